What follows belongs to an exercise in optimizing a design on an open flow for small area; a production flow would make more cautious choices.
Where RTL was checked, it was by simulation tests only, not by an equivalence proof against the original.
Order is by start time. A run may have started before the one above it ended, and the first run may already hold edits.
Not every run is shown, and edits may drop behaviour that the tests do not exercise.
Only the layout flow was run in runs 3, 5 and 7 to 12; the RTL was not checked for function there.
No driver is modelled on the clock port, so clocking that relies on it looks cheaper here than on a real chip.
Power figures rest on the tool's default switching activity, not on a simulated workload.

### flow/run.sh
#!/bin/bash
# synth_recipe.tcl (not shown) runs the flow's synth.tcl, then flattens the netlist and writes it again
# the make line also repeats each setting of config.mk as NAME=value (left out here)
make -C /OpenROAD-flow-scripts/flow DESIGN_CONFIG=/design/flow/config.mk WORK_HOME=/design/flow/orfs CLKGATE_MAP_FILE= SYNTH_SCRIPT=/design/flow/synth_recipe.tcl finish
### flow/config.mk
export PLATFORM = sky130hd
export DESIGN_NAME = INTC
export DESIGN_NICKNAME = INTC
export VERILOG_FILES = /design/flow/design.v
export SDC_FILE = /design/flow/constraint.sdc
export NUM_CORES = 4
export LEC_CHECK = 0
export CAP_MARGIN = 20
export CORE_AREA = 5 5 145 145
export DIE_AREA = 0 0 150 150
export SLEW_MARGIN = 20
### flow/constraint.sdc
create_clock -name core_clock -period 6.5 [get_ports {clk}]
set_input_delay 1.3000 -clock core_clock [delete_from_list [all_inputs] [get_ports {clk}]]
set_output_delay 1.3000 -clock core_clock [all_outputs]
set_load 0.01 [all_outputs]
### flow/design.v
module INTC
(
    input   wire            clk,
    input   wire            rst_n,
    output  wire[31:0]      data_out,
    input   wire[62:0]      set_in,      
    input   wire[62:0]      en_in,       
    input   wire            reset_in,
    output  wire[30:0]      intc_int_en
);
    wire[63:0]  res_with_set, res_with_set_t, res, res_t;
    wire[63:0]  sr_o;
    wire[63:0]  reset_en;
    wire[5:0]   data_in;
    wire[5:0]   dec_o[63:0];
    assign intc_int_en = ~(res_with_set[62:32] | sr_o[62:32]); 
    reg[5:0]    data;
    assign data_out = {26'd0, data};
    always @(posedge clk, negedge rst_n) begin
        if (!rst_n) data <= 6'b111111;
        else begin
            data <= data_in;
        end
    end
    assign sr_o[63] = 1'b1;
    assign res_with_set_t[0] = set_in[0] | sr_o[0];
    assign res_with_set_t[1] = set_in[1] | sr_o[1] | res_with_set_t[0];
    assign res_with_set_t[2] = set_in[2] | sr_o[2];
    assign res_with_set_t[3] = set_in[3] | sr_o[3] | res_with_set_t[1] | res_with_set_t[2];
    assign res_with_set_t[4] = set_in[4] | sr_o[4];
    assign res_with_set_t[5] = set_in[5] | sr_o[5] | res_with_set_t[4];
    assign res_with_set_t[6] = set_in[6] | sr_o[6];
    assign res_with_set_t[7] = set_in[7] | sr_o[7] | res_with_set_t[3] | res_with_set_t[5] | res_with_set_t[6];
    assign res_with_set_t[8] = set_in[8] | sr_o[8];
    assign res_with_set_t[9] = set_in[9] | sr_o[9] | res_with_set_t[8];
    assign res_with_set_t[10] = set_in[10] | sr_o[10];
    assign res_with_set_t[11] = set_in[11] | sr_o[11] | res_with_set_t[9] | res_with_set_t[10];
    assign res_with_set_t[12] = set_in[12] | sr_o[12];
    assign res_with_set_t[13] = set_in[13] | sr_o[13] | res_with_set_t[12];
    assign res_with_set_t[14] = set_in[14] | sr_o[14];
    assign res_with_set_t[15] = set_in[15] | sr_o[15] | res_with_set_t[7] | res_with_set_t[11] | res_with_set_t[13] | res_with_set_t[14];
    assign res_with_set_t[16] = set_in[16] | sr_o[16];
    assign res_with_set_t[17] = set_in[17] | sr_o[17] | res_with_set_t[16];
    assign res_with_set_t[18] = set_in[18] | sr_o[18];
    assign res_with_set_t[19] = set_in[19] | sr_o[19] | res_with_set_t[17] | res_with_set_t[18];
    assign res_with_set_t[20] = set_in[20] | sr_o[20];
    assign res_with_set_t[21] = set_in[21] | sr_o[21] | res_with_set_t[20];
    assign res_with_set_t[22] = set_in[22] | sr_o[22];
    assign res_with_set_t[23] = set_in[23] | sr_o[23] | res_with_set_t[19] | res_with_set_t[21] | res_with_set_t[22];
    assign res_with_set_t[24] = set_in[24] | sr_o[24];
    assign res_with_set_t[25] = set_in[25] | sr_o[25] | res_with_set_t[24];
    assign res_with_set_t[26] = set_in[26] | sr_o[26];
    assign res_with_set_t[27] = set_in[27] | sr_o[27] | res_with_set_t[25] | res_with_set_t[26];
    assign res_with_set_t[28] = set_in[28] | sr_o[28];
    assign res_with_set_t[29] = set_in[29] | sr_o[29] | res_with_set_t[28];
    assign res_with_set_t[30] = set_in[30] | sr_o[30];
    assign res_with_set_t[31] = set_in[31] | sr_o[31] | res_with_set_t[15] | res_with_set_t[23] | res_with_set_t[27] | res_with_set_t[29] | res_with_set_t[30];
    assign res_with_set_t[32] = set_in[32] | sr_o[32];
    assign res_with_set_t[33] = set_in[33] | sr_o[33] | res_with_set_t[32];
    assign res_with_set_t[34] = set_in[34] | sr_o[34];
    assign res_with_set_t[35] = set_in[35] | sr_o[35] | res_with_set_t[33] | res_with_set_t[34];
    assign res_with_set_t[36] = set_in[36] | sr_o[36];
    assign res_with_set_t[37] = set_in[37] | sr_o[37] | res_with_set_t[36];
    assign res_with_set_t[38] = set_in[38] | sr_o[38];
    assign res_with_set_t[39] = set_in[39] | sr_o[39] | res_with_set_t[35] | res_with_set_t[37] | res_with_set_t[38];
    assign res_with_set_t[40] = set_in[40] | sr_o[40];
    assign res_with_set_t[41] = set_in[41] | sr_o[41] | res_with_set_t[40];
    assign res_with_set_t[42] = set_in[42] | sr_o[42];
    assign res_with_set_t[43] = set_in[43] | sr_o[43] | res_with_set_t[41] | res_with_set_t[42];
    assign res_with_set_t[44] = set_in[44] | sr_o[44];
    assign res_with_set_t[45] = set_in[45] | sr_o[45] | res_with_set_t[44];
    assign res_with_set_t[46] = set_in[46] | sr_o[46];
    assign res_with_set_t[47] = set_in[47] | sr_o[47] | res_with_set_t[39] | res_with_set_t[43] | res_with_set_t[45] | res_with_set_t[46];
    assign res_with_set_t[48] = set_in[48] | sr_o[48];
    assign res_with_set_t[49] = set_in[49] | sr_o[49] | res_with_set_t[48];
    assign res_with_set_t[50] = set_in[50] | sr_o[50];
    assign res_with_set_t[51] = set_in[51] | sr_o[51] | res_with_set_t[49] | res_with_set_t[50];
    assign res_with_set_t[52] = set_in[52] | sr_o[52];
    assign res_with_set_t[53] = set_in[53] | sr_o[53] | res_with_set_t[52];
    assign res_with_set_t[54] = set_in[54] | sr_o[54];
    assign res_with_set_t[55] = set_in[55] | sr_o[55] | res_with_set_t[51] | res_with_set_t[53] | res_with_set_t[54];
    assign res_with_set_t[56] = set_in[56] | sr_o[56];
    assign res_with_set_t[57] = set_in[57] | sr_o[57] | res_with_set_t[56];
    assign res_with_set_t[58] = set_in[58] | sr_o[58];
    assign res_with_set_t[59] = set_in[59] | sr_o[59] | res_with_set_t[57] | res_with_set_t[58];
    assign res_with_set_t[60] = set_in[60] | sr_o[60];
    assign res_with_set_t[61] = set_in[61] | sr_o[61] | res_with_set_t[60];
    assign res_with_set_t[62] = set_in[62] | sr_o[62];
    assign res_with_set_t[63] = 1'b1;
    assign res_with_set[0] = 1'b0;
    assign res_with_set[1] = res_with_set_t[0];
    assign res_with_set[2] = res_with_set_t[1];
    assign res_with_set[3] = res_with_set_t[2] | res_with_set_t[1];
    assign res_with_set[4] = res_with_set_t[3];
    assign res_with_set[5] = res_with_set_t[4] | res_with_set_t[3];
    assign res_with_set[6] = res_with_set_t[5] | res_with_set_t[3];
    assign res_with_set[7] = res_with_set_t[6] | res_with_set_t[5] | res_with_set_t[3];
    assign res_with_set[8] = res_with_set_t[7];
    assign res_with_set[9] = res_with_set_t[8] | res_with_set_t[7];
    assign res_with_set[10] = res_with_set_t[9] | res_with_set_t[7];
    assign res_with_set[11] = res_with_set_t[10] | res_with_set_t[9] | res_with_set_t[7];
    assign res_with_set[12] = res_with_set_t[11] | res_with_set_t[7];
    assign res_with_set[13] = res_with_set_t[12] | res_with_set_t[11] | res_with_set_t[7];
    assign res_with_set[14] = res_with_set_t[13] | res_with_set_t[11] | res_with_set_t[7];
    assign res_with_set[15] = res_with_set_t[14] | res_with_set_t[13] | res_with_set_t[11] | res_with_set_t[7];
    assign res_with_set[16] = res_with_set_t[15];
    assign res_with_set[17] = res_with_set_t[16] | res_with_set_t[15];
    assign res_with_set[18] = res_with_set_t[17] | res_with_set_t[15];
    assign res_with_set[19] = res_with_set_t[18] | res_with_set_t[17] | res_with_set_t[15];
    assign res_with_set[20] = res_with_set_t[19] | res_with_set_t[15];
    assign res_with_set[21] = res_with_set_t[20] | res_with_set_t[19] | res_with_set_t[15];
    assign res_with_set[22] = res_with_set_t[21] | res_with_set_t[19] | res_with_set_t[15];
    assign res_with_set[23] = res_with_set_t[22] | res_with_set_t[21] | res_with_set_t[19] | res_with_set_t[15];
    assign res_with_set[24] = res_with_set_t[23] | res_with_set_t[15];
    assign res_with_set[25] = res_with_set_t[24] | res_with_set_t[23] | res_with_set_t[15];
    assign res_with_set[26] = res_with_set_t[25] | res_with_set_t[23] | res_with_set_t[15];
    assign res_with_set[27] = res_with_set_t[26] | res_with_set_t[25] | res_with_set_t[23] | res_with_set_t[15];
    assign res_with_set[28] = res_with_set_t[27] | res_with_set_t[23] | res_with_set_t[15];
    assign res_with_set[29] = res_with_set_t[28] | res_with_set_t[27] | res_with_set_t[23] | res_with_set_t[15];
    assign res_with_set[30] = res_with_set_t[29] | res_with_set_t[27] | res_with_set_t[23] | res_with_set_t[15];
    assign res_with_set[31] = res_with_set_t[30] | res_with_set_t[29] | res_with_set_t[27] | res_with_set_t[23] | res_with_set_t[15];
    assign res_with_set[32] = res_with_set_t[31];
    assign res_with_set[33] = res_with_set_t[32] | res_with_set_t[31];
    assign res_with_set[34] = res_with_set_t[33] | res_with_set_t[31];
    assign res_with_set[35] = res_with_set_t[34] | res_with_set_t[33] | res_with_set_t[31];
    assign res_with_set[36] = res_with_set_t[35] | res_with_set_t[31];
    assign res_with_set[37] = res_with_set_t[36] | res_with_set_t[35] | res_with_set_t[31];
    assign res_with_set[38] = res_with_set_t[37] | res_with_set_t[35] | res_with_set_t[31];
    assign res_with_set[39] = res_with_set_t[38] | res_with_set_t[37] | res_with_set_t[35] | res_with_set_t[31];
    assign res_with_set[40] = res_with_set_t[39] | res_with_set_t[31];
    assign res_with_set[41] = res_with_set_t[40] | res_with_set_t[39] | res_with_set_t[31];
    assign res_with_set[42] = res_with_set_t[41] | res_with_set_t[39] | res_with_set_t[31];
    assign res_with_set[43] = res_with_set_t[42] | res_with_set_t[41] | res_with_set_t[39] | res_with_set_t[31];
    assign res_with_set[44] = res_with_set_t[43] | res_with_set_t[39] | res_with_set_t[31];
    assign res_with_set[45] = res_with_set_t[44] | res_with_set_t[43] | res_with_set_t[39] | res_with_set_t[31];
    assign res_with_set[46] = res_with_set_t[45] | res_with_set_t[43] | res_with_set_t[39] | res_with_set_t[31];
    assign res_with_set[47] = res_with_set_t[46] | res_with_set_t[45] | res_with_set_t[43] | res_with_set_t[39] | res_with_set_t[31];
    assign res_with_set[48] = res_with_set_t[47] | res_with_set_t[31];
    assign res_with_set[49] = res_with_set_t[48] | res_with_set_t[47] | res_with_set_t[31];
    assign res_with_set[50] = res_with_set_t[49] | res_with_set_t[47] | res_with_set_t[31];
    assign res_with_set[51] = res_with_set_t[50] | res_with_set_t[49] | res_with_set_t[47] | res_with_set_t[31];
    assign res_with_set[52] = res_with_set_t[51] | res_with_set_t[47] | res_with_set_t[31];
    assign res_with_set[53] = res_with_set_t[52] | res_with_set_t[51] | res_with_set_t[47] | res_with_set_t[31];
    assign res_with_set[54] = res_with_set_t[53] | res_with_set_t[51] | res_with_set_t[47] | res_with_set_t[31];
    assign res_with_set[55] = res_with_set_t[54] | res_with_set_t[53] | res_with_set_t[51] | res_with_set_t[47] | res_with_set_t[31];
    assign res_with_set[56] = res_with_set_t[55] | res_with_set_t[47] | res_with_set_t[31];
    assign res_with_set[57] = res_with_set_t[56] | res_with_set_t[55] | res_with_set_t[47] | res_with_set_t[31];
    assign res_with_set[58] = res_with_set_t[57] | res_with_set_t[55] | res_with_set_t[47] | res_with_set_t[31];
    assign res_with_set[59] = res_with_set_t[58] | res_with_set_t[57] | res_with_set_t[55] | res_with_set_t[47] | res_with_set_t[31];
    assign res_with_set[60] = res_with_set_t[59] | res_with_set_t[55] | res_with_set_t[47] | res_with_set_t[31];
    assign res_with_set[61] = res_with_set_t[60] | res_with_set_t[59] | res_with_set_t[55] | res_with_set_t[47] | res_with_set_t[31];
    assign res_with_set[62] = res_with_set_t[61] | res_with_set_t[59] | res_with_set_t[55] | res_with_set_t[47] | res_with_set_t[31];
    assign res_with_set[63] = res_with_set_t[62] | res_with_set_t[61] | res_with_set_t[59] | res_with_set_t[55] | res_with_set_t[47] | res_with_set_t[31];
    assign res_t[0] = sr_o[0];
    assign res_t[1] = sr_o[1] | res_t[0];
    assign res_t[2] = sr_o[2];
    assign res_t[3] = sr_o[3] | res_t[1] | res_t[2];
    assign res_t[4] = sr_o[4];
    assign res_t[5] = sr_o[5] | res_t[4];
    assign res_t[6] = sr_o[6];
    assign res_t[7] = sr_o[7] | res_t[3] | res_t[5] | res_t[6];
    assign res_t[8] = sr_o[8];
    assign res_t[9] = sr_o[9] | res_t[8];
    assign res_t[10] = sr_o[10];
    assign res_t[11] = sr_o[11] | res_t[9] | res_t[10];
    assign res_t[12] = sr_o[12];
    assign res_t[13] = sr_o[13] | res_t[12];
    assign res_t[14] = sr_o[14];
    assign res_t[15] = sr_o[15] | res_t[7] | res_t[11] | res_t[13] | res_t[14];
    assign res_t[16] = sr_o[16];
    assign res_t[17] = sr_o[17] | res_t[16];
    assign res_t[18] = sr_o[18];
    assign res_t[19] = sr_o[19] | res_t[17] | res_t[18];
    assign res_t[20] = sr_o[20];
    assign res_t[21] = sr_o[21] | res_t[20];
    assign res_t[22] = sr_o[22];
    assign res_t[23] = sr_o[23] | res_t[19] | res_t[21] | res_t[22];
    assign res_t[24] = sr_o[24];
    assign res_t[25] = sr_o[25] | res_t[24];
    assign res_t[26] = sr_o[26];
    assign res_t[27] = sr_o[27] | res_t[25] | res_t[26];
    assign res_t[28] = sr_o[28];
    assign res_t[29] = sr_o[29] | res_t[28];
    assign res_t[30] = sr_o[30];
    assign res_t[31] = sr_o[31] | res_t[15] | res_t[23] | res_t[27] | res_t[29] | res_t[30];
    assign res_t[32] = sr_o[32];
    assign res_t[33] = sr_o[33] | res_t[32];
    assign res_t[34] = sr_o[34];
    assign res_t[35] = sr_o[35] | res_t[33] | res_t[34];
    assign res_t[36] = sr_o[36];
    assign res_t[37] = sr_o[37] | res_t[36];
    assign res_t[38] = sr_o[38];
    assign res_t[39] = sr_o[39] | res_t[35] | res_t[37] | res_t[38];
    assign res_t[40] = sr_o[40];
    assign res_t[41] = sr_o[41] | res_t[40];
    assign res_t[42] = sr_o[42];
    assign res_t[43] = sr_o[43] | res_t[41] | res_t[42];
    assign res_t[44] = sr_o[44];
    assign res_t[45] = sr_o[45] | res_t[44];
    assign res_t[46] = sr_o[46];
    assign res_t[47] = sr_o[47] | res_t[39] | res_t[43] | res_t[45] | res_t[46];
    assign res_t[48] = sr_o[48];
    assign res_t[49] = sr_o[49] | res_t[48];
    assign res_t[50] = sr_o[50];
    assign res_t[51] = sr_o[51] | res_t[49] | res_t[50];
    assign res_t[52] = sr_o[52];
    assign res_t[53] = sr_o[53] | res_t[52];
    assign res_t[54] = sr_o[54];
    assign res_t[55] = sr_o[55] | res_t[51] | res_t[53] | res_t[54];
    assign res_t[56] = sr_o[56];
    assign res_t[57] = sr_o[57] | res_t[56];
    assign res_t[58] = sr_o[58];
    assign res_t[59] = sr_o[59] | res_t[57] | res_t[58];
    assign res_t[60] = sr_o[60];
    assign res_t[61] = sr_o[61] | res_t[60];
    assign res_t[62] = sr_o[62];
    assign res_t[63] = 1'b1;
    assign res[0] = 1'b0;
    assign res[1] = res_t[0];
    assign res[2] = res_t[1];
    assign res[3] = res_t[2] | res_t[1];
    assign res[4] = res_t[3];
    assign res[5] = res_t[4] | res_t[3];
    assign res[6] = res_t[5] | res_t[3];
    assign res[7] = res_t[6] | res_t[5] | res_t[3];
    assign res[8] = res_t[7];
    assign res[9] = res_t[8] | res_t[7];
    assign res[10] = res_t[9] | res_t[7];
    assign res[11] = res_t[10] | res_t[9] | res_t[7];
    assign res[12] = res_t[11] | res_t[7];
    assign res[13] = res_t[12] | res_t[11] | res_t[7];
    assign res[14] = res_t[13] | res_t[11] | res_t[7];
    assign res[15] = res_t[14] | res_t[13] | res_t[11] | res_t[7];
    assign res[16] = res_t[15];
    assign res[17] = res_t[16] | res_t[15];
    assign res[18] = res_t[17] | res_t[15];
    assign res[19] = res_t[18] | res_t[17] | res_t[15];
    assign res[20] = res_t[19] | res_t[15];
    assign res[21] = res_t[20] | res_t[19] | res_t[15];
    assign res[22] = res_t[21] | res_t[19] | res_t[15];
    assign res[23] = res_t[22] | res_t[21] | res_t[19] | res_t[15];
    assign res[24] = res_t[23] | res_t[15];
    assign res[25] = res_t[24] | res_t[23] | res_t[15];
    assign res[26] = res_t[25] | res_t[23] | res_t[15];
    assign res[27] = res_t[26] | res_t[25] | res_t[23] | res_t[15];
    assign res[28] = res_t[27] | res_t[23] | res_t[15];
    assign res[29] = res_t[28] | res_t[27] | res_t[23] | res_t[15];
    assign res[30] = res_t[29] | res_t[27] | res_t[23] | res_t[15];
    assign res[31] = res_t[30] | res_t[29] | res_t[27] | res_t[23] | res_t[15];
    assign res[32] = res_t[31];
    assign res[33] = res_t[32] | res_t[31];
    assign res[34] = res_t[33] | res_t[31];
    assign res[35] = res_t[34] | res_t[33] | res_t[31];
    assign res[36] = res_t[35] | res_t[31];
    assign res[37] = res_t[36] | res_t[35] | res_t[31];
    assign res[38] = res_t[37] | res_t[35] | res_t[31];
    assign res[39] = res_t[38] | res_t[37] | res_t[35] | res_t[31];
    assign res[40] = res_t[39] | res_t[31];
    assign res[41] = res_t[40] | res_t[39] | res_t[31];
    assign res[42] = res_t[41] | res_t[39] | res_t[31];
    assign res[43] = res_t[42] | res_t[41] | res_t[39] | res_t[31];
    assign res[44] = res_t[43] | res_t[39] | res_t[31];
    assign res[45] = res_t[44] | res_t[43] | res_t[39] | res_t[31];
    assign res[46] = res_t[45] | res_t[43] | res_t[39] | res_t[31];
    assign res[47] = res_t[46] | res_t[45] | res_t[43] | res_t[39] | res_t[31];
    assign res[48] = res_t[47] | res_t[31];
    assign res[49] = res_t[48] | res_t[47] | res_t[31];
    assign res[50] = res_t[49] | res_t[47] | res_t[31];
    assign res[51] = res_t[50] | res_t[49] | res_t[47] | res_t[31];
    assign res[52] = res_t[51] | res_t[47] | res_t[31];
    assign res[53] = res_t[52] | res_t[51] | res_t[47] | res_t[31];
    assign res[54] = res_t[53] | res_t[51] | res_t[47] | res_t[31];
    assign res[55] = res_t[54] | res_t[53] | res_t[51] | res_t[47] | res_t[31];
    assign res[56] = res_t[55] | res_t[47] | res_t[31];
    assign res[57] = res_t[56] | res_t[55] | res_t[47] | res_t[31];
    assign res[58] = res_t[57] | res_t[55] | res_t[47] | res_t[31];
    assign res[59] = res_t[58] | res_t[57] | res_t[55] | res_t[47] | res_t[31];
    assign res[60] = res_t[59] | res_t[55] | res_t[47] | res_t[31];
    assign res[61] = res_t[60] | res_t[59] | res_t[55] | res_t[47] | res_t[31];
    assign res[62] = res_t[61] | res_t[59] | res_t[55] | res_t[47] | res_t[31];
    assign res[63] = res_t[62] | res_t[61] | res_t[59] | res_t[55] | res_t[47] | res_t[31];
    genvar i;
    generate
        for (i = 0 ; i < 63; i = i + 1) begin : sr_gen
            SR sr_i(
                .clk(clk),
                .rst_n(rst_n),
                .set_in(set_in[i]),
                .en(en_in[i] & !res_with_set[i]),
                .reset_in(reset_in & reset_en[i]),
                .data(sr_o[i])
            );
        end
    endgenerate
    generate
        for (i = 0; i < 63; i = i + 1) begin : dec_gen
            INTController_Decoder_Unit
            #(
                .coef(i)
            )
            dec (
                .en_in(sr_o[i]),
                .prefix_or_in(res[i]),
                .reset_out(reset_en[i]),
                .data_out(dec_o[i])
            );
        end
    endgenerate
    INTController_Decoder_Unit
    #(
        .coef(63)
    )
    dec63 (
        .en_in(1'b1),
        .prefix_or_in(res[63]),
        .reset_out(reset_en[63]),
        .data_out(dec_o[63])
    );
    integer k;
    reg[5:0]    data_in_or;
    always @(*) begin
        data_in_or = 6'd0;
        for (k = 0; k < 64; k = k + 1) data_in_or = data_in_or | dec_o[k];
    end
    assign data_in = data_in_or;
endmodule
module INTController_Decoder_Unit
#(
    parameter coef = 0
)
(
    input   wire        en_in,
    input   wire        prefix_or_in,
    output  wire        reset_out,
    output  wire[5:0]   data_out
);
    assign data_out = (prefix_or_in ? 6'd0 : (en_in ? coef[5:0] : 6'd0));
    assign reset_out = (prefix_or_in ? 1'b0 : (en_in ? 1'b1 : 1'b0));
endmodule
module SR  
(
    input   wire    clk,
    input   wire    rst_n,
    input   wire    set_in,
    input   wire    en,
    input   wire    reset_in,
    output  reg     data
);
    always @(posedge clk, negedge rst_n) begin
        if (!rst_n) data <= 1'b0;
        else if (reset_in) data <= 1'b0;
        else if (en && set_in) data <= 1'b1;
        else data <= data;
    end
endmodule
==> run summary, run 1 <==
The residual overflow from global routing is 0. Across every metal layer, demand over resource in global routing totals 0.154. The internal reg-to-reg setup slack came out at 3.12 ns. The clock tree synthesis step divided the H-tree into 3 levels. The flow ran to the end and the layout has no timing, DRC or antenna violations. The cell count after synthesis came out at 590.

The beginning of the worst register-to-register path is sr_gen[10].sr_i.data$_DFFE_PN0P_. The power density over cell area came out at 198 mW/mm². The multiplexer share of the synthesized area is 0.00211.

The maximum buffer depth of the clock tree came out at 2. The initial antenna violation count came out at 0. The worst vdd rail ir drop is 0.114 mV. The class of the tightest hold or removal check is reg2reg. The clock-pin transition on the worst setup and hold timing paths is 0.06 ns. The clock skew is 0.00446 ns. For the pin with the worst max-slew slack, the measured transition is 0.945 ns. By startpoint and endpoint, the worst setup path is classified as in2out. The count of final setup violators came out at 0.

The static leakage power came out at 2.89 nW. Clock tree synthesis found a total of 69 sinks. The number of global-route vias before repair came out at 5,265. The met2 demand-to-capacity share in global routing came out at 0.244. For this run, the register share of the synthesized area comes to 0.366. The cell area after synthesis came out at 0.00474 mm². The placed wire-length estimate after detailed placement is 14,000 µm. The layout-stage area growth over the synthesis result came out at 46.5%.

Of the available clock period, the critical path in the final layout requires 0.951. The number of synthesized flops with an enable pin is 0. In this run the post-CTS setup repair buffer count came out at 0. The total of hold buffers inserted after clock tree synthesis is 0.

The number of detailed-routing iterations run before antenna repair is 5. The root buffer cell is clkbuf_16. The count of antenna-violating nets left after detailed routing came out at 0. TritonCTS created 9 clock buffers.

For this run, asynchronously set or reset flops after synthesis account for 1.00. The number of port buffers came out at 165. The number of hold-slack violations in the final timing report is 0. Data arrives at the worst endpoint at 4.88 ns. The via count is 5,224. The simple logic cell fraction of the synthesized area is 0.358. In this run the tightest slew margin relative to its limit is 0.370. The met3 routing resource usage after global routing came out at 0.0333. The antenna diode count came out at 0. The synthesized area divided by synthesized cell count is 8.04 µm². By area the synthesized netlist is led by dfrtp_1 33%, o21ai_0 5.8%, nand2_1 5.1%, nor2_1 4.8%, buf_4 4.1%. TritonCTS built the clock tree. The final-layout fill cell count is 2,069.

The setup TNS came out at 0 ns. Setup repair after global routing left no endpoint under its margin. The wire length of the first global-routing pass is 27,600 µm.

The critical path ends at intc_int_en[24]. The number of cell rows is 51. The count of cells resized by post-cts repair is 0. From left edge to right edge, the die measures 150 µm. Dividing the detail-routed via count by the number of cells gives 5.06. The final cell count without fillers is 1,032. After detailed routing, the total wire length is 17,600 µm. The maximum number of pins on one net before global-route repair is 70. Of the post-synthesis cell area, the dominant cell type holds 0.332. The count of different cell masters after synthesis came out at 63. Routability-driven placement finished with a final weighted congestion of 0.824. In this run, synthesis produced a sequential element count of 69.

The compound-gate portion of the synthesized area was 0.197. The worst setup path is captured at an output port. The final layout contains 891 nets. The source-to-sink clock delay at the later pin of the worst-skew pair is 0.34 ns. Of the total synthesized cell area, the portion taken by full adders, half adders and majority gates is 0.

The worst register-to-register path ends at sr_gen[44].sr_i.data$_DFFE_PN0P_. The largest fanout on the critical path is 7. 192 I/O pins were placed. The clock period minus worst slack came out at 6.18 ns. The cell count of the worst reg-to-reg path came out at 6. The critical path data required time is 5.20 ns. The largest total area in the synthesized netlist belongs to dfrtp_1.

In the final routed layout, each cell accounts on average for 17.1 µm. The first-iteration detailed-routing DRC count came out at 292. The highest achievable clock rate is 0.162 GHz. The DRC violation count after routing came out at 0. The timing startpoint of the critical path is set_in[37]. The die outline height is 150 µm. The area of the die is 0.0225 mm².

The count of max-cap constraint violations came out at 0. The global-route met1 utilization came out at 0.208. The type of element launching the critical path is an input port. The total power consumption of the routed design came out at 1.38 mW.

The core area came out at 0.0194 mm². The most used flip-flop cell after synthesis is dfrtp_1. The warning count from the yosys run came out at 2.

Of the total synthesized cell area, the portion taken by XOR and XNOR cells is 0. The number of pins exceeding their max-slew limit in the final report is 0. In the final layout, the share of cells above drive strength 1 is 0.0704. The busiest layer in global routing is met2. By area, the combinational part of the netlist is dominated by simple AND/OR/NAND/NOR gates. The initial core utilization came out at 0.244. The number of placed instances with taps included came out at 1,016.
-- metal layers --
layer  up-vias  wire length (µm)
met5         -                 0
met4         0               354
met3        24              1250
met2       185              7920
met1      2484              8090
li1       2531                 -
-- final cells by class --
| class | instances | area, µm² | share of cell area |
|---|---|---|---|
| Timing Repair Buffer | 178 | 1740 | 0.251 |
| Multi-Input combinational cell | 479 | 2750 | 0.395 |
| Clock buffer | 15 | 268 | 0.0385 |
| Tap cell | 265 | 332 | 0.0477 |
| Sequential cell | 69 | 1730 | 0.250 |
| Inverter | 25 | 93.8 | 0.0135 |
| Clock inverter | 1 | 30.0 | 0.00432 |
-- synth_stat cells (all sizes together) (3+ instances only) --
| library cell | number |
|---|---|
| nor3 | 35 |
| a41oi | 7 |
| o21ai | 58 |
| or2 | 9 |
| nor2 | 61 |
| nand4 | 18 |
| nand4b | 9 |
| a32oi | 3 |
| inv | 25 |
| nand2 | 64 |
| nor2b | 4 |
| o41ai | 5 |
| or3 | 19 |
| dfstp | 6 |
| buf | 30 |
| and2 | 3 |
| a31oi | 14 |
| clkbuf | 12 |
| or4 | 9 |
| nand3 | 27 |
| a21oi | 10 |
| nor4 | 30 |
| nand3b | 8 |
| dfrtp | 63 |
| nand2b | 3 |
| o31ai | 20 |
| a32o | 4 |
-- sequential cells by signal, indices dropped and copies added (netlist names) --
signal and count:
data 6, sr_gen.sr_i.data 63
-- kinds of logic after synthesis --
family,Yosys count
AOI/OAI and AO/OA,141
buffers and inverters,67
other,1
and+or+nand+nor,311
muxes,1
DFF,69
-- stage by stage --
| step | setup WS [ns] | utilization | hold slack [ns] | instance area [µm²] |
|---|---|---|---|---|
| floorplan | 1.34 | - | 0.488 | 4840 |
| global placement | 0.243 | 0.343 | 0.521 | 6650 |
| detailed placement | 0.217 | 0.343 | 0.530 | 6650 |
| CTS | 0.196 | 0.358 | 0.545 | 6940 |
| global route | 0.103 | 0.358 | 0.587 | 6950 |
| finish | 0.316 | 0.358 | 0.545 | 6950 |
-- worst min path at each step --
stage | from | to | slack, ns | cells after the start
after global placement | sr_gen[15].sr_i.data$_DFFE_PN0P_ | sr_gen[15].sr_i.data$_DFFE_PN0P_ | 0.52 | 2
after CTS | sr_gen[15].sr_i.data$_DFFE_PN0P_ | sr_gen[15].sr_i.data$_DFFE_PN0P_ | 0.54 | 2
after floorplan | sr_gen[15].sr_i.data$_DFFE_PN0P_ | sr_gen[15].sr_i.data$_DFFE_PN0P_ | 0.49 | 2
final | sr_gen[15].sr_i.data$_DFFE_PN0P_ | sr_gen[15].sr_i.data$_DFFE_PN0P_ | 0.55 | 2
after global routing | sr_gen[61].sr_i.data$_DFFE_PN0P_ | sr_gen[62].sr_i.data$_DFFE_PN0P_ | 0.59 | 2
after detailed placement | sr_gen[15].sr_i.data$_DFFE_PN0P_ | sr_gen[15].sr_i.data$_DFFE_PN0P_ | 0.53 | 2
-- report_power, final --
group | internal, mW | switching, mW
clock | 0.319 | 0.191
sequential | 0.468 | 0.0250
combinational | 0.176 | 0.197
-- cells in the final DEF, fill, tap and decap left out, types with 3 or more instances in the layout --
master / synthesis / layout
nor4_1: 28 / 28
a41oi_1: 7 / 7
nor2_1: 61 / 61
clkdlybuf4s50_1: 0 / 164
o41ai_2: 3 / 3
nand2_1: 64 / 64
clkbuf_1: 12 / 4
o21ai_0: 55 / 55
inv_1: 25 / 25
conb_1: 1 / 26
o21ai_1: 3 / 3
nor3_1: 34 / 34
dfrtp_1: 63 / 63
a21oi_1: 10 / 10
buf_4: 26 / 13
or3_4: 3 / 3
or2_2: 7 / 7
nand3_1: 27 / 27
a32oi_1: 3 / 3
a31oi_1: 14 / 14
nor2b_1: 4 / 4
or3_1: 16 / 16
clkbuf_16: 0 / 9
nand4_1: 18 / 18
a32o_1: 4 / 4
nand3b_1: 7 / 7
o31ai_1: 20 / 20
dfstp_2: 6 / 6
or4_1: 9 / 8
nand4b_1: 8 / 8
-- critical path, cell delays in order --
cell,delay [ns]
clkdlybuf4s50_1,0.45
or3_4,0.41
or4b_2,0.66
or4_1,0.49
or4_4,0.50
or2_1,0.30
nor3_1,0.18
clkdlybuf4s50_1,0.59
==> run 2: changes to the inputs <==
==> flow/design.v (replaced) <==
module INTC
(
    input   wire            clk,
    input   wire            rst_n,
    output  wire[31:0]      data_out,
    input   wire[62:0]      set_in,
    input   wire[62:0]      en_in,
    input   wire            reset_in,
    output  wire[30:0]      intc_int_en
);
    reg  [62:0] lat;
    reg  [5:0]  data;
    wire [62:0] p = set_in | lat;
    reg  [63:0] b, a;
    integer i;
    always @(*) begin
        b[0] = 1'b0;
        a[0] = 1'b0;
        for (i = 0; i < 63; i = i + 1) begin
            b[i+1] = b[i] | p[i];
            a[i+1] = a[i] | lat[i];
        end
    end
    reg  [5:0] cur;
    always @(*) begin
        cur = 6'd63;
        for (i = 62; i >= 0; i = i - 1)
            if (lat[i]) cur = i[5:0];
    end
    wire [62:0] clr = {63{reset_in}} & lat & ~a[62:0];
    wire [62:0] nxt = ~clr & (lat | (set_in & en_in & ~b[62:0]));
    always @(posedge clk, negedge rst_n) begin
        if (!rst_n) begin
            lat  <= 63'd0;
            data <= 6'b111111;
        end else begin
            lat  <= nxt;
            data <= cur;
        end
    end
    assign data_out = {26'd0, data};
    assign intc_int_en = ~(b[62:32] | lat[62:32]);
endmodule
==> run 2 against run 1 <==
  * Global-route usage down 0.42 points
  * Cell count down 0.78%
  * Sequential cell count unchanged
  * Die area unchanged
  * Final area down 2.3%
  * Register-to-register slack worse by 0.30 ns
  * Clock power up 2%
  * Critical endpoint is now intc_int_en[22]
  * Synthesized cell count down 0.68%
  * Still clean
  * Non-clock buffer count down 4
  * Combinational power down 13%
  * First-iteration DRC count up 1.7%
==> run summary, run 2 <==
The total buffers and inverters traversed by the critical path is 2 (unchanged). For this run, the leading register cell type out of synthesis is dfrtp_1. The initial antenna violation count is 1 (+1).

The synthesized area divided by synthesized cell count is 7.89 µm² (-1.9%). The clock-pin transition on the worst setup and hold timing paths came to 0.06 ns (about the same). The highest achievable clock rate is 0.156 GHz (-3.4%).

The number of global-route vias before repair came out at 5,096 (-3.2%). The critical path data required time is 5.20 ns (about the same). The part of the cycle the worst path needs is 0.985 (+0.0331). The power density over cell area is 197 mW/mm² (-0.28%).

The start-to-end type of the worst setup path is in2out. The residual overflow from global routing came to 0 (unchanged). STA classifies the critical path endpoint as an output port. The internal portion of total power came out at 0.957 mW (-0.59%). The via count is 5,110 (-2.2%). The source-to-sink clock delay at the later pin of the worst-skew pair came out at 0.34 ns (about the same). The area of the die is 0.0225 mm² (unchanged). The detailed-route vias per instance came out at 4.99 (-1.4%). By instance count, the cell type seen most on the critical path is or4_4. The max-slew headroom at the worst pin is 0.383 (+0.0125). The flow ran to the end and the layout has no timing, DRC or antenna violations. The largest fanout on the critical path came to 9 (+2).

TritonCTS built the clock tree. The share of synthesized flip-flops with an asynchronous set or reset is 1.00 (unchanged). The flip-flop count of the largest register, all copies and words added is 63 (unchanged). The relative contribution of sequential cells to total power came out at 0.370 (+0.012). The largest incremental delay on the critical path is 0.57 ns (-0.09 ns). The number of pins exceeding their max-slew limit in the final report came out at 0 (unchanged). The average routed wire per standard cell is 16.7 µm (-2.3%). The net switching power of the design came out at 0.383 mW (-7.2%). The warning count from the yosys run came out at 1 (-1).

Setup repair after global routing left no endpoint under its margin. The cell area after synthesis was 0.00462 mm² (-2.5%). The net switching fraction of the power was 0.286 (-0.0142). The number of port buffers is 165 (unchanged). The proportion of power drawn by the clock network came out at 0.389 (+0.019).

The DRC violation count after routing is 0 (unchanged). The slowest stage of the critical path belongs to the cell clkdlybuf4s50_1. The number of synthesized flops with an enable pin came out at 0 (unchanged). The clock period minus worst slack was 6.40 ns (+0.215 ns). The critical path goes through clkdlybuf4s50_1 -> or4_4 -> or4_4 -> or4_4 -> or4_4 -> or4_4 -> nor3_1 -> clkdlybuf4s50_1. The core area was 0.0194 mm² (unchanged). The count of max-cap constraint violations came to 0 (unchanged). Among all cell types in the netlist, the one instantiated most often is nor2_1. The root buffer cell is clkbuf_16. The clock skew came out at 0.0110 ns (+0.00651 ns). The count of different cell masters after synthesis is 49 (-22%). The register with the most flip-flops in the final layout is lat. The global placer's final weighted congestion is 0.792 (-3.8%). The total routing resource utilization after global routing is 0.150 (-0.00425). The number of detailed-routing iterations run before antenna repair came out at 5 (unchanged). The number of cell rows came out at 51 (unchanged).

The final-layout fill cell count came out at 2,054 (-0.72%). The largest registers in the layout are lat: 63 flops, data: 6 flops. The class of the tightest hold or removal check is reg2reg. The count of antenna-violating nets left after detailed routing came to 0 (unchanged).

The number of hold-slack violations in the final timing report is 0 (unchanged). The placed wire-length estimate after detailed placement came out at 13,700 µm (-2.3%). The area of combinational cells with multiple inputs came out at 0.00263 mm² (-4.3%). The commonest cells after synthesis are 68 x nor2_1, 66 x nand2_1, 64 x o21ai_0. The share of final-layout standard cells stronger than drive strength 1 came out at 0.0632 (-0.00716). Yosys attributes the largest share of cell area to dfrtp_1 34%, o21ai_0 6.9%, nor2_1 5.5%, nand2_1 5.4%, buf_4 4.2%.

The maximum buffer depth of the clock tree is 2 (unchanged). The total of hold buffers inserted after clock tree synthesis came to 0 (unchanged). The CTS sink count is 69 (unchanged). The CTS buffer count is 9 (unchanged). The die outline height is 150 µm (unchanged). The antenna diode count was 0 (unchanged). The die outline width came to 150 µm (unchanged). The data arrival time of the critical path is 5.10 ns (+0.22 ns). The initial core utilization is 0.238 (-0.00619). The layout-stage area growth over the synthesis result is 46.9%. The cell family contributing the most delay on the critical path is simple AND/OR/NAND/NOR gates. The fraction of synthesized cell area taken by the top area cell type came out at 0.341 (+0.00864). The number of placed instances with taps included came out at 1,007 (-0.89%). The worst vdd rail ir drop came out at 0.130 mV (+13%). The synthesized instance count was 586 (-0.68%).

The wire length of the first global-routing pass is 26,500 µm (-3.9%). The library cell used most frequently in the layout, excluding fill and tap cells, is clkdlybuf4s50_1. The final layout net count came out at 883 (-0.90%). The first-iteration detailed-routing DRC count came out at 297 (+1.7%). The biggest area contributor in the post-synthesis netlist is dfrtp_1. The transition time of the tightest slew-check pin came out at 0.926 ns (-0.0188 ns).

The static leakage power is 2.77 nW (-4.1%). The share of synthesized area occupied by flip-flops and latches came out at 0.375 (+0.00950). The count of final setup violators is 0 (unchanged). The sequential standard cell area came to 0.00173 mm² (unchanged). STA classifies the critical path startpoint as an input port. The part of the total power dissipated in combinational logic came out at 0.241 (-0.030). The maximum number of pins on one net before global-route repair came to 70 (unchanged). The total wire length is 17,100 µm (-3.0%). The depth of the CTS H-tree is 3 (unchanged).

The top-level port count is 192 (unchanged). The final cell count without fillers was 1,024 (-0.78%). In the layout the commonest cells are 163 x clkdlybuf4s50_1, 68 x nor2_1, 66 x nand2_1.

The number of storage elements in the synthesis netlist came to 69 (unchanged). The setup TNS came out at 0 ns (unchanged).
-- run 2: stage by stage --
step	util	hold WS, ns	worst slack, ns	cell area, µm²	total power, mW
finish	0.350	0.537	0.100	6790	1.34
global route	0.350	0.556	0.00375	6790	1.41
CTS	0.349	0.537	0.0531	6780	1.36
detailed placement	0.334	0.523	0.0625	6470	0.827
global placement	0.334	0.517	0.114	6470	0.826
floorplan	-	0.485	0.946	4720	0.648
-- run 2: power by group through the flow --
stage	Clock, mW	Combinational [mW]	Sequential [mW]
floorplan	0	0.148	0.499
global placement	0	0.323	0.504
detailed placement	0	0.324	0.503
CTS	0.535	0.325	0.496
global route	0.552	0.358	0.500
finish	0.521	0.324	0.495
-- run 2: repair_timing --
| item | in CTS | in global routing |
|---|---|---|
| setup endpoints to repair | 0 | 3 |
| setup buffers | 0 | 1 |
| gates resized for setup | 0 | 1 |
-- run 2: cell type report --
type / count / share of cell area
multi-input cells: 481 / 0.387
flip-flops and latches: 69 / 0.255
repair buffers: 174 / 0.253
well taps: 265 / 0.0488
clock buffers: 11 / 0.0343
clock inverters: 5 / 0.0111
inverters: 19 / 0.0105
-- run 2: cells by family (layout without fill, tap and decap cells) --
group,Yosys count,after routing,share of synthesized area
and+or+nand+nor,312,312,0.347
AOI/OAI and AO/OA,143,143,0.200
buffers and inverters,61,209,0.0769
DFF,69,69,0.375
other,1,26,0.000811
-- run 2: final timing paths --
check,from,end,depth (start not counted),slack (ns)
max,set_in[15],intc_int_en[22],8,0.10
min,lat[61]$_DFF_PN0_,lat[61]$_DFF_PN0_,2,0.54
max reg2reg,lat[14]$_DFF_PN0_,lat[52]$_DFF_PN0_,7,2.82
min reg2reg,lat[61]$_DFF_PN0_,lat[61]$_DFF_PN0_,2,0.54
max in group asynchronous,rst_n,lat[15]$_DFF_PN0_,2,4.70
min in group asynchronous,rst_n,lat[62]$_DFF_PN0_,2,1.17
-- run 2: worst min-delay path, cell delays in order (launching register included) --
cell and delay, ns:
dfrtp_1 0.36, o31ai_1 0.07, o21ai_0 0.07
-- run 2: routing by layer --
layer  vias to the layer above  wire [µm]  GRT usage
li1                       2498          -          -
met1                      2383       7810      0.204
met2                       190       7390      0.224
met3                        37       1410     0.0448
met4                         2        466     0.0581
met5                         -         13          0
==> run 3: changes to the inputs <==
==> flow/design.v (replaced) <==
module INTC
(
    input   wire            clk,
    input   wire            rst_n,
    output  wire[31:0]      data_out,
    input   wire[62:0]      set_in,
    input   wire[62:0]      en_in,
    input   wire            reset_in,
    output  wire[30:0]      intc_int_en
);
    reg  [62:0] lat;
    reg  [5:0]  data;
    wire [62:0] nxt;
    wire [5:0]  cur;
    wire [63:0] a, na, sp, nsp;
    wire [62:0] q;
    wire        rn;
    INTC_inv u_rn (.a(reset_in), .y(rn));
    INTC_inv u_a1 (.a(lat[0]), .y(na[1]));
    INTC_ornb u_a2 (.a(lat[1]), .bn(na[1]), .y(a[2]));
    INTC_nor2 u_a3 (.a(a[2]), .b(lat[2]), .y(na[3]));
    INTC_ornb u_a4 (.a(lat[3]), .bn(na[3]), .y(a[4]));
    INTC_nor2 u_a5 (.a(a[4]), .b(lat[4]), .y(na[5]));
    INTC_ornb u_a6 (.a(lat[5]), .bn(na[5]), .y(a[6]));
    INTC_nor2 u_a7 (.a(a[6]), .b(lat[6]), .y(na[7]));
    INTC_ornb u_a8 (.a(lat[7]), .bn(na[7]), .y(a[8]));
    INTC_nor2 u_a9 (.a(a[8]), .b(lat[8]), .y(na[9]));
    INTC_ornb u_a10 (.a(lat[9]), .bn(na[9]), .y(a[10]));
    INTC_nor2 u_a11 (.a(a[10]), .b(lat[10]), .y(na[11]));
    INTC_ornb u_a12 (.a(lat[11]), .bn(na[11]), .y(a[12]));
    INTC_nor2 u_a13 (.a(a[12]), .b(lat[12]), .y(na[13]));
    INTC_ornb u_a14 (.a(lat[13]), .bn(na[13]), .y(a[14]));
    INTC_nor2 u_a15 (.a(a[14]), .b(lat[14]), .y(na[15]));
    INTC_ornb u_a16 (.a(lat[15]), .bn(na[15]), .y(a[16]));
    INTC_nor2 u_a17 (.a(a[16]), .b(lat[16]), .y(na[17]));
    INTC_ornb u_a18 (.a(lat[17]), .bn(na[17]), .y(a[18]));
    INTC_nor2 u_a19 (.a(a[18]), .b(lat[18]), .y(na[19]));
    INTC_ornb u_a20 (.a(lat[19]), .bn(na[19]), .y(a[20]));
    INTC_nor2 u_a21 (.a(a[20]), .b(lat[20]), .y(na[21]));
    INTC_ornb u_a22 (.a(lat[21]), .bn(na[21]), .y(a[22]));
    INTC_nor2 u_a23 (.a(a[22]), .b(lat[22]), .y(na[23]));
    INTC_ornb u_a24 (.a(lat[23]), .bn(na[23]), .y(a[24]));
    INTC_nor2 u_a25 (.a(a[24]), .b(lat[24]), .y(na[25]));
    INTC_ornb u_a26 (.a(lat[25]), .bn(na[25]), .y(a[26]));
    INTC_nor2 u_a27 (.a(a[26]), .b(lat[26]), .y(na[27]));
    INTC_ornb u_a28 (.a(lat[27]), .bn(na[27]), .y(a[28]));
    INTC_nor2 u_a29 (.a(a[28]), .b(lat[28]), .y(na[29]));
    INTC_ornb u_a30 (.a(lat[29]), .bn(na[29]), .y(a[30]));
    INTC_nor2 u_a31 (.a(a[30]), .b(lat[30]), .y(na[31]));
    INTC_or32 u_a32 (.a(lat[31:0]), .y(a[32]));
    INTC_nor2 u_a33 (.a(a[32]), .b(lat[32]), .y(na[33]));
    INTC_ornb u_a34 (.a(lat[33]), .bn(na[33]), .y(a[34]));
    INTC_nor2 u_a35 (.a(a[34]), .b(lat[34]), .y(na[35]));
    INTC_ornb u_a36 (.a(lat[35]), .bn(na[35]), .y(a[36]));
    INTC_nor2 u_a37 (.a(a[36]), .b(lat[36]), .y(na[37]));
    INTC_ornb u_a38 (.a(lat[37]), .bn(na[37]), .y(a[38]));
    INTC_nor2 u_a39 (.a(a[38]), .b(lat[38]), .y(na[39]));
    INTC_ornb u_a40 (.a(lat[39]), .bn(na[39]), .y(a[40]));
    INTC_nor2 u_a41 (.a(a[40]), .b(lat[40]), .y(na[41]));
    INTC_ornb u_a42 (.a(lat[41]), .bn(na[41]), .y(a[42]));
    INTC_nor2 u_a43 (.a(a[42]), .b(lat[42]), .y(na[43]));
    INTC_ornb u_a44 (.a(lat[43]), .bn(na[43]), .y(a[44]));
    INTC_nor2 u_a45 (.a(a[44]), .b(lat[44]), .y(na[45]));
    INTC_ornb u_a46 (.a(lat[45]), .bn(na[45]), .y(a[46]));
    INTC_nor2 u_a47 (.a(a[46]), .b(lat[46]), .y(na[47]));
    INTC_ornb u_a48 (.a(lat[47]), .bn(na[47]), .y(a[48]));
    INTC_nor2 u_a49 (.a(a[48]), .b(lat[48]), .y(na[49]));
    INTC_ornb u_a50 (.a(lat[49]), .bn(na[49]), .y(a[50]));
    INTC_nor2 u_a51 (.a(a[50]), .b(lat[50]), .y(na[51]));
    INTC_ornb u_a52 (.a(lat[51]), .bn(na[51]), .y(a[52]));
    INTC_nor2 u_a53 (.a(a[52]), .b(lat[52]), .y(na[53]));
    INTC_ornb u_a54 (.a(lat[53]), .bn(na[53]), .y(a[54]));
    INTC_nor2 u_a55 (.a(a[54]), .b(lat[54]), .y(na[55]));
    INTC_ornb u_a56 (.a(lat[55]), .bn(na[55]), .y(a[56]));
    INTC_nor2 u_a57 (.a(a[56]), .b(lat[56]), .y(na[57]));
    INTC_ornb u_a58 (.a(lat[57]), .bn(na[57]), .y(a[58]));
    INTC_nor2 u_a59 (.a(a[58]), .b(lat[58]), .y(na[59]));
    INTC_ornb u_a60 (.a(lat[59]), .bn(na[59]), .y(a[60]));
    INTC_nor2 u_a61 (.a(a[60]), .b(lat[60]), .y(na[61]));
    INTC_ornb u_a62 (.a(lat[61]), .bn(na[61]), .y(a[62]));
    INTC_nor2 u_a63 (.a(a[62]), .b(lat[62]), .y(na[63]));
    INTC_buf u_s1 (.a(set_in[0]), .y(sp[1]));
    INTC_nor2 u_s2 (.a(sp[1]), .b(set_in[1]), .y(nsp[2]));
    INTC_ornb u_s3 (.a(set_in[2]), .bn(nsp[2]), .y(sp[3]));
    INTC_nor2 u_s4 (.a(sp[3]), .b(set_in[3]), .y(nsp[4]));
    INTC_ornb u_s5 (.a(set_in[4]), .bn(nsp[4]), .y(sp[5]));
    INTC_nor2 u_s6 (.a(sp[5]), .b(set_in[5]), .y(nsp[6]));
    INTC_ornb u_s7 (.a(set_in[6]), .bn(nsp[6]), .y(sp[7]));
    INTC_nor2 u_s8 (.a(sp[7]), .b(set_in[7]), .y(nsp[8]));
    INTC_ornb u_s9 (.a(set_in[8]), .bn(nsp[8]), .y(sp[9]));
    INTC_nor2 u_s10 (.a(sp[9]), .b(set_in[9]), .y(nsp[10]));
    INTC_ornb u_s11 (.a(set_in[10]), .bn(nsp[10]), .y(sp[11]));
    INTC_nor2 u_s12 (.a(sp[11]), .b(set_in[11]), .y(nsp[12]));
    INTC_ornb u_s13 (.a(set_in[12]), .bn(nsp[12]), .y(sp[13]));
    INTC_nor2 u_s14 (.a(sp[13]), .b(set_in[13]), .y(nsp[14]));
    INTC_ornb u_s15 (.a(set_in[14]), .bn(nsp[14]), .y(sp[15]));
    INTC_nor2 u_s16 (.a(sp[15]), .b(set_in[15]), .y(nsp[16]));
    INTC_ornb u_s17 (.a(set_in[16]), .bn(nsp[16]), .y(sp[17]));
    INTC_nor2 u_s18 (.a(sp[17]), .b(set_in[17]), .y(nsp[18]));
    INTC_ornb u_s19 (.a(set_in[18]), .bn(nsp[18]), .y(sp[19]));
    INTC_nor2 u_s20 (.a(sp[19]), .b(set_in[19]), .y(nsp[20]));
    INTC_ornb u_s21 (.a(set_in[20]), .bn(nsp[20]), .y(sp[21]));
    INTC_nor2 u_s22 (.a(sp[21]), .b(set_in[21]), .y(nsp[22]));
    INTC_ornb u_s23 (.a(set_in[22]), .bn(nsp[22]), .y(sp[23]));
    INTC_nor2 u_s24 (.a(sp[23]), .b(set_in[23]), .y(nsp[24]));
    INTC_ornb u_s25 (.a(set_in[24]), .bn(nsp[24]), .y(sp[25]));
    INTC_nor2 u_s26 (.a(sp[25]), .b(set_in[25]), .y(nsp[26]));
    INTC_ornb u_s27 (.a(set_in[26]), .bn(nsp[26]), .y(sp[27]));
    INTC_nor2 u_s28 (.a(sp[27]), .b(set_in[27]), .y(nsp[28]));
    INTC_ornb u_s29 (.a(set_in[28]), .bn(nsp[28]), .y(sp[29]));
    INTC_nor2 u_s30 (.a(sp[29]), .b(set_in[29]), .y(nsp[30]));
    INTC_ornb u_s31 (.a(set_in[30]), .bn(nsp[30]), .y(sp[31]));
    INTC_nor32 u_s32 (.a(set_in[31:0]), .y(nsp[32]));
    INTC_ornb u_s33 (.a(set_in[32]), .bn(nsp[32]), .y(sp[33]));
    INTC_nor2 u_s34 (.a(sp[33]), .b(set_in[33]), .y(nsp[34]));
    INTC_ornb u_s35 (.a(set_in[34]), .bn(nsp[34]), .y(sp[35]));
    INTC_nor2 u_s36 (.a(sp[35]), .b(set_in[35]), .y(nsp[36]));
    INTC_ornb u_s37 (.a(set_in[36]), .bn(nsp[36]), .y(sp[37]));
    INTC_nor2 u_s38 (.a(sp[37]), .b(set_in[37]), .y(nsp[38]));
    INTC_ornb u_s39 (.a(set_in[38]), .bn(nsp[38]), .y(sp[39]));
    INTC_nor2 u_s40 (.a(sp[39]), .b(set_in[39]), .y(nsp[40]));
    INTC_ornb u_s41 (.a(set_in[40]), .bn(nsp[40]), .y(sp[41]));
    INTC_nor2 u_s42 (.a(sp[41]), .b(set_in[41]), .y(nsp[42]));
    INTC_ornb u_s43 (.a(set_in[42]), .bn(nsp[42]), .y(sp[43]));
    INTC_nor2 u_s44 (.a(sp[43]), .b(set_in[43]), .y(nsp[44]));
    INTC_ornb u_s45 (.a(set_in[44]), .bn(nsp[44]), .y(sp[45]));
    INTC_nor2 u_s46 (.a(sp[45]), .b(set_in[45]), .y(nsp[46]));
    INTC_ornb u_s47 (.a(set_in[46]), .bn(nsp[46]), .y(sp[47]));
    INTC_nor2 u_s48 (.a(sp[47]), .b(set_in[47]), .y(nsp[48]));
    INTC_ornb u_s49 (.a(set_in[48]), .bn(nsp[48]), .y(sp[49]));
    INTC_nor2 u_s50 (.a(sp[49]), .b(set_in[49]), .y(nsp[50]));
    INTC_ornb u_s51 (.a(set_in[50]), .bn(nsp[50]), .y(sp[51]));
    INTC_nor2 u_s52 (.a(sp[51]), .b(set_in[51]), .y(nsp[52]));
    INTC_ornb u_s53 (.a(set_in[52]), .bn(nsp[52]), .y(sp[53]));
    INTC_nor2 u_s54 (.a(sp[53]), .b(set_in[53]), .y(nsp[54]));
    INTC_ornb u_s55 (.a(set_in[54]), .bn(nsp[54]), .y(sp[55]));
    INTC_nor2 u_s56 (.a(sp[55]), .b(set_in[55]), .y(nsp[56]));
    INTC_ornb u_s57 (.a(set_in[56]), .bn(nsp[56]), .y(sp[57]));
    INTC_nor2 u_s58 (.a(sp[57]), .b(set_in[57]), .y(nsp[58]));
    INTC_ornb u_s59 (.a(set_in[58]), .bn(nsp[58]), .y(sp[59]));
    INTC_nor2 u_s60 (.a(sp[59]), .b(set_in[59]), .y(nsp[60]));
    INTC_ornb u_s61 (.a(set_in[60]), .bn(nsp[60]), .y(sp[61]));
    INTC_nor2 u_s62 (.a(sp[61]), .b(set_in[61]), .y(nsp[62]));
    INTC_bit_en u_b0 (.s(set_in[0]), .e(en_in[0]), .l(lat[0]), .rn(rn), .a_i(1'b0), .na_o(na[1]), .nsp_i(1'b1), .nxt(nxt[0]));
    INTC_bit_o u_b1 (.s(set_in[1]), .e(en_in[1]), .l(lat[1]), .r(reset_in), .na_i(na[1]), .a_o(a[2]), .sp_i(sp[1]), .nxt(nxt[1]), .q(q[1]));
    INTC_bit_en u_b2 (.s(set_in[2]), .e(en_in[2]), .l(lat[2]), .rn(rn), .a_i(a[2]), .na_o(na[3]), .nsp_i(nsp[2]), .nxt(nxt[2]));
    INTC_bit_o u_b3 (.s(set_in[3]), .e(en_in[3]), .l(lat[3]), .r(reset_in), .na_i(na[3]), .a_o(a[4]), .sp_i(sp[3]), .nxt(nxt[3]), .q(q[3]));
    INTC_bit_en u_b4 (.s(set_in[4]), .e(en_in[4]), .l(lat[4]), .rn(rn), .a_i(a[4]), .na_o(na[5]), .nsp_i(nsp[4]), .nxt(nxt[4]));
    INTC_bit_o u_b5 (.s(set_in[5]), .e(en_in[5]), .l(lat[5]), .r(reset_in), .na_i(na[5]), .a_o(a[6]), .sp_i(sp[5]), .nxt(nxt[5]), .q(q[5]));
    INTC_bit_en u_b6 (.s(set_in[6]), .e(en_in[6]), .l(lat[6]), .rn(rn), .a_i(a[6]), .na_o(na[7]), .nsp_i(nsp[6]), .nxt(nxt[6]));
    INTC_bit_o u_b7 (.s(set_in[7]), .e(en_in[7]), .l(lat[7]), .r(reset_in), .na_i(na[7]), .a_o(a[8]), .sp_i(sp[7]), .nxt(nxt[7]), .q(q[7]));
    INTC_bit_en u_b8 (.s(set_in[8]), .e(en_in[8]), .l(lat[8]), .rn(rn), .a_i(a[8]), .na_o(na[9]), .nsp_i(nsp[8]), .nxt(nxt[8]));
    INTC_bit_o u_b9 (.s(set_in[9]), .e(en_in[9]), .l(lat[9]), .r(reset_in), .na_i(na[9]), .a_o(a[10]), .sp_i(sp[9]), .nxt(nxt[9]), .q(q[9]));
    INTC_bit_en u_b10 (.s(set_in[10]), .e(en_in[10]), .l(lat[10]), .rn(rn), .a_i(a[10]), .na_o(na[11]), .nsp_i(nsp[10]), .nxt(nxt[10]));
    INTC_bit_o u_b11 (.s(set_in[11]), .e(en_in[11]), .l(lat[11]), .r(reset_in), .na_i(na[11]), .a_o(a[12]), .sp_i(sp[11]), .nxt(nxt[11]), .q(q[11]));
    INTC_bit_en u_b12 (.s(set_in[12]), .e(en_in[12]), .l(lat[12]), .rn(rn), .a_i(a[12]), .na_o(na[13]), .nsp_i(nsp[12]), .nxt(nxt[12]));
    INTC_bit_o u_b13 (.s(set_in[13]), .e(en_in[13]), .l(lat[13]), .r(reset_in), .na_i(na[13]), .a_o(a[14]), .sp_i(sp[13]), .nxt(nxt[13]), .q(q[13]));
    INTC_bit_en u_b14 (.s(set_in[14]), .e(en_in[14]), .l(lat[14]), .rn(rn), .a_i(a[14]), .na_o(na[15]), .nsp_i(nsp[14]), .nxt(nxt[14]));
    INTC_bit_o u_b15 (.s(set_in[15]), .e(en_in[15]), .l(lat[15]), .r(reset_in), .na_i(na[15]), .a_o(a[16]), .sp_i(sp[15]), .nxt(nxt[15]), .q(q[15]));
    INTC_bit_en u_b16 (.s(set_in[16]), .e(en_in[16]), .l(lat[16]), .rn(rn), .a_i(a[16]), .na_o(na[17]), .nsp_i(nsp[16]), .nxt(nxt[16]));
    INTC_bit_o u_b17 (.s(set_in[17]), .e(en_in[17]), .l(lat[17]), .r(reset_in), .na_i(na[17]), .a_o(a[18]), .sp_i(sp[17]), .nxt(nxt[17]), .q(q[17]));
    INTC_bit_en u_b18 (.s(set_in[18]), .e(en_in[18]), .l(lat[18]), .rn(rn), .a_i(a[18]), .na_o(na[19]), .nsp_i(nsp[18]), .nxt(nxt[18]));
    INTC_bit_o u_b19 (.s(set_in[19]), .e(en_in[19]), .l(lat[19]), .r(reset_in), .na_i(na[19]), .a_o(a[20]), .sp_i(sp[19]), .nxt(nxt[19]), .q(q[19]));
    INTC_bit_en u_b20 (.s(set_in[20]), .e(en_in[20]), .l(lat[20]), .rn(rn), .a_i(a[20]), .na_o(na[21]), .nsp_i(nsp[20]), .nxt(nxt[20]));
    INTC_bit_o u_b21 (.s(set_in[21]), .e(en_in[21]), .l(lat[21]), .r(reset_in), .na_i(na[21]), .a_o(a[22]), .sp_i(sp[21]), .nxt(nxt[21]), .q(q[21]));
    INTC_bit_en u_b22 (.s(set_in[22]), .e(en_in[22]), .l(lat[22]), .rn(rn), .a_i(a[22]), .na_o(na[23]), .nsp_i(nsp[22]), .nxt(nxt[22]));
    INTC_bit_o u_b23 (.s(set_in[23]), .e(en_in[23]), .l(lat[23]), .r(reset_in), .na_i(na[23]), .a_o(a[24]), .sp_i(sp[23]), .nxt(nxt[23]), .q(q[23]));
    INTC_bit_en u_b24 (.s(set_in[24]), .e(en_in[24]), .l(lat[24]), .rn(rn), .a_i(a[24]), .na_o(na[25]), .nsp_i(nsp[24]), .nxt(nxt[24]));
    INTC_bit_o u_b25 (.s(set_in[25]), .e(en_in[25]), .l(lat[25]), .r(reset_in), .na_i(na[25]), .a_o(a[26]), .sp_i(sp[25]), .nxt(nxt[25]), .q(q[25]));
    INTC_bit_en u_b26 (.s(set_in[26]), .e(en_in[26]), .l(lat[26]), .rn(rn), .a_i(a[26]), .na_o(na[27]), .nsp_i(nsp[26]), .nxt(nxt[26]));
    INTC_bit_o u_b27 (.s(set_in[27]), .e(en_in[27]), .l(lat[27]), .r(reset_in), .na_i(na[27]), .a_o(a[28]), .sp_i(sp[27]), .nxt(nxt[27]), .q(q[27]));
    INTC_bit_en u_b28 (.s(set_in[28]), .e(en_in[28]), .l(lat[28]), .rn(rn), .a_i(a[28]), .na_o(na[29]), .nsp_i(nsp[28]), .nxt(nxt[28]));
    INTC_bit_o u_b29 (.s(set_in[29]), .e(en_in[29]), .l(lat[29]), .r(reset_in), .na_i(na[29]), .a_o(a[30]), .sp_i(sp[29]), .nxt(nxt[29]), .q(q[29]));
    INTC_bit_en u_b30 (.s(set_in[30]), .e(en_in[30]), .l(lat[30]), .rn(rn), .a_i(a[30]), .na_o(na[31]), .nsp_i(nsp[30]), .nxt(nxt[30]));
    INTC_bit_o u_b31 (.s(set_in[31]), .e(en_in[31]), .l(lat[31]), .r(reset_in), .na_i(na[31]), .a_o(a[32]), .sp_i(sp[31]), .nxt(nxt[31]), .q(q[31]));
    INTC_bit_e u_b32 (.s(set_in[32]), .e(en_in[32]), .l(lat[32]), .rn(rn), .a_i(a[32]), .na_o(na[33]), .nsp_i(nsp[32]), .nxt(nxt[32]), .q(q[32]));
    INTC_bit_o u_b33 (.s(set_in[33]), .e(en_in[33]), .l(lat[33]), .r(reset_in), .na_i(na[33]), .a_o(a[34]), .sp_i(sp[33]), .nxt(nxt[33]), .q(q[33]));
    INTC_bit_e u_b34 (.s(set_in[34]), .e(en_in[34]), .l(lat[34]), .rn(rn), .a_i(a[34]), .na_o(na[35]), .nsp_i(nsp[34]), .nxt(nxt[34]), .q(q[34]));
    INTC_bit_o u_b35 (.s(set_in[35]), .e(en_in[35]), .l(lat[35]), .r(reset_in), .na_i(na[35]), .a_o(a[36]), .sp_i(sp[35]), .nxt(nxt[35]), .q(q[35]));
    INTC_bit_e u_b36 (.s(set_in[36]), .e(en_in[36]), .l(lat[36]), .rn(rn), .a_i(a[36]), .na_o(na[37]), .nsp_i(nsp[36]), .nxt(nxt[36]), .q(q[36]));
    INTC_bit_o u_b37 (.s(set_in[37]), .e(en_in[37]), .l(lat[37]), .r(reset_in), .na_i(na[37]), .a_o(a[38]), .sp_i(sp[37]), .nxt(nxt[37]), .q(q[37]));
    INTC_bit_e u_b38 (.s(set_in[38]), .e(en_in[38]), .l(lat[38]), .rn(rn), .a_i(a[38]), .na_o(na[39]), .nsp_i(nsp[38]), .nxt(nxt[38]), .q(q[38]));
    INTC_bit_o u_b39 (.s(set_in[39]), .e(en_in[39]), .l(lat[39]), .r(reset_in), .na_i(na[39]), .a_o(a[40]), .sp_i(sp[39]), .nxt(nxt[39]), .q(q[39]));
    INTC_bit_e u_b40 (.s(set_in[40]), .e(en_in[40]), .l(lat[40]), .rn(rn), .a_i(a[40]), .na_o(na[41]), .nsp_i(nsp[40]), .nxt(nxt[40]), .q(q[40]));
    INTC_bit_o u_b41 (.s(set_in[41]), .e(en_in[41]), .l(lat[41]), .r(reset_in), .na_i(na[41]), .a_o(a[42]), .sp_i(sp[41]), .nxt(nxt[41]), .q(q[41]));
    INTC_bit_e u_b42 (.s(set_in[42]), .e(en_in[42]), .l(lat[42]), .rn(rn), .a_i(a[42]), .na_o(na[43]), .nsp_i(nsp[42]), .nxt(nxt[42]), .q(q[42]));
    INTC_bit_o u_b43 (.s(set_in[43]), .e(en_in[43]), .l(lat[43]), .r(reset_in), .na_i(na[43]), .a_o(a[44]), .sp_i(sp[43]), .nxt(nxt[43]), .q(q[43]));
    INTC_bit_e u_b44 (.s(set_in[44]), .e(en_in[44]), .l(lat[44]), .rn(rn), .a_i(a[44]), .na_o(na[45]), .nsp_i(nsp[44]), .nxt(nxt[44]), .q(q[44]));
    INTC_bit_o u_b45 (.s(set_in[45]), .e(en_in[45]), .l(lat[45]), .r(reset_in), .na_i(na[45]), .a_o(a[46]), .sp_i(sp[45]), .nxt(nxt[45]), .q(q[45]));
    INTC_bit_e u_b46 (.s(set_in[46]), .e(en_in[46]), .l(lat[46]), .rn(rn), .a_i(a[46]), .na_o(na[47]), .nsp_i(nsp[46]), .nxt(nxt[46]), .q(q[46]));
    INTC_bit_o u_b47 (.s(set_in[47]), .e(en_in[47]), .l(lat[47]), .r(reset_in), .na_i(na[47]), .a_o(a[48]), .sp_i(sp[47]), .nxt(nxt[47]), .q(q[47]));
    INTC_bit_e u_b48 (.s(set_in[48]), .e(en_in[48]), .l(lat[48]), .rn(rn), .a_i(a[48]), .na_o(na[49]), .nsp_i(nsp[48]), .nxt(nxt[48]), .q(q[48]));
    INTC_bit_o u_b49 (.s(set_in[49]), .e(en_in[49]), .l(lat[49]), .r(reset_in), .na_i(na[49]), .a_o(a[50]), .sp_i(sp[49]), .nxt(nxt[49]), .q(q[49]));
    INTC_bit_e u_b50 (.s(set_in[50]), .e(en_in[50]), .l(lat[50]), .rn(rn), .a_i(a[50]), .na_o(na[51]), .nsp_i(nsp[50]), .nxt(nxt[50]), .q(q[50]));
    INTC_bit_o u_b51 (.s(set_in[51]), .e(en_in[51]), .l(lat[51]), .r(reset_in), .na_i(na[51]), .a_o(a[52]), .sp_i(sp[51]), .nxt(nxt[51]), .q(q[51]));
    INTC_bit_e u_b52 (.s(set_in[52]), .e(en_in[52]), .l(lat[52]), .rn(rn), .a_i(a[52]), .na_o(na[53]), .nsp_i(nsp[52]), .nxt(nxt[52]), .q(q[52]));
    INTC_bit_o u_b53 (.s(set_in[53]), .e(en_in[53]), .l(lat[53]), .r(reset_in), .na_i(na[53]), .a_o(a[54]), .sp_i(sp[53]), .nxt(nxt[53]), .q(q[53]));
    INTC_bit_e u_b54 (.s(set_in[54]), .e(en_in[54]), .l(lat[54]), .rn(rn), .a_i(a[54]), .na_o(na[55]), .nsp_i(nsp[54]), .nxt(nxt[54]), .q(q[54]));
    INTC_bit_o u_b55 (.s(set_in[55]), .e(en_in[55]), .l(lat[55]), .r(reset_in), .na_i(na[55]), .a_o(a[56]), .sp_i(sp[55]), .nxt(nxt[55]), .q(q[55]));
    INTC_bit_e u_b56 (.s(set_in[56]), .e(en_in[56]), .l(lat[56]), .rn(rn), .a_i(a[56]), .na_o(na[57]), .nsp_i(nsp[56]), .nxt(nxt[56]), .q(q[56]));
    INTC_bit_o u_b57 (.s(set_in[57]), .e(en_in[57]), .l(lat[57]), .r(reset_in), .na_i(na[57]), .a_o(a[58]), .sp_i(sp[57]), .nxt(nxt[57]), .q(q[57]));
    INTC_bit_e u_b58 (.s(set_in[58]), .e(en_in[58]), .l(lat[58]), .rn(rn), .a_i(a[58]), .na_o(na[59]), .nsp_i(nsp[58]), .nxt(nxt[58]), .q(q[58]));
    INTC_bit_o u_b59 (.s(set_in[59]), .e(en_in[59]), .l(lat[59]), .r(reset_in), .na_i(na[59]), .a_o(a[60]), .sp_i(sp[59]), .nxt(nxt[59]), .q(q[59]));
    INTC_bit_e u_b60 (.s(set_in[60]), .e(en_in[60]), .l(lat[60]), .rn(rn), .a_i(a[60]), .na_o(na[61]), .nsp_i(nsp[60]), .nxt(nxt[60]), .q(q[60]));
    INTC_bit_o u_b61 (.s(set_in[61]), .e(en_in[61]), .l(lat[61]), .r(reset_in), .na_i(na[61]), .a_o(a[62]), .sp_i(sp[61]), .nxt(nxt[61]), .q(q[61]));
    INTC_bit_e u_b62 (.s(set_in[62]), .e(en_in[62]), .l(lat[62]), .rn(rn), .a_i(a[62]), .na_o(na[63]), .nsp_i(nsp[62]), .nxt(nxt[62]), .q(q[62]));
    INTC_enc u_enc (
        .na1(na[1]),
        .a2(a[2]),
        .na3(na[3]),
        .a4(a[4]),
        .na5(na[5]),
        .a6(a[6]),
        .na7(na[7]),
        .a8(a[8]),
        .na9(na[9]),
        .a10(a[10]),
        .na11(na[11]),
        .a12(a[12]),
        .na13(na[13]),
        .a14(a[14]),
        .na15(na[15]),
        .a16(a[16]),
        .na17(na[17]),
        .a18(a[18]),
        .na19(na[19]),
        .a20(a[20]),
        .na21(na[21]),
        .a22(a[22]),
        .na23(na[23]),
        .a24(a[24]),
        .na25(na[25]),
        .a26(a[26]),
        .na27(na[27]),
        .a28(a[28]),
        .na29(na[29]),
        .a30(a[30]),
        .na31(na[31]),
        .a32(a[32]),
        .na33(na[33]),
        .a34(a[34]),
        .na35(na[35]),
        .a36(a[36]),
        .na37(na[37]),
        .a38(a[38]),
        .na39(na[39]),
        .a40(a[40]),
        .na41(na[41]),
        .a42(a[42]),
        .na43(na[43]),
        .a44(a[44]),
        .na45(na[45]),
        .a46(a[46]),
        .na47(na[47]),
        .a48(a[48]),
        .na49(na[49]),
        .a50(a[50]),
        .na51(na[51]),
        .a52(a[52]),
        .na53(na[53]),
        .a54(a[54]),
        .na55(na[55]),
        .a56(a[56]),
        .na57(na[57]),
        .a58(a[58]),
        .na59(na[59]),
        .a60(a[60]),
        .na61(na[61]),
        .a62(a[62]),
        .na63(na[63]),
        .cur(cur)
    );
    always @(posedge clk, negedge rst_n) begin
        if (!rst_n) begin
            lat  <= 63'd0;
            data <= 6'b111111;
        end else begin
            lat  <= nxt;
            data <= cur;
        end
    end
    assign data_out = {26'd0, data};
    assign intc_int_en = q[62:32];
endmodule
module INTC_inv (input wire a, output wire y);
    assign y = ~a;
endmodule
module INTC_buf (input wire a, output wire y);
    assign y = a;
endmodule
module INTC_nor2 (input wire a, input wire b, output wire y);
    assign y = ~(a | b);
endmodule
module INTC_ornb (input wire a, input wire bn, output wire y);
    assign y = a | ~bn;
endmodule
module INTC_or32 (input wire[31:0] a, output wire y);
    assign y = |a;
endmodule
module INTC_nor32 (input wire[31:0] a, output wire y);
    assign y = ~(|a);
endmodule
module INTC_bit_en (input wire s, input wire e, input wire l, input wire rn,
                    input wire a_i, input wire na_o, input wire nsp_i, output wire nxt);
    assign nxt = (l & (a_i | rn)) | (s & e & na_o & nsp_i);
endmodule
module INTC_bit_e (input wire s, input wire e, input wire l, input wire rn,
                   input wire a_i, input wire na_o, input wire nsp_i, output wire nxt, output wire q);
    assign q = na_o & nsp_i;
    assign nxt = (l & (a_i | rn)) | (s & e & q);
endmodule
module INTC_bit_o (input wire s, input wire e, input wire l, input wire r,
                   input wire na_i, input wire a_o, input wire sp_i, output wire nxt, output wire q);
    assign q = ~(a_o | sp_i);
    assign nxt = (l & ~(na_i & r)) | (s & e & q);
endmodule
module INTC_enc (input wire na1, input wire a2, input wire na3, input wire a4, input wire na5, input wire a6, input wire na7, input wire a8, input wire na9, input wire a10, input wire na11, input wire a12, input wire na13, input wire a14, input wire na15, input wire a16, input wire na17, input wire a18, input wire na19, input wire a20, input wire na21, input wire a22, input wire na23, input wire a24, input wire na25, input wire a26, input wire na27, input wire a28, input wire na29, input wire a30, input wire na31, input wire a32, input wire na33, input wire a34, input wire na35, input wire a36, input wire na37, input wire a38, input wire na39, input wire a40, input wire na41, input wire a42, input wire na43, input wire a44, input wire na45, input wire a46, input wire na47, input wire a48, input wire na49, input wire a50, input wire na51, input wire a52, input wire na53, input wire a54, input wire na55, input wire a56, input wire na57, input wire a58, input wire na59, input wire a60, input wire na61, input wire a62, input wire na63, output wire[5:0] cur);
    wire [64:0] t;
    assign t[0] = 1'b0;
    assign t[64] = 1'b1;
    assign t[1] = ~na1;
    assign t[2] = a2;
    assign t[3] = ~na3;
    assign t[4] = a4;
    assign t[5] = ~na5;
    assign t[6] = a6;
    assign t[7] = ~na7;
    assign t[8] = a8;
    assign t[9] = ~na9;
    assign t[10] = a10;
    assign t[11] = ~na11;
    assign t[12] = a12;
    assign t[13] = ~na13;
    assign t[14] = a14;
    assign t[15] = ~na15;
    assign t[16] = a16;
    assign t[17] = ~na17;
    assign t[18] = a18;
    assign t[19] = ~na19;
    assign t[20] = a20;
    assign t[21] = ~na21;
    assign t[22] = a22;
    assign t[23] = ~na23;
    assign t[24] = a24;
    assign t[25] = ~na25;
    assign t[26] = a26;
    assign t[27] = ~na27;
    assign t[28] = a28;
    assign t[29] = ~na29;
    assign t[30] = a30;
    assign t[31] = ~na31;
    assign t[32] = a32;
    assign t[33] = ~na33;
    assign t[34] = a34;
    assign t[35] = ~na35;
    assign t[36] = a36;
    assign t[37] = ~na37;
    assign t[38] = a38;
    assign t[39] = ~na39;
    assign t[40] = a40;
    assign t[41] = ~na41;
    assign t[42] = a42;
    assign t[43] = ~na43;
    assign t[44] = a44;
    assign t[45] = ~na45;
    assign t[46] = a46;
    assign t[47] = ~na47;
    assign t[48] = a48;
    assign t[49] = ~na49;
    assign t[50] = a50;
    assign t[51] = ~na51;
    assign t[52] = a52;
    assign t[53] = ~na53;
    assign t[54] = a54;
    assign t[55] = ~na55;
    assign t[56] = a56;
    assign t[57] = ~na57;
    assign t[58] = a58;
    assign t[59] = ~na59;
    assign t[60] = a60;
    assign t[61] = ~na61;
    assign t[62] = a62;
    assign t[63] = ~na63;
    assign cur[0] = (~t[1] & t[2]) | (~t[3] & t[4]) | (~t[5] & t[6]) | (~t[7] & t[8]) | (~t[9] & t[10]) | (~t[11] & t[12]) | (~t[13] & t[14]) | (~t[15] & t[16]) | (~t[17] & t[18]) | (~t[19] & t[20]) | (~t[21] & t[22]) | (~t[23] & t[24]) | (~t[25] & t[26]) | (~t[27] & t[28]) | (~t[29] & t[30]) | (~t[31] & t[32]) | (~t[33] & t[34]) | (~t[35] & t[36]) | (~t[37] & t[38]) | (~t[39] & t[40]) | (~t[41] & t[42]) | (~t[43] & t[44]) | (~t[45] & t[46]) | (~t[47] & t[48]) | (~t[49] & t[50]) | (~t[51] & t[52]) | (~t[53] & t[54]) | (~t[55] & t[56]) | (~t[57] & t[58]) | (~t[59] & t[60]) | (~t[61] & t[62]) | (~t[63] & t[64]);
    assign cur[1] = (~t[2] & t[4]) | (~t[6] & t[8]) | (~t[10] & t[12]) | (~t[14] & t[16]) | (~t[18] & t[20]) | (~t[22] & t[24]) | (~t[26] & t[28]) | (~t[30] & t[32]) | (~t[34] & t[36]) | (~t[38] & t[40]) | (~t[42] & t[44]) | (~t[46] & t[48]) | (~t[50] & t[52]) | (~t[54] & t[56]) | (~t[58] & t[60]) | (~t[62] & t[64]);
    assign cur[2] = (~t[4] & t[8]) | (~t[12] & t[16]) | (~t[20] & t[24]) | (~t[28] & t[32]) | (~t[36] & t[40]) | (~t[44] & t[48]) | (~t[52] & t[56]) | (~t[60] & t[64]);
    assign cur[3] = (~t[8] & t[16]) | (~t[24] & t[32]) | (~t[40] & t[48]) | (~t[56] & t[64]);
    assign cur[4] = (~t[16] & t[32]) | (~t[48] & t[64]);
    assign cur[5] = (~t[32] & t[64]);
endmodule
==> flow/flow/run.sh (new file) <==
#!/bin/bash
# Standard layout with smaller port buffers and a lighter clock tree.
set -euo pipefail
export BUFFER_PORTS_ARGS="-buffer_cell sky130_fd_sc_hd__buf_1"
export CTS_ARGS="-sink_clustering_enable -repair_clock_nets -buf_list sky130_fd_sc_hd__clkbuf_4 -dont_use_dummy_load"
bash standard.sh > standard.log 2>&1
==> flow/standard.sh (new file) <==
#!/bin/bash
# synth_recipe.tcl (not shown) runs the flow's synth.tcl, then flattens the netlist and writes it again
# the make line also repeats each setting of config.mk as NAME=value (left out here)
make -C /OpenROAD-flow-scripts/flow DESIGN_CONFIG=/design/flow/config.mk WORK_HOME=/design/flow/orfs CLKGATE_MAP_FILE= SYNTH_SCRIPT=/design/flow/synth_recipe.tcl "${@:-finish}"
--- a/flow/config.mk
+++ b/flow/config.mk
@@ -6,6 +6,8 @@
 export NUM_CORES = 4
 export LEC_CHECK = 0
 export CAP_MARGIN = 20
-export CORE_AREA = 5 5 145 145
-export DIE_AREA = 0 0 150 150
+export CORE_AREA = 3 3 87 87
+export DIE_AREA = 0 0 90 90
+export PLACE_DENSITY = 0.8
 export SLEW_MARGIN = 20
+export SYNTH_HIERARCHICAL = 1
removed: flow/run.sh
==> run 3 against run 2 <==
  * The run now fails in clock tree synthesis
  * Synthesized cell count down 8.9%
  * Synthesized area decreased by 3.2%
==> run summary, run 3 <==
The flow did not finish. The stage where the run came to a stop is clock tree synthesis. The first error in the log reads "[ERROR DPL-0038] Utilization greater than 100%, impossible to legalize". The total of hold buffers inserted after clock tree synthesis is 0 (unchanged). The number of storage elements in the synthesis netlist is 69 (unchanged). The number of port buffers came out at 165 (unchanged). The initial core utilization came out at 0.678 (+0.439). The number of placed instances with taps included came out at 850 (-16%).

The number of synthesized flops with an enable pin is 0 (unchanged). The CTS sink count is 69 (unchanged). The cell area after synthesis is 0.00448 mm² (-3.2%).

The die outline width came to 90 µm (-40%). The fraction of synthesized cell area taken by the top area cell type is 0.352 (+0.0112). The global placer's final weighted congestion came out at 0.918 (+16%). The maximum buffer depth of the clock tree is 2 (unchanged).

The pre-CTS setup slack came out at -1.33 ns (-1.39 ns). The root buffer cell is clkbuf_4. The post-placement cell area is 0.00576 mm² (-11%).

In the post-synthesis netlist, the biggest area contributors are dfrtp_1 35%, buf_4 9.7%, nand2b_1 8.4%, a32o_1 6.9%, nand2_1 5.3%. Ranked by instance count, the synthesized netlist is headed by 63 x dfrtp_1, 63 x nand2_1, 63 x nor2_1. The placed wire-length estimate after detailed placement is 11,900 µm (-13%).

The CTS buffer count is 9 (unchanged). The warning count from the yosys run is 7 (+6). The die outline height is 90 µm (-40%). The synthesized instance count is 534 (-8.9%). The post-CTS setup buffer count is 136 (+136). The count of cells resized by post-cts repair was 72 (+72). The count of different cell masters after synthesis is 27 (-45%). The synthesized area divided by synthesized cell count came out at 8.38 µm² (+6.3%). The number of cell rows is 29 (-43%). The share of synthesized flip-flops with an asynchronous set or reset is 1.00 (unchanged).

The top-level port count came to 192 (unchanged). The depth of the CTS H-tree was 3 (unchanged). The most used flip-flop cell after synthesis is dfrtp_1. The largest area contributor in the synthesized netlist is dfrtp_1. The share of synthesized area occupied by flip-flops and latches came out at 0.387 (+0.0123).
-- run 3: power by group through the flow --
| stage | clock network (mW) | registers [mW] | logic, mW |
|---|---|---|---|
| 3_5_place_dp | 0 | 0.466 | 0.714 |
| 3_3_place_gp | 0 | 0.467 | 0.690 |
| 2_1_floorplan | 0 | 0.469 | 0.385 |
-- run 3: worst max path at each step --
stage	start	end	slack (ns)	cells after the start
floorplan	lat[26]$_DFF_PN0_	intc_int_en[30]	-0.21	36
global placement	set_in[1]	intc_int_en[30]	-0.88	36
detailed placement	set_in[1]	intc_int_en[30]	-1.33	36
-- run 3: through the flow --
stage	hold slack, ns	TNS [ns]
after floorplan	0.452	-0.351
after global placement	0.465	-3.88
after detailed placement	0.483	-7.44
-- run 3: cells by family after synthesis --
group	share of synthesized area
compound gates	0.156
simple gates	0.343
buf+inv	0.112
other cells	0.00168
flops	0.387
-- run 3: modules after synthesis, one instance, submodules excluded --
module / cell area (µm²) / flip-flops and latches / times used
INTC_bit_e: 21.3 / 0 / 16
INTC: 2170 / 69 / 1
INTC_bit_o: 20.0 / 0 / 31
INTC_ornb: 6.26 / 0 / 60
INTC_or32: 75.1 / 0 / 1
INTC_bit_en: 15.0 / 0 / 16
INTC_nor2: 3.75 / 0 / 61
INTC_enc: 338 / 0 / 1
INTC_inv: 3.75 / 0 / 2
INTC_nor32: 72.6 / 0 / 1
INTC_buf: 7.51 / 0 / 1
==> run 4: changes to the inputs <==
==> flow/design.v (replaced) <==
module INTC
(
    input   wire            clk,
    input   wire            rst_n,
    output  wire[31:0]      data_out,
    input   wire[62:0]      set_in,
    input   wire[62:0]      en_in,
    input   wire            reset_in,
    output  wire[30:0]      intc_int_en
);
    reg  [62:0] lat;
    reg  [5:0]  data;
    wire [62:0] p = set_in | lat;
    reg  [63:0] b, a;
    integer i;
    always @(*) begin
        b[0] = 1'b0;
        a[0] = 1'b0;
        for (i = 0; i < 63; i = i + 1) begin
            b[i+1] = b[i] | p[i];
            a[i+1] = a[i] | lat[i];
        end
    end
    reg  [5:0] cur;
    always @(*) begin
        cur = 6'd63;
        for (i = 62; i >= 0; i = i - 1)
            if (lat[i]) cur = i[5:0];
    end
    wire [62:0] clr = {63{reset_in}} & lat & ~a[62:0];
    wire [62:0] nxt = ~clr & (lat | (set_in & en_in & ~b[62:0]));
    always @(posedge clk, negedge rst_n) begin
        if (!rst_n) begin
            lat  <= 63'd0;
            data <= 6'b111111;
        end else begin
            lat  <= nxt;
            data <= cur;
        end
    end
    assign data_out = {26'd0, data};
    assign intc_int_en = ~(b[62:32] | lat[62:32]);
endmodule
--- a/flow/config.mk
+++ b/flow/config.mk
@@ -10,4 +10,3 @@
 export DIE_AREA = 0 0 90 90
 export PLACE_DENSITY = 0.8
 export SLEW_MARGIN = 20
-export SYNTH_HIERARCHICAL = 1
==> run 4 against run 3 <==
  * The run now finishes clean
  * Synthesized cell count rose by 9.7%
  * Synthesized area increased by 3.3%
==> run summary, run 4 <==
The power density over cell area came out at 180 mW/mm². The clock arrives with 0.0346 ns of skew. The synthesized instance count is 586 (+9.7%). In the post-synthesis netlist, the cell with the most instances is nor2_1. The part of the total power dissipated in combinational logic came out at 0.265.

The number of detailed-routing iterations run before antenna repair is 6. The number of cell rows came out at 29 (unchanged). dfrtp_1 takes more of the synthesized area than any other cell.

After detailed routing, the total wire length is 13,800 µm. The number of pins exceeding their max-slew limit in the final report came to 0. More flip-flops sit in one register than any other, and that register is lat. Across the run, the number of max-cap violations was 0.

After synthesis, the cell types taking the most area are dfrtp_1 34%, o21ai_0 6.9%, nor2_1 5.5%, nand2_1 5.4%, buf_4 4.2%. The critical path capture point type is an output port. The first-iteration detailed-routing DRC count came out at 479. The final layout net count is 876.

The post-placement cell area is 0.00518 mm² (-10%). For this run, the leading register cell type out of synthesis is dfrtp_1. The highest achievable clock rate is 0.170 GHz. The maximum buffer depth of the clock tree came out at 2 (unchanged). The worst register-to-register path has a setup slack of 2.77 ns. The class of the tightest hold or removal check is reg2reg.

Of all nets on the critical path, the largest fanout is 9. The cell count of the worst reg-to-reg path is 6. The worst setup path is launched from an input port. The count of final setup violators is 0. The worst-case hold path end point is lat[61]$_DFF_PN0_. The clock-pin transition on the worst setup and hold timing paths came out at 0.11 ns.

Dividing the detail-routed wire length by the instance count gives 16.5 µm. The share of synthesized area occupied by flip-flops and latches came out at 0.375 (-0.0123). The die outline width came to 90 µm (unchanged). The beginning of the worst register-to-register path is lat[14]$_DFF_PN0_. The placed wire-length estimate after detailed placement came out at 10,700 µm (-9.9%). After filler insertion, the fill cell instance count of the layout stands at 529.

For this run the aggregate overflow at the end of global routing stands at 0. The most numerous cell on the critical path is or4_4. The worst vdd rail ir drop came out at 0.149 mV.

The cell family contributing the most delay on the critical path is simple AND/OR/NAND/NOR gates. The warning count from the yosys run is 1 (-6). In the layout the commonest cells are 164 x buf_1, 68 x nor2_1, 66 x nand2_1. The number of hold-slack violations in the final timing report is 0. The fraction of synthesized cell area taken by the top area cell type is 0.341 (-0.0112).

The global placer's final weighted congestion is 0.987 (+7.5%). The worst pin sits at a relative slew slack of 0.407. The maximum number of pins on one net before global-route repair is 70. The number of port buffers is 165 (unchanged). The flow ran to the end and the layout has no timing, DRC or antenna violations. The number of global-route vias before repair is 4,707. Setup repair after global routing left no endpoint under its margin. The die covers 0.00810 mm².

The share of final-layout standard cells stronger than drive strength 1 came out at 0.0483. The DRC violation count after routing is 0. Clock latency on the worst-skew pair, taken at its later pin, is 0.43 ns.

The count of cells resized by post-cts repair is 0 (-100%). The internal portion of total power is 0.614 mW. The total buffers and inverters traversed by the critical path came out at 2. The detailed-route vias per instance is 6.21. The initial antenna violation count came to 0. The synthesized area divided by synthesized cell count is 7.89 µm² (-5.9%). For the pin with the worst max-slew slack, the measured transition is 0.882 ns. The largest single stage delay on the critical path is 0.61 ns. The static leakage power is 2.17 nW. The number of placed instances with taps included is 829 (-2.5%). The endpoint identified for the worst register-to-register timing path is lat[52]$_DFF_PN0_. The slowest stage of the critical path belongs to the cell or4_4. The first global-routing pass estimated 22,300 µm of wire. The data arrival time of the critical path came out at 4.57 ns. The relative contribution of sequential cells to total power came out at 0.522. The share of synthesized flip-flops with an asynchronous set or reset is 1.00 (unchanged). The layout-stage area growth over the synthesis result came out at 13.6%. The part of the cycle the worst path needs is 0.903. The CTS sink count is 69 (unchanged).

The total of hold buffers inserted after clock tree synthesis was 0 (unchanged). The number of storage elements in the synthesis netlist came out at 69 (unchanged). The core area is 0.00660 mm². The number of synthesized flops with an enable pin is 0 (unchanged). The CTS buffer count is 9 (unchanged).

Traced cell by cell, the critical path runs through buf_1 -> or4_4 -> or4_4 -> or4_4 -> or4_4 -> or4_4 -> nor3_1 -> buf_1. The count of antenna-violating nets left after detailed routing is 0. The net switching fraction of the power is 0.349. The die outline height is 90 µm (unchanged).

The post-CTS setup buffer count is 0 (-100%). After routing the design area is 0.00525 mm². The flip-flop count of the largest register, all copies and words added is 63. The commonest cells after synthesis are 68 x nor2_1, 66 x nand2_1, 64 x o21ai_0. The setup TNS came out at 0 ns. The initial core utilization came out at 0.700 (+0.0222). The start-to-end type of the worst setup path is in2out.

The top-level port count is 192 (unchanged). The net switching power of the design is 0.329 mW. The proportion of power drawn by the clock network came out at 0.212.

The antenna diode count is 0. The largest registers in the layout are lat: 63 flops, data: 6 flops. The number of instances on the worst hold path came out at 2.

The final cell count without fillers is 838. The critical path data required time came out at 5.20 ns. The via count is 5,208.

The total routing resource utilization after global routing came out at 0.331. The count of different cell masters after synthesis came out at 49 (+81%). The worst path needs 5.87 ns of the cycle, external delays included. The cell area after synthesis is 0.00462 mm² (+3.3%). The tree is rooted in a clkbuf_4. The most common library cell in the layout ignoring fill and taps is buf_1. The depth of the CTS H-tree is 3 (unchanged). The startpoint identified for the worst hold timing path is lat[61]$_DFF_PN0_.

TritonCTS built the clock tree.
-- run 4: cell count changes after synthesis, sizes merged, moves of 22 or more --
cell | previous run | this run
nand2b | 60 | 3
nor3 | 0 | 36
buf | 58 | 29
o21ai | 35 | 64
nand3 | 4 | 30
nor2 | 94 | 68
o31ai | 0 | 25
a32o | 31 | 9
nand4 | 37 | 15
-- run 4: how the worst max path moves through the flow --
| stage | start | end | slack, ns | cells past startpoint |
|---|---|---|---|---|
| finish | set_in[15] | intc_int_en[23] | 0.63 | 8 |
| detailed placement | set_in[15] | intc_int_en[23] | 0.74 | 8 |
| global route | set_in[15] | intc_int_en[12] | 0.54 | 10 |
| CTS | set_in[15] | intc_int_en[23] | 0.73 | 8 |
| floorplan | set_in[15] | intc_int_en[20] | 0.95 | 8 |
| global placement | set_in[15] | intc_int_en[23] | 0.86 | 8 |
-- run 4: cell type report --
type | count | area (µm²) | share of cell area
well taps | 93 | 116 | 0.0222
clock buffers | 9 | 67.6 | 0.0129
repair buffers | 167 | 636 | 0.121
flip-flops and latches | 69 | 1730 | 0.330
inverters | 19 | 71.3 | 0.0136
multi-input cells | 481 | 2630 | 0.500
-- run 4: routing by layer --
| layer | track usage | wire [µm] |
|---|---|---|
| met5 | 0 | 0 |
| met4 | 0.0944 | 352 |
| met3 | 0.0843 | 1620 |
| met2 | 0.511 | 6290 |
| met1 | 0.463 | 5520 |
-- run 4: cell families (layout without fill, tap and decap cells) --
| kind of cell | Yosys count | in the layout | synth area share |
|---|---|---|---|
| other | 1 | 26 | 0.000811 |
| buffers and inverters | 61 | 195 | 0.0769 |
| AOI/OAI and AO/OA | 143 | 143 | 0.200 |
| and+or+nand+nor | 312 | 312 | 0.347 |
| DFF | 69 | 69 | 0.375 |
-- run 4: tightest hold or removal path, cell delays in order, from the launching register on --
cell     delay (ns)
dfrtp_1        0.38
o31ai_1        0.07
o21ai_0        0.08
-- run 4: power by group through the flow --
stage / sequential [mW] / clock (mW) / combinational [mW]
final: 0.493 / 0.200 / 0.250
after floorplan: 0.499 / 0 / 0.148
after global placement: 0.498 / 0 / 0.235
after detailed placement: 0.500 / 0 / 0.243
after CTS: 0.491 / 0.201 / 0.245
after global routing: 0.497 / 0.219 / 0.277
-- run 4: per-stage QoR --
stage / setup slack [ns] / total power, mW / util / hold slack (ns)
final: 0.632 / 0.943 / 0.795 / 0.558
after global routing: 0.540 / 0.993 / 0.795 / 0.593
after detailed placement: 0.737 / 0.743 / 0.785 / 0.528
after global placement: 0.856 / 0.733 / 0.785 / 0.521
after CTS: 0.734 / 0.937 / 0.795 / 0.552
after floorplan: 0.946 / 0.648 / - / 0.485
==> run 5: changes to the inputs <==
==> flow/design.v (replaced) <==
module INTC
(
    input   wire            clk,
    input   wire            rst_n,
    output  wire[31:0]      data_out,
    input   wire[62:0]      set_in,
    input   wire[62:0]      en_in,
    input   wire            reset_in,
    output  wire[30:0]      intc_int_en
);
    reg  [62:0] lat;
    reg  [5:0]  dreg;
    wire [62:0] nxt;
    wire [5:0]  cur;
    wire [63:0] a, na, sp, nsp;
    wire [62:0] q;
    wire        rn;
    INTC_inv u_rn (.a(reset_in), .y(rn));
    INTC_inv u_a1 (.a(lat[0]), .y(na[1]));
    INTC_ornb u_a2 (.a(lat[1]), .bn(na[1]), .y(a[2]));
    INTC_nor2 u_a3 (.a(a[2]), .b(lat[2]), .y(na[3]));
    INTC_ornb u_a4 (.a(lat[3]), .bn(na[3]), .y(a[4]));
    INTC_nor2 u_a5 (.a(a[4]), .b(lat[4]), .y(na[5]));
    INTC_ornb u_a6 (.a(lat[5]), .bn(na[5]), .y(a[6]));
    INTC_nor2 u_a7 (.a(a[6]), .b(lat[6]), .y(na[7]));
    INTC_ornb u_a8 (.a(lat[7]), .bn(na[7]), .y(a[8]));
    INTC_nor2 u_a9 (.a(a[8]), .b(lat[8]), .y(na[9]));
    INTC_ornb u_a10 (.a(lat[9]), .bn(na[9]), .y(a[10]));
    INTC_nor2 u_a11 (.a(a[10]), .b(lat[10]), .y(na[11]));
    INTC_ornb u_a12 (.a(lat[11]), .bn(na[11]), .y(a[12]));
    INTC_nor2 u_a13 (.a(a[12]), .b(lat[12]), .y(na[13]));
    INTC_ornb u_a14 (.a(lat[13]), .bn(na[13]), .y(a[14]));
    INTC_nor2 u_a15 (.a(a[14]), .b(lat[14]), .y(na[15]));
    INTC_ornb u_a16 (.a(lat[15]), .bn(na[15]), .y(a[16]));
    INTC_nor2 u_a17 (.a(a[16]), .b(lat[16]), .y(na[17]));
    INTC_ornb u_a18 (.a(lat[17]), .bn(na[17]), .y(a[18]));
    INTC_nor2 u_a19 (.a(a[18]), .b(lat[18]), .y(na[19]));
    INTC_ornb u_a20 (.a(lat[19]), .bn(na[19]), .y(a[20]));
    INTC_nor2 u_a21 (.a(a[20]), .b(lat[20]), .y(na[21]));
    INTC_ornb u_a22 (.a(lat[21]), .bn(na[21]), .y(a[22]));
    INTC_nor2 u_a23 (.a(a[22]), .b(lat[22]), .y(na[23]));
    INTC_ornb u_a24 (.a(lat[23]), .bn(na[23]), .y(a[24]));
    INTC_nor2 u_a25 (.a(a[24]), .b(lat[24]), .y(na[25]));
    INTC_ornb u_a26 (.a(lat[25]), .bn(na[25]), .y(a[26]));
    INTC_nor2 u_a27 (.a(a[26]), .b(lat[26]), .y(na[27]));
    INTC_ornb u_a28 (.a(lat[27]), .bn(na[27]), .y(a[28]));
    INTC_nor2 u_a29 (.a(a[28]), .b(lat[28]), .y(na[29]));
    INTC_ornb u_a30 (.a(lat[29]), .bn(na[29]), .y(a[30]));
    INTC_nor2 u_a31 (.a(a[30]), .b(lat[30]), .y(na[31]));
    INTC_or32 u_a32 (.v(lat[31:0]), .y(a[32]));
    INTC_nor2 u_a33 (.a(a[32]), .b(lat[32]), .y(na[33]));
    INTC_ornb u_a34 (.a(lat[33]), .bn(na[33]), .y(a[34]));
    INTC_nor2 u_a35 (.a(a[34]), .b(lat[34]), .y(na[35]));
    INTC_ornb u_a36 (.a(lat[35]), .bn(na[35]), .y(a[36]));
    INTC_nor2 u_a37 (.a(a[36]), .b(lat[36]), .y(na[37]));
    INTC_ornb u_a38 (.a(lat[37]), .bn(na[37]), .y(a[38]));
    INTC_nor2 u_a39 (.a(a[38]), .b(lat[38]), .y(na[39]));
    INTC_ornb u_a40 (.a(lat[39]), .bn(na[39]), .y(a[40]));
    INTC_nor2 u_a41 (.a(a[40]), .b(lat[40]), .y(na[41]));
    INTC_ornb u_a42 (.a(lat[41]), .bn(na[41]), .y(a[42]));
    INTC_nor2 u_a43 (.a(a[42]), .b(lat[42]), .y(na[43]));
    INTC_ornb u_a44 (.a(lat[43]), .bn(na[43]), .y(a[44]));
    INTC_nor2 u_a45 (.a(a[44]), .b(lat[44]), .y(na[45]));
    INTC_ornb u_a46 (.a(lat[45]), .bn(na[45]), .y(a[46]));
    INTC_nor2 u_a47 (.a(a[46]), .b(lat[46]), .y(na[47]));
    INTC_orc16 u_a48 (.c(a[32]), .v(lat[47:32]), .y(a[48]));
    INTC_nor2 u_a49 (.a(a[48]), .b(lat[48]), .y(na[49]));
    INTC_ornb u_a50 (.a(lat[49]), .bn(na[49]), .y(a[50]));
    INTC_nor2 u_a51 (.a(a[50]), .b(lat[50]), .y(na[51]));
    INTC_ornb u_a52 (.a(lat[51]), .bn(na[51]), .y(a[52]));
    INTC_nor2 u_a53 (.a(a[52]), .b(lat[52]), .y(na[53]));
    INTC_ornb u_a54 (.a(lat[53]), .bn(na[53]), .y(a[54]));
    INTC_nor2 u_a55 (.a(a[54]), .b(lat[54]), .y(na[55]));
    INTC_ornb u_a56 (.a(lat[55]), .bn(na[55]), .y(a[56]));
    INTC_nor2 u_a57 (.a(a[56]), .b(lat[56]), .y(na[57]));
    INTC_ornb u_a58 (.a(lat[57]), .bn(na[57]), .y(a[58]));
    INTC_nor2 u_a59 (.a(a[58]), .b(lat[58]), .y(na[59]));
    INTC_ornb u_a60 (.a(lat[59]), .bn(na[59]), .y(a[60]));
    INTC_nor2 u_a61 (.a(a[60]), .b(lat[60]), .y(na[61]));
    INTC_ornb u_a62 (.a(lat[61]), .bn(na[61]), .y(a[62]));
    INTC_nor2 u_a63 (.a(a[62]), .b(lat[62]), .y(na[63]));
    INTC_buf u_s1 (.a(set_in[0]), .y(sp[1]));
    INTC_nor2 u_s2 (.a(sp[1]), .b(set_in[1]), .y(nsp[2]));
    INTC_ornb u_s3 (.a(set_in[2]), .bn(nsp[2]), .y(sp[3]));
    INTC_nor2 u_s4 (.a(sp[3]), .b(set_in[3]), .y(nsp[4]));
    INTC_ornb u_s5 (.a(set_in[4]), .bn(nsp[4]), .y(sp[5]));
    INTC_nor2 u_s6 (.a(sp[5]), .b(set_in[5]), .y(nsp[6]));
    INTC_ornb u_s7 (.a(set_in[6]), .bn(nsp[6]), .y(sp[7]));
    INTC_nor2 u_s8 (.a(sp[7]), .b(set_in[7]), .y(nsp[8]));
    INTC_ornb u_s9 (.a(set_in[8]), .bn(nsp[8]), .y(sp[9]));
    INTC_nor2 u_s10 (.a(sp[9]), .b(set_in[9]), .y(nsp[10]));
    INTC_ornb u_s11 (.a(set_in[10]), .bn(nsp[10]), .y(sp[11]));
    INTC_nor2 u_s12 (.a(sp[11]), .b(set_in[11]), .y(nsp[12]));
    INTC_ornb u_s13 (.a(set_in[12]), .bn(nsp[12]), .y(sp[13]));
    INTC_nor2 u_s14 (.a(sp[13]), .b(set_in[13]), .y(nsp[14]));
    INTC_ornb u_s15 (.a(set_in[14]), .bn(nsp[14]), .y(sp[15]));
    INTC_nor16 u_s16 (.v(set_in[15:0]), .y(nsp[16]));
    INTC_ornb u_s17 (.a(set_in[16]), .bn(nsp[16]), .y(sp[17]));
    INTC_nor2 u_s18 (.a(sp[17]), .b(set_in[17]), .y(nsp[18]));
    INTC_ornb u_s19 (.a(set_in[18]), .bn(nsp[18]), .y(sp[19]));
    INTC_nor2 u_s20 (.a(sp[19]), .b(set_in[19]), .y(nsp[20]));
    INTC_ornb u_s21 (.a(set_in[20]), .bn(nsp[20]), .y(sp[21]));
    INTC_nor2 u_s22 (.a(sp[21]), .b(set_in[21]), .y(nsp[22]));
    INTC_ornb u_s23 (.a(set_in[22]), .bn(nsp[22]), .y(sp[23]));
    INTC_nor2 u_s24 (.a(sp[23]), .b(set_in[23]), .y(nsp[24]));
    INTC_ornb u_s25 (.a(set_in[24]), .bn(nsp[24]), .y(sp[25]));
    INTC_nor2 u_s26 (.a(sp[25]), .b(set_in[25]), .y(nsp[26]));
    INTC_ornb u_s27 (.a(set_in[26]), .bn(nsp[26]), .y(sp[27]));
    INTC_nor2 u_s28 (.a(sp[27]), .b(set_in[27]), .y(nsp[28]));
    INTC_ornb u_s29 (.a(set_in[28]), .bn(nsp[28]), .y(sp[29]));
    INTC_nor2 u_s30 (.a(sp[29]), .b(set_in[29]), .y(nsp[30]));
    INTC_ornb u_s31 (.a(set_in[30]), .bn(nsp[30]), .y(sp[31]));
    INTC_norc16 u_s32 (.cn(nsp[16]), .v(set_in[31:16]), .y(nsp[32]));
    INTC_ornb u_s33 (.a(set_in[32]), .bn(nsp[32]), .y(sp[33]));
    INTC_nor2 u_s34 (.a(sp[33]), .b(set_in[33]), .y(nsp[34]));
    INTC_ornb u_s35 (.a(set_in[34]), .bn(nsp[34]), .y(sp[35]));
    INTC_nor2 u_s36 (.a(sp[35]), .b(set_in[35]), .y(nsp[36]));
    INTC_ornb u_s37 (.a(set_in[36]), .bn(nsp[36]), .y(sp[37]));
    INTC_nor2 u_s38 (.a(sp[37]), .b(set_in[37]), .y(nsp[38]));
    INTC_ornb u_s39 (.a(set_in[38]), .bn(nsp[38]), .y(sp[39]));
    INTC_nor2 u_s40 (.a(sp[39]), .b(set_in[39]), .y(nsp[40]));
    INTC_ornb u_s41 (.a(set_in[40]), .bn(nsp[40]), .y(sp[41]));
    INTC_nor2 u_s42 (.a(sp[41]), .b(set_in[41]), .y(nsp[42]));
    INTC_ornb u_s43 (.a(set_in[42]), .bn(nsp[42]), .y(sp[43]));
    INTC_nor2 u_s44 (.a(sp[43]), .b(set_in[43]), .y(nsp[44]));
    INTC_ornb u_s45 (.a(set_in[44]), .bn(nsp[44]), .y(sp[45]));
    INTC_nor2 u_s46 (.a(sp[45]), .b(set_in[45]), .y(nsp[46]));
    INTC_ornb u_s47 (.a(set_in[46]), .bn(nsp[46]), .y(sp[47]));
    INTC_norc16 u_s48 (.cn(nsp[32]), .v(set_in[47:32]), .y(nsp[48]));
    INTC_ornb u_s49 (.a(set_in[48]), .bn(nsp[48]), .y(sp[49]));
    INTC_nor2 u_s50 (.a(sp[49]), .b(set_in[49]), .y(nsp[50]));
    INTC_ornb u_s51 (.a(set_in[50]), .bn(nsp[50]), .y(sp[51]));
    INTC_nor2 u_s52 (.a(sp[51]), .b(set_in[51]), .y(nsp[52]));
    INTC_ornb u_s53 (.a(set_in[52]), .bn(nsp[52]), .y(sp[53]));
    INTC_nor2 u_s54 (.a(sp[53]), .b(set_in[53]), .y(nsp[54]));
    INTC_ornb u_s55 (.a(set_in[54]), .bn(nsp[54]), .y(sp[55]));
    INTC_nor2 u_s56 (.a(sp[55]), .b(set_in[55]), .y(nsp[56]));
    INTC_ornb u_s57 (.a(set_in[56]), .bn(nsp[56]), .y(sp[57]));
    INTC_nor2 u_s58 (.a(sp[57]), .b(set_in[57]), .y(nsp[58]));
    INTC_ornb u_s59 (.a(set_in[58]), .bn(nsp[58]), .y(sp[59]));
    INTC_nor2 u_s60 (.a(sp[59]), .b(set_in[59]), .y(nsp[60]));
    INTC_ornb u_s61 (.a(set_in[60]), .bn(nsp[60]), .y(sp[61]));
    INTC_nor2 u_s62 (.a(sp[61]), .b(set_in[61]), .y(nsp[62]));
    INTC_bit_en u_b0 (.s(set_in[0]), .e(en_in[0]), .l(lat[0]), .rn(rn), .a_i(1'b0), .na_o(na[1]), .nsp_i(1'b1), .nxt(nxt[0]));
    INTC_bit_o u_b1 (.s(set_in[1]), .e(en_in[1]), .l(lat[1]), .r(reset_in), .na_i(na[1]), .a_o(a[2]), .sp_i(sp[1]), .nxt(nxt[1]), .q(q[1]));
    INTC_bit_en u_b2 (.s(set_in[2]), .e(en_in[2]), .l(lat[2]), .rn(rn), .a_i(a[2]), .na_o(na[3]), .nsp_i(nsp[2]), .nxt(nxt[2]));
    INTC_bit_o u_b3 (.s(set_in[3]), .e(en_in[3]), .l(lat[3]), .r(reset_in), .na_i(na[3]), .a_o(a[4]), .sp_i(sp[3]), .nxt(nxt[3]), .q(q[3]));
    INTC_bit_en u_b4 (.s(set_in[4]), .e(en_in[4]), .l(lat[4]), .rn(rn), .a_i(a[4]), .na_o(na[5]), .nsp_i(nsp[4]), .nxt(nxt[4]));
    INTC_bit_o u_b5 (.s(set_in[5]), .e(en_in[5]), .l(lat[5]), .r(reset_in), .na_i(na[5]), .a_o(a[6]), .sp_i(sp[5]), .nxt(nxt[5]), .q(q[5]));
    INTC_bit_en u_b6 (.s(set_in[6]), .e(en_in[6]), .l(lat[6]), .rn(rn), .a_i(a[6]), .na_o(na[7]), .nsp_i(nsp[6]), .nxt(nxt[6]));
    INTC_bit_o u_b7 (.s(set_in[7]), .e(en_in[7]), .l(lat[7]), .r(reset_in), .na_i(na[7]), .a_o(a[8]), .sp_i(sp[7]), .nxt(nxt[7]), .q(q[7]));
    INTC_bit_en u_b8 (.s(set_in[8]), .e(en_in[8]), .l(lat[8]), .rn(rn), .a_i(a[8]), .na_o(na[9]), .nsp_i(nsp[8]), .nxt(nxt[8]));
    INTC_bit_o u_b9 (.s(set_in[9]), .e(en_in[9]), .l(lat[9]), .r(reset_in), .na_i(na[9]), .a_o(a[10]), .sp_i(sp[9]), .nxt(nxt[9]), .q(q[9]));
    INTC_bit_en u_b10 (.s(set_in[10]), .e(en_in[10]), .l(lat[10]), .rn(rn), .a_i(a[10]), .na_o(na[11]), .nsp_i(nsp[10]), .nxt(nxt[10]));
    INTC_bit_o u_b11 (.s(set_in[11]), .e(en_in[11]), .l(lat[11]), .r(reset_in), .na_i(na[11]), .a_o(a[12]), .sp_i(sp[11]), .nxt(nxt[11]), .q(q[11]));
    INTC_bit_en u_b12 (.s(set_in[12]), .e(en_in[12]), .l(lat[12]), .rn(rn), .a_i(a[12]), .na_o(na[13]), .nsp_i(nsp[12]), .nxt(nxt[12]));
    INTC_bit_o u_b13 (.s(set_in[13]), .e(en_in[13]), .l(lat[13]), .r(reset_in), .na_i(na[13]), .a_o(a[14]), .sp_i(sp[13]), .nxt(nxt[13]), .q(q[13]));
    INTC_bit_en u_b14 (.s(set_in[14]), .e(en_in[14]), .l(lat[14]), .rn(rn), .a_i(a[14]), .na_o(na[15]), .nsp_i(nsp[14]), .nxt(nxt[14]));
    INTC_bit_o u_b15 (.s(set_in[15]), .e(en_in[15]), .l(lat[15]), .r(reset_in), .na_i(na[15]), .a_o(a[16]), .sp_i(sp[15]), .nxt(nxt[15]), .q(q[15]));
    INTC_bit_en u_b16 (.s(set_in[16]), .e(en_in[16]), .l(lat[16]), .rn(rn), .a_i(a[16]), .na_o(na[17]), .nsp_i(nsp[16]), .nxt(nxt[16]));
    INTC_bit_o u_b17 (.s(set_in[17]), .e(en_in[17]), .l(lat[17]), .r(reset_in), .na_i(na[17]), .a_o(a[18]), .sp_i(sp[17]), .nxt(nxt[17]), .q(q[17]));
    INTC_bit_en u_b18 (.s(set_in[18]), .e(en_in[18]), .l(lat[18]), .rn(rn), .a_i(a[18]), .na_o(na[19]), .nsp_i(nsp[18]), .nxt(nxt[18]));
    INTC_bit_o u_b19 (.s(set_in[19]), .e(en_in[19]), .l(lat[19]), .r(reset_in), .na_i(na[19]), .a_o(a[20]), .sp_i(sp[19]), .nxt(nxt[19]), .q(q[19]));
    INTC_bit_en u_b20 (.s(set_in[20]), .e(en_in[20]), .l(lat[20]), .rn(rn), .a_i(a[20]), .na_o(na[21]), .nsp_i(nsp[20]), .nxt(nxt[20]));
    INTC_bit_o u_b21 (.s(set_in[21]), .e(en_in[21]), .l(lat[21]), .r(reset_in), .na_i(na[21]), .a_o(a[22]), .sp_i(sp[21]), .nxt(nxt[21]), .q(q[21]));
    INTC_bit_en u_b22 (.s(set_in[22]), .e(en_in[22]), .l(lat[22]), .rn(rn), .a_i(a[22]), .na_o(na[23]), .nsp_i(nsp[22]), .nxt(nxt[22]));
    INTC_bit_o u_b23 (.s(set_in[23]), .e(en_in[23]), .l(lat[23]), .r(reset_in), .na_i(na[23]), .a_o(a[24]), .sp_i(sp[23]), .nxt(nxt[23]), .q(q[23]));
    INTC_bit_en u_b24 (.s(set_in[24]), .e(en_in[24]), .l(lat[24]), .rn(rn), .a_i(a[24]), .na_o(na[25]), .nsp_i(nsp[24]), .nxt(nxt[24]));
    INTC_bit_o u_b25 (.s(set_in[25]), .e(en_in[25]), .l(lat[25]), .r(reset_in), .na_i(na[25]), .a_o(a[26]), .sp_i(sp[25]), .nxt(nxt[25]), .q(q[25]));
    INTC_bit_en u_b26 (.s(set_in[26]), .e(en_in[26]), .l(lat[26]), .rn(rn), .a_i(a[26]), .na_o(na[27]), .nsp_i(nsp[26]), .nxt(nxt[26]));
    INTC_bit_o u_b27 (.s(set_in[27]), .e(en_in[27]), .l(lat[27]), .r(reset_in), .na_i(na[27]), .a_o(a[28]), .sp_i(sp[27]), .nxt(nxt[27]), .q(q[27]));
    INTC_bit_en u_b28 (.s(set_in[28]), .e(en_in[28]), .l(lat[28]), .rn(rn), .a_i(a[28]), .na_o(na[29]), .nsp_i(nsp[28]), .nxt(nxt[28]));
    INTC_bit_o u_b29 (.s(set_in[29]), .e(en_in[29]), .l(lat[29]), .r(reset_in), .na_i(na[29]), .a_o(a[30]), .sp_i(sp[29]), .nxt(nxt[29]), .q(q[29]));
    INTC_bit_en u_b30 (.s(set_in[30]), .e(en_in[30]), .l(lat[30]), .rn(rn), .a_i(a[30]), .na_o(na[31]), .nsp_i(nsp[30]), .nxt(nxt[30]));
    INTC_bit_o u_b31 (.s(set_in[31]), .e(en_in[31]), .l(lat[31]), .r(reset_in), .na_i(na[31]), .a_o(a[32]), .sp_i(sp[31]), .nxt(nxt[31]), .q(q[31]));
    INTC_bit_e u_b32 (.s(set_in[32]), .e(en_in[32]), .l(lat[32]), .rn(rn), .a_i(a[32]), .na_o(na[33]), .nsp_i(nsp[32]), .nxt(nxt[32]), .q(q[32]));
    INTC_bit_o u_b33 (.s(set_in[33]), .e(en_in[33]), .l(lat[33]), .r(reset_in), .na_i(na[33]), .a_o(a[34]), .sp_i(sp[33]), .nxt(nxt[33]), .q(q[33]));
    INTC_bit_e u_b34 (.s(set_in[34]), .e(en_in[34]), .l(lat[34]), .rn(rn), .a_i(a[34]), .na_o(na[35]), .nsp_i(nsp[34]), .nxt(nxt[34]), .q(q[34]));
    INTC_bit_o u_b35 (.s(set_in[35]), .e(en_in[35]), .l(lat[35]), .r(reset_in), .na_i(na[35]), .a_o(a[36]), .sp_i(sp[35]), .nxt(nxt[35]), .q(q[35]));
    INTC_bit_e u_b36 (.s(set_in[36]), .e(en_in[36]), .l(lat[36]), .rn(rn), .a_i(a[36]), .na_o(na[37]), .nsp_i(nsp[36]), .nxt(nxt[36]), .q(q[36]));
    INTC_bit_o u_b37 (.s(set_in[37]), .e(en_in[37]), .l(lat[37]), .r(reset_in), .na_i(na[37]), .a_o(a[38]), .sp_i(sp[37]), .nxt(nxt[37]), .q(q[37]));
    INTC_bit_e u_b38 (.s(set_in[38]), .e(en_in[38]), .l(lat[38]), .rn(rn), .a_i(a[38]), .na_o(na[39]), .nsp_i(nsp[38]), .nxt(nxt[38]), .q(q[38]));
    INTC_bit_o u_b39 (.s(set_in[39]), .e(en_in[39]), .l(lat[39]), .r(reset_in), .na_i(na[39]), .a_o(a[40]), .sp_i(sp[39]), .nxt(nxt[39]), .q(q[39]));
    INTC_bit_e u_b40 (.s(set_in[40]), .e(en_in[40]), .l(lat[40]), .rn(rn), .a_i(a[40]), .na_o(na[41]), .nsp_i(nsp[40]), .nxt(nxt[40]), .q(q[40]));
    INTC_bit_o u_b41 (.s(set_in[41]), .e(en_in[41]), .l(lat[41]), .r(reset_in), .na_i(na[41]), .a_o(a[42]), .sp_i(sp[41]), .nxt(nxt[41]), .q(q[41]));
    INTC_bit_e u_b42 (.s(set_in[42]), .e(en_in[42]), .l(lat[42]), .rn(rn), .a_i(a[42]), .na_o(na[43]), .nsp_i(nsp[42]), .nxt(nxt[42]), .q(q[42]));
    INTC_bit_o u_b43 (.s(set_in[43]), .e(en_in[43]), .l(lat[43]), .r(reset_in), .na_i(na[43]), .a_o(a[44]), .sp_i(sp[43]), .nxt(nxt[43]), .q(q[43]));
    INTC_bit_e u_b44 (.s(set_in[44]), .e(en_in[44]), .l(lat[44]), .rn(rn), .a_i(a[44]), .na_o(na[45]), .nsp_i(nsp[44]), .nxt(nxt[44]), .q(q[44]));
    INTC_bit_o u_b45 (.s(set_in[45]), .e(en_in[45]), .l(lat[45]), .r(reset_in), .na_i(na[45]), .a_o(a[46]), .sp_i(sp[45]), .nxt(nxt[45]), .q(q[45]));
    INTC_bit_e u_b46 (.s(set_in[46]), .e(en_in[46]), .l(lat[46]), .rn(rn), .a_i(a[46]), .na_o(na[47]), .nsp_i(nsp[46]), .nxt(nxt[46]), .q(q[46]));
    INTC_bit_o u_b47 (.s(set_in[47]), .e(en_in[47]), .l(lat[47]), .r(reset_in), .na_i(na[47]), .a_o(a[48]), .sp_i(sp[47]), .nxt(nxt[47]), .q(q[47]));
    INTC_bit_e u_b48 (.s(set_in[48]), .e(en_in[48]), .l(lat[48]), .rn(rn), .a_i(a[48]), .na_o(na[49]), .nsp_i(nsp[48]), .nxt(nxt[48]), .q(q[48]));
    INTC_bit_o u_b49 (.s(set_in[49]), .e(en_in[49]), .l(lat[49]), .r(reset_in), .na_i(na[49]), .a_o(a[50]), .sp_i(sp[49]), .nxt(nxt[49]), .q(q[49]));
    INTC_bit_e u_b50 (.s(set_in[50]), .e(en_in[50]), .l(lat[50]), .rn(rn), .a_i(a[50]), .na_o(na[51]), .nsp_i(nsp[50]), .nxt(nxt[50]), .q(q[50]));
    INTC_bit_o u_b51 (.s(set_in[51]), .e(en_in[51]), .l(lat[51]), .r(reset_in), .na_i(na[51]), .a_o(a[52]), .sp_i(sp[51]), .nxt(nxt[51]), .q(q[51]));
    INTC_bit_e u_b52 (.s(set_in[52]), .e(en_in[52]), .l(lat[52]), .rn(rn), .a_i(a[52]), .na_o(na[53]), .nsp_i(nsp[52]), .nxt(nxt[52]), .q(q[52]));
    INTC_bit_o u_b53 (.s(set_in[53]), .e(en_in[53]), .l(lat[53]), .r(reset_in), .na_i(na[53]), .a_o(a[54]), .sp_i(sp[53]), .nxt(nxt[53]), .q(q[53]));
    INTC_bit_e u_b54 (.s(set_in[54]), .e(en_in[54]), .l(lat[54]), .rn(rn), .a_i(a[54]), .na_o(na[55]), .nsp_i(nsp[54]), .nxt(nxt[54]), .q(q[54]));
    INTC_bit_o u_b55 (.s(set_in[55]), .e(en_in[55]), .l(lat[55]), .r(reset_in), .na_i(na[55]), .a_o(a[56]), .sp_i(sp[55]), .nxt(nxt[55]), .q(q[55]));
    INTC_bit_e u_b56 (.s(set_in[56]), .e(en_in[56]), .l(lat[56]), .rn(rn), .a_i(a[56]), .na_o(na[57]), .nsp_i(nsp[56]), .nxt(nxt[56]), .q(q[56]));
    INTC_bit_o u_b57 (.s(set_in[57]), .e(en_in[57]), .l(lat[57]), .r(reset_in), .na_i(na[57]), .a_o(a[58]), .sp_i(sp[57]), .nxt(nxt[57]), .q(q[57]));
    INTC_bit_e u_b58 (.s(set_in[58]), .e(en_in[58]), .l(lat[58]), .rn(rn), .a_i(a[58]), .na_o(na[59]), .nsp_i(nsp[58]), .nxt(nxt[58]), .q(q[58]));
    INTC_bit_o u_b59 (.s(set_in[59]), .e(en_in[59]), .l(lat[59]), .r(reset_in), .na_i(na[59]), .a_o(a[60]), .sp_i(sp[59]), .nxt(nxt[59]), .q(q[59]));
    INTC_bit_e u_b60 (.s(set_in[60]), .e(en_in[60]), .l(lat[60]), .rn(rn), .a_i(a[60]), .na_o(na[61]), .nsp_i(nsp[60]), .nxt(nxt[60]), .q(q[60]));
    INTC_bit_o u_b61 (.s(set_in[61]), .e(en_in[61]), .l(lat[61]), .r(reset_in), .na_i(na[61]), .a_o(a[62]), .sp_i(sp[61]), .nxt(nxt[61]), .q(q[61]));
    INTC_bit_e u_b62 (.s(set_in[62]), .e(en_in[62]), .l(lat[62]), .rn(rn), .a_i(a[62]), .na_o(na[63]), .nsp_i(nsp[62]), .nxt(nxt[62]), .q(q[62]));
    INTC_enc u_enc (
        .na1(na[1]),
        .a2(a[2]),
        .na3(na[3]),
        .a4(a[4]),
        .na5(na[5]),
        .a6(a[6]),
        .na7(na[7]),
        .a8(a[8]),
        .na9(na[9]),
        .a10(a[10]),
        .na11(na[11]),
        .a12(a[12]),
        .na13(na[13]),
        .a14(a[14]),
        .na15(na[15]),
        .a16(a[16]),
        .na17(na[17]),
        .a18(a[18]),
        .na19(na[19]),
        .a20(a[20]),
        .na21(na[21]),
        .a22(a[22]),
        .na23(na[23]),
        .a24(a[24]),
        .na25(na[25]),
        .a26(a[26]),
        .na27(na[27]),
        .a28(a[28]),
        .na29(na[29]),
        .a30(a[30]),
        .na31(na[31]),
        .a32(a[32]),
        .na33(na[33]),
        .a34(a[34]),
        .na35(na[35]),
        .a36(a[36]),
        .na37(na[37]),
        .a38(a[38]),
        .na39(na[39]),
        .a40(a[40]),
        .na41(na[41]),
        .a42(a[42]),
        .na43(na[43]),
        .a44(a[44]),
        .na45(na[45]),
        .a46(a[46]),
        .na47(na[47]),
        .a48(a[48]),
        .na49(na[49]),
        .a50(a[50]),
        .na51(na[51]),
        .a52(a[52]),
        .na53(na[53]),
        .a54(a[54]),
        .na55(na[55]),
        .a56(a[56]),
        .na57(na[57]),
        .a58(a[58]),
        .na59(na[59]),
        .a60(a[60]),
        .na61(na[61]),
        .a62(a[62]),
        .na63(na[63]),
        .cur(cur)
    );
    always @(posedge clk, negedge rst_n) begin
        if (!rst_n) begin
            lat  <= 63'd0;
            dreg <= 6'b111100;
        end else begin
            lat  <= nxt;
            dreg <= cur;
        end
    end
    wire [5:0] d;
    assign d[5] = dreg[5];
    assign d[4] = dreg[4];
    assign d[3] = dreg[3];
    assign d[2] = dreg[2];
    assign d[1] = d[2] ^ dreg[1];
    assign d[0] = d[1] ^ dreg[0];
    assign data_out = {26'd0, d};
    assign intc_int_en = q[62:32];
endmodule
module INTC_inv (input wire a, output wire y);
    assign y = ~a;
endmodule
module INTC_buf (input wire a, output wire y);
    assign y = a;
endmodule
module INTC_nor2 (input wire a, input wire b, output wire y);
    assign y = ~(a | b);
endmodule
module INTC_ornb (input wire a, input wire bn, output wire y);
    assign y = a | ~bn;
endmodule
module INTC_or32 (input wire[31:0] v, output wire y);
    assign y = |v;
endmodule
module INTC_orc16 (input wire c, input wire[15:0] v, output wire y);
    assign y = c | (|v);
endmodule
module INTC_nor16 (input wire[15:0] v, output wire y);
    assign y = ~(|v);
endmodule
module INTC_norc16 (input wire cn, input wire[15:0] v, output wire y);
    assign y = cn & ~(|v);
endmodule
module INTC_bit_en (input wire s, input wire e, input wire l, input wire rn,
                    input wire a_i, input wire na_o, input wire nsp_i, output wire nxt);
    assign nxt = (l & (a_i | rn)) | (s & e & na_o & nsp_i);
endmodule
module INTC_bit_e (input wire s, input wire e, input wire l, input wire rn,
                   input wire a_i, input wire na_o, input wire nsp_i, output wire nxt, output wire q);
    assign q = na_o & nsp_i;
    assign nxt = (l & (a_i | rn)) | (s & e & q);
endmodule
module INTC_bit_o (input wire s, input wire e, input wire l, input wire r,
                   input wire na_i, input wire a_o, input wire sp_i, output wire nxt, output wire q);
    assign q = ~(a_o | sp_i);
    assign nxt = (l & ~(na_i & r)) | (s & e & q);
endmodule
module INTC_enc (input wire na1, input wire a2, input wire na3, input wire a4, input wire na5, input wire a6, input wire na7, input wire a8, input wire na9, input wire a10, input wire na11, input wire a12, input wire na13, input wire a14, input wire na15, input wire a16, input wire na17, input wire a18, input wire na19, input wire a20, input wire na21, input wire a22, input wire na23, input wire a24, input wire na25, input wire a26, input wire na27, input wire a28, input wire na29, input wire a30, input wire na31, input wire a32, input wire na33, input wire a34, input wire na35, input wire a36, input wire na37, input wire a38, input wire na39, input wire a40, input wire na41, input wire a42, input wire na43, input wire a44, input wire na45, input wire a46, input wire na47, input wire a48, input wire na49, input wire a50, input wire na51, input wire a52, input wire na53, input wire a54, input wire na55, input wire a56, input wire na57, input wire a58, input wire na59, input wire a60, input wire na61, input wire a62, input wire na63, output wire[5:0] cur);
    wire [64:0] t;
    assign t[0] = 1'b0;
    assign t[64] = 1'b1;
    assign t[1] = ~na1;
    assign t[2] = a2;
    assign t[3] = ~na3;
    assign t[4] = a4;
    assign t[5] = ~na5;
    assign t[6] = a6;
    assign t[7] = ~na7;
    assign t[8] = a8;
    assign t[9] = ~na9;
    assign t[10] = a10;
    assign t[11] = ~na11;
    assign t[12] = a12;
    assign t[13] = ~na13;
    assign t[14] = a14;
    assign t[15] = ~na15;
    assign t[16] = a16;
    assign t[17] = ~na17;
    assign t[18] = a18;
    assign t[19] = ~na19;
    assign t[20] = a20;
    assign t[21] = ~na21;
    assign t[22] = a22;
    assign t[23] = ~na23;
    assign t[24] = a24;
    assign t[25] = ~na25;
    assign t[26] = a26;
    assign t[27] = ~na27;
    assign t[28] = a28;
    assign t[29] = ~na29;
    assign t[30] = a30;
    assign t[31] = ~na31;
    assign t[32] = a32;
    assign t[33] = ~na33;
    assign t[34] = a34;
    assign t[35] = ~na35;
    assign t[36] = a36;
    assign t[37] = ~na37;
    assign t[38] = a38;
    assign t[39] = ~na39;
    assign t[40] = a40;
    assign t[41] = ~na41;
    assign t[42] = a42;
    assign t[43] = ~na43;
    assign t[44] = a44;
    assign t[45] = ~na45;
    assign t[46] = a46;
    assign t[47] = ~na47;
    assign t[48] = a48;
    assign t[49] = ~na49;
    assign t[50] = a50;
    assign t[51] = ~na51;
    assign t[52] = a52;
    assign t[53] = ~na53;
    assign t[54] = a54;
    assign t[55] = ~na55;
    assign t[56] = a56;
    assign t[57] = ~na57;
    assign t[58] = a58;
    assign t[59] = ~na59;
    assign t[60] = a60;
    assign t[61] = ~na61;
    assign t[62] = a62;
    assign t[63] = ~na63;
    assign cur[0] = (~t[1] & t[3]) | (~t[5] & t[7]) | (~t[9] & t[11]) | (~t[13] & t[15]) | (~t[17] & t[19]) | (~t[21] & t[23]) | (~t[25] & t[27]) | (~t[29] & t[31]) | (~t[33] & t[35]) | (~t[37] & t[39]) | (~t[41] & t[43]) | (~t[45] & t[47]) | (~t[49] & t[51]) | (~t[53] & t[55]) | (~t[57] & t[59]) | (~t[61] & t[63]);
    assign cur[1] = (~t[2] & t[6]) | (~t[10] & t[14]) | (~t[18] & t[22]) | (~t[26] & t[30]) | (~t[34] & t[38]) | (~t[42] & t[46]) | (~t[50] & t[54]) | (~t[58] & t[62]);
    assign cur[2] = (~t[4] & t[8]) | (~t[12] & t[16]) | (~t[20] & t[24]) | (~t[28] & t[32]) | (~t[36] & t[40]) | (~t[44] & t[48]) | (~t[52] & t[56]) | (~t[60] & t[64]);
    assign cur[3] = (~t[8] & t[16]) | (~t[24] & t[32]) | (~t[40] & t[48]) | (~t[56] & t[64]);
    assign cur[4] = (~t[16] & t[32]) | (~t[48] & t[64]);
    assign cur[5] = (~t[32] & t[64]);
endmodule
--- a/flow/config.mk
+++ b/flow/config.mk
@@ -10,3 +10,4 @@
 export DIE_AREA = 0 0 90 90
 export PLACE_DENSITY = 0.8
 export SLEW_MARGIN = 20
+export SYNTH_HIERARCHICAL = 1
==> run 5 against run 4 <==
  * Still clean on timing, DRC and antenna
  * Clock power up 2%
  * Global-route usage down 0.53 points
  * Clock skew down 0.013 ns
  * Critical path depth up 14
  * Via count down 8.7%
  * Utilization up 2.0 points
  * Sequential cell count unchanged
  * Count of clock-buffer cells in the layout unchanged
  * Synthesized area down 1.6%
  * Sequential power down 5.7%
  * Hold slack worse by 0.063 ns
  * Wire length down 1.3%
  * Highest routed layer unchanged
==> run summary, run 5 <==
The run finished with no timing, DRC or antenna violations. The total of hold buffers inserted after clock tree synthesis is 0 (unchanged). The number of hold-slack violations in the final timing report was 0 (unchanged). The setup TNS is 0 ns (unchanged). The highest achievable clock rate is 0.161 GHz (-5.5%).

STA classifies the critical path endpoint as an output port. The clock-pin transition on the worst setup and hold timing paths came out at 0.11 ns (about the same). The data arrival time of the critical path is 4.91 ns (+0.34 ns). The met2 demand-to-capacity share in global routing is 0.544 (+0.0330). The CTS sink count is 69 (unchanged). The part of the total power dissipated in combinational logic came out at 0.461 (+0.196). The share of final-layout standard cells stronger than drive strength 1 came out at 0.151 (+0.103). The wire length of the first global-routing pass is 21,600 µm (-3.2%). The DRC violation count after routing is 0 (unchanged). The total wire length is 13,600 µm (-1.3%). The net switching power of the design came out at 0.510 mW (+55%). The critical path data required time was 5.20 ns (about the same). The worst vdd rail ir drop came out at 0.134 mV (-9.7%). The sequential standard cell area is 0.00173 mm² (-0.14%).

The maximum number of pins on one net before global-route repair came out at 70 (unchanged). The clock skew came out at 0.0218 ns (-0.0128 ns). The largest registers in the layout are lat: 63 flops, dreg: 6 flops.

Among all flip-flop cells after synthesis, the most frequent one is dfrtp_1. The source-to-sink clock delay at the later pin of the worst-skew pair came out at 0.42 ns (about the same). The warning count from the yosys run is 7 (+6). The synthesized area divided by synthesized cell count came out at 8.39 µm² (+6.4%). Among all stages on the critical path, the largest delay is contributed by nor4_2. Counting stages on the worst path, the most repeated cell is nand2b_1. The met3 routing resource usage after global routing came to 0.0659 (-0.0184).

The layout-stage area growth over the synthesis result is 18.3%. The number of storage elements in the synthesis netlist is 69 (unchanged). The count of different cell masters after synthesis came out at 30 (-39%). The final cell count without fillers came out at 806 (-3.8%). The initial antenna violation count came out at 0 (unchanged). The number of detailed-routing iterations run before antenna repair came to 5 (-1). The number of global-route vias before repair is 4,613 (-2.0%).

The share of synthesized flip-flops with an asynchronous set or reset is 1.00 (unchanged). The synthesized instance count came to 542 (-7.5%). The proportion of power drawn by the clock network is 0.165 (-0.047). The top-level port count is 192 (unchanged). The largest incremental delay on the critical path came out at 0.34 ns (-0.27 ns). The area of combinational cells with multiple inputs came out at 0.00253 mm² (-3.7%). The busiest layer in global routing is met2.

The core area is 0.00660 mm² (unchanged). The depth of the CTS H-tree came out at 3 (unchanged). The tightest min-delay check is of the reg2reg type.

The largest fanout on the critical path came out at 3 (-6). The clock period minus worst slack came to 6.21 ns (+0.339 ns). The static leakage power is 2.42 nW (+11%). The number of synthesized flops with an enable pin is 0 (unchanged). The detailed-route vias per instance came out at 5.90 (-5.1%). The fraction of synthesized cell area taken by the top area cell type came out at 0.358 (+0.0164). The maximum buffer depth of the clock tree is 2 (unchanged). The worst hold slack after final layout came out at 0.495 ns (-0.0630 ns). The final-layout fill cell count came out at 485 (-8.3%). Leaving out fill and tap cells, the most frequent cell in the layout is buf_1.

The placed wire-length estimate after detailed placement is 10,600 µm (-1.1%). The final standard cell utilization of the core was 0.815 (+0.0197). The flip-flop count of the largest register, all copies and words added came out at 63 (unchanged).

The part of the cycle the worst path needs came out at 0.955 (+0.0522). The via count is 4,755 (-8.7%). The tree is rooted in a clkbuf_4.

Counting instances in the post-synthesis netlist gives the leading cell types as 65 x dfrtp_1, 63 x nand2_1, 62 x buf_4, 62 x nand2b_1, 62 x nor2_1. The cell area after synthesis came out at 0.00455 mm² (-1.6%). The transition time of the tightest slew-check pin is 1.10 ns (+0.221 ns).

The global placer's final weighted congestion is 0.904 (-8.4%). The antenna diode count came out at 0 (unchanged). The number of port buffers is 165 (unchanged).

Yosys instantiated no cell more often than dfrtp_1. The CTS buffer count was 9 (unchanged). The number of cell rows came out at 29 (unchanged). The worst setup path is of the in2out kind.

The die outline height came out at 90 µm (unchanged). The relative contribution of sequential cells to total power is 0.374 (-0.148). The global-route met1 utilization came out at 0.416 (-0.0468).

The count of final setup violators was 0 (unchanged). Of all cell types, the one taking the most synthesized area is dfrtp_1. The average routed wire per standard cell is 16.9 µm (+2.6%). STA classifies the critical path startpoint as an input port. The total routing resource utilization after global routing is 0.326 (-0.00525). The number of placed instances with taps included is 796 (-4.0%).

The share of synthesized area occupied by flip-flops and latches came out at 0.381 (+0.00544). The initial core utilization is 0.689 (-0.0110). The die outline width came out at 90 µm (unchanged). The max-slew headroom at the worst pin came out at 0.261 (-0.146). The final layout net count is 844 (-3.7%). The register with the most flip-flops in the final layout is lat. The count of antenna-violating nets left after detailed routing came out at 0 (unchanged). TritonCTS built the clock tree.

The power density over cell area came out at 231 mW/mm² (+29%). The first-iteration detailed-routing DRC count came out at 339 (-29%). The number of pins exceeding their max-slew limit in the final report was 0 (unchanged). Leaving out fill and tap cells, the most frequent cells in the layout are 164 x buf_1, 65 x dfrtp_1, 63 x nand2_1. Sorting the synthesized cells by area gives the leading types as dfrtp_1 36%, buf_4 10%, nand2b_1 8.5%, a32o_1 6.8%, nand4_1 5.2%.

The residual overflow from global routing is 0 (unchanged). The internal portion of total power came out at 0.733 mW (+19%). The area of the die was 0.00810 mm² (unchanged). Walking the worst path, the cells encountered are buf_1 -> nor4_2 -> and4_2 -> nor4b_4 -> buf_4 -> nand2b_1 -> nor2_2 -> nand2b_1 -> nor2_1 -> nand2b_1 -> nor2_1 -> nand2b_1 -> nor2_1 -> nand2b_1 -> nor2_2 -> nand2b_1 -> nor2_1 -> nand2b_1 -> nor2_1 -> nand2b_1 -> nor2_2 -> buf_1. The net switching fraction of the power is 0.410 (+0.0614).

The count of max-cap constraint violations is 0 (unchanged).
-- run 5: changes by cell type after synthesis, sizes merged, moves of 13 or more --
| cell | change |
|---|---|
| nor3 | -36 |
| buf | +33 |
| o31ai | -25 |
| o21ai | -31 |
| nand2b | +59 |
| or4 | -13 |
| nor2 | +25 |
| nand4 | +23 |
| nand3 | -30 |
| or3 | -16 |
| a32o | +22 |
-- run 5: layout make-up --
type	instances	area share
multi-input combinational	419	0.470
sequential	69	0.322
timing repair buffer	198	0.161
tap	93	0.0216
clock buffer	9	0.0126
inverter	18	0.0126
-- run 5: worst paths after layout --
check / cells past startpoint / end / startpoint / slack, ns
setup / recovery: 22 / intc_int_en[15] / set_in[12] / 0.29
hold / removal: 2 / lat[54]$_DFF_PN0_ / lat[54]$_DFF_PN0_ / 0.49
setup reg to reg: 35 / dreg[0]$_DFF_PN0_ / lat[0]$_DFF_PN0_ / 0.78
hold reg to reg: 2 / lat[54]$_DFF_PN0_ / lat[54]$_DFF_PN0_ / 0.49
max in group asynchronous: 2 / lat[2]$_DFF_PN0_ / rst_n / 4.82
min in group asynchronous: 2 / lat[5]$_DFF_PN0_ / rst_n / 1.08
-- run 5: logic make-up after synthesis --
kind of cell              count (synthesis)  synth area share
xor gates and xnor gates                  2           0.00715
DFF                                      69             0.381
other                                     2           0.00165
AOI/OAI and AO/OA                        77             0.127
and+or+nand+nor                         312             0.367
buffers and inverters                    80             0.117
-- run 5: power by group through the flow --
stage,clock network [mW],logic [mW],registers (mW)
after detailed placement,0,0.531,0.472
after global routing,0.221,0.618,0.466
after floorplan,0,0.299,0.467
after CTS,0.201,0.536,0.464
after global placement,0,0.519,0.472
final,0.204,0.573,0.465
-- run 5: Yosys stat by module (local to each module, per instance), excerpt --
module / cell area, µm² / flip-flops and latches / cells
INTC_bit_en: 15.0 / 0 / 3
INTC_bit_o: 20.0 / 0 / 3
INTC_enc: 280 / 0 / 48
INTC_inv: 3.75 / 0 / 1
INTC_norc16: 43.8 / 0 / 6
INTC_or32: 75.1 / 0 / 11
INTC_ornb: 6.26 / 0 / 1
-- run 5: stage by stage --
stage                     area [µm²]  power, mW  worst slack [ns]
after detailed placement        5160       1.00            0.0244
after global routing            5380       1.31          -0.00977
after floorplan                 4650      0.766             0.704
after CTS                       5250       1.20            0.0211
after global placement          5160      0.992             0.288
final                           5380       1.24             0.293
-- run 5: worst max-delay path, delay by kind of cell --
kind | cells | cell delay (ns)
simple gates | 19 | 3.13
buf+inv | 3 | 0.45
-- run 5: repair_timing --
item / in CTS / in global routing
resized for setup: 4 / 31
buffers inserted: 0 / 1
setup endpoints to repair: 1 / 11
-- run 5: layer usage --
| metal | vias to the layer above | routed length (µm) | part of all wire |
|---|---|---|---|
| li1 | 2183 | - | - |
| met1 | 2225 | 5160 | 0.38 |
| met2 | 310 | 6620 | 0.49 |
| met3 | 37 | 1510 | 0.11 |
| met4 | 0 | 326 | 0.024 |
| met5 | - | 0 | 0 |
==> run 6: changes to the inputs <==
--- a/flow/design.v
+++ b/flow/design.v
@@ -31,7 +31,6 @@
     INTC_nor2 u_a13 (.a(a[12]), .b(lat[12]), .y(na[13]));
     INTC_ornb u_a14 (.a(lat[13]), .bn(na[13]), .y(a[14]));
     INTC_nor2 u_a15 (.a(a[14]), .b(lat[14]), .y(na[15]));
-    INTC_ornb u_a16 (.a(lat[15]), .bn(na[15]), .y(a[16]));
     INTC_nor2 u_a17 (.a(a[16]), .b(lat[16]), .y(na[17]));
     INTC_ornb u_a18 (.a(lat[17]), .bn(na[17]), .y(a[18]));
     INTC_nor2 u_a19 (.a(a[18]), .b(lat[18]), .y(na[19]));
@@ -47,7 +46,6 @@
     INTC_nor2 u_a29 (.a(a[28]), .b(lat[28]), .y(na[29]));
     INTC_ornb u_a30 (.a(lat[29]), .bn(na[29]), .y(a[30]));
     INTC_nor2 u_a31 (.a(a[30]), .b(lat[30]), .y(na[31]));
-    INTC_or32 u_a32 (.v(lat[31:0]), .y(a[32]));
     INTC_nor2 u_a33 (.a(a[32]), .b(lat[32]), .y(na[33]));
     INTC_ornb u_a34 (.a(lat[33]), .bn(na[33]), .y(a[34]));
     INTC_nor2 u_a35 (.a(a[34]), .b(lat[34]), .y(na[35]));
@@ -63,7 +61,6 @@
     INTC_nor2 u_a45 (.a(a[44]), .b(lat[44]), .y(na[45]));
     INTC_ornb u_a46 (.a(lat[45]), .bn(na[45]), .y(a[46]));
     INTC_nor2 u_a47 (.a(a[46]), .b(lat[46]), .y(na[47]));
-    INTC_orc16 u_a48 (.c(a[32]), .v(lat[47:32]), .y(a[48]));
     INTC_nor2 u_a49 (.a(a[48]), .b(lat[48]), .y(na[49]));
     INTC_ornb u_a50 (.a(lat[49]), .bn(na[49]), .y(a[50]));
     INTC_nor2 u_a51 (.a(a[50]), .b(lat[50]), .y(na[51]));
@@ -79,7 +76,7 @@
     INTC_nor2 u_a61 (.a(a[60]), .b(lat[60]), .y(na[61]));
     INTC_ornb u_a62 (.a(lat[61]), .bn(na[61]), .y(a[62]));
     INTC_nor2 u_a63 (.a(a[62]), .b(lat[62]), .y(na[63]));
-    INTC_buf u_s1 (.a(set_in[0]), .y(sp[1]));
+    assign sp[1] = set_in[0];
     INTC_nor2 u_s2 (.a(sp[1]), .b(set_in[1]), .y(nsp[2]));
     INTC_ornb u_s3 (.a(set_in[2]), .bn(nsp[2]), .y(sp[3]));
     INTC_nor2 u_s4 (.a(sp[3]), .b(set_in[3]), .y(nsp[4]));
@@ -94,7 +91,6 @@
     INTC_ornb u_s13 (.a(set_in[12]), .bn(nsp[12]), .y(sp[13]));
     INTC_nor2 u_s14 (.a(sp[13]), .b(set_in[13]), .y(nsp[14]));
     INTC_ornb u_s15 (.a(set_in[14]), .bn(nsp[14]), .y(sp[15]));
-    INTC_nor16 u_s16 (.v(set_in[15:0]), .y(nsp[16]));
     INTC_ornb u_s17 (.a(set_in[16]), .bn(nsp[16]), .y(sp[17]));
     INTC_nor2 u_s18 (.a(sp[17]), .b(set_in[17]), .y(nsp[18]));
     INTC_ornb u_s19 (.a(set_in[18]), .bn(nsp[18]), .y(sp[19]));
@@ -110,7 +106,6 @@
     INTC_ornb u_s29 (.a(set_in[28]), .bn(nsp[28]), .y(sp[29]));
     INTC_nor2 u_s30 (.a(sp[29]), .b(set_in[29]), .y(nsp[30]));
     INTC_ornb u_s31 (.a(set_in[30]), .bn(nsp[30]), .y(sp[31]));
-    INTC_norc16 u_s32 (.cn(nsp[16]), .v(set_in[31:16]), .y(nsp[32]));
     INTC_ornb u_s33 (.a(set_in[32]), .bn(nsp[32]), .y(sp[33]));
     INTC_nor2 u_s34 (.a(sp[33]), .b(set_in[33]), .y(nsp[34]));
     INTC_ornb u_s35 (.a(set_in[34]), .bn(nsp[34]), .y(sp[35]));
@@ -126,7 +121,6 @@
     INTC_ornb u_s45 (.a(set_in[44]), .bn(nsp[44]), .y(sp[45]));
     INTC_nor2 u_s46 (.a(sp[45]), .b(set_in[45]), .y(nsp[46]));
     INTC_ornb u_s47 (.a(set_in[46]), .bn(nsp[46]), .y(sp[47]));
-    INTC_norc16 u_s48 (.cn(nsp[32]), .v(set_in[47:32]), .y(nsp[48]));
     INTC_ornb u_s49 (.a(set_in[48]), .bn(nsp[48]), .y(sp[49]));
     INTC_nor2 u_s50 (.a(sp[49]), .b(set_in[49]), .y(nsp[50]));
     INTC_ornb u_s51 (.a(set_in[50]), .bn(nsp[50]), .y(sp[51]));
@@ -141,68 +135,101 @@
     INTC_nor2 u_s60 (.a(sp[59]), .b(set_in[59]), .y(nsp[60]));
     INTC_ornb u_s61 (.a(set_in[60]), .bn(nsp[60]), .y(sp[61]));
     INTC_nor2 u_s62 (.a(sp[61]), .b(set_in[61]), .y(nsp[62]));
-    INTC_bit_en u_b0 (.s(set_in[0]), .e(en_in[0]), .l(lat[0]), .rn(rn), .a_i(1'b0), .na_o(na[1]), .nsp_i(1'b1), .nxt(nxt[0]));
-    INTC_bit_o u_b1 (.s(set_in[1]), .e(en_in[1]), .l(lat[1]), .r(reset_in), .na_i(na[1]), .a_o(a[2]), .sp_i(sp[1]), .nxt(nxt[1]), .q(q[1]));
+    INTC_skip_a u_skip_a (.v(lat[47:0]), .a16(a[16]), .a32(a[32]), .a48(a[48]));
+    INTC_skip_s u_skip_s (.v(set_in[47:0]), .nsp16(nsp[16]), .nsp32(nsp[32]), .nsp48(nsp[48]));
+    INTC_bit_0 u_b0 (.s(set_in[0]), .e(en_in[0]), .l(lat[0]), .rn(rn), .nxt(nxt[0]));
+    INTC_nor2 u_q1 (.a(a[2]), .b(sp[1]), .y(q[1]));
+    INTC_bit_o u_b1 (.s(set_in[1]), .e(en_in[1]), .l(lat[1]), .r(reset_in), .na_i(na[1]), .q(q[1]), .nxt(nxt[1]));
     INTC_bit_en u_b2 (.s(set_in[2]), .e(en_in[2]), .l(lat[2]), .rn(rn), .a_i(a[2]), .na_o(na[3]), .nsp_i(nsp[2]), .nxt(nxt[2]));
-    INTC_bit_o u_b3 (.s(set_in[3]), .e(en_in[3]), .l(lat[3]), .r(reset_in), .na_i(na[3]), .a_o(a[4]), .sp_i(sp[3]), .nxt(nxt[3]), .q(q[3]));
+    INTC_nor2 u_q3 (.a(a[4]), .b(sp[3]), .y(q[3]));
+    INTC_bit_o u_b3 (.s(set_in[3]), .e(en_in[3]), .l(lat[3]), .r(reset_in), .na_i(na[3]), .q(q[3]), .nxt(nxt[3]));
     INTC_bit_en u_b4 (.s(set_in[4]), .e(en_in[4]), .l(lat[4]), .rn(rn), .a_i(a[4]), .na_o(na[5]), .nsp_i(nsp[4]), .nxt(nxt[4]));
-    INTC_bit_o u_b5 (.s(set_in[5]), .e(en_in[5]), .l(lat[5]), .r(reset_in), .na_i(na[5]), .a_o(a[6]), .sp_i(sp[5]), .nxt(nxt[5]), .q(q[5]));
+    INTC_nor2 u_q5 (.a(a[6]), .b(sp[5]), .y(q[5]));
+    INTC_bit_o u_b5 (.s(set_in[5]), .e(en_in[5]), .l(lat[5]), .r(reset_in), .na_i(na[5]), .q(q[5]), .nxt(nxt[5]));
     INTC_bit_en u_b6 (.s(set_in[6]), .e(en_in[6]), .l(lat[6]), .rn(rn), .a_i(a[6]), .na_o(na[7]), .nsp_i(nsp[6]), .nxt(nxt[6]));
-    INTC_bit_o u_b7 (.s(set_in[7]), .e(en_in[7]), .l(lat[7]), .r(reset_in), .na_i(na[7]), .a_o(a[8]), .sp_i(sp[7]), .nxt(nxt[7]), .q(q[7]));
+    INTC_nor2 u_q7 (.a(a[8]), .b(sp[7]), .y(q[7]));
+    INTC_bit_o u_b7 (.s(set_in[7]), .e(en_in[7]), .l(lat[7]), .r(reset_in), .na_i(na[7]), .q(q[7]), .nxt(nxt[7]));
     INTC_bit_en u_b8 (.s(set_in[8]), .e(en_in[8]), .l(lat[8]), .rn(rn), .a_i(a[8]), .na_o(na[9]), .nsp_i(nsp[8]), .nxt(nxt[8]));
-    INTC_bit_o u_b9 (.s(set_in[9]), .e(en_in[9]), .l(lat[9]), .r(reset_in), .na_i(na[9]), .a_o(a[10]), .sp_i(sp[9]), .nxt(nxt[9]), .q(q[9]));
+    INTC_nor2 u_q9 (.a(a[10]), .b(sp[9]), .y(q[9]));
+    INTC_bit_o u_b9 (.s(set_in[9]), .e(en_in[9]), .l(lat[9]), .r(reset_in), .na_i(na[9]), .q(q[9]), .nxt(nxt[9]));
     INTC_bit_en u_b10 (.s(set_in[10]), .e(en_in[10]), .l(lat[10]), .rn(rn), .a_i(a[10]), .na_o(na[11]), .nsp_i(nsp[10]), .nxt(nxt[10]));
-    INTC_bit_o u_b11 (.s(set_in[11]), .e(en_in[11]), .l(lat[11]), .r(reset_in), .na_i(na[11]), .a_o(a[12]), .sp_i(sp[11]), .nxt(nxt[11]), .q(q[11]));
+    INTC_nor2 u_q11 (.a(a[12]), .b(sp[11]), .y(q[11]));
+    INTC_bit_o u_b11 (.s(set_in[11]), .e(en_in[11]), .l(lat[11]), .r(reset_in), .na_i(na[11]), .q(q[11]), .nxt(nxt[11]));
     INTC_bit_en u_b12 (.s(set_in[12]), .e(en_in[12]), .l(lat[12]), .rn(rn), .a_i(a[12]), .na_o(na[13]), .nsp_i(nsp[12]), .nxt(nxt[12]));
-    INTC_bit_o u_b13 (.s(set_in[13]), .e(en_in[13]), .l(lat[13]), .r(reset_in), .na_i(na[13]), .a_o(a[14]), .sp_i(sp[13]), .nxt(nxt[13]), .q(q[13]));
+    INTC_nor2 u_q13 (.a(a[14]), .b(sp[13]), .y(q[13]));
+    INTC_bit_o u_b13 (.s(set_in[13]), .e(en_in[13]), .l(lat[13]), .r(reset_in), .na_i(na[13]), .q(q[13]), .nxt(nxt[13]));
     INTC_bit_en u_b14 (.s(set_in[14]), .e(en_in[14]), .l(lat[14]), .rn(rn), .a_i(a[14]), .na_o(na[15]), .nsp_i(nsp[14]), .nxt(nxt[14]));
-    INTC_bit_o u_b15 (.s(set_in[15]), .e(en_in[15]), .l(lat[15]), .r(reset_in), .na_i(na[15]), .a_o(a[16]), .sp_i(sp[15]), .nxt(nxt[15]), .q(q[15]));
+    INTC_nor2 u_q15 (.a(a[16]), .b(sp[15]), .y(q[15]));
+    INTC_bit_o u_b15 (.s(set_in[15]), .e(en_in[15]), .l(lat[15]), .r(reset_in), .na_i(na[15]), .q(q[15]), .nxt(nxt[15]));
     INTC_bit_en u_b16 (.s(set_in[16]), .e(en_in[16]), .l(lat[16]), .rn(rn), .a_i(a[16]), .na_o(na[17]), .nsp_i(nsp[16]), .nxt(nxt[16]));
-    INTC_bit_o u_b17 (.s(set_in[17]), .e(en_in[17]), .l(lat[17]), .r(reset_in), .na_i(na[17]), .a_o(a[18]), .sp_i(sp[17]), .nxt(nxt[17]), .q(q[17]));
+    INTC_nor2 u_q17 (.a(a[18]), .b(sp[17]), .y(q[17]));
+    INTC_bit_o u_b17 (.s(set_in[17]), .e(en_in[17]), .l(lat[17]), .r(reset_in), .na_i(na[17]), .q(q[17]), .nxt(nxt[17]));
     INTC_bit_en u_b18 (.s(set_in[18]), .e(en_in[18]), .l(lat[18]), .rn(rn), .a_i(a[18]), .na_o(na[19]), .nsp_i(nsp[18]), .nxt(nxt[18]));
-    INTC_bit_o u_b19 (.s(set_in[19]), .e(en_in[19]), .l(lat[19]), .r(reset_in), .na_i(na[19]), .a_o(a[20]), .sp_i(sp[19]), .nxt(nxt[19]), .q(q[19]));
+    INTC_nor2 u_q19 (.a(a[20]), .b(sp[19]), .y(q[19]));
+    INTC_bit_o u_b19 (.s(set_in[19]), .e(en_in[19]), .l(lat[19]), .r(reset_in), .na_i(na[19]), .q(q[19]), .nxt(nxt[19]));
     INTC_bit_en u_b20 (.s(set_in[20]), .e(en_in[20]), .l(lat[20]), .rn(rn), .a_i(a[20]), .na_o(na[21]), .nsp_i(nsp[20]), .nxt(nxt[20]));
-    INTC_bit_o u_b21 (.s(set_in[21]), .e(en_in[21]), .l(lat[21]), .r(reset_in), .na_i(na[21]), .a_o(a[22]), .sp_i(sp[21]), .nxt(nxt[21]), .q(q[21]));
+    INTC_nor2 u_q21 (.a(a[22]), .b(sp[21]), .y(q[21]));
+    INTC_bit_o u_b21 (.s(set_in[21]), .e(en_in[21]), .l(lat[21]), .r(reset_in), .na_i(na[21]), .q(q[21]), .nxt(nxt[21]));
     INTC_bit_en u_b22 (.s(set_in[22]), .e(en_in[22]), .l(lat[22]), .rn(rn), .a_i(a[22]), .na_o(na[23]), .nsp_i(nsp[22]), .nxt(nxt[22]));
-    INTC_bit_o u_b23 (.s(set_in[23]), .e(en_in[23]), .l(lat[23]), .r(reset_in), .na_i(na[23]), .a_o(a[24]), .sp_i(sp[23]), .nxt(nxt[23]), .q(q[23]));
+    INTC_nor2 u_q23 (.a(a[24]), .b(sp[23]), .y(q[23]));
+    INTC_bit_o u_b23 (.s(set_in[23]), .e(en_in[23]), .l(lat[23]), .r(reset_in), .na_i(na[23]), .q(q[23]), .nxt(nxt[23]));
     INTC_bit_en u_b24 (.s(set_in[24]), .e(en_in[24]), .l(lat[24]), .rn(rn), .a_i(a[24]), .na_o(na[25]), .nsp_i(nsp[24]), .nxt(nxt[24]));
-    INTC_bit_o u_b25 (.s(set_in[25]), .e(en_in[25]), .l(lat[25]), .r(reset_in), .na_i(na[25]), .a_o(a[26]), .sp_i(sp[25]), .nxt(nxt[25]), .q(q[25]));
+    INTC_nor2 u_q25 (.a(a[26]), .b(sp[25]), .y(q[25]));
+    INTC_bit_o u_b25 (.s(set_in[25]), .e(en_in[25]), .l(lat[25]), .r(reset_in), .na_i(na[25]), .q(q[25]), .nxt(nxt[25]));
     INTC_bit_en u_b26 (.s(set_in[26]), .e(en_in[26]), .l(lat[26]), .rn(rn), .a_i(a[26]), .na_o(na[27]), .nsp_i(nsp[26]), .nxt(nxt[26]));
-    INTC_bit_o u_b27 (.s(set_in[27]), .e(en_in[27]), .l(lat[27]), .r(reset_in), .na_i(na[27]), .a_o(a[28]), .sp_i(sp[27]), .nxt(nxt[27]), .q(q[27]));
+    INTC_nor2 u_q27 (.a(a[28]), .b(sp[27]), .y(q[27]));
+    INTC_bit_o u_b27 (.s(set_in[27]), .e(en_in[27]), .l(lat[27]), .r(reset_in), .na_i(na[27]), .q(q[27]), .nxt(nxt[27]));
     INTC_bit_en u_b28 (.s(set_in[28]), .e(en_in[28]), .l(lat[28]), .rn(rn), .a_i(a[28]), .na_o(na[29]), .nsp_i(nsp[28]), .nxt(nxt[28]));
-    INTC_bit_o u_b29 (.s(set_in[29]), .e(en_in[29]), .l(lat[29]), .r(reset_in), .na_i(na[29]), .a_o(a[30]), .sp_i(sp[29]), .nxt(nxt[29]), .q(q[29]));
+    INTC_nor2 u_q29 (.a(a[30]), .b(sp[29]), .y(q[29]));
+    INTC_bit_o u_b29 (.s(set_in[29]), .e(en_in[29]), .l(lat[29]), .r(reset_in), .na_i(na[29]), .q(q[29]), .nxt(nxt[29]));
     INTC_bit_en u_b30 (.s(set_in[30]), .e(en_in[30]), .l(lat[30]), .rn(rn), .a_i(a[30]), .na_o(na[31]), .nsp_i(nsp[30]), .nxt(nxt[30]));
-    INTC_bit_o u_b31 (.s(set_in[31]), .e(en_in[31]), .l(lat[31]), .r(reset_in), .na_i(na[31]), .a_o(a[32]), .sp_i(sp[31]), .nxt(nxt[31]), .q(q[31]));
+    INTC_nor2 u_q31 (.a(a[32]), .b(sp[31]), .y(q[31]));
+    INTC_bit_o u_b31 (.s(set_in[31]), .e(en_in[31]), .l(lat[31]), .r(reset_in), .na_i(na[31]), .q(q[31]), .nxt(nxt[31]));
     INTC_bit_e u_b32 (.s(set_in[32]), .e(en_in[32]), .l(lat[32]), .rn(rn), .a_i(a[32]), .na_o(na[33]), .nsp_i(nsp[32]), .nxt(nxt[32]), .q(q[32]));
-    INTC_bit_o u_b33 (.s(set_in[33]), .e(en_in[33]), .l(lat[33]), .r(reset_in), .na_i(na[33]), .a_o(a[34]), .sp_i(sp[33]), .nxt(nxt[33]), .q(q[33]));
+    INTC_nor2 u_q33 (.a(a[34]), .b(sp[33]), .y(q[33]));
+    INTC_bit_o u_b33 (.s(set_in[33]), .e(en_in[33]), .l(lat[33]), .r(reset_in), .na_i(na[33]), .q(q[33]), .nxt(nxt[33]));
     INTC_bit_e u_b34 (.s(set_in[34]), .e(en_in[34]), .l(lat[34]), .rn(rn), .a_i(a[34]), .na_o(na[35]), .nsp_i(nsp[34]), .nxt(nxt[34]), .q(q[34]));
-    INTC_bit_o u_b35 (.s(set_in[35]), .e(en_in[35]), .l(lat[35]), .r(reset_in), .na_i(na[35]), .a_o(a[36]), .sp_i(sp[35]), .nxt(nxt[35]), .q(q[35]));
+    INTC_nor2 u_q35 (.a(a[36]), .b(sp[35]), .y(q[35]));
+    INTC_bit_o u_b35 (.s(set_in[35]), .e(en_in[35]), .l(lat[35]), .r(reset_in), .na_i(na[35]), .q(q[35]), .nxt(nxt[35]));
     INTC_bit_e u_b36 (.s(set_in[36]), .e(en_in[36]), .l(lat[36]), .rn(rn), .a_i(a[36]), .na_o(na[37]), .nsp_i(nsp[36]), .nxt(nxt[36]), .q(q[36]));
-    INTC_bit_o u_b37 (.s(set_in[37]), .e(en_in[37]), .l(lat[37]), .r(reset_in), .na_i(na[37]), .a_o(a[38]), .sp_i(sp[37]), .nxt(nxt[37]), .q(q[37]));
+    INTC_nor2 u_q37 (.a(a[38]), .b(sp[37]), .y(q[37]));
+    INTC_bit_o u_b37 (.s(set_in[37]), .e(en_in[37]), .l(lat[37]), .r(reset_in), .na_i(na[37]), .q(q[37]), .nxt(nxt[37]));
     INTC_bit_e u_b38 (.s(set_in[38]), .e(en_in[38]), .l(lat[38]), .rn(rn), .a_i(a[38]), .na_o(na[39]), .nsp_i(nsp[38]), .nxt(nxt[38]), .q(q[38]));
-    INTC_bit_o u_b39 (.s(set_in[39]), .e(en_in[39]), .l(lat[39]), .r(reset_in), .na_i(na[39]), .a_o(a[40]), .sp_i(sp[39]), .nxt(nxt[39]), .q(q[39]));
+    INTC_nor2 u_q39 (.a(a[40]), .b(sp[39]), .y(q[39]));
+    INTC_bit_o u_b39 (.s(set_in[39]), .e(en_in[39]), .l(lat[39]), .r(reset_in), .na_i(na[39]), .q(q[39]), .nxt(nxt[39]));
     INTC_bit_e u_b40 (.s(set_in[40]), .e(en_in[40]), .l(lat[40]), .rn(rn), .a_i(a[40]), .na_o(na[41]), .nsp_i(nsp[40]), .nxt(nxt[40]), .q(q[40]));
-    INTC_bit_o u_b41 (.s(set_in[41]), .e(en_in[41]), .l(lat[41]), .r(reset_in), .na_i(na[41]), .a_o(a[42]), .sp_i(sp[41]), .nxt(nxt[41]), .q(q[41]));
+    INTC_nor2 u_q41 (.a(a[42]), .b(sp[41]), .y(q[41]));
+    INTC_bit_o u_b41 (.s(set_in[41]), .e(en_in[41]), .l(lat[41]), .r(reset_in), .na_i(na[41]), .q(q[41]), .nxt(nxt[41]));
     INTC_bit_e u_b42 (.s(set_in[42]), .e(en_in[42]), .l(lat[42]), .rn(rn), .a_i(a[42]), .na_o(na[43]), .nsp_i(nsp[42]), .nxt(nxt[42]), .q(q[42]));
-    INTC_bit_o u_b43 (.s(set_in[43]), .e(en_in[43]), .l(lat[43]), .r(reset_in), .na_i(na[43]), .a_o(a[44]), .sp_i(sp[43]), .nxt(nxt[43]), .q(q[43]));
+    INTC_nor2 u_q43 (.a(a[44]), .b(sp[43]), .y(q[43]));
+    INTC_bit_o u_b43 (.s(set_in[43]), .e(en_in[43]), .l(lat[43]), .r(reset_in), .na_i(na[43]), .q(q[43]), .nxt(nxt[43]));
     INTC_bit_e u_b44 (.s(set_in[44]), .e(en_in[44]), .l(lat[44]), .rn(rn), .a_i(a[44]), .na_o(na[45]), .nsp_i(nsp[44]), .nxt(nxt[44]), .q(q[44]));
-    INTC_bit_o u_b45 (.s(set_in[45]), .e(en_in[45]), .l(lat[45]), .r(reset_in), .na_i(na[45]), .a_o(a[46]), .sp_i(sp[45]), .nxt(nxt[45]), .q(q[45]));
+    INTC_nor2 u_q45 (.a(a[46]), .b(sp[45]), .y(q[45]));
+    INTC_bit_o u_b45 (.s(set_in[45]), .e(en_in[45]), .l(lat[45]), .r(reset_in), .na_i(na[45]), .q(q[45]), .nxt(nxt[45]));
     INTC_bit_e u_b46 (.s(set_in[46]), .e(en_in[46]), .l(lat[46]), .rn(rn), .a_i(a[46]), .na_o(na[47]), .nsp_i(nsp[46]), .nxt(nxt[46]), .q(q[46]));
-    INTC_bit_o u_b47 (.s(set_in[47]), .e(en_in[47]), .l(lat[47]), .r(reset_in), .na_i(na[47]), .a_o(a[48]), .sp_i(sp[47]), .nxt(nxt[47]), .q(q[47]));
+    INTC_nor2 u_q47 (.a(a[48]), .b(sp[47]), .y(q[47]));
+    INTC_bit_o u_b47 (.s(set_in[47]), .e(en_in[47]), .l(lat[47]), .r(reset_in), .na_i(na[47]), .q(q[47]), .nxt(nxt[47]));
     INTC_bit_e u_b48 (.s(set_in[48]), .e(en_in[48]), .l(lat[48]), .rn(rn), .a_i(a[48]), .na_o(na[49]), .nsp_i(nsp[48]), .nxt(nxt[48]), .q(q[48]));
-    INTC_bit_o u_b49 (.s(set_in[49]), .e(en_in[49]), .l(lat[49]), .r(reset_in), .na_i(na[49]), .a_o(a[50]), .sp_i(sp[49]), .nxt(nxt[49]), .q(q[49]));
+    INTC_nor2 u_q49 (.a(a[50]), .b(sp[49]), .y(q[49]));
+    INTC_bit_o u_b49 (.s(set_in[49]), .e(en_in[49]), .l(lat[49]), .r(reset_in), .na_i(na[49]), .q(q[49]), .nxt(nxt[49]));
     INTC_bit_e u_b50 (.s(set_in[50]), .e(en_in[50]), .l(lat[50]), .rn(rn), .a_i(a[50]), .na_o(na[51]), .nsp_i(nsp[50]), .nxt(nxt[50]), .q(q[50]));
-    INTC_bit_o u_b51 (.s(set_in[51]), .e(en_in[51]), .l(lat[51]), .r(reset_in), .na_i(na[51]), .a_o(a[52]), .sp_i(sp[51]), .nxt(nxt[51]), .q(q[51]));
+    INTC_nor2 u_q51 (.a(a[52]), .b(sp[51]), .y(q[51]));
+    INTC_bit_o u_b51 (.s(set_in[51]), .e(en_in[51]), .l(lat[51]), .r(reset_in), .na_i(na[51]), .q(q[51]), .nxt(nxt[51]));
     INTC_bit_e u_b52 (.s(set_in[52]), .e(en_in[52]), .l(lat[52]), .rn(rn), .a_i(a[52]), .na_o(na[53]), .nsp_i(nsp[52]), .nxt(nxt[52]), .q(q[52]));
-    INTC_bit_o u_b53 (.s(set_in[53]), .e(en_in[53]), .l(lat[53]), .r(reset_in), .na_i(na[53]), .a_o(a[54]), .sp_i(sp[53]), .nxt(nxt[53]), .q(q[53]));
+    INTC_nor2 u_q53 (.a(a[54]), .b(sp[53]), .y(q[53]));
+    INTC_bit_o u_b53 (.s(set_in[53]), .e(en_in[53]), .l(lat[53]), .r(reset_in), .na_i(na[53]), .q(q[53]), .nxt(nxt[53]));
     INTC_bit_e u_b54 (.s(set_in[54]), .e(en_in[54]), .l(lat[54]), .rn(rn), .a_i(a[54]), .na_o(na[55]), .nsp_i(nsp[54]), .nxt(nxt[54]), .q(q[54]));
-    INTC_bit_o u_b55 (.s(set_in[55]), .e(en_in[55]), .l(lat[55]), .r(reset_in), .na_i(na[55]), .a_o(a[56]), .sp_i(sp[55]), .nxt(nxt[55]), .q(q[55]));
+    INTC_nor2 u_q55 (.a(a[56]), .b(sp[55]), .y(q[55]));
+    INTC_bit_o u_b55 (.s(set_in[55]), .e(en_in[55]), .l(lat[55]), .r(reset_in), .na_i(na[55]), .q(q[55]), .nxt(nxt[55]));
     INTC_bit_e u_b56 (.s(set_in[56]), .e(en_in[56]), .l(lat[56]), .rn(rn), .a_i(a[56]), .na_o(na[57]), .nsp_i(nsp[56]), .nxt(nxt[56]), .q(q[56]));
-    INTC_bit_o u_b57 (.s(set_in[57]), .e(en_in[57]), .l(lat[57]), .r(reset_in), .na_i(na[57]), .a_o(a[58]), .sp_i(sp[57]), .nxt(nxt[57]), .q(q[57]));
+    INTC_nor2 u_q57 (.a(a[58]), .b(sp[57]), .y(q[57]));
+    INTC_bit_o u_b57 (.s(set_in[57]), .e(en_in[57]), .l(lat[57]), .r(reset_in), .na_i(na[57]), .q(q[57]), .nxt(nxt[57]));
     INTC_bit_e u_b58 (.s(set_in[58]), .e(en_in[58]), .l(lat[58]), .rn(rn), .a_i(a[58]), .na_o(na[59]), .nsp_i(nsp[58]), .nxt(nxt[58]), .q(q[58]));
-    INTC_bit_o u_b59 (.s(set_in[59]), .e(en_in[59]), .l(lat[59]), .r(reset_in), .na_i(na[59]), .a_o(a[60]), .sp_i(sp[59]), .nxt(nxt[59]), .q(q[59]));
+    INTC_nor2 u_q59 (.a(a[60]), .b(sp[59]), .y(q[59]));
+    INTC_bit_o u_b59 (.s(set_in[59]), .e(en_in[59]), .l(lat[59]), .r(reset_in), .na_i(na[59]), .q(q[59]), .nxt(nxt[59]));
     INTC_bit_e u_b60 (.s(set_in[60]), .e(en_in[60]), .l(lat[60]), .rn(rn), .a_i(a[60]), .na_o(na[61]), .nsp_i(nsp[60]), .nxt(nxt[60]), .q(q[60]));
-    INTC_bit_o u_b61 (.s(set_in[61]), .e(en_in[61]), .l(lat[61]), .r(reset_in), .na_i(na[61]), .a_o(a[62]), .sp_i(sp[61]), .nxt(nxt[61]), .q(q[61]));
+    INTC_nor2 u_q61 (.a(a[62]), .b(sp[61]), .y(q[61]));
+    INTC_bit_o u_b61 (.s(set_in[61]), .e(en_in[61]), .l(lat[61]), .r(reset_in), .na_i(na[61]), .q(q[61]), .nxt(nxt[61]));
     INTC_bit_e u_b62 (.s(set_in[62]), .e(en_in[62]), .l(lat[62]), .rn(rn), .a_i(a[62]), .na_o(na[63]), .nsp_i(nsp[62]), .nxt(nxt[62]), .q(q[62]));
     INTC_enc u_enc (
         .na1(na[1]),
@@ -301,17 +328,21 @@
 module INTC_ornb (input wire a, input wire bn, output wire y);
     assign y = a | ~bn;
 endmodule
-module INTC_or32 (input wire[31:0] v, output wire y);
+module INTC_or #(parameter W = 2) (input wire[W-1:0] v, output wire y);
     assign y = |v;
 endmodule
-module INTC_orc16 (input wire c, input wire[15:0] v, output wire y);
-    assign y = c | (|v);
+module INTC_skip_a (input wire[47:0] v, output wire a16, output wire a32, output wire a48);
+    assign a16 = |v[15:0];
+    assign a32 = |v[31:0];
+    assign a48 = |v[47:0];
+endmodule
+module INTC_skip_s (input wire[47:0] v, output wire nsp16, output wire nsp32, output wire nsp48);
+    assign nsp16 = ~(|v[15:0]);
+    assign nsp32 = ~(|v[31:0]);
+    assign nsp48 = ~(|v[47:0]);
 endmodule
-module INTC_nor16 (input wire[15:0] v, output wire y);
-    assign y = ~(|v);
-endmodule
-module INTC_norc16 (input wire cn, input wire[15:0] v, output wire y);
-    assign y = cn & ~(|v);
+module INTC_bit_0 (input wire s, input wire e, input wire l, input wire rn, output wire nxt);
+    assign nxt = (l & rn) | (s & e & ~l);
 endmodule
 module INTC_bit_en (input wire s, input wire e, input wire l, input wire rn,
                     input wire a_i, input wire na_o, input wire nsp_i, output wire nxt);
@@ -323,8 +354,7 @@
     assign nxt = (l & (a_i | rn)) | (s & e & q);
 endmodule
 module INTC_bit_o (input wire s, input wire e, input wire l, input wire r,
-                   input wire na_i, input wire a_o, input wire sp_i, output wire nxt, output wire q);
-    assign q = ~(a_o | sp_i);
+                   input wire na_i, input wire q, output wire nxt);
     assign nxt = (l & ~(na_i & r)) | (s & e & q);
 endmodule
 module INTC_enc (input wire na1, input wire a2, input wire na3, input wire a4, input wire na5, input wire a6, input wire na7, input wire a8, input wire na9, input wire a10, input wire na11, input wire a12, input wire na13, input wire a14, input wire na15, input wire a16, input wire na17, input wire a18, input wire na19, input wire a20, input wire na21, input wire a22, input wire na23, input wire a24, input wire na25, input wire a26, input wire na27, input wire a28, input wire na29, input wire a30, input wire na31, input wire a32, input wire na33, input wire a34, input wire na35, input wire a36, input wire na37, input wire a38, input wire na39, input wire a40, input wire na41, input wire a42, input wire na43, input wire a44, input wire na45, input wire a46, input wire na47, input wire a48, input wire na49, input wire a50, input wire na51, input wire a52, input wire na53, input wire a54, input wire na55, input wire a56, input wire na57, input wire a58, input wire na59, input wire a60, input wire na61, input wire a62, input wire na63, output wire[5:0] cur);
==> run 6 against run 5 <==
  * Maximum frequency grew 0.45%
  * Clock skew is 0.013 ns higher
  * Non-clock buffer count fell by 28
  * Utilization is 5.9 points lower
  * Wire length shrank 5.0%
  * Global-route usage shrank 1.7 points
  * Sequential share of layout area up 2.5 points
  * Worst setup slack better by 0.028 ns
  * Critical path depth is 1 lower
  * Hold slack lost 0.0070 ns
  * Still clean on timing, DRC and antenna
  * Highest routed layer unchanged
==> run summary, run 6 <==
The critical path data required time is 5.20 ns (about the same). The total routing resource utilization after global routing came to 0.309 (-0.0169). The min-delay analysis places its worst path in the category reg2reg.

The depth of the CTS H-tree is 3 (unchanged). The data arrival time of the critical path is 4.88 ns (-0.03 ns). The number of global-route vias before repair came out at 4,337 (-6.0%). The number of synthesized flops with an enable pin is 0 (unchanged).

The share of synthesized flip-flops with an asynchronous set or reset was 1.00 (unchanged). The final critical-path setup slack came out at 0.321 ns (+0.0276 ns). In the post-synthesis netlist, the biggest area contributors are dfrtp_1 37%, buf_4 10%, nand2b_1 8.6%, nor2_1 7.7%, a32o_1 7.0%. The placed wire-length estimate after detailed placement came to 10,100 µm (-4.5%).

The origin of the worst min-delay path is lat[50]$_DFF_PN0_. The post-CTS setup buffer count came out at 0 (unchanged). The setup TNS is 0 ns (unchanged).

The area of the die is 0.00810 mm² (unchanged). The flip-flop count of the largest register, all copies and words added is 63 (unchanged). The post-placement cell area is 0.00486 mm² (-5.8%). The largest registers in the layout are lat: 63 flops, dreg: 6 flops. The source-to-sink clock delay at the later pin of the worst-skew pair is 0.42 ns (about the same). The most used flip-flop cell after synthesis is dfrtp_1.

The clock-pin transition on the worst setup and hold timing paths is 0.11 ns (about the same). The first-iteration detailed-routing DRC count is 377 (+11%). The path with the worst hold slack has its endpoint at lat[50]$_DFF_PN0_. TritonCTS built the clock tree. The count of antenna-violating nets left after detailed routing came out at 0 (unchanged). The startpoint identified for the worst register-to-register timing path is lat[7]$_DFF_PN0_.

The global placer's final weighted congestion came out at 0.937 (+3.6%). The detailed-route vias per instance came out at 5.81 (-1.6%). The highest achievable clock rate is 0.162 GHz (+0.45%).

The worst hold slack after final layout is 0.488 ns (-0.00699 ns). The cell family contributing the most delay on the critical path is simple AND/OR/NAND/NOR gates. The top-level port count is 192 (unchanged). The initial core utilization came out at 0.674 (-0.0152). The cell area after synthesis is 0.00445 mm² (-2.2%). The initial antenna violation count came out at 0 (unchanged). The signal on the critical path passes through nor4_1 -> nand4_1 -> buf_4 -> or2_1 -> nor2_2 -> nand2b_1 -> nor2_2 -> nand2b_1 -> nor2_2 -> nand2b_1 -> nor2_4 -> nand2b_2 -> nor2_4 -> nand2b_1 -> nor2_4 -> nand2b_1 -> nor2_4 -> nand2b_1 -> nor2_2 -> and2_1 -> buf_1. The average routed wire per standard cell came to 16.7 µm (-1.3%). The pre-CTS setup slack came to -0.0235 ns (-0.0479 ns).

The number of port buffers is 165 (unchanged). By instance count, the cell type seen most on the critical path is nand2b_1. The DRC violation count after routing is 0 (unchanged). The number of placed instances with taps included came to 767 (-3.6%). The cell count of the worst reg-to-reg path is 21 (-40%). The transition time of the tightest slew-check pin came to 1.10 ns (-0.000700 ns). The residual overflow from global routing came out at 0 (unchanged). The power density over cell area came to 210 mW/mm² (-9.0%). The final layout net count came out at 814 (-3.6%). The number of hold-slack violations in the final timing report is 0 (unchanged). The CTS sink count came out at 69 (unchanged). The warning count from the yosys run came out at 7 (unchanged). The total wire length came out at 12,900 µm (-5.0%). The part of the cycle the worst path needs came out at 0.951 (-0.00425).

The CTS buffer count is 9 (unchanged). The library cells used most frequently in the layout, excluding fill and tap cells, are 164 x buf_1, 78 x nor2_1, 65 x dfrtp_1. The largest incremental delay on the critical path came out at 0.41 ns (+0.07 ns). The count of max-cap constraint violations is 0 (unchanged). The number of detailed-routing iterations run before antenna repair came out at 5 (unchanged). The number of storage elements in the synthesis netlist is 69 (unchanged).

The largest fanout on the critical path came out at 7 (+4). The final-layout fill cell count came out at 530 (+9.3%). The final cell count without fillers came to 776 (-3.7%).

The number of cell rows is 29 (unchanged). The total power consumption of the routed design came out at 1.05 mW (-16%). The critical path is of the reg2out type. The type of element launching the critical path is a flop. The sequential standard cell area is 0.00173 mm² (unchanged). The area of combinational cells with multiple inputs is 0.00235 mm² (-7.1%).

The number of pins exceeding their max-slew limit in the final report is 0 (unchanged). The register with the highest flop count is lat. The largest area contributor in the synthesized netlist is dfrtp_1. The die outline height came to 90 µm (unchanged). The share of synthesized area occupied by flip-flops and latches is 0.389 (+0.00856). The final standard cell utilization of the core came out at 0.756 (-0.0585). The max-slew headroom at the worst pin is 0.261 (+0.000469). The static leakage power is 2.26 nW (-6.2%).

The fraction of synthesized cell area taken by the top area cell type came out at 0.366 (+0.00804). The root buffer cell is clkbuf_4. The core area came out at 0.00660 mm² (unchanged).

The maximum number of pins on one net before global-route repair came to 70 (unchanged). The synthesized area divided by synthesized cell count came out at 8.24 µm² (-1.8%). The antenna diode count is 0 (unchanged).

The cell with the most instances after synthesis is nor2_1. The layout-stage area growth over the synthesis result came out at 12.3%. The worst vdd rail ir drop came out at 0.130 mV (-3.2%). The run finished with no timing, DRC or antenna violations. The maximum buffer depth of the clock tree is 2 (unchanged). The total buffers and inverters traversed by the critical path came out at 2 (-1). The wire length of the first global-routing pass came to 20,500 µm (-4.9%). The destination of the worst register-to-register timing path is dreg[0]$_DFF_PN0_. The internal reg-to-reg setup slack is 1.19 ns (+0.41 ns). The final instance area came out at 0.00499 mm² (-7.2%). The share of final-layout standard cells stronger than drive strength 1 came out at 0.0556 (-0.0958). The count of different cell masters after synthesis was 29 (-3.3%).

The total of hold buffers inserted after clock tree synthesis was 0 (unchanged). The count of final setup violators is 0 (unchanged). The via count is 4,506 (-5.2%). The synthesized instance count came to 540 (-0.37%). Among all stages on the critical path, the largest delay is contributed by dfrtp_1. The most common library cell in the layout ignoring fill and taps is buf_1. The number of instances on the worst hold path came to 2 (unchanged).

The commonest cells after synthesis are 91 x nor2_1, 65 x dfrtp_1, 64 x nand2_1. The clock period minus worst slack is 6.18 ns (-0.0276 ns). STA classifies the critical path endpoint as an output port. The clock skew came out at 0.0347 ns (+0.0130 ns). The die outline width came out at 90 µm (unchanged).
[run 6: changes by cell type in the layout (fill, tap and decap cells not counted), moves of 2 or more]
cell and change:
buf_4 -28, conb_1 -2, nor2_1 +31, nor2_2 -33
nor4_1 +8, nor4_2 -4, nor4b_4 -2
[run 6: repair_timing]
| action | CTS | global route |
|---|---|---|
| pin swaps | 0 | 0 |
| resized for setup | 6 | 14 |
| setup endpoints to repair | 3 | 6 |
| endpoints found under the hold margin | 0 | 0 |
[run 6: final cells by class]
type,count,area share
clock buffer,9,0.0135
inverter,19,0.0143
multi-input combinational,416,0.470
sequential,69,0.347
tap,93,0.0233
timing repair buffer,170,0.132
[run 6: cells by family (layout without fill, tap and decap cells)]
logic type | after synthesis | after routing | synth area share
xor+xnor | 2 | 2 | 0.00731
buf+inv | 80 | 198 | 0.119
flops | 69 | 69 | 0.389
other cells | 1 | 26 | 0.000843
simple gates | 311 | 311 | 0.354
compound gates | 77 | 77 | 0.130
[run 6: per-module statistics from Yosys (local to each module, per instance)]
module	copies in the design	flip-flops and latches	cells inside	cell area (µm²)
INTC_skip_s	1	0	18	118
INTC_nor2	90	0	1	3.75
INTC_inv	2	0	1	3.75
INTC_enc	1	0	48	280
INTC	1	69	133	2230
INTC_bit_o	31	0	2	13.8
INTC_bit_en	15	0	3	15.0
INTC_skip_a	1	0	17	113
INTC_ornb	58	0	1	6.26
INTC_bit_0	1	0	3	12.5
INTC_bit_e	16	0	4	21.3
[run 6: layer usage]
metal / share of wire / global-route usage
met1: 0.42 / 0.426
met2: 0.45 / 0.485
met3: 0.10 / 0.0718
met4: 0.022 / 0.0969
met5: 0 / 0
[run 6: report_power, final]
part	switching [mW]	internal, mW	total, mW
Clock	0.137	0.0644	0.201
Sequential	0.0104	0.448	0.459
Combinational	0.271	0.118	0.389
[run 6: worst max path at each step]
stage / cells past startpoint / endpoint / from / slack [ns]
after floorplan: 20 / intc_int_en[30] / lat[0]$_DFF_PN0_ / 1.17
after global placement: 21 / intc_int_en[14] / lat[0]$_DFF_PN0_ / 0.09
after detailed placement: 21 / intc_int_en[14] / lat[1]$_DFF_PN0_ / -0.02
after CTS: 21 / intc_int_en[14] / lat[1]$_DFF_PN0_ / 0.07
after global routing: 21 / intc_int_en[14] / lat[12]$_DFF_PN0_ / -0.01
final: 21 / intc_int_en[14] / lat[7]$_DFF_PN0_ / 0.32
[run 6: worst register-to-register path: stages (launching register included)]
cell and delay (ns):
dfrtp_1 0.41, nor4_1 0.32, nand4_1 0.19, buf_4 0.20, nor2_1 0.19, nand2b_1 0.19, nor2_1 0.27, nand2b_1 0.19
nor2_1 0.29, nand2b_1 0.16, nor2_1 0.31, nand2b_1 0.25, nor2_1 0.26, nand2b_1 0.20, nor2_1 0.26, nand2b_1 0.20
nor2_1 0.24, nand2b_1 0.18, nor2_1 0.27, nor2b_1 0.12, a2111oi_0 0.32, nand4_1 0.13
==> run 7: changes to the inputs <==
--- a/flow/design.v
+++ b/flow/design.v
@@ -53,7 +53,6 @@
     INTC_nor2 u_a37 (.a(a[36]), .b(lat[36]), .y(na[37]));
     INTC_ornb u_a38 (.a(lat[37]), .bn(na[37]), .y(a[38]));
     INTC_nor2 u_a39 (.a(a[38]), .b(lat[38]), .y(na[39]));
-    INTC_ornb u_a40 (.a(lat[39]), .bn(na[39]), .y(a[40]));
     INTC_nor2 u_a41 (.a(a[40]), .b(lat[40]), .y(na[41]));
     INTC_ornb u_a42 (.a(lat[41]), .bn(na[41]), .y(a[42]));
     INTC_nor2 u_a43 (.a(a[42]), .b(lat[42]), .y(na[43]));
@@ -68,7 +67,6 @@
     INTC_nor2 u_a53 (.a(a[52]), .b(lat[52]), .y(na[53]));
     INTC_ornb u_a54 (.a(lat[53]), .bn(na[53]), .y(a[54]));
     INTC_nor2 u_a55 (.a(a[54]), .b(lat[54]), .y(na[55]));
-    INTC_ornb u_a56 (.a(lat[55]), .bn(na[55]), .y(a[56]));
     INTC_nor2 u_a57 (.a(a[56]), .b(lat[56]), .y(na[57]));
     INTC_ornb u_a58 (.a(lat[57]), .bn(na[57]), .y(a[58]));
     INTC_nor2 u_a59 (.a(a[58]), .b(lat[58]), .y(na[59]));
@@ -113,7 +111,6 @@
     INTC_ornb u_s37 (.a(set_in[36]), .bn(nsp[36]), .y(sp[37]));
     INTC_nor2 u_s38 (.a(sp[37]), .b(set_in[37]), .y(nsp[38]));
     INTC_ornb u_s39 (.a(set_in[38]), .bn(nsp[38]), .y(sp[39]));
-    INTC_nor2 u_s40 (.a(sp[39]), .b(set_in[39]), .y(nsp[40]));
     INTC_ornb u_s41 (.a(set_in[40]), .bn(nsp[40]), .y(sp[41]));
     INTC_nor2 u_s42 (.a(sp[41]), .b(set_in[41]), .y(nsp[42]));
     INTC_ornb u_s43 (.a(set_in[42]), .bn(nsp[42]), .y(sp[43]));
@@ -128,15 +125,14 @@
     INTC_ornb u_s53 (.a(set_in[52]), .bn(nsp[52]), .y(sp[53]));
     INTC_nor2 u_s54 (.a(sp[53]), .b(set_in[53]), .y(nsp[54]));
     INTC_ornb u_s55 (.a(set_in[54]), .bn(nsp[54]), .y(sp[55]));
-    INTC_nor2 u_s56 (.a(sp[55]), .b(set_in[55]), .y(nsp[56]));
     INTC_ornb u_s57 (.a(set_in[56]), .bn(nsp[56]), .y(sp[57]));
     INTC_nor2 u_s58 (.a(sp[57]), .b(set_in[57]), .y(nsp[58]));
     INTC_ornb u_s59 (.a(set_in[58]), .bn(nsp[58]), .y(sp[59]));
     INTC_nor2 u_s60 (.a(sp[59]), .b(set_in[59]), .y(nsp[60]));
     INTC_ornb u_s61 (.a(set_in[60]), .bn(nsp[60]), .y(sp[61]));
     INTC_nor2 u_s62 (.a(sp[61]), .b(set_in[61]), .y(nsp[62]));
-    INTC_skip_a u_skip_a (.v(lat[47:0]), .a16(a[16]), .a32(a[32]), .a48(a[48]));
-    INTC_skip_s u_skip_s (.v(set_in[47:0]), .nsp16(nsp[16]), .nsp32(nsp[32]), .nsp48(nsp[48]));
+    INTC_skip_a u_skip_a (.v(lat[55:0]), .a16(a[16]), .a32(a[32]), .a40(a[40]), .a48(a[48]), .a56(a[56]));
+    INTC_skip_s u_skip_s (.v(set_in[55:0]), .nsp16(nsp[16]), .nsp32(nsp[32]), .nsp40(nsp[40]), .nsp48(nsp[48]), .nsp56(nsp[56]));
     INTC_bit_0 u_b0 (.s(set_in[0]), .e(en_in[0]), .l(lat[0]), .rn(rn), .nxt(nxt[0]));
     INTC_nor2 u_q1 (.a(a[2]), .b(sp[1]), .y(q[1]));
     INTC_bit_o u_b1 (.s(set_in[1]), .e(en_in[1]), .l(lat[1]), .r(reset_in), .na_i(na[1]), .q(q[1]), .nxt(nxt[1]));
@@ -331,15 +327,19 @@
 module INTC_or #(parameter W = 2) (input wire[W-1:0] v, output wire y);
     assign y = |v;
 endmodule
-module INTC_skip_a (input wire[47:0] v, output wire a16, output wire a32, output wire a48);
+module INTC_skip_a (input wire[55:0] v, output wire a16, output wire a32, output wire a40, output wire a48, output wire a56);
     assign a16 = |v[15:0];
     assign a32 = |v[31:0];
+    assign a40 = |v[39:0];
     assign a48 = |v[47:0];
+    assign a56 = |v[55:0];
 endmodule
-module INTC_skip_s (input wire[47:0] v, output wire nsp16, output wire nsp32, output wire nsp48);
+module INTC_skip_s (input wire[55:0] v, output wire nsp16, output wire nsp32, output wire nsp40, output wire nsp48, output wire nsp56);
     assign nsp16 = ~(|v[15:0]);
     assign nsp32 = ~(|v[31:0]);
+    assign nsp40 = ~(|v[39:0]);
     assign nsp48 = ~(|v[47:0]);
+    assign nsp56 = ~(|v[55:0]);
 endmodule
 module INTC_bit_0 (input wire s, input wire e, input wire l, input wire rn, output wire nxt);
     assign nxt = (l & rn) | (s & e & ~l);
==> run 7 against run 6 <==
  * Cell count grew 0.77%
  * Non-clock buffer count shrank 3
  * Synthesized cell count grew 1.7%
  * Largest cell class unchanged
==> run summary, run 7 <==
The flow ran to the end and the layout has no timing, DRC or antenna violations. The worst vdd rail ir drop is 0.126 mV (-3.4%). The detailed router used layers up to and including met4. The number of storage elements in the synthesis netlist was 69 (unchanged).

The final cell count without fillers is 782 (+0.77%). The highest achievable clock rate is 0.184 GHz (+14%). The via count is 4,656 (+3.3%). The count of final setup violators is 0 (unchanged). The final instance area is 0.00500 mm² (+0.15%).

The initial antenna violation count came to 0 (unchanged). The relative contribution of sequential cells to total power is 0.444 (+0.007). The worst setup path is launched from a flop. The largest fanout on the critical path is 6 (-1). The critical path data required time came out at 5.20 ns (about the same). The warning count from the yosys run came out at 7 (unchanged).

The largest incremental delay on the critical path is 0.58 ns (+0.17 ns). The clock period minus worst slack came to 5.44 ns (-0.739 ns). The count of antenna-violating nets left after detailed routing came out at 0 (unchanged). The depth of the CTS H-tree was 3 (unchanged).

Leaving out fill and tap cells, the most frequent cell in the layout is buf_1. The post-placement cell area came out at 0.00493 mm² (+1.5%). The share of synthesized area occupied by flip-flops and latches came to 0.381 (-0.00835). The total wire length came to 13,200 µm (+1.9%). The number of cell rows came to 29 (unchanged). The post-CTS setup buffer count is 0 (unchanged). The total power consumption of the routed design is 1.03 mW (-2.0%). The initial core utilization came out at 0.689 (+0.0148).

By count the netlist is led by 91 x nor2_1, 67 x nand2_1, 65 x dfrtp_1. The clock skew came out at 0.0313 ns (-0.00347 ns). The die outline height came out at 90 µm (unchanged). The number of pins exceeding their max-slew limit in the final report came out at 0 (unchanged). The count of cells resized by post-cts repair is 0 (-6). The number of detailed-routing iterations run before antenna repair came out at 5 (unchanged). The largest registers in the layout are lat: 63 flops, dreg: 6 flops. The data arrival time of the critical path was 4.14 ns (-0.74 ns). The critical path goes through or4_4 -> nor4_4 -> nand3_1 -> nor2_1 -> nand2b_1 -> nor2_1 -> nand2b_1 -> nor2_1 -> nand2b_1 -> nor2_1 -> and2_1 -> buf_1. The count of max-cap constraint violations came out at 0 (unchanged).

The path class of the tightest hold or removal check is reg2reg. TritonCTS built the clock tree. The first-iteration detailed-routing DRC count was 357 (-5.3%). The share of final-layout standard cells stronger than drive strength 1 is 0.0363 (-0.0194).

The net switching fraction of the power came out at 0.399 (about the same). The part of the total power dissipated in combinational logic is 0.361 (-0.010). Setup repair after global routing left no endpoint under its margin. The maximum buffer depth of the clock tree was 2 (unchanged). The flip-flop count of the largest register, all copies and words added came to 63 (unchanged). The area of the die is 0.00810 mm² (unchanged). The global placer's final weighted congestion came out at 1.01 (+8.0%). The CTS sink count came out at 69 (unchanged).

The setup TNS came to 0 ns (unchanged). The net switching power of the design came to 0.410 mW (-2.0%). The fraction of synthesized cell area taken by the top area cell type is 0.358 (-0.00785). Of all cell types, the one taking the most synthesized area is dfrtp_1. The residual overflow from global routing came to 0 (unchanged). From synthesis to final layout, the design area changed by 10.0%. The max-slew headroom at the worst pin came out at 0.281 (+0.0200). The source-to-sink clock delay at the later pin of the worst-skew pair came to 0.42 ns (about the same).

The root buffer cell chosen for the clock tree is clkbuf_4. The share of synthesized flip-flops with an asynchronous set or reset came to 1.00 (unchanged). After synthesis, the cell types taking the most area are dfrtp_1 36%, buf_4 10%, nand2b_1 8.1%, nor2_1 7.5%, a32o_1 6.8%. The part of the cycle the worst path needs was 0.837 (-0.114). The maximum number of pins on one net before global-route repair is 70 (unchanged). The count of different cell masters after synthesis came out at 32 (+10%). The static leakage power came to 2.29 nW (+0.96%). The number of global-route vias before repair was 4,627 (+6.7%). The internal portion of total power is 0.618 mW (-2.1%).

The cell area after synthesis was 0.00455 mm² (+2.2%). The antenna diode count is 0 (unchanged). The routed length on met3 came out at 1380 µm (+2.6%). The total routing resource utilization after global routing was 0.325 (+0.0158). The number of synthesized flops with an enable pin is 0 (unchanged). The core area is 0.00660 mm² (unchanged).

The number of hold-slack violations in the final timing report is 0 (unchanged). The total of hold buffers inserted after clock tree synthesis came to 0 (unchanged). The CTS buffer count came out at 9 (unchanged). The top-level port count is 192 (unchanged). The average routed wire per standard cell was 16.8 µm (+1.1%).

The register with the highest flop count is lat. The number of port buffers is 165 (unchanged). The proportion of power drawn by the clock network came out at 0.196 (+0.004).

The final layout net count is 820 (+0.74%). The detailed-route vias per instance is 5.95 (+2.5%). Among all flip-flop cells after synthesis, the most frequent one is dfrtp_1. The critical path capture point type is an output port.

The placed wire-length estimate after detailed placement is 10,400 µm (+2.9%). The clock-pin transition on the worst setup and hold timing paths came out at 0.10 ns (about the same). The DRC violation count after routing is 0 (unchanged). The most numerous cell on the critical path is nor2_1.

In this design, the largest share of critical-path delay is due to simple AND/OR/NAND/NOR gates. The routed length on met1 was 5250 µm (-4.1%). The wire length of the first global-routing pass came out at 21,500 µm (+4.7%). The total buffers and inverters traversed by the critical path is 1 (-1).

The die outline width came out at 90 µm (unchanged). The synthesized area divided by synthesized cell count came out at 8.28 µm² (+0.52%). The slowest stage of the critical path is the or4_4 cell. The number of placed instances with taps included is 773 (+0.78%). The start-to-end type of the worst setup path is reg2out. In the layout the commonest cells are 164 x buf_1, 91 x nor2_1, 67 x nand2_1. The power density over cell area is 205 mW/mm² (-2.2%). The total length of routed met2 wires is 6270 µm (+7.4%).

The final-layout fill cell count is 545 (+2.8%). The synthesized instance count came out at 549 (+1.7%). The transition time of the tightest slew-check pin was 1.07 ns (-0.0299 ns).

The cell with the most instances after synthesis is nor2_1.
[run 7: cell count changes after synthesis, moves of 3 or more]
cell,delta
nor4_1,-4
or4_1,+4
nand2_1,+3
nand4_1,-3
nor4_2,+3
[run 7: logic make-up (layout without fill, tap and decap cells)]
group / after synthesis / after routing / synth area share
xor gates and xnor gates: 2 / 2 / 0.00715
DFF: 69 / 69 / 0.381
and+or+nand+nor: 319 / 319 / 0.367
AOI/OAI and AO/OA: 77 / 77 / 0.127
other: 1 / 26 / 0.000825
buffers and inverters: 81 / 196 / 0.117
[run 7: path summary, 6_finish.rpt]
kind	from	endpoint	slack (ns)	depth (start not counted)
worst max-delay path	lat[37]$_DFF_PN0_	intc_int_en[22]	1.06	12
worst min-delay path	lat[59]$_DFF_PN0_	lat[59]$_DFF_PN0_	0.49	1
worst max register to register	lat[4]$_DFF_PN0_	dreg[0]$_DFF_PN0_	1.39	21
worst min register to register	lat[59]$_DFF_PN0_	lat[59]$_DFF_PN0_	0.49	1
max in group asynchronous	rst_n	lat[3]$_DFF_PN0_	4.81	2
min in group asynchronous	rst_n	lat[26]$_DFF_PN0_	1.06	2
[run 7: routing by layer]
layer	vias up	track usage
li1	2148	-
met1	2162	0.411
met2	312	0.543
met3	34	0.0810
met4	0	0.111
met5	-	0
[run 7: metrics by stage]
step / hold slack, ns / util / worst slack [ns]
after floorplan: 0.450 / - / 2.19
after global placement: 0.462 / 0.747 / 1.42
after detailed placement: 0.470 / 0.747 / 1.46
after CTS: 0.493 / 0.757 / 1.14
after global routing: 0.520 / 0.757 / 0.707
final: 0.492 / 0.757 / 1.06
[run 7: modules after synthesis, one instance, submodules excluded]
module	cells inside	flops+latches
INTC_inv	1	0
INTC_enc	48	0
INTC_nor2	1	0
INTC_bit_o	2	0
INTC_skip_s	24	0
INTC_skip_a	24	0
INTC_bit_e	4	0
INTC_ornb	1	0
INTC_bit_0	3	0
INTC_bit_en	3	0
INTC	133	69
[run 7: area by class of cell]
type	instances	area, µm²	area share
clock buffers	9	67.6	0.0135
inverters	20	75.1	0.0150
multi-input cells	424	2380	0.475
flip-flops and latches	69	1730	0.346
well taps	93	116	0.0233
repair buffers	167	636	0.127
[run 7: power by group through the flow]
stage,clock [mW],sequential [mW],combinational [mW]
6_report,0.201,0.456,0.371
4_1_cts,0.203,0.456,0.362
5_1_grt,0.224,0.458,0.404
3_5_place_dp,0,0.465,0.360
2_1_floorplan,0,0.462,0.240
3_3_place_gp,0,0.464,0.354
==> run 8: changes to the inputs <==
--- a/flow/design.v
+++ b/flow/design.v
@@ -131,8 +131,16 @@
     INTC_nor2 u_s60 (.a(sp[59]), .b(set_in[59]), .y(nsp[60]));
     INTC_ornb u_s61 (.a(set_in[60]), .bn(nsp[60]), .y(sp[61]));
     INTC_nor2 u_s62 (.a(sp[61]), .b(set_in[61]), .y(nsp[62]));
-    INTC_skip_a u_skip_a (.v(lat[55:0]), .a16(a[16]), .a32(a[32]), .a40(a[40]), .a48(a[48]), .a56(a[56]));
-    INTC_skip_s u_skip_s (.v(set_in[55:0]), .nsp16(nsp[16]), .nsp32(nsp[32]), .nsp40(nsp[40]), .nsp48(nsp[48]), .nsp56(nsp[56]));
+    INTC_or16 u_skip_a16 (.v(lat[15:0]), .y(a[16]));
+    INTC_orc16 u_skip_a32 (.c(a[16]), .v(lat[31:16]), .y(a[32]));
+    INTC_orc8 u_skip_a40 (.c(a[32]), .v(lat[39:32]), .y(a[40]));
+    INTC_orc8 u_skip_a48 (.c(a[40]), .v(lat[47:40]), .y(a[48]));
+    INTC_orc8 u_skip_a56 (.c(a[48]), .v(lat[55:48]), .y(a[56]));
+    INTC_nor16 u_skip_s16 (.v(set_in[15:0]), .y(nsp[16]));
+    INTC_norc16 u_skip_s32 (.cn(nsp[16]), .v(set_in[31:16]), .y(nsp[32]));
+    INTC_norc8 u_skip_s40 (.cn(nsp[32]), .v(set_in[39:32]), .y(nsp[40]));
+    INTC_norc8 u_skip_s48 (.cn(nsp[40]), .v(set_in[47:40]), .y(nsp[48]));
+    INTC_norc8 u_skip_s56 (.cn(nsp[48]), .v(set_in[55:48]), .y(nsp[56]));
     INTC_bit_0 u_b0 (.s(set_in[0]), .e(en_in[0]), .l(lat[0]), .rn(rn), .nxt(nxt[0]));
     INTC_nor2 u_q1 (.a(a[2]), .b(sp[1]), .y(q[1]));
     INTC_bit_o u_b1 (.s(set_in[1]), .e(en_in[1]), .l(lat[1]), .r(reset_in), .na_i(na[1]), .q(q[1]), .nxt(nxt[1]));
@@ -307,8 +315,8 @@
     assign d[4] = dreg[4];
     assign d[3] = dreg[3];
     assign d[2] = dreg[2];
-    assign d[1] = d[2] ^ dreg[1];
-    assign d[0] = d[1] ^ dreg[0];
+    INTC_xor2 u_d1 (.a(d[2]), .b(dreg[1]), .y(d[1]));
+    INTC_xor2 u_d0 (.a(d[1]), .b(dreg[0]), .y(d[0]));
     assign data_out = {26'd0, d};
     assign intc_int_en = q[62:32];
 endmodule
@@ -318,6 +326,9 @@
 module INTC_buf (input wire a, output wire y);
     assign y = a;
 endmodule
+module INTC_xor2 (input wire a, input wire b, output wire y);
+    assign y = a ^ b;
+endmodule
 module INTC_nor2 (input wire a, input wire b, output wire y);
     assign y = ~(a | b);
 endmodule
@@ -327,19 +338,45 @@
 module INTC_or #(parameter W = 2) (input wire[W-1:0] v, output wire y);
     assign y = |v;
 endmodule
-module INTC_skip_a (input wire[55:0] v, output wire a16, output wire a32, output wire a40, output wire a48, output wire a56);
-    assign a16 = |v[15:0];
-    assign a32 = |v[31:0];
-    assign a40 = |v[39:0];
-    assign a48 = |v[47:0];
-    assign a56 = |v[55:0];
-endmodule
-module INTC_skip_s (input wire[55:0] v, output wire nsp16, output wire nsp32, output wire nsp40, output wire nsp48, output wire nsp56);
-    assign nsp16 = ~(|v[15:0]);
-    assign nsp32 = ~(|v[31:0]);
-    assign nsp40 = ~(|v[39:0]);
-    assign nsp48 = ~(|v[47:0]);
-    assign nsp56 = ~(|v[55:0]);
+module INTC_nor16 (input wire[15:0] v, output wire y);
+    assign y = ~(|v);
+endmodule
+module INTC_norc8 (input wire cn, input wire[7:0] v, output wire y);
+    wire n0, n1;
+    INTC_nor4 u_n0 (.v(v[3:0]), .y(n0));
+    INTC_nor4 u_n1 (.v(v[7:4]), .y(n1));
+    INTC_and3 u_y (.a(cn), .b(n0), .c(n1), .y(y));
+endmodule
+module INTC_norc16 (input wire cn, input wire[15:0] v, output wire y);
+    wire [3:0] n;
+    wire g;
+    INTC_nor4 u_n0 (.v(v[3:0]), .y(n[0]));
+    INTC_nor4 u_n1 (.v(v[7:4]), .y(n[1]));
+    INTC_nor4 u_n2 (.v(v[11:8]), .y(n[2]));
+    INTC_nor4 u_n3 (.v(v[15:12]), .y(n[3]));
+    INTC_nand4 u_g (.v(n), .y(g));
+    INTC_andnb u_y (.a(cn), .bn(g), .y(y));
+endmodule
+module INTC_or16 (input wire[15:0] v, output wire y);
+    assign y = |v;
+endmodule
+module INTC_orc8 (input wire c, input wire[7:0] v, output wire y);
+    assign y = c | (|v);
+endmodule
+module INTC_orc16 (input wire c, input wire[15:0] v, output wire y);
+    assign y = c | (|v);
+endmodule
+module INTC_nor4 (input wire[3:0] v, output wire y);
+    assign y = ~(|v);
+endmodule
+module INTC_nand4 (input wire[3:0] v, output wire y);
+    assign y = ~(&v);
+endmodule
+module INTC_and3 (input wire a, input wire b, input wire c, output wire y);
+    assign y = a & b & c;
+endmodule
+module INTC_andnb (input wire a, input wire bn, output wire y);
+    assign y = a & ~bn;
 endmodule
 module INTC_bit_0 (input wire s, input wire e, input wire l, input wire rn, output wire nxt);
     assign nxt = (l & rn) | (s & e & ~l);
==> flow/flow/run.sh (replaced) <==
#!/bin/bash
# Standard layout, with three changes: after the standard synthesis every
# combinational cell is set to its smallest drive strength (the later repair
# steps size up what timing needs), ports get the smallest buffer, and the
# clock tree uses small buffers without dummy loads.
set -euo pipefail
export BUFFER_PORTS_ARGS="-buffer_cell sky130_fd_sc_hd__buf_1"
export CTS_ARGS="-sink_clustering_enable -repair_clock_nets -buf_list sky130_fd_sc_hd__clkbuf_4 -dont_use_dummy_load"
R=orfs/results/$FLOW_PLATFORM/INTC/base
bash standard.sh synth > synth.log 2>&1
IN_ODB=$R/1_synth.odb OUT_ODB=$R/1_synth.odb openroad -no_init -exit flow/downsize.tcl > downsize.log 2>&1
touch $R/1_synth.sdc
bash standard.sh > standard.log 2>&1
==> flow/flow/downsize.tcl (new file) <==
# Replace every combinational cell by the smallest-area cell of the same
# function family (same base name, other drive strength). Timing repair in
# the later steps sizes up what the timing needs.
read_db $::env(IN_ODB)
set areas {}
foreach lib [[ord::get_db] getLibs] {
  foreach mm [$lib getMasters] {
    dict set areas [$mm getName] [expr {[$mm getWidth] * [$mm getHeight] / 1.0e6}]
  }
}
set block [ord::get_db_block]
set n 0
set saved 0.0
foreach inst [$block getInsts] {
  set m [[$inst getMaster] getName]
  if {![regexp {^(sky130_fd_sc_hd__)([a-z0-9]+)_([0-9]+)$} $m -> pre base drv]} { continue }
  if {[regexp {^(df|sdf|edf|dl|sed|conb|buf|clk|tap|fill|decap|diode|lpflow|probe)} $base]} { continue }
  set best $m
  set besta [dict get $areas $m]
  foreach d {0 1 2 4} {
    set c "${pre}${base}_$d"
    if {[dict exists $areas $c] && [dict get $areas $c] < $besta - 1e-6} {
      set dm [[ord::get_db] findMaster $c]
      if {$dm != "NULL"} { set best $c; set besta [dict get $areas $c] }
    }
  }
  if {$best != $m} {
    set saved [expr {$saved + [dict get $areas $m] - $besta}]
    $inst swapMaster [[ord::get_db] findMaster $best]
    incr n
  }
}
puts "downsize: $n cells resized, [format %.1f $saved] um2 saved"
write_db $::env(OUT_ODB)
==> run 8 against run 7 <==
  * Clock power decreased by 2%
  * Sequential power is essentially flat
  * Die area unchanged
  * Combinational power up 5.7%
  * Sequential cell count is the same
  * Largest cell class unchanged
==> run summary, run 8 <==
The run finished with no timing, DRC or antenna violations. The depth of the CTS H-tree came out at 3 (unchanged). The total power consumption of the routed design came out at 1.05 mW (+1.7%). The met2 demand-to-capacity share in global routing came to 0.510 (-0.0324). The library cell used most frequently in the layout, excluding fill and tap cells, is buf_1.

The final critical-path setup slack came out at 0.470 ns (-0.590 ns). The highest-delay cell along the critical path is or4_1. The number of instances on the worst hold path is 1 (unchanged). The total of hold buffers inserted after clock tree synthesis is 0 (unchanged).

The final cell count without fillers is 786 (+0.51%). The die outline width came out at 90 µm (unchanged). Leaving out fill and tap cells, the most frequent cells in the layout are 164 x buf_1, 86 x nor2_1, 65 x dfrtp_1. The cell family contributing the most delay on the critical path is simple AND/OR/NAND/NOR gates. The average routed wire per standard cell came to 16.4 µm (-2.5%).

The setup TNS came out at 0 ns (unchanged). The initial antenna violation count is 0 (unchanged). The cell area after synthesis came to 0.00444 mm² (-2.4%). The worst setup path is launched from a flop. The worst vdd rail ir drop is 0.115 mV (-8.6%). The flip-flop count of the largest register, all copies and words added came out at 63 (unchanged). The data arrival time of the critical path is 4.73 ns (+0.59 ns). The min-delay analysis places its worst path in the category reg2reg. The register with the most flip-flops in the final layout is lat. The number of pins exceeding their max-slew limit in the final report came out at 0 (unchanged). The critical path data required time is 5.20 ns (about the same). The met3 routing resource usage after global routing came out at 0.0559 (-0.0250). The number of detailed-routing iterations run before antenna repair is 5 (unchanged). The count of final setup violators was 0 (unchanged). In this run the most used layer during global routing was met2. The source-to-sink clock delay at the later pin of the worst-skew pair is 0.41 ns (about the same). The number of hold-slack violations in the final timing report is 0 (unchanged). STA classifies the critical path endpoint as an output port. The number of port buffers came to 165 (unchanged). The total wire length is 12,900 µm (-2.0%).

The signal on the critical path passes through nor4_1 -> nand4_1 -> buf_4 -> or4_1 -> nor4_2 -> nand3_1 -> nor4_1 -> nand3_1 -> buf_4 -> nor2_1 -> nand2b_1 -> nor2_2 -> nand2b_1 -> nor2_2 -> nand2b_1 -> nor2_1 -> and2_1 -> buf_1. The part of the total power dissipated in combinational logic came out at 0.375 (+0.014). The largest fanout on the critical path was 7 (+1). The cell count of the worst reg-to-reg path came out at 21 (unchanged). The relative contribution of sequential cells to total power is 0.438 (-0.006). The initial core utilization was 0.672 (-0.0163). The antenna diode count is 0 (unchanged). The residual overflow from global routing is 0 (unchanged).

The maximum buffer depth of the clock tree was 2 (unchanged). The core area is 0.00660 mm² (unchanged). The placed wire-length estimate after detailed placement came out at 10,100 µm (-3.2%).

The final instance area is 0.00500 mm² (about the same). In this run the most critical hold path is launched from lat[31]$_DFF_PN0_. The total routing resource utilization after global routing is 0.305 (-0.0191). The CTS buffer count came to 9 (unchanged).

The highest achievable clock rate is 0.166 GHz (-9.8%). The post-placement cell area was 0.00483 mm² (-2.0%). The via count came to 4,612 (-0.95%). The clock skew came out at 0.0335 ns (+0.00225 ns).

The final layout net count came out at 824 (+0.49%). The part of the cycle the worst path needs is 0.928 (+0.0907). The synthesized instance count is 544 (-0.91%).

The root buffer cell chosen for the clock tree is clkbuf_4. The count of antenna-violating nets left after detailed routing came to 0 (unchanged). The total buffers and inverters traversed by the critical path is 3 (+2). The clock period minus worst slack was 6.03 ns (+0.590 ns). The number of placed instances with taps included is 769 (-0.52%). The pre-CTS setup slack was 0.309 ns (-1.15 ns).

The top-level port count is 192 (unchanged). The clock tree from TritonCTS is done. The largest incremental delay on the critical path came out at 0.63 ns (+0.05 ns). The count of max-cap constraint violations came to 0 (unchanged).

The clock-pin transition on the worst setup and hold timing paths is 0.09 ns (about the same). The warning count from the yosys run is 7 (unchanged). The die outline height was 90 µm (unchanged). The static leakage power came out at 2.28 nW (-0.26%).

In this design, the critical path's most frequently occurring cell is nand2b_1. The detailed-route vias per instance came out at 5.87 (-1.4%). The power density over cell area is 209 mW/mm² (+1.8%). The maximum number of pins on one net before global-route repair is 70 (unchanged).

The startpoint identified for the worst register-to-register timing path is lat[11]$_DFF_PN0_. The area of the die is 0.00810 mm² (unchanged). The endpoint identified for the worst register-to-register timing path is dreg[0]$_DFF_PN0_. The DRC violation count after routing came out at 0 (unchanged).

The max-slew headroom at the worst pin is 0.220 (-0.0613). The worst setup path is of the reg2out kind. The number of cell rows was 29 (unchanged). The global-route met1 utilization is 0.396 (-0.0144). The largest registers in the layout are lat: 63 flops, dreg: 6 flops. The first-iteration detailed-routing DRC count came out at 301 (-16%). The net switching fraction of the power is 0.392 (-0.00720). The transition time of the tightest slew-check pin came out at 1.17 ns (+0.0972 ns). The proportion of power drawn by the clock network was 0.187 (-0.009). The internal reg-to-reg setup slack is 1.45 ns (+0.06 ns).

The number of global-route vias before repair came out at 4,401 (-4.9%). The synthesized area divided by synthesized cell count is 8.16 µm² (-1.5%). The CTS sink count was 69 (unchanged). The net switching power of the design is 0.409 mW (-0.13%). The layout-stage area growth over the synthesis result came out at 12.6%.

The share of final-layout standard cells stronger than drive strength 1 was 0.0476 (+0.0113). The wire length of the first global-routing pass is 20,300 µm (-5.8%). The global placer's final weighted congestion came out at 0.873 (-14%).

The internal portion of total power came out at 0.636 mW (+2.9%). The path with the worst hold slack has its endpoint at lat[31]$_DFF_PN0_.
## run 8: how the worst max path moves through the flow
stage,to,cells past startpoint,from
floorplan,intc_int_en[30],18,lat[0]$_DFF_PN0_
global placement,intc_int_en[30],19,lat[4]$_DFF_PN0_
detailed placement,intc_int_en[30],19,lat[12]$_DFF_PN0_
finish,intc_int_en[22],18,lat[11]$_DFF_PN0_
CTS,intc_int_en[30],19,lat[12]$_DFF_PN0_
global route,intc_int_en[22],18,lat[12]$_DFF_PN0_
## run 8: final cells by class
type,count,area (µm²)
inverter,18,67.6
tap,93,116
fill,556,1600
sequential,69,1730
timing repair buffer,176,703
multi-input combinational,421,2310
clock buffer,9,67.6
## run 8: power groups by stage
stage | Combinational [mW] | Sequential, mW | Clock, mW
2_1_floorplan | 0.237 | 0.461 | 0
3_3_place_gp | 0.348 | 0.465 | 0
3_5_place_dp | 0.356 | 0.466 | 0
4_1_cts | 0.360 | 0.457 | 0.199
5_1_grt | 0.431 | 0.458 | 0.221
6_report | 0.392 | 0.458 | 0.196
## run 8: metal layers
layer  share of wire  wire (µm)  vias up
li1                -          -     2145
met1            0.41       5300     2181
met2            0.49       6270      260
met3           0.082       1060       26
met4           0.021        270        0
met5               0          0        -
## run 8: repair_timing
action,in CTS,in global routing
cloned,0,0
setup endpoints to repair,1,5
pin swaps,1,2
gates resized for setup,0,10
buffers inserted,1,7
## run 8: metrics by stage
step           hold slack (ns)  utilization
5_1_grt                  0.510        0.757
3_3_place_gp             0.468        0.732
6_report                 0.502        0.757
3_5_place_dp             0.472        0.732
4_1_cts                  0.501        0.743
2_1_floorplan            0.450            -
==> run 9: changes to the inputs <==
--- a/flow/flow/run.sh
+++ b/flow/flow/run.sh
@@ -5,7 +5,7 @@
 # clock tree uses small buffers without dummy loads.
 set -euo pipefail
 export BUFFER_PORTS_ARGS="-buffer_cell sky130_fd_sc_hd__buf_1"
-export CTS_ARGS="-sink_clustering_enable -repair_clock_nets -buf_list sky130_fd_sc_hd__clkbuf_4 -dont_use_dummy_load"
+export CTS_ARGS="-sink_clustering_enable -repair_clock_nets -buf_list sky130_fd_sc_hd__clkbuf_8 -sink_clustering_size 35 -sink_clustering_max_diameter 150 -dont_use_dummy_load"
 R=orfs/results/$FLOW_PLATFORM/INTC/base
 bash standard.sh synth > synth.log 2>&1
 IN_ODB=$R/1_synth.odb OUT_ODB=$R/1_synth.odb openroad -no_init -exit flow/downsize.tcl > downsize.log 2>&1
==> run 9 against run 8 <==
  * Global-route usage increased by 0.084 points
  * Sequential share of layout area down 0.38 points
  * Maximum frequency down 0.58%
  * Largest power group unchanged
  * Highest routed layer unchanged
==> run summary, run 9 <==
The number of port buffers came out at 165 (unchanged). The post-placement cell area is 0.00483 mm² (unchanged). The DRC violation count after routing came out at 0 (unchanged). The part of the cycle the worst path needs is 0.933 (+0.00541). The count of final setup violators came out at 0 (unchanged). The share of final-layout standard cells stronger than drive strength 1 is 0.0449 (-0.00276).

The area of the die is 0.00810 mm² (unchanged). The source-to-sink clock delay at the later pin of the worst-skew pair was 0.34 ns (-0.07 ns). The sequential standard cell area is 0.00173 mm² (unchanged). The average routed wire per standard cell is 16.6 µm (+1.0%). The worst hold slack after final layout was 0.506 ns (+0.00330 ns). The CTS buffer count came out at 9 (unchanged). The worst setup path is captured at an output port.

The CTS sink count is 69 (unchanged). The number of global-route vias before repair is 4,450 (+1.1%). The final standard cell utilization of the core came out at 0.765 (+0.00834).

The number of detailed-routing iterations run before antenna repair is 6 (+1). The largest fanout on the critical path was 7 (unchanged). The clock period minus worst slack came out at 6.07 ns (+0.0352 ns). The total of hold buffers inserted after clock tree synthesis is 0 (unchanged). The count of antenna-violating nets left after detailed routing is 0 (unchanged). The largest registers in the layout are lat: 63 flops, dreg: 6 flops.

The type of element launching the critical path is a flop. The total wire length is 13,000 µm (+0.78%). The number of instances on the worst hold path came out at 1 (unchanged).

The first-iteration detailed-routing DRC count came out at 449 (+49%). The synthesized instance count is 544 (unchanged). The number of pins exceeding their max-slew limit in the final report came to 0 (unchanged). The max-slew headroom at the worst pin is 0.416 (+0.196). The count of max-cap constraint violations is 0 (unchanged). The static leakage power came out at 2.30 nW (+0.90%). The root buffer cell is clkbuf_8.

The number of cell rows is 29 (unchanged). The total routing resource utilization after global routing came out at 0.306 (+0.000841). The highest achievable clock rate is 0.165 GHz (-0.58%). In this run the worst hold path is classified as reg2reg. The antenna diode count is 0 (unchanged).

The final cell count without fillers came out at 784 (-0.25%). The clock skew came out at 0.0191 ns (-0.0144 ns). The depth of the CTS H-tree was 3 (unchanged). The warning count from the yosys run came out at 7 (unchanged). The wire length of the first global-routing pass is 20,400 µm (+0.72%). The number of placed instances with taps included was 769 (unchanged). TritonCTS built the clock tree. The synthesized area divided by synthesized cell count is 8.16 µm² (unchanged). The setup TNS came out at 0 ns (unchanged).

The cell count of the worst reg-to-reg path came out at 21 (unchanged). The initial antenna violation count came out at 0 (unchanged). The flip-flop count of the largest register, all copies and words added is 63 (unchanged).

The transition time of the tightest slew-check pin is 0.876 ns (-0.293 ns). Ranked by flip-flop count, first place goes to lat. The final critical-path setup slack was 0.435 ns (-0.0352 ns). The number of hold-slack violations in the final timing report came out at 0 (unchanged). The critical path data required time is 5.20 ns (about the same). The initial core utilization is 0.672 (unchanged).

The data arrival time of the critical path came to 4.77 ns (+0.04 ns). The pre-CTS setup slack came out at 0.309 ns (unchanged). The worst vdd rail ir drop came to 0.139 mV (+21%). The core area came out at 0.00660 mm² (unchanged). The flow ran to the end and the layout has no timing, DRC or antenna violations.

The top-level port count is 192 (unchanged). The maximum buffer depth of the clock tree came out at 2 (unchanged). The placed wire-length estimate after detailed placement is 10,100 µm (unchanged). The die outline height came out at 90 µm (unchanged). The power density over cell area is 219 mW/mm² (+4.7%). In the layout the commonest cells are 164 x buf_1, 87 x nor2_1, 65 x dfrtp_1. The most common library cell in the layout ignoring fill and taps is buf_1.

The die outline width came out at 90 µm (unchanged). The global placer's final weighted congestion is 0.873 (unchanged). The layout-stage area growth over the synthesis result came out at 13.9%. The area of combinational cells with multiple inputs is 0.00231 mm² (-0.27%). The final instance area was 0.00505 mm² (+1.1%). The via count came to 4,622 (+0.22%).

The clock-pin transition on the worst setup and hold timing paths came out at 0.05 ns (-0.04 ns). The final-layout fill cell count came to 543 (-2.3%). The final layout net count is 822 (-0.24%). The start-to-end type of the worst setup path is reg2out. The cell area after synthesis came out at 0.00444 mm² (unchanged). The residual overflow from global routing came out at 0 (unchanged). The total power consumption of the routed design is 1.11 mW (+5.8%).

The maximum number of pins on one net before global-route repair came out at 70 (unchanged). The detailed-route vias per instance is 5.90 (+0.47%).
-- run 9: cell type report --
class,count,area share
multi-input combinational,421,0.456
sequential,69,0.343
timing repair buffer,174,0.140
clock buffer,9,0.0245
tap,93,0.0230
inverter,18,0.0134
-- run 9: timing repair --
action,CTS,global route
pin swaps,1,2
buffers inserted,1,4
endpoints found under the setup margin,1,5
hold endpoints to repair,0,0
resized for setup,0,8
-- run 9: where the power goes --
group,total (mW),internal (mW),switching (mW)
Sequential,0.458,0.449,0.00942
Combinational,0.387,0.118,0.269
Clock,0.261,0.123,0.138
Total,1.11,0.690,0.416
-- run 9: final timing paths --
check	start	to	slack (ns)
min	lat[31]$_DFF_PN0_	lat[31]$_DFF_PN0_	0.51
max	lat[4]$_DFF_PN0_	intc_int_en[22]	0.43
min reg2reg	lat[31]$_DFF_PN0_	lat[31]$_DFF_PN0_	0.51
max reg2reg	lat[4]$_DFF_PN0_	dreg[0]$_DFF_PN0_	1.42
max in group asynchronous	rst_n	dreg[1]$_DFF_PN0_	4.76
min in group asynchronous	rst_n	lat[13]$_DFF_PN0_	1.18
-- run 9: metal layers --
metal,track usage,vias up,routed length [µm]
met2,0.516,266,6250
met1,0.393,2182,5360
met5,0,-,0
met3,0.0467,32,1090
li1,-,2142,-
met4,0.129,0,306
-- run 9: critical path, cell delays in order, from the launching register on --
cell      delay (ns)
dfrtp_1         0.39
nor4_1          0.34
nand4_1         0.14
buf_4           0.19
or4_1           0.63
nor4_2          0.19
nand3_1         0.18
nor4_2          0.20
nand3_1         0.18
buf_4           0.20
nor2_1          0.23
nand2b_1        0.19
nor2_2          0.23
nand2b_1        0.15
nor2_1          0.26
nand2b_1        0.17
nor2_1          0.25
and2_1          0.16
buf_1           0.15
==> run 10: changes to the inputs <==
--- a/flow/design.v
+++ b/flow/design.v
@@ -23,7 +23,6 @@
     INTC_nor2 u_a5 (.a(a[4]), .b(lat[4]), .y(na[5]));
     INTC_ornb u_a6 (.a(lat[5]), .bn(na[5]), .y(a[6]));
     INTC_nor2 u_a7 (.a(a[6]), .b(lat[6]), .y(na[7]));
-    INTC_ornb u_a8 (.a(lat[7]), .bn(na[7]), .y(a[8]));
     INTC_nor2 u_a9 (.a(a[8]), .b(lat[8]), .y(na[9]));
     INTC_ornb u_a10 (.a(lat[9]), .bn(na[9]), .y(a[10]));
     INTC_nor2 u_a11 (.a(a[10]), .b(lat[10]), .y(na[11]));
@@ -38,7 +37,6 @@
     INTC_nor2 u_a21 (.a(a[20]), .b(lat[20]), .y(na[21]));
     INTC_ornb u_a22 (.a(lat[21]), .bn(na[21]), .y(a[22]));
     INTC_nor2 u_a23 (.a(a[22]), .b(lat[22]), .y(na[23]));
-    INTC_ornb u_a24 (.a(lat[23]), .bn(na[23]), .y(a[24]));
     INTC_nor2 u_a25 (.a(a[24]), .b(lat[24]), .y(na[25]));
     INTC_ornb u_a26 (.a(lat[25]), .bn(na[25]), .y(a[26]));
     INTC_nor2 u_a27 (.a(a[26]), .b(lat[26]), .y(na[27]));
@@ -81,7 +79,6 @@
     INTC_ornb u_s5 (.a(set_in[4]), .bn(nsp[4]), .y(sp[5]));
     INTC_nor2 u_s6 (.a(sp[5]), .b(set_in[5]), .y(nsp[6]));
     INTC_ornb u_s7 (.a(set_in[6]), .bn(nsp[6]), .y(sp[7]));
-    INTC_nor2 u_s8 (.a(sp[7]), .b(set_in[7]), .y(nsp[8]));
     INTC_ornb u_s9 (.a(set_in[8]), .bn(nsp[8]), .y(sp[9]));
     INTC_nor2 u_s10 (.a(sp[9]), .b(set_in[9]), .y(nsp[10]));
     INTC_ornb u_s11 (.a(set_in[10]), .bn(nsp[10]), .y(sp[11]));
@@ -96,7 +93,6 @@
     INTC_ornb u_s21 (.a(set_in[20]), .bn(nsp[20]), .y(sp[21]));
     INTC_nor2 u_s22 (.a(sp[21]), .b(set_in[21]), .y(nsp[22]));
     INTC_ornb u_s23 (.a(set_in[22]), .bn(nsp[22]), .y(sp[23]));
-    INTC_nor2 u_s24 (.a(sp[23]), .b(set_in[23]), .y(nsp[24]));
     INTC_ornb u_s25 (.a(set_in[24]), .bn(nsp[24]), .y(sp[25]));
     INTC_nor2 u_s26 (.a(sp[25]), .b(set_in[25]), .y(nsp[26]));
     INTC_ornb u_s27 (.a(set_in[26]), .bn(nsp[26]), .y(sp[27]));
@@ -131,16 +127,8 @@
     INTC_nor2 u_s60 (.a(sp[59]), .b(set_in[59]), .y(nsp[60]));
     INTC_ornb u_s61 (.a(set_in[60]), .bn(nsp[60]), .y(sp[61]));
     INTC_nor2 u_s62 (.a(sp[61]), .b(set_in[61]), .y(nsp[62]));
-    INTC_or16 u_skip_a16 (.v(lat[15:0]), .y(a[16]));
-    INTC_orc16 u_skip_a32 (.c(a[16]), .v(lat[31:16]), .y(a[32]));
-    INTC_orc8 u_skip_a40 (.c(a[32]), .v(lat[39:32]), .y(a[40]));
-    INTC_orc8 u_skip_a48 (.c(a[40]), .v(lat[47:40]), .y(a[48]));
-    INTC_orc8 u_skip_a56 (.c(a[48]), .v(lat[55:48]), .y(a[56]));
-    INTC_nor16 u_skip_s16 (.v(set_in[15:0]), .y(nsp[16]));
-    INTC_norc16 u_skip_s32 (.cn(nsp[16]), .v(set_in[31:16]), .y(nsp[32]));
-    INTC_norc8 u_skip_s40 (.cn(nsp[32]), .v(set_in[39:32]), .y(nsp[40]));
-    INTC_norc8 u_skip_s48 (.cn(nsp[40]), .v(set_in[47:40]), .y(nsp[48]));
-    INTC_norc8 u_skip_s56 (.cn(nsp[48]), .v(set_in[55:48]), .y(nsp[56]));
+    INTC_skip_a u_skip_a (.v(lat[55:0]), .a8(a[8]), .a16(a[16]), .a24(a[24]), .a32(a[32]), .a40(a[40]), .a48(a[48]), .a56(a[56]));
+    INTC_skip_s u_skip_s (.v(set_in[55:0]), .nsp8(nsp[8]), .nsp16(nsp[16]), .nsp24(nsp[24]), .nsp32(nsp[32]), .nsp40(nsp[40]), .nsp48(nsp[48]), .nsp56(nsp[56]));
     INTC_bit_0 u_b0 (.s(set_in[0]), .e(en_in[0]), .l(lat[0]), .rn(rn), .nxt(nxt[0]));
     INTC_nor2 u_q1 (.a(a[2]), .b(sp[1]), .y(q[1]));
     INTC_bit_o u_b1 (.s(set_in[1]), .e(en_in[1]), .l(lat[1]), .r(reset_in), .na_i(na[1]), .q(q[1]), .nxt(nxt[1]));
@@ -315,8 +303,8 @@
     assign d[4] = dreg[4];
     assign d[3] = dreg[3];
     assign d[2] = dreg[2];
-    INTC_xor2 u_d1 (.a(d[2]), .b(dreg[1]), .y(d[1]));
-    INTC_xor2 u_d0 (.a(d[1]), .b(dreg[0]), .y(d[0]));
+    assign d[1] = d[2] ^ dreg[1];
+    assign d[0] = d[1] ^ dreg[0];
     assign data_out = {26'd0, d};
     assign intc_int_en = q[62:32];
 endmodule
@@ -326,9 +314,6 @@
 module INTC_buf (input wire a, output wire y);
     assign y = a;
 endmodule
-module INTC_xor2 (input wire a, input wire b, output wire y);
-    assign y = a ^ b;
-endmodule
 module INTC_nor2 (input wire a, input wire b, output wire y);
     assign y = ~(a | b);
 endmodule
@@ -338,45 +323,23 @@
 module INTC_or #(parameter W = 2) (input wire[W-1:0] v, output wire y);
     assign y = |v;
 endmodule
-module INTC_nor16 (input wire[15:0] v, output wire y);
-    assign y = ~(|v);
-endmodule
-module INTC_norc8 (input wire cn, input wire[7:0] v, output wire y);
-    wire n0, n1;
-    INTC_nor4 u_n0 (.v(v[3:0]), .y(n0));
-    INTC_nor4 u_n1 (.v(v[7:4]), .y(n1));
-    INTC_and3 u_y (.a(cn), .b(n0), .c(n1), .y(y));
-endmodule
-module INTC_norc16 (input wire cn, input wire[15:0] v, output wire y);
-    wire [3:0] n;
-    wire g;
-    INTC_nor4 u_n0 (.v(v[3:0]), .y(n[0]));
-    INTC_nor4 u_n1 (.v(v[7:4]), .y(n[1]));
-    INTC_nor4 u_n2 (.v(v[11:8]), .y(n[2]));
-    INTC_nor4 u_n3 (.v(v[15:12]), .y(n[3]));
-    INTC_nand4 u_g (.v(n), .y(g));
-    INTC_andnb u_y (.a(cn), .bn(g), .y(y));
-endmodule
-module INTC_or16 (input wire[15:0] v, output wire y);
-    assign y = |v;
-endmodule
-module INTC_orc8 (input wire c, input wire[7:0] v, output wire y);
-    assign y = c | (|v);
-endmodule
-module INTC_orc16 (input wire c, input wire[15:0] v, output wire y);
-    assign y = c | (|v);
-endmodule
-module INTC_nor4 (input wire[3:0] v, output wire y);
-    assign y = ~(|v);
-endmodule
-module INTC_nand4 (input wire[3:0] v, output wire y);
-    assign y = ~(&v);
-endmodule
-module INTC_and3 (input wire a, input wire b, input wire c, output wire y);
-    assign y = a & b & c;
-endmodule
-module INTC_andnb (input wire a, input wire bn, output wire y);
-    assign y = a & ~bn;
+module INTC_skip_a (input wire[55:0] v, output wire a8, output wire a16, output wire a24, output wire a32, output wire a40, output wire a48, output wire a56);
+    assign a8 = |v[7:0];
+    assign a16 = |v[15:0];
+    assign a24 = |v[23:0];
+    assign a32 = |v[31:0];
+    assign a40 = |v[39:0];
+    assign a48 = |v[47:0];
+    assign a56 = |v[55:0];
+endmodule
+module INTC_skip_s (input wire[55:0] v, output wire nsp8, output wire nsp16, output wire nsp24, output wire nsp32, output wire nsp40, output wire nsp48, output wire nsp56);
+    assign nsp8 = ~(|v[7:0]);
+    assign nsp16 = ~(|v[15:0]);
+    assign nsp24 = ~(|v[23:0]);
+    assign nsp32 = ~(|v[31:0]);
+    assign nsp40 = ~(|v[39:0]);
+    assign nsp48 = ~(|v[47:0]);
+    assign nsp56 = ~(|v[55:0]);
 endmodule
 module INTC_bit_0 (input wire s, input wire e, input wire l, input wire rn, output wire nxt);
     assign nxt = (l & rn) | (s & e & ~l);
--- a/flow/flow/run.sh
+++ b/flow/flow/run.sh
@@ -5,7 +5,7 @@
 # clock tree uses small buffers without dummy loads.
 set -euo pipefail
 export BUFFER_PORTS_ARGS="-buffer_cell sky130_fd_sc_hd__buf_1"
-export CTS_ARGS="-sink_clustering_enable -repair_clock_nets -buf_list sky130_fd_sc_hd__clkbuf_8 -sink_clustering_size 35 -sink_clustering_max_diameter 150 -dont_use_dummy_load"
+export CTS_ARGS="-sink_clustering_enable -repair_clock_nets -buf_list sky130_fd_sc_hd__clkbuf_4 -dont_use_dummy_load"
 R=orfs/results/$FLOW_PLATFORM/INTC/base
 bash standard.sh synth > synth.log 2>&1
 IN_ODB=$R/1_synth.odb OUT_ODB=$R/1_synth.odb openroad -no_init -exit flow/downsize.tcl > downsize.log 2>&1
==> run 10 against run 9 <==
  * Still clean on timing, DRC and antenna
  * Non-clock buffer count down 6
  * Cell count grew 0.13%
  * Sequential power about the same
  * Wire length shrank 4.4%
  * First-iteration DRC count down 31%
  * Count of clock-buffer cells in the layout is the same
  * Hold slack worse by 0.011 ns
  * Register-to-register slack improved by 0.56 ns
  * Combinational power down 6.7%
  * Critical path depth fell by 6
  * Critical endpoint is now intc_int_en[14]
==> run summary, run 10 <==
The highest achievable clock rate was 0.173 GHz (+5.0%). The top-level port count was 192 (unchanged). The layout-stage area growth over the synthesis result came out at 10.7%.

The CTS sink count is 69 (unchanged). The worst setup path is launched from a flop. The count of cells resized by post-cts repair came to 0 (unchanged). The critical path is of the reg2out type.

The count of final setup violators came out at 0 (unchanged). The destination of the worst register-to-register timing path is dreg[0]$_DFF_PN0_. The average routed wire per standard cell was 15.8 µm (-4.5%). The source-to-sink clock delay at the later pin of the worst-skew pair came out at 0.41 ns (+0.07 ns). The largest fanout on the critical path is 5 (-2). The proportion of power drawn by the clock network was 0.195 (-0.041). STA classifies the critical path endpoint as an output port. The number of hold-slack violations in the final timing report was 0 (unchanged).

The warning count from the yosys run came out at 7 (unchanged). In this design, the largest share of critical-path delay is due to simple AND/OR/NAND/NOR gates. The initial antenna violation count is 0 (unchanged). For this design, the slowest cell found on the critical path is or4_1.

The number of instances on the worst hold path was 2 (+1). The maximum buffer depth of the clock tree is 2 (unchanged). The die outline width is 90 µm (unchanged). The total wire length is 12,400 µm (-4.4%).

The number of port buffers is 165 (unchanged). The post-CTS setup buffer count came to 0 (-1). The internal reg-to-reg setup slack came to 1.98 ns (+0.56 ns).

The first-iteration detailed-routing DRC count came out at 308 (-31%). The placed wire-length estimate after detailed placement came out at 9820 µm (-2.5%). The area of the die came out at 0.00810 mm² (unchanged). Setup repair after global routing left no endpoint under its margin. The final critical-path setup slack is 0.724 ns (+0.289 ns). The cell area after synthesis came to 0.00450 mm² (+1.3%). lat holds more flip-flops than any other register. The share of final-layout standard cells stronger than drive strength 1 was 0.0246 (-0.0203). The clock period minus worst slack came out at 5.78 ns (-0.289 ns). The count of max-cap constraint violations came to 0 (unchanged). The CTS buffer count is 9 (unchanged). The data arrival time of the critical path is 4.48 ns (-0.29 ns). The largest incremental delay on the critical path came out at 0.58 ns (-0.05 ns). The synthesized area divided by synthesized cell count came out at 8.15 µm² (-0.14%). TritonCTS built the clock tree. The setup TNS is 0 ns (unchanged).

The path class of the tightest hold or removal check is reg2reg. The net switching power of the design is 0.399 mW (-4.2%). The static leakage power came out at 2.31 nW (+0.34%). The worst vdd rail ir drop is 0.0915 mV (-34%). The clock-pin transition on the worst setup and hold timing paths is 0.11 ns (+0.06 ns). The most common library cell in the layout ignoring fill and taps is buf_1. The total routing resource utilization after global routing was 0.301 (-0.00514). The internal portion of total power came out at 0.620 mW (-10%).

The core area is 0.00660 mm² (unchanged). In the final layout, the registers with the most flip-flops are lat: 63 flops, dreg: 6 flops. The part of the total power dissipated in combinational logic is 0.355 (+0.006). The signal on the critical path passes through or4_1 -> nor4_1 -> nand3_1 -> nor2_1 -> nand2b_1 -> nor2_1 -> nand2b_1 -> nor2_1 -> nand2b_1 -> nor2_1 -> and2_1 -> buf_1.

The library cells used most frequently in the layout, excluding fill and tap cells, are 164 x buf_1, 91 x nor2_1, 70 x nand2_1. The number of cell rows came out at 29 (unchanged). The power density over cell area is 205 mW/mm² (-6.5%).

The part of the cycle the worst path needs is 0.889 (-0.0445). The final layout net count is 823 (+0.12%). The depth of the CTS H-tree is 3 (unchanged). The antenna diode count is 0 (unchanged).

The wire length of the first global-routing pass came out at 20,000 µm (-1.8%). The worst hold path begins at lat[56]$_DFF_PN0_. The net switching fraction of the power came out at 0.392 (+0.0154).

The number of detailed-routing iterations run before antenna repair came to 5 (-1). The number of global-route vias before repair came out at 4,324 (-2.8%). The total buffers and inverters traversed by the critical path came out at 1 (-2). The total of hold buffers inserted after clock tree synthesis is 0 (unchanged). The flip-flop count of the largest register, all copies and words added came out at 63 (unchanged).

The count of antenna-violating nets left after detailed routing came out at 0 (unchanged). The root buffer cell is clkbuf_4. The clock skew was 0.0308 ns (+0.0117 ns). The maximum number of pins on one net before global-route repair was 70 (unchanged). The transition time of the tightest slew-check pin is 0.872 ns (-0.00420 ns). The cell count of the worst reg-to-reg path came to 13 (-38%).

The DRC violation count after routing is 0 (unchanged). The global placer's final weighted congestion came to 0.906 (+3.8%). The synthesized instance count came out at 552 (+1.5%). The relative contribution of sequential cells to total power is 0.450 (+0.036).

The pre-CTS setup slack is 1.23 ns (+0.920 ns). The residual overflow from global routing is 0 (unchanged). The max-slew headroom at the worst pin came out at 0.419 (+0.00280). The initial core utilization came out at 0.681 (+0.00890). Among the stages of the critical path, the cell type that occurs most often is nor2_1. The run finished with no timing, DRC or antenna violations.

The number of pins exceeding their max-slew limit in the final report came to 0 (unchanged). The beginning of the worst register-to-register path is lat[20]$_DFF_PN0_. The depth of the critical timing path with buffers and inverters included came to 12 (-6). The detailed-route vias per instance came out at 5.80 (-1.6%). For hold timing, the worst endpoint is lat[56]$_DFF_PN0_. The critical path data required time came to 5.20 ns (about the same). The via count was 4,554 (-1.5%). The die outline height came out at 90 µm (unchanged).
[run 10: cell type report]
type | count | area, µm²
fill | 548 | 1630
timing repair buffer | 168 | 663
sequential | 69 | 1730
tap | 93 | 116
multi-input combinational | 426 | 2320
inverter | 20 | 75.1
clock buffer | 9 | 67.6
[run 10: worst register-to-register path: cells and delay by family, from the launching register on]
family | cells | cell delay [ns]
AND/OR/NAND/NOR | 11 | 3.47
flip-flops | 1 | 0.41
AO/OA/AOI/OAI | 1 | 0.41
buffers and inverters | 1 | 0.08
[run 10: worst max path at each step]
| stage | start | to | slack, ns |
|---|---|---|---|
| floorplan | set_in[1] | intc_int_en[30] | 2.09 |
| finish | lat[20]$_DFF_PN0_ | intc_int_en[14] | 0.72 |
| global placement | set_in[1] | intc_int_en[30] | 1.23 |
| detailed placement | set_in[0] | intc_int_en[30] | 1.23 |
| global route | lat[20]$_DFF_PN0_ | intc_int_en[14] | 0.42 |
| CTS | lat[20]$_DFF_PN0_ | intc_int_en[14] | 0.81 |
[run 10: per-stage QoR]
step | power (mW) | cells | cell area [µm²] | hold WS (ns) | utilization
6_report | 1.02 | 785 | 4980 | 0.495 | 0.754
5_1_grt | 1.08 | 785 | 4980 | 0.521 | 0.754
4_1_cts | 1.01 | 784 | 4950 | 0.495 | 0.750
3_5_place_dp | 0.818 | 775 | 4880 | 0.471 | 0.739
3_3_place_gp | 0.812 | 775 | 4880 | 0.465 | 0.739
2_1_floorplan | 0.703 | 577 | 4590 | 0.450 | -
[run 10: power by group through the flow]
| stage | clock network [mW] | registers [mW] | logic (mW) |
|---|---|---|---|
| 6_report | 0.198 | 0.459 | 0.361 |
| 5_1_grt | 0.219 | 0.460 | 0.400 |
| 4_1_cts | 0.200 | 0.458 | 0.353 |
| 3_5_place_dp | 0 | 0.467 | 0.351 |
| 3_3_place_gp | 0 | 0.467 | 0.346 |
| 2_1_floorplan | 0 | 0.463 | 0.240 |
[run 10: routing by layer]
layer | track usage | up-vias | share of wire
li1 | - | 2153 | -
met1 | 0.405 | 2116 | 0.42
met2 | 0.494 | 267 | 0.48
met3 | 0.0518 | 18 | 0.086
met4 | 0.105 | 0 | 0.013
met5 | 0 | - | 0
==> run 11: changes to the inputs <==
--- a/flow/design.v
+++ b/flow/design.v
@@ -15,6 +15,7 @@
     wire [63:0] a, na, sp, nsp;
     wire [62:0] q;
     wire        rn;
+    wire [13:0] ga, gs;
     INTC_inv u_rn (.a(reset_in), .y(rn));
     INTC_inv u_a1 (.a(lat[0]), .y(na[1]));
     INTC_ornb u_a2 (.a(lat[1]), .bn(na[1]), .y(a[2]));
@@ -127,8 +128,48 @@
     INTC_nor2 u_s60 (.a(sp[59]), .b(set_in[59]), .y(nsp[60]));
     INTC_ornb u_s61 (.a(set_in[60]), .bn(nsp[60]), .y(sp[61]));
     INTC_nor2 u_s62 (.a(sp[61]), .b(set_in[61]), .y(nsp[62]));
-    INTC_skip_a u_skip_a (.v(lat[55:0]), .a8(a[8]), .a16(a[16]), .a24(a[24]), .a32(a[32]), .a40(a[40]), .a48(a[48]), .a56(a[56]));
-    INTC_skip_s u_skip_s (.v(set_in[55:0]), .nsp8(nsp[8]), .nsp16(nsp[16]), .nsp24(nsp[24]), .nsp32(nsp[32]), .nsp40(nsp[40]), .nsp48(nsp[48]), .nsp56(nsp[56]));
+    INTC_nor4 u_la00 (.v(lat[3:0]), .y(ga[0]));
+    INTC_nor4 u_ls00 (.v(set_in[3:0]), .y(gs[0]));
+    INTC_nor4 u_la01 (.v(lat[7:4]), .y(ga[1]));
+    INTC_nor4 u_ls01 (.v(set_in[7:4]), .y(gs[1]));
+    INTC_nor4 u_la10 (.v(lat[11:8]), .y(ga[2]));
+    INTC_nor4 u_ls10 (.v(set_in[11:8]), .y(gs[2]));
+    INTC_nor4 u_la11 (.v(lat[15:12]), .y(ga[3]));
+    INTC_nor4 u_ls11 (.v(set_in[15:12]), .y(gs[3]));
+    INTC_nor4 u_la20 (.v(lat[19:16]), .y(ga[4]));
+    INTC_nor4 u_ls20 (.v(set_in[19:16]), .y(gs[4]));
+    INTC_nor4 u_la21 (.v(lat[23:20]), .y(ga[5]));
+    INTC_nor4 u_ls21 (.v(set_in[23:20]), .y(gs[5]));
+    INTC_nor4 u_la30 (.v(lat[27:24]), .y(ga[6]));
+    INTC_nor4 u_ls30 (.v(set_in[27:24]), .y(gs[6]));
+    INTC_nor4 u_la31 (.v(lat[31:28]), .y(ga[7]));
+    INTC_nor4 u_ls31 (.v(set_in[31:28]), .y(gs[7]));
+    INTC_nor4 u_la40 (.v(lat[35:32]), .y(ga[8]));
+    INTC_nor4 u_ls40 (.v(set_in[35:32]), .y(gs[8]));
+    INTC_nor4 u_la41 (.v(lat[39:36]), .y(ga[9]));
+    INTC_nor4 u_ls41 (.v(set_in[39:36]), .y(gs[9]));
+    INTC_nor4 u_la50 (.v(lat[43:40]), .y(ga[10]));
+    INTC_nor4 u_ls50 (.v(set_in[43:40]), .y(gs[10]));
+    INTC_nor4 u_la51 (.v(lat[47:44]), .y(ga[11]));
+    INTC_nor4 u_ls51 (.v(set_in[47:44]), .y(gs[11]));
+    INTC_nor4 u_la60 (.v(lat[51:48]), .y(ga[12]));
+    INTC_nor4 u_ls60 (.v(set_in[51:48]), .y(gs[12]));
+    INTC_nor4 u_la61 (.v(lat[55:52]), .y(ga[13]));
+    INTC_nor4 u_ls61 (.v(set_in[55:52]), .y(gs[13]));
+    INTC_nand2 u_skip_a8 (.a(ga[0]), .b(ga[1]), .y(a[8]));
+    INTC_nand4 u_skip_a16 (.v(ga[3:0]), .y(a[16]));
+    INTC_and2 u_skip_s8 (.a(gs[0]), .b(gs[1]), .y(nsp[8]));
+    INTC_and4 u_skip_s16 (.v(gs[3:0]), .y(nsp[16]));
+    INTC_ornand2 u_skip_a24 (.c(a[16]), .a(ga[4]), .b(ga[5]), .y(a[24]));
+    INTC_and3 u_skip_s24 (.a(nsp[16]), .b(gs[4]), .c(gs[5]), .y(nsp[24]));
+    INTC_ornand2 u_skip_a32 (.c(a[24]), .a(ga[6]), .b(ga[7]), .y(a[32]));
+    INTC_and3 u_skip_s32 (.a(nsp[24]), .b(gs[6]), .c(gs[7]), .y(nsp[32]));
+    INTC_ornand2 u_skip_a40 (.c(a[32]), .a(ga[8]), .b(ga[9]), .y(a[40]));
+    INTC_and3 u_skip_s40 (.a(nsp[32]), .b(gs[8]), .c(gs[9]), .y(nsp[40]));
+    INTC_ornand2 u_skip_a48 (.c(a[40]), .a(ga[10]), .b(ga[11]), .y(a[48]));
+    INTC_and3 u_skip_s48 (.a(nsp[40]), .b(gs[10]), .c(gs[11]), .y(nsp[48]));
+    INTC_ornand2 u_skip_a56 (.c(a[48]), .a(ga[12]), .b(ga[13]), .y(a[56]));
+    INTC_and3 u_skip_s56 (.a(nsp[48]), .b(gs[12]), .c(gs[13]), .y(nsp[56]));
     INTC_bit_0 u_b0 (.s(set_in[0]), .e(en_in[0]), .l(lat[0]), .rn(rn), .nxt(nxt[0]));
     INTC_nor2 u_q1 (.a(a[2]), .b(sp[1]), .y(q[1]));
     INTC_bit_o u_b1 (.s(set_in[1]), .e(en_in[1]), .l(lat[1]), .r(reset_in), .na_i(na[1]), .q(q[1]), .nxt(nxt[1]));
@@ -314,6 +355,27 @@
 module INTC_buf (input wire a, output wire y);
     assign y = a;
 endmodule
+module INTC_nor4 (input wire[3:0] v, output wire y);
+    assign y = ~(|v);
+endmodule
+module INTC_nand4 (input wire[3:0] v, output wire y);
+    assign y = ~(&v);
+endmodule
+module INTC_and4 (input wire[3:0] v, output wire y);
+    assign y = &v;
+endmodule
+module INTC_nand2 (input wire a, input wire b, output wire y);
+    assign y = ~(a & b);
+endmodule
+module INTC_and2 (input wire a, input wire b, output wire y);
+    assign y = a & b;
+endmodule
+module INTC_and3 (input wire a, input wire b, input wire c, output wire y);
+    assign y = a & b & c;
+endmodule
+module INTC_ornand2 (input wire c, input wire a, input wire b, output wire y);
+    assign y = c | ~(a & b);
+endmodule
 module INTC_nor2 (input wire a, input wire b, output wire y);
     assign y = ~(a | b);
 endmodule
@@ -323,24 +385,6 @@
 module INTC_or #(parameter W = 2) (input wire[W-1:0] v, output wire y);
     assign y = |v;
 endmodule
-module INTC_skip_a (input wire[55:0] v, output wire a8, output wire a16, output wire a24, output wire a32, output wire a40, output wire a48, output wire a56);
-    assign a8 = |v[7:0];
-    assign a16 = |v[15:0];
-    assign a24 = |v[23:0];
-    assign a32 = |v[31:0];
-    assign a40 = |v[39:0];
-    assign a48 = |v[47:0];
-    assign a56 = |v[55:0];
-endmodule
-module INTC_skip_s (input wire[55:0] v, output wire nsp8, output wire nsp16, output wire nsp24, output wire nsp32, output wire nsp40, output wire nsp48, output wire nsp56);
-    assign nsp8 = ~(|v[7:0]);
-    assign nsp16 = ~(|v[15:0]);
-    assign nsp24 = ~(|v[23:0]);
-    assign nsp32 = ~(|v[31:0]);
-    assign nsp40 = ~(|v[39:0]);
-    assign nsp48 = ~(|v[47:0]);
-    assign nsp56 = ~(|v[55:0]);
-endmodule
 module INTC_bit_0 (input wire s, input wire e, input wire l, input wire rn, output wire nxt);
     assign nxt = (l & rn) | (s & e & ~l);
 endmodule
--- a/flow/flow/run.sh
+++ b/flow/flow/run.sh
@@ -5,7 +5,7 @@
 # clock tree uses small buffers without dummy loads.
 set -euo pipefail
 export BUFFER_PORTS_ARGS="-buffer_cell sky130_fd_sc_hd__buf_1"
-export CTS_ARGS="-sink_clustering_enable -repair_clock_nets -buf_list sky130_fd_sc_hd__clkbuf_4 -dont_use_dummy_load"
+export CTS_ARGS="-sink_clustering_enable -repair_clock_nets -buf_list {sky130_fd_sc_hd__clkbuf_4 sky130_fd_sc_hd__clkbuf_8} -dont_use_dummy_load"
 R=orfs/results/$FLOW_PLATFORM/INTC/base
 bash standard.sh synth > synth.log 2>&1
 IN_ODB=$R/1_synth.odb OUT_ODB=$R/1_synth.odb openroad -no_init -exit flow/downsize.tcl > downsize.log 2>&1
==> run 11 against run 10 <==
  * Critical path type unchanged
  * Via count increased by 0.44%
  * Clock skew decreased by 0.0079 ns
  * Critical path depth increased by 4
  * Worst setup slack got worse by 0.26 ns
  * Sequential power about the same
  * Hold slack got worse by 0.0058 ns
  * Register-to-register slack got worse by 0.42 ns
  * Die area unchanged
  * Combinational power increased by 2%
==> run summary, run 11 <==
The wire length of the first global-routing pass was 21,300 µm (+6.1%). The worst vdd rail ir drop is 0.138 mV (+51%). The static leakage power is 2.28 nW (-1.4%). The count of antenna-violating nets left after detailed routing came out at 0 (unchanged). The number of global-route vias before repair came to 4,521 (+4.6%). The final layout net count is 811 (-1.5%). The number of detailed-routing iterations run before antenna repair is 5 (unchanged). The global placer's final weighted congestion came to 0.934 (+3.1%). The top cell types in the final layout, fill and taps aside, are 164 x buf_1, 82 x nor2_1, 65 x nand2_1, 65 x dfrtp_1, 57 x nand2b_1. The die outline width came out at 90 µm (unchanged).

The class of the tightest hold or removal check is reg2reg. The cell family contributing the most delay on the critical path is simple AND/OR/NAND/NOR gates. STA classifies the critical path startpoint as a flop. The total power consumption of the routed design is 1.10 mW (+7.6%).

The highest achievable clock rate came out at 0.166 GHz (-4.2%). The flip-flop count of the largest register, all copies and words added came out at 63 (unchanged). The critical path goes through nor4_1 -> nand4_1 -> buf_4 -> nand3b_1 -> nand3b_1 -> nand3b_1 -> nand3b_1 -> nor2_1 -> nand2b_1 -> nor2_2 -> nand2b_1 -> nor2_1 -> nand2b_1 -> nor2_1 -> and2_1 -> buf_1. The warning count from the yosys run came to 7 (unchanged). The critical path data required time came to 5.20 ns (about the same). The internal reg-to-reg setup slack came out at 1.56 ns (-0.42 ns).

The register with the highest flop count is lat. The number of hold-slack violations in the final timing report came out at 0 (unchanged). The first-iteration detailed-routing DRC count is 270 (-12%). The transition time of the tightest slew-check pin is 1.06 ns (+0.187 ns). After detailed routing, no signal wire sits above met4. The beginning of the worst register-to-register path is lat[1]$_DFF_PN0_.

The total of hold buffers inserted after clock tree synthesis came out at 0 (unchanged). The CTS buffer count came out at 9 (unchanged). The routed length on met1 came to 5360 µm (+2.2%). The post-placement cell area is 0.00484 mm² (-0.79%). The number of instances on the worst hold path is 1 (-1).

The core area is 0.00660 mm² (unchanged). The flow ran to the end and the layout has no timing, DRC or antenna violations. The path with the worst hold slack has its endpoint at lat[61]$_DFF_PN0_.

The count of max-cap constraint violations came to 0 (unchanged). The final cell count without fillers is 773 (-1.5%). The placed wire-length estimate after detailed placement is 10,300 µm (+4.5%). The routed length on met3 is 1270 µm (+19%). The via count was 4,574 (+0.44%).

The cell count of the worst reg-to-reg path came out at 17 (+4). The largest incremental delay on the critical path came out at 0.39 ns (-0.19 ns). The depth of the CTS H-tree came out at 3 (unchanged). The total length of routed met2 wires came out at 6170 µm (+3.4%).

The clock period minus worst slack is 6.03 ns (+0.256 ns). The layout-stage area growth over the synthesis result is 12.0%. The synthesized area divided by synthesized cell count came out at 8.25 µm² (+1.3%).

The critical path capture point type is an output port. The final critical-path setup slack came out at 0.468 ns (-0.256 ns). The pre-CTS setup slack is 0.677 ns (-0.552 ns). The largest fanout on the critical path is 7 (+2). The data arrival time of the critical path was 4.73 ns (+0.25 ns). The number of pins exceeding their max-slew limit in the final report came out at 0 (unchanged).

The setup path with the least slack is of type reg2out. The clock-pin transition on the worst setup and hold timing paths is 0.07 ns (-0.04 ns). The antenna diode count came to 0 (unchanged). The number of placed instances with taps included was 764 (-1.4%). The total wire length came out at 13,000 µm (+4.8%). The area of the die is 0.00810 mm² (unchanged).

The source-to-sink clock delay at the later pin of the worst-skew pair is 0.34 ns (-0.07 ns). The DRC violation count after routing came out at 0 (unchanged). The total buffers and inverters traversed by the critical path is 2 (+1). The initial antenna violation count came to 0 (unchanged). Setup repair after global routing left no endpoint under its margin. The synthesized instance count is 539 (-2.4%). The part of the cycle the worst path needs was 0.928 (+0.0394). The top-level port count came out at 192 (unchanged). The maximum number of pins on one net before global-route repair came out at 70 (unchanged).

Leaving out fill and tap cells, the most frequent cell in the layout is buf_1. The number of port buffers came out at 165 (unchanged). The clock tree from TritonCTS is done. The maximum buffer depth of the clock tree is 2 (unchanged).

The total routing resource utilization after global routing is 0.320 (+0.0190). The power density over cell area is 220 mW/mm² (+7.5%). The average routed wire per standard cell is 16.9 µm (+6.5%). The root buffer cell is clkbuf_8.

The slowest stage of the critical path belongs to the cell dfrtp_1. The share of final-layout standard cells stronger than drive strength 1 was 0.0324 (+0.00779). The cell area after synthesis came to 0.00445 mm² (-1.1%). The startpoint identified for the worst hold timing path is lat[61]$_DFF_PN0_. The CTS sink count was 69 (unchanged). By instance count, the cell type seen most on the critical path is nand3b_1. The clock skew was 0.0230 ns (-0.00786 ns). In the final layout, the registers with the most flip-flops are lat: 63 flops, dreg: 6 flops. The detailed-route vias per instance came to 5.92 (+2.0%).

The number of cell rows is 29 (unchanged). The max-slew headroom at the worst pin is 0.290 (-0.129). The setup TNS is 0 ns (unchanged). The residual overflow from global routing came out at 0 (unchanged). The destination of the worst register-to-register timing path is dreg[0]$_DFF_PN0_.

The initial core utilization is 0.674 (-0.00758). The count of final setup violators came out at 0 (unchanged). The die outline height came to 90 µm (unchanged). The final instance area is 0.00498 mm² (+0.13%).
[run 11: worst max-delay path by stage]
stage                      from               to  slack, ns  cells past startpoint
2_1_floorplan  lat[0]$_DFF_PN0_  intc_int_en[30]       1.55                     16
3_3_place_gp          set_in[1]  intc_int_en[23]       0.80                     16
3_5_place_dp   lat[4]$_DFF_PN0_  intc_int_en[30]       0.68                     17
4_1_cts        lat[5]$_DFF_PN0_  intc_int_en[30]       0.30                     17
5_1_grt        lat[1]$_DFF_PN0_  intc_int_en[22]      0.002                     16
6_report       lat[1]$_DFF_PN0_  intc_int_en[22]       0.47                     16
[run 11: cell type report]
type	instances	area [µm²]
Multi-Input combinational cell	416	2300
Sequential cell	69	1730
Fill cell	524	1620
Timing Repair Buffer	168	643
Clock buffer	9	124
Tap cell	93	116
Inverter	18	67.6
[run 11: worst register-to-register path, delay by kind of cell (launching register included)]
kind                   cells  cell delay, ns
AOI/OAI and AO/OA          1            0.44
buffers and inverters      1            0.19
DFF                        1            0.39
and+or+nand+nor           15            3.75
[run 11: metal layers]
metal / track usage / vias up
met3: 0.0735 / 26
met2: 0.533 / 286
li1: - / 2114
met4: 0.0995 / 0
met5: 0 / -
met1: 0.416 / 2148
[run 11: timing repair]
action / in CTS / in global routing
setup endpoints to repair: 0 / 3
resized for setup: 0 / 5
setup buffers: 0 / 0
[run 11: report_power, final]
group	internal [mW]	switching (mW)
logic	0.111	0.259
clock network	0.123	0.143
registers	0.449	0.0111
[run 11: stage by stage]
stage                     hold WS [ns]   util
after floorplan                  0.450      -
after global placement           0.469  0.733
after detailed placement         0.473  0.733
after CTS                        0.489  0.752
after global routing             0.510  0.755
final                            0.489  0.755
==> run 12: changes to the inputs <==
--- a/flow/flow/run.sh
+++ b/flow/flow/run.sh
@@ -5,7 +5,7 @@
 # clock tree uses small buffers without dummy loads.
 set -euo pipefail
 export BUFFER_PORTS_ARGS="-buffer_cell sky130_fd_sc_hd__buf_1"
-export CTS_ARGS="-sink_clustering_enable -repair_clock_nets -buf_list {sky130_fd_sc_hd__clkbuf_4 sky130_fd_sc_hd__clkbuf_8} -dont_use_dummy_load"
+export CTS_ARGS="-sink_clustering_enable -repair_clock_nets -buf_list sky130_fd_sc_hd__clkbuf_4 -dont_use_dummy_load"
 R=orfs/results/$FLOW_PLATFORM/INTC/base
 bash standard.sh synth > synth.log 2>&1
 IN_ODB=$R/1_synth.odb OUT_ODB=$R/1_synth.odb openroad -no_init -exit flow/downsize.tcl > downsize.log 2>&1
--- a/flow/config.mk
+++ b/flow/config.mk
@@ -6,8 +6,8 @@
 export NUM_CORES = 4
 export LEC_CHECK = 0
 export CAP_MARGIN = 20
-export CORE_AREA = 3 3 87 87
-export DIE_AREA = 0 0 90 90
-export PLACE_DENSITY = 0.8
+export CORE_AREA = 3 3 83 83
+export DIE_AREA = 0 0 86 86
+export PLACE_DENSITY = 0.85
 export SLEW_MARGIN = 20
 export SYNTH_HIERARCHICAL = 1
==> run 12 against run 11 <==
  * Via count hardly changed
  * Wire length shrank 1.2%
  * First-iteration DRC count rose by 28%
  * Clock power shrank 25%
  * Critical path type unchanged
  * Highest routed layer unchanged
  * Clock skew rose by 0.015 ns
  * Combinational power grew 2%
  * Non-clock buffer count grew 2
==> run summary, run 12 <==
The number of pins exceeding their max-slew limit in the final report is 0 (unchanged). The power density over cell area is 210 mW/mm² (-4.4%). The initial antenna violation count is 0 (unchanged).

The highest achievable clock rate came out at 0.167 GHz (+0.57%). Walking the worst path, the cells encountered are nor4_2 -> nand4_1 -> buf_4 -> nand3b_1 -> nand3b_1 -> nand3b_1 -> nand3b_1 -> nor2_1 -> nand2b_1 -> nor2_2 -> nand2b_1 -> nor2_1 -> nand2b_1 -> nor2_1 -> and2_1 -> buf_1. The final-layout fill cell count came to 444 (-15%). The via count is 4,570 (-0.087%). In this run the clock root is driven by a clkbuf_4.

The largest fanout on the critical path is 7 (unchanged). The data arrival time of the critical path is 4.70 ns (-0.03 ns). The critical path capture point type is an output port. The wire length of the first global-routing pass was 20,800 µm (-2.1%).

The top-level port count was 192 (unchanged). The detailed-route vias per instance is 6.04 (+2.0%). The clock period minus worst slack is 6.00 ns (-0.0340 ns).

The max-slew headroom at the worst pin was 0.306 (+0.0169). The final critical-path setup slack came out at 0.502 ns (+0.0340 ns). The die outline width is 86 µm (-4.4%). The count of final setup violators came to 0 (unchanged). The synthesized area divided by synthesized cell count is 8.25 µm² (unchanged).

The initial core utilization is 0.734 (+0.0603). The critical path starts at lat[0]$_DFF_PN0_. The highest-delay cell along the critical path is dfrtp_1.

The count of max-cap constraint violations is 0 (unchanged). The total buffers and inverters traversed by the critical path came out at 2 (unchanged). The critical path in this run is classified as reg2out. The CTS sink count is 69 (unchanged).

The global placer's final weighted congestion came out at 0.997 (+6.8%). The area of the die came out at 0.00740 mm² (-8.7%). The run finished with no timing, DRC or antenna violations.

The placed wire-length estimate after detailed placement is 10,100 µm (-1.1%). The source-to-sink clock delay at the later pin of the worst-skew pair is 0.41 ns (+0.07 ns). The warning count from the yosys run is 7 (unchanged). The average routed wire per standard cell was 17.0 µm (+0.86%). The depth of the CTS H-tree came out at 3 (unchanged). The clock-pin transition on the worst setup and hold timing paths is 0.12 ns (+0.05 ns). lat holds more flip-flops than any other register. The cell family contributing the most delay on the critical path is simple AND/OR/NAND/NOR gates.

The cell area after synthesis came to 0.00445 mm² (unchanged). The maximum number of pins on one net before global-route repair is 70 (unchanged). The die outline height came out at 86 µm (-4.4%).

The transition time of the tightest slew-check pin came to 1.03 ns (-0.0252 ns). In this run the critical register-to-register path is launched from lat[0]$_DFF_PN0_. The number of detailed-routing iterations run before antenna repair was 8 (+3). The total routing resource utilization after global routing came out at 0.356 (+0.0356).

The antenna diode count came out at 0 (unchanged). The share of final-layout standard cells stronger than drive strength 1 is 0.0337 (+0.00137). The largest incremental delay on the critical path came out at 0.43 ns (+0.04 ns). The clock skew came to 0.0382 ns (+0.0152 ns).

Setup repair after global routing left no endpoint under its margin. The layout-stage area growth over the synthesis result came out at 10.6%. The static leakage power came out at 2.26 nW (-0.56%).

The CTS buffer count came to 9 (unchanged). The first-iteration detailed-routing DRC count came out at 345 (+28%). The synthesized instance count came out at 539 (unchanged). The worst vdd rail ir drop came out at 0.130 mV (-6.0%). The pre-CTS setup slack is 0.746 ns (+0.0688 ns). The final layout net count came out at 813 (+0.25%). The core area came to 0.00606 mm² (-8.2%). The critical path data required time is 5.20 ns (about the same). The number of hold-slack violations in the final timing report came out at 0 (unchanged). Leaving out fill and tap cells, the most frequent cell in the layout is buf_1. The number of port buffers came out at 165 (unchanged). The origin of the worst min-delay path is lat[61]$_DFF_PN0_.

The worst setup path is launched from a flop. The setup TNS came to 0 ns (unchanged). The residual overflow from global routing was 0 (unchanged). TritonCTS built the clock tree. The total wire length is 12,900 µm (-1.2%).

In the layout the commonest cells are 164 x buf_1, 84 x nor2_1, 65 x nand2_1, 65 x dfrtp_1, 57 x nand2b_1. The part of the cycle the worst path needs came out at 0.923 (-0.00524). The largest registers in the layout are lat: 63 flops, dreg: 6 flops.

Among the stages of the critical path, the cell type that occurs most often is nand3b_1. The number of cell rows came out at 28 (-3.4%). The DRC violation count after routing came to 0 (unchanged). The worst hold path belongs to the class reg2reg. The count of antenna-violating nets left after detailed routing is 0 (unchanged). The flip-flop count of the largest register, all copies and words added came out at 63 (unchanged). The maximum buffer depth of the clock tree came out at 2 (unchanged). The number of global-route vias before repair is 4,448 (-1.6%).
-- run 12: changes by cell type in the layout (fill, tap and decap cells not counted) --
| cell | before | now |
|---|---|---|
| clkbuf_4 | 0 | 9 |
| clkbuf_8 | 9 | 0 |
| buf_4 | 3 | 5 |
| nor2_1 | 82 | 84 |
| nor2_2 | 4 | 2 |
| nor4_1 | 27 | 26 |
| nor4_2 | 1 | 2 |
-- run 12: power by group --
part           total [mW]  internal, mW  switching [mW]
combinational       0.375         0.115           0.260
sequential          0.460         0.449          0.0112
clock               0.200        0.0645           0.135
-- run 12: final cells by class --
type / count / area, µm² / share of cell area
Clock buffer: 9 / 67.6 / 0.0137
Timing Repair Buffer: 170 / 658 / 0.134
Multi-Input combinational cell: 416 / 2300 / 0.468
Tap cell: 75 / 93.8 / 0.0191
Inverter: 18 / 67.6 / 0.0137
Sequential cell: 69 / 1730 / 0.352
-- run 12: timing repair --
action	4_1_cts	5_1_grt
gates resized for setup	0	4
endpoints found under the setup margin	0	3
buffers inserted	0	2
hold buffers	0	0
-- run 12: path summary, 6_finish.rpt --
kind,slack (ns),to,depth (start not counted)
setup / recovery,0.50,intc_int_en[22],16
hold / removal,0.50,lat[61]$_DFF_PN0_,1
setup reg to reg,1.70,dreg[0]$_DFF_PN0_,18
hold reg to reg,0.50,lat[61]$_DFF_PN0_,1
max in group asynchronous,4.82,lat[9]$_DFF_PN0_,2
min in group asynchronous,1.08,lat[3]$_DFF_PN0_,2
-- run 12: metrics by stage --
step | hold WS [ns] | area (µm²) | total power, mW | cells | utilization
floorplan | 0.450 | 4540 | 0.703 | 564 | -
global placement | 0.466 | 4820 | 0.815 | 746 | 0.795
detailed placement | 0.473 | 4820 | 0.825 | 746 | 0.795
CTS | 0.499 | 4890 | 1.02 | 755 | 0.807
global route | 0.534 | 4920 | 1.09 | 757 | 0.812
finish | 0.501 | 4920 | 1.03 | 757 | 0.812
-- run 12: per-layer routing --
metal,up-vias,global-route usage,wire [µm]
met5,-,0,0
li1,2122,-,-
met1,2126,0.457,5060
met3,27,0.0701,1310
met2,295,0.609,6310
met4,0,0.105,195
==> run 13: changes to the inputs <==
--- a/flow/design.v
+++ b/flow/design.v
@@ -344,8 +344,8 @@
     assign d[4] = dreg[4];
     assign d[3] = dreg[3];
     assign d[2] = dreg[2];
-    assign d[1] = d[2] ^ dreg[1];
-    assign d[0] = d[1] ^ dreg[0];
+    INTC_xor2 u_d1 (.a(d[2]), .b(dreg[1]), .y(d[1]));
+    INTC_xor2 u_d0 (.a(d[1]), .b(dreg[0]), .y(d[0]));
     assign data_out = {26'd0, d};
     assign intc_int_en = q[62:32];
 endmodule
@@ -355,6 +355,9 @@
 module INTC_buf (input wire a, output wire y);
     assign y = a;
 endmodule
+module INTC_xor2 (input wire a, input wire b, output wire y);
+    assign y = a ^ b;
+endmodule
 module INTC_nor4 (input wire[3:0] v, output wire y);
     assign y = ~(|v);
 endmodule
--- a/flow/config.mk
+++ b/flow/config.mk
@@ -6,8 +6,8 @@
 export NUM_CORES = 4
 export LEC_CHECK = 0
 export CAP_MARGIN = 20
-export CORE_AREA = 3 3 83 83
-export DIE_AREA = 0 0 86 86
-export PLACE_DENSITY = 0.85
+export CORE_AREA = 3 3 79 79
+export DIE_AREA = 0 0 82 82
+export PLACE_DENSITY = 0.9
 export SLEW_MARGIN = 20
 export SYNTH_HIERARCHICAL = 1
==> run 13 against run 12 <==
  * Clock power up 2%
  * Wire length grew 9.8%
  * First-iteration DRC count rose by 92%
  * Total power increased by 1.6%
  * Sequential cell count unchanged
  * Register-to-register slack lost 0.22 ns
  * Non-clock buffer count is 2 higher
  * Combinational power rose by 3%
  * Cell count is 0.13% lower
  * Critical endpoint unchanged
==> run summary, run 13 <==
The most common library cell in the layout ignoring fill and taps is buf_1. The top-level port count came out at 192 (unchanged). Leaving out fill and tap cells, the most frequent cells in the layout are 164 x buf_1, 83 x nor2_1, 65 x nand2_1, 65 x dfrtp_1, 57 x nand2b_1. The count of antenna-violating nets left after detailed routing came out at 0 (unchanged).

The worst vdd rail ir drop came to 0.153 mV (+18%). STA classifies the critical path startpoint as a flop. The initial antenna violation count came out at 0 (unchanged). The start-to-end type of the worst setup path is reg2out. The count of final setup violators is 0 (unchanged). The number of port buffers came out at 165 (unchanged). The number of placed instances with taps included came out at 743 (-0.40%). The worst hold path terminates at lat[57]$_DFF_PN0_. The highest achievable clock rate is 0.160 GHz (-4.3%). The count of max-cap constraint violations is 0 (unchanged). The total routing resource utilization after global routing is 0.403 (+0.0475).

The warning count from the yosys run is 7 (unchanged). The area of the die is 0.00672 mm² (-9.1%). The internal reg-to-reg setup slack is 1.48 ns (-0.22 ns). The number of global-route vias before repair came out at 4,428 (-0.45%). The critical path data required time came to 5.20 ns (about the same). The number of hold-slack violations in the final timing report is 0 (unchanged). The final critical-path setup slack came out at 0.232 ns (-0.270 ns). The CTS buffer count is 9 (unchanged). The clock period minus worst slack came out at 6.27 ns (+0.270 ns). The share of final-layout standard cells stronger than drive strength 1 came to 0.0365 (+0.00283). The static leakage power is 2.25 nW (-0.39%). The detailed-route vias per instance came to 6.60 (+9.2%).

The clock-pin transition on the worst setup and hold timing paths was 0.11 ns (about the same). The first-iteration detailed-routing DRC count came out at 663 (+92%). The initial core utilization is 0.800 (+0.0662). The part of the cycle the worst path needs is 0.964 (+0.0415).

TritonCTS built the clock tree. The total buffers and inverters traversed by the critical path is 2 (unchanged). The net switching power of the design came out at 0.424 mW (+4.5%). The net switching fraction of the power came out at 0.404 (+0.0111). The part of the total power dissipated in combinational logic came out at 0.369 (+0.007).

The setup TNS was 0 ns (unchanged). Among the stages of the critical path, the cell type that occurs most often is nand3b_1. The die outline width came out at 82 µm (-4.7%). The run finished with no timing, DRC or antenna violations. The average routed wire per standard cell came out at 18.7 µm (+10%). The max-slew headroom at the worst pin is 0.267 (-0.0398). The CTS sink count was 69 (unchanged). The largest fanout on the critical path came out at 7 (unchanged). In the final layout, the registers with the most flip-flops are lat: 63 flops, dreg: 6 flops. The core area came out at 0.00554 mm² (-8.6%). The power density over cell area is 214 mW/mm² (+1.8%). The residual overflow from global routing came out at 0 (unchanged).

In this run the worst hold path is classified as reg2reg. The cell area after synthesis came out at 0.00443 mm² (-0.34%). The beginning of the worst register-to-register path is lat[5]$_DFF_PN0_. On the critical path, the stage with the largest delay is an instance of nor4_1. The critical path goes through nor4_1 -> nand4_1 -> buf_4 -> nand3b_1 -> nand3b_1 -> nand3b_1 -> nand3b_1 -> nor2_1 -> nand2b_1 -> nor2_2 -> nand2b_1 -> nor2_1 -> nand2b_1 -> nor2_1 -> and2_1 -> buf_1. The total wire length is 14,100 µm (+9.8%). The final layout net count was 815 (+0.25%). The largest incremental delay on the critical path came out at 0.41 ns (-0.02 ns). The maximum number of pins on one net before global-route repair came out at 70 (unchanged). The number of instances on the worst hold path is 1 (unchanged). The DRC violation count after routing is 0 (unchanged). The number of pins exceeding their max-slew limit in the final report is 0 (unchanged). The source-to-sink clock delay at the later pin of the worst-skew pair came to 0.43 ns (+0.02 ns). The synthesized area divided by synthesized cell count is 8.22 µm² (-0.34%).

The number of detailed-routing iterations run before antenna repair is 12 (+4). The transition time of the tightest slew-check pin is 1.09 ns (+0.0594 ns). The proportion of power drawn by the clock network came to 0.194 (about the same). The root buffer cell is clkbuf_4. The flip-flop count of the largest register, all copies and words added is 63 (unchanged).

The pre-CTS setup slack is 0.666 ns (-0.0807 ns). The layout-stage area growth over the synthesis result came out at 10.8%. The global placer's final weighted congestion came to 0.930 (-6.8%). The internal portion of total power is 0.627 mW (-0.25%).

The antenna diode count came out at 0 (unchanged). The worst setup path is captured at an output port. The maximum buffer depth of the clock tree is 2 (unchanged). The cell family contributing the most delay on the critical path is simple AND/OR/NAND/NOR gates. The worst register-to-register path ends at dreg[0]$_DFF_PN0_. The final cell count without fillers is 756 (-0.13%). The placed wire-length estimate after detailed placement is 10,400 µm (+2.8%). The die outline height is 82 µm (-4.7%). Counting flops per register, the top entry is lat.

In this run the most critical hold path is launched from lat[57]$_DFF_PN0_. The wire length of the first global-routing pass came out at 20,300 µm (-2.4%). The synthesized instance count is 539 (unchanged).

The data arrival time of the critical path is 4.97 ns (+0.27 ns). The via count came out at 4,986 (+9.1%). The clock skew is 0.0388 ns (+0.000599 ns). The depth of the CTS H-tree is 3 (unchanged). The cell count of the worst reg-to-reg path is 18 (unchanged). The total of hold buffers inserted after clock tree synthesis is 0 (unchanged).

The relative contribution of sequential cells to total power is 0.437 (-0.008). The number of cell rows is 27 (-3.6%).
## run 13: layout make-up
class	instances	area [µm²]
clock buffers	9	67.6
flip-flops and latches	69	1730
inverters	18	67.6
repair buffers	172	673
multi-input cells	416	2280
well taps	72	90.1
fillers	315	627
## run 13: worst reg2reg max path, stage by stage (launching register included)
cell       delay (ns)
dfrtp_1          0.40
nor4_1           0.41
nand4_1          0.18
buf_4            0.21
nand3b_1         0.27
nand3b_1         0.32
nand3b_1         0.35
nand3b_1         0.32
nand3b_1         0.34
nor2_2           0.25
nand2b_1         0.17
nor2_2           0.21
nand2b_1         0.15
nor2_1           0.26
nand2b_1         0.16
nor2_1           0.20
nor2b_1          0.10
a2111oi_0        0.46
nand4_1          0.14
## run 13: routing by layer
metal / routed length, µm / vias up / global-route usage
met4: 794 / 0 / 0.154
met2: 6680 / 501 / 0.673
met1: 4840 / 2246 / 0.507
li1: - / 2123 / -
met5: 0 / - / 0
met3: 1830 / 116 / 0.0965
## run 13: worst max-delay path by stage
stage / cells after the start / endpoint / startpoint / slack, ns
finish: 16 / intc_int_en[22] / lat[5]$_DFF_PN0_ / 0.23
global route: 16 / intc_int_en[22] / lat[0]$_DFF_PN0_ / -0.05
CTS: 17 / intc_int_en[30] / lat[0]$_DFF_PN0_ / 0.16
detailed placement: 17 / intc_int_en[30] / lat[0]$_DFF_PN0_ / 0.67
global placement: 16 / intc_int_en[30] / set_in[1] / 1.03
floorplan: 16 / intc_int_en[30] / lat[0]$_DFF_PN0_ / 1.55
## run 13: stage by stage
step	area [µm²]	power, mW	util	hold WS [ns]
finish	4910	1.05	0.887	0.503
global route	4910	1.10	0.887	0.512
CTS	4870	1.01	0.879	0.499
detailed placement	4800	0.817	0.867	0.474
global placement	4800	0.802	0.867	0.465
floorplan	4530	0.697	-	0.450
## run 13: power groups by stage
| stage | logic, mW | registers (mW) | clock network, mW |
|---|---|---|---|
| after CTS | 0.356 | 0.458 | 0.197 |
| after global placement | 0.338 | 0.465 | 0 |
| after global routing | 0.420 | 0.460 | 0.219 |
| after floorplan | 0.236 | 0.461 | 0 |
| after detailed placement | 0.351 | 0.466 | 0 |
| final | 0.388 | 0.459 | 0.204 |
## run 13: what timing repair did
item / 4_1_cts / 5_1_grt
endpoints found under the setup margin: 0 / 4
buffers inserted: 0 / 4
resized for setup: 0 / 4
==> run 14: changes to the inputs <==
--- a/flow/design.v
+++ b/flow/design.v
@@ -333,7 +333,7 @@
     always @(posedge clk, negedge rst_n) begin
         if (!rst_n) begin
             lat  <= 63'd0;
-            dreg <= 6'b111100;
+            dreg <= 6'b111000;
         end else begin
             lat  <= nxt;
             dreg <= cur;
@@ -343,7 +343,7 @@
     assign d[5] = dreg[5];
     assign d[4] = dreg[4];
     assign d[3] = dreg[3];
-    assign d[2] = dreg[2];
+    INTC_xor2 u_d2 (.a(d[3]), .b(dreg[2]), .y(d[2]));
     INTC_xor2 u_d1 (.a(d[2]), .b(dreg[1]), .y(d[1]));
     INTC_xor2 u_d0 (.a(d[1]), .b(dreg[0]), .y(d[0]));
     assign data_out = {26'd0, d};
@@ -473,7 +473,7 @@
     assign t[63] = ~na63;
     assign cur[0] = (~t[1] & t[3]) | (~t[5] & t[7]) | (~t[9] & t[11]) | (~t[13] & t[15]) | (~t[17] & t[19]) | (~t[21] & t[23]) | (~t[25] & t[27]) | (~t[29] & t[31]) | (~t[33] & t[35]) | (~t[37] & t[39]) | (~t[41] & t[43]) | (~t[45] & t[47]) | (~t[49] & t[51]) | (~t[53] & t[55]) | (~t[57] & t[59]) | (~t[61] & t[63]);
     assign cur[1] = (~t[2] & t[6]) | (~t[10] & t[14]) | (~t[18] & t[22]) | (~t[26] & t[30]) | (~t[34] & t[38]) | (~t[42] & t[46]) | (~t[50] & t[54]) | (~t[58] & t[62]);
-    assign cur[2] = (~t[4] & t[8]) | (~t[12] & t[16]) | (~t[20] & t[24]) | (~t[28] & t[32]) | (~t[36] & t[40]) | (~t[44] & t[48]) | (~t[52] & t[56]) | (~t[60] & t[64]);
+    assign cur[2] = (~t[4] & t[12]) | (~t[20] & t[28]) | (~t[36] & t[44]) | (~t[52] & t[60]);
     assign cur[3] = (~t[8] & t[16]) | (~t[24] & t[32]) | (~t[40] & t[48]) | (~t[56] & t[64]);
     assign cur[4] = (~t[16] & t[32]) | (~t[48] & t[64]);
     assign cur[5] = (~t[32] & t[64]);
--- a/flow/flow/run.sh
+++ b/flow/flow/run.sh
@@ -5,7 +5,7 @@
 # clock tree uses small buffers without dummy loads.
 set -euo pipefail
 export BUFFER_PORTS_ARGS="-buffer_cell sky130_fd_sc_hd__buf_1"
-export CTS_ARGS="-sink_clustering_enable -repair_clock_nets -buf_list sky130_fd_sc_hd__clkbuf_4 -dont_use_dummy_load"
+export CTS_ARGS="-sink_clustering_enable -repair_clock_nets -buf_list sky130_fd_sc_hd__clkbuf_16 -dont_use_dummy_load"
 R=orfs/results/$FLOW_PLATFORM/INTC/base
 bash standard.sh synth > synth.log 2>&1
 IN_ODB=$R/1_synth.odb OUT_ODB=$R/1_synth.odb openroad -no_init -exit flow/downsize.tcl > downsize.log 2>&1
--- a/flow/config.mk
+++ b/flow/config.mk
@@ -6,8 +6,8 @@
 export NUM_CORES = 4
 export LEC_CHECK = 0
 export CAP_MARGIN = 20
-export CORE_AREA = 3 3 79 79
-export DIE_AREA = 0 0 82 82
-export PLACE_DENSITY = 0.9
+export CORE_AREA = 3 3 83 83
+export DIE_AREA = 0 0 86 86
+export PLACE_DENSITY = 0.85
 export SLEW_MARGIN = 20
 export SYNTH_HIERARCHICAL = 1
==> run 14 against run 13 <==
  * Synthesized area down 0.54%
  * Largest cell class unchanged
  * Critical path type unchanged
  * Die area up 10%
  * Critical path depth down 1
==> run summary, run 14 <==
The flow ran to the end and the layout has no timing, DRC or antenna violations. The global-route met1 utilization is 0.448 (-0.0587). The clock skew came out at 0.0193 ns (-0.0195 ns). The start-to-end type of the worst setup path is reg2out. The number of detailed-routing iterations run before antenna repair is 7 (-5). The static leakage power came to 2.32 nW (+2.8%).

The clock-pin transition on the worst setup and hold timing paths is 0.06 ns (-0.05 ns). The sequential standard cell area came to 0.00173 mm² (about the same). The highest achievable clock rate came to 0.165 GHz (+3.3%).

The total of hold buffers inserted after clock tree synthesis is 0 (unchanged). The antenna diode count came out at 0 (unchanged). The critical path data required time came out at 5.20 ns (about the same). The register with the most flip-flops in the final layout is lat.

The residual overflow from global routing came to 0 (unchanged). The number of instances on the worst hold path is 2 (+1). The cell area after synthesis is 0.00441 mm² (-0.54%). The core area came to 0.00606 mm² (+9.4%). The DRC violation count after routing came out at 0 (unchanged). The count of antenna-violating nets left after detailed routing came out at 0 (unchanged). The layout-stage area growth over the synthesis result is 14.2%.

The via count is 4,634 (-7.1%). The data arrival time of the critical path was 4.77 ns (-0.20 ns). The largest registers in the layout are lat: 63 flops, dreg: 6 flops.

The detailed-route vias per instance is 6.14 (-6.9%). The initial core utilization was 0.727 (-0.0726). The beginning of the worst register-to-register path is lat[9]$_DFF_PN0_. The area of the die came out at 0.00740 mm² (+10%).

The worst vdd rail ir drop is 0.277 mV (+81%). The worst hold path belongs to the class reg2reg. The cell count of the worst reg-to-reg path came to 17 (-1). The transition time of the tightest slew-check pin is 0.887 ns (-0.206 ns).

The synthesized instance count was 537 (-0.37%). The placed wire-length estimate after detailed placement came out at 9640 µm (-7.6%). The critical path capture point type is an output port. The warning count from the yosys run came to 7 (unchanged). The number of pins exceeding their max-slew limit in the final report is 0 (unchanged). The count of max-cap constraint violations came to 0 (unchanged).

STA classifies the critical path startpoint as a flop. The part of the cycle the worst path needs came out at 0.933 (-0.0308). The number of global-route vias before repair is 4,356 (-1.6%). The flip-flop count of the largest register, all copies and words added was 63 (unchanged). The first-iteration detailed-routing DRC count was 480 (-28%).

The CTS buffer count is 9 (unchanged). The die outline width was 86 µm (+4.9%). The met2 demand-to-capacity share in global routing came out at 0.562 (-0.111).

The total wire length is 12,900 µm (-8.7%). After global routing, the most crowded layer is met2. The number of cell rows is 28 (+3.7%).

TritonCTS built the clock tree. The number of hold-slack violations in the final timing report is 0 (unchanged). The clock period minus worst slack was 6.07 ns (-0.200 ns).

The depth of the CTS H-tree came out at 3 (unchanged). The met3 routing resource usage after global routing is 0.0711 (-0.0254). The wire length of the first global-routing pass is 20,100 µm (-0.92%). The startpoint identified for the worst hold timing path is lat[62]$_DFF_PN0_. The final cell count without fillers is 755 (-0.13%). The maximum number of pins on one net before global-route repair is 70 (unchanged). The maximum buffer depth of the clock tree came to 2 (unchanged).

The worst hold slack after final layout came out at 0.492 ns (-0.0106 ns). The max-slew headroom at the worst pin was 0.408 (+0.142). The top-level port count was 192 (unchanged). The number of port buffers is 165 (unchanged). The global placer's final weighted congestion is 0.926 (-0.41%).

The power density over cell area came out at 248 mW/mm² (+16%). The cell sitting at the root of the clock tree is a clkbuf_16. The average routed wire per standard cell came out at 17.1 µm (-8.6%). The internal reg-to-reg setup slack is 1.38 ns (-0.10 ns). The initial antenna violation count is 0 (unchanged). The synthesized area divided by synthesized cell count is 8.21 µm² (-0.17%). The largest fanout on the critical path is 6 (-1).

For hold timing, the worst endpoint is lat[62]$_DFF_PN0_. The source-to-sink clock delay at the later pin of the worst-skew pair came out at 0.33 ns (-0.10 ns). The destination of the worst register-to-register timing path is dreg[0]$_DFF_PN0_.

The setup TNS came out at 0 ns (unchanged). The final layout net count is 811 (-0.49%). The library cell used most frequently in the layout, excluding fill and tap cells, is buf_1. The total power consumption of the routed design came to 1.25 mW (+19%). The die outline height came to 86 µm (+4.9%). The most critical setup path has its startpoint at lat[9]$_DFF_PN0_.

The number of placed instances with taps included is 744 (+0.13%). The share of final-layout standard cells stronger than drive strength 1 came out at 0.0309 (-0.00567). The final-layout fill cell count was 405 (+29%).

The top cell types in the final layout, fill and taps aside, are 164 x buf_1, 85 x nor2_1, 66 x dfrtp_1. The total routing resource utilization after global routing was 0.345 (-0.0584). The count of final setup violators was 0 (unchanged). The area of combinational cells with multiple inputs is 0.00226 mm² (-0.93%).

The CTS sink count was 69 (unchanged).
## run 14: metal layers
metal  up-vias  wire [µm]
met5         -          0
met4         0        310
met3        29       1500
met2       324       6200
met1      2171       4890
li1       2110          -
## run 14: timing repair
item | CTS | global route
setup buffers | 0 | 2
setup endpoints to repair | 0 | 4
gates resized for setup | 0 | 3
## run 14: worst max-delay path, cell delays in order (launching register included)
cell and delay [ns]:
dfrtp_1 0.39, nor4_1 0.38, nand4_1 0.27, nand3b_1 0.35
nand3b_1 0.31, nand3b_1 0.32, nand3b_1 0.36, nor2_1 0.32
nand2b_1 0.19, nor2_1 0.32, nand2b_1 0.21, nor2_1 0.27
nand2b_1 0.20, nor2_1 0.25, and2_1 0.16, buf_1 0.15
## run 14: power breakdown
part           total [mW]  internal [mW]  switching, mW
combinational       0.390          0.112          0.278
sequential          0.461          0.450         0.0108
clock               0.401          0.242          0.159
total                1.25          0.804          0.447
## run 14: worst max path at each step
stage / endpoint / cells after the start
after floorplan: intc_int_en[30] / 15
after global placement: intc_int_en[22] / 15
after detailed placement: intc_int_en[30] / 16
after CTS: intc_int_en[30] / 16
after global routing: intc_int_en[30] / 16
final: intc_int_en[22] / 15
## run 14: stage by stage
stage | cell area, µm² | utilization | setup WS, ns
after floorplan | 4500 | - | 1.63
after global placement | 4780 | 0.789 | 1.03
after detailed placement | 4780 | 0.789 | 0.542
after CTS | 5010 | 0.826 | 0.137
after global routing | 5040 | 0.831 | -0.0180
final | 5040 | 0.831 | 0.433
## run 14: area by class of cell
cell class                      instances  share of cell area
Clock buffer                            9              0.0447
Inverter                               20              0.0149
Multi-Input combinational cell        413               0.449
Sequential cell                        69               0.344
Tap cell                               75              0.0186
Timing Repair Buffer                  169               0.129
==> run 15: changes to the inputs <==
--- a/flow/flow/run.sh
+++ b/flow/flow/run.sh
@@ -5,7 +5,7 @@
 # clock tree uses small buffers without dummy loads.
 set -euo pipefail
 export BUFFER_PORTS_ARGS="-buffer_cell sky130_fd_sc_hd__buf_1"
-export CTS_ARGS="-sink_clustering_enable -repair_clock_nets -buf_list sky130_fd_sc_hd__clkbuf_16 -dont_use_dummy_load"
+export CTS_ARGS="-sink_clustering_enable -repair_clock_nets -buf_list sky130_fd_sc_hd__clkbuf_4 -root_buf sky130_fd_sc_hd__clkbuf_8 -dont_use_dummy_load"
 R=orfs/results/$FLOW_PLATFORM/INTC/base
 bash standard.sh synth > synth.log 2>&1
 IN_ODB=$R/1_synth.odb OUT_ODB=$R/1_synth.odb openroad -no_init -exit flow/downsize.tcl > downsize.log 2>&1
==> run 15 against run 14 <==
  * Still clean on timing, DRC and antenna
  * Critical path depth rose by 1
  * Clock power fell by 34%
  * Register-to-register slack improved by 0.05 ns
  * Utilization fell by 1.7 points
  * Maximum frequency barely moved
  * Worst setup slack got worse by 0.0043 ns
  * Synthesized area did not move
  * Via count fell by 0.15%
  * Final area fell by 2.0%
  * Wire length fell by 1.6%
  * Critical endpoint is now intc_int_en[30]
==> run summary, run 15 <==
The area of the die came out at 0.00740 mm² (unchanged). The clock period minus worst slack came out at 6.07 ns (+0.00434 ns). The largest fanout on the critical path came to 6 (unchanged).

The number of global-route vias before repair is 4,259 (-2.2%). Setup repair after global routing left no endpoint under its margin. The cell count of the worst reg-to-reg path is 17 (unchanged). The critical path data required time was 5.20 ns (about the same). The most common library cell in the layout ignoring fill and taps is buf_1.

The antenna diode count came out at 0 (unchanged). The cell family contributing the most delay on the critical path is simple AND/OR/NAND/NOR gates. The worst setup path is launched from a flop. The initial core utilization was 0.727 (unchanged). The number of pins exceeding their max-slew limit in the final report is 0 (unchanged). The total routing resource utilization after global routing came out at 0.337 (-0.00781).

The share of final-layout standard cells stronger than drive strength 1 is 0.0309 (unchanged). The proportion of power drawn by the clock network came out at 0.239 (-0.081). The static leakage power came out at 2.27 nW (-2.0%). The die outline width is 86 µm (unchanged). The total wire length came out at 12,700 µm (-1.6%). The signal on the critical path passes through nor4_2 -> nand4_1 -> nand3b_1 -> nand3b_1 -> nand3b_1 -> nand3b_1 -> nand3b_1 -> nor2_1 -> nand2b_1 -> nor2_2 -> nand2b_1 -> nor2_1 -> nand2b_1 -> nor2_1 -> and2_1 -> buf_1. The net switching power of the design is 0.428 mW (-4.4%).

The number of cell rows came to 28 (unchanged). The highest-delay cell along the critical path is dfrtp_1. The transition time of the tightest slew-check pin came out at 0.886 ns (-0.00176 ns). The wire length of the first global-routing pass is 19,700 µm (-2.4%). The top-level port count came out at 192 (unchanged).

The via count came out at 4,627 (-0.15%). The DRC violation count after routing is 0 (unchanged). The data arrival time of the critical path came out at 4.77 ns (about the same). The part of the cycle the worst path needs came out at 0.934 (about the same). The number of instances on the worst hold path came out at 2 (unchanged). The synthesized area divided by synthesized cell count came out at 8.21 µm² (unchanged). The warning count from the yosys run came to 7 (unchanged). The total buffers and inverters traversed by the critical path came out at 1 (unchanged).

TritonCTS built the clock tree. In this run the clock root is driven by a clkbuf_8. The internal portion of total power came to 0.685 mW (-15%). The largest incremental delay on the critical path came out at 0.41 ns (+0.02 ns). The max-slew headroom at the worst pin is 0.410 (+0.00117). The run finished with no timing, DRC or antenna violations. The final standard cell utilization of the core came out at 0.814 (-0.0167). The clock skew is 0.0250 ns (+0.00564 ns).

The CTS sink count is 69 (unchanged). The cell area after synthesis came out at 0.00441 mm² (unchanged). The placed wire-length estimate after detailed placement came out at 9640 µm (unchanged). The class of the tightest hold or removal check is reg2reg. The global placer's final weighted congestion came out at 0.926 (unchanged). The depth of the CTS H-tree is 3 (unchanged). The highest achievable clock rate came out at 0.165 GHz (about the same). The source-to-sink clock delay at the later pin of the worst-skew pair came to 0.35 ns (+0.02 ns). The core area is 0.00606 mm² (unchanged). The net switching fraction of the power came out at 0.384 (+0.0271). The initial antenna violation count came out at 0 (unchanged). The maximum buffer depth of the clock tree came to 2 (unchanged). The most numerous cell type found on the critical path is nand3b_1. The relative contribution of sequential cells to total power came out at 0.414 (+0.045). The detailed-route vias per instance is 6.13 (-0.15%). The CTS buffer count was 9 (unchanged). The clock-pin transition on the worst setup and hold timing paths came out at 0.07 ns (about the same). The count of antenna-violating nets left after detailed routing is 0 (unchanged). The power density over cell area came to 225 mW/mm² (-9.3%).

The total of hold buffers inserted after clock tree synthesis came to 0 (unchanged). The register with the most flip-flops in the final layout is lat. The largest registers in the layout are lat: 63 flops, dreg: 6 flops. The final layout net count is 811 (unchanged). STA classifies the critical path endpoint as an output port.

The average routed wire per standard cell came to 16.8 µm (-1.6%). The depth of the critical timing path with buffers and inverters included came out at 16 (+1). The worst vdd rail ir drop is 0.252 mV (-9.1%). The layout-stage area growth over the synthesis result came out at 11.9%.

The die outline height came to 86 µm (unchanged). The part of the total power dissipated in combinational logic came out at 0.348 (+0.037). The residual overflow from global routing came out at 0 (unchanged).

The number of port buffers came to 165 (unchanged). The setup TNS came to 0 ns (unchanged). The start-to-end type of the worst setup path is reg2out. The count of final setup violators was 0 (unchanged). The count of max-cap constraint violations is 0 (unchanged).

In the layout the commonest cells are 164 x buf_1, 85 x nor2_1, 66 x dfrtp_1. The first-iteration detailed-routing DRC count came out at 466 (-2.9%). The number of hold-slack violations in the final timing report is 0 (unchanged). The maximum number of pins on one net before global-route repair came out at 70 (unchanged). The synthesized instance count came out at 537 (unchanged).

The number of detailed-routing iterations run before antenna repair is 5 (-2). The flip-flop count of the largest register, all copies and words added came out at 63 (unchanged).
==> run 15: tightest hold or removal path, delay by kind of cell (launching register included) <==
kind	cells	cell delay, ns
flops	1	0.34
compound gates	1	0.07
simple gates	1	0.06
==> run 15: cell type report <==
cell class	count	area [µm²]
sequential	69	1730
timing repair buffer	169	651
clock buffer	9	124
fill	420	1120
inverter	20	75.1
multi-input combinational	413	2260
tap	75	93.8
==> run 15: repair_timing <==
action | CTS | global route
setup endpoints to repair | 0 | 3
resized for setup | 0 | 3
setup buffers | 0 | 2
endpoints found under the hold margin | 0 | 0
==> run 15: metal layers <==
layer	share of wire	global-route usage
met5	0	0
met1	0.39	0.450
met2	0.48	0.551
met3	0.12	0.0807
met4	0.016	0.0906
==> run 15: power groups by stage <==
stage | registers (mW) | logic [mW] | clock network (mW)
after global routing | 0.461 | 0.425 | 0.285
after global placement | 0.467 | 0.358 | 0
after CTS | 0.459 | 0.371 | 0.264
final | 0.460 | 0.387 | 0.266
after detailed placement | 0.467 | 0.368 | 0
after floorplan | 0.463 | 0.244 | 0
==> run 15: metrics by stage <==
step	total power, mW	hold slack (ns)	cells	setup WS, ns	cell area [µm²]
finish	1.11	0.495	755	0.428	4940
global route	1.17	0.521	755	0.0556	4940
CTS	1.09	0.494	753	0.161	4910
detailed placement	0.835	0.475	744	0.542	4780
global placement	0.825	0.471	744	1.03	4780
floorplan	0.707	0.450	562	1.63	4500
==> run 15: worst paths after layout <==
| kind | start | endpoint | slack, ns |
|---|---|---|---|
| max | lat[5]$_DFF_PN0_ | intc_int_en[30] | 0.43 |
| min | lat[56]$_DFF_PN0_ | lat[56]$_DFF_PN0_ | 0.50 |
| max reg2reg | lat[5]$_DFF_PN0_ | dreg[0]$_DFF_PN0_ | 1.43 |
| min reg2reg | lat[56]$_DFF_PN0_ | lat[56]$_DFF_PN0_ | 0.50 |
| max in group asynchronous | rst_n | lat[13]$_DFF_PN0_ | 4.76 |
| min in group asynchronous | rst_n | lat[5]$_DFF_PN0_ | 1.13 |
==> run 16: changes to the inputs <==
--- a/flow/flow/run.sh
+++ b/flow/flow/run.sh
@@ -5,7 +5,8 @@
 # clock tree uses small buffers without dummy loads.
 set -euo pipefail
 export BUFFER_PORTS_ARGS="-buffer_cell sky130_fd_sc_hd__buf_1"
-export CTS_ARGS="-sink_clustering_enable -repair_clock_nets -buf_list sky130_fd_sc_hd__clkbuf_4 -root_buf sky130_fd_sc_hd__clkbuf_8 -dont_use_dummy_load"
+export CTS_ARGS="-sink_clustering_enable -repair_clock_nets -buf_list sky130_fd_sc_hd__clkbuf_4 -dont_use_dummy_load"
+export POST_CTS_TCL="$PWD/flow/post_cts.tcl"
 R=orfs/results/$FLOW_PLATFORM/INTC/base
 bash standard.sh synth > synth.log 2>&1
 IN_ODB=$R/1_synth.odb OUT_ODB=$R/1_synth.odb openroad -no_init -exit flow/downsize.tcl > downsize.log 2>&1
==> flow/flow/post_cts.tcl (new file) <==
# After clock tree synthesis: give a clock buffer the next drive strength when
# the estimated slew at its flip-flop clock pins is high, then re-legalize.
estimate_parasitics -placement
set n 0
foreach c [get_cells -filter "ref_name == sky130_fd_sc_hd__clkbuf_4"] {
  set out [get_pins -of_objects $c -filter "direction == output"]
  set w 0
  foreach p [get_pins -of_objects [get_nets -of_objects $out] -filter "direction == input"] {
    set s [get_property $p slew_max]
    if {$s > $w} { set w $s }
  }
  if {$w > 0.085} {
    replace_cell $c sky130_fd_sc_hd__clkbuf_8
    incr n
  }
}
puts "post_cts: $n clock buffers sized up"
if {$n > 0} {
  detailed_placement
  check_placement -verbose
  estimate_parasitics -placement
}
==> run 16 against run 15 <==
  * Hold slack improved by 0.0020 ns
  * Sequential cell count unchanged
  * Largest power group unchanged
  * Cell count did not move
  * Register-to-register slack hardly changed
  * Synthesized area is the same
  * Global-route usage shrank 0.34 points
  * Synthesized cell count did not move
  * Largest cell class unchanged
==> run summary, run 16 <==
The endpoint identified for the worst register-to-register timing path is dreg[0]$_DFF_PN0_. The source-to-sink clock delay at the later pin of the worst-skew pair came out at 0.35 ns (about the same). The initial antenna violation count is 0 (unchanged). The detailed-route vias per instance came to 6.08 (-0.86%). The global placer's final weighted congestion is 0.926 (unchanged).

The cell count of the worst reg-to-reg path came to 17 (unchanged). The static leakage power was 2.26 nW (-0.34%). The top cell types in the final layout, fill and taps aside, are 164 x buf_1, 85 x nor2_1, 66 x dfrtp_1.

The number of detailed-routing iterations run before antenna repair came out at 6 (+1). The warning count from the yosys run is 7 (unchanged). The flow ran to the end and the layout has no timing, DRC or antenna violations. The area of combinational cells with multiple inputs came out at 0.00226 mm² (unchanged). The transition time of the tightest slew-check pin is 0.881 ns (-0.00497 ns). The final layout net count came out at 811 (unchanged). TritonCTS built the clock tree.

The die outline height is 86 µm (unchanged). The share of final-layout standard cells stronger than drive strength 1 is 0.0309 (unchanged). The clock-pin transition on the worst setup and hold timing paths is 0.08 ns (about the same). The DRC violation count after routing was 0 (unchanged). The total length of routed met2 wires was 5930 µm (-1.9%). The top-level port count came to 192 (unchanged). The largest fanout on the critical path came out at 6 (unchanged). The placed wire-length estimate after detailed placement is 9640 µm (unchanged). The maximum number of pins on one net before global-route repair came to 70 (unchanged). The register with the highest flop count is lat.

The highest achievable clock rate came out at 0.165 GHz (+0.27%). The number of cell rows came out at 28 (unchanged). The number of hold-slack violations in the final timing report came out at 0 (unchanged). The power density over cell area came out at 222 mW/mm² (-1.6%).

The worst setup path is launched from a flop. The max-slew headroom at the worst pin came out at 0.413 (+0.00331). The count of max-cap constraint violations is 0 (unchanged).

The sequential standard cell area came to 0.00173 mm² (unchanged). The area of the die came to 0.00740 mm² (unchanged). Setup repair after global routing left no endpoint under its margin. The number of instances on the worst hold path is 2 (unchanged). The worst vdd rail ir drop is 0.239 mV (-5.1%). The clock period minus worst slack is 6.06 ns (-0.0166 ns). The largest registers in the layout are lat: 63 flops, dreg: 6 flops. The worst hold path terminates at lat[62]$_DFF_PN0_. The synthesized area divided by synthesized cell count is 8.21 µm² (unchanged). The origin of the worst min-delay path is lat[62]$_DFF_PN0_. The count of antenna-violating nets left after detailed routing is 0 (unchanged). The net switching power of the design came out at 0.425 mW (-0.54%).

The via count is 4,587 (-0.86%). The layout-stage area growth over the synthesis result is 11.5%. The core area came out at 0.00606 mm² (unchanged).

The clock skew was 0.0266 ns (+0.00162 ns). The cell area after synthesis came out at 0.00441 mm² (unchanged). The worst register-to-register path begins at lat[5]$_DFF_PN0_. The worst hold path belongs to the class reg2reg. The final cell count without fillers was 755 (unchanged).

The routed length on met3 came out at 1570 µm (+5.0%). The die outline width was 86 µm (unchanged). The number of placed instances with taps included is 744 (unchanged).

The data arrival time of the critical path was 4.76 ns (about the same). After detailed routing, no signal wire sits above met4. The total wire length is 12,500 µm (-1.7%). The critical path data required time is 5.20 ns (about the same). The start-to-end type of the worst setup path is reg2out. The average routed wire per standard cell was 16.5 µm (-1.7%).

The total routing resource utilization after global routing is 0.334 (-0.00340). The number of pins exceeding their max-slew limit in the final report came to 0 (unchanged). The count of final setup violators is 0 (unchanged). The initial core utilization came out at 0.727 (unchanged). The residual overflow from global routing was 0 (unchanged). The relative contribution of sequential cells to total power came out at 0.421 (+0.007).

The proportion of power drawn by the clock network is 0.225 (-0.014). The flip-flop count of the largest register, all copies and words added is 63 (unchanged). The internal reg-to-reg setup slack came to 1.44 ns (about the same). The part of the total power dissipated in combinational logic is 0.354 (+0.006). The internal portion of total power is 0.665 mW (-2.8%).

The final-layout fill cell count came out at 417 (-0.71%). Leaving out fill and tap cells, the most frequent cell in the layout is buf_1. The CTS sink count came out at 69 (unchanged). The setup TNS came out at 0 ns (unchanged). The part of the cycle the worst path needs is 0.932 (-0.00255). The wire length of the first global-routing pass is 19,500 µm (-0.81%). STA classifies the critical path endpoint as an output port. The synthesized instance count came out at 537 (unchanged). The first-iteration detailed-routing DRC count came to 562 (+21%). The number of port buffers is 165 (unchanged).

The antenna diode count came out at 0 (unchanged). The routed length on met1 came out at 4770 µm (-3.7%). The net switching fraction of the power came out at 0.390 (+0.00549).

The number of global-route vias before repair is 4,242 (-0.40%).
-- run 16: final cells by class --
cell class              count  area share
multi-input cells         413       0.460
well taps                  75      0.0191
repair buffers            169       0.132
flip-flops and latches     69       0.352
inverters                  20      0.0153
clock buffers               9      0.0214
-- run 16: power by group through the flow --
stage                     Combinational, mW  Sequential [mW]  Clock, mW
after floorplan                       0.244            0.463          0
after global placement                0.358            0.467          0
after detailed placement              0.368            0.467          0
after global routing                  0.425            0.460      0.262
final                                 0.386            0.460      0.245
-- run 16: worst max-delay path, stage by stage, from the launching register on --
cell and delay, ns:
dfrtp_1 0.41, nor4_2 0.38, nand4_1 0.23, nand3b_1 0.33
nand3b_1 0.31, nand3b_1 0.31, nand3b_1 0.34, nand3b_1 0.34
nor2_1 0.29, nand2b_1 0.18, nor2_2 0.22, nand2b_1 0.16
nor2_1 0.25, nand2b_1 0.15, nor2_1 0.19, and2_1 0.16
buf_1 0.15
-- run 16: per-stage QoR --
stage	power, mW	worst slack [ns]	utilization	hold WS (ns)	area, µm²
after detailed placement	0.835	0.542	0.789	0.475	4780
after global placement	0.825	1.03	0.789	0.471	4780
after floorplan	0.707	1.63	-	0.450	4500
after global routing	1.15	0.0673	0.811	0.521	4920
final	1.09	0.445	0.811	0.497	4920
-- run 16: worst max-delay path by stage --
stage | from | to | slack (ns)
2_1_floorplan | set_in[1] | intc_int_en[30] | 1.63
3_3_place_gp | lat[1]$_DFF_PN0_ | intc_int_en[22] | 1.03
3_5_place_dp | lat[5]$_DFF_PN0_ | intc_int_en[30] | 0.54
5_1_grt | lat[5]$_DFF_PN0_ | intc_int_en[30] | 0.07
6_report | lat[5]$_DFF_PN0_ | intc_int_en[30] | 0.44
-- run 16: layer usage --
| layer | vias to the layer above | GRT usage |
|---|---|---|
| li1 | 2115 | - |
| met5 | - | 0 |
| met2 | 334 | 0.532 |
| met4 | 0 | 0.118 |
| met1 | 2111 | 0.441 |
| met3 | 27 | 0.0865 |
==> run 17: changes to the inputs <==
--- a/flow/flow/run.sh
+++ b/flow/flow/run.sh
@@ -2,7 +2,8 @@
 # Standard layout, with three changes: after the standard synthesis every
 # combinational cell is set to its smallest drive strength (the later repair
 # steps size up what timing needs), ports get the smallest buffer, and the
-# clock tree uses small buffers without dummy loads.
+# clock tree uses small buffers without dummy loads (post_cts.tcl sizes up
+# the ones whose clock pins would switch too slowly).
 set -euo pipefail
 export BUFFER_PORTS_ARGS="-buffer_cell sky130_fd_sc_hd__buf_1"
 export CTS_ARGS="-sink_clustering_enable -repair_clock_nets -buf_list sky130_fd_sc_hd__clkbuf_4 -dont_use_dummy_load"
==> run 17 against run 16 <==
  * Clock power about the same
  * Wire length unchanged
  * Combinational power about the same
  * Hold slack unchanged
  * Global-route usage unchanged
  * Cell count unchanged
  * Final area unchanged
  * Clock skew unchanged
  * Utilization unchanged
  * Sequential share of layout area unchanged
  * Die area unchanged
  * Sequential power about the same
==> run summary, run 17 <==
The run finished with no timing, DRC or antenna violations. The power density over cell area came out at 222 mW/mm² (unchanged). The number of placed instances with taps included is 744 (unchanged). The total routing resource utilization after global routing came out at 0.334 (unchanged). The cell count of the worst reg-to-reg path came out at 17 (unchanged). The source-to-sink clock delay at the later pin of the worst-skew pair is 0.35 ns (about the same). The average routed wire per standard cell is 16.5 µm (unchanged). The total buffers and inverters traversed by the critical path is 1 (unchanged). The setup TNS came out at 0 ns (unchanged).

The max-slew headroom at the worst pin is 0.413 (unchanged). The final-layout fill cell count is 417 (unchanged). The total power consumption of the routed design is 1.09 mW (unchanged). The largest registers in the layout are lat: 63 flops, dreg: 6 flops. The clock skew was 0.0266 ns (unchanged). The DRC violation count after routing was 0 (unchanged).

The cell family contributing the most delay on the critical path is simple AND/OR/NAND/NOR gates. The worst setup path is launched from a flop. The end point of the critical path is intc_int_en[30].

The share of final-layout standard cells stronger than drive strength 1 is 0.0309 (unchanged). The die outline height is 86 µm (unchanged). The beginning of the worst register-to-register path is lat[5]$_DFF_PN0_.

Leaving out fill and tap cells, the most frequent cells in the layout are 164 x buf_1, 85 x nor2_1, 66 x dfrtp_1. The number of port buffers came out at 165 (unchanged). The area of the die is 0.00740 mm² (unchanged). The first-iteration detailed-routing DRC count is 562 (unchanged). Setup repair after global routing left no endpoint under its margin. The most common library cell in the layout ignoring fill and taps is buf_1. The number of cell rows is 28 (unchanged). The static leakage power is 2.26 nW (unchanged).

The clock period minus worst slack was 6.06 ns (unchanged). The part of the cycle the worst path needs is 0.932 (unchanged). The highest achievable clock rate was 0.165 GHz (unchanged). The final cell count without fillers is 755 (unchanged). The detailed-route vias per instance is 6.08 (unchanged). The number of global-route vias before repair came out at 4,242 (unchanged).

The warning count from the yosys run was 7 (unchanged). The depth of the critical timing path with buffers and inverters included came out at 16 (unchanged). In this run the worst hold path is classified as reg2reg.

The wire length of the first global-routing pass came out at 19,500 µm (unchanged). The internal reg-to-reg setup slack is 1.44 ns (about the same). The global placer's final weighted congestion is 0.926 (unchanged).

The final layout net count was 811 (unchanged). The layout-stage area growth over the synthesis result came out at 11.5% (unchanged). The number of pins exceeding their max-slew limit in the final report is 0 (unchanged). The largest incremental delay on the critical path is 0.41 ns (about the same). The data arrival time of the critical path is 4.76 ns (about the same). The critical path data required time is 5.20 ns (about the same). The placed wire-length estimate after detailed placement is 9640 µm (unchanged). The register with the highest flop count is lat. The CTS sink count is 69 (unchanged).

The via count is 4,587 (unchanged). The largest fanout on the critical path is 6 (unchanged). The core area came out at 0.00606 mm² (unchanged). The number of instances on the worst hold path came out at 2 (unchanged).

The destination of the worst register-to-register timing path is dreg[0]$_DFF_PN0_. The total wire length came out at 12,500 µm (unchanged). The antenna diode count is 0 (unchanged). The count of max-cap constraint violations is 0 (unchanged). The clock-pin transition on the worst setup and hold timing paths was 0.08 ns (about the same). The initial core utilization is 0.727 (unchanged).

The count of antenna-violating nets left after detailed routing is 0 (unchanged). The transition time of the tightest slew-check pin is 0.881 ns (unchanged). The die outline width came out at 86 µm (unchanged). The initial antenna violation count came out at 0 (unchanged). The area of combinational cells with multiple inputs is 0.00226 mm² (unchanged). The number of hold-slack violations in the final timing report is 0 (unchanged).

The startpoint identified for the worst hold timing path is lat[62]$_DFF_PN0_. The clock tree from TritonCTS is done. The sequential standard cell area came to 0.00173 mm² (unchanged). The synthesized area divided by synthesized cell count was 8.21 µm² (unchanged). The worst vdd rail ir drop is 0.239 mV (unchanged).

The synthesized instance count came to 537 (unchanged). The critical path goes through nor4_2 -> nand4_1 -> nand3b_1 -> nand3b_1 -> nand3b_1 -> nand3b_1 -> nand3b_1 -> nor2_1 -> nand2b_1 -> nor2_2 -> nand2b_1 -> nor2_1 -> nand2b_1 -> nor2_1 -> and2_1 -> buf_1. The flip-flop count of the largest register, all copies and words added came out at 63 (unchanged).

The cell area after synthesis came to 0.00441 mm² (unchanged). The number of detailed-routing iterations run before antenna repair is 6 (unchanged). The count of final setup violators is 0 (unchanged). The worst hold slack after final layout is 0.497 ns (unchanged). The residual overflow from global routing came out at 0 (unchanged). The highest-delay cell along the critical path is dfrtp_1. The maximum number of pins on one net before global-route repair came out at 70 (unchanged). The worst setup path is of the reg2out kind. The critical path starts at lat[5]$_DFF_PN0_. The most numerous cell on the critical path is nand3b_1.

The top-level port count is 192 (unchanged). STA classifies the critical path endpoint as an output port.
run 17: area by class of cell:
class / instances / share of cell area
flip-flops and latches: 69 / 0.352
well taps: 75 / 0.0191
repair buffers: 169 / 0.132
inverters: 20 / 0.0153
clock buffers: 9 / 0.0214
multi-input cells: 413 / 0.460
run 17: report_power, final:
part	internal (mW)	switching (mW)
Clock	0.104	0.141
Combinational	0.112	0.274
Sequential	0.449	0.0105
run 17: routing by layer:
metal / global-route usage / routed length, µm
met3: 0.0865 / 1570
met4: 0.118 / 220
met5: 0 / 0
met1: 0.441 / 4770
met2: 0.532 / 5930
run 17: how the worst min path moves through the flow:
stage,endpoint,slack [ns]
finish,lat[62]$_DFF_PN0_,0.50
global route,lat[61]$_DFF_PN0_,0.52
detailed placement,lat[62]$_DFF_PN0_,0.47
global placement,lat[58]$_DFF_PN0_,0.47
floorplan,lat[62]$_DFF_PN0_,0.45
run 17: worst reg2reg max path: cells and delay by family (launching register included):
family,cells,cell delay (ns)
AOI/OAI and AO/OA,1,0.52
DFF,1,0.41
and+or+nand+nor,16,3.97
run 17: metrics by stage:
stage	utilization	setup slack [ns]	area, µm²
floorplan	-	1.63	4500
global placement	0.789	1.03	4780
detailed placement	0.789	0.542	4780
global route	0.811	0.0673	4920
finish	0.811	0.445	4920
==> run 18: changes to the inputs <==
--- a/flow/flow/post_cts.tcl
+++ b/flow/flow/post_cts.tcl
@@ -9,7 +9,7 @@
     set s [get_property $p slew_max]
     if {$s > $w} { set w $s }
   }
-  if {$w > 0.085} {
+  if {$w > 0.105} {
     replace_cell $c sky130_fd_sc_hd__clkbuf_8
     incr n
   }
==> run 18 against run 17 <==
  * Die area is the same
  * Final area shrank 0.38%
  * Sequential power is essentially flat
  * Synthesized cell count is the same
  * Total power shrank 2.1%
  * Global-route usage is essentially flat
  * Maximum frequency shrank 0.41%
  * Critical path type unchanged
  * Largest cell class unchanged
==> run summary, run 18 <==
The count of max-cap constraint violations is 0 (unchanged). The wire length of the first global-routing pass came to 19,500 µm (about the same). The number of instances on the worst hold path is 2 (unchanged).

The global placer's final weighted congestion came to 0.926 (unchanged). The worst hold path begins at lat[62]$_DFF_PN0_. The synthesized area divided by synthesized cell count is 8.21 µm² (unchanged). The initial antenna violation count is 0 (unchanged). The internal reg-to-reg setup slack came out at 1.41 ns (-0.03 ns). The number of placed instances with taps included was 744 (unchanged). STA classifies the critical path endpoint as an output port. The worst vdd rail ir drop came out at 0.237 mV (-1.0%). The proportion of power drawn by the clock network is 0.207 (-0.018). The number of global-route vias before repair came out at 4,249 (+0.17%).

The max-slew headroom at the worst pin came out at 0.410 (-0.00242). Setup repair after global routing left no endpoint under its margin. The total wire length is 12,600 µm (+0.62%). The transition time of the tightest slew-check pin was 0.884 ns (+0.00363 ns).

The library cell used most frequently in the layout, excluding fill and tap cells, is buf_1. TritonCTS built the clock tree. The DRC violation count after routing is 0 (unchanged). The synthesized instance count came to 537 (unchanged). The largest fanout on the critical path came out at 6 (unchanged). The part of the total power dissipated in combinational logic came out at 0.363 (+0.009). The cell count of the worst reg-to-reg path is 17 (unchanged). The worst register-to-register path begins at lat[5]$_DFF_PN0_. The residual overflow from global routing came out at 0 (unchanged). The maximum number of pins on one net before global-route repair is 70 (unchanged).

The count of final setup violators came out at 0 (unchanged). The static leakage power is 2.26 nW (-0.34%). In this run the critical register-to-register path is captured at dreg[0]$_DFF_PN0_. The placed wire-length estimate after detailed placement is 9640 µm (unchanged). The via count is 4,634 (+1.0%). The power density over cell area came out at 218 mW/mm² (-1.7%). The largest registers in the layout are lat: 63 flops, dreg: 6 flops. The initial core utilization is 0.727 (unchanged).

The number of hold-slack violations in the final timing report is 0 (unchanged). The detailed-route vias per instance came to 6.14 (+1.0%). The area of the die came out at 0.00740 mm² (unchanged). The internal portion of total power is 0.646 mW (-3.0%). The highest achievable clock rate came out at 0.164 GHz (-0.41%). The data arrival time of the critical path came out at 4.78 ns (+0.02 ns). The top-level port count came out at 192 (unchanged).

The worst-case hold path end point is lat[62]$_DFF_PN0_. The count of antenna-violating nets left after detailed routing is 0 (unchanged). The average routed wire per standard cell is 16.6 µm (+0.62%).

The setup TNS came out at 0 ns (unchanged). The clock-pin transition on the worst setup and hold timing paths was 0.10 ns (+0.02 ns). The final layout net count is 811 (unchanged). The run finished with no timing, DRC or antenna violations. The final cell count without fillers came out at 755 (unchanged). The net switching fraction of the power came out at 0.395 (+0.00551). The relative contribution of sequential cells to total power came out at 0.430 (+0.009). The warning count from the yosys run came out at 7 (unchanged).

The total routing resource utilization after global routing is 0.334 (about the same). STA classifies the critical path startpoint as a flop. The die outline height is 86 µm (unchanged). The register with the highest flop count is lat. The CTS sink count came out at 69 (unchanged). The number of cell rows came out at 28 (unchanged).

The core area is 0.00606 mm² (unchanged). The number of port buffers came to 165 (unchanged). The critical path data required time came to 5.20 ns (about the same). The net switching power of the design came out at 0.422 mW (-0.69%). The final-layout fill cell count came out at 423 (+1.4%). The number of detailed-routing iterations run before antenna repair came to 5 (-1). The die outline width is 86 µm (unchanged). The antenna diode count came out at 0 (unchanged).

The number of pins exceeding their max-slew limit in the final report came out at 0 (unchanged). The part of the cycle the worst path needs came out at 0.935 (+0.00384). The source-to-sink clock delay at the later pin of the worst-skew pair is 0.35 ns (about the same).

The critical path is of the reg2out type. The first-iteration detailed-routing DRC count came to 516 (-8.2%). The cell area after synthesis came out at 0.00441 mm² (unchanged).

The min-delay analysis places its worst path in the category reg2reg. The flip-flop count of the largest register, all copies and words added came out at 63 (unchanged). The clock skew is 0.0251 ns (-0.00154 ns). The clock period minus worst slack came out at 6.08 ns (+0.0249 ns). The share of final-layout standard cells stronger than drive strength 1 came out at 0.0309 (unchanged). Leaving out fill and tap cells, the most frequent cells in the layout are 164 x buf_1, 85 x nor2_1, 66 x dfrtp_1. The layout-stage area growth over the synthesis result came out at 11.1%.
==> run 18: worst max-delay path: stages, from the launching register on <==
cell,delay [ns]
dfrtp_1,0.42
nor4_2,0.38
nand4_1,0.22
nand3b_1,0.33
nand3b_1,0.31
nand3b_1,0.31
nand3b_1,0.35
nand3b_1,0.34
nor2_1,0.29
nand2b_1,0.18
nor2_2,0.21
nand2b_1,0.16
nor2_1,0.25
nand2b_1,0.16
nor2_1,0.19
and2_1,0.16
buf_1,0.15
==> run 18: cell type report <==
cell class              instances  area (µm²)  area share
multi-input cells             413        2260       0.462
flip-flops and latches         69        1730       0.353
repair buffers                169         651       0.133
well taps                      75        93.8      0.0192
clock buffers                   9        86.3      0.0176
inverters                      20        75.1      0.0153
==> run 18: power groups by stage <==
| stage | sequential, mW | clock [mW] | combinational, mW |
|---|---|---|---|
| 6_report | 0.459 | 0.221 | 0.388 |
| 5_1_grt | 0.460 | 0.240 | 0.425 |
| 3_5_place_dp | 0.467 | 0 | 0.368 |
| 3_3_place_gp | 0.467 | 0 | 0.358 |
| 2_1_floorplan | 0.463 | 0 | 0.244 |
==> run 18: through the flow <==
| stage | hold slack (ns) | setup slack (ns) | util | power [mW] | instance area (µm²) |
|---|---|---|---|---|---|
| detailed placement | 0.475 | 0.542 | 0.789 | 0.835 | 4780 |
| global placement | 0.471 | 1.03 | 0.789 | 0.825 | 4780 |
| finish | 0.496 | 0.420 | 0.808 | 1.07 | 4900 |
| floorplan | 0.450 | 1.63 | - | 0.707 | 4500 |
| global route | 0.521 | 0.0313 | 0.808 | 1.13 | 4900 |
==> run 18: metal layers <==
metal	global-route usage	part of all wire
met1	0.442	0.39
met2	0.535	0.47
met3	0.0836	0.12
met4	0.115	0.019
met5	0	0
==> run 18: how the worst max path moves through the flow <==
stage | start | end | slack, ns
final | lat[5]$_DFF_PN0_ | intc_int_en[30] | 0.42
after global placement | lat[1]$_DFF_PN0_ | intc_int_en[22] | 1.03
after detailed placement | lat[5]$_DFF_PN0_ | intc_int_en[30] | 0.54
after floorplan | set_in[1] | intc_int_en[30] | 1.63
after global routing | lat[5]$_DFF_PN0_ | intc_int_en[30] | 0.03
==> run 19: changes to the inputs <==
--- a/flow/config.mk
+++ b/flow/config.mk
@@ -8,6 +8,7 @@
 export CAP_MARGIN = 20
 export CORE_AREA = 3 3 83 83
 export DIE_AREA = 0 0 86 86
+export GPL_TIMING_DRIVEN = 0
 export PLACE_DENSITY = 0.85
 export SLEW_MARGIN = 20
 export SYNTH_HIERARCHICAL = 1
==> run 19 against run 18 <==
  * Hold slack better by 0.0027 ns
  * Utilization is 8.0 points higher
  * Highest routed layer unchanged
  * Still clean
  * Register-to-register slack improved by 0.12 ns
  * Via count grew 5.8%
  * Cell count rose by 8.1%
  * Maximum frequency fell by 1.6%
  * Die area did not move
  * Synthesized cell count is the same
  * Clock power decreased by 5%
  * Critical endpoint is now intc_int_en[22]
==> run summary, run 19 <==
The first-iteration detailed-routing DRC count is 485 (-6.0%). The number of hold-slack violations in the final timing report came out at 0 (unchanged). The class of the tightest hold or removal check is reg2reg.

The critical path is of the reg2out type. The total power consumption of the routed design was 1.10 mW (+2.7%). The source-to-sink clock delay at the later pin of the worst-skew pair came to 0.34 ns (about the same). The final-layout fill cell count came out at 333 (-21%).

The total wire length is 13,400 µm (+6.7%). The most numerous cell on the critical path is nand3b_1. The clock-pin transition on the worst setup and hold timing paths was 0.09 ns (about the same). The static leakage power was 2.60 nW (+15%). For hold timing, the worst endpoint is lat[39]$_DFF_PN0_.

The placed wire-length estimate after detailed placement came out at 10,400 µm (+7.5%). The largest incremental delay on the critical path is 0.41 ns (about the same). More flip-flops sit in one register than any other, and that register is lat. The top-level port count is 192 (unchanged). The number of cell rows is 28 (unchanged). The layout-stage area growth over the synthesis result came out at 22.1%.

The power density over cell area is 204 mW/mm² (-6.6%). The run finished with no timing, DRC or antenna violations. The count of antenna-violating nets left after detailed routing came out at 0 (unchanged). In this run the most critical hold path is launched from lat[39]$_DFF_PN0_. Leaving out fill and tap cells, the most frequent cell in the layout is buf_1. The type of element launching the critical path is a flop. Traced cell by cell, the critical path runs through nor4_1 -> nand4_1 -> nand3b_1 -> nand3b_1 -> nand3b_1 -> nand3b_1 -> buf_4 -> nor2_1 -> nand2b_1 -> nor2_1 -> nand2b_1 -> nor2_2 -> nand2b_1 -> nor2_1 -> and2_1 -> buf_4 -> buf_1. The CTS sink count came out at 69 (unchanged). The critical path data required time came to 5.20 ns (about the same).

The detailed-route vias per instance came out at 6.01 (-2.1%). The die outline width is 86 µm (unchanged). The worst vdd rail ir drop came to 0.204 mV (-14%). The library cells used most frequently in the layout, excluding fill and tap cells, are 163 x buf_1, 82 x nor2_1, 66 x dfrtp_1. The number of detailed-routing iterations run before antenna repair is 6 (+1). The critical path capture point type is an output port. The warning count from the yosys run is 7 (unchanged). The net switching fraction of the power came out at 0.397 (+0.00110). The clock tree from TritonCTS is done. The number of placed instances with taps included is 804 (+8.1%). The count of max-cap constraint violations came out at 0 (unchanged).

The net switching power of the design came out at 0.435 mW (+3.0%). The residual overflow from global routing came out at 0 (unchanged). The final layout net count is 872 (+7.5%). The synthesized area divided by synthesized cell count is 8.21 µm² (unchanged). The average routed wire per standard cell came to 16.4 µm (-1.3%). The largest fanout on the critical path is 5 (-1). The via count came out at 4,904 (+5.8%). The cell count of the worst reg-to-reg path is 17 (unchanged).

The synthesized instance count was 537 (unchanged). The core area is 0.00606 mm² (unchanged). The max-slew headroom at the worst pin was 0.220 (-0.190). The number of port buffers came out at 165 (unchanged). The final cell count without fillers is 816 (+8.1%). The clock period minus worst slack is 6.18 ns (+0.0958 ns). The share of final-layout standard cells stronger than drive strength 1 came out at 0.113 (+0.0825). The cell area after synthesis is 0.00441 mm² (unchanged).

The startpoint identified for the worst register-to-register timing path is lat[5]$_DFF_PN0_. The number of global-route vias before repair is 4,609 (+8.5%). Setup repair after global routing left no endpoint under its margin. The die outline height is 86 µm (unchanged). The internal reg-to-reg setup slack is 1.53 ns (+0.12 ns). The relative contribution of sequential cells to total power was 0.418 (-0.012).

The maximum number of pins on one net before global-route repair is 34 (-51%). The wire length of the first global-routing pass came out at 20,800 µm (+6.4%). The transition time of the tightest slew-check pin is 1.17 ns (+0.284 ns).

The flip-flop count of the largest register, all copies and words added is 63 (unchanged). The part of the cycle the worst path needs is 0.950 (+0.0147). The setup TNS was 0 ns (unchanged). The initial core utilization was 0.727 (unchanged). The proportion of power drawn by the clock network came out at 0.191 (-0.016).

The internal portion of total power came out at 0.662 mW (+2.5%). The largest registers in the layout are lat: 63 flops, dreg: 6 flops. The area of the die is 0.00740 mm² (unchanged). The DRC violation count after routing is 0 (unchanged). The number of instances on the worst hold path is 1 (-1).

The global placer's final weighted congestion was 0.953 (+2.9%). The antenna diode count is 0 (unchanged). The number of pins exceeding their max-slew limit in the final report is 0 (unchanged). The highest achievable clock rate was 0.162 GHz (-1.6%). The data arrival time of the critical path is 4.88 ns (+0.10 ns).

The count of final setup violators is 0 (unchanged). The initial antenna violation count is 0 (unchanged). The part of the total power dissipated in combinational logic is 0.391 (+0.028). The clock skew came out at 0.0255 ns (+0.000447 ns).

In this run the critical register-to-register path is captured at dreg[0]$_DFF_PN0_. The slowest stage of the critical path belongs to the cell dfrtp_1. The total routing resource utilization after global routing came out at 0.357 (+0.0228).
## run 19: changes by cell type in the layout (fill, tap and decap cells not counted), sizes merged
cell,delta
buf,+61
## run 19: power groups by stage
stage | Combinational, mW | Sequential, mW | Clock (mW)
floorplan | 0.244 | 0.463 | 0
global placement | 0.380 | 0.464 | 0
detailed placement | 0.395 | 0.465 | 0
global route | 0.463 | 0.460 | 0.232
finish | 0.428 | 0.459 | 0.210
## run 19: routing by layer
metal,part of all wire,global-route usage,up-vias
met5,0,0,-
met4,0.031,0.173,0
met3,0.12,0.0567,53
met2,0.49,0.603,397
met1,0.36,0.445,2221
li1,-,-,2233
## run 19: how the worst max path moves through the flow
| stage | start | end | slack (ns) | depth (start not counted) |
|---|---|---|---|---|
| final | lat[5]$_DFF_PN0_ | intc_int_en[22] | 0.32 | 17 |
| after global routing | lat[5]$_DFF_PN0_ | intc_int_en[22] | 0.05 | 17 |
| after floorplan | set_in[1] | intc_int_en[30] | 1.63 | 15 |
| after detailed placement | lat[0]$_DFF_PN0_ | intc_int_en[30] | 0.33 | 17 |
| after global placement | lat[5]$_DFF_PN0_ | intc_int_en[30] | 0.43 | 17 |
## run 19: final cells by class
class	instances	area, µm²	share of cell area
multi-input combinational	413	2260	0.420
sequential	69	1730	0.321
timing repair buffer	170	692	0.128
buffer	60	450	0.0836
tap	75	93.8	0.0174
clock buffer	9	80.1	0.0149
inverter	20	75.1	0.0139
## run 19: critical path: cells and delay by family (launching register included)
kind	cells	cell delay (ns)
simple gates	14	3.70
buf+inv	3	0.44
flops	1	0.41
## run 19: through the flow
stage,util,hold WS (ns),worst slack [ns],area (µm²)
2_1_floorplan,-,0.450,1.63,4500
5_1_grt,0.889,0.516,0.0484,5390
3_3_place_gp,0.861,0.464,0.429,5220
3_5_place_dp,0.869,0.481,0.328,5270
6_report,0.889,0.499,0.324,5390

-- afterwards: timing with drivers on the ports --
No port has a modelled driver above. Below, the same layouts with a new extraction and two added sets of constraints. Step 1 assumes that a clkbuf_16 drives the clock port and a buf_2 every other input. Step 2 also shifts input and output timing later by t, the mid clock arrival at the registers, as if the neighbouring blocks saw the same clock. a / b / c = ideal / step 1 / step 2; a / b = the first two.
run	shift t [ns]	setup slack, ns	slew at the worst register clock pin (ns)	pins driven straight from the clock port
run 1	0.382	0.316 / 0.288 / 0.288	0.06 / 0.06	1
run 2	0.378	0.100 / 0.068 / 0.068	0.06 / 0.06	1
run 4	0.443	0.632 / 0.609 / 0.609	0.12 / 0.12	1
run 5	0.433	0.293 / 0.265 / 0.265	0.11 / 0.11	1
run 6	0.430	0.321 / 0.293 / 0.429	0.12 / 0.12	1
run 7	0.441	1.060 / 1.028 / 1.348	0.12 / 0.12	1
run 8	0.420	0.470 / 0.441 / 0.846	0.11 / 0.11	1
run 9	0.359	0.435 / 0.404 / 0.763	0.07 / 0.07	1
run 10	0.421	0.724 / 0.692 / 1.114	0.11 / 0.11	1
run 11	0.365	0.468 / 0.434 / 0.705	0.08 / 0.08	1
run 12	0.416	0.502 / 0.473 / 0.810	0.12 / 0.12	1
run 13	0.443	0.232 / 0.203 / 0.516	0.12 / 0.12	1
run 14	0.358	0.433 / 0.395 / 0.753	0.06 / 0.06	1
run 15	0.372	0.428 / 0.397 / 0.768	0.08 / 0.08	1
run 16	0.364	0.445 / 0.415 / 0.779	0.09 / 0.09	1
run 17	0.364	0.445 / 0.415 / 0.779	0.09 / 0.09	1
run 18	0.366	0.420 / 0.389 / 0.756	0.10 / 0.10	1
run 19	0.356	0.324 / 0.294 / 0.380	0.10 / 0.10	1
After both steps every run listed still meets setup and hold. For run 2, which loses most, drivers alone change the setup slack by -0.032 ns; drivers and shift together by -0.032 ns.
